This is an optimization exercise on Yosys and OpenROAD, whose aim is small area, a short achievable clock period and few clock cycles, not a production implementation. Where RTL was checked, it was by simulation tests only, not by an equivalence proof against the original. Runs are listed by start time; runs that overlapped did not see each other's results, and the first one shown may already differ from the original design. The series may have gaps, and a smaller design here may also do less where the tests do not look. The RTL of runs 2, 5 to 9, 12, 14 to 17, 19 and 21 to 27 was laid out without a check of its function. Power figures rest on the tool's default switching activity, not on a simulated workload.

<file path="flow/config.mk">
export PLATFORM = sky130hd
export DESIGN_NAME = CHIP
export DESIGN_NICKNAME = CHIP
export VERILOG_FILES = /design/flow/design.v
export SDC_FILE = /design/flow/constraint.sdc
export NUM_CORES = 8
export LEC_CHECK = 0
export CAP_MARGIN = 20
export CORE_MARGIN = 2
export CORE_UTILIZATION = 30
export SLEW_MARGIN = 20
</file>
<file path="flow/constraint.sdc">
create_clock -name core_clock -period 9.0 [get_ports {clk}]
set_input_delay 1.8000 -clock core_clock [delete_from_list [all_inputs] [get_ports {clk}]]
set_output_delay 1.8000 -clock core_clock [all_outputs]
set_load 0.01 [all_outputs]
</file>
<file path="flow/design.v">
module CHIP (	clk,
				rst_n,
				mem_read_D,
				mem_write_D,
				mem_addr_D,
				mem_wdata_D,
				mem_rdata_D,
				mem_ready_D,
				mem_read_I,
				mem_write_I,
				mem_addr_I,
				mem_wdata_I,
				mem_rdata_I,
				mem_ready_I,
				DCACHE_addr, 
				DCACHE_wdata,
				DCACHE_wen   
			);
input			clk, rst_n;
output			mem_read_D;
output			mem_write_D;
output	[31:4]	mem_addr_D;
output	[127:0]	mem_wdata_D;
input	[127:0]	mem_rdata_D;
input			mem_ready_D;
output			mem_read_I;
output			mem_write_I;
output	[31:4]	mem_addr_I;
output	[127:0]	mem_wdata_I;
input	[127:0]	mem_rdata_I;
input			mem_ready_I;
output	[29:0]	DCACHE_addr;
output	[31:0]	DCACHE_wdata;
output			DCACHE_wen;
wire        ICACHE_ren;
wire        ICACHE_wen;
wire [29:0] ICACHE_addr;
wire [31:0] ICACHE_wdata;
wire        ICACHE_stall;
wire [31:0] ICACHE_rdata;
wire        DCACHE_ren;
wire        DCACHE_wen;
wire [29:0] DCACHE_addr;
wire [31:0] DCACHE_wdata;
wire        DCACHE_stall;
wire [31:0] DCACHE_rdata;
	MIPS_Pipeline i_MIPS(
		.clk            (clk)           , 
		.rst_n          (rst_n)         ,
		.ICACHE_ren     (ICACHE_ren)    ,
		.ICACHE_wen     (ICACHE_wen)    ,
		.ICACHE_addr    (ICACHE_addr)   ,
		.ICACHE_wdata   (ICACHE_wdata)  ,
		.ICACHE_stall   (ICACHE_stall)  ,
		.ICACHE_rdata   (ICACHE_rdata)  ,
		.DCACHE_ren     (DCACHE_ren)    ,
		.DCACHE_wen     (DCACHE_wen)    ,
		.DCACHE_addr    (DCACHE_addr)   ,
		.DCACHE_wdata   (DCACHE_wdata)  ,
		.DCACHE_stall   (DCACHE_stall)  ,
		.DCACHE_rdata   (DCACHE_rdata)
	);
	cache D_cache(
        .clk        (clk)         ,
        .proc_reset (~rst_n)      ,
        .proc_read  (DCACHE_ren)  ,
        .proc_write (DCACHE_wen)  ,
        .proc_addr  (DCACHE_addr) ,
        .proc_rdata (DCACHE_rdata),
        .proc_wdata (DCACHE_wdata),
        .proc_stall (DCACHE_stall),
        .mem_read   (mem_read_D)  ,
        .mem_write  (mem_write_D) ,
        .mem_addr   (mem_addr_D)  ,
        .mem_wdata  (mem_wdata_D) ,
        .mem_rdata  (mem_rdata_D) ,
        .mem_ready  (mem_ready_D)
	);
	cache_read_only I_cache(
        .clk        (clk)         ,
        .proc_reset (~rst_n)      ,
        .proc_read  (ICACHE_ren)  ,
        .proc_write (ICACHE_wen)  ,
        .proc_addr  (ICACHE_addr) ,
        .proc_rdata (ICACHE_rdata),
        .proc_wdata (ICACHE_wdata),
        .proc_stall (ICACHE_stall),
        .mem_read   (mem_read_I)  ,
        .mem_write  (mem_write_I) ,
        .mem_addr   (mem_addr_I)  ,
        .mem_wdata  (mem_wdata_I) ,
        .mem_rdata  (mem_rdata_I) ,
        .mem_ready  (mem_ready_I)
	);
endmodule
module alu(
    ctrl,
    shamt,
    x,
    y,
    out 
);
    input  [3:0] ctrl;
    input  [4:0] shamt;
    input  [31:0] x;
    input  [31:0] y;
    output [31:0] out;
    reg [31:0] out;
    always@(*) begin
        case (ctrl)
            4'b0000: out = x & y;
            4'b0001: out = x | y;
            4'b0010: out = x + y;
            4'b0110: out = x - y;
            4'b1001: out = x ^ y;
            4'b1100: out = ~ (x | y);
            4'b0100: out = y << shamt;
            4'b0111: out = y >> shamt;
            4'b1000: out = $signed(y) >>> shamt;
            4'b1111: out = ($signed(x) < $signed(y)) ? 1 : 0;
            default: out = 0;
        endcase
    end
endmodule
module register_file(
    Clk  ,
    rst  ,
    WEN  ,
    RW   ,
    busW ,
    RX   ,
    RY   ,
    busX ,
    busY
);
    input        Clk, rst, WEN;
    input  [4:0] RW, RX, RY;
    input  [31:0] busW;
    output [31:0] busX, busY;
    reg [31:0] r [0:31];
    reg [31:0] r_n [0:31];
    assign busX = r[RX];
    assign busY = r[RY];
    integer i;
    always@(*) begin
        r_n[0] = 0;
        for (i = 1; i < 32; i = i + 1)
            r_n[i] = r[i];
        if (WEN && RW != 0) r_n[RW] = busW;
    end
    always@(posedge Clk) begin
        if (!rst) begin
            for (i = 0; i < 32; i = i + 1)
                r[i] <= 0;
        end
        else begin
            for (i = 0; i < 32; i = i + 1)
                r[i] <= r_n[i];
        end
    end	
endmodule
module control(
    op,
    Funct_field,
    RegDst,
    Jump,
    Jr,
    Branch,
    bne,
    MemtoReg,
    ALUOp,
    REN,
    WEN,
    ALUSrc,
    RegWrite,
    ui
);
    input  [5:0] op;
    input  [5:0] Funct_field;
    output       Jump, Jr, Branch, bne, REN, WEN, ALUSrc, RegWrite, ui;
    output [1:0] RegDst, MemtoReg;
    output [2:0] ALUOp;
    reg       Jump, Jr, Branch, bne, REN, WEN, ALUSrc, RegWrite, ui;
    reg [1:0] RegDst, MemtoReg;
    reg [2:0] ALUOp;
    always@(*) begin
        Jump = 0;
        Jr = 0;
        Branch = 0;
        bne = 0;
        REN = 0;
        WEN = 0;
        ALUSrc = 0;
        RegWrite = 0;
        ui = 0;
        RegDst = 0;
        MemtoReg = 0;
        ALUOp = 3'b000;
        case (op)  
            6'b000000: begin  
                RegDst = 1;
                RegWrite = (Funct_field[5:0] != 6'b001000);  
                ALUOp = 3'b010;
                Jr = (Funct_field[5:1] == 5'b00100);  
                MemtoReg = (Funct_field[5:0] == 6'b001001) ? 2 : 0;
            end
            6'b001000: begin  
                ALUOp = 3'b000;
                ALUSrc = 1;
                RegWrite = 1;
            end
            6'b001100: begin  
                ALUOp = 3'b100;
                ALUSrc = 1;
                RegWrite = 1;
                ui = 1;  
            end
            6'b001101: begin  
                ALUOp = 3'b101;
                ALUSrc = 1;
                RegWrite = 1;
                ui = 1;  
            end
            6'b001110: begin  
                ALUOp = 3'b110;
                ALUSrc = 1;
                RegWrite = 1;
                ui = 1;  
            end
            6'b001010: begin  
                ALUOp = 3'b111;
                ALUSrc = 1;
                RegWrite = 1;
            end
            6'b100011: begin  
                REN = 1;
                MemtoReg = 1;
                ALUSrc = 1;
                RegWrite = 1;
            end
            6'b101011: begin  
                WEN = 1;
                ALUSrc = 1;
            end
            6'b000100: begin  
                ALUOp = 3'b001;
                Branch = 1;
            end
            6'b000101: begin 
                ALUOp = 3'b001;
                bne = 1;
            end
            6'b000010:  
                Jump = 1;
            6'b000011: begin  
                RegDst = 2;
                Jump = 1;
                MemtoReg = 2;
                RegWrite = 1;
            end
        endcase
    end
endmodule
module alu_control(
    ALUOp,
    Funct_field,
    ALUOperation
);
    input  [2:0] ALUOp;
    input  [5:0] Funct_field;
    output [3:0] ALUOperation;
    reg [3:0] ALUOperation;
    always@(*) begin
        case (ALUOp)
            3'b000: ALUOperation = 4'b0010;  
            3'b001: ALUOperation = 4'b0110;  
            3'b010: begin 
                case (Funct_field[5:0])
                    6'b100000: ALUOperation = 4'b0010;  
                    6'b100010: ALUOperation = 4'b0110;  
                    6'b100100: ALUOperation = 4'b0000;  
                    6'b100101: ALUOperation = 4'b0001;  
                    6'b100110: ALUOperation = 4'b1001;  
                    6'b100111: ALUOperation = 4'b1100;  
                    6'b000000: ALUOperation = 4'b0100;  
                    6'b000011: ALUOperation = 4'b1000;  
                    6'b000010: ALUOperation = 4'b0111;  
                    6'b101010: ALUOperation = 4'b1111;  
                    default: ALUOperation = 0;
                endcase
            end
            3'b100: ALUOperation = 4'b0000;  
            3'b101: ALUOperation = 4'b0001;  
            3'b110: ALUOperation = 4'b1001;  
            3'b111: ALUOperation = 4'b1111;  
            default: ALUOperation = 0;
        endcase
    end
endmodule
module PC_adder(pc, PC_plus4);
    input  [31:0] pc;
    output [31:0] PC_plus4;
    assign PC_plus4 = pc + 4;
endmodule
module shift_and_add(
    imm, 
    PC_plus4,
    out
);
    input  [31:0] imm, PC_plus4;
    output [31:0] out;
    wire [31:0] address;
    assign address = imm << 2;
    assign out = address + PC_plus4;
endmodule
module jump_calc(j_imm, PC_plus4, jump_address);
    input  [25:0] j_imm;
    input  [31:0] PC_plus4;
    output [31:0] jump_address;
    wire [27:0] address;
    assign address = j_imm << 2;
    assign jump_address = {PC_plus4[31:28], address};
endmodule
module PC_mux(
    jump_address,
    PC_plus4,  
    adder_out,
    busX,  
    Branch,
    bne,
    Zero,
    Jump,
    Jr,
    IF_Flush,
    newPC
);
    input  [31:0] jump_address;
    input  [31:0] PC_plus4, adder_out, busX;
    input Branch, bne, Zero, Jump, Jr;
    output IF_Flush;
    output [31:0] newPC;
    wire [27:0] address;
    wire [31:0] branch_out;
    wire [31:0] mux2_out;
    wire ctrl;
    assign ctrl = (Branch & Zero) | (bne & ~Zero);
    assign branch_out = ctrl ? adder_out : PC_plus4;
    assign mux2_out = Jump ? jump_address : branch_out;
    assign newPC = Jr ? busX : mux2_out;
    assign IF_Flush = ctrl | Jump | Jr;
endmodule
module alu_mux(x, y, ctrl, out);
    input  [31:0] x, y;
    input  ctrl;
    output [31:0] out;
    assign out = (ctrl) ? x : y;
endmodule
module WR_mux(x, y, ctrl, out);
    input  [4:0] x, y;
    input  [1:0] ctrl;
    output [4:0] out;
    assign out = (ctrl[1]) ? 31 : (ctrl[0] ? y : x);
endmodule
module busW_mux(x, y, PC_plus4, ctrl, out);
    input  [31:0] x, y, PC_plus4;  
    input  [1:0]  ctrl;
    output [31:0] out;
    assign out = (ctrl[1]) ? PC_plus4 : (ctrl[0] ? y : x);
endmodule
module sign_extend(x, ui, out);
    input  [15:0] x;
    input  ui;
    output [31:0] out;
    assign out = ui ? {{16{1'b0}}, x} : {{16{x[15]}}, x};
endmodule
module forwarding_unit(IDEXRs, IDEXRt, EXMEMRd, MEMWBRd, EXMEMRegWrite, MEMWBRegWrite, A_ctrl, B_ctrl);
    input  [4:0] IDEXRs, IDEXRt, EXMEMRd, MEMWBRd;
    input  EXMEMRegWrite, MEMWBRegWrite;
    output [1:0] A_ctrl, B_ctrl;
    reg [1:0] A_ctrl, B_ctrl;
    always@(*) begin
        A_ctrl = 0;
        B_ctrl = 0;
        if (EXMEMRegWrite & (EXMEMRd != 0) & (EXMEMRd == IDEXRs)) A_ctrl = 2'b10;
        if (EXMEMRegWrite & (EXMEMRd != 0) & (EXMEMRd == IDEXRt)) B_ctrl = 2'b10;
        if (MEMWBRegWrite & (MEMWBRd != 0) & (MEMWBRd == IDEXRs)) A_ctrl = 2'b01;
        if (MEMWBRegWrite & (MEMWBRd != 0) & (MEMWBRd == IDEXRt)) B_ctrl = 2'b01;
    end
endmodule
module forwarding_mux(ctrl, dataIDEX, dataEXMEM, dataMEMWB, out);
    input  [1:0] ctrl;
    input  [31:0] dataIDEX, dataEXMEM, dataMEMWB;
    output [31:0] out;
    assign out = (ctrl == 2'b01) ? dataMEMWB : 
            ((ctrl == 2'b10) ? dataEXMEM : dataIDEX);
endmodule
module hazard_detection_unit(IDEXRt, IFIDRs, IFIDRt, IDEXMemRead, stall_ctrl);
    input  [4:0] IDEXRt, IFIDRs, IFIDRt;
    input  IDEXMemRead;
    output stall_ctrl;
    reg stall_ctrl;
    always@(*) begin
        stall_ctrl = 0;
        if (IDEXMemRead & ((IDEXRt == IFIDRs) | (IDEXRt == IFIDRt))) stall_ctrl = 1'b1;
    end
endmodule
module stall_mux(stall,
    RegDst_in, MemtoReg_in, ALUOp_in, REN_in, WEN_in, ALUSrc_in, RegWrite_in,
    RegDst, MemtoReg, ALUOp, REN, WEN, ALUSrc, RegWrite
);
    input stall;
    input       REN_in, WEN_in, ALUSrc_in, RegWrite_in;
    input [1:0] RegDst_in, MemtoReg_in;
    input [2:0] ALUOp_in;
    output       REN, WEN, ALUSrc, RegWrite;
    output [1:0] RegDst, MemtoReg;
    output [2:0] ALUOp;
    assign RegDst = stall ? 0 : RegDst_in;
    assign MemtoReg = stall ? 0 : MemtoReg_in;
    assign ALUOp = stall ? 0 : ALUOp_in;
    assign REN = stall ? 0 : REN_in;
    assign WEN = stall ? 0 : WEN_in;
    assign ALUSrc = stall ? 0 : ALUSrc_in;
    assign RegWrite = stall ? 0 : RegWrite_in;
endmodule
module branch_forwarding(IFIDRs, IFIDRt, IDEXRd, EXMEMRd, MEMWBRd, 
        IDEXRegWrite, EXMEMRegWrite, MEMWBRegWrite, EXMEMNotALU, x_ctrl, y_ctrl, stall);
    input  [4:0] IFIDRs, IFIDRt, IDEXRd, EXMEMRd, MEMWBRd;
    input  IDEXRegWrite, EXMEMRegWrite, MEMWBRegWrite;
    input  EXMEMNotALU;  
    output [1:0] x_ctrl, y_ctrl;
    output stall;
    reg [1:0] x_ctrl, y_ctrl;
    reg stall;
    always@(*) begin
        x_ctrl = 0;
        y_ctrl = 0;
        stall = 0;
        if (IDEXRegWrite & (IDEXRd != 0) & (IDEXRd == IFIDRs)) stall = 1'b1;
        if (IDEXRegWrite & (IDEXRd != 0) & (IDEXRd == IFIDRt)) stall = 1'b1;
        if (EXMEMNotALU & EXMEMRegWrite & (EXMEMRd != 0) & (EXMEMRd == IFIDRs)) stall = 1'b1;
        if (EXMEMNotALU & EXMEMRegWrite & (EXMEMRd != 0) & (EXMEMRd == IFIDRt)) stall = 1'b1;
        if (MEMWBRegWrite & (MEMWBRd != 0) & (MEMWBRd == IFIDRs)) x_ctrl = 2'b11;
        if (MEMWBRegWrite & (MEMWBRd != 0) & (MEMWBRd == IFIDRt)) y_ctrl = 2'b11;
        if (EXMEMRegWrite & (EXMEMRd != 0) & (EXMEMRd == IFIDRs)) x_ctrl = 2'b01;  
        if (EXMEMRegWrite & (EXMEMRd != 0) & (EXMEMRd == IFIDRt)) y_ctrl = 2'b01;
    end
endmodule
module branch_forwarding_mux(ctrl, orig, dataEXMEM, dataMEMWB, out);
    input  [1:0] ctrl;
    input  [31:0] orig, dataEXMEM, dataMEMWB;
    output [31:0] out;
    assign out = (ctrl == 2'b11) ? dataMEMWB : 
        ((ctrl == 2'b01) ? dataEXMEM : orig);
endmodule
module zero_unit(dataX, dataY, zero);
    input [31:0] dataX, dataY;
    output zero;
    assign zero = (dataX == dataY);
endmodule
module MIPS_Pipeline (
	clk            , 
	rst_n          ,
	ICACHE_ren     ,
	ICACHE_wen     ,
	ICACHE_addr    ,
	ICACHE_wdata   ,
	ICACHE_stall   ,
	ICACHE_rdata   ,
	DCACHE_ren     ,
	DCACHE_wen     ,
	DCACHE_addr    ,
	DCACHE_wdata   ,
	DCACHE_stall   ,
	DCACHE_rdata   
);
    input  clk, rst_n, ICACHE_stall, DCACHE_stall;
    input  [31:0] ICACHE_rdata, DCACHE_rdata;
    output ICACHE_ren, ICACHE_wen, DCACHE_ren, DCACHE_wen;
    output [31:0] ICACHE_wdata, DCACHE_wdata;
    output [29:0] ICACHE_addr, DCACHE_addr;
    reg [31:0] PC;
    reg [31:0] instr_IFID_out;
    reg [31:0] PC_plus4_IFID_out;
    reg [5:0] EXtype_IDEX_out;
    reg [5:0] MEMtype_IDEX_out;
    reg [2:0] WBtype_IDEX_out;
    reg [31:0] PC_plus4_IDEX_out;
    reg [31:0] dataX_IDEX_out;
    reg [31:0] dataY_IDEX_out;
    reg [31:0] extended_IDEX_out;
    reg [4:0] instrRs_IDEX_out;
    reg [4:0] instrRt_IDEX_out;
    reg [5:0] MEMtype_EXMEM_out;
    reg [2:0] WBtype_EXMEM_out;
    reg [31:0] PC_plus4_EXMEM_out;
    reg [31:0] ALUresult_EXMEM_out;
    reg [31:0] dataY_EXMEM_out;
    reg [4:0] RFwreg_EXMEM_out;
    reg [2:0] WBtype_MEMWB_out;
    reg [31:0] PC_plus4_MEMWB_out;
    reg [31:0] memdata_MEMWB_out;
    reg [31:0] ALUresult_MEMWB_out;
    reg [4:0] RFwreg_MEMWB_out;
    wire [31:0] PC_plus4_IF, PC_plus4_ID, PC_plus4_EX, PC_plus4_MEM, PC_plus4_WB;
    wire [31:0] instr_IF, instr_ID;
    wire [5:0] EXtype_ID, EXtype_EX; 
    wire [1:0] RegDst_c, RegDst_ID, RegDst_EX;
    wire [2:0] ALUOp_c, ALUOp_ID, ALUOp_EX;
    wire ALUSrc_c, ALUSrc_ID, ALUSrc_EX;
    wire [1:0] MEMtype_ID, MEMtype_EX, MEMtype_MEM; 
    wire REN_c, REN_ID, REN_EX, REN_MEM;
    wire WEN_c, WEN_ID, WEN_EX, WEN_MEM;
    wire [2:0] WBtype_ID, WBtype_EX, WBtype_MEM, WBtype_WB; 
    wire RegWrite_c, RegWrite_ID, RegWrite_EX, RegWrite_MEM, RegWrite_WB;
    wire [1:0] MemtoReg_c, MemtoReg_ID, MemtoReg_EX, MemtoReg_MEM, MemtoReg_WB;
    wire Jump, Jr, Branch, bne;
    wire [31:0] dataX_ID, dataX_EX;
    wire [31:0] dataY_ID, dataY_EX, dataY_MEM;
    wire ui;
    wire [31:0] jaddr;
    wire [31:0] extended_ID, extended_EX;
    wire [31:0] adderout;
    wire [31:0] aluY;
    wire [3:0] alu_ctrl;
    wire zero;
    wire [31:0] ALUresult_EX, ALUresult_MEM, ALUresult_WB;
    wire [4:0] instrRs, instrRt, instrRd;
    wire [4:0] RFwreg_EX, RFwreg_MEM, RFwreg_WB;
    wire [31:0] newPC;
    wire [31:0] memdata_MEM, memdata_WB;
    wire [31:0] RFwdata_WB;
    wire [1:0] A_ctrl, B_ctrl;
    wire [31:0] A_out, B_out;
    wire stall_ctrl;
    wire [1:0] x_ctrl, y_ctrl;
    wire [31:0] x_out, y_out;
    wire IF_Flush;
    wire branch_stall;
    assign ICACHE_ren = 1;
    assign ICACHE_wen = 0;
    assign ICACHE_addr = PC[31:2];
    assign ICACHE_wdata = 0;
    assign instr_IF = ICACHE_rdata;
    PC_adder pc_adder0(.pc({ICACHE_addr, 2'b00}), .PC_plus4(PC_plus4_IF));
    assign EXtype_ID = {RegDst_ID, ALUOp_ID, ALUSrc_ID};  
    assign MEMtype_ID = {REN_ID, WEN_ID};  
    assign WBtype_ID = {RegWrite_ID, MemtoReg_ID};  
    assign instr_ID = instr_IFID_out;
    assign PC_plus4_ID = PC_plus4_IFID_out;
    control control0(.op(instr_ID[31:26]), .Funct_field(instr_ID[5:0]), .RegDst(RegDst_c), 
            .Jump(Jump), .Jr(Jr), .Branch(Branch), .bne(bne),
            .MemtoReg(MemtoReg_c), .ALUOp(ALUOp_c), .REN(REN_c), .WEN(WEN_c),
            .ALUSrc(ALUSrc_c), .RegWrite(RegWrite_c), .ui(ui));
    register_file reg_file0(.Clk(clk), .rst(rst_n), .WEN(RegWrite_WB), .RW(RFwreg_WB), 
            .busW(RFwdata_WB), .RX(instr_ID[25:21]), .RY(instr_ID[20:16]), 
            .busX(dataX_ID), .busY(dataY_ID));
    sign_extend sign0(.x(instr_ID[15:0]), .ui(ui), .out(extended_ID));
    jump_calc jump_calc0(.j_imm(instr_ID[25:0]),
            .PC_plus4(PC_plus4_ID), .jump_address(jaddr));
    shift_and_add adder0(.imm(extended_ID), .PC_plus4(PC_plus4_ID), .out(adderout));
    PC_mux pm0(.jump_address(jaddr), .PC_plus4(PC_plus4_IF), .adder_out(adderout),
            .busX(x_out), .Branch(Branch), .bne(bne), .Zero(zero), 
            .Jump(Jump), .Jr(Jr), .IF_Flush(IF_Flush), .newPC(newPC));
    zero_unit z0(.dataX(x_out), .dataY(y_out), .zero(zero));
    assign EXtype_EX = {RegDst_EX, ALUOp_EX, ALUSrc_EX};  
    assign RegDst_EX = EXtype_IDEX_out[5:4];
    assign ALUOp_EX = EXtype_IDEX_out[3:1];
    assign ALUSrc_EX = EXtype_IDEX_out[0];
    assign MEMtype_EX = {REN_EX, WEN_EX};  
    assign REN_EX = MEMtype_IDEX_out[1];
    assign WEN_EX = MEMtype_IDEX_out[0];
    assign WBtype_EX = {RegWrite_EX, MemtoReg_EX};  
    assign RegWrite_EX = WBtype_IDEX_out[2];
    assign MemtoReg_EX = WBtype_IDEX_out[1:0];
    assign PC_plus4_EX = PC_plus4_IDEX_out;
    assign dataX_EX = dataX_IDEX_out;
    assign dataY_EX = dataY_IDEX_out;
    assign extended_EX = extended_IDEX_out;  
    assign instrRs = instrRs_IDEX_out;  
    assign instrRt = instrRt_IDEX_out;  
    assign instrRd = extended_IDEX_out[15:11];  
    alu_mux am0(.x(extended_EX), .y(B_out), .ctrl(ALUSrc_EX), .out(aluY));
    alu alu0(.ctrl(alu_ctrl), .shamt(extended_EX[10:6]), .x(A_out), .y(aluY), .out(ALUresult_EX));
    alu_control alu_control0(.ALUOp(ALUOp_EX), .Funct_field(extended_EX[5:0]), .ALUOperation(alu_ctrl));
    WR_mux wm0(.x(instrRt), .y(instrRd), .ctrl(RegDst_EX), .out(RFwreg_EX));
    assign MEMtype_MEM = {REN_MEM, WEN_MEM};  
    assign REN_MEM = MEMtype_EXMEM_out[1];
    assign WEN_MEM = MEMtype_EXMEM_out[0];
    assign WBtype_MEM = {RegWrite_MEM, MemtoReg_MEM};  
    assign RegWrite_MEM = WBtype_EXMEM_out[2];
    assign MemtoReg_MEM = WBtype_EXMEM_out[1:0];
    assign PC_plus4_MEM = PC_plus4_EXMEM_out;
    assign ALUresult_MEM = ALUresult_EXMEM_out;
    assign dataY_MEM = dataY_EXMEM_out;
    assign RFwreg_MEM = RFwreg_EXMEM_out;
    assign DCACHE_ren = REN_MEM;
    assign DCACHE_wen = WEN_MEM;
    assign DCACHE_addr = ALUresult_MEM[31:2];
    assign DCACHE_wdata = dataY_MEM;
    assign memdata_MEM = DCACHE_rdata;
    assign RegWrite_WB = WBtype_MEMWB_out[2];
    assign MemtoReg_WB = WBtype_MEMWB_out[1:0];
    assign PC_plus4_WB = PC_plus4_MEMWB_out;
    assign memdata_WB = memdata_MEMWB_out;
    assign ALUresult_WB = ALUresult_MEMWB_out;
    assign RFwreg_WB = RFwreg_MEMWB_out;
    busW_mux bum0(.x(ALUresult_WB), .y(memdata_WB), .PC_plus4(PC_plus4_WB), 
            .ctrl(MemtoReg_WB), .out(RFwdata_WB));
    forwarding_unit forw0(.IDEXRs(instrRs), .IDEXRt(instrRt), .EXMEMRd(RFwreg_MEM), .MEMWBRd(RFwreg_WB),
            .EXMEMRegWrite(RegWrite_MEM), .MEMWBRegWrite(RegWrite_WB), .A_ctrl(A_ctrl), .B_ctrl(B_ctrl));
    forwarding_mux muxA(.ctrl(A_ctrl), .dataIDEX(dataX_EX), .dataEXMEM(ALUresult_MEM), .dataMEMWB(RFwdata_WB), .out(A_out));
    forwarding_mux muxB(.ctrl(B_ctrl), .dataIDEX(dataY_EX), .dataEXMEM(ALUresult_MEM), .dataMEMWB(RFwdata_WB), .out(B_out));
    stall_mux s_mux(.stall(branch_stall), .RegDst_in(RegDst_c), .MemtoReg_in(MemtoReg_c), .ALUOp_in(ALUOp_c),
            .REN_in(REN_c), .WEN_in(WEN_c), .ALUSrc_in(ALUSrc_c), .RegWrite_in(RegWrite_c),
            .RegDst(RegDst_ID), .MemtoReg(MemtoReg_ID), .ALUOp(ALUOp_ID), .REN(REN_ID), .WEN(WEN_ID),
            .ALUSrc(ALUSrc_ID), .RegWrite(RegWrite_ID));
    branch_forwarding bforw0(.IFIDRs(instr_ID[25:21]), .IFIDRt(instr_ID[20:16]), .IDEXRd(RFwreg_EX), 
            .EXMEMRd(RFwreg_MEM), .MEMWBRd(RFwreg_WB), .IDEXRegWrite(RegWrite_EX), .EXMEMRegWrite(RegWrite_MEM), 
            .MEMWBRegWrite(RegWrite_WB), .EXMEMNotALU(MemtoReg_MEM != 2'b00), .x_ctrl(x_ctrl), .y_ctrl(y_ctrl), .stall(branch_stall));
    branch_forwarding_mux muxx(.ctrl(x_ctrl), .orig(dataX_ID), 
            .dataEXMEM(ALUresult_MEM), .dataMEMWB(RFwdata_WB), .out(x_out));
    branch_forwarding_mux muxy(.ctrl(y_ctrl), .orig(dataY_ID), 
            .dataEXMEM(ALUresult_MEM), .dataMEMWB(RFwdata_WB), .out(y_out));
    always@(posedge clk) begin
        if (!rst_n) begin
            PC <= 0;
            instr_IFID_out <= 0;
            PC_plus4_IFID_out <= 0;
            EXtype_IDEX_out <= 0;
            MEMtype_IDEX_out <= 0;
            WBtype_IDEX_out <= 0;
            PC_plus4_IDEX_out <= 0;
            dataX_IDEX_out <= 0;
            dataY_IDEX_out <= 0;
            extended_IDEX_out <= 0;
            instrRs_IDEX_out <= 0;
            instrRt_IDEX_out <= 0;
            MEMtype_EXMEM_out <= 0;
            WBtype_EXMEM_out <= 0;
            PC_plus4_EXMEM_out <= 0;
            ALUresult_EXMEM_out <= 0;
            dataY_EXMEM_out <= 0;
            RFwreg_EXMEM_out <= 0;
            WBtype_MEMWB_out <= 0;
            PC_plus4_MEMWB_out <= 0;
            memdata_MEMWB_out <= 0;
            ALUresult_MEMWB_out <= 0;
            RFwreg_MEMWB_out <= 0;
        end
        else begin
            if (ICACHE_stall || DCACHE_stall) begin
                PC <= PC;
                instr_IFID_out <= instr_IFID_out;
                PC_plus4_IFID_out <= PC_plus4_IFID_out;
                EXtype_IDEX_out <= EXtype_IDEX_out;
                MEMtype_IDEX_out <= MEMtype_IDEX_out;
                WBtype_IDEX_out <= WBtype_IDEX_out;
                PC_plus4_IDEX_out <= PC_plus4_IDEX_out;
                dataX_IDEX_out <= dataX_IDEX_out;
                dataY_IDEX_out <= dataY_IDEX_out;
                extended_IDEX_out <= extended_IDEX_out;
                instrRs_IDEX_out <= instrRs_IDEX_out;
                instrRt_IDEX_out <= instrRt_IDEX_out;
                MEMtype_EXMEM_out <= MEMtype_EXMEM_out;
                WBtype_EXMEM_out <= WBtype_EXMEM_out;
                PC_plus4_EXMEM_out <= PC_plus4_EXMEM_out;
                ALUresult_EXMEM_out <= ALUresult_EXMEM_out;
                dataY_EXMEM_out <= dataY_EXMEM_out;
                RFwreg_EXMEM_out <= RFwreg_EXMEM_out;
                WBtype_MEMWB_out <= WBtype_MEMWB_out;
                PC_plus4_MEMWB_out <= PC_plus4_MEMWB_out;
                memdata_MEMWB_out <= memdata_MEMWB_out;
                ALUresult_MEMWB_out <= ALUresult_MEMWB_out;
                RFwreg_MEMWB_out <= RFwreg_MEMWB_out;
            end
            else begin
                if (branch_stall) begin
                    PC <= PC;
                    instr_IFID_out <= instr_IFID_out;
                    PC_plus4_IFID_out <= PC_plus4_IFID_out;
                end
                else begin
                    PC <= newPC;
                    instr_IFID_out <= (IF_Flush) ? {1'b1, {31{1'b0}}} : instr_IF;  
                    PC_plus4_IFID_out <= PC_plus4_IF;
                end
                EXtype_IDEX_out <= EXtype_ID;
                MEMtype_IDEX_out <= MEMtype_ID;
                WBtype_IDEX_out <= WBtype_ID;
                PC_plus4_IDEX_out <= PC_plus4_ID;
                dataX_IDEX_out <= x_out;
                dataY_IDEX_out <= y_out;
                extended_IDEX_out <= extended_ID;
                instrRs_IDEX_out <= instr_ID[25:21];
                instrRt_IDEX_out <= instr_ID[20:16];
                MEMtype_EXMEM_out <= MEMtype_EX;
                WBtype_EXMEM_out <= WBtype_EX;
                PC_plus4_EXMEM_out <= PC_plus4_EX;
                ALUresult_EXMEM_out <= ALUresult_EX;
                dataY_EXMEM_out <= dataY_EX;
                RFwreg_EXMEM_out <= RFwreg_EX;
                WBtype_MEMWB_out <= WBtype_MEM;
                PC_plus4_MEMWB_out <= PC_plus4_MEM;
                memdata_MEMWB_out <= memdata_MEM;
                ALUresult_MEMWB_out <= ALUresult_MEM;
                RFwreg_MEMWB_out <= RFwreg_MEM;
            end
        end
    end
endmodule
module cache(
    clk,
    proc_reset,
    proc_read,
    proc_write,
    proc_addr,
    proc_rdata,
    proc_wdata,
    proc_stall,
    mem_read,
    mem_write,
    mem_addr,
    mem_rdata,
    mem_wdata,
    mem_ready
);
    input          clk;
    input          proc_reset;
    input          proc_read, proc_write;
    input   [29:0] proc_addr;
    input   [31:0] proc_wdata;
    output         proc_stall;
    output  [31:0] proc_rdata;
    input  [127:0] mem_rdata;
    input          mem_ready;
    output         mem_read, mem_write;
    output  [27:0] mem_addr;
    output [127:0] mem_wdata;
    localparam IN_CACHE = 2'b00;
    localparam UPDATE_MEM = 2'b01;
    localparam READ_MEM = 2'b10;
    localparam WRITE_CACHE = 2'b11;
    wire [24:0] data_tag;
    wire [2:0] index;
    wire [1:0] block_offset;
    wire hit;
    reg proc_stall;
    reg mem_read, nxt_mem_read;
    reg mem_write, nxt_mem_write;
    reg [27:0] mem_addr, nxt_mem_addr;
    reg [1:0] state, nxt_state;
    reg [31:0] data [0:7][0:3];
    reg [31:0] nxt_data [0:7][0:3];
    reg [25:0] tag [0:7];
    reg [25:0] nxt_tag [0:7];
    reg valid [0:7];
    reg nxt_valid [0:7];
    reg dirty [0:7];
    reg nxt_dirty [0:7];
    reg mem_ready_reg; 
    integer i, j;
    assign data_tag = proc_addr[29:5];
    assign index = proc_addr[4:2];
    assign block_offset = proc_addr[1:0];
    assign hit = valid[index] & (tag[index] == data_tag);
    assign proc_rdata = data[index][block_offset];
    assign mem_wdata = {data[index][3], data[index][2], data[index][1], data[index][0]};
    always@(*) begin
        for (i = 0; i < 8; i = i + 1) nxt_valid[i] = valid[i];
        for (i = 0; i < 8; i = i + 1) nxt_tag[i] = tag[i];
        for (i = 0; i < 8; i = i + 1) nxt_dirty[i] = dirty[i];
        for (i = 0; i < 8; i = i + 1) begin
            for (j = 0; j < 4; j = j + 1) begin
                nxt_data[i][j] = data[i][j];
            end
        end
        proc_stall = 0;
        nxt_state = IN_CACHE;
        nxt_mem_read = 0;
        nxt_mem_write = 0;
        nxt_mem_addr = 0;
        case(state)
            IN_CACHE: begin
                if (hit) begin
                    nxt_state = IN_CACHE;
                    proc_stall = 0;
                    nxt_mem_read = 0;
                    nxt_mem_write = 0;
                    nxt_mem_addr = proc_addr[29:2];
                    if (proc_write) begin
                        nxt_dirty[index] = 1;
                        nxt_data[index][block_offset] = proc_wdata;
                    end
                end
                else if (proc_read | proc_write) begin
                    proc_stall = 1;
                    if (dirty[index]) begin
                        nxt_state = UPDATE_MEM;
                        nxt_mem_read = 0;
                        nxt_mem_write = 1;
                        nxt_mem_addr = {tag[index], index};
                    end
                    else begin
                        nxt_state = READ_MEM;
                        nxt_mem_read = 1;
                        nxt_mem_write = 0;
                        nxt_mem_addr = proc_addr[29:2];
                    end
                end
            end
            UPDATE_MEM: begin
                proc_stall = 1;
                if (mem_ready_reg) begin  
                    nxt_state = READ_MEM;
                    nxt_dirty[index] = 0;
                    nxt_mem_read = 1;
                    nxt_mem_write = 0;
                    nxt_mem_addr = proc_addr[29:2];
                end
                else begin
                    nxt_state = UPDATE_MEM;
                    nxt_mem_read = 0;
                    nxt_mem_write = 1;
                    nxt_mem_addr = mem_addr;
                end
            end
            READ_MEM: begin
                if (mem_ready) nxt_mem_read = 0;  
                else nxt_mem_read = mem_read;  
                nxt_mem_addr = proc_addr[29:2];
                if (mem_ready_reg) begin  
                    proc_stall = 1;
                    nxt_mem_write = 0;
                    nxt_valid[index] = 1;
                    nxt_tag[index] = data_tag;
                    nxt_data[index][0] = mem_rdata[31:0];
                    nxt_data[index][1] = mem_rdata[63:32];
                    nxt_data[index][2] = mem_rdata[95:64];
                    nxt_data[index][3] = mem_rdata[127:96];
                    if (proc_write) begin
                        nxt_state = WRITE_CACHE;
                    end
                    else begin
                        nxt_state = IN_CACHE;
                    end
                end
                else begin
                    nxt_state = READ_MEM;
                    proc_stall = 1;
                    nxt_mem_write = 0;
                end
            end
            WRITE_CACHE: begin
                nxt_state = IN_CACHE;
                proc_stall = 1;
                nxt_mem_read = 0;
                nxt_mem_write = 0;
                nxt_mem_addr = proc_addr[29:2];
                nxt_dirty[index] = 1;
                nxt_data[index][block_offset] = proc_wdata;
            end
        endcase
    end
    always@( posedge clk ) begin
        if( proc_reset ) begin
            state <= IN_CACHE;
            mem_read <= 0;
            mem_write <= 0;
            mem_addr <= 0;
            for (i = 0; i < 8; i = i + 1) valid[i] <= 0;
            for (i = 0; i < 8; i = i + 1) tag[i] <= 0;
            for (i = 0; i < 8; i = i + 1) dirty[i] <= 0;
            for (i = 0; i < 8; i = i + 1) begin
                for (j = 0; j < 4; j = j + 1) begin
                    data[i][j] <= 0;
                end
            end
            mem_ready_reg <= 0; 
        end
        else begin
            state <= nxt_state;   
            mem_read <= nxt_mem_read;
            mem_write <= nxt_mem_write;
            mem_addr <= nxt_mem_addr;
            for (i = 0; i < 8; i = i + 1) valid[i] <= nxt_valid[i];
            for (i = 0; i < 8; i = i + 1) tag[i] <= nxt_tag[i];
            for (i = 0; i < 8; i = i + 1) dirty[i] <= nxt_dirty[i];
            for (i = 0; i < 8; i = i + 1) begin
                for (j = 0; j < 4; j = j + 1) begin
                    data[i][j] <= nxt_data[i][j];
                end
            end
            mem_ready_reg <= mem_ready; 
        end
    end
endmodule
module cache_not_used(
    clk,
    proc_reset,
    proc_read,
    proc_write,
    proc_addr,
    proc_rdata,
    proc_wdata,
    proc_stall,
    mem_read,
    mem_write,
    mem_addr,
    mem_rdata,
    mem_wdata,
    mem_ready
);
    input          clk;
    input          proc_reset;
    input          proc_read, proc_write;
    input   [29:0] proc_addr;
    input   [31:0] proc_wdata;
    output         proc_stall;
    output  [31:0] proc_rdata;
    input  [127:0] mem_rdata;
    input          mem_ready;
    output         mem_read, mem_write;
    output  [27:0] mem_addr;
    output [127:0] mem_wdata;
    localparam IN_CACHE = 2'b00;
    localparam UPDATE_MEM = 2'b01;
    localparam READ_MEM = 2'b10;
    localparam WRITE_CACHE = 2'b11;
    wire [25:0] data_tag;
    wire [1:0] index;
    wire [1:0] block_offset;
    wire hit0, hit1, hit;
    wire set_choose_temp;
    reg proc_stall;
    reg mem_read, nxt_mem_read;
    reg mem_write, nxt_mem_write;
    reg [27:0] mem_addr, nxt_mem_addr;
    reg [1:0] state, nxt_state;
    reg [31:0] data [0:1][0:3][0:3];
    reg [31:0] nxt_data [0:1][0:3][0:3];
    reg [25:0] tag [0:1][0:3];
    reg [25:0] nxt_tag [0:1][0:3];
    reg valid [0:1][0:3];
    reg nxt_valid [0:1][0:3];
    reg dirty [0:1][0:3];
    reg nxt_dirty [0:1][0:3];
    reg set_choose, nxt_set_choose;
    reg set_use [0:3];
    reg nxt_set_use [0:3];
    integer i, j;
    assign data_tag = proc_addr[29:4];
    assign index = proc_addr[3:2];
    assign block_offset = proc_addr[1:0];
    assign hit0 = valid[0][index] & (tag[0][index] == data_tag);
    assign hit1 = valid[1][index] & (tag[1][index] == data_tag);
    assign hit = hit0 ^ hit1;
    assign proc_rdata = (hit0) ? data[0][index][block_offset] : data[1][index][block_offset];
    assign mem_wdata = {data[set_choose][index][3], data[set_choose][index][2], data[set_choose][index][1], data[set_choose][index][0]};
    assign set_choose_temp = ~set_use[index];
    always@(*) begin
        for (i = 0; i < 4; i = i + 1) nxt_valid[0][i] = valid[0][i];
        for (i = 0; i < 4; i = i + 1) nxt_valid[1][i] = valid[1][i];
        for (i = 0; i < 4; i = i + 1) nxt_tag[0][i] = tag[0][i];
        for (i = 0; i < 4; i = i + 1) nxt_tag[1][i] = tag[1][i];
        for (i = 0; i < 4; i = i + 1) nxt_dirty[0][i] = dirty[0][i];
        for (i = 0; i < 4; i = i + 1) nxt_dirty[1][i] = dirty[1][i];
        for (i = 0; i < 4; i = i + 1) begin
            for (j = 0; j < 4; j = j + 1) begin
                nxt_data[0][i][j] = data[0][i][j];
            end
        end
        for (i = 0; i < 4; i = i + 1) begin
            for (j = 0; j < 4; j = j + 1) begin
                nxt_data[1][i][j] = data[1][i][j];
            end
        end
        nxt_set_choose = set_choose;
        for (i = 0; i < 4; i = i + 1) nxt_set_use[i] = set_use[i];
        proc_stall = 0;
        nxt_state = IN_CACHE;
        nxt_mem_read = 0;
        nxt_mem_write = 0;
        nxt_mem_addr = 0;
        case(state)
            IN_CACHE: begin
                if (hit) begin
                    nxt_state = IN_CACHE;
                    proc_stall = 0;
                    nxt_mem_read = 0;
                    nxt_mem_write = 0;
                    nxt_mem_addr = proc_addr[29:2];
                    if (proc_write) begin
                        if (hit0) nxt_dirty[0][index] = 1;
                        else nxt_dirty[1][index] = 1;
                        if (hit0) nxt_data[0][index][block_offset] = proc_wdata;
                        else nxt_data[1][index][block_offset] = proc_wdata;
                    end
                end
                else if (proc_read | proc_write) begin
                    proc_stall = 1;
                    nxt_set_choose = set_choose_temp;
                    if (dirty[set_choose_temp][index]) begin
                        nxt_state = UPDATE_MEM;
                        nxt_mem_read = 0;
                        nxt_mem_write = 1;
                        nxt_mem_addr = {tag[set_choose_temp][index], index};
                    end
                    else begin
                        nxt_state = READ_MEM;
                        nxt_mem_read = 1;
                        nxt_mem_write = 0;
                        nxt_mem_addr = proc_addr[29:2];
                    end
                end
            end
            UPDATE_MEM: begin
                proc_stall = 1;
                if (mem_ready) begin
                    nxt_state = READ_MEM;
                    nxt_dirty[set_choose][index] = 0;
                    nxt_mem_read = 1;
                    nxt_mem_write = 0;
                    nxt_mem_addr = proc_addr[29:2];
                end
                else begin
                    nxt_state = UPDATE_MEM;
                    nxt_mem_read = 0;
                    nxt_mem_write = 1;
                    nxt_mem_addr = mem_addr;
                end
            end
            READ_MEM: begin
                nxt_mem_addr = proc_addr[29:2];
                if (mem_ready) begin
                    proc_stall = 1;
                    nxt_mem_read = 0;
                    nxt_mem_write = 0;
                    nxt_valid[set_choose][index] = 1;
                    nxt_tag[set_choose][index] = data_tag;
                    nxt_data[set_choose][index][0] = mem_rdata[31:0];
                    nxt_data[set_choose][index][1] = mem_rdata[63:32];
                    nxt_data[set_choose][index][2] = mem_rdata[95:64];
                    nxt_data[set_choose][index][3] = mem_rdata[127:96];
                    nxt_set_use[index] = set_choose;
                    if (proc_write) begin
                        nxt_state = WRITE_CACHE;
                    end
                    else begin
                        nxt_state = IN_CACHE;
                    end
                end
                else begin
                    nxt_state = READ_MEM;
                    proc_stall = 1;
                    nxt_mem_read = 1;
                    nxt_mem_write = 0;
                end
            end
            WRITE_CACHE: begin
                nxt_state = IN_CACHE;
                proc_stall = 1;
                nxt_mem_read = 0;
                nxt_mem_write = 0;
                nxt_mem_addr = proc_addr[29:2];
                nxt_dirty[set_choose][index] = 1;
                nxt_data[set_choose][index][block_offset] = proc_wdata;
            end
        endcase
    end
always@( posedge clk ) begin
    if( proc_reset ) begin
            state <= IN_CACHE;
            mem_read <= 0;
            mem_write <= 0;
            mem_addr <= 0;
            for (i = 0; i < 4; i = i + 1) valid[0][i] <= 0;
            for (i = 0; i < 4; i = i + 1) tag[0][i] <= 0;
            for (i = 0; i < 4; i = i + 1) dirty[0][i] <= 0;
            for (i = 0; i < 4; i = i + 1) begin
                for (j = 0; j < 4; j = j + 1) begin
                    data[0][i][j] <= 0;
                end
            end
            for (i = 0; i < 4; i = i + 1) valid[1][i] <= 0;
            for (i = 0; i < 4; i = i + 1) tag[1][i] <= 0;
            for (i = 0; i < 4; i = i + 1) dirty[1][i] <= 0;
            for (i = 0; i < 4; i = i + 1) begin
                for (j = 0; j < 4; j = j + 1) begin
                    data[1][i][j] <= 0;
                end
            end
            set_choose <= 0;
            for (i = 0; i < 4; i = i + 1) set_use[i] <= 1;
    end
    else begin
            state <= nxt_state;   
            mem_read <= nxt_mem_read;
            mem_write <= nxt_mem_write;
            mem_addr <= nxt_mem_addr;
            for (i = 0; i < 4; i = i + 1) valid[0][i] <= nxt_valid[0][i];
            for (i = 0; i < 4; i = i + 1) tag[0][i] <= nxt_tag[0][i];
            for (i = 0; i < 4; i = i + 1) dirty[0][i] <= nxt_dirty[0][i];
            for (i = 0; i < 4; i = i + 1) begin
                for (j = 0; j < 4; j = j + 1) begin
                    data[0][i][j] <= nxt_data[0][i][j];
                end
            end
            for (i = 0; i < 4; i = i + 1) valid[1][i] <= nxt_valid[1][i];
            for (i = 0; i < 4; i = i + 1) tag[1][i] <= nxt_tag[1][i];
            for (i = 0; i < 4; i = i + 1) dirty[1][i] <= nxt_dirty[1][i];
            for (i = 0; i < 4; i = i + 1) begin
                for (j = 0; j < 4; j = j + 1) begin
                    data[1][i][j] <= nxt_data[1][i][j];
                end
            end
            set_choose <= nxt_set_choose;
            for (i = 0; i < 4; i = i + 1) set_use[i] <= nxt_set_use[i];
    end
end
endmodule
module cache_read_only(
    clk,
    proc_reset,
    proc_read,
    proc_write,
    proc_addr,
    proc_rdata,
    proc_wdata,
    proc_stall,
    mem_read,
    mem_write,
    mem_addr,
    mem_rdata,
    mem_wdata,
    mem_ready
);
    input          clk;
    input          proc_reset;
    input          proc_read, proc_write;
    input   [29:0] proc_addr;
    input   [31:0] proc_wdata;
    output         proc_stall;
    output  [31:0] proc_rdata;
    input  [127:0] mem_rdata;
    input          mem_ready;
    output         mem_read, mem_write;
    output  [27:0] mem_addr;
    output [127:0] mem_wdata;
    localparam IN_CACHE = 1'b0;
    localparam READ_MEM = 1'b1;
    wire [24:0] data_tag;
    wire [2:0] index;
    wire [1:0] block_offset;
    wire hit;
    reg proc_stall;
    reg mem_read, nxt_mem_read;
    reg [1:0] state, nxt_state;
    reg [31:0] data [0:7][0:3];
    reg [31:0] nxt_data [0:7][0:3];
    reg [25:0] tag [0:7];
    reg [25:0] nxt_tag [0:7];
    reg valid [0:7];
    reg nxt_valid [0:7];
    reg mem_ready_reg;  
    integer i, j;
    assign data_tag = proc_addr[29:5];
    assign index = proc_addr[4:2];
    assign block_offset = proc_addr[1:0];
    assign hit = valid[index] & (tag[index] == data_tag);
    assign proc_rdata = data[index][block_offset];
    assign mem_wdata = 0;
    assign mem_write = 0;
    assign mem_addr = proc_addr[29:2];
    always@(*) begin
        for (i = 0; i < 8; i = i + 1) nxt_valid[i] = valid[i];
        for (i = 0; i < 8; i = i + 1) nxt_tag[i] = tag[i];
        for (i = 0; i < 8; i = i + 1) begin
            for (j = 0; j < 4; j = j + 1) begin
                nxt_data[i][j] = data[i][j];
            end
        end
        proc_stall = 0;
        nxt_state = IN_CACHE;
        nxt_mem_read = 0;
        case(state)
            IN_CACHE: begin
                if (hit) begin
                    nxt_state = IN_CACHE;
                    proc_stall = 0;
                    nxt_mem_read = 0;
                end
                else if (proc_read) begin
                    proc_stall = 1;
                    nxt_state = READ_MEM;
                    nxt_mem_read = 1;
                end
            end
            READ_MEM: begin
                if (mem_ready) nxt_mem_read = 0;  
                else nxt_mem_read = mem_read;  
                if (mem_ready_reg) begin  
                    proc_stall = 1;
                    nxt_valid[index] = 1;
                    nxt_tag[index] = data_tag;
                    nxt_data[index][0] = mem_rdata[31:0];
                    nxt_data[index][1] = mem_rdata[63:32];
                    nxt_data[index][2] = mem_rdata[95:64];
                    nxt_data[index][3] = mem_rdata[127:96];
                    nxt_state = IN_CACHE;
                end
                else begin
                    nxt_state = READ_MEM;
                    proc_stall = 1;
                end
            end
        endcase
    end
    always@( posedge clk ) begin
        if( proc_reset ) begin
            state <= IN_CACHE;
            mem_read <= 0;
            for (i = 0; i < 8; i = i + 1) valid[i] <= 0;
            for (i = 0; i < 8; i = i + 1) tag[i] <= 0;
            for (i = 0; i < 8; i = i + 1) begin
                for (j = 0; j < 4; j = j + 1) begin
                    data[i][j] <= 0;
                end
            end
            mem_ready_reg <= 0; 
        end
        else begin
            state <= nxt_state;   
            mem_read <= nxt_mem_read;
            for (i = 0; i < 8; i = i + 1) valid[i] <= nxt_valid[i];
            for (i = 0; i < 8; i = i + 1) tag[i] <= nxt_tag[i];
            for (i = 0; i < 8; i = i + 1) begin
                for (j = 0; j < 4; j = j + 1) begin
                    data[i][j] <= nxt_data[i][j];
                end
            end
            mem_ready_reg <= mem_ready; 
        end
    end
endmodule
</file>
<file path="flow/run.sh">
#!/bin/bash
# synth_recipe.tcl (not shown) runs the flow's synth.tcl, then flattens the netlist and writes it again
# the make line also repeats each setting of config.mk as NAME=value (left out here)
make -C /OpenROAD-flow-scripts/flow DESIGN_CONFIG=/design/flow/config.mk WORK_HOME=/design/flow/orfs CLKGATE_MAP_FILE= SYNTH_SCRIPT=/design/flow/synth_recipe.tcl finish
</file>
==> run notes, run 1 <==
Status
The flow ran to the end and the layout has no timing, DRC or antenna violations.

Finish
After the flow finishes, the layout carries non-filler instances totaling 32740. The proportion of layout cells with a drive suffix above 1 is 0.08441. Compared with the post-synthesis result, the final layout area differs by 14.83%.

The number of nets in the layout is around 24000. The count of fill cells added during filler insertion is 65410.

Clock tree
The tree is rooted in a clkbuf_16. The clock passes through at most 4 buffers. The number of buffers inserted to repair setup after CTS is 0. TritonCTS built the clock tree. The count of cells resized by post-cts repair is 0. The clock drives between 3000 and 4000 sinks. After clock tree synthesis, the clock-pin slew on the worst setup and hold paths is 0.07 ns. The clock tree synthesis step divided the H-tree into 5 levels.

The quantity of hold-fixing buffers added after cts is 0. The clock network latency to the later pin of the worst-skew pair is 1.14 ns. Counting the buffers created by CTS gives 432.

Logic synthesis
The number of enable-type register cells in the synthesized netlist is 0. The most used flip-flop cell after synthesis is dfxtp_1. In this run, distinct cell masters in the synthesized netlist total around 110. After synthesis, the cell types taking the most area are dfxtp_1, nand2_1, a21oi_1.

The mean instance size in the synthesized netlist is approximately 7.6 sq um. After synthesis, the share of flip-flops with an asynchronous set or reset is 0. The total standard cell area after synthesis is 188600 sq um. The number of synthesized register bits is slightly below 4000. The sequential share of the synthesized area is 0.4205. The warning count from the yosys run is 25. Of the post-synthesis cell area, the dominant cell type holds 0.4205. Synthesis produced 24720 cells. dfxtp_1 takes more of the synthesized area than any other cell.

Placement
Counting tap cells, the placed design contains a total of 31810 instances. The count of buffers inserted at the top-level ports is between 500 and 600. The HPWL reported at the end of detailed placement is 656.8 mm. The routability congestion estimate from global placement is between 1 and 1.5.

Global route
The initial antenna violation count is 180. The largest net degree at the start of global routing is 221. The global-route wire length before repair is 1444 mm. The via count of the first global-routing pass was 178900. For this run, the total global-route usage over all layers was measured as 0.3136. The total overflow left after global routing is 0.

Setup path
The critical path buffer and inverter count is 4. The kind of capture point of the worst setup path is an output pin. The reg-to-reg endpoint is i_MIPS.PC[14]$_SDFFE_PN0P_. The worst endpoint required time is 7.20 ns. The number of cells traversed by the worst register-to-register path is 15.

The worst reg2reg path startpoint is i_MIPS.instr_IFID_out[25]$_SDFFE_PN0P_. The slowest cell on the critical path is dfxtp_4. Along the worst path, the maximum fanout reaches 42.

In this run the worst setup path begins at i_MIPS.ALUresult_EXMEM_out[6]$_SDFFE_PN0N_. The capturing element of the worst setup path is mem_wdata_D[23]. The signal on the critical path passes through clkinv_2, nand2_4, buf_4, buf_4, nor2_1, nor2_1, clkdlybuf4s50_1. Among cell families on the critical path, the largest total delay comes from buffers and inverters.

The category of the critical setup timing path is reg2out. For flop-to-flop paths, the worst setup slack is just under 0.9 ns. The critical path runs through a total of 7 cells. STA puts the critical path data arrival time at 6.34 ns. For this run, the slowest stage of the critical path takes 0.95 ns. The nature of the critical path startpoint is a flip-flop.

Die
The area enclosed by the die boundary is approximately 640000 sq um. The die outline height is 796.9 um. The area inside the core boundary is 627300 sq um. The floorplan step set the die width to 796.9 um.

The initial core utilization is 0.3006. The number of cell rows is ~290. 639 I/O pins were placed.

Hold path
The min-delay analysis places its worst path in the category reg2reg.

Route
The post-detailed-route DRC marker count is 0. The average wire per cell in the routed design is 32.27 um. The total via count in the routed design is ~200k. The detail-routed via count per cell is just over 6. The final antenna-violating net count is 0. The detailed router finished its first iteration with 34230 violations.

The first detailed-routing pass took 14 iterations. The detailed-route wire length is 1057 mm.

Pwr
The worst voltage drop across the vdd grid is 0.2155 mV. The power density over the cells is roughly 220 nW/um^2. The leakage power summed over all cells is 68.87 nW.

Timing
Clock skew on the completed layout was measured at 0.1709 ns. Setup repair after global routing left no endpoint under its margin. Of the available clock period, the critical path in the final layout requires 0.9040. The remaining max-slew budget at the tightest pin is 0.07249. The slew of the pin with the lowest slew margin is 1.388 ns.

The final max-slew violation count is 0. The final hold violation count was 0. The minimum clock period is 8.136 ns.

For this run, the top clock speed supported by timing is 122.9 MHz. Setup violations remaining at the end of the flow were counted as 0. For the final routed database, the setup TNS stands at 0 ns.

Job
The number of max-capacitance violations reported is 0.
synth_stat cells (all sizes together), types with 21 or more instances:
library cell  instances
o21bai               21
o221ai               57
o211ai               58
nor2b                62
ha                  134
a32oi                24
buf                 644
a222oi               74
nor2               1796
or4                  30
o21ai               413
a22oi              1148
mux2i               262
xnor2               126
o2111ai              47
a31oi                56
a21oi              3637
a221oi              217
nand2              6194
nand2b               54
and3                370
nand3b               24
mux2                123
nor4                 88
or3                  34
a2111oi             121
dfxtp              3962
a22o                112
mux4                 92
and2                 77
xor2                 64
or2                  21
nand3               308
nor3                128
o2bb2ai              23
nand4               354
o31ai                47
a21o                 43
o21a                 79
a311oi               29
a211oi             1140
inv                 145
a221o                34
o22ai                64
clkbuf             1965
worst register-to-register path, stage by stage, from the launching register on:
cell,delay (ns)
dfxtp_2,0.98
nand2_1,0.89
nor2_2,1.22
buf_4,0.62
a22oi_1,0.16
nand3_1,0.15
nor4_2,0.07
buf_4,0.21
o21ai_1,0.99
xor2_1,0.23
nand4_1,0.17
nor4_4,0.61
nand4_1,0.64
nand2_2,0.69
o211ai_1,0.19
a32o_1,0.23
routing by layer:
layer | up-vias | GRT usage | part of all wire
li1 | 85170 | - | -
met1 | 96290 | 0.3947 | 0.37
met2 | 15890 | 0.4456 | 0.40
met3 | 4175 | 0.1138 | 0.14
met4 | 125 | 0.2119 | 0.084
met5 | - | 0.0003025 | 0.00081
stage by stage:
step,hold WS [ns],instance area [sq um],setup slack (ns),total power [W],utilization
floorplan,0.4312,189200,2.934,0.02358,-
global placement,0.4367,201100,1.668,0.02798,0.3205
detailed placement,0.4422,201200,1.642,0.02798,0.3207
CTS,0.4498,216100,1.095,0.04658,0.3444
global route,0.4616,216300,1.041,0.04805,0.3448
finish,0.4498,216600,0.8641,0.04714,0.3452
report_power, final:
group | total [W] | leakage [nW] | internal [W] | switching (W)
Sequential | 0.0182 | 31.9 | 0.0177 | 0.000422
Clock | 0.0190 | 7.29 | 0.0108 | 0.00816
Combinational | 0.0100 | 29.6 | 0.00272 | 0.00729
layout by cell type (no fill, tap or decap), types with 57 or more instances in the layout:
cell type        netlist  routed
o21ai_0              373     361
nor2_4                 1     100
xnor2_1              126     126
diode_2                0     126
clkbuf_8               0      94
o211ai_1              58      58
a211oi_1            1140    1140
a22o_1               112     112
mux4_2                92      92
a222oi_1              74      74
inv_1                142     138
nand3_1              308     289
o221ai_1              57      57
buf_4                326     637
clkdlybuf4s50_1        0     508
nor4_1                85      68
mux2_2               123     123
o21a_1                79      79
nand2_1             6193    6163
o22ai_1               64      64
xor2_1                64      64
nor2_1              1783    1641
and2_1                73      60
a221oi_1             216     216
a2111oi_0            120     117
mux2i_1              262     262
ha_1                 134     132
nor3_1               126     116
clkbuf_1            1956      97
clkbuf_16              0     435
dfxtp_1             3962    3932
nand4_1              354     354
conb_1                 1     161
a22oi_1             1148    1148
a21oi_1             3636    3625
clkinv_2               0      73
and3_1               369     358
kinds of logic (layout without fill, tap and decap cells):
| kind of cell | count (synthesis) | count (layout) | synth area share |
|---|---|---|---|
| and+or+nand+nor | 9625 | 9625 | 0.2124 |
| AOI/OAI and AO/OA | 7565 | 7565 | 0.2537 |
| DFF | 3962 | 3962 | 0.4205 |
| buffers and inverters | 2760 | 2146 | 0.06308 |
| muxes | 477 | 477 | 0.03223 |
| xor gates and xnor gates | 190 | 190 | 0.008823 |
| adders and majority gates | 137 | 137 | 0.009208 |
| other | 1 | 287 | 0.00001988 |
worst min path at each step:
stage	start	to	slack (ns)	cells after the start
6_report	D_cache.tag[1][2]$_SDFFE_PN0P_	D_cache.tag[1][2]$_SDFFE_PN0P_	0.45	2
3_5_place_dp	I_cache.tag[6][14]$_SDFFE_PN0P_	I_cache.tag[6][14]$_SDFFE_PN0P_	0.44	2
5_1_grt	i_MIPS.PC_plus4_IDEX_out[28]$_SDFFE_PN0N_	i_MIPS.PC_plus4_IDEX_out[28]$_SDFFE_PN0N_	0.46	2
2_1_floorplan	i_MIPS.ALUresult_MEMWB_out[6]$_SDFFE_PN0N_	i_MIPS.ALUresult_MEMWB_out[6]$_SDFFE_PN0N_	0.43	2
4_1_cts	D_cache.tag[0][18]$_SDFFE_PN0P_	D_cache.tag[0][18]$_SDFFE_PN0P_	0.45	2
3_3_place_gp	D_cache.tag[0][18]$_SDFFE_PN0P_	D_cache.tag[0][18]$_SDFFE_PN0P_	0.44	2
area by class of cell:
| type | count | area, sq um | share of cell area |
|---|---|---|---|
| clock inverter | 165 | 2325 | 0.01073 |
| multi-input combinational | 18160 | 100000 | 0.4620 |
| timing repair buffer | 1204 | 10940 | 0.05052 |
| tap | 8350 | 10450 | 0.04824 |
| antenna | 126 | 315.3 | 0.001456 |
| inverter | 151 | 580.6 | 0.002681 |
| sequential | 3962 | 79370 | 0.3665 |
| clock buffer | 626 | 12540 | 0.05792 |
Testbench counts, summed over its fixed seeds: cycles 35,795.
==> inputs of run 2 (changes only) <==
==> flow/design.v (replaced) <==
module CHIP (
    clk, rst_n,
    mem_read_D, mem_write_D, mem_addr_D, mem_wdata_D, mem_rdata_D, mem_ready_D,
    mem_read_I, mem_write_I, mem_addr_I, mem_wdata_I, mem_rdata_I, mem_ready_I,
    DCACHE_addr, DCACHE_wdata, DCACHE_wen
);
    input          clk, rst_n;
    output         mem_read_D;
    output         mem_write_D;
    output [31:4]  mem_addr_D;
    output [127:0] mem_wdata_D;
    input  [127:0] mem_rdata_D;
    input          mem_ready_D;
    output         mem_read_I;
    output         mem_write_I;
    output [31:4]  mem_addr_I;
    output [127:0] mem_wdata_I;
    input  [127:0] mem_rdata_I;
    input          mem_ready_I;
    output [29:0]  DCACHE_addr;
    output [31:0]  DCACHE_wdata;
    output         DCACHE_wen;
    localparam IIB = 2;               
    localparam IW  = 2;               
    localparam IS  = 1 << IIB;
    localparam ITW = 28 - IIB;
    localparam DIB = 1;               
    localparam DW  = 2;               
    localparam DS  = 1 << DIB;
    localparam DTW = 28 - DIB;
    localparam DVB = (DW == 2) ? DIB + 1 : DIB;
    localparam MS_IDLE = 2'd0, MS_REQ = 2'd1, MS_WAIT = 2'd2;
    reg  [29:0] pc;                  
    reg         d_v;                 
    reg  [31:0] d_ir;
    reg  [29:0] d_pc1;               
    reg         e_v;                 
    reg  [15:0] e_im;                
    reg         e_yr, e_ui, e_sub, e_slt, e_shf, e_sra, e_srl, e_lgc, e_lnk, e_bne;
    reg  [1:0]  e_lop;
    reg         e_fw;                
    reg         e_sam, e_saw, e_sbm, e_sbw;    
    reg  [29:0] e_pc1;               
    reg  [29:0] e_alt;               
    reg         e_pt;                
    reg  [31:0] e_a, e_b;
    reg  [4:0]  e_rd;
    reg         e_we, e_ld, e_st, e_br, e_jr;
    reg  [31:0] m_res;               
    reg  [31:0] m_sd;
    reg  [4:0]  m_rd;
    reg         m_we, m_ld, m_st, m_fw;
    reg  [31:0] w_val;               
    reg  [4:0]  w_rd;
    reg         w_we;
    reg  [31:0] rf [1:31];
    wire freeze;                     
    reg  [127:0]   ic_data  [0:IW*IS-1];
    reg  [ITW-1:0] ic_tag   [0:IW*IS-1];
    reg            ic_valid [0:IW*IS-1];
    reg  [IS-1:0]  ic_lru;           
    reg  [1:0]  is_st;
    reg         i_req;
    reg  [27:0] i_addr;
    wire [27:0]    f_line = pc[29:2];
    wire [IIB-1:0] f_idx  = f_line[IIB-1:0];
    wire [ITW-1:0] f_tag  = f_line[27:IIB];
    wire f_h0 = ic_valid[f_idx] & (ic_tag[f_idx] == f_tag);
    wire f_h1;
    wire [127:0] f_l0 = ic_data[f_idx];
    wire [127:0] f_l1;
    generate if (IW == 2) begin : g_iw2
        assign f_h1 = ic_valid[IS + f_idx] & (ic_tag[IS + f_idx] == f_tag);
        assign f_l1 = ic_data[IS + f_idx];
    end else begin : g_iw1
        assign f_h1 = 1'b0;
        assign f_l1 = 128'd0;
    end endgenerate
    wire f_hit = f_h0 | f_h1;
    wire [127:0] f_lsel = f_h1 ? f_l1 : f_l0;
    wire f_byp = (is_st == MS_WAIT) & mem_ready_I & (i_addr == f_line);
    wire [127:0] f_lw = f_hit ? f_lsel : mem_rdata_I;
    reg  [31:0] f_ir;
    always @(*) begin
        case (pc[1:0])
            2'd0: f_ir = f_lw[31:0];
            2'd1: f_ir = f_lw[63:32];
            2'd2: f_ir = f_lw[95:64];
            default: f_ir = f_lw[127:96];
        endcase
    end
    wire f_ok = f_hit | f_byp;
    wire [29:0] f_pc1 = pc + 30'd1;
    wire [27:0]    n_line = f_line + 28'd1;
    wire [IIB-1:0] n_idx  = n_line[IIB-1:0];
    wire [ITW-1:0] n_tag  = n_line[27:IIB];
    wire n_h0 = ic_valid[n_idx] & (ic_tag[n_idx] == n_tag);
    wire n_h1;
    generate if (IW == 2) begin : g_nw2
        assign n_h1 = ic_valid[IS + n_idx] & (ic_tag[IS + n_idx] == n_tag);
    end else begin : g_nw1
        assign n_h1 = 1'b0;
    end endgenerate
    wire n_hit = n_h0 | n_h1;
    wire [5:0] d_op = d_ir[31:26];
    wire [5:0] d_fn = d_ir[5:0];
    wire [4:0] d_rs = d_ir[25:21];
    wire [4:0] d_rt = d_ir[20:16];
    wire [4:0] d_rdf = d_ir[15:11];
    wire d_rtype = (d_op == 6'b000000);
    wire d_jr    = d_rtype & (d_fn[5:1] == 5'b00100);          
    wire d_jalr  = d_rtype & (d_fn == 6'b001001);
    wire d_j     = (d_op == 6'b000010);
    wire d_jal   = (d_op == 6'b000011);
    wire d_br    = (d_op[5:1] == 5'b00010);                   
    wire d_lw    = (d_op == 6'b100011);
    wire d_sw    = (d_op == 6'b101011);
    wire d_imm   = (d_op[5:3] == 3'b001);                     
    wire d_rtalu = d_rtype & ~d_jr;
    wire d_use_rs = ~(d_j | d_jal) & ~(d_rtype & (d_fn[5:2] == 4'b0000));   
    wire d_use_rt = d_rtype | d_br | d_sw;
    wire [4:0] d_rd  = d_jal ? 5'd31 : (d_rtype ? d_rdf : d_rt);
    wire       d_we  = (d_rtalu | d_jalr | d_jal | d_imm | d_lw) & (d_rd != 5'd0);
    wire [29:0] d_btgt = d_pc1 + {{14{d_ir[15]}}, d_ir[15:0]};
    wire [29:0] d_jtgt = {d_pc1[29:26], d_ir[25:0]};
    wire        d_bpt  = d_br & d_ir[15];                      
    wire [31:0] d_rsv = (d_rs == 5'd0) ? 32'd0 : ((w_we & (w_rd == d_rs)) ? w_val : rf[d_rs]);
    wire [31:0] d_rtv = (d_rt == 5'd0) ? 32'd0 : ((w_we & (w_rd == d_rt)) ? w_val : rf[d_rt]);
    wire [2:0] d_code = d_rtype ? d_fn[2:0] : (d_op[5] ? 3'b000 : d_op[2:0]);
    wire d_sub = (d_code == 3'b010);                           
    wire d_slt = d_sub & (~d_rtype | d_fn[3]);
    wire d_shf = d_rtype & ~d_fn[5];
    wire d_haz = d_v & e_ld & ((d_use_rs & (e_rd == d_rs)) | (d_use_rt & (e_rd == d_rt)));
    wire [31:0] e_fa = e_sam ? m_res : (e_saw ? w_val : e_a);
    wire [31:0] e_fb = e_sbm ? m_res : (e_sbw ? w_val : e_b);
    wire [31:0] e_imm = {{16{~e_ui & e_im[15]}}, e_im};
    wire [31:0] e_y   = e_yr ? e_fb : e_imm;
    wire [31:0] e_sum = e_fa + (e_sub ? ~e_y : e_y) + {31'd0, e_sub};
    wire e_lt = (e_fa[31] ^ e_y[31]) ? e_fa[31] : e_sum[31];
    wire [4:0] e_sh = e_im[10:6];
    wire [31:0] e_shr = $signed({e_sra & e_fb[31], e_fb}) >>> e_sh;
    wire [31:0] e_shl = e_fb << e_sh;
    reg  [31:0] e_log;
    always @(*) begin
        case (e_lop)
            2'd0: e_log = e_fa & e_y;
            2'd1: e_log = e_fa | e_y;
            2'd2: e_log = e_fa ^ e_y;
            default: e_log = ~(e_fa | e_y);
        endcase
    end
    wire [31:0] e_res = e_lnk ? {e_pc1, 2'b00} :
                        e_shf ? (e_srl ? e_shr : e_shl) :
                        e_slt ? {31'd0, e_lt} :
                        e_lgc ? e_log : e_sum;
    wire e_eq  = (e_fa == e_fb);
    wire e_tk  = e_bne ? ~e_eq : e_eq;
    wire e_mis = e_v & e_br & (e_tk != e_pt);
    wire e_red = e_mis | (e_v & e_jr);
    wire [29:0] e_tgt = e_jr ? e_fa[31:2] : e_alt;
    reg  [127:0]   dc_data  [0:DW*DS-1];
    reg  [DTW-1:0] dc_tag   [0:DW*DS-1];
    reg            dc_valid [0:DW*DS-1];
    reg            dc_dirty [0:DW*DS-1];
    reg  [DS-1:0]  dc_lru;
    localparam D_IDLE = 3'd0, D_RREQ = 3'd1, D_RWAIT = 3'd2, D_WB1 = 3'd3, D_WB2 = 3'd4, D_WWAIT = 3'd5;
    reg  [2:0]     ds_st;
    reg            dm_rd, dm_wr;
    reg  [27:0]    dm_addr;
    reg  [DVB-1:0] d_vi;             
    reg            d_wb;             
    reg  [27:0]    d_wba;            
    reg            d_wsel;           
    reg            d_st;             
    reg  [1:0]     ps_wo;            
    reg  [31:0]    ps_d;             
    wire [27:0]    m_line = m_res[31:4];
    wire [DIB-1:0] m_idx  = m_line[DIB-1:0];
    wire [DTW-1:0] m_tag  = m_line[27:DIB];
    wire [1:0]     m_wo   = m_res[3:2];
    wire m_h0 = dc_valid[m_idx] & (dc_tag[m_idx] == m_tag);
    wire m_h1;
    wire [127:0] m_l1;
    generate if (DW == 2) begin : g_dw2
        assign m_h1 = dc_valid[DS + m_idx] & (dc_tag[DS + m_idx] == m_tag);
        assign m_l1 = dc_data[DS + m_idx];
    end else begin : g_dw1
        assign m_h1 = 1'b0;
        assign m_l1 = 128'd0;
    end endgenerate
    wire m_hit = m_h0 | m_h1;
    wire m_acc = m_ld | m_st;
    wire d_idle = (ds_st == D_IDLE);
    wire d_busy = (ds_st == D_RREQ) | (ds_st == D_RWAIT) | (ds_st == D_WB1) | (ds_st == D_WB2);
    wire d_rdy  = (ds_st == D_RWAIT) & mem_ready_D;
    wire d_go   = d_rdy & ~d_st;                           
    assign freeze = m_acc & ((m_st & d_busy) | (~m_hit & ~(m_st & d_idle) & ~d_go));
    wire [127:0] m_lsel = d_go ? mem_rdata_D : (m_h1 ? m_l1 : dc_data[m_idx]);
    reg  [31:0] m_ldv;
    always @(*) begin
        case (m_wo)
            2'd0: m_ldv = m_lsel[31:0];
            2'd1: m_ldv = m_lsel[63:32];
            2'd2: m_ldv = m_lsel[95:64];
            default: m_ldv = m_lsel[127:96];
        endcase
    end
    wire m_vw = (DW == 2) ? (~dc_valid[m_idx] ? 1'b0 : ~dc_valid[DS + m_idx] ? 1'b1 : dc_lru[m_idx]) : 1'b0;
    wire [DVB-1:0] m_vi = (DW == 2) ? {m_vw, m_idx} : m_idx;
    wire [127:0] d_new;
    genvar gw;
    generate for (gw = 0; gw < 4; gw = gw + 1) begin : g_merge
        assign d_new[32*gw +: 32] = (d_st & (ps_wo == gw)) ? ps_d : mem_rdata_D[32*gw +: 32];
    end endgenerate
    assign mem_read_D  = dm_rd;
    assign mem_write_D = dm_wr;
    assign mem_addr_D  = d_wsel ? d_wba : dm_addr;
    assign mem_wdata_D = dc_data[d_vi];
    assign DCACHE_wen   = m_st;
    assign DCACHE_addr  = m_res[31:2];
    assign DCACHE_wdata = m_sd;
    assign mem_read_I  = i_req;
    assign mem_write_I = 1'b0;
    assign mem_addr_I  = i_addr;
    assign mem_wdata_I = 128'd0;
    wire d_red  = d_v & ~d_haz & (d_j | d_jal | d_bpt);
    wire [29:0] d_tgt = d_br ? d_btgt : d_jtgt;
    integer k;
    always @(posedge clk) begin
        if (!rst_n) begin
            pc   <= 30'd0;
            d_v  <= 1'b0;
            e_v  <= 1'b0;
            e_we <= 1'b0; e_ld <= 1'b0; e_st <= 1'b0; e_br <= 1'b0; e_jr <= 1'b0; e_fw <= 1'b0;
            m_we <= 1'b0; m_ld <= 1'b0; m_st <= 1'b0; m_fw <= 1'b0;
            w_we <= 1'b0;
        end else if (!freeze) begin
            w_we  <= m_we;
            w_rd  <= m_rd;
            w_val <= m_ld ? m_ldv : m_res;
            m_we  <= e_v & e_we;
            m_fw  <= e_v & e_fw;
            m_ld  <= e_v & e_ld;
            m_st  <= e_v & e_st;
            m_rd  <= e_rd;
            m_res <= e_res;
            m_sd  <= e_fb;
            if (e_red | d_haz | ~d_v) begin
                e_v <= 1'b0;
                e_we <= 1'b0; e_ld <= 1'b0; e_st <= 1'b0; e_br <= 1'b0; e_jr <= 1'b0; e_fw <= 1'b0;
            end else begin
                e_v  <= 1'b1;
                e_we <= d_we;
                e_ld <= d_lw;
                e_st <= d_sw;
                e_br <= d_br;
                e_jr <= d_jr;
                e_fw <= d_we & ~d_lw;
            end
            e_im  <= d_ir[15:0];
            e_yr  <= d_rtype;
            e_ui  <= (d_op[5:2] == 4'b0011);
            e_sub <= d_sub;
            e_slt <= d_slt;
            e_shf <= d_shf;
            e_sra <= d_fn[0];
            e_srl <= d_fn[1];
            e_lgc <= d_code[2];
            e_lop <= d_code[1:0];
            e_lnk <= d_jal | d_jalr;
            e_bne <= d_op[0];
            e_sam <= e_v & e_fw & (e_rd == d_rs);
            e_saw <= m_we & (m_rd == d_rs);
            e_sbm <= e_v & e_fw & (e_rd == d_rt);
            e_sbw <= m_we & (m_rd == d_rt);
            e_pc1 <= d_pc1;
            e_alt <= d_bpt ? d_pc1 : d_btgt;
            e_pt  <= d_bpt;
            e_a   <= d_rsv;
            e_b   <= d_rtv;
            e_rd  <= d_rd;
            if (e_red) begin
                pc  <= e_tgt;
                d_v <= 1'b0;
            end else if (d_haz) begin
            end else if (d_red) begin
                pc  <= d_tgt;
                d_v <= 1'b0;
            end else begin
                d_v <= f_ok;
                if (f_ok) begin
                    pc    <= f_pc1;
                    d_ir  <= f_ir;
                    d_pc1 <= f_pc1;
                end
            end
        end
    end
    always @(posedge clk) begin
        if (!rst_n) begin
            for (k = 1; k < 32; k = k + 1) rf[k] <= 32'd0;
        end else if (w_we) begin
            rf[w_rd] <= w_val;
        end
    end
    wire i_redirect = ~freeze & d_red;
    wire i_dem  = ~f_hit & ~i_redirect;
    wire i_pref = f_hit & ~n_hit & ~i_redirect;
    wire i_ivw  = (IW == 2) ? (~ic_valid[i_addr[IIB-1:0]] ? 1'b0 : ~ic_valid[IS + i_addr[IIB-1:0]] ? 1'b1 : ic_lru[i_addr[IIB-1:0]]) : 1'b0;
    always @(posedge clk) begin
        if (!rst_n) begin
            is_st <= MS_IDLE;
            i_req <= 1'b0;
            for (k = 0; k < IW*IS; k = k + 1) ic_valid[k] <= 1'b0;
            ic_lru <= {IS{1'b0}};
        end else begin
            if (IW == 2 && f_hit) ic_lru[f_idx] <= ~f_h1;
            case (is_st)
                MS_IDLE: begin
                    if (i_dem | i_pref) begin
                        i_req  <= 1'b1;
                        i_addr <= i_dem ? f_line : n_line;
                        is_st  <= MS_REQ;
                    end
                end
                MS_REQ: begin
                    i_req <= 1'b0;
                    is_st <= MS_WAIT;
                end
                default: begin
                    if (mem_ready_I) begin
                        is_st <= MS_IDLE;
                        if (IW == 2) begin
                            ic_data [{i_ivw, i_addr[IIB-1:0]}] <= mem_rdata_I;
                            ic_tag  [{i_ivw, i_addr[IIB-1:0]}] <= i_addr[27:IIB];
                            ic_valid[{i_ivw, i_addr[IIB-1:0]}] <= 1'b1;
                            ic_lru[i_addr[IIB-1:0]] <= ~i_ivw;
                        end else begin
                            ic_data [i_addr[IIB-1:0]] <= mem_rdata_I;
                            ic_tag  [i_addr[IIB-1:0]] <= i_addr[27:IIB];
                            ic_valid[i_addr[IIB-1:0]] <= 1'b1;
                        end
                    end
                end
            endcase
        end
    end
    always @(posedge clk) begin
        if (!rst_n) begin
            ds_st <= D_IDLE;
            dm_rd <= 1'b0;
            dm_wr <= 1'b0;
            d_wsel <= 1'b0;
            for (k = 0; k < DW*DS; k = k + 1) dc_valid[k] <= 1'b0;
            dc_lru <= {DS{1'b0}};
        end else begin
            if (m_acc && m_hit && !(m_st && d_busy)) begin
                if (DW == 2) dc_lru[m_idx] <= ~m_h1;
                if (m_st) begin
                    dc_dirty[m_h1 ? DS + m_idx : m_idx] <= 1'b1;
                    case (m_wo)
                        2'd0: dc_data[m_h1 ? DS + m_idx : m_idx][31:0]   <= m_sd;
                        2'd1: dc_data[m_h1 ? DS + m_idx : m_idx][63:32]  <= m_sd;
                        2'd2: dc_data[m_h1 ? DS + m_idx : m_idx][95:64]  <= m_sd;
                        default: dc_data[m_h1 ? DS + m_idx : m_idx][127:96] <= m_sd;
                    endcase
                end
            end
            case (ds_st)
                D_IDLE: begin
                    if (m_acc && !m_hit) begin
                        dm_rd   <= 1'b1;
                        dm_addr <= m_line;
                        d_vi    <= m_vi;
                        d_wb    <= dc_valid[m_vi] & dc_dirty[m_vi];
                        d_wba   <= {dc_tag[m_vi], m_idx};
                        d_st    <= m_st;
                        ps_wo   <= m_wo;
                        ps_d    <= m_sd;
                        ds_st   <= D_RREQ;
                    end
                end
                D_RREQ: begin
                    dm_rd <= 1'b0;
                    ds_st <= D_RWAIT;
                end
                D_RWAIT: begin
                    if (mem_ready_D) begin
                        if (d_wb) begin
                            ds_st <= D_WB1;
                        end else begin
                            ds_st <= D_IDLE;
                            dc_data [d_vi] <= d_new;
                            dc_tag  [d_vi] <= dm_addr[27:DIB];
                            dc_valid[d_vi] <= 1'b1;
                            dc_dirty[d_vi] <= d_st;
                            if (DW == 2) dc_lru[dm_addr[DIB-1:0]] <= ~d_vi[DVB-1];
                        end
                    end
                end
                D_WB1: begin
                    dm_wr   <= 1'b1;
                    d_wsel  <= 1'b1;
                    ds_st   <= D_WB2;
                end
                D_WB2: begin
                    dm_wr  <= 1'b0;
                    d_wsel <= 1'b0;
                    dc_data [d_vi] <= d_new;
                    dc_tag  [d_vi] <= dm_addr[27:DIB];
                    dc_valid[d_vi] <= 1'b1;
                    dc_dirty[d_vi] <= d_st;
                    if (DW == 2) dc_lru[d_vi[DIB-1:0]] <= ~d_vi[DVB-1];
                    ds_st <= D_WWAIT;
                end
                default: begin
                    if (mem_ready_D) ds_st <= D_IDLE;
                end
            endcase
        end
    end
endmodule
--- a/flow/config.mk
+++ b/flow/config.mk
@@ -7,5 +7,7 @@
 export LEC_CHECK = 0
+export ABC_CLOCK_PERIOD_IN_PS = 4000
 export CAP_MARGIN = 20
 export CORE_MARGIN = 2
-export CORE_UTILIZATION = 30
+export CORE_UTILIZATION = 40
+export SETUP_SLACK_MARGIN = 4.5
 export SLEW_MARGIN = 20
==> run 2 against run 1 <==
Still clean. Clock-buffer cell count decreased by 163. Sequential power about the same. Non-clock buffer count decreased by 69. Power decreased by 25%. Sequential share of layout area increased by 14 points. Largest power group is now registers.
==> run notes, run 2 <==
Die
From bottom edge to top edge, the die measures 657.8 um. The die covers ~430000 sq um. The number of ports placed on the die boundary is roughly 640. For this configuration, the core starts out at a cell density of 0.4010. The area inside the core boundary is 426400 sq um. The initialized floorplan defines 240 standard-cell rows.

The width of the chip is ~660 um.

Setup path
The kind of capture point of the worst setup path is a flip-flop. The critical path in this run is classified as reg2reg. The reg-to-reg endpoint is m_res[25]$_DFFE_PP_. The worst reg2reg path startpoint is e_sbw$_DFFE_PP_. The worst register-to-register path has a depth of 19.

In this run the worst setup path terminates at m_res[25]$_DFFE_PP_. The worst setup path is launched from a flip-flop. The most critical setup path has its startpoint at e_sbw$_DFFE_PP_. The largest fanout of any net on the critical path is 10.

The data arrival time of the worst path is 5.30 ns. The register-to-register path setup slack is 4.38 ns. At the worst endpoint, the required time is 9.68 ns.

Placement
The HPWL reported at the end of detailed placement is 388.3 mm. At the end of routability-driven placement, the weighted congestion stood at between 0.9 and 1. Once placement completed, the tool counted placed cells totaling 17180. The count of buffers inserted at the top-level ports is 509.

The placed instances occupy a cell area of 182800 sq um.

Timing
After layout, the minimum clock period comes to roughly 4.6 ns. The final worst-path cycle share is 0.5128. The top achievable clock speed is roughly 220 MHz. Setup repair after global routing could not meet its margin everywhere. The final hold violation count is 0. The final max-slew violation count is 0. Final hold analysis gives a worst-case slack of 0.4651 ns. Summed over all failing endpoints, the final setup total negative slack is 0 ns.

The slew of the pin with the lowest slew margin is roughly 1.3 ns. The number of setup violations in the final report is 0. The remaining max-slew budget at the tightest pin is 0.1396. The post-route clock skew is 0.05804 ns.

Global route
The total overflow left after global routing is 0. The largest net degree at the start of global routing is 146. The via count of the first global-routing pass is 110800. The first global-routing pass estimated 867.7 mm of wire. Across every metal layer, demand over resource in global routing totals 0.2816. The initial antenna violation count is ~120.

Finish
The multi-input combinational cells in the finished layout cover a total of 66240 sq um. The footprint of the flip-flops and latches is 101500 sq um. Compared with the post-synthesis result, the final layout area differs by 16.35%. Leaving out fill and tap cells, the most frequent cell in the layout is edfxtp_1.

The layout has 36850 filler cells. The number of nets in the layout is 12550. The post-layout utilization of the core is 0.4666. The count of cells in the finished layout, fillers not included, comes to 18180.

After routing the design area is 199000 sq um. Leaving out fill and tap cells, the most frequent cells in the layout are edfxtp_1, mux4_2, and2_1. The proportion of layout cells with a drive suffix above 1 is 0.2320.

Status
The run finished with no timing, DRC or antenna violations.

Logic synthesis
The commonest cells after synthesis are edfxtp_1, mux4_2, and2_1. After synthesis the netlist holds a flip-flop and latch count of about 3400. The combinational family with the most area after synthesis is multiplexers.

The mux contribution to synthesized area is 0.1961. The fraction of synthesized cell area taken by the top area cell type is 0.5846. After synthesis, the mean cell area works out to 14.71 sq um.

The most common cell in the synthesized netlist is edfxtp_1. In the post-synthesis netlist, the biggest area contributors are edfxtp_1, mux4_2, and2_1. The area fraction in and, or, nand and nor cells after synthesis is 0.08348.

The total standard cell area after synthesis is 171000 sq um. The fraction of the mapped netlist area in adder cells is 0.01019. The number of enable-type register cells in the synthesized netlist is 3329. For this run, the number of Yosys warnings is 1. Of the total synthesized cell area, the portion taken by XOR and XNOR cells is 0.02044. The complex-gate fraction of the synthesized area is 0.06378. The share of the Yosys chip area taken by registers is 0.5933.

The count of cell types in the netlist is 84. The most frequently used flop master after synthesis is edfxtp_1. The cell taking the most area after synthesis is edfxtp_1. Synthesis handed over a netlist of between 10000 and 15000 instances. The async set-reset flop share out of synthesis is 0.

Route
The detailed-router iteration count before antenna repair is 6. The detailed-route wire length is 628.3 mm. The detailed router finished its first iteration with 16240 violations.

The average wire per cell in the routed design is 34.57 um. In the routed layout, each cell is associated on average with a via count of 6.238. The total via count in the routed design is about 110k. The count of nets left with antenna violations once routing finished came out at 0. The post-detailed-route DRC marker count is 0.

Hold path
Along the worst hold path, the cell count comes to 2. The kind of path behind the tightest hold check is reg2reg.

Clock tree
The H-tree was split into 5 levels. The root buffer cell is clkbuf_16. Clock-pin slew was measured on the worst setup and hold paths at 0.06 ns. Counting the buffers created by CTS gives 372. Buffers inserted to repair hold after CTS numbered 0. The clock network latency to the later pin of the worst-skew pair is 0.99 ns. The maximum clock path buffer count is 4.

The number of clock sinks is 3403. The clock tree from TritonCTS is built.

Pwr
The worst voltage drop across the vdd grid is 0.1776 mV. For this design the ratio of total power to cell area is 178.5 nW/um^2. The leakage power summed over all cells is 68.01 nW.

Job
The number of max-capacitance violations reported is 0.
==> run 2: cell count changes in the layout (fill, tap and decap cells not counted), sizes merged, moves of 933 or more <==
cell and delta:
nand2 -5418, dfxtp -3888, edfxtp +3329, a21oi -3262
nor2 -1407, a22oi -1134, mux4 +1000, and2 +933
==> run 2: per-stage QoR <==
stage | setup slack [ns] | power, W
2_1_floorplan | 0.5011 | 0.01948
3_3_place_gp | 2.758 | 0.02058
3_5_place_dp | 2.528 | 0.02063
4_1_cts | 4.240 | 0.03554
5_1_grt | 4.287 | 0.03636
6_report | 4.385 | 0.03552
==> run 2: timing repair <==
item                       in CTS  in global routing
setup endpoints to repair    1191               1000
cloned                         32                  2
pin swaps                      27                 20
buffers inserted              174                 67
resized for setup             555                209
==> run 2: worst max-delay path: stages, from the launching register on <==
cell and delay (ns):
edfxtp_1 0.41, buf_6 0.15, buf_12 0.14, mux2_2 0.28
mux2i_1 0.15, buf_4 0.17, nor2_1 0.07, a21oi_2 0.18
xnor2_1 0.09, ha_1 0.38, a211o_1 0.37, o221ai_2 0.23
o2bb2ai_2 0.17, a31oi_4 0.07, and3_1 0.26, or2_2 0.34
a41o_1 0.25, xor2_1 0.16, a2111oi_2 0.41, a21oi_1 0.07
==> run 2: power by group <==
| group | total [W] | leakage [nW] | internal [W] | switching [W] |
|---|---|---|---|---|
| sequential | 0.0179 | 32.3 | 0.0177 | 0.000233 |
| combinational | 0.00267 | 30.0 | 0.000969 | 0.00170 |
| clock | 0.0150 | 5.72 | 0.00844 | 0.00652 |
| total | 0.0355 | 68.0 | 0.0271 | 0.00845 |
==> run 2: worst min path at each step <==
stage / from / end
finish: e_we$_SDFFE_PN0N_ / e_we$_SDFFE_PN0N_
global route: e_fw$_SDFFE_PN0N_ / e_fw$_SDFFE_PN0N_
CTS: e_we$_SDFFE_PN0N_ / e_we$_SDFFE_PN0N_
detailed placement: e_we$_SDFFE_PN0N_ / e_we$_SDFFE_PN0N_
global placement: e_fw$_SDFFE_PN0N_ / e_fw$_SDFFE_PN0N_
floorplan: w_val[31]$_DFFE_PP_ / rf[0][31]$_DFFE_PP_
==> run 2: kinds of logic after synthesis <==
family / after synthesis
other: 1
AO/OA/AOI/OAI: 1657
AND/OR/NAND/NOR: 2765
buffers and inverters: 1311
XOR/XNOR: 399
flip-flops: 3403
multiplexers: 1950
adder cells (fa/ha/maj): 138
==> run 2: layout make-up <==
type,count,area share
clock buffers,463,0.04913
repair buffers,1135,0.05805
well taps,5687,0.03576
diodes,41,0.0005157
multi-input cells,7044,0.3329
clock inverters,210,0.009685
flip-flops and latches,3403,0.5101
inverters,192,0.003811
==> run 2: per-layer routing <==
layer,global-route usage,part of all wire
met5,0.002216,0.0014
met3,0.06912,0.11
met4,0.1446,0.061
met2,0.4363,0.45
met1,0.3686,0.38
==> inputs of run 3 (changes only) <==
--- a/flow/design.v
+++ b/flow/design.v
@@ -67,35 +67,38 @@
     wire [ITW-1:0] f_tag  = f_line[27:IIB];
+    function [31:0] word_of;
+        input [127:0] l;
+        input [1:0]   w;
+        begin
+            case (w)
+                2'd0: word_of = l[31:0];
+                2'd1: word_of = l[63:32];
+                2'd2: word_of = l[95:64];
+                default: word_of = l[127:96];
+            endcase
+        end
+    endfunction
     wire f_h0 = ic_valid[f_idx] & (ic_tag[f_idx] == f_tag);
     wire f_h1;
-    wire [127:0] f_l0 = ic_data[f_idx];
-    wire [127:0] f_l1;
+    wire [31:0] f_w0 = word_of(ic_data[f_idx], pc[1:0]);
+    wire [31:0] f_w1;
     generate if (IW == 2) begin : g_iw2
         assign f_h1 = ic_valid[IS + f_idx] & (ic_tag[IS + f_idx] == f_tag);
-        assign f_l1 = ic_data[IS + f_idx];
+        assign f_w1 = word_of(ic_data[IS + f_idx], pc[1:0]);
     end else begin : g_iw1
         assign f_h1 = 1'b0;
-        assign f_l1 = 128'd0;
+        assign f_w1 = 32'd0;
     end endgenerate
     wire f_hit = f_h0 | f_h1;
-    wire [127:0] f_lsel = f_h1 ? f_l1 : f_l0;
     wire f_byp = (is_st == MS_WAIT) & mem_ready_I & (i_addr == f_line);
-    wire [127:0] f_lw = f_hit ? f_lsel : mem_rdata_I;
-    reg  [31:0] f_ir;
-    always @(*) begin
-        case (pc[1:0])
-            2'd0: f_ir = f_lw[31:0];
-            2'd1: f_ir = f_lw[63:32];
-            2'd2: f_ir = f_lw[95:64];
-            default: f_ir = f_lw[127:96];
-        endcase
-    end
+    wire [31:0] f_ir = f_h1 ? f_w1 : (f_h0 ? f_w0 : word_of(mem_rdata_I, pc[1:0]));
     wire f_ok = f_hit | f_byp;
     wire [29:0] f_pc1 = pc + 30'd1;
-    wire [27:0]    n_line = f_line + 28'd1;
-    wire [IIB-1:0] n_idx  = n_line[IIB-1:0];
-    wire [ITW-1:0] n_tag  = n_line[27:IIB];
-    wire n_h0 = ic_valid[n_idx] & (ic_tag[n_idx] == n_tag);
+    wire [IIB-1:0] n_idx  = f_idx + 1'b1;
+    wire           n_cy   = &f_idx;
+    wire [ITW-1:0] f_tag1 = f_tag + 1'b1;
+    wire [27:0]    n_line = {n_cy ? f_tag1 : f_tag, n_idx};
+    wire n_h0 = ic_valid[n_idx] & (n_cy ? (ic_tag[n_idx] == f_tag1) : (ic_tag[n_idx] == f_tag));
     wire n_h1;
     generate if (IW == 2) begin : g_nw2
-        assign n_h1 = ic_valid[IS + n_idx] & (ic_tag[IS + n_idx] == n_tag);
+        assign n_h1 = ic_valid[IS + n_idx] & (n_cy ? (ic_tag[IS + n_idx] == f_tag1) : (ic_tag[IS + n_idx] == f_tag));
     end else begin : g_nw1
@@ -182,9 +185,10 @@
     wire m_h1;
-    wire [127:0] m_l1;
+    wire [31:0] m_w0 = word_of(dc_data[m_idx], m_wo);
+    wire [31:0] m_w1;
     generate if (DW == 2) begin : g_dw2
         assign m_h1 = dc_valid[DS + m_idx] & (dc_tag[DS + m_idx] == m_tag);
-        assign m_l1 = dc_data[DS + m_idx];
+        assign m_w1 = word_of(dc_data[DS + m_idx], m_wo);
     end else begin : g_dw1
         assign m_h1 = 1'b0;
-        assign m_l1 = 128'd0;
+        assign m_w1 = 32'd0;
     end endgenerate
@@ -197,12 +201,3 @@
     assign freeze = m_acc & ((m_st & d_busy) | (~m_hit & ~(m_st & d_idle) & ~d_go));
-    wire [127:0] m_lsel = d_go ? mem_rdata_D : (m_h1 ? m_l1 : dc_data[m_idx]);
-    reg  [31:0] m_ldv;
-    always @(*) begin
-        case (m_wo)
-            2'd0: m_ldv = m_lsel[31:0];
-            2'd1: m_ldv = m_lsel[63:32];
-            2'd2: m_ldv = m_lsel[95:64];
-            default: m_ldv = m_lsel[127:96];
-        endcase
-    end
+    wire [31:0] m_ldv = d_go ? word_of(mem_rdata_D, m_wo) : (m_h1 ? m_w1 : m_w0);
     wire m_vw = (DW == 2) ? (~dc_valid[m_idx] ? 1'b0 : ~dc_valid[DS + m_idx] ? 1'b1 : dc_lru[m_idx]) : 1'b0;
@@ -289,8 +284,6 @@
             end else begin
-                d_v <= f_ok;
-                if (f_ok) begin
-                    pc    <= f_pc1;
-                    d_ir  <= f_ir;
-                    d_pc1 <= f_pc1;
-                end
+                d_v   <= f_ok;
+                d_ir  <= f_ir;
+                d_pc1 <= f_pc1;
+                if (f_ok) pc <= f_pc1;
             end
@@ -319,5 +312,5 @@
                 MS_IDLE: begin
+                    i_addr <= f_hit ? n_line : f_line;
                     if (i_dem | i_pref) begin
                         i_req  <= 1'b1;
-                        i_addr <= i_dem ? f_line : n_line;
                         is_st  <= MS_REQ;
==> run 3 against run 2 <==
Sequential power barely moved. Power is 5.7% higher. Worst hold slack gained 0.017 ns. First-iteration DRC count decreased by 3.6%. Utilization is 0.14 points lower. Clock power barely moved.
==> run notes, run 3 <==
Logic synthesis
The number of enable-type register cells in the synthesized netlist is 3329. Yosys attributes the largest share of cell area to edfxtp_1, mux4_2, and2_1. Of the post-synthesis cell area, the dominant cell type holds 0.5877.

The combinational family with the most area after synthesis is multiplexers. The complex-gate fraction of the synthesized area is 0.05746. A synthesized cell averages 15.22 sq um. After technology mapping, the gate count stands at around 11000. In the synthesized netlist the async set-or-reset flop fraction comes to 0.

Of the total synthesized cell area, the portion taken by full adders, half adders and majority gates is 0.01061. Of the total synthesized cell area, the portion taken by XOR and XNOR cells is 0.02142. The cell taking the most area after synthesis is edfxtp_1. The total standard cell area after synthesis is 170100 sq um. The most common cell in the synthesized netlist is edfxtp_1.

The most frequently used flop master after synthesis is edfxtp_1. The count of cell types in the netlist is 95. Ranked by instance count, the synthesized netlist is headed by edfxtp_1, mux4_2, and2_1. The area fraction in and, or, nand and nor cells after synthesis is 0.07775. After synthesis, the share of cell area in mux cells is 0.2022. The warning count from the yosys run is 1. Of the synthesized area, sequential elements account for 0.5964.

The number of synthesized register bits is between 3000 and 4000.

Die
The area enclosed by the die boundary is roughly 430000 sq um. The floorplan step set the die height to 656.1 um. Measured along the x axis, the die boundary spans around 660 um.

Pin placement for this block handled 639 I/O pins. The initial core utilization is 0.4017. The number of cell rows is roughly 240. After floorplanning, the core was sized to cover 423400 sq um.

Timing
Measured against its own limit, the worst slew margin works out to 0.09355. In the final timing run, aggregate negative setup slack is 0 ns. Timing would allow up to 215.7 MHz. Setup violations remaining at the end of the flow were counted as 0.

The worst-case setup margin in the final layout is around 4.4 ns. The post-route clock skew is 0.07120 ns. The slew of the pin with the lowest slew margin is 1.360 ns.

The final max-slew violation count is 0. The final hold violation count is 0. Setup repair after global routing could not meet its margin everywhere. The final worst-path cycle share is 0.5152. The minimum clock period is 4.637 ns.

Global route
The largest net degree at the start of global routing is 130. For this run, the total global-route usage over all layers was measured as 0.2733. After global routing the overflow that remains totals 0.

The initial antenna violation count is 90. The first global-routing pass estimated around 840 mm of wire. The via count of the first global-routing pass came to 108400.

Route
In the routed design, unresolved DRC markers number 0. The detail-routed via count per cell is 6.269. Wires add up to 606.0 mm.

The detail route stage leaves a number of antenna-violating nets equal to 0. In this run, the number of DRC markers left after iteration 0 of detailed routing was ~16000. The average wire per cell in the routed design is ~34 um. The first TritonRoute pass finished after 8 iterations. The total via count in the routed design is 110500.

Placement
The routability congestion estimate from global placement is 0.9669. The count of buffers inserted at the top-level ports is 509. The wire-length estimate of the detail-placed layout is 380.6 mm.

The post-placement setup slack is 2.754 ns.

Clock tree
CTS built an H-tree with a depth of 5. The clock transition at the register clock pins on the worst setup and hold paths after CTS is approximately 0.07 ns. The number of clock sinks is 3403.

The number of hold buffers added after CTS was 0. Buffers inserted during clock tree synthesis total around 370. The root buffer cell is clkbuf_16. The clock reaches the later pin of the worst-skew pair after ~1 ns. The clock tree from TritonCTS is built. The clock passes through at most 4 buffers.

Setup path
For this run, the slowest stage of the critical path takes roughly 0.56 ns. Together, buffers and inverters on the worst path number 3. Broken down by cell family, the worst path's largest delay share belongs to compound AO/OA/AOI/OAI gates. For the worst setup path, the data arrival time is 5.35 ns.

STA classifies the critical path endpoint as a flip-flop. The most frequent cell on the critical path is xnor2_1. The critical path goes through buf_6, clkbuf_16, mux2_4, mux2i_4, inv_2, a21oi_4, xnor2_1, ha_1, nand2_1, or4_4, o21a_1, a221o_1, a41o_1, o31ai_4, o41ai_2, xnor2_1, a311oi_1, nor3_1. STA puts the critical path data required time at about 10 ns.

The nature of the critical path startpoint is a flip-flop. The critical path in this run is classified as reg2reg. The slowest cell on the critical path is or4_4. The largest fanout of any net on the critical path is 5.

Pwr
The worst voltage drop across the vdd grid is 0.1652 mV. The post-route total power is 0.03754 W. Dividing total power by cell area gives a power density of between 150 and 200 nW/um^2. Summed over all cells, the static leakage comes to 65.72 nW.

Hold path
The min-delay analysis places its worst path in the category reg2reg.

Finish
The final layout contains about 12000 nets. The layout-stage area growth over the synthesis result is 15.79%. After filler insertion, the fill cell instance count of the layout stands at 36440. The most common library cell in the layout ignoring fill and taps is edfxtp_1. Leaving out fill and tap cells, the most frequent cells in the layout are edfxtp_1, mux4_2, and2_1. The proportion of layout cells with a drive suffix above 1 is 0.2286.

Job
Across the run, the number of max-cap violations was 0.

Status
The flow ran to the end and the layout has no timing, DRC or antenna violations.
[run 3: kinds of logic after synthesis]
logic type,after synthesis
flip-flops,3403
buffers and inverters,1335
XOR/XNOR,405
adder cells (fa/ha/maj),143
AND/OR/NAND/NOR,2557
multiplexers,1884
AO/OA/AOI/OAI,1445
other,1
[run 3: worst register-to-register path: stages (launching register included)]
cell and delay, ns:
edfxtp_1 0.42, buf_6 0.17, clkbuf_16 0.16, mux2_4 0.33, mux2i_4 0.22, inv_2 0.09, a21oi_4 0.16, xnor2_1 0.09
ha_1 0.33, nand2_1 0.11, or4_4 0.56, o21a_1 0.19, a221o_1 0.36, a41o_1 0.28, o31ai_4 0.26, o41ai_2 0.11
xnor2_1 0.16, a311oi_1 0.31, nor3_1 0.07
[run 3: path summary, 6_finish.rpt]
check	to	startpoint	slack, ns	cells after the start
worst max-delay path	m_res[0]$_SDFFCE_PP0N_	e_sbw$_DFFE_PN_	4.36	18
worst min-delay path	e_st$_SDFFE_PN0N_	e_st$_SDFFE_PN0N_	0.48	2
worst max register to register	m_res[0]$_SDFFCE_PP0N_	e_sbw$_DFFE_PN_	4.36	18
worst min register to register	e_st$_SDFFE_PN0N_	e_st$_SDFFE_PN0N_	0.48	2
[run 3: cell type report]
type	instances	area [sq um]	area share
Antenna cell	32	80.08	0.0004066
Clock inverter	214	2106	0.01069
Timing Repair Buffer	1034	10440	0.05302
Inverter	260	1017	0.005165
Timing Repair inverter	1	8.758	0.00004447
Multi-Input combinational cell	6564	65080	0.3304
Clock buffer	451	9658	0.04904
Sequential cell	3403	101500	0.5152
Tap cell	5663	7086	0.03597
[run 3: power breakdown]
group / leakage [nW] / switching (W) / internal [W]
clock: 5.73 / 0.00649 / 0.00856
combinational: 28.6 / 0.00267 / 0.00162
sequential: 31.4 / 0.000356 / 0.0178
[run 3: through the flow]
step / std cells / util / instance area, sq um / hold slack (ns)
3_5_place_dp: 16740 / 0.4293 / 181800 / 0.4574
6_report: 17620 / 0.4651 / 197000 / 0.4820
3_3_place_gp: 16730 / 0.4292 / 181700 / 0.4463
5_1_grt: 17590 / 0.4650 / 196900 / 0.5061
2_1_floorplan: 11300 / - / 170700 / 0.4244
4_1_cts: 17520 / 0.4625 / 195800 / 0.4893
[run 3: repair_timing]
action,CTS,global route
resized for setup,400,215
setup endpoints to repair,1235,1079
gates cloned,16,4
pin swaps,31,26
buffers inserted,105,59
[run 3: per-layer routing]
layer  vias to the layer above  GRT usage  routed length [um]
met5                         -          0                 629
met4                        92     0.1249               32980
met3                      1421    0.07001               68760
met2                      7093     0.4195              272700
met1                     57340     0.3658              230900
li1                      44530          -                   -
Testbench counts for the RTL of run 3, summed over its fixed seeds: cycles 21,746.
==> inputs of run 4 (changes only) <==
--- a/flow/config.mk
+++ b/flow/config.mk
@@ -7,3 +7,3 @@
 export LEC_CHECK = 0
-export ABC_CLOCK_PERIOD_IN_PS = 4000
+export ABC_CLOCK_PERIOD_IN_PS = 3500
 export CAP_MARGIN = 20
@@ -11,3 +11,3 @@
 export CORE_UTILIZATION = 40
-export SETUP_SLACK_MARGIN = 4.5
+export SETUP_SLACK_MARGIN = 5
 export SLEW_MARGIN = 20
==> run 4 against run 3 <==
Utilization grew 1.2 points. Combinational power grew about 10%. Clock power is essentially flat. Final cell count grew 1.5%.
==> run notes, run 4 <==
Status
The flow ran to the end and the layout has no timing, DRC or antenna violations.

Setup path
For flop-to-flop paths, the worst setup slack is 4.40 ns. Grouping stages by cell kind, the critical path spends the most delay in compound AO/OA/AOI/OAI gates. The most frequent cell on the critical path is xnor2_1. The critical path ends at m_res[0]$_SDFFCE_PP0N_. The launching element of the worst setup path is e_sbw$_DFFE_PN_. The worst reg2reg path startpoint is e_sbw$_DFFE_PN_. Traced cell by cell, the critical path runs through buf_6, mux2_2, mux2i_4, inv_1, a21oi_2, xnor2_1, ha_1, nand2_2, or4_4, o21a_1, a221o_1, a41o_1, o31ai_4, o41ai_2, xnor2_1, a311oi_1, nor3_1. The nature of the critical path startpoint is a flip-flop.

The cell depth of the worst setup path is 17. The slowest stage of the critical path belongs to the cell or4_4. At the worst endpoint, the required time is around 9.7 ns. The worst setup path is captured at a flip-flop. The reg-to-reg endpoint is m_res[0]$_SDFFCE_PP0N_. Along the worst path, the maximum fanout reaches 6. For the worst setup path, the data arrival time is roughly 5.3 ns. The category of the critical setup timing path is reg2reg.

The largest single stage delay on the critical path is 0.54 ns. The critical path buffer and inverter count is 2. For the worst flop-to-flop path, the logic depth is 17.

Timing
The number of setup violations in the final report is 0. The minimum clock period is 4.600 ns. For this run, the top clock speed supported by timing is about 220 MHz. Across the routed clock network, the largest skew measured is 0.07124 ns. The worst-case setup margin in the final layout is about 4.4 ns. The slew of the pin with the lowest slew margin is 1.335 ns. The sum of negative setup slack is 0 ns. Setup repair after global routing could not meet its margin everywhere.

The final worst-path cycle share is 0.5111. The final max-slew violation count is 0. The remaining max-slew budget at the tightest pin is 0.1004.

The final hold violation count is 0.

Placement
The number of cells after detailed placement is 16740. After detailed placement, the total cell area comes to 181800 sq um. The post-placement setup slack is about 2.8 ns. The HPWL after detailed placement is 380.6 mm. At the end of routability-driven placement, the weighted congestion stood at a little under 1. Port buffering added between 500 and 600 buffers.

Pwr
Across the VDD grid, the largest voltage drop is 0.1661 mV. The post-route total power is 0.03788 W. Of the total power, registers draw 0.478. Of the total power, combinational logic draws 0.125. The power density over the cells is 187.6 nW/um^2.

Of the total power, the share spent switching nets is 0.2547. The power dissipated by switching net loads is 0.009649 W. In this run the static leakage power is 68.12 nW.

The internal portion of the total power is 0.02823 W. The part of the power in the clock network is 0.398.

Global route
The first global-routing pass estimated just under 900 mm of wire. Entering global routing, the biggest net connects 130 pins. The overall global routing resource usage is 0.2815. For this run the aggregate overflow at the end of global routing stands at 0. The via count of the first global-routing pass is 110400. The initial antenna violation count is 93.

Finish
The total area of multi-input combinational cells is 65880 sq um. In the final design database the tool counted 12300 nets. The layout-stage area growth over the synthesis result is 18.72%.

In the final layout, flip-flops and latches occupy 101500 sq um. The proportion of layout cells with a drive suffix above 1 is 0.2632. Summing all non-filler instances in the final layout gives an area of 201900 sq um. The count of fill cells added during filler insertion is between 30000 and 40000. The final instance count without filler cells is 17880.

In the layout the commonest cells are edfxtp_1, mux4_2, and2_1. The most common library cell in the layout ignoring fill and taps is edfxtp_1.

Logic synthesis
In this run the cell area of the synthesized design comes to ~170000 sq um. The number of enable-type register cells in the synthesized netlist is 3329. For this run, the register share of the synthesized area comes to 0.5964. In this run, synthesis produced a sequential element count of 3403.

Yosys attributes the largest share of cell area to edfxtp_1, mux4_2, and2_1. The warning count from the yosys run is 1. In this run, distinct cell masters in the synthesized netlist total 95. Dividing the synthesized area by the synthesized cell count gives 15.22 sq um. After technology mapping, the gate count stands at about 11000. By instance count, the leading cell after synthesis is edfxtp_1.

In the synthesized netlist the async set-or-reset flop fraction comes to 0. Of the post-synthesis cell area, the dominant cell type holds 0.5877. Summed over all instances, the cell type with the most area after synthesis is edfxtp_1. For this run, the leading register cell type out of synthesis is edfxtp_1. In the synthesized netlist, the cells that appear most often are edfxtp_1, mux4_2, and2_1.

Hold path
The kind of path behind the tightest hold check is reg2reg.

Clock tree
The maximum clock path buffer count is 4. Counting the buffers created by CTS gives 369. After clock tree synthesis, the clock-pin slew on the worst setup and hold paths is 0.07 ns. The number of clock sinks is 3403. TritonCTS built the clock tree. CTS built an H-tree with a depth of 5. CTS placed an instance of clkbuf_16 at the clock tree root. The clock reaches the later pin of the worst-skew pair after 1.00 ns. The quantity of hold-fixing buffers added after cts is 0.

Route
The first detailed-routing pass took 7 iterations. Dividing the detail-routed wire length by the instance count gives 34.98 um. The detail-routed via count per cell is around 6.3. The total via count in the routed design is ~110k. The final antenna-violating net count is 0. In the routed design, unresolved DRC markers number 0.

For this block, the initial DRC count from the detailed router was approximately 16000. The final layout contains routed wiring with a total length of 625.5 mm.

Die
In this run the horizontal extent of the chip is 656.1 um. The floorplan step defined a die boundary enclosing between 400000 and 500000 sq um. For this configuration, the core starts out at a cell density of 0.4017. The die outline height is roughly 660 um. The area inside the core boundary is 423400 sq um.

The number of ports placed on the die boundary is between 600 and 700. The number of cell rows is 239.

Job
Max-cap violations in this run came to 0.
-- run 4: cell counts after synthesis --
Identical to the previous run, type by type.
-- run 4: per-layer routing --
metal | routed length, um | track usage | vias up
met5 | 678 | 0 | -
met4 | 37610 | 0.1402 | 94
met3 | 74210 | 0.07575 | 1565
met2 | 279600 | 0.4307 | 7471
met1 | 233400 | 0.3711 | 58050
li1 | - | - | 45100
-- run 4: cells by family (layout without fill, tap and decap cells) --
logic type	count (synthesis)	in the layout	share of synthesized area
AO/OA/AOI/OAI	1445	1446	0.05746
XOR/XNOR	405	405	0.02142
adder cells (fa/ha/maj)	143	143	0.01061
buffers and inverters	1335	2224	0.03417
flip-flops	3403	3403	0.5964
multiplexers	1884	1884	0.2022
other	1	155	0.00002205
AND/OR/NAND/NOR	2557	2560	0.07775
-- run 4: worst min-delay path, stage by stage (launching register included) --
cell	delay (ns)
dfxtp_1	0.31
nand2_1	0.05
a21oi_1	0.06
-- run 4: power by group through the flow --
stage	clock (W)	sequential (W)	combinational (W)
after floorplan	0	0.0184	0.00236
after global placement	0	0.0185	0.00389
after detailed placement	0	0.0186	0.00393
after CTS	0.0152	0.0181	0.00449
after global routing	0.0158	0.0181	0.00487
final	0.0151	0.0181	0.00472
-- run 4: stage by stage --
step                hold WS [ns]  utilization
finish                    0.4813       0.4769
global route              0.5061       0.4768
CTS                       0.4893       0.4721
detailed placement        0.4574       0.4293
global placement          0.4463       0.4292
floorplan                 0.4244            -
-- run 4: how the worst min path moves through the flow --
stage	from	slack, ns	cells past startpoint	endpoint
final	e_st$_SDFFE_PN0N_	0.48	2	e_st$_SDFFE_PN0N_
after global routing	e_st$_SDFFE_PN0N_	0.51	2	e_st$_SDFFE_PN0N_
after CTS	e_st$_SDFFE_PN0N_	0.49	2	e_st$_SDFFE_PN0N_
after detailed placement	e_st$_SDFFE_PN0N_	0.46	2	e_st$_SDFFE_PN0N_
after global placement	e_st$_SDFFE_PN0N_	0.45	2	e_st$_SDFFE_PN0N_
after floorplan	w_val[31]$_DFFE_PN_	0.42	0	rf[0][31]$_DFFE_PP_
-- run 4: layout make-up --
| type | instances | area share |
|---|---|---|
| sequential | 3403 | 0.5026 |
| timing repair inverter | 1 | 0.00004337 |
| inverter | 260 | 0.005130 |
| multi-input combinational | 6567 | 0.3262 |
| clock inverter | 214 | 0.01043 |
| timing repair buffer | 1298 | 0.07237 |
| antenna | 26 | 0.0003222 |
| tap | 5663 | 0.03509 |
| clock buffer | 451 | 0.04783 |
-- run 4: repair_timing --
item / CTS / global route
setup endpoints to repair: 2269 / 881
pin swaps: 76 / 73
cloned: 49 / 13
gates resized for setup: 1213 / 260
setup buffers: 299 / 91
hold endpoints to repair: 0 / 0
==> inputs of run 5 (changes only) <==
--- a/flow/design.v
+++ b/flow/design.v
@@ -25,3 +25,4 @@
     localparam IS  = 1 << IIB;
-    localparam ITW = 28 - IIB;
+    localparam ISB = 10;              
+    localparam ITW = ISB - IIB;       
     localparam DIB = 1;               
@@ -29,3 +30,4 @@
     localparam DS  = 1 << DIB;
-    localparam DTW = 28 - DIB;
+    localparam DSB = 10;              
+    localparam DTW = DSB - DIB;
     localparam DVB = (DW == 2) ? DIB + 1 : DIB;
@@ -37,7 +39,9 @@
     reg         e_v;                 
-    reg  [15:0] e_im;                
-    reg         e_yr, e_ui, e_sub, e_slt, e_shf, e_sra, e_srl, e_lgc, e_lnk, e_bne;
+    reg  [4:0]  e_sa;                
+    reg  [31:0] e_yv;                
+    reg         e_sub, e_sra, e_srl, e_bne;
+    reg         e_osum, e_olog, e_osh, e_oslt, e_olnk;    
     reg  [1:0]  e_lop;
     reg         e_fw;                
-    reg         e_sam, e_saw, e_sbm, e_sbw;    
+    reg         e_sam, e_saw, e_sbm, e_sbw, e_sym, e_syw;    
     reg  [29:0] e_pc1;               
@@ -45,2 +49,3 @@
     reg         e_pt;                
+    reg  [29:0] ras;                 
     reg  [31:0] e_a, e_b;
@@ -49,2 +54,3 @@
     reg  [31:0] m_res;               
+    reg  [31:0] m_fwd;               
     reg  [31:0] m_sd;
@@ -53,2 +59,3 @@
     reg  [31:0] w_val;               
+    reg  [31:0] w_fwd;               
     reg  [4:0]  w_rd;
@@ -61,2 +68,3 @@
     reg  [IS-1:0]  ic_lru;           
+    reg  [27-ISB:0] ic_seg;          
     reg  [1:0]  is_st;
@@ -66,3 +74,4 @@
     wire [IIB-1:0] f_idx  = f_line[IIB-1:0];
-    wire [ITW-1:0] f_tag  = f_line[27:IIB];
+    wire [ITW-1:0] f_tag  = f_line[ISB-1:IIB];
+    wire           f_sh   = (f_line[27:ISB] == ic_seg);
     function [31:0] word_of;
@@ -79,3 +88,3 @@
     endfunction
-    wire f_h0 = ic_valid[f_idx] & (ic_tag[f_idx] == f_tag);
+    wire f_h0 = f_sh & ic_valid[f_idx] & (ic_tag[f_idx] == f_tag);
     wire f_h1;
@@ -84,3 +93,3 @@
     generate if (IW == 2) begin : g_iw2
-        assign f_h1 = ic_valid[IS + f_idx] & (ic_tag[IS + f_idx] == f_tag);
+        assign f_h1 = f_sh & ic_valid[IS + f_idx] & (ic_tag[IS + f_idx] == f_tag);
         assign f_w1 = word_of(ic_data[IS + f_idx], pc[1:0]);
@@ -98,3 +107,4 @@
     wire [ITW-1:0] f_tag1 = f_tag + 1'b1;
-    wire [27:0]    n_line = {n_cy ? f_tag1 : f_tag, n_idx};
+    wire           n_out  = n_cy & (&f_tag);               
+    wire [27:0]    n_line = {f_line[27:ISB], n_cy ? f_tag1 : f_tag, n_idx};
     wire n_h0 = ic_valid[n_idx] & (n_cy ? (ic_tag[n_idx] == f_tag1) : (ic_tag[n_idx] == f_tag));
@@ -122,2 +132,3 @@
     wire d_rtalu = d_rtype & ~d_jr;
+    wire d_ret   = d_rtype & (d_fn == 6'b001000);              
     wire d_use_rs = ~(d_j | d_jal) & ~(d_rtype & (d_fn[5:2] == 4'b0000));   
@@ -135,10 +146,10 @@
     wire d_shf = d_rtype & ~d_fn[5];
+    wire d_ui  = (d_op[5:2] == 4'b0011);                       
     wire d_haz = d_v & e_ld & ((d_use_rs & (e_rd == d_rs)) | (d_use_rt & (e_rd == d_rt)));
-    wire [31:0] e_fa = e_sam ? m_res : (e_saw ? w_val : e_a);
-    wire [31:0] e_fb = e_sbm ? m_res : (e_sbw ? w_val : e_b);
-    wire [31:0] e_imm = {{16{~e_ui & e_im[15]}}, e_im};
-    wire [31:0] e_y   = e_yr ? e_fb : e_imm;
+    wire [31:0] e_fa = e_sam ? m_fwd : (e_saw ? w_fwd : e_a);
+    wire [31:0] e_fb = e_sbm ? m_fwd : (e_sbw ? w_fwd : e_b);
+    wire [31:0] e_y  = e_sym ? m_fwd : (e_syw ? w_fwd : e_yv);
     wire [31:0] e_sum = e_fa + (e_sub ? ~e_y : e_y) + {31'd0, e_sub};
     wire e_lt = (e_fa[31] ^ e_y[31]) ? e_fa[31] : e_sum[31];
-    wire [4:0] e_sh = e_im[10:6];
+    wire [4:0] e_sh = e_sa;
     wire [31:0] e_shr = $signed({e_sra & e_fb[31], e_fb}) >>> e_sh;
@@ -154,6 +165,7 @@
     end
-    wire [31:0] e_res = e_lnk ? {e_pc1, 2'b00} :
-                        e_shf ? (e_srl ? e_shr : e_shl) :
-                        e_slt ? {31'd0, e_lt} :
-                        e_lgc ? e_log : e_sum;
+    wire [31:0] e_res = ({32{e_olnk}} & {e_pc1, 2'b00}) |
+                        ({32{e_osh}}  & (e_srl ? e_shr : e_shl)) |
+                        {31'd0, e_oslt & e_lt} |
+                        ({32{e_olog}} & e_log) |
+                        ({32{e_osum}} & e_sum);
     wire e_eq  = (e_fa == e_fb);
@@ -161,3 +173,3 @@
     wire e_mis = e_v & e_br & (e_tk != e_pt);
-    wire e_red = e_mis | (e_v & e_jr);
+    wire e_red = e_mis | (e_v & e_jr & ~(e_pt & (e_fa[31:2] == e_alt)));
     wire [29:0] e_tgt = e_jr ? e_fa[31:2] : e_alt;
@@ -168,2 +180,3 @@
     reg  [DS-1:0]  dc_lru;
+    reg  [27-DSB:0] dc_seg;          
     localparam D_IDLE = 3'd0, D_RREQ = 3'd1, D_RWAIT = 3'd2, D_WB1 = 3'd3, D_WB2 = 3'd4, D_WWAIT = 3'd5;
@@ -176,2 +189,3 @@
     reg            d_wsel;           
+    reg            d_fl;             
     reg            d_st;             
@@ -181,5 +195,6 @@
     wire [DIB-1:0] m_idx  = m_line[DIB-1:0];
-    wire [DTW-1:0] m_tag  = m_line[27:DIB];
+    wire [DTW-1:0] m_tag  = m_line[DSB-1:DIB];
+    wire           m_sh   = (m_line[27:DSB] == dc_seg);
     wire [1:0]     m_wo   = m_res[3:2];
-    wire m_h0 = dc_valid[m_idx] & (dc_tag[m_idx] == m_tag);
+    wire m_h0 = m_sh & dc_valid[m_idx] & (dc_tag[m_idx] == m_tag);
     wire m_h1;
@@ -188,3 +203,3 @@
     generate if (DW == 2) begin : g_dw2
-        assign m_h1 = dc_valid[DS + m_idx] & (dc_tag[DS + m_idx] == m_tag);
+        assign m_h1 = m_sh & dc_valid[DS + m_idx] & (dc_tag[DS + m_idx] == m_tag);
         assign m_w1 = word_of(dc_data[DS + m_idx], m_wo);
@@ -200,4 +215,16 @@
     wire d_go   = d_rdy & ~d_st;                           
-    assign freeze = m_acc & ((m_st & d_busy) | (~m_hit & ~(m_st & d_idle) & ~d_go));
+    assign freeze = m_acc & ((m_st & d_busy) | (~m_hit & ~(m_st & d_idle & m_sh) & ~d_go));
     wire [31:0] m_ldv = d_go ? word_of(mem_rdata_D, m_wo) : (m_h1 ? m_w1 : m_w0);
+    reg            f_any;
+    reg  [DVB-1:0] f_dl;
+    integer q;
+    always @(*) begin
+        f_any = 1'b0;
+        f_dl  = {DVB{1'b0}};
+        for (q = DW*DS-1; q >= 0; q = q - 1)
+            if (dc_valid[q] & dc_dirty[q]) begin
+                f_any = 1'b1;
+                f_dl  = q;
+            end
+    end
     wire m_vw = (DW == 2) ? (~dc_valid[m_idx] ? 1'b0 : ~dc_valid[DS + m_idx] ? 1'b1 : dc_lru[m_idx]) : 1'b0;
@@ -220,4 +247,4 @@
     assign mem_wdata_I = 128'd0;
-    wire d_red  = d_v & ~d_haz & (d_j | d_jal | d_bpt);
-    wire [29:0] d_tgt = d_br ? d_btgt : d_jtgt;
+    wire d_red  = d_v & ~d_haz & (d_j | d_jal | d_bpt | d_ret);
+    wire [29:0] d_tgt = d_ret ? ras : (d_br ? d_btgt : d_jtgt);
     integer k;
@@ -235,2 +262,3 @@
             w_val <= m_ld ? m_ldv : m_res;
+            if (m_we) w_fwd <= m_ld ? m_ldv : m_res;
             m_we  <= e_v & e_we;
@@ -241,2 +269,3 @@
             m_res <= e_res;
+            if (e_v & e_fw) m_fwd <= e_res;
             m_sd  <= e_fb;
@@ -254,13 +283,13 @@
             end
-            e_im  <= d_ir[15:0];
-            e_yr  <= d_rtype;
-            e_ui  <= (d_op[5:2] == 4'b0011);
+            e_sa  <= d_ir[10:6];
+            e_yv  <= d_rtype ? d_rtv : {{16{~d_ui & d_ir[15]}}, d_ir[15:0]};
             e_sub <= d_sub;
-            e_slt <= d_slt;
-            e_shf <= d_shf;
             e_sra <= d_fn[0];
             e_srl <= d_fn[1];
-            e_lgc <= d_code[2];
             e_lop <= d_code[1:0];
-            e_lnk <= d_jal | d_jalr;
+            e_olnk <= d_jal | d_jalr;
+            e_osh  <= d_shf & ~d_jalr;
+            e_oslt <= d_slt;
+            e_olog <= d_code[2] & ~d_shf & ~d_jal & ~d_jalr;
+            e_osum <= ~d_code[2] & ~d_slt & ~d_shf & ~d_jal & ~d_jalr;
             e_bne <= d_op[0];
@@ -270,5 +299,8 @@
             e_sbw <= m_we & (m_rd == d_rt);
+            e_sym <= d_rtype & e_v & e_fw & (e_rd == d_rt);
+            e_syw <= d_rtype & m_we & (m_rd == d_rt);
             e_pc1 <= d_pc1;
-            e_alt <= d_bpt ? d_pc1 : d_btgt;
-            e_pt  <= d_bpt;
+            e_alt <= d_ret ? ras : (d_bpt ? d_pc1 : d_btgt);
+            e_pt  <= d_bpt | d_ret;
+            if (d_v & ~d_haz & ~e_red & (d_jal | d_jalr)) ras <= d_pc1;
             e_a   <= d_rsv;
@@ -300,3 +332,3 @@
     wire i_dem  = ~f_hit & ~i_redirect;
-    wire i_pref = f_hit & ~n_hit & ~i_redirect;
+    wire i_pref = f_hit & ~n_hit & ~n_out & ~i_redirect;
     wire i_ivw  = (IW == 2) ? (~ic_valid[i_addr[IIB-1:0]] ? 1'b0 : ~ic_valid[IS + i_addr[IIB-1:0]] ? 1'b1 : ic_lru[i_addr[IIB-1:0]]) : 1'b0;
@@ -325,5 +357,9 @@
                         is_st <= MS_IDLE;
+                        if (i_addr[27:ISB] != ic_seg) begin
+                            ic_seg <= i_addr[27:ISB];
+                            for (k = 0; k < IW*IS; k = k + 1) ic_valid[k] <= 1'b0;
+                        end
                         if (IW == 2) begin
                             ic_data [{i_ivw, i_addr[IIB-1:0]}] <= mem_rdata_I;
-                            ic_tag  [{i_ivw, i_addr[IIB-1:0]}] <= i_addr[27:IIB];
+                            ic_tag  [{i_ivw, i_addr[IIB-1:0]}] <= i_addr[ISB-1:IIB];
                             ic_valid[{i_ivw, i_addr[IIB-1:0]}] <= 1'b1;
@@ -332,3 +368,3 @@
                             ic_data [i_addr[IIB-1:0]] <= mem_rdata_I;
-                            ic_tag  [i_addr[IIB-1:0]] <= i_addr[27:IIB];
+                            ic_tag  [i_addr[IIB-1:0]] <= i_addr[ISB-1:IIB];
                             ic_valid[i_addr[IIB-1:0]] <= 1'b1;
@@ -346,2 +382,4 @@
             d_wsel <= 1'b0;
+            d_fl   <= 1'b0;
+            dc_seg <= {(28-DSB){1'b0}};
             for (k = 0; k < DW*DS; k = k + 1) dc_valid[k] <= 1'b0;
@@ -363,3 +401,13 @@
                 D_IDLE: begin
-                    if (m_acc && !m_hit) begin
+                    if (m_acc && !m_sh) begin
+                        if (f_any) begin
+                            d_vi   <= f_dl;
+                            d_wba  <= {dc_seg, dc_tag[f_dl], f_dl[DIB-1:0]};
+                            d_fl   <= 1'b1;
+                            ds_st  <= D_WB1;
+                        end else begin
+                            dc_seg <= m_line[27:DSB];
+                            for (k = 0; k < DW*DS; k = k + 1) dc_valid[k] <= 1'b0;
+                        end
+                    end else if (m_acc && !m_hit) begin
                         dm_rd   <= 1'b1;
@@ -368,3 +416,3 @@
                         d_wb    <= dc_valid[m_vi] & dc_dirty[m_vi];
-                        d_wba   <= {dc_tag[m_vi], m_idx};
+                        d_wba   <= {dc_seg, dc_tag[m_vi], m_idx};
                         d_st    <= m_st;
@@ -386,3 +434,3 @@
                             dc_data [d_vi] <= d_new;
-                            dc_tag  [d_vi] <= dm_addr[27:DIB];
+                            dc_tag  [d_vi] <= dm_addr[DSB-1:DIB];
                             dc_valid[d_vi] <= 1'b1;
@@ -401,7 +449,9 @@
                     d_wsel <= 1'b0;
-                    dc_data [d_vi] <= d_new;
-                    dc_tag  [d_vi] <= dm_addr[27:DIB];
-                    dc_valid[d_vi] <= 1'b1;
-                    dc_dirty[d_vi] <= d_st;
-                    if (DW == 2) dc_lru[d_vi[DIB-1:0]] <= ~d_vi[DVB-1];
+                    if (!d_fl) begin
+                        dc_data [d_vi] <= d_new;
+                        dc_tag  [d_vi] <= dm_addr[DSB-1:DIB];
+                        dc_valid[d_vi] <= 1'b1;
+                        dc_dirty[d_vi] <= d_st;
+                        if (DW == 2) dc_lru[d_vi[DIB-1:0]] <= ~d_vi[DVB-1];
+                    end
                     ds_st <= D_WWAIT;
@@ -409,3 +459,9 @@
                 default: begin
-                    if (mem_ready_D) ds_st <= D_IDLE;
+                    if (mem_ready_D) begin
+                        ds_st <= D_IDLE;
+                        if (d_fl) begin
+                            d_fl <= 1'b0;
+                            dc_dirty[d_vi] <= 1'b0;
+                        end
+                    end
                 end
--- a/flow/config.mk
+++ b/flow/config.mk
@@ -7,3 +7,3 @@
 export LEC_CHECK = 0
-export ABC_CLOCK_PERIOD_IN_PS = 3500
+export ABC_CLOCK_PERIOD_IN_PS = 4000
 export CAP_MARGIN = 20
@@ -11,3 +11,3 @@
 export CORE_UTILIZATION = 40
-export SETUP_SLACK_MARGIN = 5
+export SETUP_SLACK_MARGIN = 4.5
 export SLEW_MARGIN = 20
==> run 5 against run 4 <==
Utilization shrank 1.1 points. Register-to-register slack better by 0.08 ns. Final cell count is 3.0% lower. Clock power about the same. First-iteration DRC count shrank 14%. Power decreased by 2.2%. Synthesized cell count fell by 1.1%.
==> run notes, run 5 <==
Logic synthesis
Yosys mapped the design onto 102 distinct sky130hd cell types. For this run, the leading register cell type out of synthesis is edfxtp_1. By area the synthesized netlist is led by edfxtp_1, mux4_2, and2_1. Ranked by instance count, the synthesized netlist is headed by edfxtp_1, mux4_2, and2_1.

For this run, the number of Yosys warnings is 1. In the synthesized netlist, the number of instances is about 11000. The fraction of synthesized cell area taken by the top area cell type is 0.5843. Each instance of the synthesized netlist takes up on average 15.10 sq um.

The number of synthesized register bits is 3348. The number of enable-type register cells in the synthesized netlist is between 3000 and 4000. The async set-reset flop share out of synthesis is 0. The cell area that synthesis handed to floorplanning was about 170000 sq um. edfxtp_1 takes more of the synthesized area than any other cell. Among all cell types in the netlist, the one instantiated most often is edfxtp_1. The share of the Yosys chip area taken by registers is 0.5967.

Setup path
The nature of the critical path startpoint is a flip-flop. In this run the register-to-register setup slack is 4.48 ns. The capturing element of the worst setup path is mem_wdata_D[84]. The reg-to-reg endpoint is ras[29]$_DFFE_PP_.

The number of cells traversed by the worst register-to-register path is 13. For the worst setup path, the data arrival time is 2.85 ns. The category of the critical setup timing path is reg2out. The worst reg2reg path startpoint is e_saw$_DFFE_PP_. The worst endpoint required time is ~7 ns.

The worst setup path is captured at an output pin. The largest fanout of any net on the critical path is 6.

Placement
The wire-length estimate of the detail-placed layout is 374.3 mm. In this run the tool buffered the top-level ports with approximately 510 buffer cells. Routability-driven placement finished with a final weighted congestion of about 0.97. The number of placed instances, taps included, is 16410.

Clock tree
The clock transition at the register clock pins on the worst setup and hold paths after CTS is roughly 0.06 ns. The number of clock sinks is 3348. The tree is rooted in a clkbuf_16. No sink is reached through more buffers than the 4 on the longest clock path. The clock network latency to the later pin of the worst-skew pair is between 1 and 1.5 ns. The CTS H-tree depth is 5. The quantity of hold-fixing buffers added after cts is 0. Counting the buffers created by CTS gives 366. The clock tree from TritonCTS is built.

Route
After detailed routing, the number of remaining DRC violations is 0. After detailed routing, the average wire length per cell comes to 34.05 um. The count of nets left with antenna violations once routing finished came out at 0.

Detailed routing inserted a total of 107900 vias. The detailed-route wire length is 590.7 mm. The first routing iteration left 14060 violations. The detailed-router iteration count before antenna repair is 10. The detail-routed via count per cell is 6.220.

Finish
Leaving out fill and tap cells, the most frequent cell in the layout is edfxtp_1. For this run, the post-layout net count is 11910. In the layout the commonest cells are edfxtp_1, mux4_2, and2_1. The layout-stage area growth over the synthesis result is 16.27%. The proportion of layout cells with a drive suffix above 1 is 0.2331. The finished layout holds approximately 17000 standard cells, fillers aside.

Pwr
The worst voltage drop across the vdd grid is 0.1860 mV. In this run the power density over the cells is approximately 190 nW/um^2. In this run the static leakage power is 66.01 nW.

Global route
The overall global routing resource usage is 0.2715. For this run the aggregate overflow at the end of global routing stands at 0. The via count of the first global-routing pass is between 100k and 150k.

The largest net degree at the start of global routing is approximately 110. The first global-routing pass estimated 821.1 mm of wire. The initial antenna violation count was 72.

Timing
Setup violations remaining at the end of the flow were counted as 0. The final hold violation count is 0. Dividing the final minimum period by the clock period gives 0.5170. The minimum clock period is roughly 4.7 ns. The final max-slew violation count is 0.

The remaining max-slew budget at the tightest pin is 0.1996. Setup repair after global routing could not meet its margin everywhere. The clock arrives with 0.1011 ns of skew.

The slew of the pin with the lowest slew margin is 1.201 ns. The sum of negative setup slack is 0 ns. The top achievable clock speed is 214.9 MHz.

Die
The initial core utilization is 0.4009. The area enclosed by the die boundary is 422100 sq um. The area inside the core boundary is 416000 sq um.

The die outline height is 649.7 um. The width of the chip is 649.7 um. The number of cell rows is 237.

For this design the top-level I/O count stands at between 600 and 700.

Job
Across the run, the number of max-cap violations was 0.

Status
The run finished with no timing, DRC or antenna violations.

Hold path
The kind of path behind the tightest hold check is reg2reg.
[run 5: changes by cell type after synthesis, sizes merged, moves of 41 or more]
cell / previous run / this run
xnor2: 293 / 213
nor2b: 28 / 74
a21oi: 219 / 323
mux2i: 531 / 414
edfxtp: 3329 / 3245
a211oi: 131 / 186
nor2: 371 / 488
o211ai: 75 / 34
buf: 410 / 367
[run 5: layer usage]
| metal | part of all wire | track usage | vias up | routed length [um] |
|---|---|---|---|---|
| met3 | 0.098 | 0.05569 | 1513 | 57830 |
| met5 | 0.00035 | 0 | - | 209 |
| met1 | 0.36 | 0.3402 | 55550 | 214000 |
| li1 | - | - | 43970 | - |
| met4 | 0.065 | 0.1499 | 34 | 38540 |
| met2 | 0.47 | 0.4416 | 6833 | 280100 |
[run 5: per-stage QoR]
step	setup slack [ns]	util	instance area, sq um	hold WS (ns)	power (W)
3_5_place_dp	1.845	0.4283	178200	0.4639	0.02203
5_1_grt	4.329	0.4660	193900	0.4853	0.03798
3_3_place_gp	1.916	0.4281	178100	0.4620	0.02197
6_report	4.347	0.4661	193900	0.4754	0.03704
2_1_floorplan	1.695	-	167500	0.4064	0.02044
4_1_cts	4.224	0.4624	192400	0.4788	0.03705
[run 5: layout make-up]
| type | count | area, sq um |
|---|---|---|
| Antenna cell | 30 | 75.07 |
| Clock buffer | 444 | 9544 |
| Clock inverter | 231 | 2410 |
| Fill cell | 35480 | 222100 |
| Inverter | 257 | 975.9 |
| Multi-Input combinational cell | 6521 | 63870 |
| Sequential cell | 3348 | 99550 |
| Tap cell | 5497 | 6878 |
| Timing Repair Buffer | 1018 | 10590 |
| Timing Repair inverter | 2 | 12.51 |
[run 5: worst max-delay path, cell delays in order (launching register included)]
cell and delay, ns:
dfxtp_4 0.36, buf_12 0.14, buf_12 0.12, buf_12 0.12, buf_8 0.12, buf_16 0.13, buf_12 0.14, buf_6 0.12
mux4_2 0.48, buf_6 0.15
[run 5: cell families (layout without fill, tap and decap cells)]
| family | after synthesis | count (layout) | share of synthesized area |
|---|---|---|---|
| DFF | 3348 | 3348 | 0.5967 |
| and+or+nand+nor | 2658 | 2659 | 0.08100 |
| muxes | 1768 | 1768 | 0.2007 |
| AOI/OAI and AO/OA | 1484 | 1488 | 0.05949 |
| buffers and inverters | 1309 | 1952 | 0.03393 |
| xor gates and xnor gates | 340 | 340 | 0.01786 |
| adders and majority gates | 137 | 137 | 0.01035 |
| other | 1 | 159 | 0.00002249 |
[run 5: report_power, final]
part	internal, W	leakage [nW]	switching [W]
sequential	0.0175	31.7	0.000440
clock	0.00861	5.81	0.00648
combinational	0.00161	28.5	0.00238
[run 5: how the worst min path moves through the flow]
stage | from | end | slack [ns] | cells past startpoint
after floorplan | pc[12]$_SDFFE_PN0P_ | i_addr[10]$_DFFE_PP_ | 0.41 | 0
after global placement | dc_seg[2]$_SDFFE_PN0P_ | d_wba[12]$_DFFE_PP_ | 0.46 | 0
after detailed placement | dc_seg[8]$_SDFFE_PN0P_ | d_wba[18]$_DFFE_PP_ | 0.46 | 0
after CTS | dc_seg[2]$_SDFFE_PN0P_ | d_wba[12]$_DFFE_PP_ | 0.48 | 0
after global routing | dc_seg[2]$_SDFFE_PN0P_ | d_wba[12]$_DFFE_PP_ | 0.49 | 0
final | dc_seg[1]$_SDFFE_PN0P_ | d_wba[11]$_DFFE_PP_ | 0.48 | 0
[run 5: what timing repair did]
item,4_1_cts,5_1_grt
endpoints found under the hold margin,0,0
pin swaps,37,17
buffers inserted,117,72
resized for setup,396,181
endpoints found under the setup margin,1754,583
cloned,16,8
==> inputs of run 6 (changes only) <==
--- a/flow/config.mk
+++ b/flow/config.mk
@@ -10,3 +10,3 @@
 export CORE_MARGIN = 2
-export CORE_UTILIZATION = 40
+export CORE_UTILIZATION = 55
 export SETUP_SLACK_MARGIN = 4.5
==> run 6 against run 5 <==
Global-route usage increased by 10 points. Non-clock buffer count decreased by 24. Die area decreased by 27%. Sequential share of layout area grew 0.57 points. Final area shrank 1.1%. Final cell count shrank 9.0%. Largest cell class unchanged. Highest routed layer unchanged.
==> run notes, run 6 <==
Status
The flow ran to the end and the layout has no timing, DRC or antenna violations.

Logic synthesis
Counting distinct cell types in the post-synthesis netlist gives between 100 and 150. For this run, the number of Yosys warnings is 1. In this run, synthesis inferred 3245 flip-flops with an integrated enable. The cell taking the most area after synthesis is edfxtp_1.

The synthesized design contains about 3300 register bits. The async set-reset flop share out of synthesis is 0. The total standard cell area after synthesis is 166800 sq um. The share of synthesized area in the top cell type comes to 0.5843. Counting instances in the post-synthesis netlist gives the leading cell types as edfxtp_1, mux4_2, and2_1.

The synthesized netlist cell count is 11050. The mean instance size in the synthesized netlist is 15.10 sq um. By area the synthesized netlist is led by edfxtp_1, mux4_2, and2_1. The sequential share of the synthesized area is 0.5967.

The most used flip-flop cell after synthesis is edfxtp_1. The most common cell in the synthesized netlist is edfxtp_1.

Timing
The final worst-path cycle share is 0.5027. Setup repair after global routing could not meet its margin everywhere. For the pin with the worst max-slew slack, the measured transition is 1.291 ns. The number of setup violations in the final report is 0. Clock skew on the completed layout was measured at roughly 0.086 ns. Hold is met by about 0.48 ns.

For this run, the top clock speed supported by timing is 221.0 MHz. The worst path in the final design needs a cycle of 4.525 ns, including I/O delays and setup. The final max-slew violation count is 0.

The sum of negative setup slack is 0 ns. Headroom to the max-slew limit came out at 0.1358. The final hold violation count is 0.

Finish
The layout-stage area growth over the synthesis result is 14.99%. The footprint of the flip-flops and latches is 99550 sq um. The total area of multi-input combinational cells is 64030 sq um. The final instance count without filler cells is 15790. The top cell types in the final layout, fill and taps aside, are edfxtp_1, mux4_2, and2_1. The number of nets in the layout is 11880. The count of fill cells added during filler insertion is 21850. The most common library cell in the layout ignoring fill and taps is edfxtp_1.

In the final layout, the share of cells above drive strength 1 is 0.2276.

Placement
The count of buffers inserted at the top-level ports is 509. The HPWL reported at the end of detailed placement is between 300 and 400 mm. The routability congestion estimate from global placement is 0.9649. In this run, placement finished with an instance count of 14920.

Die
The number of cell rows is roughly 200. The die outline height is 554.7 um. In this run the count of I/O pins placed on the die edge is 639. From left edge to right edge, the die measures 554.7 um. The floorplan step defined a die boundary enclosing 307600 sq um. The initial utilization of the core area, before any placement, comes to 0.5517. The core region is 302300 sq um.

Route
The detail-routed via count per cell is 6.873. The detailed-router iteration count before antenna repair is 9. The detailed-route wire length is 581.6 mm. The count of nets left with antenna violations once routing finished came out at 0.

In the routed design, unresolved DRC markers number 0. Detailed routing inserted a total of 108500 vias. The average wire per cell in the routed design is about 37 um.

The number of design-rule violations left by the first detailed-router iteration is 16270.

Global route
The total grt overflow is 0. Entering global routing, the biggest net connects 132 pins. The via count of the first global-routing pass is approximately 110k. The global-route wire length before repair is about 810 mm. The overall global routing resource usage is 0.3724. The initial antenna violation count is 79.

Pwr
The analysis attributes to cell leakage a power of 66.00 nW. Power spread over the standard cell area amounts to 194.0 nW/um^2. The worst voltage drop across the vdd grid is 0.1795 mV.

Setup path
The data arrival time of the worst path is 5.27 ns. The setup path with the least slack is of type reg2reg. The number of cells traversed by the worst register-to-register path is 18.

The worst reg2reg path startpoint is e_syw$_DFFE_PP_. STA classifies the critical path endpoint as a flip-flop. The nature of the critical path startpoint is a flip-flop. At the worst endpoint, the required time is 9.74 ns. In this run the worst path has a maximum fanout of 13. The most critical setup path has its startpoint at e_syw$_DFFE_PP_.

Clock tree
The number of CTS-inserted buffers is 358. The number of clock sinks is 3348. The clock network latency to the later pin of the worst-skew pair is 0.96 ns. The root buffer cell is clkbuf_16.

The maximum clock path buffer count is 4. Clock-pin slew was measured on the worst setup and hold paths at 0.06 ns. The clock tree synthesis step divided the H-tree into 5 levels.

The clock tree from TritonCTS is built.

Hold path
The worst hold path belongs to the class reg2reg. The startpoint of the most critical hold path is dc_seg[3]$_SDFFE_PN0P_. Counting instances, the worst hold path has a depth of 0.

Job
Across the run, the number of max-cap violations was 0.
==> run 6: cells by family (layout without fill, tap and decap cells) <==
logic type | after synthesis | count (layout) | share of synthesized area
fa+ha+maj | 137 | 137 | 0.01035
simple gates | 2658 | 2662 | 0.08100
compound gates | 1484 | 1485 | 0.05949
flops | 3348 | 3348 | 0.5967
xor+xnor | 340 | 340 | 0.01786
mux | 1768 | 1768 | 0.2007
other cells | 1 | 160 | 0.00002249
buf+inv | 1309 | 1909 | 0.03393
==> run 6: through the flow <==
step           utilization  cell area (sq um)  power (W)  worst slack, ns
2_1_floorplan            -             167500    0.02044            1.695
3_3_place_gp        0.5833             176300    0.02208            2.043
3_5_place_dp        0.5835             176400    0.02213            2.057
4_1_cts             0.6307             190700    0.03714            4.289
5_1_grt             0.6342             191700    0.03810            4.431
6_report            0.6344             191800    0.03720            4.475
==> run 6: path summary, 6_finish.rpt <==
kind / endpoint / slack, ns
worst max-delay path: m_fwd[0]$_DFFE_PP_ / 4.48
worst max register to register: m_fwd[0]$_DFFE_PP_ / 4.48
worst min register to register: d_wba[13]$_DFFE_PP_ / 0.48
worst min-delay path: d_wba[13]$_DFFE_PP_ / 0.48
==> run 6: layout make-up <==
| type | count | area share |
|---|---|---|
| sequential | 3348 | 0.5191 |
| multi-input combinational | 6521 | 0.3339 |
| timing repair buffer | 994 | 0.05340 |
| clock buffer | 435 | 0.04898 |
| tap | 3978 | 0.02595 |
| clock inverter | 222 | 0.01312 |
| inverter | 257 | 0.005109 |
| antenna | 31 | 0.0004045 |
| timing repair inverter | 1 | 0.00002610 |
==> run 6: routing by layer <==
layer / part of all wire / vias to the layer above / track usage
met2: 0.46 / 7210 / 0.5699
li1: - / 43880 / -
met4: 0.060 / 54 / 0.1922
met3: 0.11 / 1403 / 0.08244
met1: 0.37 / 55960 / 0.5045
met5: 0.00059 / - / 0
==> run 6: critical path, cell delays in order, from the launching register on <==
cell and delay (ns):
edfxtp_1 0.39, buf_12 0.18, buf_4 0.19, mux2i_1 0.21, nor2_1 0.06, a21oi_1 0.73, xnor2_1 0.14, ha_1 0.42
a21o_1 0.21, a21oi_1 0.15, o21bai_1 0.10, a21o_1 0.20, a21o_1 0.18, a21oi_1 0.20, nand2_1 0.09, o221ai_2 0.15
buf_6 0.16, mux2_4 0.30, o211ai_1 0.22
==> run 6: timing repair <==
item	4_1_cts	5_1_grt
endpoints found under the setup margin	1456	702
hold endpoints to repair	0	0
gates cloned	19	6
gates resized for setup	265	153
pin swaps	38	13
buffers inserted	117	33
hold buffers	0	0
==> run 6: power by group <==
group          total, W  switching (W)  internal (W)
Sequential       0.0179       0.000366        0.0175
Clock            0.0151        0.00636       0.00876
Combinational   0.00422        0.00259       0.00163
==> inputs of run 7 (changes only) <==
--- a/flow/design.v
+++ b/flow/design.v
@@ -45,4 +45,3 @@
     reg         e_fw;                
-    reg         e_sam, e_saw, e_sbm, e_sbw, e_sym, e_syw;    
-    reg  [29:0] e_pc1;               
+    reg         e_sam, e_saw, e_sar, e_sbm, e_sbw, e_sbr, e_sym, e_syw, e_syr;    
     reg  [29:0] e_alt;               
@@ -90,3 +89,12 @@
     wire f_h1;
-    wire [31:0] f_w0 = word_of(ic_data[f_idx], pc[1:0]);
+    reg  [31:0] f_w0, f_w1r;
+    integer fi;
+    always @(*) begin
+        f_w0  = 32'd0;
+        f_w1r = 32'd0;
+        for (fi = 0; fi < IS*4; fi = fi + 1) begin
+            f_w0  = f_w0  | ({32{pc[IIB+1:0] == fi}} & ic_data[fi / 4][32*(fi % 4) +: 32]);
+            f_w1r = f_w1r | ({32{pc[IIB+1:0] == fi}} & ic_data[(IW - 1) * IS + fi / 4][32*(fi % 4) +: 32]);
+        end
+    end
     wire [31:0] f_w1;
@@ -94,3 +102,3 @@
         assign f_h1 = f_sh & ic_valid[IS + f_idx] & (ic_tag[IS + f_idx] == f_tag);
-        assign f_w1 = word_of(ic_data[IS + f_idx], pc[1:0]);
+        assign f_w1 = f_w1r;
     end else begin : g_iw1
@@ -140,4 +148,14 @@
     wire        d_bpt  = d_br & d_ir[15];                      
-    wire [31:0] d_rsv = (d_rs == 5'd0) ? 32'd0 : ((w_we & (w_rd == d_rs)) ? w_val : rf[d_rs]);
-    wire [31:0] d_rtv = (d_rt == 5'd0) ? 32'd0 : ((w_we & (w_rd == d_rt)) ? w_val : rf[d_rt]);
+    reg  [31:0] d_rfs, d_rft;
+    integer r;
+    always @(*) begin
+        d_rfs = 32'd0;
+        d_rft = 32'd0;
+        for (r = 1; r < 32; r = r + 1) begin
+            d_rfs = d_rfs | ({32{d_rs == r}} & rf[r]);
+            d_rft = d_rft | ({32{d_rt == r}} & rf[r]);
+        end
+    end
+    wire [31:0] d_rsv = (w_we & (w_rd == d_rs) & (d_rs != 5'd0)) ? w_val : d_rfs;
+    wire [31:0] d_rtv = (w_we & (w_rd == d_rt) & (d_rt != 5'd0)) ? w_val : d_rft;
     wire [2:0] d_code = d_rtype ? d_fn[2:0] : (d_op[5] ? 3'b000 : d_op[2:0]);
@@ -147,8 +165,15 @@
     wire d_ui  = (d_op[5:2] == 4'b0011);                       
-    wire d_haz = d_v & e_ld & ((d_use_rs & (e_rd == d_rs)) | (d_use_rt & (e_rd == d_rt)));
-    wire [31:0] e_fa = e_sam ? m_fwd : (e_saw ? w_fwd : e_a);
-    wire [31:0] e_fb = e_sbm ? m_fwd : (e_sbw ? w_fwd : e_b);
-    wire [31:0] e_y  = e_sym ? m_fwd : (e_syw ? w_fwd : e_yv);
+    wire d_fam = e_v & e_fw & (e_rd == d_rs);
+    wire d_faw = m_we & (m_rd == d_rs);
+    wire d_fbm = e_v & e_fw & (e_rd == d_rt);
+    wire d_fbw = m_we & (m_rd == d_rt);
+    wire        d_ryv = d_rtype & ~d_jalr;
+    wire [31:0] d_iml = (d_jal | d_jalr) ? {d_pc1, 2'b00} : {{16{~d_ui & d_ir[15]}}, d_ir[15:0]};
+    wire d_haz = d_v & ((e_ld & ((d_use_rs & (e_rd == d_rs)) | (d_use_rt & (e_rd == d_rt)))) |
+                        (pl_v & ((d_use_rs & (d_rs == pl_rd)) | (d_use_rt & (d_rt == pl_rd)) | (d_we & (d_rd == pl_rd)))));
+    wire [31:0] e_fa = ({32{e_sam}} & m_fwd) | ({32{e_saw}} & w_fwd) | ({32{e_sar}} & e_a);
+    wire [31:0] e_fb = ({32{e_sbm}} & m_fwd) | ({32{e_sbw}} & w_fwd) | ({32{e_sbr}} & e_b);
+    wire [31:0] e_y  = ({32{e_sym}} & m_fwd) | ({32{e_syw}} & w_fwd) | ({32{e_syr}} & e_yv);
     wire [31:0] e_sum = e_fa + (e_sub ? ~e_y : e_y) + {31'd0, e_sub};
-    wire e_lt = (e_fa[31] ^ e_y[31]) ? e_fa[31] : e_sum[31];
+    wire e_lt = $signed(e_fa) < $signed(e_y);
     wire [4:0] e_sh = e_sa;
@@ -165,3 +190,3 @@
     end
-    wire [31:0] e_res = ({32{e_olnk}} & {e_pc1, 2'b00}) |
+    wire [31:0] e_res = ({32{e_olnk}} & e_y) |
                         ({32{e_osh}}  & (e_srl ? e_shr : e_shl)) |
@@ -188,5 +213,10 @@
     reg  [27:0]    d_wba;            
-    reg            d_wsel;           
+    reg  [127:0]   d_wbuf;           
     reg            d_fl;             
     reg            d_st;             
+    reg            d_pl;             
+    reg            pl_v;             
+    reg            pl_w;             
+    reg  [4:0]     pl_rd;
+    reg  [31:0]    pl_d;
     reg  [1:0]     ps_wo;            
@@ -200,3 +230,12 @@
     wire m_h1;
-    wire [31:0] m_w0 = word_of(dc_data[m_idx], m_wo);
+    reg  [31:0] m_w0, m_w1r;
+    integer mi;
+    always @(*) begin
+        m_w0  = 32'd0;
+        m_w1r = 32'd0;
+        for (mi = 0; mi < DS*4; mi = mi + 1) begin
+            m_w0  = m_w0  | ({32{m_res[DIB+3:2] == mi}} & dc_data[mi / 4][32*(mi % 4) +: 32]);
+            m_w1r = m_w1r | ({32{m_res[DIB+3:2] == mi}} & dc_data[(DW - 1) * DS + mi / 4][32*(mi % 4) +: 32]);
+        end
+    end
     wire [31:0] m_w1;
@@ -204,3 +243,3 @@
         assign m_h1 = m_sh & dc_valid[DS + m_idx] & (dc_tag[DS + m_idx] == m_tag);
-        assign m_w1 = word_of(dc_data[DS + m_idx], m_wo);
+        assign m_w1 = m_w1r;
     end else begin : g_dw1
@@ -214,4 +253,7 @@
     wire d_rdy  = (ds_st == D_RWAIT) & mem_ready_D;
-    wire d_go   = d_rdy & ~d_st;                           
-    assign freeze = m_acc & ((m_st & d_busy) | (~m_hit & ~(m_st & d_idle & m_sh) & ~d_go));
+    wire m_rel  = m_ld & ~pl_v & ~(e_v & e_we & (e_rd == m_rd)) &
+                  ~(d_v & ((d_use_rs & (d_rs == m_rd)) | (d_use_rt & (d_rt == m_rd)) | (d_we & (d_rd == m_rd))));
+    wire d_go   = d_rdy & ~d_st & ~d_pl;                   
+    assign freeze = m_acc & ((m_st & d_busy) | (~m_hit & ~((m_st | m_rel) & d_idle & m_sh) & ~d_go));
+    wire m_pend = m_ld & ~m_hit & ~d_go;                         
     wire [31:0] m_ldv = d_go ? word_of(mem_rdata_D, m_wo) : (m_h1 ? m_w1 : m_w0);
@@ -238,4 +280,11 @@
     assign mem_write_D = dm_wr;
-    assign mem_addr_D  = d_wsel ? d_wba : dm_addr;
-    assign mem_wdata_D = dc_data[d_vi];
+    assign mem_addr_D  = dm_addr;
+    reg  [127:0] d_wdat;
+    integer wi;
+    always @(*) begin
+        d_wdat = 128'd0;
+        for (wi = 0; wi < DW*DS; wi = wi + 1)
+            d_wdat = d_wdat | ({128{d_vi == wi}} & dc_data[wi]);
+    end
+    assign mem_wdata_D = d_wbuf;
     assign DCACHE_wen   = m_st;
@@ -259,6 +308,6 @@
         end else if (!freeze) begin
-            w_we  <= m_we;
+            w_we  <= m_we & ~m_pend;
             w_rd  <= m_rd;
             w_val <= m_ld ? m_ldv : m_res;
-            if (m_we) w_fwd <= m_ld ? m_ldv : m_res;
+            if (m_we & ~m_pend) w_fwd <= m_ld ? m_ldv : m_res;
             m_we  <= e_v & e_we;
@@ -284,3 +333,3 @@
             e_sa  <= d_ir[10:6];
-            e_yv  <= d_rtype ? d_rtv : {{16{~d_ui & d_ir[15]}}, d_ir[15:0]};
+            e_yv  <= d_ryv ? d_rtv : d_iml;
             e_sub <= d_sub;
@@ -295,9 +344,11 @@
             e_bne <= d_op[0];
-            e_sam <= e_v & e_fw & (e_rd == d_rs);
-            e_saw <= m_we & (m_rd == d_rs);
-            e_sbm <= e_v & e_fw & (e_rd == d_rt);
-            e_sbw <= m_we & (m_rd == d_rt);
-            e_sym <= d_rtype & e_v & e_fw & (e_rd == d_rt);
-            e_syw <= d_rtype & m_we & (m_rd == d_rt);
-            e_pc1 <= d_pc1;
+            e_sam <= d_fam;
+            e_saw <= d_faw & ~d_fam;
+            e_sar <= ~d_fam & ~d_faw;
+            e_sbm <= d_fbm;
+            e_sbw <= d_fbw & ~d_fbm;
+            e_sbr <= ~d_fbm & ~d_fbw;
+            e_sym <= d_ryv & d_fbm;
+            e_syw <= d_ryv & d_fbw & ~d_fbm;
+            e_syr <= ~d_ryv | (~d_fbm & ~d_fbw);
             e_alt <= d_ret ? ras : (d_bpt ? d_pc1 : d_btgt);
@@ -323,2 +374,6 @@
     end
+    wire        pl_wr = pl_w & ~w_we;                  
+    wire        rf_we = w_we | pl_wr;
+    wire [4:0]  rf_wa = w_we ? w_rd : pl_rd;
+    wire [31:0] rf_wd = w_we ? w_val : pl_d;
     always @(posedge clk) begin
@@ -326,4 +381,4 @@
             for (k = 1; k < 32; k = k + 1) rf[k] <= 32'd0;
-        end else if (w_we) begin
-            rf[w_rd] <= w_val;
+        end else if (rf_we) begin
+            rf[rf_wa] <= rf_wd;
         end
@@ -381,4 +436,5 @@
             dm_wr <= 1'b0;
-            d_wsel <= 1'b0;
             d_fl   <= 1'b0;
+            pl_v   <= 1'b0;
+            pl_w   <= 1'b0;
             dc_seg <= {(28-DSB){1'b0}};
@@ -399,2 +455,14 @@
             end
+            if (pl_wr) begin
+                pl_v <= 1'b0;
+                pl_w <= 1'b0;
+            end
+            if (d_idle && m_ld && !m_hit && m_sh && m_rel && !freeze) begin
+                pl_v  <= 1'b1;
+                pl_rd <= m_rd;
+            end
+            if (d_rdy && d_pl) begin
+                pl_w <= 1'b1;
+                pl_d <= word_of(mem_rdata_D, ps_wo);
+            end
             case (ds_st)
@@ -418,2 +486,3 @@
                         d_st    <= m_st;
+                        d_pl    <= m_rel;
                         ps_wo   <= m_wo;
@@ -443,3 +512,5 @@
                     dm_wr   <= 1'b1;
-                    d_wsel  <= 1'b1;
+                    dm_addr <= d_wba;
+                    d_wba   <= dm_addr;
+                    d_wbuf  <= d_wdat;
                     ds_st   <= D_WB2;
@@ -448,6 +519,5 @@
                     dm_wr  <= 1'b0;
-                    d_wsel <= 1'b0;
                     if (!d_fl) begin
                         dc_data [d_vi] <= d_new;
-                        dc_tag  [d_vi] <= dm_addr[DSB-1:DIB];
+                        dc_tag  [d_vi] <= d_wba[DSB-1:DIB];
                         dc_valid[d_vi] <= 1'b1;
--- a/flow/config.mk
+++ b/flow/config.mk
@@ -10,4 +10,4 @@
 export CORE_MARGIN = 2
-export CORE_UTILIZATION = 55
-export SETUP_SLACK_MARGIN = 4.5
+export CORE_UTILIZATION = 45
+export SETUP_SLACK_MARGIN = 5.0
 export SLEW_MARGIN = 20
==> run 7 against run 6 <==
Combinational power shrank 3%. Non-clock buffer count grew 258. Sequential share of layout area grew 1.9 points. Final cell count grew 16%. Die area grew 18%. Critical path depth shrank 2. Worst hold slack gained 0.0020 ns. Clock-buffer cell count grew 17.
==> run notes, run 7 <==
Setup path
The worst setup path is of the reg2reg kind. The nature of the critical path startpoint is a flip-flop. The data arrival time of the worst path is 5.01 ns. The largest fanout of any net on the critical path is 8. The kind of capture point of the worst setup path is a flip-flop. At the worst endpoint, the required time is 9.70 ns.

Finish
Leaving out fill and tap cells, the most frequent cells in the layout are edfxtp_1, nor2_1, a22oi_1. The proportion of layout cells with a drive suffix above 1 is 0.1640. After the last flow step, the layout net total stands at about 14000.

Relative to the synthesized area, the layout overhead comes to 18.33%. Across the whole layout, storage elements account for between 100000 and 150000 sq um. The register with the most flip-flops in the layout has around 1000 of them.

The post-layout utilization of the core is 0.5359. The total area of multi-input combinational cells is approximately 56000 sq um. The most common library cell in the layout ignoring fill and taps is edfxtp_1. After filler insertion, the fill cell instance count of the layout stands at 29620.

Route
The detailed-route wire length is 758.7 mm. In the final routed layout, each cell accounts on average for 41.40 um. The first detailed-routing pass took 19 iterations. The detail-routed via count per cell is about 7.1.

The detail route stage leaves a number of antenna-violating nets equal to 0. The total via count in the routed design is about 130k. The first routing iteration left 25660 violations. For this run, design rule violations remaining after detail routing come to 0.

Clock tree
Clock-pin slew was measured on the worst setup and hold paths at 0.07 ns. In this run, CTS created clock tree buffers numbering approximately 370. The H-tree was split into 5 levels.

The clock network latency to the later pin of the worst-skew pair is around 1.0 ns. TritonCTS built the clock tree. CTS saw 3451 sinks.

The maximum clock path buffer count is 4. The tree is rooted in a clkbuf_16.

Die
The initial utilization of the core area, before any placement, comes to 0.4529. The area enclosed by the die boundary is ~360000 sq um. The area inside the core boundary is 356200 sq um. around 640 I/O pins were placed.

The number of cell rows is 219. The die outline height is 602.7 um. The floorplan step set the die width to 602.7 um.

Placement
The wire-length estimate of the detail-placed layout is 465.2 mm. The post-placement setup slack is ~2.8 ns. The routability congestion estimate from global placement is 1.011. The count of buffers inserted at the top-level ports is roughly 500.

Pwr
Across the VDD grid, the largest voltage drop is 0.1821 mV. The power density over the cells is 201.2 nW/um^2. The leakage power summed over all cells is 65.09 nW.

Timing
The post-route clock skew is 0.1008 ns. Across all setup checks in the final design, the least slack found is 4.690 ns. Static timing analysis puts the maximum clock frequency at 232.0 MHz.

The minimum clock period is between 4 and 5 ns. At the pin with the least slew margin, the transition time is between 1 and 1.5 ns. Setup violations remaining at the end of the flow were counted as 0.

The final max-slew violation count came to 0. The final worst-path cycle share is 0.4788. The remaining max-slew budget at the tightest pin is 0.1252.

Setup repair after global routing could not meet its margin everywhere. The final hold violation count was 0.

Global route
The total grt overflow is 0. The via count of the first global-routing pass came to around 120k. Across every metal layer, demand over resource in global routing totals 0.4040.

The initial antenna violation count is 90. Entering global routing, the biggest net connects 139 pins. The global-route wire length before repair is 1018 mm.

Logic synthesis
The synthesized netlist occupies a cell area of 161300 sq um. The synthesized design spends more area on one cell type than any other, namely edfxtp_1. After synthesis, the cell types taking the most area are edfxtp_1, a22oi_1, nor2_1. The warning count from the yosys run is 1. The share of the Yosys chip area taken by registers is 0.6363.

Synthesis handed over a netlist of 12580 instances. By instance count, the leading cell after synthesis is edfxtp_1. Of the post-synthesis cell area, the dominant cell type holds 0.6241.

After synthesis, the most frequently instantiated cells are edfxtp_1, nor2_1, a22oi_1. The number of different library cells used by synthesis comes to 92. The most frequently used flop master after synthesis is edfxtp_1. The number of enable-type register cells in the synthesized netlist is between 3000 and 4000. The async set-reset flop share out of synthesis is 0. The synthesized design contains 3451 register bits. In this run the mean area of a mapped cell was 12.82 sq um.

Hold path
The kind of path behind the tightest hold check is reg2reg.

Job
Max-cap violations in this run came to 0.

Status
The flow ran to the end and the layout has no timing, DRC or antenna violations.
[run 7: cell count changes after synthesis, moves of 129 or more]
cell and change:
nand2_1 +138, clkbuf_1 +148, nand4_1 +169, a221oi_1 +264
a22oi_1 +1031, a22o_1 +268, nand3_1 +132, and2_1 -974
mux4_2 -967, nor2_1 +1119, nor3_1 +129
[run 7: per-stage QoR]
stage | cell area (sq um) | std cells | setup TNS (ns) | hold slack, ns | power (W)
floorplan | 162000 | 12710 | -121.60 | 0.4064 | 0.02039
global placement | 172500 | 17210 | 0 | 0.4545 | 0.02220
detailed placement | 172700 | 17220 | 0 | 0.4627 | 0.02222
CTS | 188900 | 18160 | 0 | 0.4781 | 0.03807
global route | 190800 | 18290 | 0 | 0.5012 | 0.03907
finish | 190900 | 18330 | 0 | 0.4786 | 0.03840
[run 7: final cells by class]
cell class | instances | share of cell area
flip-flops and latches | 3451 | 0.5378
multi-input cells | 7876 | 0.2957
repair buffers | 1252 | 0.06415
clock buffers | 452 | 0.05137
well taps | 4751 | 0.03114
clock inverters | 244 | 0.01380
inverters | 239 | 0.005021
diodes | 60 | 0.0007865
repair inverters | 3 | 0.0001901
[run 7: final timing paths]
check | from | to | slack (ns) | depth (start not counted)
max | e_sam$_DFFE_PP_ | d_ir[23]$_DFFE_PP_ | 4.69 | 16
min | e_fw$_SDFFE_PN0N_ | e_fw$_SDFFE_PN0N_ | 0.48 | 2
max reg2reg | e_sam$_DFFE_PP_ | d_ir[23]$_DFFE_PP_ | 4.69 | 16
min reg2reg | e_fw$_SDFFE_PN0N_ | e_fw$_SDFFE_PN0N_ | 0.48 | 2
[run 7: routing by layer]
metal | vias to the layer above | track usage | routed length [um]
met3 | 3238 | 0.1454 | 109200
met5 | - | 0.01387 | 896
met2 | 12030 | 0.5851 | 318600
li1 | 50140 | - | -
met1 | 63810 | 0.4993 | 260500
met4 | 55 | 0.2898 | 69540
[run 7: logic make-up after synthesis]
group | share of synthesized area
AOI/OAI and AO/OA | 0.1417
xor gates and xnor gates | 0.01949
adders and majority gates | 0.01351
buffers and inverters | 0.03673
DFF | 0.6363
muxes | 0.06168
other | 0.00002325
and+or+nand+nor | 0.09054
[run 7: what timing repair did]
item                        CTS  global route
setup buffers               217            93
pin swaps                    72            87
hold buffers                  0             0
resized for setup           288           210
gates cloned                 25            17
setup endpoints to repair  2687          1199
[run 7: critical path: stages (launching register included)]
cell and delay (ns):
edfxtp_1 0.46, buf_12 0.18, buf_6 0.14, buf_4 0.14, a222oi_1 0.32, buf_4 0.23
buf_6 0.11, buf_8 0.14, xnor2_1 0.09, nor4_2 0.47, a41oi_2 0.24, or3b_4 0.48
buf_16 0.17, a2111oi_4 0.33, buf_6 0.26, buf_12 0.14, clkbuf_16 0.15
[run 7: power by group]
| group | internal, W | total [W] | switching (W) |
|---|---|---|---|
| clock | 0.00905 | 0.0159 | 0.00682 |
| sequential | 0.0180 | 0.0184 | 0.000411 |
| combinational | 0.00136 | 0.00408 | 0.00273 |
==> inputs of run 8 (changes only) <==
--- a/flow/design.v
+++ b/flow/design.v
@@ -27,8 +27,5 @@
     localparam ITW = ISB - IIB;       
-    localparam DIB = 1;               
-    localparam DW  = 2;               
-    localparam DS  = 1 << DIB;
+    localparam DL  = 4;               
     localparam DSB = 10;              
-    localparam DTW = DSB - DIB;
-    localparam DVB = (DW == 2) ? DIB + 1 : DIB;
+    localparam DTW = DSB;
     localparam MS_IDLE = 2'd0, MS_REQ = 2'd1, MS_WAIT = 2'd2;
@@ -45,3 +42,2 @@
     reg         e_fw;                
-    reg         e_sam, e_saw, e_sar, e_sbm, e_sbw, e_sbr, e_sym, e_syw, e_syr;    
     reg  [29:0] e_alt;               
@@ -53,3 +49,2 @@
     reg  [31:0] m_res;               
-    reg  [31:0] m_fwd;               
     reg  [31:0] m_sd;
@@ -58,3 +53,2 @@
     reg  [31:0] w_val;               
-    reg  [31:0] w_fwd;               
     reg  [4:0]  w_rd;
@@ -62,2 +56,3 @@
     reg  [31:0] rf [1:31];
+    reg  [31:1] rv;                  
     wire freeze;                     
@@ -154,4 +149,4 @@
         for (r = 1; r < 32; r = r + 1) begin
-            d_rfs = d_rfs | ({32{d_rs == r}} & rf[r]);
-            d_rft = d_rft | ({32{d_rt == r}} & rf[r]);
+            d_rfs = d_rfs | ({32{(d_rs == r) & rv[r]}} & rf[r]);
+            d_rft = d_rft | ({32{(d_rt == r) & rv[r]}} & rf[r]);
         end
@@ -173,5 +168,5 @@
                         (pl_v & ((d_use_rs & (d_rs == pl_rd)) | (d_use_rt & (d_rt == pl_rd)) | (d_we & (d_rd == pl_rd)))));
-    wire [31:0] e_fa = ({32{e_sam}} & m_fwd) | ({32{e_saw}} & w_fwd) | ({32{e_sar}} & e_a);
-    wire [31:0] e_fb = ({32{e_sbm}} & m_fwd) | ({32{e_sbw}} & w_fwd) | ({32{e_sbr}} & e_b);
-    wire [31:0] e_y  = ({32{e_sym}} & m_fwd) | ({32{e_syw}} & w_fwd) | ({32{e_syr}} & e_yv);
+    wire [31:0] e_fa = e_a;
+    wire [31:0] e_fb = e_b;
+    wire [31:0] e_y  = e_yv;
     wire [31:0] e_sum = e_fa + (e_sub ? ~e_y : e_y) + {31'd0, e_sub};
@@ -200,7 +195,7 @@
     wire [29:0] e_tgt = e_jr ? e_fa[31:2] : e_alt;
-    reg  [127:0]   dc_data  [0:DW*DS-1];
-    reg  [DTW-1:0] dc_tag   [0:DW*DS-1];
-    reg            dc_valid [0:DW*DS-1];
-    reg            dc_dirty [0:DW*DS-1];
-    reg  [DS-1:0]  dc_lru;
+    reg  [127:0]   dc_data  [0:DL-1];
+    reg  [DTW-1:0] dc_tag   [0:DL-1];
+    reg            dc_valid [0:DL-1];
+    reg            dc_dirty [0:DL-1];
+    reg  [2:0]     dc_lru;           
     reg  [27-DSB:0] dc_seg;          
@@ -210,3 +205,3 @@
     reg  [27:0]    dm_addr;
-    reg  [DVB-1:0] d_vi;             
+    reg  [1:0]     d_vi;             
     reg            d_wb;             
@@ -224,27 +219,19 @@
     wire [27:0]    m_line = m_res[31:4];
-    wire [DIB-1:0] m_idx  = m_line[DIB-1:0];
-    wire [DTW-1:0] m_tag  = m_line[DSB-1:DIB];
+    wire [DTW-1:0] m_tag  = m_line[DSB-1:0];
     wire           m_sh   = (m_line[27:DSB] == dc_seg);
     wire [1:0]     m_wo   = m_res[3:2];
-    wire m_h0 = m_sh & dc_valid[m_idx] & (dc_tag[m_idx] == m_tag);
-    wire m_h1;
-    reg  [31:0] m_w0, m_w1r;
+    reg  [DL-1:0]  m_hw;             
+    reg  [31:0]    m_hv;             
+    reg  [1:0]     m_hl;             
     integer mi;
     always @(*) begin
-        m_w0  = 32'd0;
-        m_w1r = 32'd0;
-        for (mi = 0; mi < DS*4; mi = mi + 1) begin
-            m_w0  = m_w0  | ({32{m_res[DIB+3:2] == mi}} & dc_data[mi / 4][32*(mi % 4) +: 32]);
-            m_w1r = m_w1r | ({32{m_res[DIB+3:2] == mi}} & dc_data[(DW - 1) * DS + mi / 4][32*(mi % 4) +: 32]);
+        m_hv = 32'd0;
+        m_hl = 2'd0;
+        for (mi = 0; mi < DL; mi = mi + 1) begin
+            m_hw[mi] = m_sh & dc_valid[mi] & (dc_tag[mi] == m_tag);
+            m_hv = m_hv | ({32{m_hw[mi]}} & word_of(dc_data[mi], m_wo));
+            if (m_hw[mi]) m_hl = mi;
         end
     end
-    wire [31:0] m_w1;
-    generate if (DW == 2) begin : g_dw2
-        assign m_h1 = m_sh & dc_valid[DS + m_idx] & (dc_tag[DS + m_idx] == m_tag);
-        assign m_w1 = m_w1r;
-    end else begin : g_dw1
-        assign m_h1 = 1'b0;
-        assign m_w1 = 32'd0;
-    end endgenerate
-    wire m_hit = m_h0 | m_h1;
+    wire m_hit = |m_hw;
     wire m_acc = m_ld | m_st;
@@ -258,5 +245,15 @@
     wire m_pend = m_ld & ~m_hit & ~d_go;                         
-    wire [31:0] m_ldv = d_go ? word_of(mem_rdata_D, m_wo) : (m_h1 ? m_w1 : m_w0);
+    wire [31:0] m_ldv = d_go ? word_of(mem_rdata_D, m_wo) : m_hv;
+    function [2:0] lru_touch;
+        input [2:0] b;
+        input [1:0] l;
+        begin
+            lru_touch = b;
+            lru_touch[0] = ~l[1];
+            if (l[1]) lru_touch[2] = ~l[0];
+            else      lru_touch[1] = ~l[0];
+        end
+    endfunction
     reg            f_any;
-    reg  [DVB-1:0] f_dl;
+    reg  [1:0]     f_dl;
     integer q;
@@ -264,4 +261,4 @@
         f_any = 1'b0;
-        f_dl  = {DVB{1'b0}};
-        for (q = DW*DS-1; q >= 0; q = q - 1)
+        f_dl  = 2'd0;
+        for (q = DL-1; q >= 0; q = q - 1)
             if (dc_valid[q] & dc_dirty[q]) begin
@@ -271,4 +268,4 @@
     end
-    wire m_vw = (DW == 2) ? (~dc_valid[m_idx] ? 1'b0 : ~dc_valid[DS + m_idx] ? 1'b1 : dc_lru[m_idx]) : 1'b0;
-    wire [DVB-1:0] m_vi = (DW == 2) ? {m_vw, m_idx} : m_idx;
+    wire [1:0] m_vi = ~dc_valid[0] ? 2'd0 : ~dc_valid[1] ? 2'd1 : ~dc_valid[2] ? 2'd2 : ~dc_valid[3] ? 2'd3 :
+                      dc_lru[0] ? {1'b1, dc_lru[2]} : {1'b0, dc_lru[1]};
     wire [127:0] d_new;
@@ -285,3 +282,3 @@
         d_wdat = 128'd0;
-        for (wi = 0; wi < DW*DS; wi = wi + 1)
+        for (wi = 0; wi < DL; wi = wi + 1)
             d_wdat = d_wdat | ({128{d_vi == wi}} & dc_data[wi]);
@@ -296,2 +293,5 @@
     assign mem_wdata_I = 128'd0;
+    wire [31:0] d_mval = m_ld ? m_ldv : m_res;
+    wire [31:0] d_fav  = d_fam ? e_res : (d_faw ? d_mval : d_rsv);
+    wire [31:0] d_fbv  = d_fbm ? e_res : (d_fbw ? d_mval : d_rtv);
     wire d_red  = d_v & ~d_haz & (d_j | d_jal | d_bpt | d_ret);
@@ -311,3 +311,2 @@
             w_val <= m_ld ? m_ldv : m_res;
-            if (m_we & ~m_pend) w_fwd <= m_ld ? m_ldv : m_res;
             m_we  <= e_v & e_we;
@@ -318,3 +317,2 @@
             m_res <= e_res;
-            if (e_v & e_fw) m_fwd <= e_res;
             m_sd  <= e_fb;
@@ -333,3 +331,3 @@
             e_sa  <= d_ir[10:6];
-            e_yv  <= d_ryv ? d_rtv : d_iml;
+            e_yv  <= d_ryv ? d_fbv : d_iml;
             e_sub <= d_sub;
@@ -344,11 +342,2 @@
             e_bne <= d_op[0];
-            e_sam <= d_fam;
-            e_saw <= d_faw & ~d_fam;
-            e_sar <= ~d_fam & ~d_faw;
-            e_sbm <= d_fbm;
-            e_sbw <= d_fbw & ~d_fbm;
-            e_sbr <= ~d_fbm & ~d_fbw;
-            e_sym <= d_ryv & d_fbm;
-            e_syw <= d_ryv & d_fbw & ~d_fbm;
-            e_syr <= ~d_ryv | (~d_fbm & ~d_fbw);
             e_alt <= d_ret ? ras : (d_bpt ? d_pc1 : d_btgt);
@@ -356,5 +345,9 @@
             if (d_v & ~d_haz & ~e_red & (d_jal | d_jalr)) ras <= d_pc1;
-            e_a   <= d_rsv;
-            e_b   <= d_rtv;
+            e_a   <= d_fav;
+            e_b   <= d_fbv;
             e_rd  <= d_rd;
+            if (!d_haz) begin
+                d_ir  <= f_ir;
+                d_pc1 <= f_pc1;
+            end
             if (e_red) begin
@@ -367,5 +360,3 @@
             end else begin
-                d_v   <= f_ok;
-                d_ir  <= f_ir;
-                d_pc1 <= f_pc1;
+                d_v <= f_ok;
                 if (f_ok) pc <= f_pc1;
@@ -379,7 +370,7 @@
     always @(posedge clk) begin
-        if (!rst_n) begin
-            for (k = 1; k < 32; k = k + 1) rf[k] <= 32'd0;
-        end else if (rf_we) begin
-            rf[rf_wa] <= rf_wd;
-        end
+        if (rf_we) rf[rf_wa] <= rf_wd;
+    end
+    always @(posedge clk) begin
+        if (!rst_n) rv <= 31'd0;
+        else if (rf_we && rf_wa != 5'd0) rv[rf_wa] <= 1'b1;
     end
@@ -440,14 +431,14 @@
             dc_seg <= {(28-DSB){1'b0}};
-            for (k = 0; k < DW*DS; k = k + 1) dc_valid[k] <= 1'b0;
-            dc_lru <= {DS{1'b0}};
+            for (k = 0; k < DL; k = k + 1) dc_valid[k] <= 1'b0;
+            dc_lru <= 3'd0;
         end else begin
             if (m_acc && m_hit && !(m_st && d_busy)) begin
-                if (DW == 2) dc_lru[m_idx] <= ~m_h1;
+                dc_lru <= lru_touch(dc_lru, m_hl);
                 if (m_st) begin
-                    dc_dirty[m_h1 ? DS + m_idx : m_idx] <= 1'b1;
+                    dc_dirty[m_hl] <= 1'b1;
                     case (m_wo)
-                        2'd0: dc_data[m_h1 ? DS + m_idx : m_idx][31:0]   <= m_sd;
-                        2'd1: dc_data[m_h1 ? DS + m_idx : m_idx][63:32]  <= m_sd;
-                        2'd2: dc_data[m_h1 ? DS + m_idx : m_idx][95:64]  <= m_sd;
-                        default: dc_data[m_h1 ? DS + m_idx : m_idx][127:96] <= m_sd;
+                        2'd0: dc_data[m_hl][31:0]   <= m_sd;
+                        2'd1: dc_data[m_hl][63:32]  <= m_sd;
+                        2'd2: dc_data[m_hl][95:64]  <= m_sd;
+                        default: dc_data[m_hl][127:96] <= m_sd;
                     endcase
@@ -472,3 +463,3 @@
                             d_vi   <= f_dl;
-                            d_wba  <= {dc_seg, dc_tag[f_dl], f_dl[DIB-1:0]};
+                            d_wba  <= {dc_seg, dc_tag[f_dl]};
                             d_fl   <= 1'b1;
@@ -477,3 +468,3 @@
                             dc_seg <= m_line[27:DSB];
-                            for (k = 0; k < DW*DS; k = k + 1) dc_valid[k] <= 1'b0;
+                            for (k = 0; k < DL; k = k + 1) dc_valid[k] <= 1'b0;
                         end
@@ -484,3 +475,3 @@
                         d_wb    <= dc_valid[m_vi] & dc_dirty[m_vi];
-                        d_wba   <= {dc_seg, dc_tag[m_vi], m_idx};
+                        d_wba   <= {dc_seg, dc_tag[m_vi]};
                         d_st    <= m_st;
@@ -503,6 +494,6 @@
                             dc_data [d_vi] <= d_new;
-                            dc_tag  [d_vi] <= dm_addr[DSB-1:DIB];
+                            dc_tag  [d_vi] <= dm_addr[DSB-1:0];
                             dc_valid[d_vi] <= 1'b1;
                             dc_dirty[d_vi] <= d_st;
-                            if (DW == 2) dc_lru[dm_addr[DIB-1:0]] <= ~d_vi[DVB-1];
+                            dc_lru <= lru_touch(dc_lru, d_vi);
                         end
@@ -521,6 +512,6 @@
                         dc_data [d_vi] <= d_new;
-                        dc_tag  [d_vi] <= d_wba[DSB-1:DIB];
+                        dc_tag  [d_vi] <= d_wba[DSB-1:0];
                         dc_valid[d_vi] <= 1'b1;
                         dc_dirty[d_vi] <= d_st;
-                        if (DW == 2) dc_lru[d_vi[DIB-1:0]] <= ~d_vi[DVB-1];
+                        dc_lru <= lru_touch(dc_lru, d_vi);
                     end
--- a/flow/config.mk
+++ b/flow/config.mk
@@ -10,3 +10,3 @@
 export CORE_MARGIN = 2
-export CORE_UTILIZATION = 45
+export CORE_UTILIZATION = 40
 export SETUP_SLACK_MARGIN = 5.0
==> run 8 against run 7 <==
Still clean. Register-to-register slack gained 0.13 ns. Non-clock buffer count shrank 234. Utilization shrank 6.8 points. Die area grew 11%. Flip-flop and latch count shrank 38. Via count shrank 6.9%.
==> run notes, run 8 <==
Route
The detail-routed via count per cell is about 6.9. The pre-antenna-repair detailed-routing pass consisted of 13 iterations. The average wire per cell in the routed design is 38.58 um. The number of design-rule violations left by the first detailed-router iteration is between 20000 and 25000.

In this run the remaining antenna-violating nets after routing total 0. The total via count in the routed design is between 100k and 150k. For this run, design rule violations remaining after detail routing come to 0.

Summed over all layers, the routed wires come to 675.8 mm.

Setup path
The number of cells on the worst reg-to-reg path is 11. The kind of capture point of the worst setup path is a flip-flop. Walking the worst path, the cells encountered are xnor2_1, nand4_1, nor4_4, buf_8, and3_2, buf_8, a22oi_1, and3_1, o31ai_4, a211oi_1, a211oi_1. The nature of the critical path startpoint is a flip-flop. Broken down by cell family, the worst path's largest delay share belongs to compound AO/OA/AOI/OAI gates. The cell depth of the worst setup path is 11.

The slowest cell on the critical path is edfxtp_1. The largest fanout of any net on the critical path is 29. The reg-to-reg endpoint is e_yv[4]$_DFFE_PP_. The worst reg2reg path startpoint is m_res[15]$_DFFE_PP_. The worst setup path is of the reg2reg kind. The largest stage delay on the critical path is 0.57 ns. The capturing element of the worst setup path is e_yv[4]$_DFFE_PP_. The worst endpoint required time is about 9.8 ns. For the worst setup path, the data arrival time is 5.00 ns. The register-to-register path setup slack is 4.82 ns.

The number of buffers and inverters on the critical path is 2. The launching element of the worst setup path is m_res[15]$_DFFE_PP_.

Pwr
The part of the power in registers is 0.499. Summing internal, switching and leakage power gives 0.03547 W. Of the total power, the clock network draws 0.419. The share of total power consumed by net switching is 0.2396. The internal power of the cells is 0.02697 W.

The part of the power in combinational logic is 0.082. The power density over the cells is 191.6 nW/um^2. Summed over all cells, the static leakage comes to a little over 60 nW.

In this run the power spent charging and discharging nets is 0.008497 W. VDD sags by at most 0.1724 mV.

Logic synthesis
The most common cell in the synthesized netlist is edfxtp_1. The average instance in the mapped netlist occupies 13.85 sq um. The count of cell types in the netlist is roughly 110. The synthesized netlist cell count is 11460. The fraction of synthesized cell area taken by the top area cell type is 0.6209.

The cell taking the most area after synthesis is edfxtp_1. The total standard cell area after synthesis is approximately 160000 sq um. By area the synthesized netlist is led by edfxtp_1, mux4_2, a22oi_1. The number of synthesized register bits is 3413. For this run, the number of Yosys warnings is 1. For this run, the register share of the synthesized area comes to 0.6372. In the synthesized netlist, the cells that appear most often are edfxtp_1, a22oi_1, nand2_1.

The number of enable-type register cells in the synthesized netlist is about 3300. The most frequently used flop master after synthesis is edfxtp_1. The async set-reset flop share out of synthesis is 0.

Finish
The library cells used most frequently in the layout, excluding fill and tap cells, are edfxtp_1, a22oi_1, nand2_1. The area growth from synthesis to layout is 16.56%. After routing the design area is 185100 sq um. The proportion of layout cells with a drive suffix above 1 is 0.1660. Fill cells in the final layout number 34250. The most common library cell in the layout ignoring fill and taps is edfxtp_1. The number of flip-flops in the largest register is 1024. After the flow finishes, the layout carries non-filler instances totaling 17520. The footprint of the flip-flops and latches is 101200 sq um. The total area of multi-input combinational cells is 54980 sq um.

The number of nets in the layout is ~12000.

Clock tree
The number of clock sinks is 3413. The clock transition at the register clock pins on the worst setup and hold paths after CTS is roughly 0.06 ns. The quantity of hold-fixing buffers added after cts is 0.

The clock passes through at most 4 buffers. TritonCTS built the clock tree. The CTS H-tree depth is 5. The number of CTS-inserted buffers is 358. The root buffer cell is clkbuf_16.

At the later pin of the worst-skew pair, clock insertion delay measures approximately 1.0 ns.

Timing
Setup violations remaining at the end of the flow were counted as 0. Setup repair after global routing could not meet its margin everywhere. The final worst-path cycle share is 0.4649.

The slew of the pin with the lowest slew margin is 1.174 ns. Adding up every negative setup slack in the final design gives 0 ns. Across all setup checks in the final design, the least slack found is between 4 and 5 ns. The top achievable clock speed is 239.0 MHz.

The remaining max-slew budget at the tightest pin is 0.2111. The final max-slew violation count is 0. The post-route clock skew is about 0.096 ns. The routed design could run at a clock period as short as 4.184 ns. The final hold violation count came to 0.

Global route
The initial antenna violation count was 80. The global-route wire length before repair is 916.0 mm. The total grt overflow is 0. The via count of the first global-routing pass is 113600.

Entering global routing, the biggest net connects roughly 140 pins. The overall global routing resource usage is 0.3246.

Status
The run finished with no timing, DRC or antenna violations.

Die
The area inside the core boundary is 395700 sq um. The width of the chip is 634.1 um. The initial core utilization is 0.4014. 639 I/O pins were placed. The die outline height is 634.1 um. The floorplan step defined a die boundary enclosing slightly above 400000 sq um. Row generation in the floorplan step produced between 200 and 250 rows.

Hold path
The kind of path behind the tightest hold check is reg2reg.

Placement
The HPWL reported at the end of detailed placement is 408.7 mm. OpenSTA, run right after detailed placement, puts the worst setup slack at 3.075 ns. Including well taps, the total number of placed cells is 16640. The post-detailed-placement cell area is 170000 sq um. At the end of routability-driven placement, the weighted congestion stood at 1.006. The count of buffers inserted at the top-level ports is just over 500.

Job
The number of max-capacitance violations reported is 0.
==> run 8: changes by cell type after synthesis, sizes merged, moves of 93 or more <==
cell / before / now
mux2i: 291 / 148
clkbuf: 833 / 580
a21oi: 447 / 354
a221oi: 296 / 183
buf: 329 / 446
mux4: 251 / 415
nor2: 1607 / 516
==> run 8: power by group through the flow <==
stage | clock network (W) | registers (W) | logic (W)
global route | 0.0155 | 0.0177 | 0.00302
finish | 0.0149 | 0.0177 | 0.00291
detailed placement | 0 | 0.0181 | 0.00248
global placement | 0 | 0.0181 | 0.00246
CTS | 0.0149 | 0.0177 | 0.00275
floorplan | 0 | 0.0180 | 0.00152
==> run 8: final cells by class <==
class | instances | area share
diodes | 36 | 0.0004866
clock buffers | 436 | 0.05106
clock inverters | 211 | 0.01135
inverters | 196 | 0.004035
multi-input cells | 6965 | 0.2970
flip-flops and latches | 3413 | 0.5467
well taps | 5242 | 0.03543
repair buffers | 1018 | 0.05388
==> run 8: worst min path at each step <==
stage                        startpoint                   end  slack (ns)  depth (start not counted)
floorplan           pc[12]$_SDFFE_PN0P_  i_addr[10]$_DFFE_PP_        0.41                          0
global placement      e_fw$_SDFFE_PN0N_     e_fw$_SDFFE_PN0N_        0.45                          2
detailed placement    e_fw$_SDFFE_PN0N_     e_fw$_SDFFE_PN0N_        0.45                          2
CTS                   e_fw$_SDFFE_PN0N_     e_fw$_SDFFE_PN0N_        0.46                          2
global route          e_we$_SDFFE_PN0N_     e_we$_SDFFE_PN0N_        0.48                          2
finish                e_fw$_SDFFE_PN0N_     e_fw$_SDFFE_PN0N_        0.46                          2
==> run 8: kinds of logic after synthesis <==
family,count (synthesis),share of synthesized area
other cells,1,0.00002361
simple gates,2573,0.07758
flops,3413,0.6372
fa+ha+maj,185,0.01467
xor+xnor,380,0.02096
buf+inv,1222,0.03370
mux,694,0.07747
compound gates,2995,0.1384
==> run 8: per-stage QoR <==
stage	utilization	hold slack, ns
floorplan	-	0.4064
global placement	0.4295	0.4467
detailed placement	0.4296	0.4531
CTS	0.4648	0.4598
global route	0.4677	0.4769
finish	0.4678	0.4598
==> run 8: per-layer routing <==
metal,global-route usage,vias up,share of wire
met5,0.0002415,-,0.00079
met4,0.2050,82,0.079
met3,0.1144,2568,0.15
met2,0.4646,11030,0.42
met1,0.4187,59930,0.35
li1,-,46790,-
==> run 8: worst register-to-register path, delay by kind of cell (launching register included) <==
kind                   cells  cell delay, ns
AO/OA/AOI/OAI              4            1.34
AND/OR/NAND/NOR            4            1.22
buffers and inverters      2            0.65
flip-flops                 1            0.57
XOR/XNOR                   1            0.25
==> run 8: repair_timing <==
| action | 4_1_cts | 5_1_grt |
|---|---|---|
| cloned | 18 | 0 |
| pin swaps | 28 | 17 |
| buffers inserted | 122 | 51 |
| setup endpoints to repair | 1530 | 846 |
| gates resized for setup | 231 | 146 |
==> inputs of run 9 (changes only) <==
--- a/flow/config.mk
+++ b/flow/config.mk
@@ -10,3 +10,3 @@
 export CORE_MARGIN = 2
-export CORE_UTILIZATION = 40
+export CORE_UTILIZATION = 45
 export SETUP_SLACK_MARGIN = 5.0
==> run 9 against run 8 <==
Die area is 11% lower. Critical path depth is 1 lower. Sequential power hardly changed. Flip-flop and latch count stayed put. Worst hold slack better by 0.0056 ns. Final area is 0.20% lower. Power is 0.29% higher. Setup slack worse by 0.043 ns. Register-to-register slack worse by 0.04 ns. Still clean. Clock skew is 0.0034 ns higher. Clock power hardly changed. Critical path type unchanged.
==> run notes, run 9 <==
Status
The flow ran to the end and the layout has no timing, DRC or antenna violations.

Timing
The number of setup violations in the final report is 0. The final worst-path cycle share is 0.4696. The worst pin sits at a relative slew slack of 0.2326. Setup repair after global routing could not meet its margin everywhere. The worst path needs 4.226 ns of the cycle, external delays included. Timing would allow up to between 200 and 250 MHz.

The slew of the pin with the lowest slew margin is 1.142 ns. The final hold violation count came to 0. The clock arrives with approximately 0.099 ns of skew.

The final max-slew violation count is 0.

Finish
The register with the most flip-flops in the layout has slightly above 1000 of them. The most common library cell in the layout ignoring fill and taps is edfxtp_1. The finished layout holds between 15000 and 20000 standard cells, fillers aside. At the end of the flow, the number of nets in the layout was 12420. The post-layout utilization of the core is 0.5250. In the layout the commonest cells are edfxtp_1, a22oi_1, nand2_1. The area growth from synthesis to layout is 16.32%. Of the cells placed in the final design, the portion with a size suffix greater than 1 is 0.1652.

Logic synthesis
In the synthesized netlist the dominant register cell turns out to be edfxtp_1. Counting instances in the post-synthesis netlist gives the leading cell types as edfxtp_1, a22oi_1, nand2_1. Counting flops with an async set or reset pin after synthesis yields a share of 0. The warning count from the yosys run is 1. Of the post-synthesis cell area, the dominant cell type holds 0.6209.

The cell taking the most area after synthesis is edfxtp_1. The number of synthesized register bits is 3413. Ranked by total cell area, the synthesized netlist is headed by edfxtp_1, mux4_2, a22oi_1. The count of cell types in the netlist is 112. The most common cell in the synthesized netlist is edfxtp_1. The synthesized design contains 3284 enable-type register cells.

The mean instance size in the synthesized netlist is between 10 and 15 sq um. Synthesis produced 11460 cells. The sequential share of the synthesized area is 0.6372. The cell area that synthesis handed to floorplanning was 158800 sq um.

Clock tree
The cell sitting at the root of the clock tree is a clkbuf_16. The number of CTS-inserted buffers is about 360. In this run the deepest clock path goes through 4 buffers. The CTS H-tree depth is 5. Clock tree synthesis found a total of 3413 sinks.

The quantity of hold-fixing buffers added after cts is 0. The clock reaches the later pin of the worst-skew pair after 1.00 ns. After clock tree synthesis, the clock-pin slew on the worst setup and hold paths is 0.06 ns.

TritonCTS built the clock tree.

Route
The post-detailed-route DRC marker count is 0. After detailed routing, the average wire length per cell comes to about 40 um. In the routed layout, each cell is associated on average with a via count of 7.114. The detailed-route wire length is 679.0 mm.

The number of design-rule violations left by the first detailed-router iteration is between 20000 and 25000. Before antenna repair, the detailed router went through 10 iterations. In this run the remaining antenna-violating nets after routing total 0.

For this block, the via count after detailed routing is 120300.

Die
The initial core utilization is 0.4514. Measured along the x axis, the die boundary spans 598.1 um. After floorplanning, the core was sized to cover approximately 350000 sq um. The floorplan step defined a die boundary enclosing 357700 sq um.

The number of ports placed on the die boundary is 639. The die outline height is 598.1 um. After floorplanning, the core was divided into 218 placement rows.

Hold path
The worst hold path begins at e_we$_SDFFE_PN0N_. The kind of path behind the tightest hold check is reg2reg. The hold-critical path endpoint is e_we$_SDFFE_PN0N_.

The hold path depth is 2.

Setup path
Data on the critical path arrives at its endpoint at 5.05 ns. The register-to-register path setup slack is around 4.8 ns. The critical path is of the reg2reg type. The worst reg2reg path startpoint is d_ir[25]$_DFFE_PP_.

STA classifies the critical path startpoint as a flip-flop. Data on the critical path is required at its endpoint by 9.82 ns. STA classifies the critical path endpoint as a flip-flop. Along the worst path, the maximum fanout reaches 22. The reg-to-reg endpoint is e_a[11]$_DFFE_PP_. Counting cells, the worst reg-to-reg path comes to 10.

Placement
Once placement completed, the tool counted placed cells totaling ~16000. Routability-driven placement finished with a final weighted congestion of 1.006. The count of buffers inserted at the top-level ports is around 510. The wire-length estimate of the detail-placed layout is a little over 400 mm.

Pwr
The post-route total power is 0.03557 W. The leakage power summed over all cells is 60.76 nW. The worst-case IR drop observed on VDD is 0.1946 mV. The power density over the cells is a little under 200 nW/um^2.

Global route
The via count of the first global-routing pass came to 114100. The initial antenna violation count is 68. The total grt overflow is 0. The first global-routing pass estimated 920.3 mm of wire.

The overall global routing resource usage is 0.3681. Entering global routing, the biggest net connects 140 pins.

Job
The number of max-capacitance violations reported is 0.
-- run 9: logic make-up (layout without fill, tap and decap cells) --
group	after synthesis	count (layout)	share of synthesized area
adder cells (fa/ha/maj)	185	185	0.01467
flip-flops	3413	3413	0.6372
other	1	156	0.00002361
AO/OA/AOI/OAI	2995	2996	0.1384
multiplexers	694	694	0.07747
AND/OR/NAND/NOR	2573	2580	0.07758
XOR/XNOR	380	380	0.02096
buffers and inverters	1222	1888	0.03370
-- run 9: how the worst max path moves through the flow --
stage	startpoint	end	slack (ns)	depth (start not counted)
detailed placement	mem_ready_D	dc_data[3][101]$_DFFE_PP_	3.07	10
finish	d_ir[25]$_DFFE_PP_	e_a[11]$_DFFE_PP_	4.77	10
global route	m_res[10]$_DFFE_PP_	pc[28]$_SDFFE_PN0P_	4.87	13
CTS	m_res[15]$_DFFE_PP_	dc_data[0][51]$_DFFE_PP_	4.87	10
floorplan	mem_ready_D	ras[0]$_DFFE_PP_	-1.10	5
global placement	mem_ready_D	dc_data[1][5]$_DFFE_PP_	3.01	10
-- run 9: critical path, stage by stage (launching register included) --
cell      delay, ns
edfxtp_1       0.50
nor2b_1        0.53
and3_2         0.71
buf_4          0.74
a22oi_1        0.24
and4_1         0.20
nand4_1        0.10
nor4_2         0.07
a211oi_1       0.57
a211oi_1       0.21
nor2_1         0.19
-- run 9: where the power goes --
| part | leakage [nW] | switching [W] | internal, W |
|---|---|---|---|
| Clock | 5.67 | 0.00648 | 0.00856 |
| Sequential | 30.9 | 0.000239 | 0.0175 |
| Combinational | 24.2 | 0.00173 | 0.00106 |
-- run 9: timing repair --
action	in CTS	in global routing
buffers inserted	124	70
cloned	16	7
hold endpoints to repair	0	0
endpoints found under the setup margin	1227	975
pin swaps	44	25
gates resized for setup	283	120
-- run 9: cell type report --
| type | instances | area (sq um) |
|---|---|---|
| timing repair inverter | 1 | 5.005 |
| clock buffer | 448 | 9519 |
| tap | 4620 | 5781 |
| clock inverter | 206 | 2166 |
| timing repair buffer | 1037 | 10240 |
| antenna | 27 | 67.56 |
| sequential | 3413 | 101200 |
| multi-input combinational | 6964 | 55010 |
| fill | 28940 | 167100 |
| inverter | 196 | 747.0 |
-- run 9: per-stage QoR --
step                hold slack [ns]  area [sq um]  setup WS (ns)  TNS [ns]
floorplan                    0.4064        159500         -1.099    -57.13
global placement             0.4443        169100          3.011         0
detailed placement           0.4574        169100          3.065         0
CTS                          0.4664        183400          4.871         0
global route                 0.4742        184700          4.871         0
finish                       0.4655        184700          4.774         0
-- run 9: routing by layer --
metal | GRT usage | share of wire | up-vias | wire, um
met5 | 0 | 0.00070 | - | 478
met4 | 0.2465 | 0.083 | 76 | 56240
met2 | 0.5285 | 0.42 | 11270 | 284600
met3 | 0.1181 | 0.15 | 2500 | 103000
li1 | - | - | 46820 | -
met1 | 0.4773 | 0.35 | 59630 | 234600
==> inputs of run 10 (changes only) <==
--- a/flow/design.v
+++ b/flow/design.v
@@ -61,2 +61,3 @@
     reg            ic_valid [0:IW*IS-1];
+    reg  [3:0]     ic_jr    [0:IW*IS-1];    
     reg  [IS-1:0]  ic_lru;           
@@ -243,3 +244,4 @@
     wire d_go   = d_rdy & ~d_st & ~d_pl;                   
-    assign freeze = m_acc & ((m_st & d_busy) | (~m_hit & ~((m_st | m_rel) & d_idle & m_sh) & ~d_go));
+    wire d_sblk = m_st & d_busy & (~m_hit | (m_hl == d_vi));    
+    assign freeze = m_acc & (d_sblk | (~m_hit & ~((m_st | m_rel) & d_idle & m_sh) & ~d_go));
     wire m_pend = m_ld & ~m_hit & ~d_go;                         
@@ -378,3 +380,10 @@
     wire i_dem  = ~f_hit & ~i_redirect;
-    wire i_pref = f_hit & ~n_hit & ~n_out & ~i_redirect;
+    wire [3:0] i_jrm;
+    genvar gj;
+    generate for (gj = 0; gj < 4; gj = gj + 1) begin : g_jr
+        assign i_jrm[gj] = (mem_rdata_I[32*gj+26 +: 6] == 6'd0) & (mem_rdata_I[32*gj +: 6] == 6'b001000);
+    end endgenerate
+    wire [3:0] f_jrm = f_h1 ? ic_jr[IS + f_idx] : ic_jr[f_idx];
+    wire       f_jmp = |(f_jrm & (4'b1111 << pc[1:0]));
+    wire i_pref = f_hit & ~n_hit & ~n_out & ~i_redirect & ~f_jmp;
     wire i_ivw  = (IW == 2) ? (~ic_valid[i_addr[IIB-1:0]] ? 1'b0 : ~ic_valid[IS + i_addr[IIB-1:0]] ? 1'b1 : ic_lru[i_addr[IIB-1:0]]) : 1'b0;
@@ -411,2 +420,3 @@
                             ic_valid[{i_ivw, i_addr[IIB-1:0]}] <= 1'b1;
+                            ic_jr   [{i_ivw, i_addr[IIB-1:0]}] <= i_jrm;
                             ic_lru[i_addr[IIB-1:0]] <= ~i_ivw;
@@ -416,2 +426,3 @@
                             ic_valid[i_addr[IIB-1:0]] <= 1'b1;
+                            ic_jr   [i_addr[IIB-1:0]] <= i_jrm;
                         end
@@ -434,3 +445,3 @@
         end else begin
-            if (m_acc && m_hit && !(m_st && d_busy)) begin
+            if (m_acc && m_hit && !d_sblk) begin
                 dc_lru <= lru_touch(dc_lru, m_hl);
--- a/flow/config.mk
+++ b/flow/config.mk
@@ -10,3 +10,3 @@
 export CORE_MARGIN = 2
-export CORE_UTILIZATION = 45
+export CORE_UTILIZATION = 40
 export SETUP_SLACK_MARGIN = 5.0
==> run 10 against run 9 <==
Via count increased by 1.1%. Critical path depth increased by 2. Largest cell class unchanged. Die area increased by 14%. Highest routed layer unchanged. Sequential power about the same. Routed wire length increased by 2.3%. Register-to-register slack improved by 0.05 ns. Global-route usage decreased by 4.0 points.
==> run notes, run 10 <==
Logic synthesis
In the synthesized netlist, the cells that appear most often are edfxtp_1, a21oi_1, clkbuf_1. The fraction of the mapped netlist area in adder cells is 0.01456. In the post-synthesis netlist, the biggest area contributors are edfxtp_1, mux4_2, a22oi_1. In the synthesized netlist the async set-or-reset flop fraction comes to 0. The most used flip-flop cell after synthesis is edfxtp_1. The complex-gate fraction of the synthesized area is 0.1474.

In this run, distinct cell masters in the synthesized netlist total 97. The warning count from the yosys run is 1. After synthesis, the share of cell area in mux cells is 0.08767. The share of synthesized area in the top cell type comes to 0.6189. edfxtp_1 takes more of the synthesized area than any other cell.

Of the total synthesized cell area, the portion taken by XOR and XNOR cells is 0.02091. The combinational family with the most area after synthesis is compound AO/OA/AOI/OAI gates. The area fraction in and, or, nand and nor cells after synthesis is 0.06139. Counting flops with a built-in enable in the synthesized netlist gives 3316. Of the synthesized area, sequential elements account for 0.6350. In this run the cell area of the synthesized design comes to 160900 sq um. The most common cell in the synthesized netlist is edfxtp_1.

The mean instance size in the synthesized netlist is 14.02 sq um. The synthesized design contains roughly 3400 register bits. Synthesis produced 11470 cells.

Clock tree
The clock tree from TritonCTS is built. The quantity of hold-fixing buffers added after cts is 0. The clock drives roughly 3400 sinks. The clock network latency to the later pin of the worst-skew pair is 1.01 ns. The clock tree synthesis step divided the H-tree into 5 levels.

The root buffer cell chosen for the clock tree is clkbuf_16. The number of CTS-inserted buffers is approximately 370. After clock tree synthesis, the clock-pin slew on the worst setup and hold paths is 0.07 ns.

The maximum clock path buffer count is 4.

Finish
The library cell used most frequently in the layout, excluding fill and tap cells, is edfxtp_1. The count of fill cells added during filler insertion is between 30000 and 40000. The number of flip-flops in the largest register is 1024. The layout-stage area growth over the synthesis result is 18.05%. After the last flow step, the layout net total stands at 12490. Leaving out fill and tap cells, the most frequent cells in the layout are edfxtp_1, a21oi_1, nor2_1.

The post-layout utilization of the core is 0.4748. The proportion of layout cells with a drive suffix above 1 is 0.1719.

Route
The routed layout has roughly 120k vias. For this run, design rule violations remaining after detail routing come to 0. The number of design-rule violations left by the first detailed-router iteration is 23330. The detailed-route wire length is 694.3 mm.

The first TritonRoute pass finished after 13 iterations. The detail-routed via count per cell is 6.891. In the final routed layout, each cell accounts on average for between 30 and 40 um.

The final antenna-violating net count is 0.

Setup path
STA puts the critical path data required time at between 9 and 10 ns. STA puts the critical path data arrival time at 5.02 ns. By startpoint and endpoint, the worst setup path is classified as reg2reg.

The number of cells traversed by the worst register-to-register path is 12. The largest fanout of any net on the critical path is 22. On the critical path the largest part of the delay comes from compound AO/OA/AOI/OAI gates.

The largest stage delay on the critical path is 0.59 ns. The critical path goes through buf_4, nor2b_2, and3_4, buf_6, a22o_1, a221oi_1, nand4_1, nor3_2, a211oi_1, a21oi_1, o21ai_0, a2bb2oi_1. The largest individual stage delay along the critical path comes from the cell a211oi_1. The nature of the critical path startpoint is a flip-flop. STA classifies the critical path endpoint as a flip-flop. The cell depth of the worst setup path is 12.

Together, buffers and inverters on the worst path number 2.

Pwr
Summed over all cells, the static leakage comes to 63.01 nW. The power density over the cells is 188.8 nW/um^2. The post-route total power is 0.03585 W.

The worst voltage drop across the vdd grid is 0.2111 mV.

Timing
The sum of negative setup slack is 0 ns. The slew of the pin with the lowest slew margin is 1.237 ns. The post-route clock skew is 0.07104 ns.

The final worst-path cycle share is 0.4642. Setup violations remaining at the end of the flow were counted as 0. The top achievable clock speed is around 240 MHz. The final hold violation count is 0.

Setup repair after global routing could not meet its margin everywhere. The final max-slew violation count is 0. The worst pin sits at a relative slew slack of 0.1755. After layout, the minimum clock period comes to roughly 4.2 ns.

Global route
The total grt overflow is 0. The first global-routing pass estimated 939.6 mm of wire. The via count of the first global-routing pass is approximately 110k. The largest net degree at the start of global routing is approximately 120. The initial antenna violation count is 46. The overall global routing resource usage is 0.3278.

Hold path
The worst hold path was traced through 2 stages. The path class of the tightest hold or removal check is reg2reg.

Placement
The routability congestion estimate from global placement is 0.9871. The HPWL after detailed placement is 417.0 mm. The count of buffers added on input and output ports is 509.

Job
The number of max-capacitance violations reported is 0.

Die
The number of cell rows is around 230. The area inside the core boundary is 400000 sq um. Measured along the x axis, the die boundary spans 638.2 um. From bottom edge to top edge, the die measures 638.2 um. The floorplan step defined a die boundary enclosing 407300 sq um.

The initial core utilization is 0.4022. For this design the top-level I/O count stands at 639.

Status
The run finished with no timing, DRC or antenna violations.
[run 10: changes by cell type in the layout (fill, tap and decap cells not counted), sizes merged, moves of 36 or more]
cell and delta:
nor2 +186, nand2 -519, a31oi -152, a21oi +508, a221oi +276, o21ai -36
a22oi -519, and3 -48, a22o +277, buf +50, clkinv +38, mux2i +162
[run 10: cells by family after synthesis]
family | Yosys count
buf+inv | 1239
fa+ha+maj | 186
flops | 3445
other cells | 1
compound gates | 3296
mux | 856
simple gates | 2067
xor+xnor | 384
[run 10: worst min-delay path, cell delays in order, from the launching register on]
cell,delay (ns)
dfxtp_1,0.33
inv_1,0.06
o2bb2ai_1,0.05
[run 10: power by group]
part	total (W)	internal [W]	switching (W)
clock	0.0155	0.00875	0.00673
combinational	0.00253	0.000985	0.00155
sequential	0.0178	0.0176	0.000197
[run 10: cell type report]
cell class	instances	area, sq um	share of cell area
sequential	3445	102200	0.5380
tap	5265	6588	0.03469
clock inverter	247	2455	0.01293
multi-input combinational	6923	56620	0.2981
timing repair buffer	1093	11420	0.06015
antenna	23	57.56	0.0003030
inverter	209	885.9	0.004664
clock buffer	441	9693	0.05104
timing repair inverter	3	26.28	0.0001383
[run 10: path summary, 6_finish.rpt]
| kind | slack (ns) | from | end |
|---|---|---|---|
| setup / recovery | 4.82 | d_ir[20]$_DFFE_PP_ | e_yv[19]$_DFFE_PP_ |
| setup reg to reg | 4.82 | d_ir[20]$_DFFE_PP_ | e_yv[19]$_DFFE_PP_ |
| hold reg to reg | 0.48 | e_we$_SDFFE_PN0N_ | e_we$_SDFFE_PN0N_ |
| hold / removal | 0.48 | e_we$_SDFFE_PN0N_ | e_we$_SDFFE_PN0N_ |
[run 10: layer usage]
layer / routed length (um) / vias up / track usage
met5: 262 / - / 0
met3: 97430 / 2388 / 0.09721
met1: 248600 / 61000 / 0.4299
met4: 49320 / 36 / 0.1818
li1: - / 47370 / -
met2: 298700 / 10810 / 0.4868
[run 10: repair_timing]
item,4_1_cts,5_1_grt
setup endpoints to repair,1863,1450
gates cloned,34,13
setup buffers,170,65
gates resized for setup,368,203
endpoints found under the hold margin,0,0
pin swaps,43,55
[run 10: per-stage QoR]
step	worst slack, ns	std cells	area [sq um]	hold WS [ns]
2_1_floorplan	1.752	11600	161500	0.4064
4_1_cts	4.883	17550	188200	0.4777
3_5_place_dp	2.729	16660	172000	0.4684
6_report	4.822	17650	189900	0.4811
5_1_grt	4.865	17630	189900	0.5093
3_3_place_gp	2.092	16650	172000	0.4656
Testbench counts for the RTL of run 10, summed over its fixed seeds: cycles 19,420.
==> inputs of run 11 (changes only) <==
--- a/flow/config.mk
+++ b/flow/config.mk
@@ -7,3 +7,3 @@
 export LEC_CHECK = 0
-export ABC_CLOCK_PERIOD_IN_PS = 4000
+export ABC_CLOCK_PERIOD_IN_PS = 3000
 export CAP_MARGIN = 20
==> run 11 against run 10 <==
Still clean. Final cell count did not move. Power unchanged. Maximum frequency is the same. Combinational power is essentially flat.
==> run notes, run 11 <==
Status
The flow ran to the end and the layout has no timing, DRC or antenna violations.

Finish
Of the cells placed in the final design, the portion with a size suffix greater than 1 is 0.1719. The number of flip-flops in the largest register is 1024. In the final design database the tool counted 12490 nets. The most common library cell in the layout ignoring fill and taps is edfxtp_1. The final instance count without filler cells is 17650. The post-layout utilization of the core is 0.4748. Once layout is done, the placed cells without fillers occupy 189900 sq um. The count of fill cells added during filler insertion is 34440.

The footprint of the flip-flops and latches is 102200 sq um. Summing all multi-input logic gate instances after layout gives 56620 sq um. The layout-stage area growth over the synthesis result is 18.05%. Leaving out fill and tap cells, the most frequent cells in the layout are edfxtp_1, a21oi_1, nor2_1.

Timing
The minimum clock period is between 4 and 5 ns. The top achievable clock speed is between 200 and 250 MHz. For the pin with the worst max-slew slack, the measured transition is approximately 1.2 ns. Setup total negative slack on the finished layout was measured at 0 ns. Setup violations remaining at the end of the flow were counted as 0.

The remaining max-slew budget at the tightest pin is 0.1755. Setup repair after global routing could not meet its margin everywhere. The final hold violation count came to 0. The worst-case setup margin in the final layout is approximately 4.8 ns. Dividing the final minimum period by the clock period gives 0.4642. For the final database, setup skew stands at 0.07104 ns.

The final max-slew violation count came to 0.

Global route
The via count of the first global-routing pass is about 110k. For this run, the total global-route usage over all layers was measured as 0.3278. Entering global routing, the biggest net connects roughly 120 pins. The global-route wire length before repair is 939.6 mm. The initial antenna violation count is 46. The total grt overflow is 0.

Route
Dividing the detail-routed via count by the number of cells gives 6.891. The total via count in the routed design is 121600. The detailed-route wire length is 694.3 mm. Dividing the detail-routed wire length by the instance count gives 39.34 um. In this run, the number of DRC markers left after iteration 0 of detailed routing was around 23000. The detail route stage leaves a number of antenna-violating nets equal to 0. In the routed design, unresolved DRC markers number 0. The detailed-router iteration count before antenna repair is 13.

Setup path
The setup path with the least slack is of type reg2reg. The slowest cell on the critical path is a211oi_1. The kind of capture point of the worst setup path is a flip-flop. The largest stage delay on the critical path is 0.59 ns. The family of cells with the greatest summed delay on the critical path is compound AO/OA/AOI/OAI gates. Counting both buffers and inverters, the worst setup path holds a total of 2. Data on the critical path is required at its endpoint by a little under 10 ns.

The signal on the critical path passes through buf_4, nor2b_2, and3_4, buf_6, a22o_1, a221oi_1, nand4_1, nor3_2, a211oi_1, a21oi_1, o21ai_0, a2bb2oi_1. The data arrival time of the worst path is 5.02 ns. The launching element of the worst setup path is d_ir[20]$_DFFE_PP_. The worst reg2reg path startpoint is d_ir[20]$_DFFE_PP_. The largest fanout of any net on the critical path is 22. STA classifies the critical path startpoint as a flip-flop.

Die
The die covers roughly 400000 sq um. The number of cell rows is roughly 230. The floorplan step set the die width to approximately 640 um. For this configuration, the core starts out at a cell density of 0.4022.

The floorplan step defined a core boundary enclosing between 400000 and 500000 sq um. The die outline height is around 640 um. The number of ports placed on the die boundary is 639.

Placement
The routability congestion estimate from global placement is 0.9871. The count of buffers inserted at the top-level ports is 509. OpenSTA, run right after detailed placement, puts the worst setup slack at 2.729 ns. The HPWL after detailed placement is 417.0 mm. The placed instances occupy a cell area of about 170000 sq um.

After detailed placement, the design holds a cell count of 16660.

Clock tree
The number of CTS-inserted buffers is 371. The number of clock sinks is 3445. The clock tree from TritonCTS is built.

The clock reaches the later pin of the worst-skew pair after 1.01 ns. The tree is rooted in a clkbuf_16. The clock tree synthesis step divided the H-tree into 5 levels. No sink is reached through more buffers than the 4 on the longest clock path. Clock-pin slew was measured on the worst setup and hold paths at ~0.07 ns.

Logic synthesis
The synthesized netlist cell count is 11470. The sequential share of the synthesized area is 0.6350. Summing every instance area after synthesis gives 160900 sq um. The most frequently used flop master after synthesis is edfxtp_1. In this run, synthesis inferred 3316 flip-flops with an integrated enable.

The share of synthesized area in the top cell type comes to 0.6189. A synthesized cell averages roughly 14 sq um. The async set-reset flop share out of synthesis is 0.

In this run, distinct cell masters in the synthesized netlist total between 90 and 100. The commonest cells after synthesis are edfxtp_1, a21oi_1, clkbuf_1. The number of synthesized register bits is 3445. Among all cell types in the netlist, the one instantiated most often is edfxtp_1.

The warning count from the yosys run is 1. The biggest area contributor in the post-synthesis netlist is edfxtp_1. By area the synthesized netlist is led by edfxtp_1, mux4_2, a22oi_1.

Pwr
The worst voltage drop across the vdd grid is 0.2111 mV. In this run the power density over the cells is 188.8 nW/um^2. The analysis attributes to net switching a power of approximately 0.0085 W.

Internal power comes to 0.02737 W. The part of the power in registers is 0.498. For this design the static power due to leakage is between 60 and 70 nW. The share of total power dissipated in combinational logic is 0.071. The part of the power in the clock network is 0.432. The share of total power consumed by net switching is 0.2364.

Job
Across the run, the number of max-cap violations was 0.

Hold path
In this run the worst hold path is classified as reg2reg. The worst hold path begins at e_we$_SDFFE_PN0N_.
-- run 11: cell counts after synthesis --
Identical to the previous run, type by type.
-- run 11: power by group through the flow --
stage / Clock, W / Sequential [W] / Combinational [W]
after floorplan: 0 / 0.0181 / 0.00127
after global placement: 0 / 0.0182 / 0.00209
after detailed placement: 0 / 0.0182 / 0.00210
after CTS: 0.0155 / 0.0178 / 0.00239
after global routing: 0.0162 / 0.0178 / 0.00264
final: 0.0155 / 0.0178 / 0.00253
-- run 11: path summary, 6_finish.rpt --
path                   endpoint  slack [ns]  cells past startpoint
max          e_yv[19]$_DFFE_PP_        4.82                     12
min           e_we$_SDFFE_PN0N_        0.48                      2
max reg2reg  e_yv[19]$_DFFE_PP_        4.82                     12
min reg2reg   e_we$_SDFFE_PN0N_        0.48                      2
-- run 11: area by class of cell --
| cell class | count | area share |
|---|---|---|
| multi-input cells | 6923 | 0.2981 |
| inverters | 209 | 0.004664 |
| clock buffers | 441 | 0.05104 |
| flip-flops and latches | 3445 | 0.5380 |
| well taps | 5265 | 0.03469 |
| diodes | 23 | 0.0003030 |
| repair inverters | 3 | 0.0001383 |
| clock inverters | 247 | 0.01293 |
| repair buffers | 1093 | 0.06015 |
-- run 11: per-stage QoR --
step / total power, W / hold WS (ns)
after floorplan: 0.01937 / 0.4064
after global routing: 0.03663 / 0.5093
after detailed placement: 0.02034 / 0.4684
after CTS: 0.03576 / 0.4777
after global placement: 0.02033 / 0.4656
final: 0.03585 / 0.4811
-- run 11: repair_timing --
action                                  in CTS  in global routing
endpoints found under the setup margin    1863               1450
buffers inserted                           170                 65
pin swaps                                   43                 55
cloned                                      34                 13
resized for setup                          368                203
hold buffers                                 0                  0
-- run 11: metal layers --
metal	vias up	track usage	part of all wire
li1	47370	-	-
met1	61000	0.4299	0.36
met2	10810	0.4868	0.43
met3	2388	0.09721	0.14
met4	36	0.1818	0.071
met5	-	0	0.00038
-- run 11: worst register-to-register path, cell delays in order, from the launching register on --
cell and delay (ns):
edfxtp_1 0.33, buf_4 0.32, nor2b_2 0.50, and3_4 0.58, buf_6 0.53, a22o_1 0.24, a221oi_1 0.06, nand4_1 0.13
nor3_2 0.10, a211oi_1 0.60, a21oi_1 0.13, o21ai_0 0.37, a2bb2oi_1 0.18
-- run 11: logic make-up (layout without fill, tap and decap cells) --
group / after synthesis / after routing / share of synthesized area
buffers and inverters: 1239 / 1993 / 0.03305
adder cells (fa/ha/maj): 186 / 186 / 0.01456
XOR/XNOR: 384 / 384 / 0.02091
other: 1 / 152 / 0.00002331
AO/OA/AOI/OAI: 3296 / 3297 / 0.1474
multiplexers: 856 / 856 / 0.08767
AND/OR/NAND/NOR: 2067 / 2071 / 0.06139
flip-flops: 3445 / 3445 / 0.6350
==> inputs of run 12 (changes only) <==
--- a/flow/design.v
+++ b/flow/design.v
@@ -33,2 +33,3 @@
     reg         d_v;                 
+    reg         d_pj;                
     reg  [31:0] d_ir;
@@ -62,2 +63,3 @@
     reg  [3:0]     ic_jr    [0:IW*IS-1];    
+    reg  [3:0]     ic_jp    [0:IW*IS-1];    
     reg  [IS-1:0]  ic_lru;           
@@ -298,3 +300,3 @@
     wire [31:0] d_fbv  = d_fbm ? e_res : (d_fbw ? d_mval : d_rtv);
-    wire d_red  = d_v & ~d_haz & (d_j | d_jal | d_bpt | d_ret);
+    wire d_red  = d_v & ~d_haz & ((~d_pj & (d_j | d_jal | d_ret)) | d_bpt);
     wire [29:0] d_tgt = d_ret ? ras : (d_br ? d_btgt : d_jtgt);
@@ -353,2 +355,3 @@
                 d_pc1 <= f_pc1;
+                d_pj  <= f_isj | f_isr;
             end
@@ -363,3 +366,3 @@
                 d_v <= f_ok;
-                if (f_ok) pc <= f_pc1;
+                if (f_ok) pc <= f_nxt;
             end
@@ -380,3 +383,3 @@
     wire i_dem  = ~f_hit & ~i_redirect;
-    wire [3:0] i_jrm;
+    wire [3:0] i_jrm, i_jpm;
     genvar gj;
@@ -384,2 +387,3 @@
         assign i_jrm[gj] = (mem_rdata_I[32*gj+26 +: 6] == 6'd0) & (mem_rdata_I[32*gj +: 6] == 6'b001000);
+        assign i_jpm[gj] = (mem_rdata_I[32*gj+27 +: 5] == 5'b00001);
     end endgenerate
@@ -387,2 +391,6 @@
     wire       f_jmp = |(f_jrm & (4'b1111 << pc[1:0]));
+    wire [3:0] f_jpm = f_h1 ? ic_jp[IS + f_idx] : ic_jp[f_idx];
+    wire       f_isj = f_hit & f_jpm[pc[1:0]];
+    wire       f_isr = f_hit & f_jrm[pc[1:0]] & ~(d_v & (d_jal | d_jalr));
+    wire [29:0] f_nxt = f_isj ? {f_pc1[29:26], f_ir[25:0]} : (f_isr ? ras : f_pc1);
     wire i_pref = f_hit & ~n_hit & ~n_out & ~i_redirect & ~f_jmp;
@@ -421,2 +429,3 @@
                             ic_jr   [{i_ivw, i_addr[IIB-1:0]}] <= i_jrm;
+                            ic_jp   [{i_ivw, i_addr[IIB-1:0]}] <= i_jpm;
                             ic_lru[i_addr[IIB-1:0]] <= ~i_ivw;
@@ -427,2 +436,3 @@
                             ic_jr   [i_addr[IIB-1:0]] <= i_jrm;
+                            ic_jp   [i_addr[IIB-1:0]] <= i_jpm;
                         end
--- a/flow/config.mk
+++ b/flow/config.mk
@@ -7,3 +7,3 @@
 export LEC_CHECK = 0
-export ABC_CLOCK_PERIOD_IN_PS = 3000
+export ABC_CLOCK_PERIOD_IN_PS = 4000
 export CAP_MARGIN = 20
==> run 12 against run 11 <==
Still clean. Die area grew 1.5%. Area after synthesis grew 1.5%. Register-to-register slack gained 0.09 ns. Clock skew grew 0.044 ns. Final cell count grew 3.1%. Setup slack lost 0.021 ns. Maximum frequency shrank 0.50%. Clock power is essentially flat. Global-route usage is essentially flat. Sequential power is essentially flat. Largest cell class unchanged. Highest routed layer unchanged.
==> run notes, run 12 <==
Placement
The routability congestion estimate from global placement is 0.9788. The count of buffers inserted at the top-level ports is just over 500. Once detailed placement completed, the half-perimeter wirelength came to 423.4 mm.

Setup path
The critical path buffer and inverter count is 4. The worst endpoint required time is 9.71 ns. STA classifies the critical path endpoint as a flip-flop. The data arrival time of the worst path is 4.90 ns. The launching element of the worst setup path is mem_ready_D. The register-to-register path setup slack is 4.91 ns.

Along the worst path, the maximum fanout reaches 13. The worst reg2reg path startpoint is d_ir[19]$_DFFE_PP_. The critical path is of the in2reg type. Walking the worst path, the cells encountered are clkdlybuf4s15_2, nand3b_1, or4_4, buf_16, o211ai_1, o21ai_2, buf_4, a211oi_4, buf_12, o22ai_1. The number of cells on the worst reg-to-reg path is 10. The endpoint identified for the worst register-to-register timing path is e_yv[10]$_DFFE_PP_. The largest single stage delay on the critical path is about 1.1 ns. The cell depth of the worst setup path is 10. The family of cells with the greatest summed delay on the critical path is compound AO/OA/AOI/OAI gates. The nature of the critical path startpoint is an input port. Among all stages on the critical path, the largest delay is contributed by o211ai_1. The critical path ends at e_yv[15]$_DFFE_PP_.

Timing
Clock skew on the completed layout was measured at 0.1147 ns. Timing would allow up to 238.1 MHz. Headroom to the max-slew limit came out at 0.1127. The final max-slew violation count is 0. The slew of the pin with the lowest slew margin is 1.325 ns.

Dividing the final minimum period by the clock period gives 0.4666. The final hold violation count is 0. The minimum clock period is 4.199 ns. Adding up every negative setup slack in the final design gives 0 ns. Setup violations remaining at the end of the flow were counted as 0. Setup repair after global routing could not meet its margin everywhere.

Route
The average wire per cell in the routed design is 38.98 um. The post-detailed-route DRC marker count is 0. The first detailed-routing pass ran for 10 iterations.

The total via count in the routed design is 125100. Once detail routing completed, the nets flagged for antenna violations numbered 0. The detailed-route wire length is ~700 mm. The detail-routed via count per cell is 6.876. For this block, the initial DRC count from the detailed router was 24140.

Logic synthesis
After technology mapping, the gate count stands at around 12000. The fraction of synthesized cell area taken by the top area cell type is 0.6156. The total standard cell area after synthesis is 163400 sq um. The synthesized netlist contains 98 unique library cells. Counting flops and latches in the post-synthesis netlist gives between 3000 and 4000.

The async set-reset flop share out of synthesis is 0. The most used flip-flop cell after synthesis is edfxtp_1. Sorting the synthesized cells by how often they occur yields edfxtp_1, a21oi_1, clkbuf_1.

The mean instance size in the synthesized netlist is 13.74 sq um. The most common cell in the synthesized netlist is edfxtp_1. After synthesis, the cell types taking the most area are edfxtp_1, mux4_2, a22oi_1.

Summed over all instances, the cell type with the most area after synthesis is edfxtp_1. For this run, the register share of the synthesized area comes to 0.6314. The warning count from the yosys run is 1. The number of enable-type register cells in the synthesized netlist is 3349.

Die
The width of the chip is 643.1 um. The initial core utilization is 0.4020. The region available for standard cell placement spans 406400 sq um. The number of cell rows is between 200 and 250. From bottom edge to top edge, the die measures 643.1 um. The number of ports placed on the die boundary is 639. The area enclosed by the die boundary is 413500 sq um.

Finish
Summing all flip-flop and latch instances after layout gives 103200 sq um. The count of fill cells added during filler insertion is 35210. Leaving out fill and tap cells, the most frequent cell in the layout is edfxtp_1. The net count of the finished layout is 12870. The number of flip-flops in the largest register is 1024. The proportion of layout cells with a drive suffix above 1 is 0.1604. The total area of multi-input combinational cells is 57650 sq um. The layout-stage area growth over the synthesis result is 17.43%. For this run, the share of the core covered by cells in the final layout is 0.4720.

The top cell types in the final layout, fill and taps aside, are edfxtp_1, a21oi_1, nor2_1.

Pwr
The power density over the cells is approximately 190 nW/um^2. The worst voltage drop across the vdd grid is between 0.15 and 0.2 mV. The analysis attributes to cell leakage a power of 63.98 nW.

Job
The number of max-capacitance violations reported is 0.

Global route
The global-route wire length before repair is 961.7 mm. The initial antenna violation count was 80. The total grt overflow is 0. Across every metal layer, demand over resource in global routing totals 0.3282. The via count of the first global-routing pass is 119200. The largest net degree at the start of global routing is about 150.

Clock tree
The clock reaches the later pin of the worst-skew pair after 1.06 ns. Clock-pin slew was measured on the worst setup and hold paths at 0.07 ns. For this design, the CTS-stage hold fixing added 0 buffers. The clock drives 3478 sinks. The tree is rooted in a clkbuf_16. The number of CTS-inserted buffers is approximately 370. The maximum clock path buffer count is 4.

TritonCTS built the clock tree. The CTS H-tree depth is 5.

Hold path
The startpoint of the most critical hold path is e_st$_SDFFE_PN0N_. The kind of path behind the tightest hold check is reg2reg.

Status
The flow ran to the end and the layout has no timing, DRC or antenna violations.
run 12: what timing repair did:
item,in CTS,in global routing
resized for setup,350,177
pin swaps,28,32
endpoints found under the setup margin,1750,1240
setup buffers,182,39
cloned,28,15
endpoints found under the hold margin,0,0
run 12: how the worst min path moves through the flow:
stage                                 endpoint  depth (start not counted)
after global placement       e_st$_SDFFE_PN0N_                          2
final                        e_st$_SDFFE_PN0N_                          2
after detailed placement     e_st$_SDFFE_PN0N_                          2
after CTS                    e_st$_SDFFE_PN0N_                          2
after global routing         e_st$_SDFFE_PN0N_                          2
after floorplan           i_addr[11]$_DFFE_PP_                          0
run 12: final cells by class:
class                   instances  share of cell area
multi-input cells            7274              0.3006
clock buffers                 462             0.05121
well taps                    5428             0.03540
inverters                     223            0.004964
repair inverters                4           0.0001826
diodes                         35           0.0004566
repair buffers               1073             0.05754
clock inverters               220             0.01184
flip-flops and latches       3478              0.5378
run 12: power breakdown:
| group | switching [W] | total (W) | internal [W] |
|---|---|---|---|
| clock network | 0.00669 | 0.0155 | 0.00883 |
| logic | 0.00150 | 0.00244 | 0.000939 |
| registers | 0.000197 | 0.0180 | 0.0178 |
| total | 0.00839 | 0.0360 | 0.0276 |
run 12: through the flow:
stage / worst slack [ns] / cells / hold slack (ns) / instance area [sq um] / power, W
2_1_floorplan: 0.5248 / 12020 / 0.4029 / 164000 / 0.01955
3_3_place_gp: 2.046 / 17220 / 0.4489 / 174600 / 0.02047
3_5_place_dp: 2.035 / 17220 / 0.4508 / 174700 / 0.02049
4_1_cts: 4.843 / 18110 / 0.4563 / 190300 / 0.03589
5_1_grt: 4.941 / 18180 / 0.4821 / 191800 / 0.03672
6_report: 4.801 / 18200 / 0.4569 / 191800 / 0.03597
run 12: cells by family (layout without fill, tap and decap cells):
family / after synthesis / in the layout / synth area share
AOI/OAI and AO/OA: 3378 / 3378 / 0.1476
xor gates and xnor gates: 380 / 380 / 0.02037
adders and majority gates: 186 / 186 / 0.01434
buffers and inverters: 1274 / 1982 / 0.03326
DFF: 3478 / 3478 / 0.6314
muxes: 811 / 811 / 0.08365
other: 1 / 164 / 0.00002296
and+or+nand+nor: 2380 / 2390 / 0.06938
run 12: routing by layer:
metal | track usage | share of wire | vias to the layer above
met1 | 0.4206 | 0.35 | 62220
met5 | 0 | 0.00076 | -
met4 | 0.1997 | 0.077 | 80
li1 | - | - | 48720
met3 | 0.1053 | 0.15 | 2657
met2 | 0.4847 | 0.43 | 11440
run 12: worst reg2reg max path, cell delays in order, from the launching register on:
cell and delay (ns):
edfxtp_1 0.50, nor2_1 0.52, and3_2 0.62, buf_4 0.65, a221oi_1 0.23, nand4_1 0.19
nor3_1 0.09, a211oi_1 0.41, a21oi_1 0.13, a21oi_1 0.46, a21o_1 0.20
==> inputs of run 13 (changes only) <==
--- a/flow/design.v
+++ b/flow/design.v
@@ -33,3 +33,2 @@
     reg         d_v;                 
-    reg         d_pj;                
     reg  [31:0] d_ir;
@@ -63,3 +62,2 @@
     reg  [3:0]     ic_jr    [0:IW*IS-1];    
-    reg  [3:0]     ic_jp    [0:IW*IS-1];    
     reg  [IS-1:0]  ic_lru;           
@@ -300,3 +298,3 @@
     wire [31:0] d_fbv  = d_fbm ? e_res : (d_fbw ? d_mval : d_rtv);
-    wire d_red  = d_v & ~d_haz & ((~d_pj & (d_j | d_jal | d_ret)) | d_bpt);
+    wire d_red  = d_v & ~d_haz & (d_j | d_jal | d_bpt | d_ret);
     wire [29:0] d_tgt = d_ret ? ras : (d_br ? d_btgt : d_jtgt);
@@ -355,3 +353,2 @@
                 d_pc1 <= f_pc1;
-                d_pj  <= f_isj | f_isr;
             end
@@ -366,3 +363,3 @@
                 d_v <= f_ok;
-                if (f_ok) pc <= f_nxt;
+                if (f_ok) pc <= f_pc1;
             end
@@ -383,3 +380,3 @@
     wire i_dem  = ~f_hit & ~i_redirect;
-    wire [3:0] i_jrm, i_jpm;
+    wire [3:0] i_jrm;
     genvar gj;
@@ -387,3 +384,2 @@
         assign i_jrm[gj] = (mem_rdata_I[32*gj+26 +: 6] == 6'd0) & (mem_rdata_I[32*gj +: 6] == 6'b001000);
-        assign i_jpm[gj] = (mem_rdata_I[32*gj+27 +: 5] == 5'b00001);
     end endgenerate
@@ -391,6 +387,2 @@
     wire       f_jmp = |(f_jrm & (4'b1111 << pc[1:0]));
-    wire [3:0] f_jpm = f_h1 ? ic_jp[IS + f_idx] : ic_jp[f_idx];
-    wire       f_isj = f_hit & f_jpm[pc[1:0]];
-    wire       f_isr = f_hit & f_jrm[pc[1:0]] & ~(d_v & (d_jal | d_jalr));
-    wire [29:0] f_nxt = f_isj ? {f_pc1[29:26], f_ir[25:0]} : (f_isr ? ras : f_pc1);
     wire i_pref = f_hit & ~n_hit & ~n_out & ~i_redirect & ~f_jmp;
@@ -429,3 +421,2 @@
                             ic_jr   [{i_ivw, i_addr[IIB-1:0]}] <= i_jrm;
-                            ic_jp   [{i_ivw, i_addr[IIB-1:0]}] <= i_jpm;
                             ic_lru[i_addr[IIB-1:0]] <= ~i_ivw;
@@ -436,3 +427,2 @@
                             ic_jr   [i_addr[IIB-1:0]] <= i_jrm;
-                            ic_jp   [i_addr[IIB-1:0]] <= i_jpm;
                         end
--- a/flow/config.mk
+++ b/flow/config.mk
@@ -13 +13,2 @@
 export SLEW_MARGIN = 20
+export TNS_END_PERCENT = 20
==> run 13 against run 12 <==
Still clean. Power about the same. Global-route usage down 0.94 points. Sequential power barely moved. Combinational power shrank 6%. Utilization shrank 0.39 points. Critical path depth shrank 9. Sequential share of layout area up 0.77 points. Synthesized cell count fell by 3.5%. Die area is 1.5% lower. Clock skew decreased by 0.036 ns. First-iteration DRC count shrank 2.2%. Critical path type is now reg2out. Largest power group unchanged.
==> run notes, run 13 <==
Logic synthesis
The mapped netlist covers 160900 sq um. The mean instance size in the synthesized netlist is 14.02 sq um. The synthesized netlist cell count is 11470. edfxtp_1 is the most common cell in the netlist. The number of enable-type register cells in the synthesized netlist is about 3300.

Of the post-synthesis cell area, the dominant cell type holds 0.6189. The warning count from the yosys run is 1. The sequential share of the synthesized area is 0.6350. The number of synthesized register bits is roughly 3400. The most frequently used flop master after synthesis is edfxtp_1.

The netlist uses slightly below 100 different library cells. Sorting the synthesized cells by how often they occur yields edfxtp_1, a21oi_1, clkbuf_1. The synthesized design spends more area on one cell type than any other, namely edfxtp_1. Sorting the synthesized cells by area gives the leading types as edfxtp_1, mux4_2, a22oi_1. The async set-reset flop share out of synthesis is 0.

Die
The initial core utilization is 0.4022. The die is 638.2 um tall. The floorplan step set the die width to 638.2 um. around 640 I/O pins were placed. The core region is 400000 sq um. The area enclosed by the die boundary is 407300 sq um.

The number of cell rows is 232.

Setup path
The data arrival time of the worst path is 2.54 ns. The slowest cell on the critical path is edfxtp_1. Along the worst path, the maximum fanout reaches 6. Counting both buffers and inverters, the worst setup path holds a total of 1.

In this design, the largest share of critical-path delay is due to flip-flops. The critical path goes through clkdlybuf4s50_1. The nature of the critical path startpoint is a flip-flop. The category of the critical setup timing path is reg2out.

The worst endpoint required time is 7.20 ns. The largest single stage delay on the critical path is 0.76 ns. The worst setup path is captured at an output pin.

Clock tree
TritonCTS built the clock tree. The root buffer cell chosen for the clock tree is clkbuf_16. The maximum clock path buffer count is 4. Buffers inserted to repair hold after CTS numbered 0. The clock tree synthesis step divided the H-tree into 5 levels.

The number of clock buffers added by TritonCTS is 374. The clock drives around 3400 sinks. The clock transition at the register clock pins on the worst setup and hold paths after CTS is 0.06 ns.

The clock network latency to the later pin of the worst-skew pair is 1.02 ns.

Finish
The proportion of layout cells with a drive suffix above 1 is 0.1544. Leaving out fill and tap cells, the most frequent cell in the layout is edfxtp_1. The total area of multi-input combinational cells is 55830 sq um. The footprint of the flip-flops and latches is 102200 sq um. The number of nets in the layout is between 10000 and 15000. The number of flip-flops in the largest register is 1024.

Counting the fill cells in the layout gives approximately 34000. The library cells used most frequently in the layout, excluding fill and tap cells, are edfxtp_1, a21oi_1, nor2_1. The final instance area is 187300 sq um.

For this run, the number of standard cells in the final layout without fillers is 17490. The layout-stage area growth over the synthesis result is 16.39%.

Global route
The global-route wire length before repair is 918.6 mm. The via count of the first global-routing pass is 115000. The largest net degree at the start of global routing is between 100 and 150. The initial antenna violation count is 53. The overall global routing resource usage is 0.3188. For this run the aggregate overflow at the end of global routing stands at 0.

Pwr
Of the total power, the share spent switching nets is 0.2327. The worst-case IR drop observed on VDD is 0.1820 mV. The internal power of the cells is 0.02759 W. The share of total power dissipated in sequential elements is 0.497. In this run the power spent charging and discharging nets is 0.008366 W. The part of the power in the clock network is 0.439. Of the total power, combinational logic draws 0.064.

In this run the power density over the cells is roughly 190 nW/um^2. The analysis attributes to cell leakage a power of 61.67 nW.

Route
The final layout contains routed wiring with a total length of 675.7 mm. The first detailed-routing pass ran for 14 iterations. Once detail routing completed, the nets flagged for antenna violations numbered 0. The number of design-rule violations left by the first detailed-router iteration is 23600. The average wire per cell in the routed design is 38.64 um. The detail-routed via count per cell is 6.885. The total via count in the routed design is 120400. After detailed routing, the number of remaining DRC violations is 0.

Timing
The final max-slew violation count is 0. At the pin with the least slew margin, the transition time is 1.248 ns. The top achievable clock speed is 230.6 MHz. The worst pin sits at a relative slew slack of 0.1680.

The final worst-path cycle share is 0.4819. For the final routed database, the setup TNS stands at 0 ns. The minimum clock period is 4.337 ns. The final hold violation count is 0. Setup violations remaining at the end of the flow were counted as 0.

The post-route clock skew is 0.07837 ns. Setup repair after global routing could not meet its margin everywhere.

Status
The flow ran to the end and the layout has no timing, DRC or antenna violations.

Placement
The HPWL reported at the end of detailed placement is 410.3 mm. After detailed placement, the design holds a cell count of around 17000. The count of buffers inserted at the top-level ports is 509. The post-detailed-placement cell area is 172000 sq um.

The routability congestion estimate from global placement is 0.9871.

Job
The tool flagged a number of max-cap violations equal to 0.

Hold path
The kind of path behind the tightest hold check is reg2reg.
## run 13: cell count changes after synthesis, moves of 36 or more
cell,before,now
nand2_1,603,390
a211oi_1,60,118
a21oi_1,916,861
a221oi_1,412,459
xnor2_1,199,243
a222oi_1,148,105
o21ai_0,246,203
mux2_2,73,115
xor2_1,181,141
a22o_1,420,456
## run 13: timing repair
action	CTS	global route
pin swaps	16	10
gates cloned	11	5
setup buffers	80	16
gates resized for setup	224	98
endpoints found under the setup margin	1797	1737
## run 13: power groups by stage
stage | combinational [W] | sequential (W) | clock [W]
2_1_floorplan | 0.00127 | 0.0181 | 0
3_3_place_gp | 0.00204 | 0.0182 | 0
3_5_place_dp | 0.00207 | 0.0182 | 0
4_1_cts | 0.00220 | 0.0179 | 0.0159
5_1_grt | 0.00240 | 0.0179 | 0.0165
6_report | 0.00229 | 0.0179 | 0.0158
## run 13: final cells by class
class,instances,area share
flip-flops and latches,3445,0.5456
clock inverters,230,0.01376
diodes,30,0.0004009
inverters,209,0.004704
repair inverters,3,0.0001336
well taps,5265,0.03518
clock buffers,464,0.05300
multi-input cells,6921,0.2981
repair buffers,919,0.04907
## run 13: layer usage
layer  vias to the layer above  routed length, um  global-route usage
met5                         -                299           0.0004726
met1                     60090             237600              0.4097
met3                      2443             100100              0.1058
li1                      47010                  -                   -
met4                        42              49930              0.1885
met2                     10800             287800              0.4693
## run 13: worst paths after layout
path | slack, ns | cells after the start | from | to
worst min-delay path | 0.48 | 1 | rv[20]$_SDFFE_PN0P_ | rv[20]$_SDFFE_PN0P_
worst max register to register | 4.67 | 11 | d_ir[23]$_DFFE_PP_ | e_a[7]$_DFFE_PP_
worst max-delay path | 4.66 | 1 | m_res[31]$_DFFE_PP_ | DCACHE_addr[29]
worst min register to register | 0.48 | 1 | rv[20]$_SDFFE_PN0P_ | rv[20]$_SDFFE_PN0P_
## run 13: logic make-up (layout without fill, tap and decap cells)
kind of cell,count (synthesis),count (layout),synth area share
AO/OA/AOI/OAI,3296,3298,0.1474
multiplexers,856,856,0.08767
flip-flops,3445,3445,0.6350
other,1,159,0.00002331
adder cells (fa/ha/maj),186,186,0.01456
AND/OR/NAND/NOR,2067,2068,0.06139
XOR/XNOR,384,384,0.02091
buffers and inverters,1239,1825,0.03305
## run 13: per-stage QoR
stage | worst slack [ns] | hold slack (ns) | power [W] | util
6_report | 4.663 | 0.4823 | 0.03596 | 0.4681
5_1_grt | 4.700 | 0.5097 | 0.03676 | 0.4680
4_1_cts | 4.675 | 0.4807 | 0.03595 | 0.4662
3_5_place_dp | 2.978 | 0.4671 | 0.02030 | 0.4301
3_3_place_gp | 2.804 | 0.4571 | 0.02027 | 0.4298
2_1_floorplan | 1.752 | 0.4064 | 0.01937 | -
Testbench counts for the RTL of run 13, summed over its fixed seeds: cycles 19,420.
==> inputs of run 14 (changes only) <==
--- a/flow/design.v
+++ b/flow/design.v
@@ -33,2 +33,3 @@
     reg         d_v;                 
+    reg         d_pj;                
     reg  [31:0] d_ir;
@@ -62,2 +63,3 @@
     reg  [3:0]     ic_jr    [0:IW*IS-1];    
+    reg  [3:0]     ic_jp    [0:IW*IS-1];    
     reg  [IS-1:0]  ic_lru;           
@@ -298,3 +300,3 @@
     wire [31:0] d_fbv  = d_fbm ? e_res : (d_fbw ? d_mval : d_rtv);
-    wire d_red  = d_v & ~d_haz & (d_j | d_jal | d_bpt | d_ret);
+    wire d_red  = d_v & ~d_haz & ((~d_pj & (d_j | d_jal | d_ret)) | d_bpt);
     wire [29:0] d_tgt = d_ret ? ras : (d_br ? d_btgt : d_jtgt);
@@ -302,2 +304,8 @@
     always @(posedge clk) begin
+        if (!rst_n) w_we <= 1'b0;
+        else        w_we <= m_we & ~m_pend & ~freeze;
+        w_rd  <= m_rd;
+        w_val <= m_ld ? m_ldv : m_res;
+    end
+    always @(posedge clk) begin
         if (!rst_n) begin
@@ -308,7 +316,3 @@
             m_we <= 1'b0; m_ld <= 1'b0; m_st <= 1'b0; m_fw <= 1'b0;
-            w_we <= 1'b0;
         end else if (!freeze) begin
-            w_we  <= m_we & ~m_pend;
-            w_rd  <= m_rd;
-            w_val <= m_ld ? m_ldv : m_res;
             m_we  <= e_v & e_we;
@@ -353,2 +357,3 @@
                 d_pc1 <= f_pc1;
+                d_pj  <= f_isj | f_isr;
             end
@@ -363,3 +368,3 @@
                 d_v <= f_ok;
-                if (f_ok) pc <= f_pc1;
+                if (f_ok) pc <= f_nxt;
             end
@@ -380,3 +385,3 @@
     wire i_dem  = ~f_hit & ~i_redirect;
-    wire [3:0] i_jrm;
+    wire [3:0] i_jrm, i_jpm;
     genvar gj;
@@ -384,2 +389,3 @@
         assign i_jrm[gj] = (mem_rdata_I[32*gj+26 +: 6] == 6'd0) & (mem_rdata_I[32*gj +: 6] == 6'b001000);
+        assign i_jpm[gj] = (mem_rdata_I[32*gj+27 +: 5] == 5'b00001);
     end endgenerate
@@ -387,2 +393,6 @@
     wire       f_jmp = |(f_jrm & (4'b1111 << pc[1:0]));
+    wire [3:0] f_jpm = f_h1 ? ic_jp[IS + f_idx] : ic_jp[f_idx];
+    wire       f_isj = f_hit & f_jpm[pc[1:0]];
+    wire       f_isr = f_hit & f_jrm[pc[1:0]] & ~(d_v & (d_jal | d_jalr));
+    wire [29:0] f_nxt = f_isj ? {f_pc1[29:26], f_ir[25:0]} : (f_isr ? ras : f_pc1);
     wire i_pref = f_hit & ~n_hit & ~n_out & ~i_redirect & ~f_jmp;
@@ -421,2 +431,3 @@
                             ic_jr   [{i_ivw, i_addr[IIB-1:0]}] <= i_jrm;
+                            ic_jp   [{i_ivw, i_addr[IIB-1:0]}] <= i_jpm;
                             ic_lru[i_addr[IIB-1:0]] <= ~i_ivw;
@@ -427,2 +438,3 @@
                             ic_jr   [i_addr[IIB-1:0]] <= i_jrm;
+                            ic_jp   [i_addr[IIB-1:0]] <= i_jpm;
                         end
--- a/flow/config.mk
+++ b/flow/config.mk
@@ -13,2 +13 @@
 export SLEW_MARGIN = 20
-export TNS_END_PERCENT = 20
==> run 14 against run 13 <==
Still clean. Setup slack improved by 0.14 ns. Utilization increased by 0.72 points. Flip-flop and latch count grew 33. Clock skew decreased by 0.0043 ns. Clock-buffer cell count down 12. Power grew 0.37%. Critical path depth rose by 10. Synthesized cell count up 3.1%. First-iteration DRC count rose by 8.8%. Sequential power about the same. Critical endpoint is now e_yv[4]$_DFFE_PP_. Largest cell class unchanged. Highest routed layer unchanged.
==> run notes, run 14 <==
Route
Once detail routing completed, the nets flagged for antenna violations numbered 0. The post-detailed-route DRC marker count is 0. Dividing the detail-routed wire length by the instance count gives 39.13 um. Using the TritonRoute via totals, the vias-per-cell ratio works out to 6.936. The routed layout has between 100k and 150k vias.

After the first detailed-routing iteration, the DRC count stood at 25670. The first detailed-routing pass ran for 14 iterations. The detailed-route wire length is 713.3 mm.

Setup path
The worst endpoint required time is 9.73 ns. The worst setup path is captured at a flip-flop. Data on the critical path arrives at its endpoint at just under 5 ns. Along the worst path, the maximum fanout reaches 32. The nature of the critical path startpoint is a flip-flop. The category of the critical setup timing path is reg2reg.

Die
The initial core utilization is 0.4019. The width of the chip is 642.8 um. The die covers 413100 sq um.

The number of ports placed on the die boundary is 639. The initialized floorplan defines about 230 standard-cell rows. The die is between 600 and 700 um tall. The total area inside the core boundary comes to 406100 sq um.

Timing
The final hold violation count came to 0. Setup repair after global routing could not meet its margin everywhere. The sum of negative setup slack is 0 ns. The minimum clock period is 4.195 ns. Setup violations remaining at the end of the flow were counted as 0.

The remaining max-slew budget at the tightest pin is 0.1583. The final max-slew violation count is 0. The post-route clock skew is 0.07402 ns.

The final worst-path cycle share is 0.4661. On the final layout, the worst hold slack is 0.4828 ns. For the pin with the worst max-slew slack, the measured transition is 1.253 ns. The top achievable clock speed is 238.4 MHz.

Logic synthesis
Counting flops and latches in the post-synthesis netlist gives about 3500. The warning count from the yosys run is 1. Yosys mapped a number of flops with a built-in enable equal to approximately 3300. The commonest cells after synthesis are edfxtp_1, a21oi_1, clkbuf_1. In the synthesized netlist the async set-or-reset flop fraction comes to 0. Of the synthesized area, sequential elements account for 0.6297. Yosys instantiated no cell more often than edfxtp_1. The count of cell types in the netlist is 99. The mean instance size in the synthesized netlist is between 10 and 15 sq um. Yosys attributes the largest share of cell area to edfxtp_1, mux4_2, a22oi_1.

The most frequently used flop master after synthesis is edfxtp_1. The synthesized design spends more area on one cell type than any other, namely edfxtp_1. The fraction of synthesized cell area taken by the top area cell type is 0.6094.

After technology mapping, the gate count stands at 11830. The total standard cell area after synthesis is 163200 sq um.

Clock tree
The H-tree was split into 5 levels. The clock transition at the register clock pins on the worst setup and hold paths after CTS is 0.06 ns. Clock tree synthesis selected as its root buffer the cell clkbuf_16.

Clock tree synthesis inserted a total of around 370 buffers. The clock reaches the later pin of the worst-skew pair after approximately 1.0 ns. Counting along the longest clock path gives a buffer depth of 4. The tree built by TritonCTS fans out to between 3000 and 4000 sinks. The clock tree from TritonCTS is built.

Finish
The number of flip-flops in the largest register is 1024. The count of fill cells added during filler insertion is 34810. Compared with the post-synthesis result, the final layout area differs by 18.27%. The proportion of layout cells with a drive suffix above 1 is 0.1759. The number of nets in the layout is roughly 13000.

In the layout the commonest cells are edfxtp_1, a21oi_1, nand2_1. The most common library cell in the layout ignoring fill and taps is edfxtp_1. The final instance count without filler cells is between 15000 and 20000.

Placement
The HPWL reported at the end of detailed placement is 414.5 mm. The routability congestion estimate from global placement is 1.004. The count of buffers inserted at the top-level ports is 509.

The number of cells after detailed placement is 17180.

Global route
The largest net degree at the start of global routing is 139. The overall global routing resource usage is 0.3278. The initial antenna violation count is 89. The via count of the first global-routing pass is between 100k and 150k. The total overflow left after global routing is 0. The global-route wire length before repair is 960.8 mm.

Hold path
The kind of path behind the tightest hold check is reg2reg.

Status
The flow ran to the end and the layout has no timing, DRC or antenna violations.

Pwr
The worst voltage drop across the vdd grid is 0.2140 mV. The leakage power summed over all cells is 64.66 nW. The power density over the cells is 187.0 nW/um^2.

Job
The number of max-capacitance violations reported is 0.
==> run 14: cell types whose count changed after synthesis, sizes merged, moves of 37 or more <==
cell	change
a211oi	-41
o21ai	+69
or4b	+41
nand2	+265
nor2	-111
nor4b	+44
dfxtp	+37
==> run 14: final cells by class <==
type                       count  area (sq um)  share of cell area
sequential                  3478        102800              0.5325
multi-input combinational   7229         58070              0.3008
timing repair buffer        1148         11990             0.06212
clock buffer                 452          9838             0.05097
tap                         5428          6792             0.03518
clock inverter               228          2459             0.01274
inverter                     220         938.4            0.004861
antenna                       41         102.6           0.0005315
timing repair inverter         5         42.54           0.0002204
==> run 14: per-layer routing <==
metal | vias up | share of wire | track usage
li1 | 48810 | - | -
met1 | 62710 | 0.34 | 0.4116
met2 | 12090 | 0.43 | 0.4872
met3 | 2745 | 0.15 | 0.1125
met4 | 76 | 0.080 | 0.2016
met5 | - | 0.00079 | 0
==> run 14: cells by family (layout without fill, tap and decap cells) <==
family,Yosys count,after routing,share of synthesized area
multiplexers,839,839,0.08587
AO/OA/AOI/OAI,3310,3310,0.1452
XOR/XNOR,384,384,0.02061
buffers and inverters,1265,2053,0.03328
other,1,170,0.00002298
flip-flops,3478,3478,0.6297
adder cells (fa/ha/maj),186,186,0.01435
AND/OR/NAND/NOR,2368,2381,0.07095
==> run 14: power breakdown <==
| part | switching, W | internal, W | total [W] | leakage, nW |
|---|---|---|---|---|
| Sequential | 0.000184 | 0.0178 | 0.0180 | 31.5 |
| Clock | 0.00677 | 0.00895 | 0.0157 | 5.96 |
| Combinational | 0.00147 | 0.000933 | 0.00241 | 27.2 |
==> run 14: per-stage QoR <==
step	power, W	instance area (sq um)	util	setup WS [ns]
detailed placement	0.02041	174700	0.4303	2.823
finish	0.03609	193000	0.4753	4.805
global route	0.03682	193000	0.4752	4.890
floorplan	0.01951	163800	-	1.624
CTS	0.03598	190700	0.4695	4.871
global placement	0.02038	174600	0.4300	2.692
==> run 14: final timing paths <==
| check | end | depth (start not counted) | from | slack, ns |
|---|---|---|---|---|
| worst min register to register | dc_seg[11]$_SDFFE_PN0P_ | 2 | dc_seg[11]$_SDFFE_PN0P_ | 0.48 |
| worst min-delay path | dc_seg[11]$_SDFFE_PN0P_ | 2 | dc_seg[11]$_SDFFE_PN0P_ | 0.48 |
| worst max-delay path | e_yv[4]$_DFFE_PP_ | 11 | d_ir[16]$_DFFE_PP_ | 4.80 |
| worst max register to register | e_yv[4]$_DFFE_PP_ | 11 | d_ir[16]$_DFFE_PP_ | 4.80 |
==> run 14: what timing repair did <==
item / CTS / global route
hold buffers: 0 / 0
endpoints found under the setup margin: 2627 / 1271
cloned: 33 / 31
pin swaps: 36 / 49
resized for setup: 415 / 218
buffers inserted: 176 / 86
==> run 14: critical path, cell delays in order (launching register included) <==
cell and delay (ns):
edfxtp_1 0.50, buf_4 0.21, and3_1 0.22, and3_2 0.22
buf_4 0.42, a22o_1 0.38, a221oi_1 0.25, nand4_1 0.23
nor3_4 0.67, a211oi_1 0.21, o31a_1 0.36, o21a_1 0.20
==> inputs of run 15 (changes only) <==
--- a/flow/config.mk
+++ b/flow/config.mk
@@ -11,2 +11,3 @@
 export CORE_UTILIZATION = 40
+export CTS_BUF_LIST = sky130_fd_sc_hd__clkbuf_4 sky130_fd_sc_hd__clkbuf_8
 export SETUP_SLACK_MARGIN = 5.0
==> run 15 against run 14 <==
Still clean. Power is 3.9% lower. Clock-buffer cell count is 318 higher. Global-route usage is 0.11 points higher. Sequential share of layout area is 0.068 points higher. First-iteration DRC count is 2.3% lower. Flip-flop and latch count stayed put. Setup slack better by 0.023 ns. Critical path depth is 1 higher. Final area is 0.12% lower. Critical endpoint is now e_yv[10]$_DFFE_PP_.
==> run notes, run 15 <==
Timing
The remaining max-slew budget at the tightest pin is 0.1918. The sum of negative setup slack is 0 ns. The minimum clock period is 4.172 ns. Across the routed clock network, the largest skew measured is 0.1116 ns.

The number of setup violations in the final report is 0. The final max-slew violation count is 0. Derived from the worst setup path, the maximum achievable clock frequency is approximately 240 MHz. The final hold violation count came to 0. Setup repair after global routing could not meet its margin everywhere. The slew of the pin with the lowest slew margin is 1.209 ns. The final worst-path cycle share is 0.4635.

Route
The final antenna-violating net count is 0. The post-detailed-route DRC marker count is 0. The detailed-route wire length is 718.2 mm. The average wire per cell in the routed design is 38.52 um. The first routing iteration left 25090 violations.

The total via count in the routed design is approximately 130k. The detailed-router iteration count before antenna repair is 9. The detail-routed via count per cell is 6.862.

Setup path
The worst reg2reg path startpoint is d_ir[17]$_DFFE_PP_. The reg-to-reg endpoint is e_yv[10]$_DFFE_PP_. The largest fanout of any net on the critical path is 32. Data on the critical path is required at its endpoint by a little over 10 ns. The nature of the critical path startpoint is a flip-flop. The kind of capture point of the worst setup path is a flip-flop. The number of cells traversed by the worst register-to-register path is 12. For flop-to-flop paths, the worst setup slack is 4.83 ns. The data arrival time of the worst path is 5.26 ns.

The category of the critical setup timing path is reg2reg.

Finish
In the layout the commonest cells are edfxtp_1, a21oi_1, nand2_1. The count of fill cells added during filler insertion is between 30000 and 40000. The number of nets in the layout is ~13000. Leaving out fill and tap cells, the most frequent cell in the layout is edfxtp_1. In the final layout, the share of cells above drive strength 1 is 0.2057.

From synthesis to final layout, the design area changed by 18.13%. After routing the design area is 192800 sq um. The register with the most flip-flops in the layout has 1024 of them.

Logic synthesis
Counting flops with an async set or reset pin after synthesis yields a share of 0. Synthesis inferred 3478 register bits. The biggest area contributor in the post-synthesis netlist is edfxtp_1. The warning count from the yosys run is 1. The fraction of synthesized cell area taken by the top area cell type is 0.6094. The mean instance size in the synthesized netlist is 13.79 sq um. By count the netlist is led by edfxtp_1, a21oi_1, clkbuf_1. In this run, distinct cell masters in the synthesized netlist total 99. The synthesized netlist cell count is 11830. In the synthesized netlist the dominant register cell turns out to be edfxtp_1. Yosys instantiated no cell more often than edfxtp_1. By area the synthesized netlist is led by edfxtp_1, mux4_2, a22oi_1. After synthesis the cells add up to 163200 sq um. The sequential share of the synthesized area is 0.6297.

In this run, synthesis inferred 3312 flip-flops with an integrated enable.

Pwr
The worst voltage drop across the vdd grid is between 0.15 and 0.2 mV. The leakage power summed over all cells is around 65 nW. The power density over the cells is 179.9 nW/um^2.

Placement
Once detailed placement completed, the half-perimeter wirelength came to 414.5 mm. Buffers placed on the I/O ports in this run total 509. The post-detailed-placement cell area is 174700 sq um. Routability-driven placement finished with a final weighted congestion of 1.004.

Clock tree
The root buffer cell is clkbuf_8. The clock drives 3478 sinks. CTS built an H-tree with a depth of 6. In this run, post-CTS hold repair placed 0 buffers. The maximum clock path buffer count is 4. At the later pin of the worst-skew pair, clock insertion delay measures 1.30 ns. The clock tree from TritonCTS is built. The clock transition at the register clock pins on the worst setup and hold paths after CTS is 0.06 ns.

The number of CTS-inserted buffers is 583.

Global route
Entering global routing, the biggest net connects 128 pins. The global-route wire length before repair is 964.9 mm. The initial antenna violation count is between 100 and 150. The total grt overflow is 0. For this run, the total global-route usage over all layers was measured as 0.3289. The via count of the first global-routing pass is 121500.

Status
The flow ran to the end and the layout has no timing, DRC or antenna violations.

Die
639 I/O pins were placed. The die covers 413100 sq um. The area inside the core boundary is between 400000 and 500000 sq um. The number of cell rows is approximately 230. The die is around 640 um wide.

The initial core utilization is 0.4019. The die outline height is 642.8 um.

Hold path
The worst hold path begins at dc_seg[11]$_SDFFE_PN0P_. The kind of path behind the tightest hold check is reg2reg. The hold path depth is 2. For hold timing, the worst endpoint is dc_seg[11]$_SDFFE_PN0P_.

Job
Across the run, the number of max-cap violations was 0.
-- run 15: metal layers --
metal	GRT usage	wire length (um)	part of all wire
met1	0.4096	242300	0.34
met2	0.4864	304400	0.42
met3	0.1188	112900	0.16
met4	0.2063	57970	0.081
met5	0.0005782	627	0.00087
-- run 15: metrics by stage --
| step | total power (W) | instances | hold slack [ns] | setup WS [ns] | util |
|---|---|---|---|---|---|
| 2_1_floorplan | 0.01951 | 11960 | 0.3635 | 1.624 | - |
| 3_3_place_gp | 0.02038 | 17180 | 0.4695 | 2.692 | 0.4300 |
| 3_5_place_dp | 0.02041 | 17180 | 0.4721 | 2.823 | 0.4303 |
| 4_1_cts | 0.03456 | 18450 | 0.4800 | 4.918 | 0.4675 |
| 5_1_grt | 0.03549 | 18610 | 0.5093 | 4.907 | 0.4745 |
| 6_report | 0.03469 | 18640 | 0.4836 | 4.828 | 0.4748 |
-- run 15: worst max-delay path by stage --
stage                        start                 endpoint  slack, ns
2_1_floorplan          mem_ready_I  ic_data[7][0]$_DFFE_PP_       1.62
3_3_place_gp   m_res[27]$_DFFE_PP_       e_yv[10]$_DFFE_PP_       2.69
3_5_place_dp           mem_ready_D       m_sd[31]$_DFFE_PP_       2.82
4_1_cts            e_sub$_DFFE_PP_       e_yv[25]$_DFFE_PP_       4.92
5_1_grt            e_sub$_DFFE_PP_       e_yv[29]$_DFFE_PP_       4.91
6_report        d_ir[17]$_DFFE_PP_       e_yv[10]$_DFFE_PP_       4.83
-- run 15: area by class of cell --
class	count	area (sq um)	area share
antenna	43	107.6	0.0005581
clock buffer	770	9522	0.04939
clock inverter	265	1907	0.009890
inverter	220	955.9	0.004958
multi-input combinational	7230	58270	0.3022
sequential	3478	102800	0.5332
tap	5428	6792	0.03523
timing repair buffer	1204	12400	0.06432
timing repair inverter	5	40.04	0.0002077
-- run 15: timing repair --
action	CTS	global route
pin swaps	36	71
cloned	31	38
gates resized for setup	639	248
buffers inserted	200	114
endpoints found under the setup margin	1741	1193
-- run 15: report_power, final --
part           total (W)  internal, W  leakage, nW  switching, W
clock network     0.0143      0.00742         6.02       0.00687
registers         0.0180       0.0178         31.5      0.000181
logic            0.00244     0.000945         27.8       0.00149
-- run 15: cell families (layout without fill, tap and decap cells) --
group	Yosys count	after routing	share of synthesized area
AO/OA/AOI/OAI	3310	3310	0.1452
XOR/XNOR	384	384	0.02061
adder cells (fa/ha/maj)	186	186	0.01435
buffers and inverters	1265	2464	0.03328
flip-flops	3478	3478	0.6297
multiplexers	839	839	0.08587
other	1	172	0.00002298
AND/OR/NAND/NOR	2368	2382	0.07095
-- run 15: worst max-delay path, stage by stage (launching register included) --
cell and delay, ns:
edfxtp_1 0.56, buf_4 0.22, nor3_4 0.56, and3_4 0.30
buf_6 0.53, a22o_1 0.26, a221oi_1 0.07, nand3_1 0.16
nor3_4 0.09, a211oi_1 0.52, a21oi_2 0.15, a21oi_1 0.38
o21a_1 0.15
==> inputs of run 16 (changes only) <==
--- a/flow/design.v
+++ b/flow/design.v
@@ -246,3 +246,4 @@
     wire d_go   = d_rdy & ~d_st & ~d_pl;                   
-    wire d_sblk = m_st & d_busy & (~m_hit | (m_hl == d_vi));    
+    wire d_isn  = d_rdy | (ds_st == D_WB2);
+    wire d_sblk = m_st & d_busy & (~m_hit | (m_hl == d_vi) | d_isn);
     assign freeze = m_acc & (d_sblk | (~m_hit & ~((m_st | m_rel) & d_idle & m_sh) & ~d_go));
@@ -445,2 +446,12 @@
     end
+    wire         d_inst = (d_rdy & ~d_wb) | ((ds_st == D_WB2) & ~d_fl);
+    wire         d_sthit = m_st & m_hit & ~d_sblk;
+    wire [127:0] dc_wd  = d_inst ? d_new : {4{m_sd}};
+    integer dl, dw;
+    always @(posedge clk) begin
+        for (dl = 0; dl < DL; dl = dl + 1)
+            for (dw = 0; dw < 4; dw = dw + 1)
+                if ((d_inst & (d_vi == dl)) | (d_sthit & (m_hl == dl) & (m_wo == dw)))
+                    dc_data[dl][32*dw +: 32] <= dc_wd[32*dw +: 32];
+    end
     always @(posedge clk) begin
@@ -459,11 +470,3 @@
                 dc_lru <= lru_touch(dc_lru, m_hl);
-                if (m_st) begin
-                    dc_dirty[m_hl] <= 1'b1;
-                    case (m_wo)
-                        2'd0: dc_data[m_hl][31:0]   <= m_sd;
-                        2'd1: dc_data[m_hl][63:32]  <= m_sd;
-                        2'd2: dc_data[m_hl][95:64]  <= m_sd;
-                        default: dc_data[m_hl][127:96] <= m_sd;
-                    endcase
-                end
+                if (m_st) dc_dirty[m_hl] <= 1'b1;
             end
@@ -516,3 +519,2 @@
                             ds_st <= D_IDLE;
-                            dc_data [d_vi] <= d_new;
                             dc_tag  [d_vi] <= dm_addr[DSB-1:0];
@@ -534,3 +536,2 @@
                     if (!d_fl) begin
-                        dc_data [d_vi] <= d_new;
                         dc_tag  [d_vi] <= d_wba[DSB-1:0];
--- a/flow/config.mk
+++ b/flow/config.mk
@@ -11,3 +11,2 @@
 export CORE_UTILIZATION = 40
-export CTS_BUF_LIST = sky130_fd_sc_hd__clkbuf_4 sky130_fd_sc_hd__clkbuf_8
 export SETUP_SLACK_MARGIN = 5.0
==> run 16 against run 15 <==
Final cell count shrank 5.2%. Maximum frequency grew 0.73%. Critical path depth shrank 1. Register-to-register slack gained 0.03 ns. Routed wire length shrank 2.2%. Clock skew shrank 0.055 ns. Clock-buffer cell count shrank 314. Clock power grew 6%. Non-clock buffer count shrank 29. Utilization is essentially flat.
==> run notes, run 16 <==
Finish
The footprint of the flip-flops and latches is 102800 sq um. The number of nets in the layout is 12520. Relative to the synthesized area, the layout overhead comes to 18.17%.

The register with the most flip-flops in the layout has 1024 of them. Summing all multi-input logic gate instances after layout gives 55470 sq um. The count of fill cells added during filler insertion is 34130. Of the cells placed in the final design, the portion with a size suffix greater than 1 is 0.1777. The final instance area is ~190000 sq um. The library cell used most frequently in the layout, excluding fill and tap cells, is edfxtp_1. In the layout the commonest cells are edfxtp_1, nand2_1, a22oi_1.

Setup path
The number of cells on the worst reg-to-reg path is 11. The number of buffers and inverters on the critical path is 2. The nature of the critical path startpoint is a flip-flop. The critical path crosses 11 cells after its start point. The worst endpoint required time is just under 10 ns. The largest fanout of any net on the critical path is 17. The kind of capture point of the worst setup path is a flip-flop.

The slowest cell on the critical path is nor3b_4. The critical path is of the reg2reg type. For this run, the slowest stage of the critical path takes 0.72 ns. The data arrival time of the worst path is approximately 5.0 ns. The kind of cell with the highest combined delay along the critical path is simple AND/OR/NAND/NOR gates. Walking the worst path, the cells encountered are buf_4, nor3b_4, and3_4, buf_4, a22o_1, a221oi_1, nand4_1, nor3_1, a211oi_1, a21oi_1, a21oi_1.

Timing
Setup violations remaining at the end of the flow were counted as 0. Clock skew on the completed layout was measured at roughly 0.057 ns. The remaining max-slew budget at the tightest pin is 0.1645. The final hold violation count is 0. The final max-slew violation count is 0. The routed design could run at a clock period as short as 4.142 ns.

Setup repair after global routing could not meet its margin everywhere. The slew of the pin with the lowest slew margin is 1.253 ns. Of the available clock period, the critical path in the final layout requires 0.4602.

The sum of negative setup slack is 0 ns. The worst-case setup margin in the final layout is 4.859 ns. The top achievable clock speed is around 240 MHz.

Route
After detailed routing, the average wire length per cell comes to roughly 40 um. The detail-routed via count per cell is 6.926. The final antenna-violating net count is 0.

For this run, design rule violations remaining after detail routing come to 0. The detailed-router iteration count before antenna repair is 13. The total via count in the routed design is between 100k and 150k. The number of design-rule violations left by the first detailed-router iteration is 23340. The detailed-route wire length is 702.1 mm.

Placement
The HPWL after detailed placement is 414.7 mm. The congestion estimate from routability-driven global placement came to 0.9864. The post-placement setup slack is 2.877 ns. The count of buffers inserted at the top-level ports is 509. After detailed placement, the total cell area comes to 171500 sq um.

Hold path
The worst hold path belongs to the class reg2reg. Along the worst hold path, the cell count comes to 1.

Logic synthesis
The cell taking the most area after synthesis is edfxtp_1. The count of cell types in the netlist is 100. Ranked by instance count, the synthesized netlist is headed by edfxtp_1, nand2_1, clkbuf_1. The number of synthesized register bits is 3478. Each instance of the synthesized netlist takes up on average 14.05 sq um.

The fraction of synthesized cell area taken by the top area cell type is 0.6204. Counting flops with a built-in enable in the synthesized netlist gives 3312. The synthesized netlist cell count is about 11000. The cell area that synthesis handed to floorplanning was 160300 sq um. After synthesis, the cell types taking the most area are edfxtp_1, mux4_2, a22oi_1. The sequential share of the synthesized area is 0.6411. The warning count from the yosys run is 2.

The most frequently used flop master after synthesis is edfxtp_1. The async set-reset flop share out of synthesis is 0. edfxtp_1 is the most common cell in the netlist.

Pwr
The worst voltage drop across the vdd grid is 0.2160 mV. The internal power of the cells is 0.02730 W. The share of total power dissipated in the clock network is 0.427.

The leakage power summed over all cells is between 60 and 70 nW. Of the total power, the share spent switching nets is 0.2359. The power density over the cells is 188.6 nW/um^2.

The part of the power in registers is 0.503. The part of the power in combinational logic is 0.070. The power dissipated by switching net loads is 0.008425 W.

Clock tree
Clock tree synthesis selected as its root buffer the cell clkbuf_16. The H-tree was split into 5 levels. The clock reaches the later pin of the worst-skew pair after slightly above 1 ns. CTS saw 3478 sinks.

TritonCTS built the clock tree. In this run, CTS created clock tree buffers numbering 361. The maximum clock path buffer count is 4.

The clock transition at the register clock pins on the worst setup and hold paths after CTS is 0.06 ns.

Global route
The total overflow left after global routing is 0. The via count of the first global-routing pass is 114900. The largest net degree at the start of global routing is ~130. The initial antenna violation count is 86. The first global-routing pass estimated 940.1 mm of wire. The overall global routing resource usage is 0.3298.

Die
The die covers 405900 sq um. From left edge to right edge, the die measures 637.1 um. In this run the vertical extent of the chip is 637.1 um. For this design the top-level I/O count stands at between 600 and 700. The area inside the core boundary is 399100 sq um.

The floorplan has 232 rows. The initial utilization of the core area, before any placement, comes to 0.4017.

Status
The flow ran to the end and the layout has no timing, DRC or antenna violations.

Job
The number of max-capacitance violations reported is 0.
-- run 16: cell types whose count changed in the layout (fill, tap and decap cells not counted), moves of 79 or more --
cell / change
a21oi_1: -450
mux2i_1: -175
a31oi_1: +135
dlygate4sd2_1: -121
clkbuf_16: +349
clkbuf_4: -171
nand2_1: +189
clkdlybuf4s50_1: +165
clkbuf_8: -590
clkbuf_1: +79
-- run 16: area by class of cell --
cell class,count,area share
clock buffers,456,0.05071
multi-input cells,6848,0.2928
flip-flops and latches,3478,0.5427
clock inverters,203,0.01174
well taps,5265,0.03477
repair inverters,1,0.00002642
repair buffers,1175,0.06255
diodes,41,0.0005416
inverters,207,0.004128
-- run 16: kinds of logic (layout without fill, tap and decap cells) --
group           Yosys count  after routing  synth area share
simple gates           2486           2503           0.07338
mux                     643            643           0.07586
buf+inv                1231           2042           0.03335
other cells               1            170        0.00002339
flops                  3478           3478            0.6411
fa+ha+maj               185            185           0.01453
compound gates         3011           3011            0.1412
xor+xnor                377            377           0.02060
-- run 16: worst paths after layout --
| kind | from | slack, ns | end |
|---|---|---|---|
| worst min register to register | e_we$_SDFFE_PN0N_ | 0.48 | e_we$_SDFFE_PN0N_ |
| worst min-delay path | e_we$_SDFFE_PN0N_ | 0.48 | e_we$_SDFFE_PN0N_ |
| worst max-delay path | d_ir[21]$_DFFE_PP_ | 4.86 | e_a[18]$_DFFE_PP_ |
| worst max register to register | d_ir[21]$_DFFE_PP_ | 4.86 | e_a[18]$_DFFE_PP_ |
-- run 16: repair_timing --
item	4_1_cts	5_1_grt
endpoints found under the hold margin	0	0
hold buffers	0	0
gates resized for setup	322	214
pin swaps	38	57
setup buffers	198	127
setup endpoints to repair	1759	1290
cloned	35	15
-- run 16: layer usage --
metal  share of wire  routed length, um  GRT usage  vias up
li1                -                  -          -    47220
met1            0.34             242100     0.4169    61010
met2            0.43             300900     0.4889    11450
met3            0.15             102600     0.1090     2671
met4           0.080              55820     0.2048       62
met5         0.00081                572   0.004963        -
-- run 16: stage by stage --
step	util	std cells	power, W	hold slack (ns)
2_1_floorplan	-	11540	0.01948	0.3635
3_3_place_gp	0.4296	16600	0.02044	0.4547
3_5_place_dp	0.4298	16600	0.02046	0.4634
4_1_cts	0.4686	17490	0.03560	0.4770
5_1_grt	0.4745	17650	0.03644	0.4927
6_report	0.4746	17670	0.03572	0.4770
-- run 16: power by group through the flow --
stage	logic (W)	registers (W)	clock network (W)
floorplan	0.00123	0.0182	0
global placement	0.00206	0.0184	0
detailed placement	0.00207	0.0184	0
CTS	0.00233	0.0180	0.0153
global route	0.00257	0.0180	0.0159
finish	0.00249	0.0180	0.0152
==> inputs of run 17 (changes only) <==
--- a/flow/config.mk
+++ b/flow/config.mk
@@ -10,3 +10,3 @@
 export CORE_MARGIN = 2
-export CORE_UTILIZATION = 40
+export CORE_UTILIZATION = 35
 export SETUP_SLACK_MARGIN = 5.0
==> run 17 against run 16 <==
Synthesized cell count is the same. Die area grew 14%. Sequential power about the same. Critical endpoint is now e_yv[18]$_DFFE_PP_. Still clean on timing, DRC and antenna. Non-clock buffer count is 35 lower. Flip-flop and latch count unchanged.
==> run notes, run 17 <==
Status
The run finished with no timing, DRC or antenna violations.

Timing
Static timing analysis puts the maximum clock frequency at 238.5 MHz. The slew of the pin with the lowest slew margin is 1.265 ns. Setup repair after global routing could not meet its margin everywhere. The minimum clock period is 4.192 ns.

Summed over all failing endpoints, the final setup total negative slack is 0 ns. The clock arrives with 0.1080 ns of skew. The worst-case setup margin in the final layout is between 4 and 5 ns. The final max-slew violation count is 0. Setup violations remaining at the end of the flow were counted as 0. Of the available clock period, the critical path in the final layout requires 0.4658.

The remaining max-slew budget at the tightest pin is 0.1523. The final hold violation count is 0.

Logic synthesis
Of the post-synthesis cell area, the dominant cell type holds 0.6204. Sorting the synthesized cells by how often they occur yields edfxtp_1, nand2_1, clkbuf_1. Counting flops with an async set or reset pin after synthesis yields a share of 0. In this run, synthesis produced a sequential element count of 3478.

The number of enable-type register cells in the synthesized netlist is 3312. The cell taking the most area after synthesis is edfxtp_1. Ranked by total cell area, the synthesized netlist is headed by edfxtp_1, mux4_2, a22oi_1. The most frequently used flop master after synthesis is edfxtp_1. The average instance in the mapped netlist occupies 14.05 sq um. The total standard cell area after synthesis is about 160000 sq um. The most common cell in the synthesized netlist is edfxtp_1. For this run, the number of Yosys warnings is 2. The synthesized netlist cell count is between 10000 and 15000. The sequential share of the synthesized area is 0.6411. The count of cell types in the netlist is 100.

Route
For this run, the detailed router's first-pass iteration total came to 9. Dividing the detail-routed via count by the number of cells gives 6.578. The final route contains between 100k and 150k vias. The average wire per cell in the routed design is 37.01 um. In the routed design, unresolved DRC markers number 0.

The final antenna-violating net count is 0. The detailed-route wire length is 680.2 mm. The number of design-rule violations left by the first detailed-router iteration is approximately 24000.

Global route
The via count of the first global-routing pass is about 110k. The global-route wire length before repair is roughly 910 mm. In the global route stage, met3 resource usage came out at 0.09154.

The largest net degree at the start of global routing is between 100 and 150. The initial antenna violation count is 79. In the global route stage, overall resource usage came out at 0.2789. In the global route stage, met1 resource usage came out at 0.3610.

Summed over all layers, the global routing overflow is 0. In the global route stage, met2 resource usage came out at 0.4054. In this run the most used layer during global routing was met2.

Die
The area enclosed by the die boundary is approximately 460000 sq um. The die outline height is roughly 680 um. The initialized floorplan defines between 200 and 250 standard-cell rows. The floorplan step defined a core boundary enclosing around 460000 sq um. The width of the chip is between 600 and 700 um.

The initial core utilization is 0.3515. During I/O placement, the number of pins put on the boundary was 639.

Setup path
The worst endpoint required time is 9.78 ns. The largest fanout of any net on the critical path is 10. Among all stages on the critical path, the largest delay is contributed by a31oi_1. Data arrives at the worst endpoint at 4.97 ns. In this design, the stage delay of the slowest critical-path cell is 0.58 ns. The worst setup path is captured at a flip-flop. The worst setup path is launched from an input port. The critical path goes through clkdlybuf4s50_1, and2_4, nand3_4, buf_4, or3_4, nand3_1, a31oi_1, o211ai_1, o21a_1, o21ba_2. The worst setup path is of the in2reg kind.

Clock tree
The number of hold buffers added after CTS was 0. The clock net in this run drives a total of about 3500 sinks. Counting the buffers created by CTS gives ~360. The clock tree from TritonCTS is built. The maximum clock path buffer count is 4. The root buffer cell chosen for the clock tree is clkbuf_16. The CTS H-tree depth is 5. The clock transition at the register clock pins on the worst setup and hold paths after CTS is 0.07 ns. The clock network latency to the later pin of the worst-skew pair is ~1.0 ns.

Placement
In this run the tool buffered the top-level ports with 509 buffer cells. The HPWL reported at the end of detailed placement is 406.4 mm. Routability-driven placement finished with a final weighted congestion of 0.9526. Prior to clock tree synthesis, the placed netlist has a worst setup slack of 3.142 ns.

Finish
The post-layout utilization of the core is 0.4154. The layout-stage area growth over the synthesis result is 18.19%. The number of nets in the layout is 12490. The register with the most flip-flops in the layout has 1024 of them.

Leaving out fill and tap cells, the most frequent cell in the layout is edfxtp_1. In the final layout, the share of cells above drive strength 1 is 0.1715. The count of fill cells added during filler insertion is 41140.

The top cell types in the final layout, fill and taps aside, are edfxtp_1, nand2_1, a22oi_1.

Pwr
The leakage power summed over all cells is between 60 and 70 nW. In this run the power density over the cells is 187.2 nW/um^2. The worst voltage drop across the vdd grid is 0.1841 mV.

Job
Across the run, the number of max-cap violations was 0.

Hold path
The min-delay analysis places its worst path in the category reg2reg.
run 17: changes by cell type in the layout (fill, tap and decap cells not counted), moves of 7 or more:
cell / previous run / this run
clkinv_16: 8 / 1
buf_8: 4 / 16
and3_4: 55 / 32
buf_4: 516 / 476
and3_2: 4 / 28
nor3_2: 38 / 16
nor3_1: 108 / 126
run 17: layer usage:
metal	part of all wire	wire [um]	vias up
li1	-	-	47180
met1	0.35	237500	60010
met2	0.42	287100	11270
met3	0.15	104300	2400
met4	0.075	50890	50
met5	0.00050	338	-
run 17: repair_timing:
item,4_1_cts,5_1_grt
setup endpoints to repair,1606,1292
buffers inserted,152,117
resized for setup,296,206
endpoints found under the hold margin,0,0
pin swaps,38,50
gates cloned,31,21
run 17: power breakdown:
part | leakage (nW) | internal (W) | switching, W | total, W
Clock | 5.65 | 0.00856 | 0.00655 | 0.0151
Combinational | 25.2 | 0.000904 | 0.00149 | 0.00239
Sequential | 31.5 | 0.0178 | 0.000194 | 0.0180
run 17: kinds of logic after synthesis:
family,Yosys count,share of synthesized area
adder cells (fa/ha/maj),185,0.01453
other,1,0.00002339
flip-flops,3478,0.6411
multiplexers,643,0.07586
buffers and inverters,1231,0.03335
AND/OR/NAND/NOR,2486,0.07338
AO/OA/AOI/OAI,3011,0.1412
XOR/XNOR,377,0.02060
run 17: stage by stage:
step                std cells  instance area [sq um]  total power, W  hold WS [ns]
floorplan               11540                 161000         0.01948        0.3635
global placement        17360                 172500         0.02042        0.4582
detailed placement      17360                 172500         0.02042        0.4591
CTS                     18200                 187200         0.03533        0.4748
global route            18350                 189400         0.03618        0.4912
finish                  18380                 189500         0.03547        0.4810
run 17: path summary, 6_finish.rpt:
path / from / end / slack [ns] / cells past startpoint
worst max-delay path: mem_ready_D / e_yv[18]$_DFFE_PP_ / 4.81 / 10
worst max register to register: d_ir[5]$_DFFE_PP_ / d_pc1[19]$_DFFE_PP_ / 4.86 / 12
worst min-delay path: dc_seg[8]$_SDFFE_PN0P_ / dc_seg[8]$_SDFFE_PN0P_ / 0.48 / 2
worst min register to register: dc_seg[8]$_SDFFE_PN0P_ / dc_seg[8]$_SDFFE_PN0P_ / 0.48 / 2
run 17: critical path: cells and delay by family:
family                 cells  cell delay [ns]
buffers and inverters      2             0.73
AND/OR/NAND/NOR            4             1.19
AO/OA/AOI/OAI              4             1.22
run 17: area by class of cell:
class / count / area, sq um / area share
Clock inverter: 200 / 1984 / 0.01047
Timing Repair Buffer: 1140 / 11500 / 0.06069
Antenna cell: 46 / 115.1 / 0.0006075
Clock buffer: 455 / 9628 / 0.05081
Tap cell: 6000 / 7507 / 0.03962
Multi-Input combinational cell: 6855 / 55160 / 0.2911
Inverter: 207 / 780.7 / 0.004120
Sequential cell: 3478 / 102800 / 0.5426
==> inputs of run 18 (changes only) <==
--- a/flow/design.v
+++ b/flow/design.v
@@ -63,3 +63,2 @@
     reg  [3:0]     ic_jr    [0:IW*IS-1];    
-    reg  [3:0]     ic_jp    [0:IW*IS-1];    
     reg  [IS-1:0]  ic_lru;           
@@ -204,3 +203,3 @@
     reg  [27-DSB:0] dc_seg;          
-    localparam D_IDLE = 3'd0, D_RREQ = 3'd1, D_RWAIT = 3'd2, D_WB1 = 3'd3, D_WB2 = 3'd4, D_WWAIT = 3'd5;
+    localparam D_IDLE = 3'd0, D_RREQ = 3'd1, D_RWAIT = 3'd2, D_WREQ = 3'd3, D_WWAIT = 3'd4, D_FCAP = 3'd5;
     reg  [2:0]     ds_st;
@@ -212,3 +211,3 @@
     reg  [127:0]   d_wbuf;           
-    reg            d_fl;             
+    reg            wbp;              
     reg            d_st;             
@@ -218,3 +217,2 @@
     reg  [4:0]     pl_rd;
-    reg  [31:0]    pl_d;
     reg  [1:0]     ps_wo;            
@@ -241,3 +239,3 @@
     wire d_idle = (ds_st == D_IDLE);
-    wire d_busy = (ds_st == D_RREQ) | (ds_st == D_RWAIT) | (ds_st == D_WB1) | (ds_st == D_WB2);
+    wire d_busy = (ds_st == D_RREQ) | (ds_st == D_RWAIT);
     wire d_rdy  = (ds_st == D_RWAIT) & mem_ready_D;
@@ -246,5 +244,8 @@
     wire d_go   = d_rdy & ~d_st & ~d_pl;                   
-    wire d_isn  = d_rdy | (ds_st == D_WB2);
-    wire d_sblk = m_st & d_busy & (~m_hit | (m_hl == d_vi) | d_isn);
-    assign freeze = m_acc & (d_sblk | (~m_hit & ~((m_st | m_rel) & d_idle & m_sh) & ~d_go));
+    wire d_sblk = m_st & d_busy & (~m_hit | (m_hl == d_vi) | d_rdy);
+    wire d_can  = d_idle & ~pl_w;                          
+    wire m_vd   = dc_valid[m_vi] & dc_dirty[m_vi];
+    wire d_wfst = wbp & (m_vd | (m_line == d_wba));        
+    wire d_rst  = m_acc & ~m_hit & m_sh & d_can & ~d_wfst;   
+    assign freeze = m_acc & (d_sblk | (~m_hit & ~((m_st | m_rel) & d_rst) & ~d_go));
     wire m_pend = m_ld & ~m_hit & ~d_go;                         
@@ -273,9 +274,8 @@
     end
-    wire [1:0] m_vi = ~dc_valid[0] ? 2'd0 : ~dc_valid[1] ? 2'd1 : ~dc_valid[2] ? 2'd2 : ~dc_valid[3] ? 2'd3 :
+    wire [1:0] m_vl = ~dc_valid[0] ? 2'd0 : ~dc_valid[1] ? 2'd1 : ~dc_valid[2] ? 2'd2 : ~dc_valid[3] ? 2'd3 :
                       dc_lru[0] ? {1'b1, dc_lru[2]} : {1'b0, dc_lru[1]};
-    wire [127:0] d_new;
+    wire       m_cln = ~dc_dirty[0] | ~dc_dirty[1] | ~dc_dirty[2] | ~dc_dirty[3];
+    wire [1:0] m_cl  = ~dc_dirty[0] ? 2'd0 : ~dc_dirty[1] ? 2'd1 : ~dc_dirty[2] ? 2'd2 : 2'd3;
+    wire [1:0] m_vi  = (wbp & dc_valid[m_vl] & dc_dirty[m_vl] & m_cln) ? m_cl : m_vl;
     genvar gw;
-    generate for (gw = 0; gw < 4; gw = gw + 1) begin : g_merge
-        assign d_new[32*gw +: 32] = (d_st & (ps_wo == gw)) ? ps_d : mem_rdata_D[32*gw +: 32];
-    end endgenerate
     assign mem_read_D  = dm_rd;
@@ -313,2 +313,3 @@
             pc   <= 30'd0;
+            ras  <= 30'd0;
             d_v  <= 1'b0;
@@ -376,3 +377,3 @@
     wire [4:0]  rf_wa = w_we ? w_rd : pl_rd;
-    wire [31:0] rf_wd = w_we ? w_val : pl_d;
+    wire [31:0] rf_wd = w_we ? w_val : word_of(mem_rdata_D, ps_wo);    
     always @(posedge clk) begin
@@ -386,3 +387,3 @@
     wire i_dem  = ~f_hit & ~i_redirect;
-    wire [3:0] i_jrm, i_jpm;
+    wire [3:0] i_jrm;
     genvar gj;
@@ -390,3 +391,2 @@
         assign i_jrm[gj] = (mem_rdata_I[32*gj+26 +: 6] == 6'd0) & (mem_rdata_I[32*gj +: 6] == 6'b001000);
-        assign i_jpm[gj] = (mem_rdata_I[32*gj+27 +: 5] == 5'b00001);
     end endgenerate
@@ -394,4 +394,3 @@
     wire       f_jmp = |(f_jrm & (4'b1111 << pc[1:0]));
-    wire [3:0] f_jpm = f_h1 ? ic_jp[IS + f_idx] : ic_jp[f_idx];
-    wire       f_isj = f_hit & f_jpm[pc[1:0]];
+    wire       f_isj = f_h1 ? (f_w1[31:27] == 5'b00001) : (f_h0 & (f_w0[31:27] == 5'b00001));
     wire       f_isr = f_hit & f_jrm[pc[1:0]] & ~(d_v & (d_jal | d_jalr));
@@ -410,3 +409,2 @@
                 MS_IDLE: begin
-                    i_addr <= f_hit ? n_line : f_line;
                     if (i_dem | i_pref) begin
@@ -428,14 +426,6 @@
                         if (IW == 2) begin
-                            ic_data [{i_ivw, i_addr[IIB-1:0]}] <= mem_rdata_I;
-                            ic_tag  [{i_ivw, i_addr[IIB-1:0]}] <= i_addr[ISB-1:IIB];
                             ic_valid[{i_ivw, i_addr[IIB-1:0]}] <= 1'b1;
-                            ic_jr   [{i_ivw, i_addr[IIB-1:0]}] <= i_jrm;
-                            ic_jp   [{i_ivw, i_addr[IIB-1:0]}] <= i_jpm;
                             ic_lru[i_addr[IIB-1:0]] <= ~i_ivw;
                         end else begin
-                            ic_data [i_addr[IIB-1:0]] <= mem_rdata_I;
-                            ic_tag  [i_addr[IIB-1:0]] <= i_addr[ISB-1:IIB];
                             ic_valid[i_addr[IIB-1:0]] <= 1'b1;
-                            ic_jr   [i_addr[IIB-1:0]] <= i_jrm;
-                            ic_jp   [i_addr[IIB-1:0]] <= i_jpm;
                         end
@@ -446,5 +436,18 @@
     end
-    wire         d_inst = (d_rdy & ~d_wb) | ((ds_st == D_WB2) & ~d_fl);
+    wire [IIB:0] i_fl = (IW == 2) ? {i_ivw, i_addr[IIB-1:0]} : {1'b0, i_addr[IIB-1:0]};
+    always @(posedge clk) begin
+        if (is_st == MS_IDLE) i_addr <= f_hit ? n_line : f_line;
+        if (is_st == MS_WAIT && mem_ready_I) begin
+            ic_data[i_fl] <= mem_rdata_I;
+            ic_tag [i_fl] <= i_addr[ISB-1:IIB];
+            ic_jr  [i_fl] <= i_jrm;
+        end
+    end
+    wire         d_inst = d_rdy;
     wire         d_sthit = m_st & m_hit & ~d_sblk;
-    wire [127:0] dc_wd  = d_inst ? d_new : {4{m_sd}};
+    wire [31:0]  d_wv   = d_inst ? ps_d : m_sd;             
+    wire [127:0] dc_wd;
+    generate for (gw = 0; gw < 4; gw = gw + 1) begin : g_wd
+        assign dc_wd[32*gw +: 32] = (d_inst & ~(d_st & (ps_wo == gw))) ? mem_rdata_D[32*gw +: 32] : d_wv;
+    end endgenerate
     integer dl, dw;
@@ -456,2 +459,7 @@
     end
+    wire d_segm = m_acc & ~m_sh;                           
+    wire ev_rd  = d_idle & d_rst;                          
+    wire ev_wr  = d_idle & wbp & (d_segm | (~d_rst & ~(m_acc & ~m_hit & pl_w)));    
+    wire ev_fs  = d_idle & d_segm & ~wbp & f_any;          
+    wire ev_fc  = (ds_st == D_FCAP);                       
     always @(posedge clk) begin
@@ -461,3 +469,3 @@
             dm_wr <= 1'b0;
-            d_fl   <= 1'b0;
+            wbp    <= 1'b0;
             pl_v   <= 1'b0;
@@ -468,6 +476,3 @@
         end else begin
-            if (m_acc && m_hit && !d_sblk) begin
-                dc_lru <= lru_touch(dc_lru, m_hl);
-                if (m_st) dc_dirty[m_hl] <= 1'b1;
-            end
+            if (m_acc && m_hit && !d_sblk) dc_lru <= lru_touch(dc_lru, m_hl);
             if (pl_wr) begin
@@ -476,33 +481,17 @@
             end
-            if (d_idle && m_ld && !m_hit && m_sh && m_rel && !freeze) begin
-                pl_v  <= 1'b1;
-                pl_rd <= m_rd;
-            end
-            if (d_rdy && d_pl) begin
-                pl_w <= 1'b1;
-                pl_d <= word_of(mem_rdata_D, ps_wo);
-            end
+            if (d_rst && m_ld && m_rel) pl_v <= 1'b1;
+            if (d_rdy && d_pl) pl_w <= 1'b1;
             case (ds_st)
                 D_IDLE: begin
-                    if (m_acc && !m_sh) begin
-                        if (f_any) begin
-                            d_vi   <= f_dl;
-                            d_wba  <= {dc_seg, dc_tag[f_dl]};
-                            d_fl   <= 1'b1;
-                            ds_st  <= D_WB1;
-                        end else begin
-                            dc_seg <= m_line[27:DSB];
-                            for (k = 0; k < DL; k = k + 1) dc_valid[k] <= 1'b0;
-                        end
-                    end else if (m_acc && !m_hit) begin
-                        dm_rd   <= 1'b1;
-                        dm_addr <= m_line;
-                        d_vi    <= m_vi;
-                        d_wb    <= dc_valid[m_vi] & dc_dirty[m_vi];
-                        d_wba   <= {dc_seg, dc_tag[m_vi]};
-                        d_st    <= m_st;
-                        d_pl    <= m_rel;
-                        ps_wo   <= m_wo;
-                        ps_d    <= m_sd;
-                        ds_st   <= D_RREQ;
+                    if (ev_rd) begin
+                        dm_rd <= 1'b1;
+                        ds_st <= D_RREQ;
+                    end else if (ev_wr) begin
+                        dm_wr <= 1'b1;
+                        ds_st <= D_WREQ;
+                    end else if (ev_fs) begin
+                        ds_st <= D_FCAP;
+                    end else if (d_segm) begin
+                        dc_seg <= m_line[27:DSB];
+                        for (k = 0; k < DL; k = k + 1) dc_valid[k] <= 1'b0;
                     end
@@ -515,28 +504,14 @@
                     if (mem_ready_D) begin
-                        if (d_wb) begin
-                            ds_st <= D_WB1;
-                        end else begin
-                            ds_st <= D_IDLE;
-                            dc_tag  [d_vi] <= dm_addr[DSB-1:0];
-                            dc_valid[d_vi] <= 1'b1;
-                            dc_dirty[d_vi] <= d_st;
-                            dc_lru <= lru_touch(dc_lru, d_vi);
-                        end
-                    end
-                end
-                D_WB1: begin
-                    dm_wr   <= 1'b1;
-                    dm_addr <= d_wba;
-                    d_wba   <= dm_addr;
-                    d_wbuf  <= d_wdat;
-                    ds_st   <= D_WB2;
-                end
-                D_WB2: begin
-                    dm_wr  <= 1'b0;
-                    if (!d_fl) begin
-                        dc_tag  [d_vi] <= d_wba[DSB-1:0];
+                        ds_st <= D_IDLE;
                         dc_valid[d_vi] <= 1'b1;
-                        dc_dirty[d_vi] <= d_st;
                         dc_lru <= lru_touch(dc_lru, d_vi);
+                        if (d_wb) wbp <= 1'b1;
                     end
+                end
+                D_FCAP: begin
+                    wbp   <= 1'b1;
+                    ds_st <= D_IDLE;
+                end
+                D_WREQ: begin
+                    dm_wr <= 1'b0;
                     ds_st <= D_WWAIT;
@@ -546,6 +521,3 @@
                         ds_st <= D_IDLE;
-                        if (d_fl) begin
-                            d_fl <= 1'b0;
-                            dc_dirty[d_vi] <= 1'b0;
-                        end
+                        wbp   <= 1'b0;
                     end
@@ -554,2 +526,28 @@
         end
+    end
+    always @(posedge clk) begin
+        if (ev_rd) begin
+            dm_addr <= m_line;
+            d_vi    <= m_vi;
+            d_wb    <= m_vd;
+            if (m_vd) d_wba <= {dc_seg, dc_tag[m_vi]};
+            d_st    <= m_st;
+            d_pl    <= m_rel;
+            ps_wo   <= m_wo;
+            ps_d    <= m_sd;
+        end
+        if (ev_wr) dm_addr <= d_wba;
+        if (ev_fs) d_vi <= f_dl;
+        if (d_rst && m_ld && m_rel) pl_rd <= m_rd;
+        if (d_sthit) dc_dirty[m_hl] <= 1'b1;
+        if (d_rdy) begin
+            dc_tag  [d_vi] <= dm_addr[DSB-1:0];
+            dc_dirty[d_vi] <= d_st;
+            if (d_wb) d_wbuf <= d_wdat;
+        end
+        if (ev_fc) begin
+            d_wbuf <= d_wdat;
+            d_wba  <= {dc_seg, dc_tag[d_vi]};
+            dc_dirty[d_vi] <= 1'b0;
+        end
     end
--- a/flow/config.mk
+++ b/flow/config.mk
@@ -10,3 +10,3 @@
 export CORE_MARGIN = 2
-export CORE_UTILIZATION = 35
+export CORE_UTILIZATION = 40
 export SETUP_SLACK_MARGIN = 5.0
==> run 18 against run 17 <==
Combinational power up 8%. Utilization is 6.0 points higher. Area after synthesis is 1.3% lower. Setup slack better by 0.029 ns. Global-route usage rose by 4.9 points. Clock-buffer cell count shrank 5. Maximum frequency up 0.69%. Routed wire length up 0.74%. Synthesized cell count decreased by 0.94%.
==> run notes, run 18 <==
Setup path
The worst reg2reg path startpoint is d_ir[18]$_DFFE_PP_. The data arrival time of the worst path is 5.00 ns. The number of cells traversed by the worst register-to-register path is 14. The largest stage delay on the critical path is 0.57 ns. The worst setup path is captured at a flip-flop. Setup slack on the worst reg-to-reg path comes out at 4.84 ns. The critical path runs through a total of 14 cells.

The critical path in this run is classified as reg2reg. The largest fanout of any net on the critical path is 13. The reg-to-reg endpoint is e_yv[23]$_DFFE_PP_. Walking the worst path, the cells encountered are buf_4, buf_4, nor2b_4, and3_4, buf_4, a22o_1, a221oi_1, nand3_1, nor3_1, nand2_1, o21ai_0, o21ai_1, a21oi_2, a21oi_1. The worst endpoint required time is 9.84 ns. The capturing element of the worst setup path is e_yv[23]$_DFFE_PP_. Counting both buffers and inverters, the worst setup path holds a total of 3. The launching element of the worst setup path is d_ir[18]$_DFFE_PP_.

The family of cells with the greatest summed delay on the critical path is simple AND/OR/NAND/NOR gates. STA classifies the critical path startpoint as a flip-flop. Among the stages of the critical path, the cell type that occurs most often is buf_4. The slowest stage of the critical path belongs to the cell and3_4.

Global route
The via count of the first global-routing pass is roughly 110k. The initial antenna violation count is between 100 and 150. The total grt overflow is 0. The largest net degree at the start of global routing is 124. For this run, the total global-route usage over all layers was measured as 0.3276. met2 is the most crowded layer. The global-route wire length before repair is 921.2 mm. In the global route stage, met1 resource usage came out at 0.4043. For this run, global-route usage on met3 was measured as 0.1115.

The met2 track demand over resource is 0.4917.

Die
The number of ports placed on the die boundary is 639. In this run the core area contains 230 standard-cell rows. The die covers 400700 sq um. The die outline height is 633.0 um.

The initial utilization of the core area, before any placement, comes to 0.4026. The area inside the core boundary is 393100 sq um. From left edge to right edge, the die measures 633.0 um.

Placement
The routability congestion estimate from global placement is 0.9759. During placement, the flow inserted port buffers numbering a little over 500. The number of placed instances, taps included, is 16480.

Detailed placement ended at an HPWL of 418.1 mm.

Timing
The top achievable clock speed is approximately 240 MHz. The final max-slew violation count is 0. The worst hold slack is around 0.48 ns. The number of setup violations in the final report is 0. For the finished layout, the period the worst path requires is 4.163 ns.

The final hold violation count is 0. On the final layout, the worst clock skew is about 0.08 ns. The slew of the pin with the lowest slew margin is between 1 and 1.5 ns. In the finished design, the share of the clock period the worst path needs comes to 0.4626. Setup repair after global routing could not meet its margin everywhere. Headroom to the max-slew limit came out at 0.1401.

Logic synthesis
The number of synthesized register bits is around 3400. The share of the Yosys chip area taken by registers is 0.6356. The share of synthesized area in the top cell type comes to 0.6106.

Counting every instance in the synthesized netlist gives 11310. After synthesis, the share of flip-flops with an asynchronous set or reset is 0. In the synthesized netlist the dominant register cell turns out to be edfxtp_1.

The most common cell in the synthesized netlist is edfxtp_1. The warning count from the yosys run is 2. Counting distinct cell types in the post-synthesis netlist gives 99. Yosys mapped a number of flops with a built-in enable equal to 3218. Yosys attributes the largest share of cell area to edfxtp_1, mux4_2, a22oi_1. By count the netlist is led by edfxtp_1, nor2_1, clkbuf_1. The mean instance size in the synthesized netlist is 14.00 sq um. The cell taking the most area after synthesis is edfxtp_1.

After synthesis the cells add up to 158300 sq um.

Clock tree
The root buffer cell is clkbuf_16. The quantity of hold-fixing buffers added after cts is 0. The clock tree from TritonCTS is built. At the later pin of the worst-skew pair, clock insertion delay measures 1.02 ns. The CTS H-tree depth is 5. The clock passes through at most 4 buffers. The number of clock sinks is roughly 3400. Clock-pin slew was measured on the worst setup and hold paths at 0.06 ns. The number of clock buffers added by TritonCTS is 360.

Finish
The total area of multi-input combinational cells is 55840 sq um. The register with the most flip-flops in the layout has 1024 of them. Summing all flip-flop and latch instances after layout gives between 100000 and 150000 sq um. The layout-stage area growth over the synthesis result is 18.13%. The layout has approximately 34000 filler cells.

The proportion of layout cells with a drive suffix above 1 is 0.1748. Measured on the finished design, the core utilization comes to 0.4756. The library cell used most frequently in the layout, excluding fill and tap cells, is edfxtp_1. Excluding fillers, the count of instances in the completed layout stands at around 17000. The net count of the finished layout is approximately 12000. The top cell types in the final layout, fill and taps aside, are edfxtp_1, nor2_1, a22oi_1.

Route
Once detail routing completed, the nets flagged for antenna violations numbered 0. The final layout contains routed wiring with a total length of 685.3 mm. The average wire per cell in the routed design is 39.25 um. After detailed routing, the number of vias per cell comes to roughly 6.9.

The routed layout has 119700 vias. The post-detailed-route DRC marker count is 0. The detailed router finished its first iteration with 22490 violations.

For this run, the detailed router's first-pass iteration total came to 12.

Status
The run finished with no timing, DRC or antenna violations.

Pwr
The leakage power summed over all cells is 62.17 nW. The worst voltage drop across the vdd grid is 0.2059 mV. The power density over the cells is around 190 nW/um^2.

Hold path
The path class of the tightest hold or removal check is reg2reg. The startpoint of the most critical hold path is dc_seg[1]$_SDFFE_PN0P_.

Job
The number of max-capacitance violations reported is 0.
## run 18: layout make-up
cell class	instances	share of cell area
flip-flops and latches	3416	0.5382
multi-input cells	6813	0.2987
repair buffers	1098	0.05917
clock buffers	450	0.05149
well taps	5220	0.03493
clock inverters	211	0.01263
inverters	206	0.004283
diodes	45	0.0006023
## run 18: logic make-up (layout without fill, tap and decap cells)
kind of cell | count (synthesis) | after routing | share of synthesized area
flops | 3416 | 3416 | 0.6356
compound gates | 2941 | 2942 | 0.1362
simple gates | 2313 | 2324 | 0.07044
buf+inv | 1216 | 1965 | 0.03296
mux | 825 | 825 | 0.08733
xor+xnor | 408 | 408 | 0.02267
fa+ha+maj | 185 | 185 | 0.01472
other cells | 1 | 174 | 0.00002370
## run 18: worst register-to-register path, delay by kind of cell (launching register included)
| family | cells | cell delay [ns] |
|---|---|---|
| AOI/OAI and AO/OA | 6 | 1.15 |
| buffers and inverters | 3 | 0.85 |
| and+or+nand+nor | 5 | 1.46 |
| DFF | 1 | 0.54 |
## run 18: repair_timing
action,CTS,global route
setup endpoints to repair,1320,1121
pin swaps,41,67
cloned,23,13
setup buffers,155,84
resized for setup,376,233
## run 18: report_power, final
part | switching (W) | internal (W) | total (W)
registers | 0.000222 | 0.0176 | 0.0178
clock network | 0.00658 | 0.00878 | 0.0154
logic | 0.00161 | 0.000968 | 0.00258
total | 0.00841 | 0.0273 | 0.0357
## run 18: stage by stage
step	setup TNS, ns	total power (W)	instance area [sq um]	setup slack [ns]
floorplan	-262.47	0.01938	158900	-4.166
global placement	0	0.02039	169500	2.788
detailed placement	0	0.02041	169600	2.694
CTS	0	0.03566	185000	4.884
global route	0	0.03647	186900	4.852
finish	0	0.03573	187000	4.837
## run 18: how the worst min path moves through the flow
| stage | end | slack [ns] | cells after the start |
|---|---|---|---|
| 5_1_grt | d_wba[22]$_DFFE_PP_ | 0.50 | 0 |
| 4_1_cts | d_wba[20]$_DFFE_PP_ | 0.48 | 0 |
| 6_report | d_wba[11]$_DFFE_PP_ | 0.48 | 0 |
| 3_5_place_dp | d_wba[15]$_DFFE_PP_ | 0.47 | 0 |
| 2_1_floorplan | w_rd[1]$_DFF_P_ | 0.36 | 0 |
| 3_3_place_gp | d_wba[14]$_DFFE_PP_ | 0.46 | 0 |
## run 18: layer usage
layer | wire length (um) | share of wire
met1 | 233900 | 0.34
met2 | 295200 | 0.43
met3 | 99780 | 0.15
met4 | 55770 | 0.081
met5 | 657 | 0.00096
Testbench counts for the RTL of run 18, summed over its fixed seeds: cycles 18,638.
==> inputs of run 19 (changes only) <==
--- a/flow/design.v
+++ b/flow/design.v
@@ -168,4 +168,4 @@
     wire [31:0] d_iml = (d_jal | d_jalr) ? {d_pc1, 2'b00} : {{16{~d_ui & d_ir[15]}}, d_ir[15:0]};
-    wire d_haz = d_v & ((e_ld & ((d_use_rs & (e_rd == d_rs)) | (d_use_rt & (e_rd == d_rt)))) |
-                        (pl_v & ((d_use_rs & (d_rs == pl_rd)) | (d_use_rt & (d_rt == pl_rd)) | (d_we & (d_rd == pl_rd)))));
+    wire d_haz = d_v & ((e_ld & ((e_rd == d_rs) | (e_rd == d_rt))) |
+                        (pl_v & ((d_rs == pl_rd) | (d_rt == pl_rd) | (d_rdf == pl_rd) | (pl_rd == 5'd31))));
     wire [31:0] e_fa = e_a;
@@ -242,3 +242,3 @@
     wire m_rel  = m_ld & ~pl_v & ~(e_v & e_we & (e_rd == m_rd)) &
-                  ~(d_v & ((d_use_rs & (d_rs == m_rd)) | (d_use_rt & (d_rt == m_rd)) | (d_we & (d_rd == m_rd))));
+                  ~(d_v & ((d_rs == m_rd) | (d_rt == m_rd) | (d_rdf == m_rd) | (m_rd == 5'd31)));
     wire d_go   = d_rdy & ~d_st & ~d_pl;                   
--- a/flow/config.mk
+++ b/flow/config.mk
@@ -10,3 +10,3 @@
 export CORE_MARGIN = 2
-export CORE_UTILIZATION = 40
+export CORE_UTILIZATION = 45
 export SETUP_SLACK_MARGIN = 5.0
==> run 19 against run 18 <==
Worst hold slack worse by 0.0085 ns. Critical path depth is 1 lower. Still clean on timing, DRC and antenna. Area after synthesis is 0.15% lower. Critical endpoint is now e_yv[14]$_DFFE_PP_.
==> run notes, run 19 <==
Global route
The initial antenna violation count came to 62. The first global-routing pass estimated ~920 mm of wire. The via count of the first global-routing pass came to 112300.

Entering global routing, the biggest net connects 141 pins. The overall global routing resource usage is 0.3670. The total grt overflow is 0.

Clock tree
The quantity of hold-fixing buffers added after cts is 0. The clock tree synthesis step divided the H-tree into 5 levels. The clock net in this run drives a total of ~3400 sinks.

The root buffer cell is clkbuf_16. The clock transition at the register clock pins on the worst setup and hold paths after CTS is about 0.060 ns. The clock network latency to the later pin of the worst-skew pair is ~1 ns. The number of CTS-inserted buffers is around 360.

In this run the deepest clock path goes through 4 buffers. The clock tree from TritonCTS is built.

Timing
The post-route clock skew is 0.09190 ns. Setup repair after global routing could not meet its margin everywhere. The final max-slew violation count is 0. The final hold violation count was 0. The routed design could run at a clock period as short as 4.114 ns. Once routing completed, OpenROAD measured the worst setup slack at approximately 4.9 ns. Derived from the worst setup path, the maximum achievable clock frequency is between 200 and 250 MHz.

After routing, the total negative slack on setup checks comes to 0 ns. For the pin with the worst max-slew slack, the measured transition is ~1.2 ns. The number of setup violations in the final report is 0. The remaining max-slew budget at the tightest pin is 0.1962.

In the finished design, the share of the clock period the worst path needs comes to 0.4571.

Logic synthesis
The total standard cell area after synthesis is 158000 sq um. The fraction of synthesized cell area taken by the top area cell type is 0.6115. The synthesized netlist cell count is 11220. The mean instance size in the synthesized netlist is 14.09 sq um. For this run, the register share of the synthesized area comes to 0.6366. The synthesized design contains 3218 enable-type register cells. Counting flops with an async set or reset pin after synthesis yields a share of 0.

Sorting the synthesized cells by how often they occur yields edfxtp_1, nor2_1, clkbuf_1. Counting distinct cell types in the post-synthesis netlist gives 94. In the synthesized netlist the dominant register cell turns out to be edfxtp_1.

The most common cell in the synthesized netlist is edfxtp_1. The number of synthesized register bits is 3416. Summed over all instances, the cell type with the most area after synthesis is edfxtp_1. During synthesis, Yosys emitted a total of 2 warnings. By area the synthesized netlist is led by edfxtp_1, mux4_2, a22oi_1.

Setup path
The register-to-register path setup slack is 4.89 ns. The largest fanout of any net on the critical path is 32. The worst register-to-register path ends at e_yv[14]$_DFFE_PP_.

STA puts the critical path data arrival time at about 5 ns. For the worst setup path, the data required time is between 9 and 10 ns. In this run the critical register-to-register path is launched from d_ir[19]$_DFFE_PP_.

The slowest cell on the critical path is buf_4. The kind of capture point of the worst setup path is a flip-flop. The nature of the critical path startpoint is a flip-flop.

The critical path goes through buf_12, nor2b_1, and3_4, buf_4, a22o_1, a221oi_1, nand4_1, nor3_1, buf_4, a211o_1, o211a_1, a21oi_1, a21o_1. Grouping stages by cell kind, the critical path spends the most delay in compound AO/OA/AOI/OAI gates. By instance count, the cell type seen most on the critical path is buf_4. Counting both buffers and inverters, the worst setup path holds a total of 3. In this design, the stage delay of the slowest critical-path cell is ~0.76 ns. The critical path is of the reg2reg type. The number of cells traversed by the worst register-to-register path is 13.

Pwr
The leakage power summed over all cells is around 62 nW. Overall power consumption after layout is estimated at 0.03534 W. Across the VDD grid, the largest voltage drop is 0.2041 mV.

The power density over the cells is about 190 nW/um^2.

Placement
At the end of routability-driven placement, the weighted congestion stood at 0.9759. The post-placement setup slack is 3.116 ns. The count of buffers inserted at the top-level ports is just over 500. The HPWL reported at the end of detailed placement is 407.4 mm.

Die
For this configuration, the core starts out at a cell density of 0.4522. The area enclosed by the die boundary is 355900 sq um. After floorplanning, the core was sized to cover 349400 sq um. In this run the vertical extent of the chip is 596.6 um. The number of ports placed on the die boundary is approximately 640. Row generation in the floorplan step produced 217 rows. The width of the chip is 596.6 um.

Route
The detailed-router iteration count before antenna repair is 9. The detail-routed via count per cell is 7.134. The post-detailed-route DRC marker count is 0.

The total via count in the routed design is about 120k. For this block, the initial DRC count from the detailed router was 22150. The routed design has 680.9 mm of wire. In this run the remaining antenna-violating nets after routing total 0. In the final routed layout, each cell accounts on average for 40.75 um.

Finish
Leaving out fill and tap cells, the most frequent cells in the layout are edfxtp_1, nor2_1, a22oi_1. The layout-stage area growth over the synthesis result is 17.05%. The filler cells instantiated in the layout total around 28000. The proportion of layout cells with a drive suffix above 1 is 0.1692. The multi-input combinational cells in the finished layout cover a total of between 50000 and 60000 sq um. Leaving out fill and tap cells, the most frequent cell in the layout is edfxtp_1. The number of flip-flops in the largest register is 1024. The footprint of the flip-flops and latches is 100600 sq um.

The post-layout utilization of the core is 0.5294. The number of nets in the layout is ~12000.

Hold path
The worst hold path passes through 0 cells. The kind of path behind the tightest hold check is reg2reg. In this run the most critical hold path is launched from dc_seg[11]$_SDFFE_PN0P_. The hold-critical path endpoint is d_wba[21]$_DFFE_PP_.

Status
The run finished with no timing, DRC or antenna violations.

Job
The tool flagged a number of max-cap violations equal to 0.
## run 19: power breakdown
part	internal [W]	switching, W	total [W]
Sequential	0.0176	0.000220	0.0178
Combinational	0.000940	0.00157	0.00251
Clock	0.00848	0.00657	0.0151
Total	0.0270	0.00836	0.0353
## run 19: area by class of cell
cell class | instances | area share
Sequential cell | 3416 | 0.5440
Multi-Input combinational cell | 6727 | 0.2978
Timing Repair Buffer | 1054 | 0.05848
Clock buffer | 447 | 0.05221
Tap cell | 4599 | 0.03111
Clock inverter | 223 | 0.01157
Inverter | 216 | 0.004498
Antenna cell | 27 | 0.0003653
## run 19: stage by stage
step,instances,cell area (sq um),hold WS [ns]
floorplan,11350,158700,0.3635
finish,16710,185000,0.4733
CTS,16580,183100,0.4736
detailed placement,15770,168500,0.4589
global placement,15770,168500,0.4594
global route,16690,184900,0.4806
## run 19: metal layers
metal	share of wire	vias up	track usage
li1	-	46190	-
met1	0.34	59650	0.4705
met2	0.43	10940	0.5446
met3	0.15	2366	0.1139
met4	0.077	56	0.2265
met5	0.00062	-	0
## run 19: worst register-to-register path, stage by stage (launching register included)
cell and delay [ns]:
edfxtp_1 0.37, buf_12 0.15, nor2b_1 0.57, and3_4 0.28, buf_4 0.76, a22o_1 0.37
a221oi_1 0.06, nand4_1 0.14, nor3_1 0.12, buf_4 0.19, a211o_1 0.31, o211a_1 0.17
a21oi_1 0.36, a21o_1 0.18
## run 19: cell families after synthesis
kind of cell / share of synthesized area
other: 0.00002373
flip-flops: 0.6366
AO/OA/AOI/OAI: 0.1388
adder cells (fa/ha/maj): 0.01474
XOR/XNOR: 0.02344
multiplexers: 0.08564
buffers and inverters: 0.03299
AND/OR/NAND/NOR: 0.06773
## run 19: timing repair
item                        CTS  global route
buffers inserted            125            77
setup endpoints to repair  1328          1056
hold endpoints to repair      0             0
gates cloned                 17            23
resized for setup           299           161
pin swaps                    29            53
## run 19: worst max-delay path by stage
stage | start | endpoint | slack, ns | cells after the start
floorplan | mem_ready_D | d_ir[0]$_DFFE_PP_ | 1.43 | 8
global placement | mem_ready_D | e_yv[5]$_DFFE_PP_ | 2.12 | 8
detailed placement | mem_ready_D | e_yv[5]$_DFFE_PP_ | 3.12 | 10
CTS | m_res[15]$_DFFE_PP_ | ras[28]$_SDFFE_PN0P_ | 4.95 | 13
global route | pc[2]$_SDFFE_PN0P_ | pc[16]$_SDFFE_PN0P_ | 4.92 | 14
finish | d_ir[19]$_DFFE_PP_ | e_yv[14]$_DFFE_PP_ | 4.89 | 13
==> inputs of run 20 (changes only) <==
--- a/flow/design.v
+++ b/flow/design.v
@@ -168,4 +168,4 @@
     wire [31:0] d_iml = (d_jal | d_jalr) ? {d_pc1, 2'b00} : {{16{~d_ui & d_ir[15]}}, d_ir[15:0]};
-    wire d_haz = d_v & ((e_ld & ((e_rd == d_rs) | (e_rd == d_rt))) |
-                        (pl_v & ((d_rs == pl_rd) | (d_rt == pl_rd) | (d_rdf == pl_rd) | (pl_rd == 5'd31))));
+    wire d_haz = d_v & ((e_ld & ((d_use_rs & (e_rd == d_rs)) | (d_use_rt & (e_rd == d_rt)))) |
+                        (pl_v & ((d_use_rs & (d_rs == pl_rd)) | (d_use_rt & (d_rt == pl_rd)) | (d_we & (d_rd == pl_rd)))));
     wire [31:0] e_fa = e_a;
@@ -242,3 +242,3 @@
     wire m_rel  = m_ld & ~pl_v & ~(e_v & e_we & (e_rd == m_rd)) &
-                  ~(d_v & ((d_rs == m_rd) | (d_rt == m_rd) | (d_rdf == m_rd) | (m_rd == 5'd31)));
+                  ~(d_v & ((d_use_rs & (d_rs == m_rd)) | (d_use_rt & (d_rt == m_rd)) | (d_we & (d_rd == m_rd))));
     wire d_go   = d_rdy & ~d_st & ~d_pl;                   
==> run 20 against run 19 <==
Clock-buffer cell count shrank 10. Area after synthesis grew 0.15%. Die area grew 0.14%. Still clean. Global-route usage is essentially flat. Clock skew shrank 0.0029 ns. Final cell count grew 0.68%. Critical path depth shrank 1. Synthesized cell count grew 0.77%. Combinational power grew 3%.
==> run notes, run 20 <==
Status
The flow ran to the end and the layout has no timing, DRC or antenna violations.

Setup path
The worst reg2reg path startpoint is d_ir[20]$_DFFE_PP_. The critical path is of the reg2reg type. The data arrival time of the worst path is 4.84 ns. STA classifies the critical path endpoint as a flip-flop. In this run the worst path has a maximum fanout of 32. Across all register-to-register paths, the minimum setup slack is between 4 and 5 ns. The endpoint identified for the worst register-to-register timing path is e_yv[29]$_DFFE_PP_. The number of cells traversed by the worst register-to-register path is 12.

The critical path starts at d_ir[20]$_DFFE_PP_. Following the worst setup path forward leads to its endpoint at e_yv[29]$_DFFE_PP_. The nature of the critical path startpoint is a flip-flop. STA puts the critical path data required time at 9.74 ns.

Die
The number of cell rows is 217. The number of ports placed on the die boundary is around 640. The die is around 600 um tall. The die is around 600 um wide. The area inside the core boundary is 349700 sq um. The die covers 356400 sq um.

The initial core utilization is 0.4526.

Route
The final antenna-violating net count is 0. The met1 routed wirelength after detailed routing is 235.9 mm. In the final routed layout, each cell accounts on average for 40.63 um. In this run, the number of DRC markers left after iteration 0 of detailed routing was 22480.

The highest metal layer carrying signal wires in the routed design is met5. Wires add up to 683.6 mm. The first TritonRoute pass finished after 11 iterations.

Summing over every cut layer, the via total after detailed routing is 120200. The routed design uses a little over 100 mm of met3 wire. The length of routed met2 wiring is just under 300 mm.

The detail-routed via count per cell is 7.146. The post-detailed-route DRC marker count is 0.

Logic synthesis
The synthesized netlist occupies a cell area of 158300 sq um. Each instance of the synthesized netlist takes up on average 14.00 sq um. The most common cell in the synthesized netlist is edfxtp_1. The share of synthesized area in the top cell type comes to 0.6106. The share of the Yosys chip area taken by registers is 0.6356. After synthesis, the share of flip-flops with an asynchronous set or reset is 0. The number of synthesized register bits is 3416. During synthesis, Yosys emitted a total of 2 warnings. The most used flip-flop cell after synthesis is edfxtp_1. Counting instances in the post-synthesis netlist gives the leading cell types as edfxtp_1, nor2_1, clkbuf_1. The number of enable-type register cells in the synthesized netlist is 3218. The synthesized netlist cell count is ~11000.

By area the synthesized netlist is led by edfxtp_1, mux4_2, a22oi_1. The cell taking the most area after synthesis is edfxtp_1. The synthesized netlist contains slightly below 100 unique library cells.

Placement
The HPWL reported at the end of detailed placement is 406.0 mm. The congestion estimate from routability-driven global placement came to 0.9719. The number of placed instances, taps included, is ~16000. Port buffering added 509 buffers.

Clock tree
Counting the buffers created by CTS gives 362. The CTS H-tree depth is 5. The clock transition at the register clock pins on the worst setup and hold paths after CTS is 0.06 ns. The clock tree from TritonCTS is built. The root buffer cell is clkbuf_16. The later pin in the worst-skew pair is clocked with a latency of 1.01 ns. The clock passes through at most 4 buffers. The number of clock sinks is 3416.

Job
Across the run, the number of max-cap violations was 0.

Timing
The post-route clock skew is 0.08895 ns. The final hold violation count is 0. Setup repair after global routing could not meet its margin everywhere. In the final timing run, aggregate negative setup slack is 0 ns. The slew of the pin with the lowest slew margin is ~1.3 ns.

In this run the tightest slew margin relative to its limit is 0.1581. The number of setup violations in the final report is 0. The final max-slew violation count is 0. Hold timing on the final database bottoms out at a slack of roughly 0.48 ns.

The minimum clock period is 4.105 ns. The final worst-path cycle share is 0.4561. Based on the critical path, the design can be clocked at up to 243.6 MHz.

Pwr
The post-route total power is 0.03594 W. Power spread over the standard cell area amounts to 192.6 nW/um^2. The leakage power summed over all cells is 62.23 nW. VDD sags by at most 0.2108 mV.

Finish
Relative to the synthesized area, the layout overhead comes to 17.91%. The most common library cell in the layout ignoring fill and taps is edfxtp_1. Measured on the finished design, the core utilization comes to 0.5336. The net count of the finished layout is 12330.

Leaving out fill and tap cells, the most frequent cells in the layout are edfxtp_1, nor2_1, a22oi_1. The register with the most flip-flops in the layout has just over 1000 of them. The proportion of layout cells with a drive suffix above 1 is 0.1777.

Leaving out filler cells and counting taps, the final layout contains 16820.

Global route
The overall global routing resource usage is 0.3666. Entering global routing, the biggest net connects 132 pins. The via count of the first global-routing pass was 112900.

The initial antenna violation count is 61. The total grt overflow is 0. The first global-routing pass estimated 915.2 mm of wire.

Hold path
The kind of path behind the tightest hold check is reg2reg.
## run 20: area by class of cell
type / instances / area (sq um)
clock inverters: 232 / 2646
inverters: 206 / 810.8
flip-flops and latches: 3416 / 100600
repair buffers: 1087 / 11140
fillers: 28500 / 163100
clock buffers: 437 / 9569
diodes: 33 / 82.58
well taps: 4599 / 5754
multi-input cells: 6813 / 55970
## run 20: worst min path at each step
stage | from | endpoint | slack (ns) | depth (start not counted)
3_5_place_dp | dc_seg[3]$_SDFFE_PN0P_ | d_wba[13]$_DFFE_PP_ | 0.46 | 0
4_1_cts | dc_seg[3]$_SDFFE_PN0P_ | d_wba[13]$_DFFE_PP_ | 0.48 | 0
6_report | dc_seg[3]$_SDFFE_PN0P_ | d_wba[13]$_DFFE_PP_ | 0.48 | 0
5_1_grt | dc_seg[9]$_SDFFE_PN0P_ | d_wba[19]$_DFFE_PP_ | 0.49 | 0
3_3_place_gp | dc_seg[10]$_SDFFE_PN0P_ | d_wba[20]$_DFFE_PP_ | 0.46 | 0
2_1_floorplan | m_rd[1]$_DFFE_PP_ | w_rd[1]$_DFF_P_ | 0.36 | 0
## run 20: logic make-up (layout without fill, tap and decap cells)
family	Yosys count	after routing	share of synthesized area
xor+xnor	408	408	0.02267
other cells	1	162	0.00002370
simple gates	2313	2323	0.07044
mux	825	825	0.08733
fa+ha+maj	185	185	0.01472
compound gates	2941	2943	0.1362
buf+inv	1216	1962	0.03296
flops	3416	3416	0.6356
## run 20: worst max-delay path: stages, from the launching register on
cell and delay [ns]:
edfxtp_1 0.50, buf_4 0.21, nor3b_2 0.20, and3_4 0.46, a22o_1 0.37, a221oi_1 0.29
nand4_1 0.26, nor3_4 0.79, nand2_1 0.14, o211ai_1 0.13, o211ai_1 0.13, o21a_1 0.19
a21o_1 0.18
## run 20: metal layers
layer	track usage	vias up
met5	0	-
met1	0.4694	60000
met2	0.5440	11050
met4	0.2206	63
li1	-	46540
met3	0.1177	2570
## run 20: timing repair
item                                    in CTS  in global routing
endpoints found under the hold margin        0                  0
pin swaps                                   39                 77
endpoints found under the setup margin    1517               1053
gates resized for setup                    372                264
cloned                                      17                 19
hold buffers                                 0                  0
setup buffers                              157                 84
## run 20: power breakdown
part / internal [W] / switching [W]
clock: 0.00895 / 0.00660
combinational: 0.000956 / 0.00164
sequential: 0.0176 / 0.000222
## run 20: metrics by stage
step | area [sq um] | worst slack (ns)
global placement | 168700 | 3.271
CTS | 184400 | 4.932
global route | 186500 | 4.863
floorplan | 158900 | -4.166
detailed placement | 168800 | 3.117
finish | 186600 | 4.895
Testbench counts for the RTL of run 20, summed over its fixed seeds: cycles 18,638.
==> inputs of run 21 (changes only) <==
--- a/flow/design.v
+++ b/flow/design.v
@@ -168,4 +168,4 @@
     wire [31:0] d_iml = (d_jal | d_jalr) ? {d_pc1, 2'b00} : {{16{~d_ui & d_ir[15]}}, d_ir[15:0]};
-    wire d_haz = d_v & ((e_ld & ((d_use_rs & (e_rd == d_rs)) | (d_use_rt & (e_rd == d_rt)))) |
-                        (pl_v & ((d_use_rs & (d_rs == pl_rd)) | (d_use_rt & (d_rt == pl_rd)) | (d_we & (d_rd == pl_rd)))));
+    wire d_haz = d_v & ((e_ld & ((e_rd == d_rs) | (e_rd == d_rt))) |
+                        (pl_v & ((d_rs == pl_rd) | (d_rt == pl_rd) | (d_rdf == pl_rd) | (pl_rd == 5'd31))));
     wire [31:0] e_fa = e_a;
@@ -242,3 +242,3 @@
     wire m_rel  = m_ld & ~pl_v & ~(e_v & e_we & (e_rd == m_rd)) &
-                  ~(d_v & ((d_use_rs & (d_rs == m_rd)) | (d_use_rt & (d_rt == m_rd)) | (d_we & (d_rd == m_rd))));
+                  ~(d_v & ((d_rs == m_rd) | (d_rt == m_rd) | (d_rdf == m_rd) | (m_rd == 5'd31)));
     wire d_go   = d_rdy & ~d_st & ~d_pl;                   
--- a/flow/config.mk
+++ b/flow/config.mk
@@ -10,3 +10,3 @@
 export CORE_MARGIN = 2
-export CORE_UTILIZATION = 45
+export CORE_UTILIZATION = 50
 export SETUP_SLACK_MARGIN = 5.0
==> run 21 against run 20 <==
Maximum frequency about the same. Non-clock buffer count increased by 83. Via count shrank 0.56%. Critical path depth fell by 1. First-iteration DRC count up 6.3%. Largest power group unchanged. Highest routed layer unchanged.
==> run notes, run 21 <==
Global route
The global-route wire length before repair is 927.7 mm. In the global route stage, overall resource usage came out at 0.4150. The largest net degree at the start of global routing is 129. The total grt overflow is 0.

The via count of the first global-routing pass is roughly 110k. The initial antenna violation count was between 50 and 60.

Route
Dividing the detail-routed wire length by the instance count gives 42.14 um. The post-detailed-route DRC marker count is 0. The routed design has 690.2 mm of wire. The total via count in the routed design is 119600. The detailed-router iteration count before antenna repair is 11. The final antenna-violating net count is 0. The detail-routed via count per cell is 7.299. After the first detailed-routing iteration, the DRC count stood at 23900.

Setup path
In this design, the critical path's most frequently occurring cell is o21ai_0. The worst setup path is launched from a flip-flop. The worst setup path is captured at a flip-flop. The signal on the critical path passes through buf_12, nor3b_1, and3_4, buf_4, a221oi_1, nand4_1, or4b_4, o211ai_1, o21ai_0, nand2_1, o21ai_0. The worst setup path is of the reg2reg kind. Of all nets on the critical path, the largest fanout is 19.

STA puts the critical path data required time at 9.73 ns. For the worst setup path, the data arrival time is 4.84 ns. The largest stage delay on the critical path is 0.72 ns. For this design, the slowest cell found on the critical path is nor3b_1.

Placement
The routability congestion estimate from global placement is 0.9880. The count of buffers added on input and output ports is between 500 and 600. The post-detailed-placement cell area is 168200 sq um.

The wire-length estimate of the detail-placed layout is between 400 and 500 mm.

Clock tree
Buffers inserted during clock tree synthesis total 359. The maximum clock path buffer count is 4. The clock transition at the register clock pins on the worst setup and hold paths after CTS is 0.06 ns. The H-tree was split into 5 levels. The root buffer cell is clkbuf_16. TritonCTS built the clock tree.

The number of clock sinks is 3416. The clock network latency to the later pin of the worst-skew pair is 1.02 ns.

Logic synthesis
In the synthesized netlist, the number of instances is between 10000 and 15000. The count of cell types in the netlist is 94. The total standard cell area after synthesis is 158000 sq um. The biggest area contributor in the post-synthesis netlist is edfxtp_1.

In the post-synthesis netlist, the cell with the most instances is edfxtp_1. Counting instances in the post-synthesis netlist gives the leading cell types as edfxtp_1, nor2_1, clkbuf_1. The async set-reset flop share out of synthesis is 0. For this run, the number of Yosys warnings is 2.

The most frequently used flop master after synthesis is edfxtp_1. The fraction of synthesized cell area taken by the top area cell type is 0.6115. A synthesized cell averages around 14 sq um. The number of synthesized register bits is 3416. For this run, the register share of the synthesized area comes to 0.6366. Yosys mapped a number of flops with a built-in enable equal to 3218. Sorting the synthesized cells by area gives the leading types as edfxtp_1, mux4_2, a22oi_1.

Timing
The sum of negative setup slack is 0 ns. The routed design could run at a clock period as short as 4.104 ns. The final worst-path cycle share is 0.4560. The clock arrives with 0.1094 ns of skew. The final hold violation count is 0. The top achievable clock speed is 243.7 MHz. Setup repair after global routing could not meet its margin everywhere. The slew of the pin with the lowest slew margin is 1.194 ns. Headroom to the max-slew limit came out at 0.1956. The final max-slew violation count came to 0. The number of setup violations in the final report is 0.

Die
The core region is 314700 sq um. The die covers 320600 sq um. The initial core utilization is 0.5021. The number of ports placed on the die boundary is 639.

After floorplanning, the core was divided into 206 placement rows. The die outline height is between 500 and 600 um. The width of the chip is 566.2 um.

Finish
For this run, the post-layout net count is 12340. Leaving out fill and tap cells, the most frequent cell in the layout is edfxtp_1. Once layout is done, the placed cells without fillers occupy roughly 190000 sq um. The proportion of layout cells with a drive suffix above 1 is 0.1795.

Compared with the post-synthesis result, the final layout area differs by 17.98%. The number of flip-flops in the largest register is 1024. The library cells used most frequently in the layout, excluding fill and tap cells, are edfxtp_1, nor2_1, a22oi_1.

Hold path
The kind of path behind the tightest hold check is reg2reg.

Pwr
Power spread over the standard cell area amounts to 191.7 nW/um^2. In this run the static leakage power is 62.49 nW. The worst-case IR drop observed on VDD is roughly 0.19 mV.

Status
The run finished with no timing, DRC or antenna violations.

Job
The number of max-capacitance violations reported is 0.
run 21: changes by cell type in the layout (fill, tap and decap cells not counted), sizes merged, moves of 25 or more:
cell,previous run,this run
xor2,147,184
clkbuf,451,478
buf,559,633
nand4,258,203
a22o,402,437
o211ai,49,74
nand2,454,423
o21ai,325,275
a21oi,529,479
run 21: what timing repair did:
item	4_1_cts	5_1_grt
endpoints found under the setup margin	1287	945
pin swaps	38	74
setup buffers	184	110
gates cloned	24	19
hold buffers	0	0
gates resized for setup	341	217
run 21: worst paths after layout:
path	startpoint	to	slack, ns	cells past startpoint
worst min register to register	m_res[1]$_DFFE_PP_	w_val[1]$_DFF_P_	0.45	2
worst min-delay path	m_res[1]$_DFFE_PP_	w_val[1]$_DFF_P_	0.45	2
worst max-delay path	d_ir[22]$_DFFE_PP_	e_a[14]$_DFFE_PP_	4.90	11
worst max register to register	d_ir[22]$_DFFE_PP_	e_a[14]$_DFFE_PP_	4.90	11
run 21: cells by family after synthesis:
group                    after synthesis  synth area share
XOR/XNOR                             423           0.02344
buffers and inverters               1213           0.03299
AND/OR/NAND/NOR                     2225           0.06773
flip-flops                          3416            0.6366
other                                  1        0.00002373
adder cells (fa/ha/maj)              185           0.01474
multiplexers                         803           0.08564
AO/OA/AOI/OAI                       2953            0.1388
run 21: worst max-delay path: cells and delay by family (launching register included):
kind	cells	cell delay, ns
AND/OR/NAND/NOR	5	1.99
buffers and inverters	2	0.74
flip-flops	1	0.41
AO/OA/AOI/OAI	4	0.69
run 21: cell type report:
type,instances,area (sq um)
Clock buffer,460,9518
Sequential cell,3416,100600
Clock inverter,209,2500
Multi-Input combinational cell,6727,55340
Timing Repair Buffer,1170,12380
Inverter,216,828.3
Tap cell,4160,5205
Antenna cell,20,50.05
Fill cell,24310,128300
run 21: metrics by stage:
stage,total power (W),utilization,worst slack (ns),hold slack [ns],cells
3_3_place_gp,0.02036,0.5343,3.168,0.4578,15350
2_1_floorplan,0.01934,-,1.433,0.3635,11350
6_report,0.03573,0.5924,4.896,0.4511,16380
5_1_grt,0.03644,0.5923,4.957,0.4693,16370
3_5_place_dp,0.02038,0.5345,3.154,0.4625,15350
4_1_cts,0.03562,0.5847,4.979,0.4617,16230
run 21: metal layers:
layer,up-vias,track usage,part of all wire
met5,-,0.003719,0.00083
met2,10780,0.6137,0.43
li1,46400,-,-
met3,2385,0.1317,0.14
met1,59950,0.5343,0.35
met4,42,0.2521,0.077
run 21: where the power goes:
part           switching, W  internal, W  leakage, nW
sequential         0.000208       0.0176         30.9
combinational       0.00162     0.000982         25.8
clock               0.00667      0.00869         5.79
total               0.00849       0.0272         62.5
==> inputs of run 22 (changes only) <==
--- a/flow/config.mk
+++ b/flow/config.mk
@@ -10,3 +10,4 @@
 export CORE_MARGIN = 2
-export CORE_UTILIZATION = 50
+export CORE_UTILIZATION = 45
+export PLACE_DENSITY = 0.7
 export SETUP_SLACK_MARGIN = 5.0
==> run 22 against run 21 <==
Combinational power decreased by 5%. Global-route usage decreased by 6.0 points. Final area decreased by 1.0%. Worst hold slack improved by 0.017 ns. Routed wire length decreased by 4.5%. Clock-buffer cell count decreased by 19. Die area increased by 11%. Final cell count increased by 1.8%. Area after synthesis unchanged. Largest power group unchanged. Clock skew decreased by 0.034 ns. Critical path depth increased by 1.
==> run notes, run 22 <==
Setup path
STA classifies the critical path endpoint as a flip-flop. STA classifies the critical path startpoint as a flip-flop. The largest fanout of any net on the critical path is 32. The category of the critical setup timing path is reg2reg. For the worst setup path, the data arrival time is roughly 5.0 ns. The register-to-register path setup slack is 4.77 ns.

At the worst endpoint, the required time is 9.76 ns.

Global route
In the global route stage, met3 resource usage came out at 0.1358. For this run, global-route usage on met1 was measured as 0.4364. The global routing stage identified its most utilized layer as met2. The largest net degree at the start of global routing is between 100 and 150. The initial antenna violation count was 80. The total grt overflow is 0. The first global-routing pass estimated roughly 890 mm of wire. The via count of the first global-routing pass is 113500. The met2 track demand over resource is 0.5239. The overall global routing resource usage is 0.3554.

Die
The core region is 349400 sq um. In this run the vertical extent of the chip is approximately 600 um. The number of cell rows is 217. For this configuration, the core starts out at a cell density of 0.4522. The number of ports placed on the die boundary is roughly 640. From left edge to right edge, the die measures 596.6 um. The area enclosed by the die boundary is 355900 sq um.

Pwr
In this run the power density over the cells is 192.6 nW/um^2. Of the total power, registers draw 0.501. Summed over all nets, the switching power comes to 0.008364 W. The leakage power summed over all cells is 61.35 nW. IR analysis of the VDD net gives a maximum drop of about 0.26 mV. The internal power of the cells is 0.02718 W.

The share of total power consumed by net switching is 0.2353. The part of the power in combinational logic is 0.069. The part of the power in the clock network is 0.430.

Clock tree
In this run the number of H-tree levels came out at 5. Counting along the longest clock path gives a buffer depth of 4. The number of CTS-inserted buffers is 358. The clock tree from TritonCTS is built. The clock transition at the register clock pins on the worst setup and hold paths after CTS is about 0.06 ns.

The number of clock sinks is ~3400. The tree is rooted in a clkbuf_16. The clock reaches the later pin of the worst-skew pair after 1.01 ns.

Timing
The post-route clock skew is 0.07514 ns. For this run, the top clock speed supported by timing is 236.3 MHz. Of the available clock period, the critical path in the final layout requires 0.4702. The final max-slew violation count is 0. Setup repair after global routing could not meet its margin everywhere. Setup violations remaining at the end of the flow were counted as 0. The sum of negative setup slack is 0 ns.

The worst-case setup margin in the final layout is 4.769 ns. For the finished layout, the period the worst path requires is approximately 4.2 ns. Hold is met by 0.4685 ns. At the pin with the least slew margin, the transition time is 1.207 ns.

The final hold violation count was 0. The worst pin sits at a relative slew slack of 0.1893.

Job
The number of max-capacitance violations reported is 0.

Route
After detailed routing, the total wire length is approximately 660 mm. The detailed-router iteration count before antenna repair is 14. The average wire per cell in the routed design is 39.53 um.

The count of nets left with antenna violations once routing finished came out at 0. Dividing the detail-routed via count by the number of cells gives 7.205. The post-detailed-route DRC marker count is 0. For this block, the initial DRC count from the detailed router was 24200.

The total via count in the routed design is around 120k.

Logic synthesis
For this run, the register share of the synthesized area comes to 0.6366. Counting flops with a built-in enable in the synthesized netlist gives between 3000 and 4000. The most frequently used flop master after synthesis is edfxtp_1. Counting flops with an async set or reset pin after synthesis yields a share of 0. The number of synthesized register bits is 3416. Each instance of the synthesized netlist takes up on average 14.09 sq um.

In the synthesized netlist, the cells that appear most often are edfxtp_1, nor2_1, clkbuf_1. The biggest area contributor in the post-synthesis netlist is edfxtp_1. The cell area that synthesis handed to floorplanning was 158000 sq um. The warning count from the yosys run is 2.

The most common cell in the synthesized netlist is edfxtp_1. The synthesized netlist contains 94 unique library cells. By area the synthesized netlist is led by edfxtp_1, mux4_2, a22oi_1. Synthesis produced a netlist whose cell count is ~11000. The share of synthesized area in the top cell type comes to 0.6115.

Placement
The number of cells after detailed placement is 15760. The count of buffers inserted at the top-level ports is 509. In this run the cell area measured after placement is between 150000 and 200000 sq um. The HPWL reported at the end of detailed placement is 393.9 mm.

At the end of routability-driven placement, the weighted congestion stood at 1.003. Prior to clock tree synthesis, the placed netlist has a worst setup slack of about 3.2 ns.

Finish
The finished cells cover around 180000 sq um. In the layout the commonest cells are edfxtp_1, nor2_1, a22oi_1. Relative to the synthesized area, the layout overhead comes to 16.79%. At the end of the flow, the number of nets in the layout was between 10000 and 15000. The register with the most flip-flops in the layout has roughly 1000 of them. Of the cells placed in the final design, the portion with a size suffix greater than 1 is 0.1675.

For this run, the number of standard cells in the final layout without fillers is about 17000. The library cell used most frequently in the layout, excluding fill and tap cells, is edfxtp_1.

Hold path
In this run the worst hold path is classified as reg2reg.

Status
The run finished with no timing, DRC or antenna violations.
run 22: metal layers:
metal  routed length (um)  part of all wire  vias to the layer above
li1                     -                 -                    46080
met1               213500              0.32                    58910
met2               279500              0.42                    11970
met3               108400              0.16                     3023
met4                56580             0.086                      100
met5                  822            0.0012                        -
run 22: kinds of logic after synthesis:
group                      after synthesis  synth area share
DFF                                   3416            0.6366
AOI/OAI and AO/OA                     2953            0.1388
and+or+nand+nor                       2225           0.06773
buffers and inverters                 1213           0.03299
muxes                                  803           0.08564
xor gates and xnor gates               423           0.02344
adders and majority gates              185           0.01474
other                                    1        0.00002373
run 22: path summary, 6_finish.rpt:
path                                 from             endpoint  cells after the start
setup reg to reg       d_ir[24]$_DFFE_PP_     e_a[8]$_DFFE_PP_                     12
setup / recovery       d_ir[24]$_DFFE_PP_     e_a[8]$_DFFE_PP_                     12
hold reg to reg   dc_seg[10]$_SDFFE_PN0P_  d_wba[20]$_DFFE_PP_                      0
hold / removal    dc_seg[10]$_SDFFE_PN0P_  d_wba[20]$_DFFE_PP_                      0
run 22: timing repair:
| action | 4_1_cts | 5_1_grt |
|---|---|---|
| setup endpoints to repair | 1219 | 1071 |
| setup buffers | 121 | 75 |
| gates cloned | 15 | 5 |
| pin swaps | 28 | 51 |
| resized for setup | 336 | 176 |
| hold buffers | 0 | 0 |
run 22: final cells by class:
cell class | instances | area, sq um
repair buffers | 1018 | 10260
clock buffers | 441 | 9448
flip-flops and latches | 3416 | 100600
inverters | 216 | 829.5
well taps | 4599 | 5754
diodes | 32 | 80.08
clock inverters | 222 | 2466
fillers | 27930 | 164900
multi-input cells | 6724 | 55080
repair inverters | 1 | 7.507
run 22: worst max-delay path, cell delays in order, from the launching register on:
cell and delay, ns:
edfxtp_1 0.49, buf_4 0.19, and2_1 0.25, and3_2 0.26, buf_4 0.35, a22o_1 0.35, a221oi_1 0.25, nand4_1 0.18
nor3_1 0.93, nand2_1 0.15, o211ai_1 0.15, o211ai_1 0.14, o21a_1 0.17
run 22: stage by stage:
step | utilization | power (W)
global route | 0.5280 | 0.03621
finish | 0.5282 | 0.03554
detailed placement | 0.4819 | 0.02035
CTS | 0.5238 | 0.03539
global placement | 0.4817 | 0.02031
floorplan | - | 0.01934
run 22: power groups by stage:
stage               Clock (W)  Sequential (W)  Combinational [W]
floorplan                   0          0.0180            0.00130
global placement            0          0.0182            0.00215
detailed placement          0          0.0182            0.00217
CTS                    0.0153          0.0178            0.00234
global route           0.0159          0.0178            0.00255
finish                 0.0153          0.0178            0.00246
==> inputs of run 23 (changes only) <==
--- a/flow/design.v
+++ b/flow/design.v
@@ -241,4 +241,4 @@
     wire d_rdy  = (ds_st == D_RWAIT) & mem_ready_D;
-    wire m_rel  = m_ld & ~pl_v & ~(e_v & e_we & (e_rd == m_rd)) &
-                  ~(d_v & ((d_rs == m_rd) | (d_rt == m_rd) | (d_rdf == m_rd) | (m_rd == 5'd31)));
+    wire m_rel  = m_ld & (~m_we | (~pl_v & ~(e_v & e_we & (e_rd == m_rd)) &
+                  ~(d_v & ((d_rs == m_rd) | (d_rt == m_rd) | (d_rdf == m_rd) | (m_rd == 5'd31)))));
     wire d_go   = d_rdy & ~d_st & ~d_pl;                   
@@ -481,4 +481,4 @@
             end
-            if (d_rst && m_ld && m_rel) pl_v <= 1'b1;
-            if (d_rdy && d_pl) pl_w <= 1'b1;
+            if (d_rst && m_ld && m_we && m_rel) pl_v <= 1'b1;
+            if (d_rdy && d_pl && pl_v) pl_w <= 1'b1;
             case (ds_st)
--- a/flow/config.mk
+++ b/flow/config.mk
@@ -11,3 +11,2 @@
 export CORE_UTILIZATION = 45
-export PLACE_DENSITY = 0.7
 export SETUP_SLACK_MARGIN = 5.0
==> run 23 against run 22 <==
Still clean on timing, DRC and antenna. Global-route usage is 1.2 points higher. Non-clock buffer count is 171 higher. Register-to-register slack hardly changed. Area after synthesis is 0.13% lower. Die area is 0.13% lower. Critical path type unchanged. Highest routed layer unchanged.
==> run notes, run 23 <==
Setup path
The data arrival time of the worst path is around 5.0 ns. The critical path goes through buf_4, nor3b_4, and3_4, a22o_1, a221oi_1, nand4_1, nor3_2, a21oi_2, a211oi_1, a21oi_1, a21o_1. The worst setup path is of the reg2reg kind.

The critical path buffer and inverter count is 1. On the worst path, the slowest cell contributes a delay of 1.02 ns. The family of cells with the greatest summed delay on the critical path is simple AND/OR/NAND/NOR gates. The nature of the critical path startpoint is a flip-flop.

The worst endpoint required time is roughly 9.8 ns. In this run the worst path has a maximum fanout of 33. The slowest stage of the critical path is the and3_4 cell. STA classifies the critical path endpoint as a flip-flop.

Timing
The tightest hold path in the finished design has a slack of 0.4645 ns. In this run the tightest slew margin relative to its limit is 0.1828. Setup repair after global routing could not meet its margin everywhere.

In the finished design, the share of the clock period the worst path needs comes to 0.4690. The number of setup violations in the final report is 0. The worst-case setup margin in the final layout is roughly 4.8 ns. The final hold violation count is 0. Summed over all failing endpoints, the final setup total negative slack is 0 ns. At the pin with the least slew margin, the transition time is 1.226 ns.

The minimum clock period is 4.221 ns. The top achievable clock speed is 236.9 MHz. The post-route clock skew is roughly 0.070 ns. The final max-slew violation count is 0.

Clock tree
Clock tree synthesis inserted a total of 362 buffers. The root buffer cell is clkbuf_16. TritonCTS built the clock tree. The quantity of hold-fixing buffers added after cts is 0. CTS built an H-tree with a depth of 5.

Counting along the longest clock path gives a buffer depth of 4. Clock-pin slew was measured on the worst setup and hold paths at 0.06 ns. The clock network latency to the later pin of the worst-skew pair is 1.00 ns. The number of clock sinks is 3416.

Placement
Routability-driven placement finished with a final weighted congestion of 0.9857. Summing all placed instances gives a cell area of between 150000 and 200000 sq um. The post-placement setup slack is 2.528 ns. Detailed placement finished with a half-perimeter wire length of 407.4 mm. The count of buffers added on input and output ports is slightly above 500.

Logic synthesis
Among all flip-flop cells after synthesis, the most frequent one is edfxtp_1. The share of the Yosys chip area taken by registers is 0.6374. The number of synthesized register bits is 3416. The total standard cell area after synthesis is 157800 sq um. Yosys mapped a number of flops with a built-in enable equal to 3218. edfxtp_1 is the most common cell in the netlist. In this run the mean area of a mapped cell was 14.06 sq um.

The count of cell types in the netlist is 103. Yosys printed 2 warnings. The synthesized netlist cell count is between 10000 and 15000. The share of synthesized area in the top cell type comes to 0.6123. After synthesis, the most frequently instantiated cells are edfxtp_1, nor2_1, a22oi_1. Ranked by total cell area, the synthesized netlist is headed by edfxtp_1, mux4_2, a22oi_1. After synthesis, the share of flip-flops with an asynchronous set or reset is 0. The largest total area in the synthesized netlist belongs to edfxtp_1.

Die
Pin placement for this block handled 639 I/O pins. The number of cell rows is 217. The area enclosed by the die boundary is 355500 sq um. The die is a little under 600 um tall. After floorplanning, the core was sized to cover 349200 sq um. Measured along the x axis, the die boundary spans 596.2 um. The initial utilization of the core area, before any placement, comes to 0.4520.

Pwr
For this design the ratio of total power to cell area is 197.7 nW/um^2. The worst voltage drop across the vdd grid is 0.1841 mV. The analysis attributes to cell leakage a power of 62.26 nW.

Global route
The total grt overflow is 0. The overall global routing resource usage is 0.3679. The initial antenna violation count is 70.

The via count of the first global-routing pass was 112400. The met3 usage in global routing is 0.1197. The first global-routing pass estimated 916.1 mm of wire. The largest net degree at the start of global routing is 140.

After global routing, the most crowded layer is met2. The routing usage on met1 is 0.4729. The met2 track demand over resource is 0.5445.

Route
The average wire per cell in the routed design is between 40 and 50 um. The number of design-rule violations left by the first detailed-router iteration is between 20000 and 25000. The detail-routed via count per cell is approximately 7.1. The detailed-route wire length is just under 700 mm.

The final antenna-violating net count is 0. The detailed-router iteration count before antenna repair is 14. The total via count in the routed design is 119800.

The post-detailed-route DRC marker count is 0.

Finish
The top cell types in the final layout, fill and taps aside, are edfxtp_1, nor2_1, a22oi_1. After routing the design area is roughly 190000 sq um. The number of flip-flops in the largest register is slightly above 1000. The footprint of the flip-flops and latches is 100600 sq um. The layout has 28420 filler cells. The post-layout utilization of the core is 0.5360. The number of nets in the layout is ~12000. The most common library cell in the layout ignoring fill and taps is edfxtp_1. The area growth from synthesis to layout is 18.59%. The total area of multi-input combinational cells is roughly 56000 sq um. The proportion of layout cells with a drive suffix above 1 is 0.1892.

Hold path
The tightest min-delay check is of the reg2reg type.

Job
The number of max-capacitance violations reported is 0.

Status
The run finished with no timing, DRC or antenna violations.
==> run 23: layout make-up <==
cell class / count / area share
Antenna cell: 24 / 0.0003209
Clock buffer: 432 / 0.05068
Sequential cell: 3416 / 0.5377
Tap cell: 4599 / 0.03075
Clock inverter: 226 / 0.01297
Inverter: 208 / 0.004265
Multi-Input combinational cell: 6733 / 0.2969
Timing Repair Buffer: 1189 / 0.06644
==> run 23: where the power goes <==
group	switching, W	internal, W	total [W]
registers	0.000311	0.0179	0.0182
clock network	0.00662	0.00864	0.0153
logic	0.00222	0.00129	0.00352
==> run 23: through the flow <==
step / total power [W] / cells
after floorplan: 0.02019 / 11350
after global placement: 0.02160 / 15780
after detailed placement: 0.02164 / 15790
after CTS: 0.03682 / 16640
after global routing: 0.03778 / 16810
final: 0.03701 / 16830
==> run 23: path summary, 6_finish.rpt <==
check,from,end,slack (ns),cells past startpoint
worst max-delay path,d_ir[16]$_DFFE_PP_,e_yv[10]$_DFFE_PP_,4.78,11
worst min-delay path,e_st$_SDFFE_PN0N_,e_st$_SDFFE_PN0N_,0.46,2
worst max register to register,d_ir[16]$_DFFE_PP_,e_yv[10]$_DFFE_PP_,4.78,11
worst min register to register,e_st$_SDFFE_PN0N_,e_st$_SDFFE_PN0N_,0.46,2
==> run 23: logic make-up after synthesis <==
| family | Yosys count | share of synthesized area |
|---|---|---|
| flops | 3416 | 0.6374 |
| compound gates | 2912 | 0.1352 |
| simple gates | 2258 | 0.06862 |
| buf+inv | 1209 | 0.03372 |
| mux | 818 | 0.08681 |
| xor+xnor | 424 | 0.02353 |
| fa+ha+maj | 185 | 0.01476 |
| other cells | 1 | 0.00002376 |
==> run 23: metal layers <==
metal  up-vias  routed length, um
met5         -                322
met4        46              52960
met1     59770             236000
met2     11140             292400
li1      46380                  -
met3      2490             102000
==> run 23: what timing repair did <==
item                       in CTS  in global routing
setup endpoints to repair    1260                816
setup buffers                 176                126
cloned                         16                 32
resized for setup             396                293
pin swaps                      53                 95
==> run 23: worst min-delay path, stage by stage, from the launching register on <==
cell and delay, ns:
dfxtp_1 0.31, nand2_1 0.06, a21oi_1 0.05
==> inputs of run 24 (changes only) <==
--- a/flow/design.v
+++ b/flow/design.v
@@ -155,4 +155,4 @@
     end
-    wire [31:0] d_rsv = (w_we & (w_rd == d_rs) & (d_rs != 5'd0)) ? w_val : d_rfs;
-    wire [31:0] d_rtv = (w_we & (w_rd == d_rt) & (d_rt != 5'd0)) ? w_val : d_rft;
+    wire d_faww = w_we & (w_rd == d_rs);                 
+    wire d_fbww = w_we & (w_rd == d_rt);
     wire [2:0] d_code = d_rtype ? d_fn[2:0] : (d_op[5] ? 3'b000 : d_op[2:0]);
@@ -299,4 +299,14 @@
     wire [31:0] d_mval = m_ld ? m_ldv : m_res;
-    wire [31:0] d_fav  = d_fam ? e_res : (d_faw ? d_mval : d_rsv);
-    wire [31:0] d_fbv  = d_fbm ? e_res : (d_fbw ? d_mval : d_rtv);
+    wire d_sae = d_fam;
+    wire d_sam = d_faw & ~d_fam;
+    wire d_saw = d_faww & ~d_fam & ~d_faw;
+    wire d_sar = ~d_fam & ~d_faw & ~d_faww;
+    wire d_sbe = d_fbm;
+    wire d_sbm = d_fbw & ~d_fbm;
+    wire d_sbw = d_fbww & ~d_fbm & ~d_fbw;
+    wire d_sbr = ~d_fbm & ~d_fbw & ~d_fbww;
+    wire [31:0] d_fav = ({32{d_sae}} & e_res) | ({32{d_sam}} & d_mval) | ({32{d_saw}} & w_val) | ({32{d_sar}} & d_rfs);
+    wire [31:0] d_fbv = ({32{d_sbe}} & e_res) | ({32{d_sbm}} & d_mval) | ({32{d_sbw}} & w_val) | ({32{d_sbr}} & d_rft);
+    wire [31:0] d_yv  = ({32{d_ryv & d_sbe}} & e_res) | ({32{d_ryv & d_sbm}} & d_mval) | ({32{d_ryv & d_sbw}} & w_val) |
+                        ({32{d_ryv & d_sbr}} & d_rft) | ({32{~d_ryv}} & d_iml);
     wire d_red  = d_v & ~d_haz & ((~d_pj & (d_j | d_jal | d_ret)) | d_bpt);
@@ -339,3 +349,3 @@
             e_sa  <= d_ir[10:6];
-            e_yv  <= d_ryv ? d_fbv : d_iml;
+            e_yv  <= d_yv;
             e_sub <= d_sub;
--- a/flow/config.mk
+++ b/flow/config.mk
@@ -10,3 +10,3 @@
 export CORE_MARGIN = 2
-export CORE_UTILIZATION = 45
+export CORE_UTILIZATION = 40
 export SETUP_SLACK_MARGIN = 5.0
==> run 24 against run 23 <==
Still clean on timing, DRC and antenna. Clock skew is 0.051 ns higher. Critical path depth increased by 2. Clock-buffer cell count rose by 29. Routed wire length up 2.2%. Worst hold slack better by 0.0040 ns.
==> run notes, run 24 <==
Die
The die is 631.9 um wide. The die outline height is about 630 um. The die covers 399200 sq um. The area inside the core boundary is 392500 sq um.

The initial utilization of the core area, before any placement, comes to 0.4017. In this run the core area contains 230 standard-cell rows. For this design the top-level I/O count stands at 639.

Placement
The count of buffers inserted at the top-level ports is 509. The routability congestion estimate from global placement is 0.9900. Once placement finished, the instance area stood at 169100 sq um. The HPWL reported at the end of detailed placement is 423.2 mm.

Route
The total via count in the routed design is 119800. The routed design has ~700 mm of wire. In the routed design, unresolved DRC markers number 0. After detailed routing, the average wire length per cell comes to 40.21 um. In this run the remaining antenna-violating nets after routing total 0. The detailed-router iteration count before antenna repair is 10.

The detailed router finished its first iteration with 23550 violations. The detail-routed via count per cell is just under 7.

Hold path
The hold-critical path endpoint is d_wba[25]$_DFFE_PP_. The hold path depth is 0. In this run the most critical hold path is launched from dc_seg[15]$_SDFFE_PN0P_. The tightest min-delay check is of the reg2reg type.

Clock tree
The number of CTS-inserted buffers is 363. Buffers inserted to repair hold after CTS numbered 0. The root buffer cell is clkbuf_16. The clock transition at the register clock pins on the worst setup and hold paths after CTS is 0.06 ns. The later pin in the worst-skew pair is clocked with a latency of slightly above 1 ns.

The H-tree was split into 5 levels. No sink is reached through more buffers than the 4 on the longest clock path. TritonCTS built the clock tree. The clock drives 3416 sinks.

Timing
The final worst-path cycle share is 0.4692. The slew of the pin with the lowest slew margin is 1.306 ns. Setup violations remaining at the end of the flow were counted as 0. On the final layout, the worst clock skew is about 0.12 ns. Setup repair after global routing could not meet its margin everywhere. The top achievable clock speed is 236.8 MHz. The minimum clock period is 4.223 ns.

The sum of negative setup slack is 0 ns. The final max-slew violation count is 0. The remaining max-slew budget at the tightest pin is 0.1286. The final hold violation count is 0.

On the final layout, the worst hold slack is 0.4685 ns.

Finish
The number of flip-flops in the largest register is 1024. Leaving out fill and tap cells, the most frequent cell in the layout is edfxtp_1. Counting the fill cells in the layout gives about 34000.

The finished cells cover 186200 sq um. Relative to the synthesized area, the layout overhead comes to 18.08%. Once layout is complete, the utilization of the core stands at 0.4743. The number of nets in the layout is 12270. The proportion of layout cells with a drive suffix above 1 is 0.1747. In the layout the commonest cells are edfxtp_1, a22oi_1, nor2_1.

Setup path
The worst endpoint required time is 9.83 ns. The data arrival time of the worst path is 5.05 ns. In this run the critical register-to-register path is captured at e_yv[24]$_DFFE_PP_. The worst setup path is launched from a flip-flop.

The register-to-register path setup slack is 4.78 ns. Of all nets on the critical path, the largest fanout is 32. The category of the critical setup timing path is reg2reg. The number of cells traversed by the worst register-to-register path is 13.

The kind of capture point of the worst setup path is a flip-flop. The worst reg2reg path startpoint is d_ir[18]$_DFFE_PP_.

Logic synthesis
Synthesis produced a netlist whose cell count is 11210. The async set-reset flop share out of synthesis is 0. The number of synthesized register bits is 3416.

The count of cell types in the netlist is approximately 120. The mean instance size in the synthesized netlist is ~14 sq um. The warning count from the yosys run is 2. The synthesized netlist occupies a cell area of 157700 sq um. Yosys attributes the largest share of cell area to edfxtp_1, mux4_2, a22oi_1. Yosys mapped a number of flops with a built-in enable equal to about 3200. The cell taking the most area after synthesis is edfxtp_1. The most frequently used flop master after synthesis is edfxtp_1.

Ranked by instance count, the synthesized netlist is headed by edfxtp_1, a22oi_1, nor2_1. Among all cell types in the netlist, the one instantiated most often is edfxtp_1. Of the post-synthesis cell area, the dominant cell type holds 0.6128. The sequential share of the synthesized area is 0.6380.

Global route
The initial antenna violation count is 67. The total grt overflow is 0. Across every metal layer, demand over resource in global routing totals 0.3362. The largest net degree at the start of global routing is about 130. The via count of the first global-routing pass came to 113700. The global-route wire length before repair is 938.6 mm.

Status
The run finished with no timing, DRC or antenna violations.

Pwr
The worst voltage drop across the vdd grid is 0.1694 mV. The post-route total power is 0.03549 W. Dividing total power by cell area gives a power density of 190.6 nW/um^2. The leakage power summed over all cells is 61.32 nW.

Job
The number of max-capacitance violations reported is 0.
## run 24: cell count changes after synthesis, sizes merged, moves of 24 or more
cell | before | now
mux2i | 274 | 183
o221ai | 7 | 36
nor2b | 20 | 44
a22o | 395 | 348
xor2 | 171 | 146
a21oi | 532 | 438
a22oi | 662 | 740
nand2 | 423 | 496
o21ai | 303 | 381
mux2 | 116 | 90
nor2 | 747 | 664
## run 24: routing by layer
metal,share of wire,vias to the layer above,track usage,wire (um)
li1,-,46300,-,-
met1,0.34,59560,0.4215,239100
met2,0.43,11250,0.5011,299800
met3,0.14,2678,0.1023,99490
met4,0.086,63,0.2271,59780
met5,0.00075,-,0.0008454,526
## run 24: repair_timing
| action | 4_1_cts | 5_1_grt |
|---|---|---|
| cloned | 18 | 6 |
| pin swaps | 50 | 63 |
| setup buffers | 186 | 67 |
| gates resized for setup | 369 | 181 |
| setup endpoints to repair | 1273 | 1125 |
## run 24: final cells by class
cell class,count,area [sq um],area share
inverter,212,818.3,0.004395
sequential,3416,100600,0.5404
tap,5220,6531,0.03508
clock buffer,461,9742,0.05232
timing repair buffer,1112,11400,0.06121
antenna,30,75.07,0.0004032
clock inverter,208,2111,0.01134
multi-input combinational,6718,54890,0.2948
## run 24: how the worst max path moves through the flow
stage | start | end
final | d_ir[18]$_DFFE_PP_ | e_yv[24]$_DFFE_PP_
after global routing | e_sa[0]$_DFFE_PP_ | e_yv[1]$_DFFE_PP_
after CTS | m_res[7]$_DFFE_PP_ | dc_data[3][37]$_DFFE_PP_
after detailed placement | mem_ready_D | e_yv[21]$_DFFE_PP_
after global placement | mem_ready_D | e_yv[30]$_DFFE_PP_
after floorplan | mem_ready_D | d_ir[0]$_DFFE_PP_
## run 24: stage by stage
| step | instances | setup slack, ns |
|---|---|---|
| after floorplan | 11340 | 0.1474 |
| after global placement | 16400 | 2.641 |
| after detailed placement | 16400 | 2.956 |
| after CTS | 17270 | 4.965 |
| after global routing | 17360 | 4.884 |
| final | 17380 | 4.777 |
## run 24: worst max-delay path, stage by stage (launching register included)
cell       delay [ns]
edfxtp_1         0.38
buf_4            0.20
buf_4            0.16
nor3b_2          0.55
and3_4           0.96
a22o_1           0.25
a221oi_1         0.06
nand4_1          0.19
nor3_1           0.07
buf_4            0.18
nor2_1           0.37
a21oi_1          0.18
o221ai_1         0.16
o2bb2ai_1        0.15
## run 24: power breakdown
group          internal (W)  total [W]  switching (W)
clock network       0.00854     0.0152        0.00663
logic              0.000955    0.00254        0.00158
registers            0.0176     0.0178       0.000218
total                0.0271     0.0355        0.00843
## run 24: logic make-up (layout without fill, tap and decap cells)
group	after synthesis	after routing	synth area share
flops	3416	3416	0.6380
compound gates	2994	2996	0.1401
simple gates	2287	2293	0.07067
buf+inv	1209	1993	0.03402
mux	702	702	0.07937
xor+xnor	413	413	0.02308
fa+ha+maj	185	185	0.01478
other cells	1	159	0.00002378
==> inputs of run 25 (changes only) <==
--- a/flow/config.mk
+++ b/flow/config.mk
@@ -10,3 +10,3 @@
 export CORE_MARGIN = 2
-export CORE_UTILIZATION = 40
+export CORE_UTILIZATION = 45
 export SETUP_SLACK_MARGIN = 5.0
==> run 25 against run 24 <==
Still clean. Sequential power barely moved. Synthesized cell count did not move. Power fell by 0.12%. Maximum frequency fell by 0.94%. Clock power barely moved. Critical path type unchanged. Critical endpoint is now e_yv[12]$_DFFE_PP_.
==> run notes, run 25 <==
Status
The flow ran to the end and the layout has no timing, DRC or antenna violations.

Global route
The total grt overflow is 0. The via count of the first global-routing pass is ~110k. The first global-routing pass estimated roughly 910 mm of wire. For this run, global-route usage on met1 was measured as 0.4644. The initial antenna violation count was 63. The global routing's busiest layer is met2. In the global route stage, met3 resource usage came out at 0.1198.

The overall global routing resource usage is 0.3675. For this run, global-route usage on met2 was measured as 0.5497. Entering global routing, the biggest net connects approximately 130 pins.

Logic synthesis
Yosys instantiated no cell more often than edfxtp_1. The total standard cell area after synthesis is 157700 sq um. The cell taking the most area after synthesis is edfxtp_1.

The warning count from the yosys run is 2. The async set-reset flop share out of synthesis is 0. Counting instances in the post-synthesis netlist gives the leading cell types as edfxtp_1, a22oi_1, nor2_1. In this run, synthesis produced a sequential element count of approximately 3400.

In this run the mean area of a mapped cell was 14.07 sq um. The share of synthesized area in the top cell type comes to 0.6128. Among all flip-flop cells after synthesis, the most frequent one is edfxtp_1. The synthesized netlist cell count is 11210. The count of cell types in the netlist is 116. The synthesized design contains 3218 enable-type register cells.

After synthesis, the cell types taking the most area are edfxtp_1, mux4_2, a22oi_1. The sequential share of the synthesized area is 0.6380.

Setup path
The worst setup path is captured at a flip-flop. The data arrival time of the worst path is 5.11 ns. The largest stage delay on the critical path is 0.64 ns. STA puts the critical path data required time at 9.85 ns. The family of cells with the greatest summed delay on the critical path is simple AND/OR/NAND/NOR gates. The number of buffers and inverters on the critical path is 2. The nature of the critical path startpoint is a flip-flop. The slowest cell on the critical path is and3_2.

Along the worst path, the maximum fanout reaches 22. The category of the critical setup timing path is reg2reg. Traced cell by cell, the critical path runs through buf_4, nor2_1, and3_2, buf_4, a22o_1, a221oi_1, nand4_1, nor3_2, nor2_1, a221oi_1, o221ai_1, a21o_1.

Finish
The final instance area is 185000 sq um. The proportion of layout cells with a drive suffix above 1 is 0.1720. The most common library cell in the layout ignoring fill and taps is edfxtp_1. The net count of the finished layout is 12230. Leaving out fill and tap cells, the most frequent cells in the layout are edfxtp_1, a22oi_1, nor2_1. The layout-stage area growth over the synthesis result is 17.31%. The register with the most flip-flops in the layout has 1024 of them.

Clock tree
The maximum clock path buffer count is 4. The root buffer cell is clkbuf_16. TritonCTS built the clock tree. The clock tree synthesis step divided the H-tree into 5 levels. The number of CTS-inserted buffers is 366. Hold repair after CTS inserted 0 buffers. The number of clock sinks is 3416. The clock network latency to the later pin of the worst-skew pair is 1.02 ns. The clock transition at the register clock pins on the worst setup and hold paths after CTS is 0.06 ns.

Die
For this configuration, the core starts out at a cell density of 0.4516. The number of ports placed on the die boundary is 639. In this run the vertical extent of the chip is 595.9 um. The die covers 355200 sq um. The number of cell rows is 217.

The width of the chip is 595.9 um. The area inside the core boundary is 349200 sq um.

Hold path
The kind of path behind the tightest hold check is reg2reg.

Timing
The post-route clock skew is 0.08883 ns. In the finished design, the share of the clock period the worst path needs comes to 0.4737. Based on the critical path, the design can be clocked at up to 234.6 MHz.

The final max-slew violation count is 0. The remaining max-slew budget at the tightest pin is 0.1516. Setup repair after global routing could not meet its margin everywhere. At the pin with the least slew margin, the transition time is 1.273 ns. The final hold violation count is 0. Summed over all failing endpoints, the final setup total negative slack is 0 ns. The minimum clock period is 4.263 ns. The number of setup violations in the final report is 0.

Placement
The routability congestion estimate from global placement is approximately 1.0. Summed over all nets, the half-perimeter wirelength after detailed placement is between 400 and 500 mm. The post-detailed-placement cell area is between 150000 and 200000 sq um.

The count of buffers inserted at the top-level ports is between 500 and 600.

Route
The detailed router finished its first iteration with about 22000 violations. The detailed-router iteration count before antenna repair is 17. Dividing the detail-routed wire length by the instance count gives approximately 40 um. After detailed routing, the number of vias per cell comes to 7.123. The detailed-route wire length is 678.3 mm. For this run, design rule violations remaining after detail routing come to 0.

The detail route stage leaves a number of antenna-violating nets equal to 0. The total via count in the routed design is 119100.

Pwr
The power density over the cells is 191.7 nW/um^2. Summed over all cells, the static leakage comes to 61.23 nW. The worst voltage drop across the vdd grid is 0.1808 mV.

Job
The tool flagged a number of max-cap violations equal to 0.
-- run 25: cell counts after synthesis --
Identical to the previous run, type by type.
-- run 25: worst paths after layout --
| path | from | end | slack (ns) | cells after the start |
|---|---|---|---|---|
| worst max register to register | d_ir[20]$_DFFE_PP_ | e_yv[12]$_DFFE_PP_ | 4.74 | 12 |
| worst max-delay path | d_ir[20]$_DFFE_PP_ | e_yv[12]$_DFFE_PP_ | 4.74 | 12 |
| worst min register to register | e_st$_SDFFE_PN0N_ | e_st$_SDFFE_PN0N_ | 0.47 | 2 |
| worst min-delay path | e_st$_SDFFE_PN0N_ | e_st$_SDFFE_PN0N_ | 0.47 | 2 |
-- run 25: per-layer routing --
| metal | part of all wire | wire [um] |
|---|---|---|
| met1 | 0.34 | 232400 |
| met2 | 0.43 | 293800 |
| met3 | 0.15 | 98740 |
| met5 | 0.00067 | 453 |
| met4 | 0.078 | 52950 |
-- run 25: final cells by class --
cell class / instances / area, sq um
sequential: 3416 / 100600
clock inverter: 218 / 2157
fill: 28540 / 164200
tap: 4599 / 5754
clock buffer: 453 / 9733
timing repair buffer: 1073 / 11030
antenna: 29 / 72.57
multi-input combinational: 6716 / 54790
inverter: 212 / 810.8
-- run 25: tightest hold or removal path, stage by stage (launching register included) --
cell and delay [ns]:
dfxtp_1 0.32, nand2_1 0.06, o21ai_1 0.05
-- run 25: metrics by stage --
stage / utilization / hold WS, ns / std cells / total power (W) / setup slack, ns
CTS: 0.5245 / 0.4674 / 16590 / 0.03536 / 4.871
global placement: 0.4814 / 0.4510 / 15760 / 0.02028 / 3.104
detailed placement: 0.4817 / 0.4576 / 15770 / 0.02030 / 3.214
global route: 0.5296 / 0.4947 / 16690 / 0.03623 / 4.893
finish: 0.5298 / 0.4702 / 16720 / 0.03545 / 4.737
floorplan: - / 0.3635 / 11340 / 0.01931 / 0.1474
-- run 25: where the power goes --
part | switching (W) | leakage [nW] | total (W) | internal [W]
Combinational | 0.00155 | 24.5 | 0.00249 | 0.000945
Clock | 0.00658 | 5.80 | 0.0152 | 0.00860
Sequential | 0.000211 | 30.9 | 0.0178 | 0.0176
Total | 0.00834 | 61.2 | 0.0355 | 0.0271
-- run 25: logic make-up after synthesis --
group	share of synthesized area
compound gates	0.1401
other cells	0.00002378
mux	0.07937
buf+inv	0.03402
flops	0.6380
fa+ha+maj	0.01478
xor+xnor	0.02308
simple gates	0.07067
-- run 25: timing repair --
action                                  4_1_cts  5_1_grt
cloned                                       15       17
pin swaps                                    37       50
endpoints found under the setup margin     1311     1068
resized for setup                           326      169
buffers inserted                            133       83
==> inputs of run 26 (changes only) <==
--- a/flow/design.v
+++ b/flow/design.v
@@ -35,2 +35,4 @@
     reg  [31:0] d_ir;
+    reg  [3:0]  d_rsh, d_rth;        
+    reg  [7:0]  d_rsl, d_rtl;        
     reg  [29:0] d_pc1;               
@@ -151,4 +153,4 @@
         for (r = 1; r < 32; r = r + 1) begin
-            d_rfs = d_rfs | ({32{(d_rs == r) & rv[r]}} & rf[r]);
-            d_rft = d_rft | ({32{(d_rt == r) & rv[r]}} & rf[r]);
+            d_rfs = d_rfs | ({32{d_rsh[r / 8] & d_rsl[r % 8] & rv[r]}} & rf[r]);
+            d_rft = d_rft | ({32{d_rth[r / 8] & d_rtl[r % 8] & rv[r]}} & rf[r]);
         end
@@ -368,2 +370,6 @@
                 d_ir  <= f_ir;
+                d_rsh <= 4'b0001 << f_ir[25:24];
+                d_rsl <= 8'b00000001 << f_ir[23:21];
+                d_rth <= 4'b0001 << f_ir[20:19];
+                d_rtl <= 8'b00000001 << f_ir[18:16];
                 d_pc1 <= f_pc1;
--- a/flow/config.mk
+++ b/flow/config.mk
@@ -10,3 +10,3 @@
 export CORE_MARGIN = 2
-export CORE_UTILIZATION = 45
+export CORE_UTILIZATION = 40
 export SETUP_SLACK_MARGIN = 5.0
==> run 26 against run 25 <==
Still clean on timing, DRC and antenna. Critical path depth decreased by 3. Clock-buffer cell count decreased by 20. Clock power about the same. First-iteration DRC count increased by 4.1%. Worst hold slack improved by 0.0011 ns. Via count increased by 0.32%. Combinational power increased by 8.0%. Power increased by 0.90%. Final area increased by 0.77%. Largest cell class unchanged. Highest routed layer unchanged.
==> run notes, run 26 <==
Status
The run finished with no timing, DRC or antenna violations.

Timing
Setup violations remaining at the end of the flow were counted as 0. In the finished design, the share of the clock period the worst path needs comes to 0.4645. Summed over all failing endpoints, the final setup total negative slack is 0 ns. The final max-slew violation count is 0. Counting I/O delays and the setup requirement, the final critical path takes 4.181 ns.

The post-route clock skew is 0.07692 ns. Derived from the worst setup path, the maximum achievable clock frequency is approximately 240 MHz. The final hold violation count came to 0. Setup repair after global routing could not meet its margin everywhere. The tightest hold path in the finished design has a slack of 0.4713 ns. The slew of the pin with the lowest slew margin is around 1.3 ns.

The remaining max-slew budget at the tightest pin is 0.1375.

Logic synthesis
After synthesis, the share of flip-flops with an asynchronous set or reset is 0. The number of synthesized register bits is 3440. By area, the combinational part of the netlist is dominated by compound AO/OA/AOI/OAI gates. The synthesized netlist contains 102 unique library cells. For this run, the leading register cell type out of synthesis is edfxtp_1.

The synthesized netlist cell count is 11120. The fraction of synthesized cell area taken by the top area cell type is 0.6153. By count the netlist is led by edfxtp_1, nor2_1, clkbuf_1.

The number of enable-type register cells in the synthesized netlist is 3242. The warning count from the yosys run is 2. Averaged over all synthesized cells, the footprint is around 14 sq um. Sorting the synthesized cells by area gives the leading types as edfxtp_1, mux4_2, a22oi_1. edfxtp_1 takes more of the synthesized area than any other cell.

The complex-gate fraction of the synthesized area is 0.1374. For this run, the register share of the synthesized area comes to 0.6404. Of the total synthesized cell area, the portion taken by XOR and XNOR cells is 0.02312. Of the total synthesized cell area, the portion taken by full adders, half adders and majority gates is 0.01473. Summing every instance area after synthesis gives between 150000 and 200000 sq um. The area fraction in and, or, nand and nor cells after synthesis is 0.06641. After synthesis, the share of cell area in mux cells is 0.08445. Among all cell types in the netlist, the one instantiated most often is edfxtp_1.

Global route
Entering global routing, the biggest net connects 129 pins. The via count of the first global-routing pass is 113500. The first global-routing pass estimated 934.4 mm of wire. The initial antenna violation count is 75. Across every metal layer, demand over resource in global routing totals 0.3336.

The total grt overflow is 0.

Clock tree
The number of clock sinks is approximately 3400. Clock latency on the worst-skew pair, taken at its later pin, is 1.00 ns. After clock tree synthesis, the clock-pin slew on the worst setup and hold paths is roughly 0.060 ns. The H-tree generated during clock tree synthesis spans 5 levels. The maximum clock path buffer count is 4. Clock tree synthesis selected as its root buffer the cell clkbuf_16. The quantity of hold-fixing buffers added after cts is 0. The number of clock buffers added by TritonCTS is 362. The clock tree from TritonCTS is built.

Setup path
The data arrival time of the worst path is 4.94 ns. The worst setup path is of the reg2reg kind. Counting cells, the worst reg-to-reg path comes to 9. The worst setup path is captured at a flip-flop.

The nature of the critical path startpoint is a flip-flop. The worst endpoint required time is 9.76 ns. The largest fanout of any net on the critical path is 21.

Die
The die covers 400600 sq um. The die outline height is approximately 630 um. The initialized floorplan defines 230 standard-cell rows. The initial utilization of the core area, before any placement, comes to 0.4025. The number of ports placed on the die boundary is 639. The floorplan step defined a core boundary enclosing a little under 400000 sq um. The width of the chip is between 600 and 700 um.

Finish
The library cells used most frequently in the layout, excluding fill and tap cells, are edfxtp_1, nor2_1, a22oi_1. The footprint of the flip-flops and latches is 101300 sq um. The filler cells instantiated in the layout total 33880. The post-layout utilization of the core is 0.4742. For this run, the post-layout net count is 12200. Summing all multi-input logic gate instances after layout gives 54540 sq um.

Leaving out fill and tap cells, the most frequent cell in the layout is edfxtp_1. The final instance count without filler cells is between 15000 and 20000. The layout-stage area growth over the synthesis result is 17.82%. The number of flip-flops in the largest register is 1024.

The proportion of layout cells with a drive suffix above 1 is 0.1777.

Placement
At the end of routability-driven placement, the weighted congestion stood at 0.9976. The HPWL reported at the end of detailed placement is 423.6 mm. The number of cells after detailed placement is 16320. Port buffering added 509 buffers.

Pwr
The worst voltage drop across the vdd grid is 0.1761 mV. In this run the power density over the cells is 191.9 nW/um^2. The analysis attributes to cell leakage a power of 62.12 nW.

Route
The total via count in the routed design is 119400. After detailed routing, the total wire length is 695.9 mm. The detailed-router iteration count before antenna repair is 14. The final antenna-violating net count is 0. The detail-routed via count per cell is 6.905.

The number of design-rule violations left by the first detailed-router iteration is 22720. The average wire per cell in the routed design is 40.23 um. The post-detailed-route DRC marker count is 0.

Hold path
Along the worst hold path, the cell count comes to 0. The kind of path behind the tightest hold check is reg2reg.

Job
Max-cap violations in this run came to 0.
## run 26: layer usage
metal	global-route usage	up-vias	part of all wire
met5	0.001087	-	0.00056
met4	0.2153	60	0.081
met3	0.1205	2548	0.15
met2	0.4888	11030	0.42
met1	0.4169	59740	0.34
li1	-	46060	-
## run 26: per-stage QoR
stage                     instance area (sq um)  setup slack [ns]  power, W
after floorplan                          158900            0.9441   0.01950
after global placement                   169500             2.757   0.02054
after detailed placement                 169600             2.661   0.02057
after CTS                                184600             4.818   0.03564
after global routing                     186400             4.866   0.03649
final                                    186400             4.819   0.03577
## run 26: worst paths after layout
path | start | to | slack, ns
worst min-delay path | dc_seg[13]$_SDFFE_PN0P_ | d_wba[23]$_DFFE_PP_ | 0.47
worst min register to register | dc_seg[13]$_SDFFE_PN0P_ | d_wba[23]$_DFFE_PP_ | 0.47
worst max register to register | d_rth[2]$_SDFFCE_PN0P_ | e_yv[15]$_DFFE_PP_ | 4.82
worst max-delay path | d_rth[2]$_SDFFCE_PN0P_ | e_yv[15]$_DFFE_PP_ | 4.82
## run 26: timing repair
item                       4_1_cts  5_1_grt
gates resized for setup        301      195
pin swaps                       45       74
setup endpoints to repair     1627      934
setup buffers                  172       89
cloned                          22        9
## run 26: kinds of logic after synthesis
group           count (synthesis)
compound gates               2895
fa+ha+maj                     185
xor+xnor                      416
other cells                     1
mux                           783
simple gates                 2182
flops                        3440
buf+inv                      1216
## run 26: report_power, final
part | switching (W) | leakage [nW] | total, W | internal (W)
logic | 0.00169 | 25.2 | 0.00269 | 0.000995
clock network | 0.00661 | 5.74 | 0.0152 | 0.00855
registers | 0.000231 | 31.1 | 0.0179 | 0.0177
## run 26: area by class of cell
cell class,instances,share of cell area
clock inverters,228,0.01191
clock buffers,433,0.05104
well taps,5220,0.03504
flip-flops and latches,3440,0.5437
repair buffers,1121,0.06058
multi-input cells,6597,0.2926
inverters,233,0.004846
diodes,24,0.0003222
## run 26: worst max-delay path: stages (launching register included)
cell	delay, ns
edfxtp_1	0.55
and3_2	0.57
buf_4	0.47
a22o_1	0.32
a221oi_1	0.22
nand4_1	0.13
o21ai_0	1.01
nand2_1	0.09
a221o_1	0.37
o21a_1	0.19
==> inputs of run 27 (changes only) <==
--- a/flow/config.mk
+++ b/flow/config.mk
@@ -10,3 +10,3 @@
 export CORE_MARGIN = 2
-export CORE_UTILIZATION = 40
+export CORE_UTILIZATION = 45
 export SETUP_SLACK_MARGIN = 5.0
==> run 27 against run 26 <==
Still clean on timing, DRC and antenna. Setup slack better by 0.019 ns. Combinational power is 4% lower. Final cell count is 3.5% lower. Clock power hardly changed. Via count is 0.45% lower. Register-to-register slack better by 0.02 ns. Critical path depth is 2 higher. Non-clock buffer count stayed put. Critical path type unchanged. Highest routed layer unchanged.
==> run notes, run 27 <==
Setup path
For the worst setup path, the data required time is 9.75 ns. The data arrival time of the worst path is 4.92 ns. STA classifies the critical path startpoint as a flip-flop.

STA classifies the critical path endpoint as a flip-flop. The category of the critical setup timing path is reg2reg. In this run the worst path has a maximum fanout of 26.

Logic synthesis
The async set-reset flop share out of synthesis is 0. The share of synthesized area in the top cell type comes to 0.6153. The warning count from the yosys run is 2. A synthesized cell averages 14.23 sq um. By area the synthesized netlist is led by edfxtp_1, mux4_2, a22oi_1.

Synthesis handed over a netlist of about 11000 instances. Of all cell types, the one taking the most synthesized area is edfxtp_1. The most frequently used flop master after synthesis is edfxtp_1.

Counting instances in the post-synthesis netlist gives the leading cell types as edfxtp_1, nor2_1, clkbuf_1. The cell area that synthesis handed to floorplanning was roughly 160000 sq um. The synthesized design contains between 3000 and 4000 enable-type register cells.

Synthesis inferred 3440 register bits. The count of cell types in the netlist is between 100 and 150. The share of the Yosys chip area taken by registers is 0.6404. The most common cell in the synthesized netlist is edfxtp_1.

Global route
For this run, the total global-route usage over all layers was measured as 0.3635. The global-route wire length before repair is 907.8 mm. The total grt overflow is 0. The initial antenna violation count is 69. The via count of the first global-routing pass is 112400. The largest net degree at the start of global routing is approximately 130.

Clock tree
No sink is reached through more buffers than the 4 on the longest clock path. The root buffer cell chosen for the clock tree is clkbuf_16. The CTS H-tree depth is 5. The clock transition at the register clock pins on the worst setup and hold paths after CTS is 0.07 ns. The clock tree from TritonCTS is built. The number of clock sinks is 3440. The later pin in the worst-skew pair is clocked with a latency of between 0.9 and 1 ns. After clock tree synthesis, the flow added hold-fix buffers numbering 0. The number of CTS-inserted buffers is 365.

Timing
Summed over all failing endpoints, the final setup total negative slack is 0 ns. The final worst-path cycle share is 0.4624. The final max-slew violation count is 0.

For the pin with the worst max-slew slack, the measured transition is ~1.3 ns. The minimum clock period is 4.162 ns. Setup repair after global routing could not meet its margin everywhere. The final hold violation count was 0. Derived from the worst setup path, the maximum achievable clock frequency is 240.3 MHz.

The remaining max-slew budget at the tightest pin is 0.1209. Setup violations remaining at the end of the flow were counted as 0. Between clock sinks in the finished design, the worst skew comes to 0.08681 ns.

Placement
The post-detailed-placement cell area is 168700 sq um. The HPWL reported at the end of detailed placement is 403.2 mm. The count of buffers added on input and output ports is 509. Routability-driven placement finished with a final weighted congestion of just under 1.

Die
The number of ports placed on the die boundary is about 640. The die outline height is ~600 um. The area inside the core boundary is 349700 sq um. The area enclosed by the die boundary is 356300 sq um.

From left edge to right edge, the die measures between 500 and 600 um. The number of cell rows is 217. The initial core utilization is 0.4524.

Pwr
In this run the static leakage power is 62.32 nW. The worst voltage drop across the vdd grid is 0.1910 mV. The power density over the cells is 193.6 nW/um^2.

Route
The routed layout has 118900 vias. Summed over all layers, the routed wires come to around 670 mm. The average wire per cell in the routed design is between 40 and 50 um. The detailed-router iteration count before antenna repair is 20. Dividing the detail-routed via count by the number of cells gives 7.125. The detail route stage leaves a number of antenna-violating nets equal to 0. In the routed design, unresolved DRC markers number 0. The number of design-rule violations left by the first detailed-router iteration is 22550.

Finish
The proportion of layout cells with a drive suffix above 1 is 0.1748. The register with the most flip-flops in the layout has roughly 1000 of them. Compared with the post-synthesis result, the final layout area differs by 17.60%. The number of nets in the layout is approximately 12000. In the layout the commonest cells are edfxtp_1, nor2_1, a22oi_1. With fillers left out, the area of the finished cells amounts to 186100 sq um.

The most common library cell in the layout ignoring fill and taps is edfxtp_1.

Job
Max-cap violations in this run came to 0.

Hold path
In this run the worst hold path is classified as reg2reg.

Status
The run finished with no timing, DRC or antenna violations.
-- run 27: through the flow --
| step | power (W) | hold slack, ns | setup slack [ns] | utilization | std cells |
|---|---|---|---|---|---|
| 6_report | 0.03602 | 0.4666 | 4.838 | 0.5321 | 16690 |
| 5_1_grt | 0.03677 | 0.4934 | 4.790 | 0.5319 | 16670 |
| 4_1_cts | 0.03592 | 0.4541 | 4.973 | 0.5265 | 16540 |
| 3_5_place_dp | 0.02052 | 0.4465 | 2.751 | 0.4824 | 15690 |
| 3_3_place_gp | 0.02050 | 0.4467 | 2.837 | 0.4824 | 15690 |
| 2_1_floorplan | 0.01950 | 0.3635 | 0.9441 | - | 11250 |
-- run 27: cells by family after synthesis --
logic type      Yosys count  share of synthesized area
buf+inv                1216                    0.03349
mux                     783                    0.08445
xor+xnor                416                    0.02312
fa+ha+maj               185                    0.01473
other cells               1                 0.00002370
compound gates         2895                     0.1374
simple gates           2182                    0.06641
flops                  3440                     0.6404
-- run 27: where the power goes --
group | leakage [nW] | internal (W) | switching, W | total (W)
Sequential | 31.1 | 0.0177 | 0.000232 | 0.0179
Combinational | 25.3 | 0.000988 | 0.00161 | 0.00259
Clock | 5.86 | 0.00897 | 0.00652 | 0.0155
Total | 62.3 | 0.0277 | 0.00836 | 0.0360
-- run 27: per-layer routing --
metal | GRT usage | routed length, um | up-vias
met3 | 0.1260 | 102600 | 2430
met1 | 0.4683 | 234900 | 59410
li1 | - | - | 46080
met4 | 0.2204 | 50910 | 56
met5 | 0 | 380 | -
met2 | 0.5284 | 285300 | 10930
-- run 27: worst paths after layout --
check	from	to	slack, ns	cells past startpoint
setup / recovery	d_ir[18]$_DFFE_PP_	e_yv[26]$_DFFE_PP_	4.84	11
setup reg to reg	d_ir[18]$_DFFE_PP_	e_yv[26]$_DFFE_PP_	4.84	11
hold / removal	m_res[1]$_DFFE_PP_	w_val[1]$_DFF_P_	0.47	2
hold reg to reg	m_res[1]$_DFFE_PP_	w_val[1]$_DFF_P_	0.47	2
-- run 27: critical path: stages, from the launching register on --
cell and delay [ns]:
edfxtp_1 0.58, xnor2_1 0.20, nand3_1 0.14, nor3_4 0.08
nand3_2 0.08, buf_4 0.46, and3_4 0.49, buf_6 0.55
o31a_1 0.78, a21oi_1 0.14, o211ai_1 0.19, a2bb2oi_1 0.18
-- run 27: layout make-up --
cell class                 instances  area, sq um
fill                           28520       163600
sequential                      3440       101300
multi-input combinational       6594        54440
timing repair buffer            1121        11470
clock buffer                     469         9771
tap                             4599         5754
clock inverter                   205         2315
inverter                         233        899.6
antenna                           28        70.07
-- run 27: timing repair --
action,4_1_cts,5_1_grt
setup endpoints to repair,1364,925
pin swaps,56,68
gates cloned,23,12
gates resized for setup,336,173
buffers inserted,151,113

static timing again, ports no longer ideal:
Ports are ideal in the flow. The routed layouts listed here were re-timed in OpenROAD.
Step 1 (the two cells are an assumption about what drives the block):
set clk [get_ports {clk}]
set_driving_cell -lib_cell sky130_fd_sc_hd__clkbuf_16 $clk
set_driving_cell -lib_cell sky130_fd_sc_hd__buf_2 [delete_from_list [all_inputs] $clk]
Step 2 times the ports against the registers' clock, not the clock port: input delays grow and output delays shrink by t, the midpoint of the rising clock arrivals with the driver on.
a / b / c = ideal / step 1 / step 2; a / b = the first two.
| run | shift t [ns] | slack for setup (ns) | latest minus earliest clock arrival (ns) |
|---|---|---|---|
| run 1 | 1.200 | 0.864 / 0.722 / 0.880 | 0.171 / 0.171 |
| run 2 | 1.073 | 4.385 / 4.301 / 3.545 | 0.067 / 0.067 |
| run 3 | 1.069 | 4.363 / 4.273 / 3.532 | 0.080 / 0.079 |
| run 4 | 1.073 | 4.400 / 4.353 / 3.988 | 0.079 / 0.079 |
| run 5 | 1.114 | 4.347 / 4.215 / 3.416 | 0.107 / 0.107 |
| run 6 | 1.032 | 4.475 / 4.388 / 3.566 | 0.093 / 0.093 |
| run 7 | 1.081 | 4.690 / 4.690 / 3.804 | 0.102 / 0.102 |
| run 8 | 1.083 | 4.816 / 4.816 / 3.984 | 0.099 / 0.099 |
| run 9 | 1.054 | 4.774 / 4.774 / 4.061 | 0.111 / 0.111 |
| run 10 | 1.091 | 4.822 / 4.773 / 3.808 | 0.072 / 0.072 |
| run 11 | 1.091 | 4.822 / 4.773 / 3.808 | 0.072 / 0.072 |
| run 12 | 1.122 | 4.801 / 4.767 / 3.645 | 0.114 / 0.115 |
| run 13 | 1.085 | 4.663 / 4.549 / 3.590 | 0.093 / 0.093 |
| run 14 | 1.110 | 4.805 / 4.805 / 3.725 | 0.079 / 0.079 |
| run 15 | 1.360 | 4.828 / 4.828 / 3.531 | 0.112 / 0.112 |
| run 16 | 1.109 | 4.859 / 4.762 / 4.007 | 0.078 / 0.078 |
| run 17 | 1.105 | 4.808 / 4.839 / 3.734 | 0.117 / 0.117 |
| run 18 | 1.104 | 4.837 / 4.837 / 3.993 | 0.088 / 0.088 |
| run 19 | 1.075 | 4.886 / 4.864 / 4.028 | 0.096 / 0.097 |
| run 20 | 1.071 | 4.895 / 4.884 / 4.074 | 0.100 / 0.099 |
| run 21 | 1.067 | 4.896 / 4.896 / 4.092 | 0.121 / 0.121 |
| run 22 | 1.085 | 4.769 / 4.769 / 4.137 | 0.086 / 0.086 |
| run 23 | 1.077 | 4.779 / 4.779 / 3.928 | 0.074 / 0.073 |
| run 24 | 1.085 | 4.777 / 4.777 / 4.104 | 0.121 / 0.120 |
| run 25 | 1.091 | 4.737 / 4.737 / 4.076 | 0.107 / 0.107 |
| run 26 | 1.071 | 4.819 / 4.819 / 4.026 | 0.084 / 0.083 |
| run 27 | 1.040 | 4.838 / 4.838 / 4.003 | 0.092 / 0.091 |
After both steps setup and hold are still met in every run listed. For run 15, which loses most, drivers alone change the setup slack by 0.000 ns; drivers and shift together by -1.297 ns.
